This design comes from an exercise in tuning for small area on the open sky130 flow, not from production work.
At most, simulation tests tie the RTL to the original design; equivalence was not proved.
The runs stand in the order in which they began. Some may have run side by side, so a run need not build on the results above it, and the first need not be the original design.
Not every run is shown, and edits may drop behaviour that the tests do not exercise.
The RTL of runs 2 to 5, 19, 25, 27 and 29 to 32 was laid out without a check of its function.

File: flow/run.sh
#!/bin/bash
# synth_recipe.tcl (not shown) runs the flow's synth.tcl, then flattens the netlist and writes it again
# the make line also repeats each setting of config.mk as NAME=value (left out here)
make -C /OpenROAD-flow-scripts/flow DESIGN_CONFIG=/design/flow/config.mk WORK_HOME=/design/flow/orfs CLKGATE_MAP_FILE= SYNTH_SCRIPT=/design/flow/synth_recipe.tcl finish
File: flow/config.mk
export PLATFORM = sky130hd
export DESIGN_NAME = cordic_pipelined
export DESIGN_NICKNAME = cordic_pipelined
export VERILOG_FILES = /design/flow/design.v
export SDC_FILE = /design/flow/constraint.sdc
export NUM_CORES = 4
export LEC_CHECK = 0
export CAP_MARGIN = 20
export CORE_MARGIN = 2
export CORE_UTILIZATION = 40
export SLEW_MARGIN = 20
File: flow/constraint.sdc
create_clock -name core_clock -period 5.0 [get_ports {clk}]
set_input_delay 1.0000 -clock core_clock [delete_from_list [all_inputs] [get_ports {clk}]]
set_output_delay 1.0000 -clock core_clock [all_outputs]
set_load 0.01 [all_outputs]
File: flow/design.v
`timescale 1ns/100ps
module cordic_stage(clk, x_i, y_i, z_i, x_o, y_o, z_o, arctan);
  parameter z_width = 12; 
  parameter iter_width = 17;  	 
  parameter i=0;  		 
  input signed [z_width:0] arctan;
  input clk;
  input signed [iter_width:0] x_i, y_i;
  input signed [z_width:0] z_i;
  output [iter_width:0] x_o, y_o;
  output [z_width:0] z_o;
  reg d;
  reg signed [iter_width:0] x_o, x_next;
  reg signed [iter_width:0] y_o, y_next;
  reg signed [z_width:0] z_o, z_next;
  always @ (posedge clk)
    begin
      x_o <= x_next;
      y_o <= y_next;
      z_o <= z_next; 
    end
  always @(*)
    begin    
      d = (z_i[11] == 0) ? 0 : 1;
      if(d == 0) begin
        x_next = x_i - (y_i >>> i);
        y_next = y_i + (x_i >>> i);
        z_next = z_i - arctan;
      end
      else begin
        x_next = x_i + (y_i >>> i);
        y_next = y_i - (x_i >>> i);
        z_next = z_i + arctan;
      end
  end
endmodule
`timescale 1ns/100ps
module cordic_pipelined(clk, z0, xn, yn);
  parameter z_width = 12; 
  parameter iter_width = 17;   
  input clk;
  input signed [z_width:0] z0;
  output reg signed [iter_width:0] xn, yn;
  parameter N = 10;  
  reg [(N-1):0] d;
  wire signed [iter_width:0] x [N:0];
  wire signed [iter_width:0] y [N:0];
  wire signed [z_width:0] z [N:0];
  reg signed [z_width:0] z_start;
  assign x[0] = 'b01_0011_0110_1110_1001;   
  assign y[0] = 0;
  assign z[0] = z_start;
  reg [(N-1):0] flip;
  wire flip_in;
  assign flip_in = ((z0[z_width]==1) && (z0 < 'h1A60)) || 
   	((z0[z_width]==0) && (z0 > 'h05A0));    
  always @ (posedge clk)
    flip <= {flip[(N-2):0], flip_in};
  always @ (flip, x[N], y[N]) begin
    if (flip[N-1]) begin    
  	xn = ~( x[N]-1 );  
	yn = ~( y[N]-1 );  
    end
    else begin		 
	xn = x[N];	 
	yn = y[N];	 
    end
  end
  always @ (z0) begin
    if (((z0[z_width]==1) && (z0 < 'h1A60)) || 
   	((z0[z_width]==0) && (z0 > 'h05A0))) begin    
	if (z0[z_width] == 1) begin 			 
	    z_start = z0 + 'hB40; 	   
	end
	else begin
	    z_start = z0 - 'hB40;	   
	end
    end
    else begin
	z_start = z0; 
    end
  end
  wire signed [z_width:0] arctan [(N-1):0];
  assign arctan[0] = 'b0_0010_1101_0000;  
  assign arctan[1] = 'b0_0001_1010_1001;  
  assign arctan[2] = 'b0_0000_1110_0000;  
  assign arctan[3] = 'b0_0000_0111_0010;  
  assign arctan[4] = 'b0_0000_0011_1001;  
  assign arctan[5] = 'b0_0000_0001_1100;  
  assign arctan[6] = 'b0_0000_0000_1110;  
  assign arctan[7] = 'b0_0000_0000_0111;  
  assign arctan[8] = 'b0_0000_0000_0011;  
  assign arctan[9] = 'b0_0000_0000_0001;  
  genvar i;
  generate
    for(i=0; i<N; i=i+1)
      begin: stage_generate
        cordic_stage #(.i(i)) stage_i
        (
          .clk(clk), 
          .x_i(x[i]), .x_o(x[i+1]), 
          .y_i(y[i]), .y_o(y[i+1]), 
          .z_i(z[i]), .z_o(z[i+1]),
          .arctan(arctan[i])
        );
      end
  endgenerate
endmodule
==> reports/qor.txt, run 1 <==
H-tree Lvls - 2
Endpoints failing hold - 0
Setup CP Type - in -> reg
Worst EP required - 5490 ps
Largest net degree at the start of global routing - 37
Cell Chain, Critical Path - clkdlybuf4s50_1, inv_1, ha_1, a21o_1, a21oi_1, nor2_1, o311ai_1, mux2i_4, inv_2, xnor2_1, ha_1, or3_1, a21oi_1, o21ai_1, xor2_1
Max_slew headroom - 0.391
R2R setup slack - 920 ps
First-pass GRT wire length - 104 mm
Clock sink count - 426
Ys Warns - 11
Max-slew violations - 0
Drt wl/cell - 14.4 um
HP Start - flip[7]
DRC viols - 0
Fraction of registers with async set or reset after synthesis - 0
Hpwl dp - 49.9 mm
Post-layout min period - 4170 ps
Primary FF master, synth - dfxtp_1
Total gr overflow - 0
CTS clock-pin slew for the worst setup and hold paths - 60 ps
Post-layout util - 0.450
Register area share after synthesis - 0.296
CTS root buf - clkbuf_16
Hold depth - 0
Largest area contributor in the netlist - dfxtp_1
Final wirelength - 61.8 mm
Die H - 272 um
Worst-Skew Late Latency - 600 ps
I/O pin count - 50
Slowest CP cell - o311ai_1
Critical Path AT - 4660 ps
Synth-to-Final Area Change - 11.5%
Post-CTS Repair Setup Buffers - 0
Share of the synthesized area in the top cell type - 0.296
Fill count - 7066
IO buf count - 49
FMAX - 0.240 GHz
Post-Syn Area - 28800 um2
Fin crit share - 0.834
Iter 0 DRT Violations - 1018
Setup TNS - 0 ps
# resized after CTS - 0
Post-Route Skew - 33.6 ps
Drt pass-1 iters - 5
Routability congestion estimate - 0.865
Antenna Nets Post-Route - 0
CORE AREA - 71400 um2
FF-to-FF path depth - 13
Synth Area per Inst - 8.87 um2
R2R Path End - stage_generate[4].stage_i.x_o[17]
RSZ-0062 raised after global routing - no
Post-synth top cells - 426 x dfxtp_1, 382 x ha_1, 359 x xnor2_1
Synth area leaders - dfxtp_1 30%, ha_1 17%, xnor2_1 11%
Die width - 272 um
CTS tree - yes
Critical path startpoint category - input port
CP Capture Type - register
FP Rows - 98
TritonCTS Buffers - 46
CP peak stage delay - 650 ps
Share of layout cells above drive strength 1 - 0.0438
Initial antenna violation count - 0
FF-to-FF Start - stage_generate[3].stage_i.y_o[8]
Worst slew pin tran - 901 ps
DR vias - 22000
Seq cells post-synth - 426
Max Cap Viol - 0
Hold Crit Endpoint - flip[8]
Total die area - 74100 um2
Most numerous cell in the Yosys netlist - dfxtp_1
Final setup viols - 0
Initial core utilization - 0.403
Post-synth EDFFs - 0
CTS Hold Bufs - 0
CTS max path bufs - 3
Netlist cell types - 76
Vias in the first global route - 21300
Final net count - 3722
Hold Crit Class - reg -> reg
Diode count - 0
Outcome - complete, no violations
Mapped Cells - 3243
Vias per cell - 5.12
Gr usage total - 0.168
Worst Path Max Fanout - 6
-- how the worst max path moves through the flow --
stage | end | from | depth (start not counted)
after CTS | xn[17] | stage_generate[9].stage_i.x_o[0] | 9
final | stage_generate[0].stage_i.z_o[10] | z0[12] | 15
after detailed placement | stage_generate[0].stage_i.z_o[10] | z0[12] | 15
after global placement | stage_generate[0].stage_i.z_o[10] | z0[12] | 15
after floorplan | stage_generate[0].stage_i.z_o[10] | z0[12] | 14
after global routing | stage_generate[0].stage_i.z_o[10] | z0[12] | 15
-- stage by stage --
| step | hold WS [ps] | area [um2] | setup slack (ps) | instances |
|---|---|---|---|---|
| 3_3_place_gp | 310 | 30300 | 194 | 4201 |
| 2_1_floorplan | 310 | 28800 | 1220 | 3243 |
| 3_5_place_dp | 312 | 30300 | 198 | 4201 |
| 6_report | 323 | 32100 | 830 | 4286 |
| 4_1_cts | 325 | 32100 | 822 | 4286 |
| 5_1_grt | 328 | 32100 | 506 | 4286 |
-- critical path, delay by kind of cell --
kind | cells | cell delay (ps)
AO/OA/AOI/OAI | 5 | 1410
buffers and inverters | 3 | 880
adder cells (fa/ha/maj) | 2 | 530
AND/OR/NAND/NOR | 2 | 440
XOR/XNOR | 2 | 220
multiplexers | 1 | 200
-- placed cells by master, fill, tap and decap left out, types with 49 or more instances in the layout --
master	netlist	routed
dfxtp_1	426	426
o21bai_1	53	53
a21oi_1	284	284
xor2_1	160	160
nor2_1	281	281
inv_1	203	203
a21o_1	85	85
o21ai_0	101	101
ha_1	382	382
clkdlybuf4s50_1	0	49
xnor2_1	359	359
nand2_1	140	140
nor3_1	107	107
-- area by class of cell --
cell class,instances,area [um2],area share
Clock inverter,24,423,0.0132
Inverter,204,766,0.0239
Sequential cell,426,8530,0.266
Timing Repair Buffer,61,581,0.0181
Multi-Input combinational cell,2560,19300,0.600
Tap cell,950,1190,0.0370
Clock buffer,61,1340,0.0417
-- state kept, by name, summed over array words and instances (netlist names) --
signal                      count
flip                           10
stage_generate.stage_i.y_o    162
stage_generate.stage_i.x_o    157
stage_generate.stage_i.z_o     97
-- cells by family after synthesis --
logic type               after synthesis  synth area share
other                                  1          0.000130
adder cells (fa/ha/maj)              409             0.185
multiplexers                          46            0.0174
flip-flops                           426             0.296
AND/OR/NAND/NOR                      808             0.137
XOR/XNOR                             520             0.159
buffers and inverters                257            0.0340
AO/OA/AOI/OAI                        776             0.172
-- per-layer routing --
metal  up-vias  track usage  part of all wire
met4         0       0.0442             0.022
met2       224        0.314              0.50
met3        83       0.0196             0.025
met5         -            0                 0
met1     10100        0.203              0.45
li1      11500            -                 -
Power of run 1 is left out: the tool's default activity adds up to more than one toggle a clock period on the data nets, which glitch-free logic cannot reach.
==> inputs of run 2 (changes only) <==
==> flow/design.v (replaced) <==
`timescale 1ns/100ps
module cordic_stage(x_i, y_i, d, x_o, y_o);
  parameter i = 0;
  input  signed [17:0] x_i, y_i;
  input  d;
  output signed [17:0] x_o, y_o;
  assign x_o = d ? x_i + (y_i >>> i) : x_i - (y_i >>> i);
  assign y_o = d ? y_i - (x_i >>> i) : y_i + (x_i >>> i);
endmodule
`timescale 1ns/100ps
module cordic_pipelined(clk, z0, xn, yn);
  input clk;
  input signed [12:0] z0;
  output signed [17:0] xn, yn;
  wire flip_in = (z0[12] && z0 < -13'sh5A0) || (!z0[12] && z0 > 13'sh5A0);
  wire signed [12:0] zs = flip_in ? (z0[12] ? z0 + 13'shB40 : z0 - 13'shB40) : z0;
  wire d0_in = zs[12];
  wire signed [12:0] z1_full = d0_in ? zs + 13'sh2D0 : zs - 13'sh2D0;
  reg flip1, d0_1; reg signed [10:0] z1_r;
  always @(posedge clk) begin flip1 <= flip_in; d0_1 <= d0_in; z1_r <= z1_full[10:0]; end
  wire d1 = z1_r[10];
  wire signed [10:0] z2 = d1 ? z1_r + 11'sh1A9 : z1_r - 11'sh1A9;
  wire d2 = z2[10];
  wire signed [10:0] z3 = d2 ? z2 + 11'sh0E0 : z2 - 11'sh0E0;
  reg flip2; reg [2:0] dd2; reg signed [8:0] z3_r;
  always @(posedge clk) begin flip2 <= flip1; dd2 <= {d2,d1,d0_1}; z3_r <= z3[8:0]; end
  wire d3 = z3_r[8];
  wire signed [8:0] z4 = d3 ? z3_r + 9'sh072 : z3_r - 9'sh072;
  wire d4 = z4[8];
  wire signed [8:0] z5 = d4 ? z4 + 9'sh039 : z4 - 9'sh039;
  wire d5 = z5[8];
  wire signed [8:0] z6 = d5 ? z5 + 9'sh01C : z5 - 9'sh01C;
  wire d6 = z6[8];
  wire signed [8:0] z7 = d6 ? z6 + 9'sh00E : z6 - 9'sh00E;
  reg flip3; reg [6:0] dd3; reg signed [4:0] z7_r;
  always @(posedge clk) begin flip3 <= flip2; dd3 <= {d6,d5,d4,d3,dd2}; z7_r <= z7[4:0]; end
  wire d7 = z7_r[4];
  wire signed [4:0] z8 = d7 ? z7_r + 5'sh07 : z7_r - 5'sh07;
  wire d8 = z8[4];
  wire signed [4:0] z9 = d8 ? z8 + 5'sh03 : z8 - 5'sh03;
  wire d9 = z9[4];
  reg [10:0] p4, p5, p6;
  always @(posedge clk) begin p4 <= {flip3, d9, d8, d7, dd3}; p5 <= p4; p6 <= p5; end
  reg signed [17:0] xl, yl;
  always @(*) begin
    case (p6[4:0])
      5'd0: begin xl = 18'h3c7d6; yl = 18'h1fc90; end
      5'd1: begin xl = 18'h1fc94; yl = 18'h0382a; end
      5'd2: begin xl = 18'h17528; yl = 18'h15e13; end
      5'd3: begin xl = 18'h15e14; yl = 18'h28ad8; end
      5'd4: begin xl = 18'h0bdc4; yl = 18'h1db2a; end
      5'd5: begin xl = 18'h1db2c; yl = 18'h3423c; end
      5'd6: begin xl = 18'h1edff; yl = 18'h0854a; end
      5'd7: begin xl = 18'h0854a; yl = 18'h21201; end
      5'd8: begin xl = 18'h046c0; yl = 18'h1fabf; end
      5'd9: begin xl = 18'h1fac1; yl = 18'h3b941; end
      5'd10: begin xl = 18'h1bfd8; yl = 18'h0f774; end
      5'd11: begin xl = 18'h0f775; yl = 18'h24028; end
      5'd12: begin xl = 18'h12ce5; yl = 18'h19dd6; end
      5'd13: begin xl = 18'h19dd6; yl = 18'h2d31b; end
      5'd14: begin xl = 18'h1ff9a; yl = 18'h00798; end
      5'd15: begin xl = 18'h00796; yl = 18'h20066; end
      5'd16: begin xl = 18'h00798; yl = 18'h1ff9a; end
      5'd17: begin xl = 18'h1ff9c; yl = 18'h3f868; end
      5'd18: begin xl = 18'h19dd6; yl = 18'h12ce5; end
      5'd19: begin xl = 18'h12ce4; yl = 18'h2622a; end
      5'd20: begin xl = 18'h0f774; yl = 18'h1bfd8; end
      5'd21: begin xl = 18'h1bfd8; yl = 18'h3088c; end
      5'd22: begin xl = 18'h1fabf; yl = 18'h046c0; end
      5'd23: begin xl = 18'h046be; yl = 18'h20541; end
      5'd24: begin xl = 18'h0854a; yl = 18'h1edff; end
      5'd25: begin xl = 18'h1edff; yl = 18'h37ab5; end
      5'd26: begin xl = 18'h1db2a; yl = 18'h0bdc4; end
      5'd27: begin xl = 18'h0bdc3; yl = 18'h224d6; end
      5'd28: begin xl = 18'h15e13; yl = 18'h17528; end
      5'd29: begin xl = 18'h17526; yl = 18'h2a1ed; end
      5'd30: begin xl = 18'h1fc90; yl = 18'h3c7d6; end
      5'd31: begin xl = 18'h3c7d2; yl = 18'h20370; end
      default: begin xl = 18'h0; yl = 18'h0; end
    endcase
  end
  wire signed [17:0] x6, y6;
  cordic_stage #(.i(5)) st5 (.x_i(xl), .y_i(yl), .d(p6[5]), .x_o(x6), .y_o(y6));
  reg signed [17:0] x7_r, y7_r; reg [4:0] q7;
  always @(posedge clk) begin x7_r <= x6; y7_r <= y6; q7 <= {p6[10], p6[9:6]}; end
  wire signed [17:0] x7, y7;
  cordic_stage #(.i(6)) st6 (.x_i(x7_r), .y_i(y7_r), .d(q7[0]), .x_o(x7), .y_o(y7));
  reg signed [17:0] x8_r, y8_r; reg [3:0] q8;
  always @(posedge clk) begin x8_r <= x7; y8_r <= y7; q8 <= {q7[4], q7[3:1]}; end
  wire signed [17:0] x8, y8;
  cordic_stage #(.i(7)) st7 (.x_i(x8_r), .y_i(y8_r), .d(q8[0]), .x_o(x8), .y_o(y8));
  reg signed [17:0] x9_r, y9_r; reg [2:0] q9;
  always @(posedge clk) begin x9_r <= x8; y9_r <= y8; q9 <= {q8[3], q8[2:1]}; end
  wire signed [17:0] x9, y9;
  cordic_stage #(.i(8)) st8 (.x_i(x9_r), .y_i(y9_r), .d(q9[0]), .x_o(x9), .y_o(y9));
  reg signed [17:0] x10_r, y10_r; reg [1:0] q10;
  always @(posedge clk) begin x10_r <= x9; y10_r <= y9; q10 <= {q9[2], q9[1]}; end
  wire signed [17:0] xf, yf;
  cordic_stage #(.i(9)) st9 (.x_i(x10_r), .y_i(y10_r), .d(q10[0]), .x_o(xf), .y_o(yf));
  assign xn = q10[1] ? -xf : xf;
  assign yn = q10[1] ? -yf : yf;
endmodule
==> reports/qor.txt, run 2 <==
Worst slew pin tran - 802 ps (was 901 ps)
CP Capture Type - primary output (was register)
Post-Synth Adder-Cell Area - 0.171 (was 0.185)
RSZ-0062 raised after global routing - yes (was no)
CTS root buf - clkbuf_16 (unchanged)
Clock sink count - 261 (was 426)
Final setup viols - 6 (was 0)
CORE AREA - 48500 um2 (was 71400 um2)
Setup CP Type - reg -> out (was in -> reg)
Vias in the first global route - 16700 (was 21300)
Register area share after synthesis - 0.267 (was 0.296)
Mapped Cells - 2342 (was 3243)
Gr usage total - 0.194 (was 0.168)
Critical path startpoint category - register (was input port)
Routability congestion estimate - 0.947 (was 0.865)
Post-synth EDFFs - 0 (unchanged)
Max_slew headroom - 0.465 (was 0.391)
Share of layout cells above drive strength 1 - 0.142 (was 0.0438)
Post-Syn Area - 19600 um2 (was 28800 um2)
TritonCTS Buffers - 29 (was 46)
Netlist cell types - 81 (was 76)
Initial core utilization - 0.403 (about the same)
DR vias - 16900 (was 22000)
Post-layout min period - 5260 ps (was 4170 ps)
CTS tree - yes (unchanged)
Largest family of logic cells by synthesized area - compound AO/OA/AOI/OAI gates (was adder cells)
Max-slew violations - 0 (unchanged)
Initial antenna violation count - 0 (unchanged)
Most frequent cells in the layout - 251 x dfxtp_1, 232 x ha_1, 209 x a21oi_1, 190 x xnor2_1, 178 x nor2_1 (was 426 x dfxtp_1, 382 x ha_1, 359 x xnor2_1, 284 x a21oi_1, 281 x nor2_1)
Worst-Skew Late Latency - 550 ps (was 600 ps)
R2R setup slack - 300 ps (was 920 ps)
Endpoints failing hold - 0 (unchanged)
First-pass GRT wire length - 81.8 mm (was 104 mm)
Hold Crit Class - reg -> reg (unchanged)
Antenna Nets Post-Route - 0 (unchanged)
Worst EP required - 4000 ps (was 5490 ps)
Largest area contributor in the netlist - dfxtp_1 (unchanged)
I/O pin count - 50 (unchanged)
H-tree Lvls - 1 (was 2)
CTS max path bufs - 3 (unchanged)
Share of the synthesized area in the top cell type - 0.267 (was 0.296)
CP most frequent cell - ha_4
Synth area leaders - dfxtp_1 27%, ha_1 15%, xnor2_1 8.6% (was dfxtp_1 30%, ha_1 17%, xnor2_1 11%)
CP peak stage delay - 480 ps (was 650 ps)
Synth-to-Final Area Change - 18.9% (was 11.5%)
Fraction of registers with async set or reset after synthesis - 0 (unchanged)
Ys Warns - 1 (was 11)
FMAX - 0.190 GHz (was 0.240 GHz)
Synth Area per Inst - 8.35 um2 (was 8.87 um2)
CTS Hold Bufs - 0 (unchanged)
Seq cells post-synth - 261 (was 426)
Die width - 225 um (was 272 um)
Fill count - 4725 (was 7066)
Slowest CP cell - or4_4 (was o311ai_1)
Largest net degree at the start of global routing - 73 (was 37)
Most common cell after layout, fill and taps aside - dfxtp_1 (unchanged)
Max Cap Viol - 0 (unchanged)
Cell Chain, Critical Path - inv_2, ha_4, nand2_4, nor3_4, nand2_1, ha_1, mux2_4, ha_4, or4_4, o21ba_4, o21ai_4, nor3b_4, o211ai_1, buf_4, o41ai_4, xnor3_1, buf_2 (was clkdlybuf4s50_1, inv_1, ha_1, a21o_1, a21oi_1, nor2_1, o311ai_1, mux2i_4, inv_2, xnor2_1, ha_1, or3_1, a21oi_1, o21ai_1, xor2_1)
Drt wl/cell - 15.9 um (was 14.4 um)
Worst setup margin - -261 ps (was 830 ps)
DP Worst Slack - -162 ps (was 198 ps)
Fin crit share - 1.05 (was 0.834)
Post-Synth Simple-Gate Area - 0.156 (was 0.137)
Post-synth top cells - 261 x dfxtp_1, 240 x ha_1, 219 x a21oi_1 (was 426 x dfxtp_1, 382 x ha_1, 359 x xnor2_1)
Mux cell area share after synthesis - 0.0209 (was 0.0174)
Die H - 225 um (was 272 um)
CTS clock-pin slew for the worst setup and hold paths - 60 ps (about the same)
Final wirelength - 49.8 mm (was 61.8 mm)
Compound-Gate Fraction of Synth Area - 0.215 (was 0.172)
Diode count - 0 (unchanged)
Hpwl dp - 39.1 mm (was 49.9 mm)
DRC viols - 0 (unchanged)
Post-Route Skew - 8.78 ps (was 33.6 ps)
Total gr overflow - 0 (unchanged)
IO buf count - 49 (unchanged)
SO Viols - negative setup slack
Outcome - failed layout checks (was complete, no violations)
FP Rows - 81 (was 98)
Most numerous cell in the Yosys netlist - dfxtp_1 (unchanged)
Critical Path AT - 4260 ps (was 4660 ps)
Worst Path Max Fanout - 3 (was 6)
Iter 0 DRT Violations - 830 (was 1018)
Xor/xnor share of the synthesized area - 0.128 (was 0.159)
Total die area - 50700 um2 (was 74100 um2)
Final net count - 2755 (was 3722)
Primary FF master, synth - dfxtp_1 (unchanged)
Vias per cell - 5.41 (was 5.12)
Drt pass-1 iters - 7 (was 5)
[run 2: cell count changes after synthesis, moves of 56 or more]
cell / change
a21oi_1: -65
dfxtp_1: -165
ha_1: -142
inv_1: -56
nor2_1: -101
xnor2_1: -166
xor2_1: -69
[run 2: cells by family after synthesis]
family          Yosys count
mux                      37
compound gates          666
xor+xnor                285
fa+ha+maj               257
simple gates            620
flops                   261
buf+inv                 216
[run 2: area by class of cell]
class,instances,area [um2],area share
clock buffer,31,743,0.0320
timing repair buffer,179,1450,0.0623
inverter,148,559,0.0241
sequential,261,5240,0.225
clock inverter,22,284,0.0122
multi-input combinational,1865,14200,0.610
tap,622,778,0.0335
[run 2: metrics by stage]
| step | cells | instance area [um2] | setup TNS, ps | util | hold WS, ps |
|---|---|---|---|---|---|
| after floorplan | 2342 | 19600 | 0 | - | 310 |
| after global placement | 3041 | 21300 | -121 | 0.439 | 311 |
| after detailed placement | 3041 | 21300 | -290 | 0.439 | 312 |
| after CTS | 3108 | 22700 | -1240 | 0.467 | 326 |
| after global routing | 3128 | 23200 | -2830 | 0.479 | 328 |
| final | 3128 | 23200 | -465 | 0.479 | 325 |
[run 2: layer usage]
metal | vias up | share of wire | GRT usage
met1 | 7860 | 0.41 | 0.216
met5 | - | 0 | 0
li1 | 8646 | - | -
met3 | 94 | 0.031 | 0.0179
met2 | 316 | 0.53 | 0.383
met4 | 0 | 0.032 | 0.0658
[run 2: final timing paths]
path / from / cells past startpoint / endpoint
max: x10_r[9] / 17 / yn[17]
min: p4[3] / 0 / p5[3]
max reg2reg: z3_r[8] / 26 / z7_r[3]
min reg2reg: p4[3] / 0 / p5[3]
[run 2: what timing repair did]
action	in CTS	in global routing
gates cloned	0	0
setup buffers	17	20
setup endpoints to repair	22	24
pin swaps	32	66
resized for setup	101	118
[run 2: worst max-delay path, delay by kind of cell, from the launching register on]
family	cells	cell delay, ps
AOI/OAI and AO/OA	4	850
xor gates and xnor gates	1	250
adders and majority gates	3	610
buffers and inverters	3	390
DFF	1	330
muxes	1	290
and+or+nand+nor	5	1000
Power of run 2 is left out for the same reason.
==> inputs of run 3 (changes only) <==
==> flow/design.v (replaced) <==
`timescale 1ns/100ps
module cordic_fa(a, b, c, s, co);
  input a, b, c;
  output s, co;
  assign s  = a ^ b ^ c;
  assign co = (a & b) | (a & c) | (b & c);
endmodule
module cordic_ha(a, b, s, co);
  input a, b;
  output s, co;
  assign s  = a ^ b;
  assign co = a & b;
endmodule
module cordic_cct(a, b, c, p, nco);
  input a, b, c;
  output p, nco;
  assign p   = a ^ b;
  assign nco = ~((a & b) | (p & c));
endmodule
module cordic_cci(a, b, nc, p, co);
  input a, b, nc;
  output p, co;
  assign p  = a ^ b;
  assign co = (a & b) | (p & ~nc);
endmodule
`timescale 1ns/100ps
module cordic_pipelined(clk, z0, xn, yn);
  input clk;
  input signed [12:0] z0;
  output [17:0] xn, yn;
  wire flip_in = (z0[12] && z0 < -13'sh5A0) || (!z0[12] && z0 > 13'sh5A0);
  wire [12:0] zs = flip_in ? (z0[12] ? z0 + 13'hB40 : z0 - 13'hB40) : z0;
  wire d0_c0 = zs[12];
  wire [10:0] z1_c0 = d0_c0 ? zs[10:0] + 11'h2D0 : zs[10:0] - 11'h2D0;
  reg f_r1, d0_r1; reg [10:0] z1_r1;
  always @(posedge clk) begin f_r1 <= flip_in; d0_r1 <= d0_c0; z1_r1 <= z1_c0; end
  wire d1_c1 = z1_r1[10];
  wire [9:0] z2_c1 = d1_c1 ? z1_r1[9:0] + 10'h1A9 : z1_r1[9:0] - 10'h1A9;
  wire d2_c1 = z2_c1[9];
  wire [8:0] z3_c1 = d2_c1 ? z2_c1[8:0] + 9'h0E0 : z2_c1[8:0] - 9'h0E0;
  reg f_r2; reg [2:0] d_r2; reg [8:0] z3_r2;
  always @(posedge clk) begin f_r2 <= f_r1; d_r2 <= {d2_c1, d1_c1, d0_r1}; z3_r2 <= z3_c1; end
  wire d3_c2 = z3_r2[8];
  wire [7:0] z4_c2 = d3_c2 ? z3_r2[7:0] + 8'h72 : z3_r2[7:0] - 8'h72;
  wire d4_c2 = z4_c2[7];
  wire [6:0] z5_c2 = d4_c2 ? z4_c2[6:0] + 7'h39 : z4_c2[6:0] - 7'h39;
  wire d5_c2 = z5_c2[6];
  wire [5:0] z6_c2 = d5_c2 ? z5_c2[5:0] + 6'h1C : z5_c2[5:0] - 6'h1C;
  reg f_r3; reg [5:0] d_r3; reg [5:0] z6_r3;
  always @(posedge clk) begin f_r3 <= f_r2; d_r3 <= {d5_c2, d4_c2, d3_c2, d_r2}; z6_r3 <= z6_c2; end
  wire d6 = z6_r3[5];
  wire [4:0] z7_c3 = d6 ? z6_r3[4:0] + 5'h0E : z6_r3[4:0] - 5'h0E;
  wire d7 = z7_c3[4];
  wire [3:0] z8_c3 = d7 ? z7_c3[3:0] + 4'h7 : z7_c3[3:0] - 4'h7;
  wire d8 = z8_c3[3];
  wire [3:0] z9_c3 = d8 ? z8_c3 + 4'h3 : z8_c3 - 4'h3;
  wire d9 = z9_c3[3];
  wire f = f_r3;
  wire d0 = d_r3[0], d1 = d_r3[1], d2 = d_r3[2], d3 = d_r3[3], d4 = d_r3[4], d5 = d_r3[5];
  wire lx0;
  wire lx1;
  wire lx2;
  wire lx3;
  wire lx4;
  wire lx5;
  wire lx6;
  wire lx7;
  wire lx8;
  wire lx9;
  wire lx10;
  wire lx11;
  wire lx12;
  wire lx13;
  wire lx14;
  wire lx15;
  wire lx16;
  wire lx17;
  wire ly0;
  wire ly1;
  wire ly2;
  wire ly3;
  wire ly4;
  wire ly5;
  wire ly6;
  wire ly7;
  wire ly8;
  wire ly9;
  wire ly10;
  wire ly11;
  wire ly12;
  wire ly13;
  wire ly14;
  wire ly15;
  wire ly16;
  wire ly17;
  wire nf;
  wire q5;
  wire q6;
  wire q7;
  wire q8;
  wire q9;
  wire xt5_0;
  wire xt5_1;
  wire xt5_2;
  wire xt5_3;
  wire xt5_4;
  wire xt5_5;
  wire xt5_6;
  wire xt5_7;
  wire xt5_8;
  wire xt5_9;
  wire xt5_10;
  wire xt5_11;
  wire xt5_12;
  wire xt5_13;
  wire xt5_14;
  wire xt5_15;
  wire xt5_16;
  wire xt5_17;
  wire yt5_0;
  wire yt5_1;
  wire yt5_2;
  wire yt5_3;
  wire yt5_4;
  wire yt5_5;
  wire yt5_6;
  wire yt5_7;
  wire yt5_8;
  wire yt5_9;
  wire yt5_10;
  wire yt5_11;
  wire yt5_12;
  wire yt5_13;
  wire yt5_14;
  wire yt5_15;
  wire yt5_16;
  wire yt5_17;
  wire ax5_s0;
  wire ax5_c1;
  wire ax5_s1;
  wire ax5_c2;
  wire ax5_s2;
  wire ax5_c3;
  wire ax5_s3;
  wire ax5_c4;
  wire ax5_s4;
  wire ax5_c5;
  wire ax5_s5;
  wire ax5_c6;
  wire ax5_s6;
  wire ax5_c7;
  wire ax5_s7;
  wire ax5_c8;
  wire ax5_s8;
  wire ax5_c9;
  wire ax5_s9;
  wire ax5_c10;
  wire ax5_s10;
  wire ax5_c11;
  wire ax5_s11;
  wire ax5_c12;
  wire ax5_s12;
  wire ax5_c13;
  wire ax5_s13;
  wire ax5_c14;
  wire ax5_s14;
  wire ax5_c15;
  wire ax5_s15;
  wire ax5_c16;
  wire ax5_s16;
  wire ax5_c17;
  wire ax5_s17;
  wire ax5_c18;
  wire xi5_5;
  wire xi5_6;
  wire xi5_7;
  wire xi5_8;
  wire xi5_9;
  wire xi5_10;
  wire xi5_11;
  wire xi5_12;
  wire xi5_13;
  wire xi5_14;
  wire xi5_15;
  wire xi5_16;
  wire xi5_17;
  wire ay5_s0;
  wire ay5_c1;
  wire ay5_s1;
  wire ay5_c2;
  wire ay5_s2;
  wire ay5_c3;
  wire ay5_s3;
  wire ay5_c4;
  wire ay5_s4;
  wire ay5_c5;
  wire ay5_s5;
  wire ay5_c6;
  wire ay5_s6;
  wire ay5_c7;
  wire ay5_s7;
  wire ay5_c8;
  wire ay5_s8;
  wire ay5_c9;
  wire ay5_s9;
  wire ay5_c10;
  wire ay5_s10;
  wire ay5_c11;
  wire ay5_s11;
  wire ay5_c12;
  wire ay5_s12;
  wire ay5_c13;
  wire ay5_s13;
  wire ay5_c14;
  wire ay5_s14;
  wire ay5_c15;
  wire ay5_s15;
  wire ay5_c16;
  wire ay5_s16;
  wire ay5_c17;
  wire ay5_s17;
  wire ay5_c18;
  wire e5;
  wire yt6_0;
  wire yt6_1;
  wire yt6_2;
  wire yt6_3;
  wire yt6_4;
  wire yt6_5;
  wire yt6_6;
  wire yt6_7;
  wire yt6_8;
  wire yt6_9;
  wire yt6_10;
  wire yt6_11;
  wire yt6_12;
  wire yt6_13;
  wire yt6_14;
  wire yt6_15;
  wire yt6_16;
  wire yt6_17;
  wire ax6_s0;
  wire ax6_c1;
  wire ax6_s1;
  wire ax6_c2;
  wire ax6_s2;
  wire ax6_c3;
  wire ax6_s3;
  wire ax6_c4;
  wire ax6_s4;
  wire ax6_c5;
  wire ax6_s5;
  wire ax6_c6;
  wire ax6_s6;
  wire ax6_c7;
  wire ax6_s7;
  wire ax6_c8;
  wire ax6_s8;
  wire ax6_c9;
  wire ax6_s9;
  wire ax6_c10;
  wire ax6_s10;
  wire ax6_c11;
  wire ax6_s11;
  wire ax6_c12;
  wire ax6_s12;
  wire ax6_c13;
  wire ax6_s13;
  wire ax6_c14;
  wire ax6_s14;
  wire ax6_c15;
  wire ax6_s15;
  wire ax6_c16;
  wire ax6_s16;
  wire ax6_c17;
  wire ax6_s17;
  wire ax6_c18;
  wire xi6_6;
  wire xi6_7;
  wire xi6_8;
  wire xi6_9;
  wire xi6_10;
  wire xi6_11;
  wire xi6_12;
  wire xi6_13;
  wire xi6_14;
  wire xi6_15;
  wire xi6_16;
  wire xi6_17;
  wire ay6_s0;
  wire ay6_c1;
  wire ay6_s1;
  wire ay6_c2;
  wire ay6_s2;
  wire ay6_c3;
  wire ay6_s3;
  wire ay6_c4;
  wire ay6_s4;
  wire ay6_c5;
  wire ay6_s5;
  wire ay6_c6;
  wire ay6_s6;
  wire ay6_c7;
  wire ay6_s7;
  wire ay6_c8;
  wire ay6_s8;
  wire ay6_c9;
  wire ay6_s9;
  wire ay6_c10;
  wire ay6_s10;
  wire ay6_c11;
  wire ay6_s11;
  wire ay6_c12;
  wire ay6_s12;
  wire ay6_c13;
  wire ay6_s13;
  wire ay6_c14;
  wire ay6_s14;
  wire ay6_c15;
  wire ay6_s15;
  wire ay6_c16;
  wire ay6_s16;
  wire ay6_c17;
  wire ay6_s17;
  wire ay6_c18;
  wire e6;
  wire yt7_0;
  wire yt7_1;
  wire yt7_2;
  wire yt7_3;
  wire yt7_4;
  wire yt7_5;
  wire yt7_6;
  wire yt7_7;
  wire yt7_8;
  wire yt7_9;
  wire yt7_10;
  wire yt7_11;
  wire yt7_12;
  wire yt7_13;
  wire yt7_14;
  wire yt7_15;
  wire yt7_16;
  wire yt7_17;
  wire ax7_s0;
  wire ax7_c1;
  wire ax7_s1;
  wire ax7_c2;
  wire ax7_s2;
  wire ax7_c3;
  wire ax7_s3;
  wire ax7_c4;
  wire ax7_s4;
  wire ax7_c5;
  wire ax7_s5;
  wire ax7_c6;
  wire ax7_s6;
  wire ax7_c7;
  wire ax7_s7;
  wire ax7_c8;
  wire ax7_s8;
  wire ax7_c9;
  wire ax7_s9;
  wire ax7_c10;
  wire ax7_s10;
  wire ax7_c11;
  wire ax7_s11;
  wire ax7_c12;
  wire ax7_s12;
  wire ax7_c13;
  wire ax7_s13;
  wire ax7_c14;
  wire ax7_s14;
  wire ax7_c15;
  wire ax7_s15;
  wire ax7_c16;
  wire ax7_s16;
  wire ax7_c17;
  wire ax7_s17;
  wire ax7_c18;
  wire xi7_7;
  wire xi7_8;
  wire xi7_9;
  wire xi7_10;
  wire xi7_11;
  wire xi7_12;
  wire xi7_13;
  wire xi7_14;
  wire xi7_15;
  wire xi7_16;
  wire xi7_17;
  wire ay7_s0;
  wire ay7_c1;
  wire ay7_s1;
  wire ay7_c2;
  wire ay7_s2;
  wire ay7_c3;
  wire ay7_s3;
  wire ay7_c4;
  wire ay7_s4;
  wire ay7_c5;
  wire ay7_s5;
  wire ay7_c6;
  wire ay7_s6;
  wire ay7_c7;
  wire ay7_s7;
  wire ay7_c8;
  wire ay7_s8;
  wire ay7_c9;
  wire ay7_s9;
  wire ay7_c10;
  wire ay7_s10;
  wire ay7_c11;
  wire ay7_s11;
  wire ay7_c12;
  wire ay7_s12;
  wire ay7_c13;
  wire ay7_s13;
  wire ay7_c14;
  wire ay7_s14;
  wire ay7_c15;
  wire ay7_s15;
  wire ay7_c16;
  wire ay7_s16;
  wire ay7_c17;
  wire ay7_s17;
  wire ay7_c18;
  wire e7;
  wire yt8_0;
  wire yt8_1;
  wire yt8_2;
  wire yt8_3;
  wire yt8_4;
  wire yt8_5;
  wire yt8_6;
  wire yt8_7;
  wire yt8_8;
  wire yt8_9;
  wire yt8_10;
  wire yt8_11;
  wire yt8_12;
  wire yt8_13;
  wire yt8_14;
  wire yt8_15;
  wire yt8_16;
  wire yt8_17;
  wire ax8_s0;
  wire ax8_c1;
  wire ax8_s1;
  wire ax8_c2;
  wire ax8_s2;
  wire ax8_c3;
  wire ax8_s3;
  wire ax8_c4;
  wire ax8_s4;
  wire ax8_c5;
  wire ax8_s5;
  wire ax8_c6;
  wire ax8_s6;
  wire ax8_c7;
  wire ax8_s7;
  wire ax8_c8;
  wire ax8_s8;
  wire ax8_c9;
  wire ax8_s9;
  wire ax8_c10;
  wire ax8_s10;
  wire ax8_c11;
  wire ax8_s11;
  wire ax8_c12;
  wire ax8_s12;
  wire ax8_c13;
  wire ax8_s13;
  wire ax8_c14;
  wire ax8_s14;
  wire ax8_c15;
  wire ax8_s15;
  wire ax8_c16;
  wire ax8_s16;
  wire ax8_c17;
  wire ax8_s17;
  wire ax8_c18;
  wire xi8_8;
  wire xi8_9;
  wire xi8_10;
  wire xi8_11;
  wire xi8_12;
  wire xi8_13;
  wire xi8_14;
  wire xi8_15;
  wire xi8_16;
  wire xi8_17;
  wire ay8_s0;
  wire ay8_c1;
  wire ay8_s1;
  wire ay8_c2;
  wire ay8_s2;
  wire ay8_c3;
  wire ay8_s3;
  wire ay8_c4;
  wire ay8_s4;
  wire ay8_c5;
  wire ay8_s5;
  wire ay8_c6;
  wire ay8_s6;
  wire ay8_c7;
  wire ay8_s7;
  wire ay8_c8;
  wire ay8_s8;
  wire ay8_c9;
  wire ay8_s9;
  wire ay8_c10;
  wire ay8_s10;
  wire ay8_c11;
  wire ay8_s11;
  wire ay8_c12;
  wire ay8_s12;
  wire ay8_c13;
  wire ay8_s13;
  wire ay8_c14;
  wire ay8_s14;
  wire ay8_c15;
  wire ay8_s15;
  wire ay8_c16;
  wire ay8_s16;
  wire ay8_c17;
  wire ay8_s17;
  wire ay8_c18;
  wire e8;
  wire yt9_0;
  wire yt9_1;
  wire yt9_2;
  wire yt9_3;
  wire yt9_4;
  wire yt9_5;
  wire yt9_6;
  wire yt9_7;
  wire yt9_8;
  wire yt9_9;
  wire yt9_10;
  wire yt9_11;
  wire yt9_12;
  wire yt9_13;
  wire yt9_14;
  wire yt9_15;
  wire yt9_16;
  wire yt9_17;
  wire ax9_s0;
  wire ax9_c1;
  wire ax9_s1;
  wire ax9_c2;
  wire ax9_s2;
  wire ax9_c3;
  wire ax9_s3;
  wire ax9_c4;
  wire ax9_s4;
  wire ax9_c5;
  wire ax9_s5;
  wire ax9_c6;
  wire ax9_s6;
  wire ax9_c7;
  wire ax9_s7;
  wire ax9_c8;
  wire ax9_s8;
  wire ax9_c9;
  wire ax9_s9;
  wire ax9_c10;
  wire ax9_s10;
  wire ax9_c11;
  wire ax9_s11;
  wire ax9_c12;
  wire ax9_s12;
  wire ax9_c13;
  wire ax9_s13;
  wire ax9_c14;
  wire ax9_s14;
  wire ax9_c15;
  wire ax9_s15;
  wire ax9_c16;
  wire ax9_s16;
  wire ax9_c17;
  wire ax9_s17;
  wire ax9_c18;
  wire xi9_9;
  wire xi9_10;
  wire xi9_11;
  wire xi9_12;
  wire xi9_13;
  wire xi9_14;
  wire xi9_15;
  wire xi9_16;
  wire xi9_17;
  wire ay9_s0;
  wire ay9_c1;
  wire ay9_s1;
  wire ay9_c2;
  wire ay9_s2;
  wire ay9_c3;
  wire ay9_s3;
  wire ay9_c4;
  wire ay9_s4;
  wire ay9_c5;
  wire ay9_s5;
  wire ay9_c6;
  wire ay9_s6;
  wire ay9_c7;
  wire ay9_s7;
  wire ay9_c8;
  wire ay9_s8;
  wire ay9_c9;
  wire ay9_s9;
  wire ay9_c10;
  wire ay9_s10;
  wire ay9_c11;
  wire ay9_s11;
  wire ay9_c12;
  wire ay9_s12;
  wire ay9_c13;
  wire ay9_s13;
  wire ay9_c14;
  wire ay9_s14;
  wire ay9_c15;
  wire ay9_s15;
  wire ay9_c16;
  wire ay9_s16;
  wire ay9_c17;
  wire ay9_s17;
  wire ay9_c18;
  wire nd9;
  wire yt10_0;
  wire yt10_1;
  wire yt10_2;
  wire yt10_3;
  wire yt10_4;
  wire yt10_5;
  wire yt10_6;
  wire yt10_7;
  wire yt10_8;
  wire yt10_9;
  wire yt10_10;
  wire yt10_11;
  wire yt10_12;
  wire yt10_13;
  wire yt10_14;
  wire yt10_15;
  wire yt10_16;
  wire yt10_17;
  wire xno0;
  wire xnh1;
  wire xno1;
  wire xnh2;
  wire xno2;
  wire xnh3;
  wire xno3;
  wire xnh4;
  wire xno4;
  wire xnh5;
  wire xno5;
  wire xnh6;
  wire xno6;
  wire xnh7;
  wire xno7;
  wire xnh8;
  wire xno8;
  wire xnh9;
  wire xno9;
  wire xnh10;
  wire xno10;
  wire xnh11;
  wire xno11;
  wire xnh12;
  wire xno12;
  wire xnh13;
  wire xno13;
  wire xnh14;
  wire xno14;
  wire xnh15;
  wire xno15;
  wire xnh16;
  wire xno16;
  wire xnh17;
  wire xno17;
  wire yno0;
  wire ynh1;
  wire yno1;
  wire ynh2;
  wire yno2;
  wire ynh3;
  wire yno3;
  wire ynh4;
  wire yno4;
  wire ynh5;
  wire yno5;
  wire ynh6;
  wire yno6;
  wire ynh7;
  wire yno7;
  wire ynh8;
  wire yno8;
  wire ynh9;
  wire yno9;
  wire ynh10;
  wire yno10;
  wire ynh11;
  wire yno11;
  wire ynh12;
  wire yno12;
  wire ynh13;
  wire yno13;
  wire ynh14;
  wire yno14;
  wire ynh15;
  wire yno15;
  wire ynh16;
  wire yno16;
  wire ynh17;
  wire yno17;
  function [35:0] lut5;
    input [4:0] dd;
    begin
      case (dd)
        5'd0: lut5 = {18'h1fc90, 18'h3c7d6};
        5'd1: lut5 = {18'h0382a, 18'h1fc94};
        5'd2: lut5 = {18'h15e13, 18'h17528};
        5'd3: lut5 = {18'h28ad8, 18'h15e14};
        5'd4: lut5 = {18'h1db2a, 18'h0bdc4};
        5'd5: lut5 = {18'h3423c, 18'h1db2c};
        5'd6: lut5 = {18'h0854a, 18'h1edff};
        5'd7: lut5 = {18'h21201, 18'h0854a};
        5'd8: lut5 = {18'h1fabf, 18'h046c0};
        5'd9: lut5 = {18'h3b941, 18'h1fac1};
        5'd10: lut5 = {18'h0f774, 18'h1bfd8};
        5'd11: lut5 = {18'h24028, 18'h0f775};
        5'd12: lut5 = {18'h19dd6, 18'h12ce5};
        5'd13: lut5 = {18'h2d31b, 18'h19dd6};
        5'd14: lut5 = {18'h00798, 18'h1ff9a};
        5'd15: lut5 = {18'h20066, 18'h00796};
        5'd16: lut5 = {18'h1ff9a, 18'h00798};
        5'd17: lut5 = {18'h3f868, 18'h1ff9c};
        5'd18: lut5 = {18'h12ce5, 18'h19dd6};
        5'd19: lut5 = {18'h2622a, 18'h12ce4};
        5'd20: lut5 = {18'h1bfd8, 18'h0f774};
        5'd21: lut5 = {18'h3088c, 18'h1bfd8};
        5'd22: lut5 = {18'h046c0, 18'h1fabf};
        5'd23: lut5 = {18'h20541, 18'h046be};
        5'd24: lut5 = {18'h1edff, 18'h0854a};
        5'd25: lut5 = {18'h37ab5, 18'h1edff};
        5'd26: lut5 = {18'h0bdc4, 18'h1db2a};
        5'd27: lut5 = {18'h224d6, 18'h0bdc3};
        5'd28: lut5 = {18'h17528, 18'h15e13};
        5'd29: lut5 = {18'h2a1ed, 18'h17526};
        5'd30: lut5 = {18'h3c7d6, 18'h1fc90};
        5'd31: lut5 = {18'h20370, 18'h3c7d2};
        default: lut5 = 36'h0;
      endcase
    end
  endfunction
  wire [35:0] lutv_c3 = lut5({d4,d3,d2,d1,d0});
  wire [35:0] lutv_c4 = lut5({d4_p4,d3_p4,d2_p4,d1_p4,d0_p4});
  wire [35:0] lutv_c5 = lut5({d4_p5,d3_p5,d2_p5,d1_p5,d0_p5});
  assign lx0 = lutv_c4[0];
  assign lx1 = lutv_c4[1];
  assign lx2 = lutv_c4[2];
  assign lx3 = lutv_c4[3];
  assign lx4 = lutv_c4[4];
  assign lx5 = lutv_c3[5];
  assign lx6 = lutv_c4[6];
  assign lx7 = lutv_c4[7];
  assign lx8 = lutv_c4[8];
  assign lx9 = lutv_c4[9];
  assign lx10 = lutv_c4[10];
  assign lx11 = lutv_c4[11];
  assign lx12 = lutv_c4[12];
  assign lx13 = lutv_c4[13];
  assign lx14 = lutv_c4[14];
  assign lx15 = lutv_c5[15];
  assign lx16 = lutv_c5[16];
  assign lx17 = lutv_c5[17];
  assign ly0 = lutv_c4[18];
  assign ly1 = lutv_c4[19];
  assign ly2 = lutv_c4[20];
  assign ly3 = lutv_c4[21];
  assign ly4 = lutv_c4[22];
  assign ly5 = lutv_c4[23];
  assign ly6 = lutv_c4[24];
  assign ly7 = lutv_c4[25];
  assign ly8 = lutv_c4[26];
  assign ly9 = lutv_c4[27];
  assign ly10 = lutv_c4[28];
  assign ly11 = lutv_c4[29];
  assign ly12 = lutv_c4[30];
  assign ly13 = lutv_c4[31];
  assign ly14 = lutv_c5[32];
  assign ly15 = lutv_c5[33];
  assign ly16 = lutv_c5[34];
  assign ly17 = lutv_c5[35];
  assign nf = ~f_p4;
  assign q5 = ~(f_p4 ^ d5_p4);
  assign q6 = ~(f_p5 ^ d6_p5);
  assign q7 = ~(f_p6 ^ d7_p6);
  assign q8 = ~(f_p7 ^ d8_p7);
  assign q9 = ~(f_p8 ^ d9_p8);
  assign xt5_0 = lx0 ^ f_p4;
  assign xt5_1 = lx1 ^ f_p4;
  assign xt5_2 = lx2 ^ f_p4;
  assign xt5_3 = lx3 ^ f_p4;
  assign xt5_4 = lx4 ^ f_p4;
  assign xt5_5 = lx5_p4 ^ f_p4;
  assign xt5_6 = lx6 ^ f_p4;
  assign xt5_7 = lx7 ^ f_p4;
  assign xt5_8 = lx8 ^ f_p4;
  assign xt5_9 = lx9 ^ f_p4;
  assign xt5_10 = lx10 ^ f_p4;
  assign xt5_11 = lx11 ^ f_p4;
  assign xt5_12 = lx12_p5 ^ f_p5;
  assign xt5_13 = lx13_p5 ^ f_p5;
  assign xt5_14 = lx14_p5 ^ f_p5;
  assign xt5_15 = lx15 ^ f_p5;
  assign xt5_16 = lx16 ^ f_p5;
  assign xt5_17 = lx17 ^ f_p5;
  assign yt5_0 = ly0 ^ q5;
  assign yt5_1 = ly1 ^ q5;
  assign yt5_2 = ly2 ^ q5;
  assign yt5_3 = ly3 ^ q5;
  assign yt5_4 = ly4 ^ q5;
  assign yt5_5 = ly5 ^ q5;
  assign yt5_6 = ly6 ^ q5;
  assign yt5_7 = ly7 ^ q5;
  assign yt5_8 = ly8 ^ q5;
  assign yt5_9 = ly9 ^ q5;
  assign yt5_10 = ly10 ^ q5;
  assign yt5_11 = ly11 ^ q5;
  assign yt5_12 = ly12_p5 ^ q5_p5;
  assign yt5_13 = ly13_p5 ^ q5_p5;
  assign yt5_14 = ly14 ^ q5_p5;
  assign yt5_15 = ly15 ^ q5_p5;
  assign yt5_16 = ly16 ^ q5_p5;
  assign yt5_17 = ly17 ^ q5_p5;
  cordic_fa u78 (.a(xt5_0), .b(yt5_5), .c(q5), .s(ax5_s0), .co(ax5_c1));
  cordic_fa u79 (.a(xt5_1), .b(yt5_6), .c(ax5_c1), .s(ax5_s1), .co(ax5_c2));
  cordic_fa u80 (.a(xt5_2), .b(yt5_7), .c(ax5_c2), .s(ax5_s2), .co(ax5_c3));
  cordic_fa u81 (.a(xt5_3), .b(yt5_8), .c(ax5_c3), .s(ax5_s3), .co(ax5_c4));
  cordic_fa u82 (.a(xt5_4), .b(yt5_9), .c(ax5_c4), .s(ax5_s4), .co(ax5_c5));
  cordic_fa u83 (.a(xt5_5), .b(yt5_10), .c(ax5_c5), .s(ax5_s5), .co(ax5_c6));
  cordic_fa u84 (.a(xt5_6_p5), .b(yt5_11_p5), .c(ax5_c6_p5), .s(ax5_s6), .co(ax5_c7));
  cordic_fa u85 (.a(xt5_7_p5), .b(yt5_12), .c(ax5_c7), .s(ax5_s7), .co(ax5_c8));
  cordic_fa u86 (.a(xt5_8_p5), .b(yt5_13), .c(ax5_c8), .s(ax5_s8), .co(ax5_c9));
  cordic_fa u87 (.a(xt5_9_p5), .b(yt5_14), .c(ax5_c9), .s(ax5_s9), .co(ax5_c10));
  cordic_fa u88 (.a(xt5_10_p5), .b(yt5_15), .c(ax5_c10), .s(ax5_s10), .co(ax5_c11));
  cordic_fa u89 (.a(xt5_11_p5), .b(yt5_16), .c(ax5_c11), .s(ax5_s11), .co(ax5_c12));
  cordic_fa u90 (.a(xt5_12), .b(yt5_17), .c(ax5_c12), .s(ax5_s12), .co(ax5_c13));
  cordic_fa u91 (.a(xt5_13), .b(yt5_17), .c(ax5_c13), .s(ax5_s13), .co(ax5_c14));
  cordic_fa u92 (.a(xt5_14), .b(yt5_17), .c(ax5_c14), .s(ax5_s14), .co(ax5_c15));
  cordic_fa u93 (.a(xt5_15_p6), .b(yt5_17_p6), .c(ax5_c15_p6), .s(ax5_s15), .co(ax5_c16));
  cordic_fa u94 (.a(xt5_16_p6), .b(yt5_17_p6), .c(ax5_c16), .s(ax5_s16), .co(ax5_c17));
  cordic_fa u95 (.a(xt5_17_p6), .b(yt5_17_p6), .c(ax5_c17), .s(ax5_s17), .co(ax5_c18));
  assign xi5_5 = ~xt5_5;
  assign xi5_6 = ~xt5_6;
  assign xi5_7 = ~xt5_7;
  assign xi5_8 = ~xt5_8;
  assign xi5_9 = ~xt5_9;
  assign xi5_10 = ~xt5_10;
  assign xi5_11 = ~xt5_11_p5;
  assign xi5_12 = ~xt5_12;
  assign xi5_13 = ~xt5_13;
  assign xi5_14 = ~xt5_14;
  assign xi5_15 = ~xt5_15;
  assign xi5_16 = ~xt5_16;
  assign xi5_17 = ~xt5_17;
  cordic_fa u109 (.a(yt5_0), .b(xi5_5), .c(nf), .s(ay5_s0), .co(ay5_c1));
  cordic_fa u110 (.a(yt5_1), .b(xi5_6), .c(ay5_c1), .s(ay5_s1), .co(ay5_c2));
  cordic_fa u111 (.a(yt5_2), .b(xi5_7), .c(ay5_c2), .s(ay5_s2), .co(ay5_c3));
  cordic_fa u112 (.a(yt5_3), .b(xi5_8), .c(ay5_c3), .s(ay5_s3), .co(ay5_c4));
  cordic_fa u113 (.a(yt5_4), .b(xi5_9), .c(ay5_c4), .s(ay5_s4), .co(ay5_c5));
  cordic_fa u114 (.a(yt5_5), .b(xi5_10), .c(ay5_c5), .s(ay5_s5), .co(ay5_c6));
  cordic_fa u115 (.a(yt5_6_p5), .b(xi5_11), .c(ay5_c6_p5), .s(ay5_s6), .co(ay5_c7));
  cordic_fa u116 (.a(yt5_7_p5), .b(xi5_12), .c(ay5_c7), .s(ay5_s7), .co(ay5_c8));
  cordic_fa u117 (.a(yt5_8_p5), .b(xi5_13), .c(ay5_c8), .s(ay5_s8), .co(ay5_c9));
  cordic_fa u118 (.a(yt5_9_p5), .b(xi5_14), .c(ay5_c9), .s(ay5_s9), .co(ay5_c10));
  cordic_fa u119 (.a(yt5_10_p5), .b(xi5_15), .c(ay5_c10), .s(ay5_s10), .co(ay5_c11));
  cordic_fa u120 (.a(yt5_11_p5), .b(xi5_16), .c(ay5_c11), .s(ay5_s11), .co(ay5_c12));
  cordic_fa u121 (.a(yt5_12), .b(xi5_17), .c(ay5_c12), .s(ay5_s12), .co(ay5_c13));
  cordic_fa u122 (.a(yt5_13), .b(xi5_17), .c(ay5_c13), .s(ay5_s13), .co(ay5_c14));
  cordic_fa u123 (.a(yt5_14), .b(xi5_17), .c(ay5_c14), .s(ay5_s14), .co(ay5_c15));
  cordic_fa u124 (.a(yt5_15_p6), .b(xi5_17_p6), .c(ay5_c15_p6), .s(ay5_s15), .co(ay5_c16));
  cordic_fa u125 (.a(yt5_16_p6), .b(xi5_17_p6), .c(ay5_c16), .s(ay5_s16), .co(ay5_c17));
  cordic_fa u126 (.a(yt5_17_p6), .b(xi5_17_p6), .c(ay5_c17), .s(ay5_s17), .co(ay5_c18));
  assign e5 = d5_p5 ^ d6_p5;
  assign yt6_0 = ay5_s0_p5 ^ e5;
  assign yt6_1 = ay5_s1_p5 ^ e5;
  assign yt6_2 = ay5_s2_p5 ^ e5;
  assign yt6_3 = ay5_s3_p5 ^ e5;
  assign yt6_4 = ay5_s4_p5 ^ e5;
  assign yt6_5 = ay5_s5_p5 ^ e5;
  assign yt6_6 = ay5_s6 ^ e5;
  assign yt6_7 = ay5_s7 ^ e5;
  assign yt6_8 = ay5_s8 ^ e5;
  assign yt6_9 = ay5_s9 ^ e5;
  assign yt6_10 = ay5_s10 ^ e5;
  assign yt6_11 = ay5_s11 ^ e5;
  assign yt6_12 = ay5_s12 ^ e5;
  assign yt6_13 = ay5_s13 ^ e5;
  assign yt6_14 = ay5_s14_p6 ^ e5_p6;
  assign yt6_15 = ay5_s15 ^ e5_p6;
  assign yt6_16 = ay5_s16 ^ e5_p6;
  assign yt6_17 = ay5_s17 ^ e5_p6;
  cordic_fa u146 (.a(ax5_s0_p5), .b(yt6_6), .c(q6), .s(ax6_s0), .co(ax6_c1));
  cordic_fa u147 (.a(ax5_s1_p5), .b(yt6_7), .c(ax6_c1), .s(ax6_s1), .co(ax6_c2));
  cordic_fa u148 (.a(ax5_s2_p5), .b(yt6_8), .c(ax6_c2), .s(ax6_s2), .co(ax6_c3));
  cordic_fa u149 (.a(ax5_s3_p5), .b(yt6_9), .c(ax6_c3), .s(ax6_s3), .co(ax6_c4));
  cordic_fa u150 (.a(ax5_s4_p5), .b(yt6_10), .c(ax6_c4), .s(ax6_s4), .co(ax6_c5));
  cordic_fa u151 (.a(ax5_s5_p5), .b(yt6_11), .c(ax6_c5), .s(ax6_s5), .co(ax6_c6));
  cordic_fa u152 (.a(ax5_s6), .b(yt6_12), .c(ax6_c6), .s(ax6_s6), .co(ax6_c7));
  cordic_fa u153 (.a(ax5_s7_p6), .b(yt6_13_p6), .c(ax6_c7_p6), .s(ax6_s7), .co(ax6_c8));
  cordic_fa u154 (.a(ax5_s8_p6), .b(yt6_14), .c(ax6_c8), .s(ax6_s8), .co(ax6_c9));
  cordic_fa u155 (.a(ax5_s9_p6), .b(yt6_15), .c(ax6_c9), .s(ax6_s9), .co(ax6_c10));
  cordic_fa u156 (.a(ax5_s10_p6), .b(yt6_16), .c(ax6_c10), .s(ax6_s10), .co(ax6_c11));
  cordic_fa u157 (.a(ax5_s11_p6), .b(yt6_17), .c(ax6_c11), .s(ax6_s11), .co(ax6_c12));
  cordic_fa u158 (.a(ax5_s12_p6), .b(yt6_17), .c(ax6_c12), .s(ax6_s12), .co(ax6_c13));
  cordic_fa u159 (.a(ax5_s13_p6), .b(yt6_17), .c(ax6_c13), .s(ax6_s13), .co(ax6_c14));
  cordic_fa u160 (.a(ax5_s14_p6), .b(yt6_17), .c(ax6_c14), .s(ax6_s14), .co(ax6_c15));
  cordic_fa u161 (.a(ax5_s15), .b(yt6_17), .c(ax6_c15), .s(ax6_s15), .co(ax6_c16));
  cordic_fa u162 (.a(ax5_s16_p7), .b(yt6_17_p7), .c(ax6_c16_p7), .s(ax6_s16), .co(ax6_c17));
  cordic_fa u163 (.a(ax5_s17_p7), .b(yt6_17_p7), .c(ax6_c17), .s(ax6_s17), .co(ax6_c18));
  assign xi6_6 = ~ax5_s6;
  assign xi6_7 = ~ax5_s7;
  assign xi6_8 = ~ax5_s8;
  assign xi6_9 = ~ax5_s9;
  assign xi6_10 = ~ax5_s10;
  assign xi6_11 = ~ax5_s11;
  assign xi6_12 = ~ax5_s12;
  assign xi6_13 = ~ax5_s13_p6;
  assign xi6_14 = ~ax5_s14_p6;
  assign xi6_15 = ~ax5_s15;
  assign xi6_16 = ~ax5_s16;
  assign xi6_17 = ~ax5_s17;
  cordic_fa u176 (.a(yt6_0), .b(xi6_6), .c(nf_p5), .s(ay6_s0), .co(ay6_c1));
  cordic_fa u177 (.a(yt6_1), .b(xi6_7), .c(ay6_c1), .s(ay6_s1), .co(ay6_c2));
  cordic_fa u178 (.a(yt6_2), .b(xi6_8), .c(ay6_c2), .s(ay6_s2), .co(ay6_c3));
  cordic_fa u179 (.a(yt6_3), .b(xi6_9), .c(ay6_c3), .s(ay6_s3), .co(ay6_c4));
  cordic_fa u180 (.a(yt6_4), .b(xi6_10), .c(ay6_c4), .s(ay6_s4), .co(ay6_c5));
  cordic_fa u181 (.a(yt6_5), .b(xi6_11), .c(ay6_c5), .s(ay6_s5), .co(ay6_c6));
  cordic_fa u182 (.a(yt6_6), .b(xi6_12), .c(ay6_c6), .s(ay6_s6), .co(ay6_c7));
  cordic_fa u183 (.a(yt6_7_p6), .b(xi6_13), .c(ay6_c7_p6), .s(ay6_s7), .co(ay6_c8));
  cordic_fa u184 (.a(yt6_8_p6), .b(xi6_14), .c(ay6_c8), .s(ay6_s8), .co(ay6_c9));
  cordic_fa u185 (.a(yt6_9_p6), .b(xi6_15), .c(ay6_c9), .s(ay6_s9), .co(ay6_c10));
  cordic_fa u186 (.a(yt6_10_p6), .b(xi6_16), .c(ay6_c10), .s(ay6_s10), .co(ay6_c11));
  cordic_fa u187 (.a(yt6_11_p6), .b(xi6_17), .c(ay6_c11), .s(ay6_s11), .co(ay6_c12));
  cordic_fa u188 (.a(yt6_12_p6), .b(xi6_17), .c(ay6_c12), .s(ay6_s12), .co(ay6_c13));
  cordic_fa u189 (.a(yt6_13_p6), .b(xi6_17), .c(ay6_c13), .s(ay6_s13), .co(ay6_c14));
  cordic_fa u190 (.a(yt6_14), .b(xi6_17), .c(ay6_c14), .s(ay6_s14), .co(ay6_c15));
  cordic_fa u191 (.a(yt6_15), .b(xi6_17), .c(ay6_c15), .s(ay6_s15), .co(ay6_c16));
  cordic_fa u192 (.a(yt6_16_p7), .b(xi6_17_p7), .c(ay6_c16_p7), .s(ay6_s16), .co(ay6_c17));
  cordic_fa u193 (.a(yt6_17_p7), .b(xi6_17_p7), .c(ay6_c17), .s(ay6_s17), .co(ay6_c18));
  assign e6 = d6_p6 ^ d7_p6;
  assign yt7_0 = ay6_s0_p6 ^ e6;
  assign yt7_1 = ay6_s1_p6 ^ e6;
  assign yt7_2 = ay6_s2_p6 ^ e6;
  assign yt7_3 = ay6_s3_p6 ^ e6;
  assign yt7_4 = ay6_s4_p6 ^ e6;
  assign yt7_5 = ay6_s5_p6 ^ e6;
  assign yt7_6 = ay6_s6_p6 ^ e6;
  assign yt7_7 = ay6_s7 ^ e6;
  assign yt7_8 = ay6_s8 ^ e6;
  assign yt7_9 = ay6_s9 ^ e6;
  assign yt7_10 = ay6_s10 ^ e6;
  assign yt7_11 = ay6_s11 ^ e6;
  assign yt7_12 = ay6_s12 ^ e6;
  assign yt7_13 = ay6_s13 ^ e6;
  assign yt7_14 = ay6_s14 ^ e6;
  assign yt7_15 = ay6_s15_p7 ^ e6_p7;
  assign yt7_16 = ay6_s16 ^ e6_p7;
  assign yt7_17 = ay6_s17 ^ e6_p7;
  cordic_fa u213 (.a(ax6_s0_p6), .b(yt7_7), .c(q7), .s(ax7_s0), .co(ax7_c1));
  cordic_fa u214 (.a(ax6_s1_p6), .b(yt7_8), .c(ax7_c1), .s(ax7_s1), .co(ax7_c2));
  cordic_fa u215 (.a(ax6_s2_p6), .b(yt7_9), .c(ax7_c2), .s(ax7_s2), .co(ax7_c3));
  cordic_fa u216 (.a(ax6_s3_p6), .b(yt7_10), .c(ax7_c3), .s(ax7_s3), .co(ax7_c4));
  cordic_fa u217 (.a(ax6_s4_p6), .b(yt7_11), .c(ax7_c4), .s(ax7_s4), .co(ax7_c5));
  cordic_fa u218 (.a(ax6_s5_p6), .b(yt7_12), .c(ax7_c5), .s(ax7_s5), .co(ax7_c6));
  cordic_fa u219 (.a(ax6_s6_p6), .b(yt7_13), .c(ax7_c6), .s(ax7_s6), .co(ax7_c7));
  cordic_fa u220 (.a(ax6_s7_p7), .b(yt7_14_p7), .c(ax7_c7_p7), .s(ax7_s7), .co(ax7_c8));
  cordic_fa u221 (.a(ax6_s8_p7), .b(yt7_15), .c(ax7_c8), .s(ax7_s8), .co(ax7_c9));
  cordic_fa u222 (.a(ax6_s9_p7), .b(yt7_16), .c(ax7_c9), .s(ax7_s9), .co(ax7_c10));
  cordic_fa u223 (.a(ax6_s10_p7), .b(yt7_17), .c(ax7_c10), .s(ax7_s10), .co(ax7_c11));
  cordic_fa u224 (.a(ax6_s11_p7), .b(yt7_17), .c(ax7_c11), .s(ax7_s11), .co(ax7_c12));
  cordic_fa u225 (.a(ax6_s12_p7), .b(yt7_17), .c(ax7_c12), .s(ax7_s12), .co(ax7_c13));
  cordic_fa u226 (.a(ax6_s13_p7), .b(yt7_17), .c(ax7_c13), .s(ax7_s13), .co(ax7_c14));
  cordic_fa u227 (.a(ax6_s14_p7), .b(yt7_17), .c(ax7_c14), .s(ax7_s14), .co(ax7_c15));
  cordic_fa u228 (.a(ax6_s15_p7), .b(yt7_17), .c(ax7_c15), .s(ax7_s15), .co(ax7_c16));
  cordic_fa u229 (.a(ax6_s16_p8), .b(yt7_17_p8), .c(ax7_c16_p8), .s(ax7_s16), .co(ax7_c17));
  cordic_fa u230 (.a(ax6_s17_p8), .b(yt7_17_p8), .c(ax7_c17), .s(ax7_s17), .co(ax7_c18));
  assign xi7_7 = ~ax6_s7;
  assign xi7_8 = ~ax6_s8;
  assign xi7_9 = ~ax6_s9;
  assign xi7_10 = ~ax6_s10;
  assign xi7_11 = ~ax6_s11;
  assign xi7_12 = ~ax6_s12;
  assign xi7_13 = ~ax6_s13;
  assign xi7_14 = ~ax6_s14_p7;
  assign xi7_15 = ~ax6_s15_p7;
  assign xi7_16 = ~ax6_s16;
  assign xi7_17 = ~ax6_s17;
  cordic_fa u242 (.a(yt7_0), .b(xi7_7), .c(nf_p6), .s(ay7_s0), .co(ay7_c1));
  cordic_fa u243 (.a(yt7_1), .b(xi7_8), .c(ay7_c1), .s(ay7_s1), .co(ay7_c2));
  cordic_fa u244 (.a(yt7_2), .b(xi7_9), .c(ay7_c2), .s(ay7_s2), .co(ay7_c3));
  cordic_fa u245 (.a(yt7_3), .b(xi7_10), .c(ay7_c3), .s(ay7_s3), .co(ay7_c4));
  cordic_fa u246 (.a(yt7_4), .b(xi7_11), .c(ay7_c4), .s(ay7_s4), .co(ay7_c5));
  cordic_fa u247 (.a(yt7_5), .b(xi7_12), .c(ay7_c5), .s(ay7_s5), .co(ay7_c6));
  cordic_fa u248 (.a(yt7_6), .b(xi7_13), .c(ay7_c6), .s(ay7_s6), .co(ay7_c7));
  cordic_fa u249 (.a(yt7_7_p7), .b(xi7_14), .c(ay7_c7_p7), .s(ay7_s7), .co(ay7_c8));
  cordic_fa u250 (.a(yt7_8_p7), .b(xi7_15), .c(ay7_c8), .s(ay7_s8), .co(ay7_c9));
  cordic_fa u251 (.a(yt7_9_p7), .b(xi7_16), .c(ay7_c9), .s(ay7_s9), .co(ay7_c10));
  cordic_fa u252 (.a(yt7_10_p7), .b(xi7_17), .c(ay7_c10), .s(ay7_s10), .co(ay7_c11));
  cordic_fa u253 (.a(yt7_11_p7), .b(xi7_17), .c(ay7_c11), .s(ay7_s11), .co(ay7_c12));
  cordic_fa u254 (.a(yt7_12_p7), .b(xi7_17), .c(ay7_c12), .s(ay7_s12), .co(ay7_c13));
  cordic_fa u255 (.a(yt7_13_p7), .b(xi7_17), .c(ay7_c13), .s(ay7_s13), .co(ay7_c14));
  cordic_fa u256 (.a(yt7_14_p7), .b(xi7_17), .c(ay7_c14), .s(ay7_s14), .co(ay7_c15));
  cordic_fa u257 (.a(yt7_15), .b(xi7_17), .c(ay7_c15), .s(ay7_s15), .co(ay7_c16));
  cordic_fa u258 (.a(yt7_16_p8), .b(xi7_17_p8), .c(ay7_c16_p8), .s(ay7_s16), .co(ay7_c17));
  cordic_fa u259 (.a(yt7_17_p8), .b(xi7_17_p8), .c(ay7_c17), .s(ay7_s17), .co(ay7_c18));
  assign e7 = d7_p7 ^ d8_p7;
  assign yt8_0 = ay7_s0_p7 ^ e7;
  assign yt8_1 = ay7_s1_p7 ^ e7;
  assign yt8_2 = ay7_s2_p7 ^ e7;
  assign yt8_3 = ay7_s3_p7 ^ e7;
  assign yt8_4 = ay7_s4_p7 ^ e7;
  assign yt8_5 = ay7_s5_p7 ^ e7;
  assign yt8_6 = ay7_s6_p7 ^ e7;
  assign yt8_7 = ay7_s7_p8 ^ e7_p8;
  assign yt8_8 = ay7_s8 ^ e7;
  assign yt8_9 = ay7_s9 ^ e7;
  assign yt8_10 = ay7_s10 ^ e7;
  assign yt8_11 = ay7_s11 ^ e7;
  assign yt8_12 = ay7_s12 ^ e7;
  assign yt8_13 = ay7_s13 ^ e7;
  assign yt8_14 = ay7_s14 ^ e7;
  assign yt8_15 = ay7_s15_p8 ^ e7_p8;
  assign yt8_16 = ay7_s16 ^ e7_p8;
  assign yt8_17 = ay7_s17 ^ e7_p8;
  cordic_fa u279 (.a(ax7_s0_p7), .b(yt8_8), .c(q8), .s(ax8_s0), .co(ax8_c1));
  cordic_fa u280 (.a(ax7_s1_p7), .b(yt8_9), .c(ax8_c1), .s(ax8_s1), .co(ax8_c2));
  cordic_fa u281 (.a(ax7_s2_p7), .b(yt8_10), .c(ax8_c2), .s(ax8_s2), .co(ax8_c3));
  cordic_fa u282 (.a(ax7_s3_p7), .b(yt8_11), .c(ax8_c3), .s(ax8_s3), .co(ax8_c4));
  cordic_fa u283 (.a(ax7_s4_p7), .b(yt8_12), .c(ax8_c4), .s(ax8_s4), .co(ax8_c5));
  cordic_fa u284 (.a(ax7_s5_p7), .b(yt8_13), .c(ax8_c5), .s(ax8_s5), .co(ax8_c6));
  cordic_fa u285 (.a(ax7_s6_p8), .b(yt8_14_p8), .c(ax8_c6_p8), .s(ax8_s6), .co(ax8_c7));
  cordic_fa u286 (.a(ax7_s7_p8), .b(yt8_15), .c(ax8_c7), .s(ax8_s7), .co(ax8_c8));
  cordic_fa u287 (.a(ax7_s8_p8), .b(yt8_16), .c(ax8_c8), .s(ax8_s8), .co(ax8_c9));
  cordic_fa u288 (.a(ax7_s9_p8), .b(yt8_17), .c(ax8_c9), .s(ax8_s9), .co(ax8_c10));
  cordic_fa u289 (.a(ax7_s10_p8), .b(yt8_17), .c(ax8_c10), .s(ax8_s10), .co(ax8_c11));
  cordic_fa u290 (.a(ax7_s11_p8), .b(yt8_17), .c(ax8_c11), .s(ax8_s11), .co(ax8_c12));
  cordic_fa u291 (.a(ax7_s12_p8), .b(yt8_17), .c(ax8_c12), .s(ax8_s12), .co(ax8_c13));
  cordic_fa u292 (.a(ax7_s13_p8), .b(yt8_17), .c(ax8_c13), .s(ax8_s13), .co(ax8_c14));
  cordic_fa u293 (.a(ax7_s14_p8), .b(yt8_17), .c(ax8_c14), .s(ax8_s14), .co(ax8_c15));
  cordic_fa u294 (.a(ax7_s15_p9), .b(yt8_17_p9), .c(ax8_c15_p9), .s(ax8_s15), .co(ax8_c16));
  cordic_fa u295 (.a(ax7_s16_p9), .b(yt8_17_p9), .c(ax8_c16), .s(ax8_s16), .co(ax8_c17));
  cordic_fa u296 (.a(ax7_s17_p9), .b(yt8_17_p9), .c(ax8_c17), .s(ax8_s17), .co(ax8_c18));
  assign xi8_8 = ~ax7_s8;
  assign xi8_9 = ~ax7_s9;
  assign xi8_10 = ~ax7_s10;
  assign xi8_11 = ~ax7_s11;
  assign xi8_12 = ~ax7_s12;
  assign xi8_13 = ~ax7_s13;
  assign xi8_14 = ~ax7_s14_p8;
  assign xi8_15 = ~ax7_s15_p8;
  assign xi8_16 = ~ax7_s16;
  assign xi8_17 = ~ax7_s17;
  cordic_fa u307 (.a(yt8_0), .b(xi8_8), .c(nf_p7), .s(ay8_s0), .co(ay8_c1));
  cordic_fa u308 (.a(yt8_1), .b(xi8_9), .c(ay8_c1), .s(ay8_s1), .co(ay8_c2));
  cordic_fa u309 (.a(yt8_2), .b(xi8_10), .c(ay8_c2), .s(ay8_s2), .co(ay8_c3));
  cordic_fa u310 (.a(yt8_3), .b(xi8_11), .c(ay8_c3), .s(ay8_s3), .co(ay8_c4));
  cordic_fa u311 (.a(yt8_4), .b(xi8_12), .c(ay8_c4), .s(ay8_s4), .co(ay8_c5));
  cordic_fa u312 (.a(yt8_5), .b(xi8_13), .c(ay8_c5), .s(ay8_s5), .co(ay8_c6));
  cordic_fa u313 (.a(yt8_6_p8), .b(xi8_14), .c(ay8_c6_p8), .s(ay8_s6), .co(ay8_c7));
  cordic_fa u314 (.a(yt8_7), .b(xi8_15), .c(ay8_c7), .s(ay8_s7), .co(ay8_c8));
  cordic_fa u315 (.a(yt8_8_p8), .b(xi8_16), .c(ay8_c8), .s(ay8_s8), .co(ay8_c9));
  cordic_fa u316 (.a(yt8_9_p8), .b(xi8_17), .c(ay8_c9), .s(ay8_s9), .co(ay8_c10));
  cordic_fa u317 (.a(yt8_10_p8), .b(xi8_17), .c(ay8_c10), .s(ay8_s10), .co(ay8_c11));
  cordic_fa u318 (.a(yt8_11_p8), .b(xi8_17), .c(ay8_c11), .s(ay8_s11), .co(ay8_c12));
  cordic_fa u319 (.a(yt8_12_p8), .b(xi8_17), .c(ay8_c12), .s(ay8_s12), .co(ay8_c13));
  cordic_fa u320 (.a(yt8_13_p8), .b(xi8_17), .c(ay8_c13), .s(ay8_s13), .co(ay8_c14));
  cordic_fa u321 (.a(yt8_14_p8), .b(xi8_17), .c(ay8_c14), .s(ay8_s14), .co(ay8_c15));
  cordic_fa u322 (.a(yt8_15_p9), .b(xi8_17_p9), .c(ay8_c15_p9), .s(ay8_s15), .co(ay8_c16));
  cordic_fa u323 (.a(yt8_16_p9), .b(xi8_17_p9), .c(ay8_c16), .s(ay8_s16), .co(ay8_c17));
  cordic_fa u324 (.a(yt8_17_p9), .b(xi8_17_p9), .c(ay8_c17), .s(ay8_s17), .co(ay8_c18));
  assign e8 = d8_p8 ^ d9_p8;
  assign yt9_0 = ay8_s0_p8 ^ e8;
  assign yt9_1 = ay8_s1_p8 ^ e8;
  assign yt9_2 = ay8_s2_p8 ^ e8;
  assign yt9_3 = ay8_s3_p8 ^ e8;
  assign yt9_4 = ay8_s4_p8 ^ e8;
  assign yt9_5 = ay8_s5_p9 ^ e8_p9;
  assign yt9_6 = ay8_s6_p9 ^ e8_p9;
  assign yt9_7 = ay8_s7_p9 ^ e8_p9;
  assign yt9_8 = ay8_s8_p9 ^ e8_p9;
  assign yt9_9 = ay8_s9 ^ e8;
  assign yt9_10 = ay8_s10 ^ e8;
  assign yt9_11 = ay8_s11 ^ e8;
  assign yt9_12 = ay8_s12 ^ e8;
  assign yt9_13 = ay8_s13 ^ e8;
  assign yt9_14 = ay8_s14_p9 ^ e8_p9;
  assign yt9_15 = ay8_s15 ^ e8_p9;
  assign yt9_16 = ay8_s16 ^ e8_p9;
  assign yt9_17 = ay8_s17 ^ e8_p9;
  cordic_fa u344 (.a(ax8_s0_p8), .b(yt9_9), .c(q9), .s(ax9_s0), .co(ax9_c1));
  cordic_fa u345 (.a(ax8_s1_p8), .b(yt9_10), .c(ax9_c1), .s(ax9_s1), .co(ax9_c2));
  cordic_fa u346 (.a(ax8_s2_p8), .b(yt9_11), .c(ax9_c2), .s(ax9_s2), .co(ax9_c3));
  cordic_fa u347 (.a(ax8_s3_p8), .b(yt9_12), .c(ax9_c3), .s(ax9_s3), .co(ax9_c4));
  cordic_fa u348 (.a(ax8_s4_p9), .b(yt9_13_p9), .c(ax9_c4_p9), .s(ax9_s4), .co(ax9_c5));
  cordic_fa u349 (.a(ax8_s5_p9), .b(yt9_14), .c(ax9_c5), .s(ax9_s5), .co(ax9_c6));
  cordic_fa u350 (.a(ax8_s6_p9), .b(yt9_15), .c(ax9_c6), .s(ax9_s6), .co(ax9_c7));
  cordic_fa u351 (.a(ax8_s7_p9), .b(yt9_16), .c(ax9_c7), .s(ax9_s7), .co(ax9_c8));
  cordic_fa u352 (.a(ax8_s8_p9), .b(yt9_17), .c(ax9_c8), .s(ax9_s8), .co(ax9_c9));
  cordic_fa u353 (.a(ax8_s9_p9), .b(yt9_17), .c(ax9_c9), .s(ax9_s9), .co(ax9_c10));
  cordic_fa u354 (.a(ax8_s10_p9), .b(yt9_17), .c(ax9_c10), .s(ax9_s10), .co(ax9_c11));
  cordic_fa u355 (.a(ax8_s11_p9), .b(yt9_17), .c(ax9_c11), .s(ax9_s11), .co(ax9_c12));
  cordic_fa u356 (.a(ax8_s12_p9), .b(yt9_17), .c(ax9_c12), .s(ax9_s12), .co(ax9_c13));
  cordic_fa u357 (.a(ax8_s13_p10), .b(yt9_17_p10), .c(ax9_c13_p10), .s(ax9_s13), .co(ax9_c14));
  cordic_fa u358 (.a(ax8_s14_p10), .b(yt9_17_p10), .c(ax9_c14), .s(ax9_s14), .co(ax9_c15));
  cordic_fa u359 (.a(ax8_s15_p10), .b(yt9_17_p10), .c(ax9_c15), .s(ax9_s15), .co(ax9_c16));
  cordic_fa u360 (.a(ax8_s16_p10), .b(yt9_17_p10), .c(ax9_c16), .s(ax9_s16), .co(ax9_c17));
  cordic_fa u361 (.a(ax8_s17_p10), .b(yt9_17_p10), .c(ax9_c17), .s(ax9_s17), .co(ax9_c18));
  assign xi9_9 = ~ax8_s9;
  assign xi9_10 = ~ax8_s10;
  assign xi9_11 = ~ax8_s11;
  assign xi9_12 = ~ax8_s12;
  assign xi9_13 = ~ax8_s13_p9;
  assign xi9_14 = ~ax8_s14_p9;
  assign xi9_15 = ~ax8_s15;
  assign xi9_16 = ~ax8_s16;
  assign xi9_17 = ~ax8_s17;
  cordic_fa u371 (.a(yt9_0), .b(xi9_9), .c(nf_p8), .s(ay9_s0), .co(ay9_c1));
  cordic_fa u372 (.a(yt9_1), .b(xi9_10), .c(ay9_c1), .s(ay9_s1), .co(ay9_c2));
  cordic_fa u373 (.a(yt9_2), .b(xi9_11), .c(ay9_c2), .s(ay9_s2), .co(ay9_c3));
  cordic_fa u374 (.a(yt9_3), .b(xi9_12), .c(ay9_c3), .s(ay9_s3), .co(ay9_c4));
  cordic_fa u375 (.a(yt9_4_p9), .b(xi9_13), .c(ay9_c4_p9), .s(ay9_s4), .co(ay9_c5));
  cordic_fa u376 (.a(yt9_5), .b(xi9_14), .c(ay9_c5), .s(ay9_s5), .co(ay9_c6));
  cordic_fa u377 (.a(yt9_6), .b(xi9_15), .c(ay9_c6), .s(ay9_s6), .co(ay9_c7));
  cordic_fa u378 (.a(yt9_7), .b(xi9_16), .c(ay9_c7), .s(ay9_s7), .co(ay9_c8));
  cordic_fa u379 (.a(yt9_8), .b(xi9_17), .c(ay9_c8), .s(ay9_s8), .co(ay9_c9));
  cordic_fa u380 (.a(yt9_9_p9), .b(xi9_17), .c(ay9_c9), .s(ay9_s9), .co(ay9_c10));
  cordic_fa u381 (.a(yt9_10_p9), .b(xi9_17), .c(ay9_c10), .s(ay9_s10), .co(ay9_c11));
  cordic_fa u382 (.a(yt9_11_p9), .b(xi9_17), .c(ay9_c11), .s(ay9_s11), .co(ay9_c12));
  cordic_fa u383 (.a(yt9_12_p9), .b(xi9_17), .c(ay9_c12), .s(ay9_s12), .co(ay9_c13));
  cordic_fa u384 (.a(yt9_13_p10), .b(xi9_17_p10), .c(ay9_c13_p10), .s(ay9_s13), .co(ay9_c14));
  cordic_fa u385 (.a(yt9_14_p10), .b(xi9_17_p10), .c(ay9_c14), .s(ay9_s14), .co(ay9_c15));
  cordic_fa u386 (.a(yt9_15_p10), .b(xi9_17_p10), .c(ay9_c15), .s(ay9_s15), .co(ay9_c16));
  cordic_fa u387 (.a(yt9_16_p10), .b(xi9_17_p10), .c(ay9_c16), .s(ay9_s16), .co(ay9_c17));
  cordic_fa u388 (.a(yt9_17_p10), .b(xi9_17_p10), .c(ay9_c17), .s(ay9_s17), .co(ay9_c18));
  assign nd9 = ~d9_p9;
  assign yt10_0 = ay9_s0_p9 ^ nd9;
  assign yt10_1 = ay9_s1_p9 ^ nd9;
  assign yt10_2 = ay9_s2_p9 ^ nd9;
  assign yt10_3 = ay9_s3_p9 ^ nd9;
  assign yt10_4 = ay9_s4 ^ nd9;
  assign yt10_5 = ay9_s5 ^ nd9;
  assign yt10_6 = ay9_s6_p10 ^ nd9_p10;
  assign yt10_7 = ay9_s7_p10 ^ nd9_p10;
  assign yt10_8 = ay9_s8_p10 ^ nd9_p10;
  assign yt10_9 = ay9_s9_p10 ^ nd9_p10;
  assign yt10_10 = ay9_s10_p10 ^ nd9_p10;
  assign yt10_11 = ay9_s11_p10 ^ nd9_p10;
  assign yt10_12 = ay9_s12_p10 ^ nd9_p10;
  assign yt10_13 = ay9_s13 ^ nd9_p10;
  assign yt10_14 = ay9_s14 ^ nd9_p10;
  assign yt10_15 = ay9_s15 ^ nd9_p10;
  assign yt10_16 = ay9_s16 ^ nd9_p10;
  assign yt10_17 = ay9_s17 ^ nd9_p10;
  cordic_ha u408 (.a(ax9_s0_p9), .b(f_p9), .s(xno0), .co(xnh1));
  cordic_ha u409 (.a(ax9_s1_p9), .b(xnh1), .s(xno1), .co(xnh2));
  cordic_ha u410 (.a(ax9_s2_p9), .b(xnh2), .s(xno2), .co(xnh3));
  cordic_ha u411 (.a(ax9_s3_p9), .b(xnh3), .s(xno3), .co(xnh4));
  cordic_ha u412 (.a(ax9_s4), .b(xnh4), .s(xno4), .co(xnh5));
  cordic_ha u413 (.a(ax9_s5_p10), .b(xnh5_p10), .s(xno5), .co(xnh6));
  cordic_ha u414 (.a(ax9_s6_p10), .b(xnh6), .s(xno6), .co(xnh7));
  cordic_ha u415 (.a(ax9_s7_p10), .b(xnh7), .s(xno7), .co(xnh8));
  cordic_ha u416 (.a(ax9_s8_p10), .b(xnh8), .s(xno8), .co(xnh9));
  cordic_ha u417 (.a(ax9_s9_p10), .b(xnh9), .s(xno9), .co(xnh10));
  cordic_ha u418 (.a(ax9_s10_p10), .b(xnh10), .s(xno10), .co(xnh11));
  cordic_ha u419 (.a(ax9_s11_p10), .b(xnh11), .s(xno11), .co(xnh12));
  cordic_ha u420 (.a(ax9_s12_p10), .b(xnh12), .s(xno12), .co(xnh13));
  cordic_ha u421 (.a(ax9_s13), .b(xnh13), .s(xno13), .co(xnh14));
  cordic_ha u422 (.a(ax9_s14), .b(xnh14), .s(xno14), .co(xnh15));
  cordic_ha u423 (.a(ax9_s15), .b(xnh15), .s(xno15), .co(xnh16));
  cordic_ha u424 (.a(ax9_s16), .b(xnh16), .s(xno16), .co(xnh17));
  assign xno17 = ax9_s17 ^ xnh17;
  cordic_ha u426 (.a(yt10_0), .b(f_p9), .s(yno0), .co(ynh1));
  cordic_ha u427 (.a(yt10_1), .b(ynh1), .s(yno1), .co(ynh2));
  cordic_ha u428 (.a(yt10_2), .b(ynh2), .s(yno2), .co(ynh3));
  cordic_ha u429 (.a(yt10_3), .b(ynh3), .s(yno3), .co(ynh4));
  cordic_ha u430 (.a(yt10_4), .b(ynh4), .s(yno4), .co(ynh5));
  cordic_ha u431 (.a(yt10_5_p10), .b(ynh5_p10), .s(yno5), .co(ynh6));
  cordic_ha u432 (.a(yt10_6), .b(ynh6), .s(yno6), .co(ynh7));
  cordic_ha u433 (.a(yt10_7), .b(ynh7), .s(yno7), .co(ynh8));
  cordic_ha u434 (.a(yt10_8), .b(ynh8), .s(yno8), .co(ynh9));
  cordic_ha u435 (.a(yt10_9), .b(ynh9), .s(yno9), .co(ynh10));
  cordic_ha u436 (.a(yt10_10), .b(ynh10), .s(yno10), .co(ynh11));
  cordic_ha u437 (.a(yt10_11), .b(ynh11), .s(yno11), .co(ynh12));
  cordic_ha u438 (.a(yt10_12), .b(ynh12), .s(yno12), .co(ynh13));
  cordic_ha u439 (.a(yt10_13), .b(ynh13), .s(yno13), .co(ynh14));
  cordic_ha u440 (.a(yt10_14), .b(ynh14), .s(yno14), .co(ynh15));
  cordic_ha u441 (.a(yt10_15), .b(ynh15), .s(yno15), .co(ynh16));
  cordic_ha u442 (.a(yt10_16), .b(ynh16), .s(yno16), .co(ynh17));
  assign yno17 = yt10_17 ^ ynh17;
  reg d0_p4;
  reg d0_p5;
  reg d1_p4;
  reg d1_p5;
  reg d2_p4;
  reg d2_p5;
  reg d3_p4;
  reg d3_p5;
  reg d4_p4;
  reg d4_p5;
  reg d5_p4;
  reg d5_p5;
  reg d6_p4;
  reg d6_p5;
  reg d6_p6;
  reg d7_p4;
  reg d7_p5;
  reg d7_p6;
  reg d7_p7;
  reg d8_p4;
  reg d8_p5;
  reg d8_p6;
  reg d8_p7;
  reg d8_p8;
  reg d9_p4;
  reg d9_p5;
  reg d9_p6;
  reg d9_p7;
  reg d9_p8;
  reg d9_p9;
  reg f_p4;
  reg f_p5;
  reg f_p6;
  reg f_p7;
  reg f_p8;
  reg f_p9;
  reg lx5_p4;
  reg lx12_p5;
  reg lx13_p5;
  reg lx14_p5;
  reg ly12_p5;
  reg ly13_p5;
  reg nf_p5;
  reg nf_p6;
  reg nf_p7;
  reg nf_p8;
  reg q5_p5;
  reg xt5_6_p5;
  reg xt5_7_p5;
  reg xt5_8_p5;
  reg xt5_9_p5;
  reg xt5_10_p5;
  reg xt5_11_p5;
  reg xt5_15_p6;
  reg xt5_16_p6;
  reg xt5_17_p6;
  reg yt5_6_p5;
  reg yt5_7_p5;
  reg yt5_8_p5;
  reg yt5_9_p5;
  reg yt5_10_p5;
  reg yt5_11_p5;
  reg yt5_15_p6;
  reg yt5_16_p6;
  reg yt5_17_p6;
  reg ax5_s0_p5;
  reg ax5_s1_p5;
  reg ax5_s2_p5;
  reg ax5_s3_p5;
  reg ax5_s4_p5;
  reg ax5_s5_p5;
  reg ax5_c6_p5;
  reg ax5_s7_p6;
  reg ax5_s8_p6;
  reg ax5_s9_p6;
  reg ax5_s10_p6;
  reg ax5_s11_p6;
  reg ax5_s12_p6;
  reg ax5_s13_p6;
  reg ax5_s14_p6;
  reg ax5_c15_p6;
  reg ax5_s16_p7;
  reg ax5_s17_p7;
  reg xi5_17_p6;
  reg ay5_s0_p5;
  reg ay5_s1_p5;
  reg ay5_s2_p5;
  reg ay5_s3_p5;
  reg ay5_s4_p5;
  reg ay5_s5_p5;
  reg ay5_c6_p5;
  reg ay5_s14_p6;
  reg ay5_c15_p6;
  reg e5_p6;
  reg yt6_7_p6;
  reg yt6_8_p6;
  reg yt6_9_p6;
  reg yt6_10_p6;
  reg yt6_11_p6;
  reg yt6_12_p6;
  reg yt6_13_p6;
  reg yt6_16_p7;
  reg yt6_17_p7;
  reg ax6_s0_p6;
  reg ax6_s1_p6;
  reg ax6_s2_p6;
  reg ax6_s3_p6;
  reg ax6_s4_p6;
  reg ax6_s5_p6;
  reg ax6_s6_p6;
  reg ax6_c7_p6;
  reg ax6_s7_p7;
  reg ax6_s8_p7;
  reg ax6_s9_p7;
  reg ax6_s10_p7;
  reg ax6_s11_p7;
  reg ax6_s12_p7;
  reg ax6_s13_p7;
  reg ax6_s14_p7;
  reg ax6_s15_p7;
  reg ax6_c16_p7;
  reg ax6_s16_p8;
  reg ax6_s17_p8;
  reg xi6_17_p7;
  reg ay6_s0_p6;
  reg ay6_s1_p6;
  reg ay6_s2_p6;
  reg ay6_s3_p6;
  reg ay6_s4_p6;
  reg ay6_s5_p6;
  reg ay6_s6_p6;
  reg ay6_c7_p6;
  reg ay6_s15_p7;
  reg ay6_c16_p7;
  reg e6_p7;
  reg yt7_7_p7;
  reg yt7_8_p7;
  reg yt7_9_p7;
  reg yt7_10_p7;
  reg yt7_11_p7;
  reg yt7_12_p7;
  reg yt7_13_p7;
  reg yt7_14_p7;
  reg yt7_16_p8;
  reg yt7_17_p8;
  reg ax7_s0_p7;
  reg ax7_s1_p7;
  reg ax7_s2_p7;
  reg ax7_s3_p7;
  reg ax7_s4_p7;
  reg ax7_s5_p7;
  reg ax7_s6_p7;
  reg ax7_s6_p8;
  reg ax7_c7_p7;
  reg ax7_s7_p8;
  reg ax7_s8_p8;
  reg ax7_s9_p8;
  reg ax7_s10_p8;
  reg ax7_s11_p8;
  reg ax7_s12_p8;
  reg ax7_s13_p8;
  reg ax7_s14_p8;
  reg ax7_s15_p8;
  reg ax7_s15_p9;
  reg ax7_c16_p8;
  reg ax7_s16_p9;
  reg ax7_s17_p9;
  reg xi7_17_p8;
  reg ay7_s0_p7;
  reg ay7_s1_p7;
  reg ay7_s2_p7;
  reg ay7_s3_p7;
  reg ay7_s4_p7;
  reg ay7_s5_p7;
  reg ay7_s6_p7;
  reg ay7_c7_p7;
  reg ay7_s7_p8;
  reg ay7_s15_p8;
  reg ay7_c16_p8;
  reg e7_p8;
  reg yt8_6_p8;
  reg yt8_8_p8;
  reg yt8_9_p8;
  reg yt8_10_p8;
  reg yt8_11_p8;
  reg yt8_12_p8;
  reg yt8_13_p8;
  reg yt8_14_p8;
  reg yt8_15_p9;
  reg yt8_16_p9;
  reg yt8_17_p9;
  reg ax8_s0_p8;
  reg ax8_s1_p8;
  reg ax8_s2_p8;
  reg ax8_s3_p8;
  reg ax8_s4_p8;
  reg ax8_s4_p9;
  reg ax8_s5_p8;
  reg ax8_s5_p9;
  reg ax8_c6_p8;
  reg ax8_s6_p9;
  reg ax8_s7_p9;
  reg ax8_s8_p9;
  reg ax8_s9_p9;
  reg ax8_s10_p9;
  reg ax8_s11_p9;
  reg ax8_s12_p9;
  reg ax8_s13_p9;
  reg ax8_s13_p10;
  reg ax8_s14_p9;
  reg ax8_s14_p10;
  reg ax8_c15_p9;
  reg ax8_s15_p10;
  reg ax8_s16_p10;
  reg ax8_s17_p10;
  reg xi8_17_p9;
  reg ay8_s0_p8;
  reg ay8_s1_p8;
  reg ay8_s2_p8;
  reg ay8_s3_p8;
  reg ay8_s4_p8;
  reg ay8_s5_p8;
  reg ay8_s5_p9;
  reg ay8_c6_p8;
  reg ay8_s6_p9;
  reg ay8_s7_p9;
  reg ay8_s8_p9;
  reg ay8_s14_p9;
  reg ay8_c15_p9;
  reg e8_p9;
  reg yt9_4_p9;
  reg yt9_9_p9;
  reg yt9_10_p9;
  reg yt9_11_p9;
  reg yt9_12_p9;
  reg yt9_13_p9;
  reg yt9_13_p10;
  reg yt9_14_p10;
  reg yt9_15_p10;
  reg yt9_16_p10;
  reg yt9_17_p10;
  reg ax9_s0_p9;
  reg ax9_s1_p9;
  reg ax9_s2_p9;
  reg ax9_s3_p9;
  reg ax9_c4_p9;
  reg ax9_s5_p10;
  reg ax9_s6_p10;
  reg ax9_s7_p10;
  reg ax9_s8_p10;
  reg ax9_s9_p10;
  reg ax9_s10_p10;
  reg ax9_s11_p10;
  reg ax9_s12_p10;
  reg ax9_c13_p10;
  reg xi9_17_p10;
  reg ay9_s0_p9;
  reg ay9_s1_p9;
  reg ay9_s2_p9;
  reg ay9_s3_p9;
  reg ay9_c4_p9;
  reg ay9_s6_p10;
  reg ay9_s7_p10;
  reg ay9_s8_p10;
  reg ay9_s9_p10;
  reg ay9_s10_p10;
  reg ay9_s11_p10;
  reg ay9_s12_p10;
  reg ay9_c13_p10;
  reg nd9_p10;
  reg yt10_5_p10;
  reg xno0_p10;
  reg xno1_p10;
  reg xno2_p10;
  reg xno3_p10;
  reg xno4_p10;
  reg xnh5_p10;
  reg yno0_p10;
  reg yno1_p10;
  reg yno2_p10;
  reg yno3_p10;
  reg yno4_p10;
  reg ynh5_p10;
  always @(posedge clk) begin
    d0_p4 <= d0;
    d0_p5 <= d0_p4;
    d1_p4 <= d1;
    d1_p5 <= d1_p4;
    d2_p4 <= d2;
    d2_p5 <= d2_p4;
    d3_p4 <= d3;
    d3_p5 <= d3_p4;
    d4_p4 <= d4;
    d4_p5 <= d4_p4;
    d5_p4 <= d5;
    d5_p5 <= d5_p4;
    d6_p4 <= d6;
    d6_p5 <= d6_p4;
    d6_p6 <= d6_p5;
    d7_p4 <= d7;
    d7_p5 <= d7_p4;
    d7_p6 <= d7_p5;
    d7_p7 <= d7_p6;
    d8_p4 <= d8;
    d8_p5 <= d8_p4;
    d8_p6 <= d8_p5;
    d8_p7 <= d8_p6;
    d8_p8 <= d8_p7;
    d9_p4 <= d9;
    d9_p5 <= d9_p4;
    d9_p6 <= d9_p5;
    d9_p7 <= d9_p6;
    d9_p8 <= d9_p7;
    d9_p9 <= d9_p8;
    f_p4 <= f;
    f_p5 <= f_p4;
    f_p6 <= f_p5;
    f_p7 <= f_p6;
    f_p8 <= f_p7;
    f_p9 <= f_p8;
    lx5_p4 <= lx5;
    lx12_p5 <= lx12;
    lx13_p5 <= lx13;
    lx14_p5 <= lx14;
    ly12_p5 <= ly12;
    ly13_p5 <= ly13;
    nf_p5 <= nf;
    nf_p6 <= nf_p5;
    nf_p7 <= nf_p6;
    nf_p8 <= nf_p7;
    q5_p5 <= q5;
    xt5_6_p5 <= xt5_6;
    xt5_7_p5 <= xt5_7;
    xt5_8_p5 <= xt5_8;
    xt5_9_p5 <= xt5_9;
    xt5_10_p5 <= xt5_10;
    xt5_11_p5 <= xt5_11;
    xt5_15_p6 <= xt5_15;
    xt5_16_p6 <= xt5_16;
    xt5_17_p6 <= xt5_17;
    yt5_6_p5 <= yt5_6;
    yt5_7_p5 <= yt5_7;
    yt5_8_p5 <= yt5_8;
    yt5_9_p5 <= yt5_9;
    yt5_10_p5 <= yt5_10;
    yt5_11_p5 <= yt5_11;
    yt5_15_p6 <= yt5_15;
    yt5_16_p6 <= yt5_16;
    yt5_17_p6 <= yt5_17;
    ax5_s0_p5 <= ax5_s0;
    ax5_s1_p5 <= ax5_s1;
    ax5_s2_p5 <= ax5_s2;
    ax5_s3_p5 <= ax5_s3;
    ax5_s4_p5 <= ax5_s4;
    ax5_s5_p5 <= ax5_s5;
    ax5_c6_p5 <= ax5_c6;
    ax5_s7_p6 <= ax5_s7;
    ax5_s8_p6 <= ax5_s8;
    ax5_s9_p6 <= ax5_s9;
    ax5_s10_p6 <= ax5_s10;
    ax5_s11_p6 <= ax5_s11;
    ax5_s12_p6 <= ax5_s12;
    ax5_s13_p6 <= ax5_s13;
    ax5_s14_p6 <= ax5_s14;
    ax5_c15_p6 <= ax5_c15;
    ax5_s16_p7 <= ax5_s16;
    ax5_s17_p7 <= ax5_s17;
    xi5_17_p6 <= xi5_17;
    ay5_s0_p5 <= ay5_s0;
    ay5_s1_p5 <= ay5_s1;
    ay5_s2_p5 <= ay5_s2;
    ay5_s3_p5 <= ay5_s3;
    ay5_s4_p5 <= ay5_s4;
    ay5_s5_p5 <= ay5_s5;
    ay5_c6_p5 <= ay5_c6;
    ay5_s14_p6 <= ay5_s14;
    ay5_c15_p6 <= ay5_c15;
    e5_p6 <= e5;
    yt6_7_p6 <= yt6_7;
    yt6_8_p6 <= yt6_8;
    yt6_9_p6 <= yt6_9;
    yt6_10_p6 <= yt6_10;
    yt6_11_p6 <= yt6_11;
    yt6_12_p6 <= yt6_12;
    yt6_13_p6 <= yt6_13;
    yt6_16_p7 <= yt6_16;
    yt6_17_p7 <= yt6_17;
    ax6_s0_p6 <= ax6_s0;
    ax6_s1_p6 <= ax6_s1;
    ax6_s2_p6 <= ax6_s2;
    ax6_s3_p6 <= ax6_s3;
    ax6_s4_p6 <= ax6_s4;
    ax6_s5_p6 <= ax6_s5;
    ax6_s6_p6 <= ax6_s6;
    ax6_c7_p6 <= ax6_c7;
    ax6_s7_p7 <= ax6_s7;
    ax6_s8_p7 <= ax6_s8;
    ax6_s9_p7 <= ax6_s9;
    ax6_s10_p7 <= ax6_s10;
    ax6_s11_p7 <= ax6_s11;
    ax6_s12_p7 <= ax6_s12;
    ax6_s13_p7 <= ax6_s13;
    ax6_s14_p7 <= ax6_s14;
    ax6_s15_p7 <= ax6_s15;
    ax6_c16_p7 <= ax6_c16;
    ax6_s16_p8 <= ax6_s16;
    ax6_s17_p8 <= ax6_s17;
    xi6_17_p7 <= xi6_17;
    ay6_s0_p6 <= ay6_s0;
    ay6_s1_p6 <= ay6_s1;
    ay6_s2_p6 <= ay6_s2;
    ay6_s3_p6 <= ay6_s3;
    ay6_s4_p6 <= ay6_s4;
    ay6_s5_p6 <= ay6_s5;
    ay6_s6_p6 <= ay6_s6;
    ay6_c7_p6 <= ay6_c7;
    ay6_s15_p7 <= ay6_s15;
    ay6_c16_p7 <= ay6_c16;
    e6_p7 <= e6;
    yt7_7_p7 <= yt7_7;
    yt7_8_p7 <= yt7_8;
    yt7_9_p7 <= yt7_9;
    yt7_10_p7 <= yt7_10;
    yt7_11_p7 <= yt7_11;
    yt7_12_p7 <= yt7_12;
    yt7_13_p7 <= yt7_13;
    yt7_14_p7 <= yt7_14;
    yt7_16_p8 <= yt7_16;
    yt7_17_p8 <= yt7_17;
    ax7_s0_p7 <= ax7_s0;
    ax7_s1_p7 <= ax7_s1;
    ax7_s2_p7 <= ax7_s2;
    ax7_s3_p7 <= ax7_s3;
    ax7_s4_p7 <= ax7_s4;
    ax7_s5_p7 <= ax7_s5;
    ax7_s6_p7 <= ax7_s6;
    ax7_s6_p8 <= ax7_s6_p7;
    ax7_c7_p7 <= ax7_c7;
    ax7_s7_p8 <= ax7_s7;
    ax7_s8_p8 <= ax7_s8;
    ax7_s9_p8 <= ax7_s9;
    ax7_s10_p8 <= ax7_s10;
    ax7_s11_p8 <= ax7_s11;
    ax7_s12_p8 <= ax7_s12;
    ax7_s13_p8 <= ax7_s13;
    ax7_s14_p8 <= ax7_s14;
    ax7_s15_p8 <= ax7_s15;
    ax7_s15_p9 <= ax7_s15_p8;
    ax7_c16_p8 <= ax7_c16;
    ax7_s16_p9 <= ax7_s16;
    ax7_s17_p9 <= ax7_s17;
    xi7_17_p8 <= xi7_17;
    ay7_s0_p7 <= ay7_s0;
    ay7_s1_p7 <= ay7_s1;
    ay7_s2_p7 <= ay7_s2;
    ay7_s3_p7 <= ay7_s3;
    ay7_s4_p7 <= ay7_s4;
    ay7_s5_p7 <= ay7_s5;
    ay7_s6_p7 <= ay7_s6;
    ay7_c7_p7 <= ay7_c7;
    ay7_s7_p8 <= ay7_s7;
    ay7_s15_p8 <= ay7_s15;
    ay7_c16_p8 <= ay7_c16;
    e7_p8 <= e7;
    yt8_6_p8 <= yt8_6;
    yt8_8_p8 <= yt8_8;
    yt8_9_p8 <= yt8_9;
    yt8_10_p8 <= yt8_10;
    yt8_11_p8 <= yt8_11;
    yt8_12_p8 <= yt8_12;
    yt8_13_p8 <= yt8_13;
    yt8_14_p8 <= yt8_14;
    yt8_15_p9 <= yt8_15;
    yt8_16_p9 <= yt8_16;
    yt8_17_p9 <= yt8_17;
    ax8_s0_p8 <= ax8_s0;
    ax8_s1_p8 <= ax8_s1;
    ax8_s2_p8 <= ax8_s2;
    ax8_s3_p8 <= ax8_s3;
    ax8_s4_p8 <= ax8_s4;
    ax8_s4_p9 <= ax8_s4_p8;
    ax8_s5_p8 <= ax8_s5;
    ax8_s5_p9 <= ax8_s5_p8;
    ax8_c6_p8 <= ax8_c6;
    ax8_s6_p9 <= ax8_s6;
    ax8_s7_p9 <= ax8_s7;
    ax8_s8_p9 <= ax8_s8;
    ax8_s9_p9 <= ax8_s9;
    ax8_s10_p9 <= ax8_s10;
    ax8_s11_p9 <= ax8_s11;
    ax8_s12_p9 <= ax8_s12;
    ax8_s13_p9 <= ax8_s13;
    ax8_s13_p10 <= ax8_s13_p9;
    ax8_s14_p9 <= ax8_s14;
    ax8_s14_p10 <= ax8_s14_p9;
    ax8_c15_p9 <= ax8_c15;
    ax8_s15_p10 <= ax8_s15;
    ax8_s16_p10 <= ax8_s16;
    ax8_s17_p10 <= ax8_s17;
    xi8_17_p9 <= xi8_17;
    ay8_s0_p8 <= ay8_s0;
    ay8_s1_p8 <= ay8_s1;
    ay8_s2_p8 <= ay8_s2;
    ay8_s3_p8 <= ay8_s3;
    ay8_s4_p8 <= ay8_s4;
    ay8_s5_p8 <= ay8_s5;
    ay8_s5_p9 <= ay8_s5_p8;
    ay8_c6_p8 <= ay8_c6;
    ay8_s6_p9 <= ay8_s6;
    ay8_s7_p9 <= ay8_s7;
    ay8_s8_p9 <= ay8_s8;
    ay8_s14_p9 <= ay8_s14;
    ay8_c15_p9 <= ay8_c15;
    e8_p9 <= e8;
    yt9_4_p9 <= yt9_4;
    yt9_9_p9 <= yt9_9;
    yt9_10_p9 <= yt9_10;
    yt9_11_p9 <= yt9_11;
    yt9_12_p9 <= yt9_12;
    yt9_13_p9 <= yt9_13;
    yt9_13_p10 <= yt9_13_p9;
    yt9_14_p10 <= yt9_14;
    yt9_15_p10 <= yt9_15;
    yt9_16_p10 <= yt9_16;
    yt9_17_p10 <= yt9_17;
    ax9_s0_p9 <= ax9_s0;
    ax9_s1_p9 <= ax9_s1;
    ax9_s2_p9 <= ax9_s2;
    ax9_s3_p9 <= ax9_s3;
    ax9_c4_p9 <= ax9_c4;
    ax9_s5_p10 <= ax9_s5;
    ax9_s6_p10 <= ax9_s6;
    ax9_s7_p10 <= ax9_s7;
    ax9_s8_p10 <= ax9_s8;
    ax9_s9_p10 <= ax9_s9;
    ax9_s10_p10 <= ax9_s10;
    ax9_s11_p10 <= ax9_s11;
    ax9_s12_p10 <= ax9_s12;
    ax9_c13_p10 <= ax9_c13;
    xi9_17_p10 <= xi9_17;
    ay9_s0_p9 <= ay9_s0;
    ay9_s1_p9 <= ay9_s1;
    ay9_s2_p9 <= ay9_s2;
    ay9_s3_p9 <= ay9_s3;
    ay9_c4_p9 <= ay9_c4;
    ay9_s6_p10 <= ay9_s6;
    ay9_s7_p10 <= ay9_s7;
    ay9_s8_p10 <= ay9_s8;
    ay9_s9_p10 <= ay9_s9;
    ay9_s10_p10 <= ay9_s10;
    ay9_s11_p10 <= ay9_s11;
    ay9_s12_p10 <= ay9_s12;
    ay9_c13_p10 <= ay9_c13;
    nd9_p10 <= nd9;
    yt10_5_p10 <= yt10_5;
    xno0_p10 <= xno0;
    xno1_p10 <= xno1;
    xno2_p10 <= xno2;
    xno3_p10 <= xno3;
    xno4_p10 <= xno4;
    xnh5_p10 <= xnh5;
    yno0_p10 <= yno0;
    yno1_p10 <= yno1;
    yno2_p10 <= yno2;
    yno3_p10 <= yno3;
    yno4_p10 <= yno4;
    ynh5_p10 <= ynh5;
  end
  assign xn = {xno17,xno16,xno15,xno14,xno13,xno12,xno11,xno10,xno9,xno8,xno7,xno6,xno5,xno4_p10,xno3_p10,xno2_p10,xno1_p10,xno0_p10};
  assign yn = {yno17,yno16,yno15,yno14,yno13,yno12,yno11,yno10,yno9,yno8,yno7,yno6,yno5,yno4_p10,yno3_p10,yno2_p10,yno1_p10,yno0_p10};
endmodule
--- a/flow/config.mk
+++ b/flow/config.mk
@@ -10,2 +10,3 @@
 export CORE_UTILIZATION = 40
 export SLEW_MARGIN = 20
+export SYNTH_HIERARCHICAL = 1
==> reports/qor.txt, run 3 <==
Outcome - complete, no violations (was failed layout checks)
DR vias - 8876 (was 16900)
Max-slew violations - 0 (unchanged)
H-tree Lvls - 2 (was 1)
Max_slew headroom - 0.446 (was 0.465)
GR Util met1 - 0.153 (was 0.216)
Setup CP Type - reg -> out (unchanged)
Register area share after synthesis - 0.424 (was 0.267)
Met3 Resource Use GR - 0.0212 (was 0.0179)
IO buf count - 49 (unchanged)
Synth area leaders - dfxtp_1 42%, fa_1 23%, ha_1 6.9% (was dfxtp_1 27%, ha_1 15%, xnor2_1 8.6%)
Worst Path Max Fanout - 6 (was 3)
Met2 Use GR - 0.244 (was 0.383)
Largest net degree at the start of global routing - 63 (was 73)
FP Rows - 74 (was 81)
Drt pass-1 iters - 4 (was 7)
Multi-input logic area - 8730 um2 (was 14200 um2)
Final net count - 1686 (was 2755)
# resized after CTS - 0 (was 101)
Total die area - 43200 um2 (was 50700 um2)
Ys Warns - 7 (was 1)
Largest area contributor in the netlist - dfxtp_1 (unchanged)
Post-synth top cells - 352 x dfxtp_1, 187 x fa_1, 110 x xnor2_1 (was 261 x dfxtp_1, 240 x ha_1, 219 x a21oi_1)
Primary FF master, synth - dfxtp_1 (unchanged)
Diode count - 0 (unchanged)
Seq cells post-synth - 352 (was 261)
Largest register FFs - 29
Iter 0 DRT Violations - 422 (was 830)
CTS max path bufs - 3 (unchanged)
Die H - 208 um (was 225 um)
CTS tree - yes (unchanged)
Share of the synthesized area in the top cell type - 0.424 (was 0.267)
CORE AREA - 40900 um2 (was 48500 um2)
Most numerous cell in the Yosys netlist - dfxtp_1 (unchanged)
Most common cell after layout, fill and taps aside - dfxtp_1 (unchanged)
FMAX - 0.210 GHz (was 0.190 GHz)
CTS clock-pin slew for the worst setup and hold paths - 60 ps (about the same)
Initial antenna violation count - 0 (unchanged)
Total gr overflow - 0 (unchanged)
Vias in the first global route - 9459 (was 16700)
Most frequent cells in the layout - 351 x dfxtp_1, 187 x fa_1, 108 x inv_1, 107 x xnor2_1, 91 x ha_1 (was 251 x dfxtp_1, 232 x ha_1, 209 x a21oi_1, 190 x xnor2_1, 178 x nor2_1)
Max Cap Viol - 0 (unchanged)
CTS root buf - clkbuf_16 (unchanged)
CP Capture Type - primary output (unchanged)
Clock sink count - 352 (was 261)
Final setup viols - 0 (was 6)
CTS Hold Bufs - 0 (unchanged)
Gr usage total - 0.132 (was 0.194)
Final wirelength - 27.7 mm (was 49.8 mm)
Die width - 208 um (was 225 um)
First-pass GRT wire length - 46.9 mm (was 81.8 mm)
Critical path startpoint category - register (unchanged)
Post-Route Skew - 24.6 ps (was 8.78 ps)
Antenna Nets Post-Route - 0 (unchanged)
Post-synth EDFFs - 0 (unchanged)
Synth-to-Final Area Change - 12.6% (was 18.9%)
Fin crit share - 0.951 (was 1.05)
Drt wl/cell - 14.2 um (was 15.9 um)
Layer with the highest usage - met2 (unchanged)
Register area - 7050 um2 (was 5240 um2)
I/O pin count - 50 (unchanged)
Post-CTS Repair Setup Buffers - 0 (was 17)
Post-Syn Area - 16600 um2 (was 19600 um2)
Synth Area per Inst - 12.1 um2 (was 8.35 um2)
DRC viols - 0 (unchanged)
Share of layout cells above drive strength 1 - 0.0795 (was 0.142)
Vias per cell - 4.54 (was 5.41)
Routability congestion estimate - 0.841 (was 0.947)
Fill count - 3777 (was 4725)
TritonCTS Buffers - 37 (was 29)
Worst EP required - 4000 ps (about the same)
Worst-Skew Late Latency - 510 ps (was 550 ps)
Setup TNS - 0 ps (was -465 ps)
Initial core utilization - 0.406 (was 0.403)
Hpwl dp - 21.8 mm (was 39.1 mm)
Endpoints failing hold - 0 (unchanged)
Post-layout min period - 4760 ps (was 5260 ps)
Fraction of registers with async set or reset after synthesis - 0 (unchanged)
Worst slew pin tran - 829 ps (was 802 ps)
RSZ-0062 raised after global routing - no (was yes)
Mapped Cells - 1371 (was 2342)
Hold Crit Class - reg -> reg (unchanged)
Critical Path AT - 3760 ps (was 4260 ps)
Netlist cell types - 67 (was 81)
==> run 3: worst paths after layout <==
check | cells after the start | slack (ps) | from | to
setup reg to reg | 20 | 490 | z3_r2[8] | z6_r3[5]
hold reg to reg | 0 | 320 | d6_p4 | d6_p5
hold / removal | 0 | 320 | d6_p4 | d6_p5
setup / recovery | 7 | 240 | yt9_17_p10 | xn[17]
==> run 3: kinds of logic (layout without fill, tap and decap cells) <==
group / count (synthesis) / in the layout / synth area share
multiplexers: 18 / 18 / 0.0151
AO/OA/AOI/OAI: 201 / 201 / 0.0778
adder cells (fa/ha/maj): 278 / 278 / 0.294
XOR/XNOR: 177 / 177 / 0.0950
AND/OR/NAND/NOR: 153 / 153 / 0.0425
buffers and inverters: 192 / 243 / 0.0519
flip-flops: 352 / 352 / 0.424
==> run 3: routing by layer <==
layer	share of wire	up-vias
met4	0.030	0
met3	0.035	58
met1	0.41	4226
met5	0	-
met2	0.53	148
li1	-	4444
==> run 3: Yosys stat by module, one instance, submodules excluded <==
module	cells inside	flops+latches	area, um2
cordic_fa	1	0	20.0
cordic_pipelined	1157	352	12600
cordic_ha	1	0	12.5
==> run 3: worst max-delay path, stage by stage, from the launching register on <==
cell and delay (ps):
dfxtp_1 430, fa_1 460, fa_1 390, fa_1 390, fa_1 390, fa_1 500, xor2_1 150, clkdlybuf4s50_1 550
==> run 3: through the flow <==
stage	setup WS [ps]	utilization	area [um2]	instances	hold slack (ps)
2_1_floorplan	602	-	16600	1371	310
3_3_place_gp	612	0.427	17500	1887	311
3_5_place_dp	494	0.427	17500	1887	312
4_1_cts	41.5	0.457	18700	1954	326
5_1_grt	44.1	0.457	18700	1954	325
6_report	244	0.457	18700	1954	322
==> run 3: final cells by class <==
class	count	share of cell area
well taps	532	0.0356
inverters	111	0.0225
multi-input cells	827	0.466
flip-flops and latches	352	0.376
clock inverters	14	0.00655
repair buffers	65	0.0327
clock buffers	53	0.0597
Power of run 3 is left out for the same reason.
==> inputs of run 4 (changes only) <==
--- a/flow/config.mk
+++ b/flow/config.mk
@@ -9,4 +9,6 @@
 export CORE_MARGIN = 2
 export CORE_UTILIZATION = 40
+export CTS_BUF_LIST = sky130_fd_sc_hd__clkbuf_2
+export CTS_CLUSTER_SIZE = 20
 export SLEW_MARGIN = 20
 export SYNTH_HIERARCHICAL = 1
==> reports/qor.txt, run 4 <==
Netlist cell types - 67 (unchanged)
Final setup viols - 0 (unchanged)
Clock sink count - 352 (unchanged)
Total die area - 43200 um2 (unchanged)
Drt wl/cell - 13.8 um (was 14.2 um)
Final net count - 1735 (was 1686)
CTS max path bufs - 3 (unchanged)
Max Cap Viol - 0 (unchanged)
Largest register FFs - 29 (unchanged)
Antenna Nets Post-Route - 0 (unchanged)
Crit path max-delay family - adder cells (unchanged)
CP Capture Type - primary output (unchanged)
Worst slew pin tran - 831 ps (was 829 ps)
Critical Path AT - 3790 ps (was 3760 ps)
Final instance area - 18300 um2 (was 18700 um2)
Post-layout min period - 4790 ps (was 4760 ps)
Total gr overflow - 0 (unchanged)
Max_slew headroom - 0.444 (was 0.446)
IO buf count - 49 (unchanged)
Gr usage total - 0.135 (was 0.132)
Synth-to-Final Area Change - 9.90% (was 12.6%)
Post-Route Skew - 92.3 ps (was 24.6 ps)
Post-synth top cells - 352 x dfxtp_1, 187 x fa_1, 110 x xnor2_1 (unchanged)
Cell Chain, Critical Path - fa_1, fa_1, fa_1, fa_1, fa_1, xnor2_1, xnor2_1, buf_2 (was fa_1, fa_1, fa_1, fa_1, fa_1, xor2_1, clkdlybuf4s50_1)
I/O pin count - 50 (unchanged)
Worst Path Max Fanout - 5 (was 6)
CTS clock-pin slew for the worst setup and hold paths - 110 ps (was 60 ps)
Iter 0 DRT Violations - 343 (was 422)
CTS Hold Bufs - 0 (unchanged)
Drt pass-1 iters - 5 (was 4)
Post-synth EDFFs - 0 (unchanged)
First-pass GRT wire length - 47.7 mm (was 46.9 mm)
Ys Warns - 7 (unchanged)
Primary FF master, synth - dfxtp_1 (unchanged)
Outcome - complete, no violations (unchanged)
Endpoints failing hold - 0 (unchanged)
Mapped Cells - 1371 (unchanged)
CP peak stage delay - 510 ps (was 550 ps)
Hold Crit Class - reg -> reg (unchanged)
DRC viols - 0 (unchanged)
Critical path startpoint category - register (unchanged)
CP Buf/Inv Count - 1 (unchanged)
Setup CP Type - reg -> out (unchanged)
CP most frequent cell - fa_1 (unchanged)
Max-slew violations - 0 (unchanged)
H-tree Lvls - 3 (was 2)
Worst-Skew Late Latency - 900 ps (was 510 ps)
RSZ-0062 raised after global routing - yes (was no)
Dpl cell area - 17500 um2 (unchanged)
CTS tree - yes (unchanged)
FMAX - 0.209 GHz (was 0.210 GHz)
Most common cell after layout, fill and taps aside - dfxtp_1 (unchanged)
WHS - 320 ps (was 322 ps)
Post-Syn Area - 16600 um2 (unchanged)
Most numerous cell in the Yosys netlist - dfxtp_1 (unchanged)
Fraction of registers with async set or reset after synthesis - 0 (unchanged)
FP Rows - 74 (unchanged)
Die H - 208 um (unchanged)
Share of layout cells above drive strength 1 - 0.126 (was 0.0795)
Die width - 208 um (unchanged)
Synth area leaders - dfxtp_1 42%, fa_1 23%, ha_1 6.9% (unchanged)
Vias per cell - 4.51 (was 4.54)
CORE AREA - 40900 um2 (unchanged)
Slowest CP cell - fa_1 (was clkdlybuf4s50_1)
Post-CTS Repair Setup Buffers - 0 (unchanged)
Synth Area per Inst - 12.1 um2 (unchanged)
Initial antenna violation count - 2 (was 0)
Most frequent cells in the layout - 349 x dfxtp_1, 187 x fa_1, 122 x clkbuf_2, 108 x inv_1, 107 x xnor2_1 (was 351 x dfxtp_1, 187 x fa_1, 108 x inv_1, 107 x xnor2_1, 91 x ha_1)
Share of the synthesized area in the top cell type - 0.424 (unchanged)
Initial core utilization - 0.406 (unchanged)
Largest area contributor in the netlist - dfxtp_1 (unchanged)
Final wirelength - 28.2 mm (was 27.7 mm)
Seq cells post-synth - 352 (unchanged)
Register area share after synthesis - 0.424 (unchanged)
TritonCTS Buffers - 86 (was 37)
Routability congestion estimate - 0.841 (unchanged)
Worst EP required - 4000 ps (about the same)
Fill count - 3881 (was 3777)
CTS root buf - clkbuf_2 (was clkbuf_16)
Hpwl dp - 21.8 mm (unchanged)
DR vias - 9202 (was 8876)
Vias in the first global route - 9892 (was 9459)
Largest net degree at the start of global routing - 63 (unchanged)
Fin crit share - 0.958 (was 0.951)
## run 4: cell families after synthesis
kind of cell / Yosys count / share of synthesized area
DFF: 352 / 0.424
adders and majority gates: 278 / 0.294
AOI/OAI and AO/OA: 201 / 0.0778
buffers and inverters: 192 / 0.0519
xor gates and xnor gates: 177 / 0.0950
and+or+nand+nor: 153 / 0.0425
muxes: 18 / 0.0151
## run 4: worst paths after layout
path | from | end | slack (ps) | depth (start not counted)
setup / recovery | xi9_17_p10 | yn[17] | 210 | 8
hold / removal | f_r3 | f_p4 | 320 | 0
setup reg to reg | z3_r2[8] | z6_r3[5] | 480 | 20
hold reg to reg | f_r3 | f_p4 | 320 | 0
## run 4: final cells by class
type | count | area (um2) | area share
diodes | 3 | 7.51 | 0.000411
clock buffers | 121 | 606 | 0.0332
clock inverters | 30 | 165 | 0.00904
inverters | 111 | 422 | 0.0231
multi-input cells | 827 | 8750 | 0.479
flip-flops and latches | 352 | 7050 | 0.386
well taps | 532 | 666 | 0.0364
repair buffers | 65 | 601 | 0.0329
## run 4: Yosys stat by module (local to each module, per instance)
module | times used | flip-flops and latches | cells inside
cordic_pipelined | 1 | 352 | 1157
cordic_ha | 34 | 0 | 1
cordic_fa | 180 | 0 | 1
## run 4: through the flow
stage / setup slack, ps / setup TNS (ps) / utilization / instances
after detailed placement: 494 / 0 / 0.427 / 1887
after floorplan: 602 / 0 / - / 1371
after global placement: 612 / 0 / 0.427 / 1887
after CTS: -109 / -109 / 0.446 / 2038
final: 211 / 0 / 0.446 / 2041
after global routing: -79.8 / -79.8 / 0.446 / 2041
## run 4: timing repair
action                                  4_1_cts  5_1_grt
endpoints found under the setup margin        5        6
gates resized for setup                       8       14
pin swaps                                     0        3
hold endpoints to repair                      0        0
## run 4: metal layers
metal  track usage  share of wire  vias up
met4        0.0501          0.022        0
met3        0.0313          0.044       51
met1         0.149           0.40     4353
li1              -              -     4602
met5             0              0        -
met2         0.249           0.53      196
Power of run 4 is left out for the same reason.
==> inputs of run 5 (changes only) <==
--- a/flow/config.mk
+++ b/flow/config.mk
@@ -9,6 +9,5 @@
 export CORE_MARGIN = 2
 export CORE_UTILIZATION = 40
-export CTS_BUF_LIST = sky130_fd_sc_hd__clkbuf_2
-export CTS_CLUSTER_SIZE = 20
+export CTS_BUF_LIST = sky130_fd_sc_hd__clkbuf_4
 export SLEW_MARGIN = 20
 export SYNTH_HIERARCHICAL = 1
==> reports/qor.txt, run 5 <==
CORE AREA - 40900 um2 (unchanged)
Synth Area per Inst - 12.1 um2 (unchanged)
H-tree Lvls - 3 (unchanged)
Critical path startpoint category - register (unchanged)
Register area - 7050 um2 (about the same)
CTS clock-pin slew for the worst setup and hold paths - 60 ps (was 110 ps)
Initial antenna violation count - 2 (unchanged)
Total die area - 43200 um2 (unchanged)
Synth area leaders - dfxtp_1 42%, fa_1 23%, ha_1 6.9% (unchanged)
Clock sink count - 352 (unchanged)
Fill count - 3841 (was 3881)
Drt wl/cell - 13.8 um (about the same)
Hold Crit Class - reg -> reg (unchanged)
Fin crit share - 0.941 (was 0.958)
HP Start - lut5$func$/design/flow/design.v:759$5471.$result[31] (was f_r3)
Outcome - complete, no violations (unchanged)
Max Cap Viol - 0 (unchanged)
Post-synth top cells - 352 x dfxtp_1, 187 x fa_1, 110 x xnor2_1 (unchanged)
Most common cell after layout, fill and taps aside - dfxtp_1 (unchanged)
Post-Synth Adder-Cell Area - 0.294 (unchanged)
R2R setup slack - 490 ps (was 480 ps)
DR vias - 9201 (was 9202)
Worst slew pin tran - 843 ps (was 831 ps)
Setup CP Type - reg -> out (unchanged)
First-pass GRT wire length - 47.9 mm (was 47.7 mm)
Die H - 208 um (unchanged)
CTS max path bufs - 3 (unchanged)
Register area share after synthesis - 0.424 (unchanged)
Final net count - 1738 (was 1735)
CP Capture Type - primary output (unchanged)
FF-to-FF path depth - 20 (unchanged)
Post-layout min period - 4700 ps (was 4790 ps)
Ys Warns - 7 (unchanged)
Compound-Gate Fraction of Synth Area - 0.0778 (unchanged)
Hpwl dp - 21.8 mm (unchanged)
Worst EP required - 4000 ps (about the same)
Routability congestion estimate - 0.841 (unchanged)
Largest family of logic cells by synthesized area - adder cells (unchanged)
Max-slew violations - 0 (unchanged)
Endpoints failing hold - 0 (unchanged)
Post-Syn Area - 16600 um2 (unchanged)
Final wirelength - 28.3 mm (was 28.2 mm)
Worst-Skew Late Latency - 730 ps (was 900 ps)
Vias in the first global route - 9986 (was 9892)
Seq cells post-synth - 352 (unchanged)
IO buf count - 49 (unchanged)
Largest area contributor in the netlist - dfxtp_1 (unchanged)
Hold Crit Endpoint - ly13_p5 (was f_p4)
Largest net degree at the start of global routing - 63 (unchanged)
Xor/xnor share of the synthesized area - 0.0950 (unchanged)
CTS tree - yes (unchanged)
Final setup viols - 0 (unchanged)
Largest register FFs - 29 (unchanged)
Worst Path Max Fanout - 5 (unchanged)
Post-Route Skew - 52.7 ps (was 92.3 ps)
Total gr overflow - 0 (unchanged)
Share of layout cells above drive strength 1 - 0.129 (was 0.126)
CTS root buf - clkbuf_4 (was clkbuf_2)
Post-synth EDFFs - 0 (unchanged)
I/O pin count - 50 (unchanged)
RSZ-0062 raised after global routing - no (was yes)
Drt pass-1 iters - 4 (was 5)
Fraction of registers with async set or reset after synthesis - 0 (unchanged)
Netlist cell types - 67 (unchanged)
Antenna Nets Post-Route - 0 (unchanged)
Mux cell area share after synthesis - 0.0151 (unchanged)
Primary FF master, synth - dfxtp_1 (unchanged)
Mapped Cells - 1371 (unchanged)
Post-Synth Simple-Gate Area - 0.0425 (unchanged)
Most frequent cells in the layout - 351 x dfxtp_1, 187 x fa_1, 132 x clkbuf_4, 108 x inv_1, 107 x xnor2_1 (was 349 x dfxtp_1, 187 x fa_1, 122 x clkbuf_2, 108 x inv_1, 107 x xnor2_1)
Setup TNS - 0 ps (unchanged)
DRC viols - 0 (unchanged)
Most numerous cell in the Yosys netlist - dfxtp_1 (unchanged)
Iter 0 DRT Violations - 370 (was 343)
FMAX - 0.213 GHz (was 0.209 GHz)
Gr usage total - 0.135 (about the same)
Synth-to-Final Area Change - 12.3% (was 9.90%)
Max_slew headroom - 0.436 (was 0.444)
Hold depth - 0 (unchanged)
Vias per cell - 4.49 (was 4.51)
FF-to-FF Start - z3_r2[8] (unchanged)
TritonCTS Buffers - 89 (was 86)
R2R Path End - z6_r3[5] (unchanged)
Initial core utilization - 0.406 (unchanged)
Multi-input logic area - 8730 um2 (was 8750 um2)
CTS Hold Bufs - 0 (unchanged)
Share of the synthesized area in the top cell type - 0.424 (unchanged)
Die width - 208 um (unchanged)
FP Rows - 74 (unchanged)
Critical Path AT - 3700 ps (was 3790 ps)
-- run 5: changes by cell type in the layout (fill, tap and decap cells not counted), moves of 2 or more --
cell and delta:
clkbuf_4 +132, ha_1 +6, ha_2 -6, dfxtp_1 +2, dfxtp_2 -2, inv_6 +5, clkinv_4 -3, clkbuf_2 -121
buf_2 -2, clkinv_2 +2, clkinv_1 -8
-- run 5: per-layer routing --
metal  vias to the layer above  track usage  part of all wire  routed length, um
li1                       4614            -                 -                  -
met1                      4356        0.149              0.40              11400
met2                       175        0.250              0.53              15100
met3                        56       0.0324             0.041               1160
met4                         0       0.0523             0.023                654
met5                         -            0                 0                  0
-- run 5: per-module statistics from Yosys, one instance, submodules excluded --
| module | times used | cells inside |
|---|---|---|
| cordic_fa | 180 | 1 |
| cordic_pipelined | 1 | 1157 |
| cordic_ha | 34 | 1 |
-- run 5: how the worst max path moves through the flow --
stage | endpoint | startpoint
finish | yn[17] | xi9_17_p10
global route | yn[17] | nd9_p10
CTS | xn[16] | xnh5_p10
floorplan | ay7_s6_p7 | d7_p6
detailed placement | z1_r1[10] | z0[7]
global placement | z1_r1[10] | z0[6]
-- run 5: worst max-delay path, stage by stage (launching register included) --
cell and delay, ps:
dfxtp_1 400, fa_1 440, fa_1 400, fa_1 400, fa_1 400, fa_1 460, xnor2_1 200, xnor2_1 140
clkbuf_2 150
-- run 5: metrics by stage --
step           cells  hold WS [ps]  instance area (um2)  setup WS [ps]  utilization
2_1_floorplan   1371           310                16600            602            -
3_3_place_gp    1887           311                17500            612        0.427
3_5_place_dp    1887           312                17500            494        0.427
4_1_cts         2045           318                18700           14.3        0.456
5_1_grt         2048           332                18700           27.3        0.456
6_report        2048           315                18700            296        0.456
-- run 5: logic make-up after synthesis --
kind of cell               Yosys count
adders and majority gates          278
muxes                               18
DFF                                352
xor gates and xnor gates           177
AOI/OAI and AO/OA                  201
buffers and inverters              192
and+or+nand+nor                    153
-- run 5: final cells by class --
cell class / instances / share of cell area
Timing Repair Buffer: 65 / 0.0328
Sequential cell: 352 / 0.378
Inverter: 111 / 0.0226
Clock buffer: 132 / 0.0531
Clock inverter: 26 / 0.00992
Tap cell: 532 / 0.0357
Multi-Input combinational cell: 827 / 0.468
Antenna cell: 3 / 0.000402
-- run 5: repair_timing --
action                                  4_1_cts  5_1_grt
gates resized for setup                       2        5
endpoints found under the setup margin        2        3
setup buffers                                 0        0
Power of run 5 is left out for the same reason.
==> run 6: too many edits to list; what changed since run 5 <==
flow/design.v: 1775 -> 1759 lines; modules unchanged: 4
  cordic_pipelined: edited, 1749 -> 1733 lines, not shown
--- a/flow/config.mk
+++ b/flow/config.mk
@@ -9,5 +9,7 @@
 export CORE_MARGIN = 2
 export CORE_UTILIZATION = 40
-export CTS_BUF_LIST = sky130_fd_sc_hd__clkbuf_4
+export CTS_BUF_LIST = sky130_fd_sc_hd__clkbuf_8
+export CTS_CLUSTER_DIAMETER = 100
+export CTS_CLUSTER_SIZE = 20
 export SLEW_MARGIN = 20
 export SYNTH_HIERARCHICAL = 1
==> reports/qor.txt, run 6 <==
Worst-Skew Late Latency - 550 ps (was 730 ps)
Hold Crit Class - reg -> reg (unchanged)
Most frequent cells in the layout - 285 x dfxtp_1, 147 x fa_1, 121 x xnor2_1, 74 x a21oi_1, 72 x ha_1 (was 351 x dfxtp_1, 187 x fa_1, 132 x clkbuf_4, 108 x inv_1, 107 x xnor2_1)
Register area - 5790 um2 (was 7050 um2)
IO buf count - 49 (unchanged)
First-pass GRT wire length - 52.5 mm (was 47.9 mm)
Synth-to-Final Area Change - 9.11% (was 12.3%)
Critical path startpoint category - register (unchanged)
Largest register FFs - 11 (was 29)
Primary FF master, synth - dfxtp_1 (unchanged)
Final net count - 1620 (was 1738)
Iter 0 DRT Violations - 582 (was 370)
CTS tree - yes (unchanged)
DR vias - 9592 (was 9201)
Register area share after synthesis - 0.382 (was 0.424)
H-tree Lvls - 1 (was 3)
Post-synth EDFFs - 0 (unchanged)
Crit path to - xn[17] (was yn[17])
Post-synth top cells - 289 x dfxtp_1, 147 x fa_1, 124 x xnor2_1 (was 352 x dfxtp_1, 187 x fa_1, 110 x xnor2_1)
CTS clock-pin slew for the worst setup and hold paths - 120 ps (was 60 ps)
Clock sink count - 289 (was 352)
Max Cap Viol - 0 (unchanged)
Endpoints failing hold - 0 (unchanged)
Routability congestion estimate - 0.937 (was 0.841)
Mapped Cells - 1351 (was 1371)
FF-to-FF Start - d0_p5 (was z3_r2[8])
Max_slew headroom - 0.412 (was 0.436)
Seq cells post-synth - 289 (was 352)
CORE AREA - 37500 um2 (was 40900 um2)
Outcome - complete, no violations (unchanged)
Total die area - 39400 um2 (was 43200 um2)
Most common cell after layout, fill and taps aside - dfxtp_1 (unchanged)
Netlist cell types - 80 (was 67)
Worst EP required - 4000 ps (about the same)
Post-Route Skew - 50.2 ps (was 52.7 ps)
Vias in the first global route - 9672 (was 9986)
Synth Area per Inst - 11.2 um2 (was 12.1 um2)
Largest net degree at the start of global routing - 51 (was 63)
Largest area contributor in the netlist - dfxtp_1 (unchanged)
Initial core utilization - 0.404 (was 0.406)
Ys Warns - 7 (unchanged)
Hpwl dp - 26.1 mm (was 21.8 mm)
Drt pass-1 iters - 5 (was 4)
Die H - 199 um (was 208 um)
TritonCTS Buffers - 18 (was 89)
Diode count - 0 (was 3)
Initial antenna violation count - 0 (was 2)
Post-layout min period - 4800 ps (was 4700 ps)
Synth area leaders - dfxtp_1 38%, fa_1 19%, xnor2_1 7.2% (was dfxtp_1 42%, fa_1 23%, ha_1 6.9%)
RSZ-0062 raised after global routing - no (unchanged)
CTS Hold Bufs - 0 (unchanged)
FMAX - 0.208 GHz (was 0.213 GHz)
Worst slew pin tran - 859 ps (was 843 ps)
Fill count - 3579 (was 3841)
CP startpoint - yt9_17_p10 (was xi9_17_p10)
Final setup viols - 0 (unchanged)
CP Capture Type - primary output (unchanged)
Multi-input logic area - 8670 um2 (was 8730 um2)
R2R Path End - ax6_s6_p6 (was z6_r3[5])
Setup TNS - 0 ps (unchanged)
Fin crit share - 0.960 (was 0.941)
Share of the synthesized area in the top cell type - 0.382 (was 0.424)
Inst Count DP - 1877 (was 1887)
Gr usage total - 0.171 (was 0.135)
CTS max path bufs - 3 (unchanged)
Die width - 199 um (was 208 um)
Max-slew violations - 0 (unchanged)
Antenna Nets Post-Route - 0 (unchanged)
Drt wl/cell - 17.4 um (was 13.8 um)
FF-to-FF path depth - 13 (was 20)
R2R setup slack - 300 ps (was 490 ps)
Setup CP Type - reg -> out (unchanged)
FP Rows - 71 (was 74)
Post-Syn Area - 15100 um2 (was 16600 um2)
DRC viols - 0 (unchanged)
Final wirelength - 33.0 mm (was 28.3 mm)
Most numerous cell in the Yosys netlist - dfxtp_1 (unchanged)
Worst Path Max Fanout - 6 (was 5)
Critical Path AT - 3800 ps (was 3700 ps)
Total gr overflow - 0 (unchanged)
Vias per cell - 5.06 (was 4.49)
Fraction of registers with async set or reset after synthesis - 0 (unchanged)
Share of layout cells above drive strength 1 - 0.0743 (was 0.129)
Finished Layout Cells - 1897 (was 2048)
I/O pin count - 50 (unchanged)
CTS root buf - clkbuf_8 (was clkbuf_4)
==> run 6: changes by cell type in the layout (fill, tap and decap cells not counted), sizes merged, moves of 12 or more <==
| cell | before | now |
|---|---|---|
| clkinv | 21 | 1 |
| dfxtp | 352 | 289 |
| nor2b | 5 | 33 |
| inv | 114 | 72 |
| ha | 91 | 73 |
| xor2 | 64 | 23 |
| a21oi | 51 | 74 |
| buf | 16 | 51 |
| nor3 | 10 | 22 |
| fa | 187 | 147 |
| clkbuf | 133 | 18 |
| xnor2 | 112 | 126 |
| nand2b | 4 | 23 |
==> run 6: critical path: stages (launching register included) <==
cell and delay (ps):
dfxtp_1 460, fa_1 460, fa_1 400, fa_1 400, fa_1 390, fa_1 500, xor2_1 140, clkdlybuf4s50_1 540
==> run 6: cell type report <==
class,count,share of cell area
multi-input cells,906,0.524
well taps,511,0.0387
clock buffers,18,0.0150
clock inverters,2,0.00151
flip-flops and latches,289,0.351
repair buffers,100,0.0538
inverters,71,0.0161
==> run 6: cells by family after synthesis <==
| family | count (synthesis) | share of synthesized area |
|---|---|---|
| adders and majority gates | 220 | 0.255 |
| and+or+nand+nor | 229 | 0.0800 |
| buffers and inverters | 156 | 0.0475 |
| muxes | 19 | 0.0202 |
| DFF | 289 | 0.382 |
| AOI/OAI and AO/OA | 289 | 0.129 |
| xor gates and xnor gates | 149 | 0.0872 |
==> run 6: worst min-delay path by stage <==
stage / startpoint / endpoint / slack [ps] / depth (start not counted)
after floorplan: ax7_s6_p7 / ax7_s6_p8 / 310 / 0
after global placement: d_r3[0] / d0_p4 / 310 / 0
after detailed placement: ay8_s5_p8 / ay8_s5_p9 / 310 / 0
after CTS: ay8_s5_p8 / ay8_s5_p9 / 330 / 0
after global routing: d9_p6 / d9_p7 / 340 / 0
final: d9_p6 / d9_p7 / 330 / 0
==> run 6: Yosys stat by module, one instance, submodules excluded <==
module	flip-flops and latches	copies in the design
cordic_fa	0	144
cordic_pipelined	289	1
==> run 6: what timing repair did <==
action / 4_1_cts / 5_1_grt
setup endpoints to repair: 1 / 4
buffers inserted: 0 / 0
resized for setup: 3 / 1
==> run 6: metal layers <==
metal | track usage | wire length (um)
met3 | 0.0214 | 1670
met4 | 0.0558 | 1000
met5 | 0 | 0
met1 | 0.212 | 13600
met2 | 0.307 | 16700
==> run 6: metrics by stage <==
stage                     area (um2)  hold slack, ps  setup WS (ps)   util
after CTS                      16500             332            138  0.441
after detailed placement       16200             313            216  0.433
after floorplan                15100             310            335      -
final                          16500             332            202  0.441
after global routing           16500             344           19.8  0.441
after global placement         16200             310            344  0.433
Power of run 6 is left out for the same reason.
==> inputs of run 7 (changes only) <==
==> flow/flow/run.sh (new file) <==
#!/bin/bash
# Standard layout, with the port buffers made from the smallest buffer cell.
cp standard.sh standard_sh.txt
export BUFFER_PORTS_ARGS="-buffer_cell sky130_fd_sc_hd__buf_1"
bash standard.sh > standard.log 2>&1
==> flow/standard.sh (new file) <==
#!/bin/bash
# synth_recipe.tcl (not shown) runs the flow's synth.tcl, then flattens the netlist and writes it again
# the make line also repeats each setting of config.mk as NAME=value (left out here)
make -C /OpenROAD-flow-scripts/flow DESIGN_CONFIG=/design/flow/config.mk WORK_HOME=/design/flow/orfs CLKGATE_MAP_FILE= SYNTH_SCRIPT=/design/flow/synth_recipe.tcl "${@:-finish}"
removed: flow/run.sh
==> reports/qor.txt, run 7 <==
FP Rows - 71 (unchanged)
Most frequent cells in the layout - 286 x dfxtp_1, 147 x fa_1, 120 x xnor2_1, 74 x a21oi_1, 72 x ha_1 (was 285 x dfxtp_1, 147 x fa_1, 121 x xnor2_1, 74 x a21oi_1, 72 x ha_1)
Post-layout min period - 4740 ps (was 4800 ps)
RSZ-0062 raised after global routing - no (unchanged)
Worst-Skew Late Latency - 550 ps (about the same)
Met3 Resource Use GR - 0.0266 (was 0.0214)
Initial antenna violation count - 1 (was 0)
FF-to-FF Start - d0_p5 (unchanged)
DP Worst Slack - 278 ps (was 216 ps)
Met2 Use GR - 0.312 (was 0.307)
Synth-to-Final Area Change - 7.48% (was 9.11%)
Netlist cell types - 80 (unchanged)
Routability congestion estimate - 0.963 (was 0.937)
Largest area contributor in the netlist - dfxtp_1 (unchanged)
CP startpoint - d0_p5 (was yt9_17_p10)
Worst EP required - 5410 ps (was 4000 ps)
Total die area - 39400 um2 (unchanged)
Gr usage total - 0.177 (was 0.171)
H-tree Lvls - 1 (unchanged)
Hpwl dp - 26.8 mm (was 26.1 mm)
Die H - 199 um (unchanged)
Post-CTS Repair Setup Buffers - 0 (unchanged)
Register area - 5790 um2 (about the same)
Critical path startpoint category - register (unchanged)
FMAX - 0.211 GHz (was 0.208 GHz)
Seq cells post-synth - 289 (unchanged)
Setup CP Type - reg -> reg (was reg -> out)
Final wirelength - 33.9 mm (was 33.0 mm)
CTS tree - yes (unchanged)
DRC viols - 0 (unchanged)
Fill count - 3625 (was 3579)
Post-synth EDFFs - 0 (unchanged)
CTS max path bufs - 3 (unchanged)
Die width - 199 um (unchanged)
First-pass GRT wire length - 54.0 mm (was 52.5 mm)
Share of layout cells above drive strength 1 - 0.0769 (was 0.0743)
Drt wl/cell - 17.8 um (was 17.4 um)
Largest register FFs - 11 (unchanged)
Initial core utilization - 0.404 (unchanged)
CP Capture Type - register (was primary output)
Register area share after synthesis - 0.382 (unchanged)
DR vias - 9704 (was 9592)
Max-slew violations - 0 (unchanged)
Total gr overflow - 0 (unchanged)
Outcome - complete, no violations (unchanged)
Mapped Cells - 1351 (unchanged)
Synth Area per Inst - 11.2 um2 (unchanged)
Worst slew pin tran - 875 ps (was 859 ps)
Setup TNS - 0 ps (unchanged)
Worst Path Max Fanout - 22 (was 6)
Largest net degree at the start of global routing - 38 (was 51)
CTS root buf - clkbuf_8 (unchanged)
Vias in the first global route - 9804 (was 9672)
Most numerous cell in the Yosys netlist - dfxtp_1 (unchanged)
Multi-input logic area - 8670 um2 (about the same)
CORE AREA - 37500 um2 (unchanged)
CTS clock-pin slew for the worst setup and hold paths - 120 ps (about the same)
Final setup viols - 0 (unchanged)
HP Start - d_r3[4] (was d9_p6)
Clock sink count - 289 (unchanged)
Post-Route Skew - 49.1 ps (was 50.2 ps)
Drt pass-1 iters - 5 (unchanged)
Layer with the highest usage - met2 (unchanged)
Iter 0 DRT Violations - 504 (was 582)
Max Cap Viol - 0 (unchanged)
IO buf count - 49 (unchanged)
Endpoints failing hold - 0 (unchanged)
Post-Syn Area - 15100 um2 (unchanged)
Fraction of registers with async set or reset after synthesis - 0 (unchanged)
Vias per cell - 5.10 (was 5.06)
Ys Warns - 7 (unchanged)
Post-synth top cells - 289 x dfxtp_1, 147 x fa_1, 124 x xnor2_1 (unchanged)
TritonCTS Buffers - 19 (was 18)
Max_slew headroom - 0.402 (was 0.412)
Antenna Nets Post-Route - 0 (unchanged)
Synth area leaders - dfxtp_1 38%, fa_1 19%, xnor2_1 7.2% (unchanged)
GR Util met1 - 0.219 (was 0.212)
Worst setup margin - 258 ps (was 202 ps)
Hold Crit Class - reg -> reg (unchanged)
Fin crit share - 0.948 (was 0.960)
Most common cell after layout, fill and taps aside - dfxtp_1 (unchanged)
Share of the synthesized area in the top cell type - 0.382 (unchanged)
Critical Path AT - 5160 ps (was 3800 ps)
I/O pin count - 50 (unchanged)
Final net count - 1623 (was 1620)
Primary FF master, synth - dfxtp_1 (unchanged)
-- run 7: through the flow --
stage,hold slack (ps),std cells,area (um2),util
5_1_grt,344,1902,16300,0.434
2_1_floorplan,310,1351,15100,-
3_3_place_gp,310,1879,16000,0.426
3_5_place_dp,312,1879,16000,0.426
6_report,337,1903,16300,0.434
4_1_cts,334,1902,16300,0.434
-- run 7: cell families after synthesis --
group,synth area share
adder cells (fa/ha/maj),0.255
XOR/XNOR,0.0872
flip-flops,0.382
buffers and inverters,0.0475
multiplexers,0.0202
AND/OR/NAND/NOR,0.0800
AO/OA/AOI/OAI,0.129
-- run 7: cell type report --
cell class                      count  area share
Multi-Input combinational cell    906       0.533
Sequential cell                   289       0.356
Tap cell                          511      0.0393
Timing Repair Buffer              102      0.0365
Inverter                           71      0.0164
Clock buffer                       19      0.0161
Clock inverter                      4     0.00292
Antenna cell                        1    0.000154
-- run 7: path summary, 6_finish.rpt --
| check | slack, ps | endpoint | cells past startpoint |
|---|---|---|---|
| min | 340 | d4_p4 | 0 |
| max | 260 | ax6_s6_p6 | 13 |
| max reg2reg | 260 | ax6_s6_p6 | 13 |
| min reg2reg | 340 | d4_p4 | 0 |
-- run 7: repair_timing --
| action | in CTS | in global routing |
|---|---|---|
| endpoints found under the setup margin | 0 | 1 |
| gates resized for setup | 0 | 2 |
| hold buffers | 0 | 0 |
-- run 7: routing by layer --
metal	vias up	routed length [um]
li1	4657	-
met1	4710	14100
met2	274	16800
met3	63	1800
met4	0	1160
met5	-	0
-- run 7: worst max-delay path, stage by stage, from the launching register on --
cell	delay (ps)
dfxtp_1	350
buf_4	270
ha_1	320
nand2b_1	160
and3_1	220
a2111oi_1	450
a31oi_1	140
xor2_1	220
fa_1	440
fa_1	400
fa_1	410
fa_1	400
fa_1	390
fa_1	440
-- run 7: per-module statistics from Yosys, one instance, submodules excluded --
module / cells inside / times used / flops+latches
cordic_fa: 1 / 144 / 0
cordic_pipelined: 1207 / 1 / 289
Power of run 7 is left out for the same reason.
--- run 8: outline of the changes from run 7 ---
flow/design.v: 1759 -> 1718 lines; modules unchanged: 4
  cordic_pipelined: edited, 1733 -> 1692 lines, not shown
==> flow/flow/run.sh (replaced) <==
#!/bin/bash
# The standard layout (standard.sh: ORFS synthesis through finish, unchanged),
# except that the input/output port buffers are made from the smallest buffer cell.
cp standard.sh standard_sh.txt
export BUFFER_PORTS_ARGS="-buffer_cell sky130_fd_sc_hd__buf_1"
bash standard.sh > standard.log 2>&1
==> reports/qor.txt, run 8 <==
Outcome - complete, no violations (unchanged)
Critical Path AT - 5290 ps (was 5160 ps)
Worst-Skew Late Latency - 540 ps (was 550 ps)
Mapped Cells - 1332 (was 1351)
Clock sink count - 269 (was 289)
Most frequent cells in the layout - 263 x dfxtp_1, 146 x fa_1, 130 x xnor2_1, 77 x ha_1, 74 x buf_4 (was 286 x dfxtp_1, 147 x fa_1, 120 x xnor2_1, 74 x a21oi_1, 72 x ha_1)
Dpl cell area - 15700 um2 (was 16000 um2)
Worst EP required - 5430 ps (was 5410 ps)
Share of layout cells above drive strength 1 - 0.0985 (was 0.0769)
Die width - 196 um (was 199 um)
Post-synth top cells - 269 x dfxtp_1, 147 x fa_1, 132 x xnor2_1 (was 289 x dfxtp_1, 147 x fa_1, 124 x xnor2_1)
DR vias - 9608 (was 9704)
Ys Warns - 7 (unchanged)
Final wirelength - 31.9 mm (was 33.9 mm)
Final instance area - 16000 um2 (was 16300 um2)
Post-synth EDFFs - 0 (unchanged)
Post-layout min period - 4860 ps (was 4740 ps)
Synth-to-Final Area Change - 8.96% (was 7.48%)
CP Buf/Inv Count - 0 (was 1)
Slowest CP cell - xnor2_1 (was a2111oi_1)
Gr usage total - 0.167 (was 0.177)
Crit path max-delay family - adder cells (unchanged)
Hold Crit Class - reg -> reg (unchanged)
Largest net degree at the start of global routing - 62 (was 38)
Cell Chain, Critical Path - xnor2_1, xnor2_1, fa_1, fa_1, fa_1, fa_1, fa_1, fa_1, fa_1, fa_1, fa_1 (was buf_4, ha_1, nand2b_1, and3_1, a2111oi_1, a31oi_1, xor2_1, fa_1, fa_1, fa_1, fa_1, fa_1, fa_1)
Worst Path Max Fanout - 4 (was 22)
Largest area contributor in the netlist - dfxtp_1 (unchanged)
CP Capture Type - register (unchanged)
DRC viols - 0 (unchanged)
CTS root buf - clkbuf_8 (unchanged)
Total gr overflow - 0 (unchanged)
Multi-input logic area - 8650 um2 (was 8670 um2)
Worst slew pin tran - 1030 ps (was 875 ps)
Antenna Nets Post-Route - 0 (unchanged)
Iter 0 DRT Violations - 840 (was 504)
CTS Hold Bufs - 0 (unchanged)
FMAX - 0.206 GHz (was 0.211 GHz)
Initial core utilization - 0.403 (was 0.404)
Endpoints failing hold - 0 (unchanged)
Vias per cell - 5.14 (was 5.10)
CP peak stage delay - 480 ps (was 450 ps)
Final net count - 1637 (was 1623)
Fin crit share - 0.972 (was 0.948)
Max-slew violations - 0 (unchanged)
Fraction of registers with async set or reset after synthesis - 0 (unchanged)
Seq cells post-synth - 269 (was 289)
Register area share after synthesis - 0.366 (was 0.382)
CTS max path bufs - 3 (unchanged)
Fill count - 3452 (was 3625)
Synth Area per Inst - 11.0 um2 (was 11.2 um2)
Total die area - 38300 um2 (was 39400 um2)
First-pass GRT wire length - 51.6 mm (was 54.0 mm)
Primary FF master, synth - dfxtp_1 (unchanged)
CTS clock-pin slew for the worst setup and hold paths - 110 ps (was 120 ps)
Final setup viols - 0 (unchanged)
Largest register FFs - 11 (unchanged)
FP Rows - 70 (was 71)
I/O pin count - 50 (unchanged)
Vias in the first global route - 9563 (was 9804)
DP Worst Slack - 117 ps (was 278 ps)
Most common cell after layout, fill and taps aside - dfxtp_1 (unchanged)
CORE AREA - 36400 um2 (was 37500 um2)
Setup TNS - 0 ps (unchanged)
Diode count - 0 (was 1)
Share of the synthesized area in the top cell type - 0.366 (was 0.382)
Hpwl dp - 25.2 mm (was 26.8 mm)
Synth area leaders - dfxtp_1 37%, fa_1 20%, xnor2_1 7.9% (was dfxtp_1 38%, fa_1 19%, xnor2_1 7.2%)
Post-Route Skew - 28.5 ps (was 49.1 ps)
H-tree Lvls - 1 (unchanged)
CTS tree - yes (unchanged)
Die H - 196 um (was 199 um)
Drt pass-1 iters - 6 (was 5)
Routability congestion estimate - 0.927 (was 0.963)
RSZ-0062 raised after global routing - yes (was no)
Drt wl/cell - 17.1 um (was 17.8 um)
Max_slew headroom - 0.311 (was 0.402)
Initial antenna violation count - 0 (was 1)
CP most frequent cell - fa_1 (unchanged)
Netlist cell types - 79 (was 80)
Most numerous cell in the Yosys netlist - dfxtp_1 (unchanged)
Max Cap Viol - 0 (unchanged)
Post-Syn Area - 14700 um2 (was 15100 um2)
Post-layout util - 0.440 (was 0.434)
TritonCTS Buffers - 18 (was 19)
IO buf count - 49 (unchanged)
Register area - 5400 um2 (was 5790 um2)
Critical path startpoint category - register (unchanged)
Worst setup margin - 140 ps (was 258 ps)
Setup CP Type - reg -> reg (unchanged)
-- run 8: changes by cell type in the layout (fill, tap and decap cells not counted), moves of 10 or more --
| cell | before | now |
|---|---|---|
| dfxtp_1 | 286 | 263 |
| buf_4 | 52 | 74 |
| xnor2_1 | 120 | 130 |
| nor2_1 | 49 | 59 |
| o22ai_1 | 2 | 12 |
| nor2b_1 | 33 | 20 |
| a21oi_1 | 74 | 64 |
| o21ai_0 | 45 | 56 |
-- run 8: Yosys stat by module (local to each module, per instance) --
module	cells	flip-flops and latches	cell area, um2
cordic_fa	1	0	20.0
cordic_pipelined	1188	269	11800
-- run 8: cells by family (layout without fill, tap and decap cells) --
logic type	after synthesis	count (layout)	synth area share
compound gates	290	290	0.134
xor+xnor	150	150	0.0899
fa+ha+maj	224	224	0.266
buf+inv	155	224	0.0473
flops	269	269	0.366
mux	24	24	0.0230
simple gates	220	220	0.0739
-- run 8: final cells by class --
class | count | share of cell area
Clock buffer | 18 | 0.0155
Clock inverter | 4 | 0.00297
Tap cell | 468 | 0.0366
Timing Repair Buffer | 126 | 0.0500
Sequential cell | 269 | 0.337
Multi-Input combinational cell | 908 | 0.540
Inverter | 76 | 0.0178
-- run 8: worst paths after layout --
kind | startpoint | endpoint | slack [ps] | cells past startpoint
hold / removal | d_r2[1] | d_r3[1] | 330 | 0
setup / recovery | d9_p9 | ax9_s11_p10 | 140 | 11
hold reg to reg | d_r2[1] | d_r3[1] | 330 | 0
setup reg to reg | d9_p9 | ax9_s11_p10 | 140 | 11
-- run 8: routing by layer --
layer  vias up  routed length, um  GRT usage
li1       4645                  -          -
met1      4667              13800      0.216
met2       249              16100      0.299
met3        47               1230     0.0172
met4         0                799     0.0455
met5         -                  0          0
-- run 8: worst register-to-register path, delay by kind of cell (launching register included) --
kind,cells,cell delay [ps]
flops,1,340
fa+ha+maj,9,3750
xor+xnor,2,680
-- run 8: stage by stage --
| step | std cells | hold slack [ps] |
|---|---|---|
| floorplan | 1332 | 310 |
| global placement | 1846 | 310 |
| detailed placement | 1846 | 312 |
| CTS | 1868 | 329 |
| global route | 1869 | 342 |
| finish | 1869 | 330 |
-- run 8: what timing repair did --
action / 4_1_cts / 5_1_grt
setup endpoints to repair: 2 / 7
endpoints found under the hold margin: 0 / 0
resized for setup: 2 / 9
setup buffers: 0 / 1
pin swaps: 0 / 1
Power of run 8 is left out for the same reason.
==> inputs of run 9 (changes only) <==
--- a/flow/config.mk
+++ b/flow/config.mk
@@ -8,5 +8,5 @@
 export CAP_MARGIN = 20
 export CORE_MARGIN = 2
-export CORE_UTILIZATION = 40
+export CORE_UTILIZATION = 60
 export CTS_BUF_LIST = sky130_fd_sc_hd__clkbuf_8
 export CTS_CLUSTER_DIAMETER = 100
==> reports/qor.txt, run 9 <==
Outcome - complete, no violations (unchanged)
Critical Path AT - 5260 ps (was 5290 ps)
CP most frequent cell - fa_1 (unchanged)
Fill count - 1879 (was 3452)
Mux cell area share after synthesis - 0.0230 (unchanged)
Hold Crit Class - reg -> reg (unchanged)
Largest register FFs - 11 (unchanged)
Synth Area per Inst - 11.0 um2 (unchanged)
Primary FF master, synth - dfxtp_1 (unchanged)
Most frequent cells in the layout - 262 x dfxtp_1, 145 x fa_1, 131 x xnor2_1, 77 x ha_1, 74 x buf_4 (was 263 x dfxtp_1, 146 x fa_1, 130 x xnor2_1, 77 x ha_1, 74 x buf_4)
Die width - 161 um (was 196 um)
CTS tree - yes (unchanged)
Diode count - 0 (unchanged)
FMAX - 0.206 GHz (about the same)
Initial core utilization - 0.608 (was 0.403)
CTS root buf - clkbuf_8 (unchanged)
Post-synth EDFFs - 0 (unchanged)
First-pass GRT wire length - 51.4 mm (was 51.6 mm)
Worst Path Max Fanout - 11 (was 4)
CORE AREA - 24200 um2 (was 36400 um2)
Max Cap Viol - 0 (unchanged)
Total die area - 25800 um2 (was 38300 um2)
Netlist cell types - 79 (unchanged)
Final wirelength - 31.6 mm (was 31.9 mm)
Initial antenna violation count - 0 (unchanged)
Most numerous cell in the Yosys netlist - dfxtp_1 (unchanged)
Final setup viols - 0 (unchanged)
CTS max path bufs - 3 (unchanged)
Post-Syn Area - 14700 um2 (unchanged)
Compound-Gate Fraction of Synth Area - 0.134 (unchanged)
Clock sink count - 269 (unchanged)
Worst slew pin tran - 849 ps (was 1030 ps)
Drt wl/cell - 18.4 um (was 17.1 um)
Post-layout util - 0.652 (was 0.440)
Setup CP Type - reg -> reg (unchanged)
IO buf count - 49 (unchanged)
Gr usage total - 0.253 (was 0.167)
H-tree Lvls - 1 (unchanged)
Post-Route Skew - 44.9 ps (was 28.5 ps)
Largest net degree at the start of global routing - 61 (was 62)
Share of the synthesized area in the top cell type - 0.366 (unchanged)
Seq cells post-synth - 269 (unchanged)
Worst EP required - 5400 ps (was 5430 ps)
Xor/xnor share of the synthesized area - 0.0899 (unchanged)
Largest area contributor in the netlist - dfxtp_1 (unchanged)
Multi-input logic area - 8640 um2 (was 8650 um2)
Max-slew violations - 0 (unchanged)
Crit path max-delay family - adder cells (unchanged)
Final net count - 1635 (was 1637)
Mapped Cells - 1332 (unchanged)
Vias in the first global route - 9658 (was 9563)
DR vias - 9627 (was 9608)
Vias per cell - 5.59 (was 5.14)
Largest family of logic cells by synthesized area - adder cells (unchanged)
DRC viols - 0 (unchanged)
CP Capture Type - register (unchanged)
Fin crit share - 0.970 (was 0.972)
Share of layout cells above drive strength 1 - 0.0973 (was 0.0985)
Slowest CP cell - dfxtp_1 (was xnor2_1)
Post-layout min period - 4850 ps (was 4860 ps)
Most common cell after layout, fill and taps aside - dfxtp_1 (unchanged)
Iter 0 DRT Violations - 554 (was 840)
Hpwl dp - 24.7 mm (was 25.2 mm)
RSZ-0062 raised after global routing - yes (unchanged)
Antenna Nets Post-Route - 0 (unchanged)
Synth area leaders - dfxtp_1 37%, fa_1 20%, xnor2_1 7.9% (unchanged)
Post-Synth Adder-Cell Area - 0.266 (unchanged)
Register area - 5400 um2 (about the same)
Fraction of registers with async set or reset after synthesis - 0 (unchanged)
TritonCTS Buffers - 18 (unchanged)
Die H - 161 um (was 196 um)
Critical path startpoint category - register (unchanged)
Ys Warns - 7 (unchanged)
Endpoints failing hold - 0 (unchanged)
Synth-to-Final Area Change - 7.34% (was 8.96%)
Total gr overflow - 0 (unchanged)
Post-synth top cells - 269 x dfxtp_1, 147 x fa_1, 132 x xnor2_1 (unchanged)
FP Rows - 57 (was 70)
CP peak stage delay - 470 ps (was 480 ps)
Register area share after synthesis - 0.366 (unchanged)
I/O pin count - 50 (unchanged)
Drt pass-1 iters - 5 (was 6)
Max_slew headroom - 0.430 (was 0.311)
Post-Synth Simple-Gate Area - 0.0739 (unchanged)
CTS clock-pin slew for the worst setup and hold paths - 120 ps (was 110 ps)
Cell Chain, Critical Path - xor2_2, buf_6, xnor2_1, fa_1, fa_1, fa_1, fa_1, fa_1, fa_1, fa_1, fa_1, fa_1 (was xnor2_1, xnor2_1, fa_1, fa_1, fa_1, fa_1, fa_1, fa_1, fa_1, fa_1, fa_1)
Routability congestion estimate - 0.975 (was 0.927)
Worst-Skew Late Latency - 540 ps (about the same)
CP Buf/Inv Count - 1 (was 0)
## run 9: cell counts after synthesis
No cell type changed its count.
## run 9: logic make-up after synthesis
family | Yosys count
AO/OA/AOI/OAI | 290
adder cells (fa/ha/maj) | 224
buffers and inverters | 155
multiplexers | 24
flip-flops | 269
AND/OR/NAND/NOR | 220
XOR/XNOR | 150
## run 9: area by class of cell
class	instances	share of cell area
Clock buffer	18	0.0157
Clock inverter	3	0.00262
Inverter	76	0.0181
Multi-Input combinational cell	908	0.548
Sequential cell	269	0.342
Tap cell	324	0.0257
Timing Repair Buffer	124	0.0477
## run 9: timing repair
item                                    CTS  global route
pin swaps                                 0             1
resized for setup                         1            12
setup buffers                             0             2
endpoints found under the setup margin    1            12
hold buffers                              0             0
## run 9: Yosys stat by module, one instance, submodules excluded
| module | flip-flops and latches | times used | cells |
|---|---|---|---|
| cordic_fa | 0 | 144 | 1 |
| cordic_pipelined | 269 | 1 | 1188 |
## run 9: worst register-to-register path, delay by kind of cell (launching register included)
kind | cells | cell delay [ps]
flops | 1 | 470
fa+ha+maj | 9 | 3700
xor+xnor | 2 | 340
buf+inv | 1 | 200
## run 9: through the flow
step | instances | setup slack [ps] | setup TNS [ps] | hold slack [ps] | cell area (um2)
2_1_floorplan | 1332 | 48.6 | 0 | 310 | 14700
5_1_grt | 1722 | -27.2 | -41.9 | 330 | 15800
3_3_place_gp | 1699 | 129 | 0 | 310 | 15400
4_1_cts | 1720 | 39.1 | 0 | 323 | 15700
6_report | 1722 | 148 | 0 | 324 | 15800
3_5_place_dp | 1699 | 72.3 | 0 | 312 | 15400
## run 9: final timing paths
path | start | endpoint | slack (ps) | cells after the start
max | f_p6 | ay6_s10_p7 | 150 | 12
min | d0_r1 | d_r2[0] | 320 | 0
max reg2reg | f_p6 | ay6_s10_p7 | 150 | 12
min reg2reg | d0_r1 | d_r2[0] | 320 | 0
## run 9: routing by layer
layer | global-route usage | up-vias | share of wire
met1 | 0.330 | 4630 | 0.42
met3 | 0.0289 | 56 | 0.051
met5 | 0 | - | 0
met2 | 0.445 | 284 | 0.50
li1 | - | 4657 | -
met4 | 0.0786 | 0 | 0.033
Power of run 9 is left out for the same reason.
==> inputs of run 10 (changes only) <==
--- a/flow/config.mk
+++ b/flow/config.mk
@@ -6,5 +6,5 @@
 export NUM_CORES = 4
 export LEC_CHECK = 0
-export CAP_MARGIN = 20
+export CAP_MARGIN = 5
 export CORE_MARGIN = 2
 export CORE_UTILIZATION = 60
@@ -12,4 +12,4 @@
 export CTS_CLUSTER_DIAMETER = 100
 export CTS_CLUSTER_SIZE = 20
-export SLEW_MARGIN = 20
+export SLEW_MARGIN = 5
 export SYNTH_HIERARCHICAL = 1
==> reports/qor.txt, run 10 <==
CTS tree - yes (unchanged)
H-tree Lvls - 1 (unchanged)
Final wirelength - 31.6 mm (unchanged)
Initial core utilization - 0.608 (unchanged)
Most common cell after layout, fill and taps aside - dfxtp_1 (unchanged)
Synth Area per Inst - 11.0 um2 (unchanged)
Post-Route Skew - 44.9 ps (unchanged)
Routability congestion estimate - 0.975 (unchanged)
Register area share after synthesis - 0.366 (unchanged)
Die H - 161 um (unchanged)
Vias in the first global route - 9658 (unchanged)
Post-Syn Area - 14700 um2 (unchanged)
I/O pin count - 50 (unchanged)
CTS max path bufs - 3 (unchanged)
FMAX - 0.206 GHz (unchanged)
Max-slew violations - 0 (unchanged)
Mapped Cells - 1332 (unchanged)
Share of the synthesized area in the top cell type - 0.366 (unchanged)
Synth-to-Final Area Change - 7.34% (unchanged)
Critical Path AT - 5260 ps (about the same)
IO buf count - 49 (unchanged)
RSZ-0062 raised after global routing - yes (unchanged)
WHS - 324 ps (unchanged)
Vias per cell - 5.59 (unchanged)
Cell Chain, Critical Path - xor2_2, buf_6, xnor2_1, fa_1, fa_1, fa_1, fa_1, fa_1, fa_1, fa_1, fa_1, fa_1 (unchanged)
Worst-Skew Late Latency - 540 ps (about the same)
Critical path startpoint category - register (unchanged)
Synth area leaders - dfxtp_1 37%, fa_1 20%, xnor2_1 7.9% (unchanged)
DP Worst Slack - 72.3 ps (unchanged)
TritonCTS Buffers - 18 (unchanged)
Largest register FFs - 11 (unchanged)
CTS Hold Bufs - 0 (unchanged)
Outcome - complete, no violations (unchanged)
DR vias - 9627 (unchanged)
Worst setup margin - 148 ps (unchanged)
Worst EP required - 5400 ps (about the same)
CTS clock-pin slew for the worst setup and hold paths - 120 ps (about the same)
Ys Warns - 7 (unchanged)
CP peak stage delay - 470 ps (about the same)
Gr usage total - 0.253 (unchanged)
Most frequent cells in the layout - 262 x dfxtp_1, 145 x fa_1, 131 x xnor2_1, 77 x ha_1, 74 x buf_4 (unchanged)
Total gr overflow - 0 (unchanged)
Final setup viols - 0 (unchanged)
Post-synth EDFFs - 0 (unchanged)
Largest area contributor in the netlist - dfxtp_1 (unchanged)
FF-to-FF path depth - 12 (unchanged)
Primary FF master, synth - dfxtp_1 (unchanged)
Hold Crit Class - reg -> reg (unchanged)
CP Capture Type - register (unchanged)
Diode count - 0 (unchanged)
Slowest CP cell - dfxtp_1 (unchanged)
Netlist cell types - 79 (unchanged)
Antenna Nets Post-Route - 0 (unchanged)
Iter 0 DRT Violations - 554 (unchanged)
Fraction of registers with async set or reset after synthesis - 0 (unchanged)
Max Cap Viol - 0 (unchanged)
Worst Path Max Fanout - 11 (unchanged)
CTS root buf - clkbuf_8 (unchanged)
Post-synth top cells - 269 x dfxtp_1, 147 x fa_1, 132 x xnor2_1 (unchanged)
Post-layout min period - 4850 ps (unchanged)
First-pass GRT wire length - 51.4 mm (unchanged)
Max_slew headroom - 0.430 (unchanged)
DRC viols - 0 (unchanged)
Largest net degree at the start of global routing - 61 (unchanged)
Final net count - 1635 (unchanged)
R2R setup slack - 150 ps (about the same)
Drt wl/cell - 18.4 um (unchanged)
FP Rows - 57 (unchanged)
Die width - 161 um (unchanged)
Worst slew pin tran - 849 ps (unchanged)
Hpwl dp - 24.7 mm (unchanged)
Initial antenna violation count - 0 (unchanged)
Endpoints failing hold - 0 (unchanged)
Drt pass-1 iters - 5 (unchanged)
Clock sink count - 269 (unchanged)
Setup CP Type - reg -> reg (unchanged)
Most numerous cell in the Yosys netlist - dfxtp_1 (unchanged)
Seq cells post-synth - 269 (unchanged)
CP most frequent cell - fa_1 (unchanged)
Hold depth - 0 (unchanged)
Fin crit share - 0.970 (unchanged)
Total die area - 25800 um2 (unchanged)
CORE AREA - 24200 um2 (unchanged)
Share of layout cells above drive strength 1 - 0.0973 (unchanged)
run 10: what timing repair did:
item,4_1_cts,5_1_grt
setup endpoints to repair,1,12
pin swaps,0,1
setup buffers,0,2
gates resized for setup,1,12
run 10: cell families after synthesis:
group / share of synthesized area
buffers and inverters: 0.0473
AO/OA/AOI/OAI: 0.134
multiplexers: 0.0230
flip-flops: 0.366
AND/OR/NAND/NOR: 0.0739
adder cells (fa/ha/maj): 0.266
XOR/XNOR: 0.0899
run 10: stage by stage:
stage | utilization | TNS, ps | cell area, um2 | std cells
after global routing | 0.652 | -41.9 | 15800 | 1722
after detailed placement | 0.638 | 0 | 15400 | 1699
final | 0.652 | 0 | 15800 | 1722
after global placement | 0.638 | 0 | 15400 | 1699
after CTS | 0.650 | 0 | 15700 | 1720
after floorplan | - | 0 | 14700 | 1332
run 10: modules after synthesis, one instance, submodules excluded:
module	flops+latches	cells	area (um2)	times used
cordic_pipelined	269	1188	11800	1
cordic_fa	0	1	20.0	144
run 10: path summary, 6_finish.rpt:
kind,to,from
setup / recovery,ay6_s10_p7,f_p6
hold / removal,d_r2[0],d0_r1
setup reg to reg,ay6_s10_p7,f_p6
hold reg to reg,d_r2[0],d0_r1
run 10: metal layers:
layer	up-vias	GRT usage	wire length, um
met5	-	0	0
met1	4630	0.330	13200
met4	0	0.0786	1030
met2	284	0.445	15800
li1	4657	-	-
met3	56	0.0289	1610
run 10: final cells by class:
type | instances | area (um2)
clock buffers | 18 | 248
inverters | 76 | 285
flip-flops and latches | 269 | 5400
fillers | 1879 | 8400
clock inverters | 3 | 41.3
multi-input cells | 908 | 8640
repair buffers | 124 | 752
well taps | 324 | 405
run 10: worst max-delay path: cells and delay by family (launching register included):
kind	cells	cell delay, ps
adder cells (fa/ha/maj)	9	3700
flip-flops	1	470
XOR/XNOR	2	340
buffers and inverters	1	200
Power of run 10 is left out for the same reason.
==> inputs of run 11 (changes only) <==
--- a/flow/config.mk
+++ b/flow/config.mk
@@ -6,10 +6,10 @@
 export NUM_CORES = 4
 export LEC_CHECK = 0
-export CAP_MARGIN = 5
+export CAP_MARGIN = 20
 export CORE_MARGIN = 2
 export CORE_UTILIZATION = 60
 export CTS_BUF_LIST = sky130_fd_sc_hd__clkbuf_8
 export CTS_CLUSTER_DIAMETER = 100
-export CTS_CLUSTER_SIZE = 20
-export SLEW_MARGIN = 5
+export CTS_CLUSTER_SIZE = 18
+export SLEW_MARGIN = 20
 export SYNTH_HIERARCHICAL = 1
==> reports/qor.txt, run 11 <==
Outcome - complete, no violations (unchanged)
Compound-Gate Fraction of Synth Area - 0.134 (unchanged)
Netlist cell types - 79 (unchanged)
Share of layout cells above drive strength 1 - 0.0979 (was 0.0973)
Ys Warns - 7 (unchanged)
TritonCTS Buffers - 19 (was 18)
First-pass GRT wire length - 51.2 mm (was 51.4 mm)
Post-synth EDFFs - 0 (unchanged)
Diode count - 0 (unchanged)
Synth-to-Final Area Change - 7.40% (was 7.34%)
FP Rows - 57 (unchanged)
Die H - 161 um (unchanged)
Routability congestion estimate - 0.975 (unchanged)
Register area - 5400 um2 (unchanged)
Worst-Skew Late Latency - 530 ps (was 540 ps)
CP startpoint - xi9_17_p10 (was f_p6)
Finished Layout Cells - 1723 (was 1722)
DR vias - 9612 (was 9627)
Hold depth - 0 (unchanged)
Vias per cell - 5.58 (was 5.59)
Hold Crit Class - reg -> reg (unchanged)
CTS max path bufs - 3 (unchanged)
Post-layout min period - 4870 ps (was 4850 ps)
Initial core utilization - 0.608 (unchanged)
CTS clock-pin slew for the worst setup and hold paths - 110 ps (was 120 ps)
Post-Route Skew - 24.1 ps (was 44.9 ps)
Primary FF master, synth - dfxtp_1 (unchanged)
Register area share after synthesis - 0.366 (unchanged)
Max Cap Viol - 0 (unchanged)
Inst Count DP - 1699 (unchanged)
I/O pin count - 50 (unchanged)
Seq cells post-synth - 269 (unchanged)
Initial antenna violation count - 0 (unchanged)
Final net count - 1636 (was 1635)
CORE AREA - 24200 um2 (unchanged)
Mux cell area share after synthesis - 0.0230 (unchanged)
FF-to-FF path depth - 14 (was 12)
CP Capture Type - primary output (was register)
Total gr overflow - 0 (unchanged)
Final setup viols - 0 (unchanged)
Final wirelength - 31.4 mm (was 31.6 mm)
Post-synth top cells - 269 x dfxtp_1, 147 x fa_1, 132 x xnor2_1 (unchanged)
Post-Synth Simple-Gate Area - 0.0739 (unchanged)
Hpwl dp - 24.7 mm (unchanged)
Iter 0 DRT Violations - 549 (was 554)
Most frequent cells in the layout - 262 x dfxtp_1, 146 x fa_1, 130 x xnor2_1, 77 x ha_1, 74 x buf_4 (was 262 x dfxtp_1, 145 x fa_1, 131 x xnor2_1, 77 x ha_1, 74 x buf_4)
Largest family of logic cells by synthesized area - adder cells (unchanged)
H-tree Lvls - 1 (unchanged)
Max-slew violations - 0 (unchanged)
Largest area contributor in the netlist - dfxtp_1 (unchanged)
Post-Synth Adder-Cell Area - 0.266 (unchanged)
Clock sink count - 269 (unchanged)
Largest net degree at the start of global routing - 61 (unchanged)
HP Start - d0_r1 (unchanged)
Gr usage total - 0.252 (was 0.253)
DP Worst Slack - 72.3 ps (unchanged)
Die width - 161 um (unchanged)
Fin crit share - 0.973 (was 0.970)
Setup CP Type - reg -> out (was reg -> reg)
Largest register FFs - 11 (unchanged)
FMAX - 0.206 GHz (about the same)
Fraction of registers with async set or reset after synthesis - 0 (unchanged)
Synth area leaders - dfxtp_1 37%, fa_1 20%, xnor2_1 7.9% (unchanged)
IO buf count - 49 (unchanged)
Critical path startpoint category - register (unchanged)
Share of the synthesized area in the top cell type - 0.366 (unchanged)
Mapped Cells - 1332 (unchanged)
Worst EP required - 4000 ps (was 5400 ps)
Vias in the first global route - 9669 (was 9658)
Post-Syn Area - 14700 um2 (unchanged)
Worst Path Max Fanout - 4 (was 11)
Drt pass-1 iters - 5 (unchanged)
Total die area - 25800 um2 (unchanged)
Worst setup margin - 135 ps (was 148 ps)
Xor/xnor share of the synthesized area - 0.0899 (unchanged)
CTS root buf - clkbuf_8 (unchanged)
DRC viols - 0 (unchanged)
Max_slew headroom - 0.403 (was 0.430)
Worst slew pin tran - 889 ps (was 849 ps)
Synth Area per Inst - 11.0 um2 (unchanged)
Drt wl/cell - 18.2 um (was 18.4 um)
Most common cell after layout, fill and taps aside - dfxtp_1 (unchanged)
CTS tree - yes (unchanged)
Most numerous cell in the Yosys netlist - dfxtp_1 (unchanged)
Critical Path AT - 3870 ps (was 5260 ps)
Fill count - 1870 (was 1879)
Antenna Nets Post-Route - 0 (unchanged)
FF-to-FF Start - d1_p6 (was f_p6)
Multi-input logic area - 8650 um2 (was 8640 um2)
Endpoints failing hold - 0 (unchanged)
run 11: final cells by class:
class / count / area share
clock inverters: 3 / 0.00198
clock buffers: 19 / 0.0166
well taps: 324 / 0.0257
repair buffers: 124 / 0.0476
flip-flops and latches: 269 / 0.342
inverters: 76 / 0.0181
multi-input cells: 908 / 0.548
run 11: worst paths after layout:
check                           slack (ps)         end
worst min register to register         320     d_r2[0]
worst min-delay path                   320     d_r2[0]
worst max-delay path                   130      yn[17]
worst max register to register         160  ay6_s10_p7
run 11: repair_timing:
item	4_1_cts	5_1_grt
gates resized for setup	1	12
pin swaps	0	1
hold buffers	0	0
endpoints found under the hold margin	0	0
endpoints found under the setup margin	1	10
setup buffers	0	2
run 11: through the flow:
stage	TNS [ps]	cell area (um2)	hold WS, ps	util
after floorplan	0	14700	310	-
after global placement	0	15400	310	0.638
after detailed placement	0	15400	312	0.638
after CTS	0	15700	318	0.650
after global routing	-19.4	15800	322	0.653
final	0	15800	321	0.653
run 11: modules after synthesis, one instance, submodules excluded:
module,cells inside,times used,flip-flops and latches
cordic_pipelined,1188,1,269
cordic_fa,1,144,0
run 11: cell families after synthesis:
group / count (synthesis)
simple gates: 220
compound gates: 290
xor+xnor: 150
flops: 269
buf+inv: 155
fa+ha+maj: 224
mux: 24
run 11: critical path: stages, from the launching register on:
cell      delay (ps)
dfxtp_4          370
fa_1             410
fa_1             390
fa_1             390
fa_1             390
fa_1             390
fa_1             520
xor2_1           190
xnor2_1          140
clkbuf_2         150
run 11: metal layers:
metal	part of all wire	track usage	wire length [um]	up-vias
li1	-	-	-	4661
met1	0.41	0.329	13000	4586
met2	0.50	0.443	15600	309
met3	0.057	0.0310	1800	56
met4	0.032	0.0758	1000	0
met5	0	0	0	-
Power of run 11 is left out for the same reason.
==> inputs of run 12 (changes only) <==
==> flow/flow/run.sh (replaced) <==
#!/bin/bash
# The standard layout (standard.sh: ORFS synthesis through finish, unchanged), except:
#  - the input/output port buffers are made from the smallest buffer cell,
#  - buffers that synthesis inserted are removed at floorplan (repair re-buffers where needed),
#  - after global routing, gates on paths with positive slack are downsized (RECOVER_POWER).
cp standard.sh standard_sh.txt
export BUFFER_PORTS_ARGS="-buffer_cell sky130_fd_sc_hd__buf_1"
export REMOVE_ABC_BUFFERS=1
export RECOVER_POWER=100
bash standard.sh > standard.log 2>&1
==> reports/qor.txt, run 12 <==
Clock sink count - 269 (unchanged)
Share of the synthesized area in the top cell type - 0.366 (unchanged)
Most common cell after layout, fill and taps aside - dfxtp_1 (unchanged)
Final setup viols - 0 (unchanged)
CP peak stage delay - 590 ps (was 520 ps)
Total die area - 25800 um2 (unchanged)
Antenna Nets Post-Route - 0 (unchanged)
SO Viols - max-capacitance violations, max-slew violations
Die width - 161 um (unchanged)
DRC viols - 0 (unchanged)
CTS tree - yes (unchanged)
Largest area contributor in the netlist - dfxtp_1 (unchanged)
Seq cells post-synth - 269 (unchanged)
Post-Route Skew - 46.8 ps (was 24.1 ps)
I/O pin count - 50 (unchanged)
Gr usage total - 0.248 (was 0.252)
Primary FF master, synth - dfxtp_1 (unchanged)
Hold Crit Class - reg -> reg (unchanged)
Hold Crit Endpoint - f_r2 (was d_r2[0])
Post-synth top cells - 269 x dfxtp_1, 147 x fa_1, 132 x xnor2_1 (unchanged)
FF-to-FF path depth - 11 (was 14)
IO buf count - 49 (unchanged)
Synth Area per Inst - 11.0 um2 (unchanged)
Most numerous cell in the Yosys netlist - dfxtp_1 (unchanged)
Met3 routed WL - 1.62 mm (was 1.80 mm)
Final net count - 1631 (was 1636)
Vias in the first global route - 9603 (was 9669)
RSZ-0062 raised after global routing - no
Fill count - 1989 (was 1870)
FF-to-FF Start - yt6_16_p7 (was d1_p6)
Top Layer Used - met4 (unchanged)
Hpwl dp - 24.1 mm (was 24.7 mm)
Synth-to-Final Area Change - 6.90% (was 7.40%)
Cell Chain, Critical Path - fa_1, inv_1, fa_1, fa_1, fa_1, fa_1, fa_1, fa_1, fa_1, fa_1, fa_1 (was fa_1, fa_1, fa_1, fa_1, fa_1, fa_1, xor2_1, xnor2_1, clkbuf_2)
Outcome - failed layout checks (was complete, no violations)
Initial core utilization - 0.608 (unchanged)
Worst slew pin tran - 2410 ps (was 889 ps)
Die H - 161 um (unchanged)
Post-Syn Area - 14700 um2 (unchanged)
Drt wl/cell - 18.0 um (was 18.2 um)
CP most frequent cell - fa_1 (unchanged)
Hold depth - 0 (unchanged)
Synth area leaders - dfxtp_1 37%, fa_1 20%, xnor2_1 7.9% (unchanged)
DP Worst Slack - 69.3 ps (was 72.3 ps)
Worst setup margin - 144 ps (was 135 ps)
Netlist cell types - 79 (unchanged)
Initial antenna violation count - 0 (unchanged)
Largest net degree at the start of global routing - 61 (unchanged)
Worst-Skew Late Latency - 550 ps (was 530 ps)
Critical Path AT - 5250 ps (was 3870 ps)
Post-layout min period - 4860 ps (was 4870 ps)
CORE AREA - 24200 um2 (unchanged)
Ys Warns - 7 (unchanged)
Share of layout cells above drive strength 1 - 0.0861 (was 0.0979)
R2R Path End - ay7_s11_p8 (was ay6_s10_p7)
Routability congestion estimate - 0.932 (was 0.975)
Met1 WL - 12.8 mm (was 13.0 mm)
Setup CP Type - reg -> reg (was reg -> out)
FMAX - 0.206 GHz (about the same)
FP Rows - 57 (unchanged)
Largest register FFs - 11 (unchanged)
WL met2 - 15.7 mm (was 15.6 mm)
Max_slew headroom - -0.606 (was 0.403)
Total gr overflow - 0 (unchanged)
Diode count - 0 (unchanged)
Mapped Cells - 1332 (unchanged)
CTS max path bufs - 3 (unchanged)
Fin crit share - 0.971 (was 0.973)
Register area share after synthesis - 0.366 (unchanged)
Max-slew violations - 197 (was 0)
HP Start - f_r1 (was d0_r1)
Most frequent cells in the layout - 263 x dfxtp_1, 143 x fa_1, 129 x xnor2_1, 76 x ha_1, 71 x inv_1 (was 262 x dfxtp_1, 146 x fa_1, 130 x xnor2_1, 77 x ha_1, 74 x buf_4)
Fraction of registers with async set or reset after synthesis - 0 (unchanged)
H-tree Lvls - 1 (unchanged)
Final wirelength - 30.9 mm (was 31.4 mm)
CTS clock-pin slew for the worst setup and hold paths - 120 ps (was 110 ps)
Drt pass-1 iters - 5 (unchanged)
Slowest CP cell - fa_1 (unchanged)
First-pass GRT wire length - 51.0 mm (was 51.2 mm)
DR vias - 9620 (was 9612)
Iter 0 DRT Violations - 884 (was 549)
Post-synth EDFFs - 0 (unchanged)
CP Capture Type - register (was primary output)
Worst EP required - 5400 ps (was 4000 ps)
TritonCTS Buffers - 18 (was 19)
R2R setup slack - 140 ps (was 160 ps)
Max Cap Viol - 4 (was 0)
Endpoints failing hold - 0 (unchanged)
Vias per cell - 5.60 (was 5.58)
CTS root buf - clkbuf_8 (unchanged)
Critical path startpoint category - register (unchanged)
Worst Path Max Fanout - 2 (was 4)
## run 12: cell counts after synthesis
No cell type changed its count.
## run 12: per-layer routing
layer,vias up,global-route usage
li1,4638,-
met1,4602,0.321
met3,60,0.0320
met4,0,0.0569
met2,320,0.445
met5,-,0
## run 12: logic make-up after synthesis
kind of cell	Yosys count	share of synthesized area
AOI/OAI and AO/OA	290	0.134
adders and majority gates	224	0.266
muxes	24	0.0230
xor gates and xnor gates	150	0.0899
DFF	269	0.366
buffers and inverters	155	0.0473
and+or+nand+nor	220	0.0739
## run 12: what timing repair did
item | 4_1_cts | 5_1_grt
pin swaps | 0 | 4
endpoints found under the setup margin | 1 | 12
setup buffers | 0 | 2
resized for setup | 1 | 26
cloned | 0 | 0
hold buffers | 0 | 0
## run 12: worst max path at each step
stage          startpoint    endpoint  slack [ps]  cells after the start
2_1_floorplan        f_p6   ay7_s1_p7        -720                     12
3_3_place_gp         f_p6   ay7_s1_p7         130                     12
3_5_place_dp         f_p6   ay7_s1_p7          70                     12
4_1_cts              f_p6   ay7_s1_p7          20                     12
5_1_grt              f_p6   ay7_s1_p7           6                     12
6_report        yt6_16_p7  ay7_s11_p8         140                     11
## run 12: final cells by class
| cell class | count | area (um2) | area share |
|---|---|---|---|
| multi-input cells | 908 | 8680 | 0.553 |
| clock inverters | 2 | 12.5 | 0.000796 |
| inverters | 76 | 285 | 0.0182 |
| clock buffers | 18 | 248 | 0.0158 |
| repair buffers | 120 | 684 | 0.0436 |
| flip-flops and latches | 269 | 5400 | 0.343 |
| well taps | 324 | 405 | 0.0258 |
## run 12: per-module statistics from Yosys, one instance, submodules excluded
module / area [um2] / flip-flops and latches
cordic_fa: 20.0 / 0
cordic_pipelined: 11800 / 269
## run 12: stage by stage
stage	TNS [ps]	instances	utilization	area [um2]	hold WS, ps
floorplan	-7520	1253	-	14300	310
global placement	0	1695	0.637	15400	310
detailed placement	0	1695	0.637	15400	312
CTS	0	1715	0.648	15700	332
global route	0	1717	0.650	15700	338
finish	0	1717	0.650	15700	330
## run 12: worst max-delay path, delay by kind of cell (launching register included)
kind / cells / cell delay, ps
buffers and inverters: 1 / 90
flip-flops: 1 / 370
adder cells (fa/ha/maj): 10 / 4290
Power of run 12 is left out for the same reason.
==> inputs of run 13 (changes only) <==
==> flow/flow/run.sh (replaced) <==
#!/bin/bash
# The standard layout (standard.sh: ORFS synthesis through finish, unchanged),
# except that the input/output port buffers are made from the smallest buffer cell.
cp standard.sh standard_sh.txt
export BUFFER_PORTS_ARGS="-buffer_cell sky130_fd_sc_hd__buf_1"
export REMOVE_ABC_BUFFERS=1
bash standard.sh > standard.log 2>&1
==> reports/qor.txt, run 13 <==
Worst EP required - 5400 ps (about the same)
Post-layout util - 0.653 (was 0.650)
FP Rows - 57 (unchanged)
Antenna Nets Post-Route - 0 (unchanged)
Largest area contributor in the netlist - dfxtp_1 (unchanged)
Post-Route Skew - 50.9 ps (was 46.8 ps)
CP Buf/Inv Count - 1 (unchanged)
Gr usage total - 0.248 (unchanged)
Hold Crit Endpoint - f_r2 (unchanged)
TritonCTS Buffers - 18 (unchanged)
Slowest CP cell - fa_1 (unchanged)
Critical path startpoint category - register (unchanged)
Worst-Skew Late Latency - 560 ps (was 550 ps)
DR vias - 9589 (was 9620)
DRC viols - 0 (unchanged)
Crit path max-delay family - adder cells (unchanged)
Mapped Cells - 1332 (unchanged)
Fill count - 1969 (was 1989)
CORE AREA - 24200 um2 (unchanged)
Die H - 161 um (unchanged)
Initial core utilization - 0.608 (unchanged)
Share of layout cells above drive strength 1 - 0.101 (was 0.0861)
R2R Path End - ay7_s11_p8 (unchanged)
RSZ-0062 raised after global routing - no (unchanged)
Post-Syn Area - 14700 um2 (unchanged)
DP Worst Slack - 69.3 ps (unchanged)
Synth Area per Inst - 11.0 um2 (unchanged)
CTS tree - yes (unchanged)
Worst slew pin tran - 852 ps (was 2410 ps)
Most numerous cell in the Yosys netlist - dfxtp_1 (unchanged)
Seq cells post-synth - 269 (unchanged)
Setup CP Type - reg -> reg (unchanged)
Endpoints failing hold - 0 (unchanged)
FF-to-FF Start - yt6_16_p7 (unchanged)
Post-layout min period - 4860 ps (about the same)
Routability congestion estimate - 0.932 (unchanged)
CTS root buf - clkbuf_8 (unchanged)
Iter 0 DRT Violations - 893 (was 884)
Hpwl dp - 24.1 mm (unchanged)
Final setup viols - 0 (unchanged)
Max Cap Viol - 0 (was 4)
Outcome - complete, no violations (was failed layout checks)
Worst Path Max Fanout - 2 (unchanged)
Synth-to-Final Area Change - 7.37% (was 6.90%)
I/O pin count - 50 (unchanged)
Drt wl/cell - 18.0 um (about the same)
FF-to-FF path depth - 11 (unchanged)
CP Capture Type - register (unchanged)
CTS max path bufs - 3 (unchanged)
CP peak stage delay - 590 ps (about the same)
Hold depth - 0 (unchanged)
Post-synth EDFFs - 0 (unchanged)
Diode count - 0 (unchanged)
Fraction of registers with async set or reset after synthesis - 0 (unchanged)
Fin crit share - 0.971 (about the same)
Cell Chain, Critical Path - fa_1, inv_1, fa_1, fa_1, fa_1, fa_1, fa_1, fa_1, fa_1, fa_1, fa_1 (unchanged)
Max-slew violations - 0 (was 197)
Final net count - 1631 (unchanged)
Drt pass-1 iters - 6 (was 5)
Vias per cell - 5.58 (was 5.60)
CTS clock-pin slew for the worst setup and hold paths - 120 ps (about the same)
Total gr overflow - 0 (unchanged)
Inst Count DP - 1695 (unchanged)
Most common cell after layout, fill and taps aside - dfxtp_1 (unchanged)
IO buf count - 49 (unchanged)
Primary FF master, synth - dfxtp_1 (unchanged)
Finished Layout Cells - 1717 (unchanged)
Share of the synthesized area in the top cell type - 0.366 (unchanged)
Max_slew headroom - 0.428 (was -0.606)
Most frequent cells in the layout - 262 x dfxtp_1, 143 x fa_1, 129 x xnor2_1, 76 x ha_1, 69 x inv_1 (was 263 x dfxtp_1, 143 x fa_1, 129 x xnor2_1, 76 x ha_1, 71 x inv_1)
WHS - 328 ps (was 330 ps)
Hold Crit Class - reg -> reg (unchanged)
CP most frequent cell - fa_1 (unchanged)
FMAX - 0.206 GHz (about the same)
HP Start - f_r1 (unchanged)
Synth area leaders - dfxtp_1 37%, fa_1 20%, xnor2_1 7.9% (unchanged)
Worst setup margin - 145 ps (was 144 ps)
Vias in the first global route - 9603 (unchanged)
H-tree Lvls - 1 (unchanged)
First-pass GRT wire length - 51.0 mm (unchanged)
R2R setup slack - 140 ps (about the same)
Initial antenna violation count - 0 (unchanged)
Total die area - 25800 um2 (unchanged)
Critical Path AT - 5250 ps (about the same)
Clock sink count - 269 (unchanged)
Die width - 161 um (unchanged)
Register area share after synthesis - 0.366 (unchanged)
Ys Warns - 7 (unchanged)
Largest net degree at the start of global routing - 61 (unchanged)
Final wirelength - 30.9 mm (about the same)
Largest register FFs - 11 (unchanged)
Post-synth top cells - 269 x dfxtp_1, 147 x fa_1, 132 x xnor2_1 (unchanged)
Netlist cell types - 79 (unchanged)
==> run 13: cell counts after synthesis <==
No cell type changed its count.
==> run 13: layout make-up <==
class                      instances  area (um2)  share of cell area
timing repair buffer             120         741              0.0469
inverter                          76         285              0.0181
multi-input combinational        908        8690               0.551
sequential                       269        5400               0.342
clock inverter                     2        12.5            0.000793
clock buffer                      18         248              0.0157
tap                              324         405              0.0257
==> run 13: timing repair <==
action,CTS,global route
hold buffers,0,0
resized for setup,1,26
endpoints found under the setup margin,1,12
gates cloned,0,0
setup buffers,0,2
pin swaps,0,4
==> run 13: per-stage QoR <==
step | cell area (um2) | setup TNS [ps]
6_report | 15800 | 0
5_1_grt | 15800 | 0
4_1_cts | 15700 | 0
3_5_place_dp | 15400 | 0
3_3_place_gp | 15400 | 0
2_1_floorplan | 14300 | -7520
==> run 13: kinds of logic after synthesis <==
group           share of synthesized area
compound gates                      0.134
xor+xnor                           0.0899
fa+ha+maj                           0.266
buf+inv                            0.0473
flops                               0.366
mux                                0.0230
simple gates                       0.0739
==> run 13: how the worst max path moves through the flow <==
stage | start | endpoint | slack (ps) | cells after the start
after floorplan | f_p6 | ay7_s1_p7 | -720 | 12
after global routing | f_p6 | ay7_s1_p7 | 6 | 12
after detailed placement | f_p6 | ay7_s1_p7 | 70 | 12
final | yt6_16_p7 | ay7_s11_p8 | 140 | 11
after CTS | f_p6 | ay7_s1_p7 | 20 | 12
after global placement | f_p6 | ay7_s1_p7 | 130 | 12
==> run 13: modules after synthesis (local to each module, per instance) <==
| module | cells | times used |
|---|---|---|
| cordic_fa | 1 | 144 |
| cordic_pipelined | 1188 | 1 |
==> run 13: routing by layer <==
metal,track usage,share of wire,up-vias
li1,-,-,4636
met1,0.321,0.42,4623
met2,0.445,0.51,286
met3,0.0320,0.052,44
met4,0.0569,0.021,0
met5,0,0,-
Power of run 13 is left out for the same reason.
==> inputs of run 14 (changes only) <==
--- a/flow/flow/run.sh
+++ b/flow/flow/run.sh
@@ -4,4 +4,3 @@
 cp standard.sh standard_sh.txt
 export BUFFER_PORTS_ARGS="-buffer_cell sky130_fd_sc_hd__buf_1"
-export REMOVE_ABC_BUFFERS=1
 bash standard.sh > standard.log 2>&1
--- a/flow/config.mk
+++ b/flow/config.mk
@@ -12,4 +12,5 @@
 export CTS_CLUSTER_DIAMETER = 100
 export CTS_CLUSTER_SIZE = 18
+export GPL_TIMING_DRIVEN = 0
 export SLEW_MARGIN = 20
 export SYNTH_HIERARCHICAL = 1
==> reports/qor.txt, run 14 <==
Critical path startpoint category - register (unchanged)
H-tree Lvls - 1 (unchanged)
HP Start - d_r3[5] (was f_r1)
Primary FF master, synth - dfxtp_1 (unchanged)
Hold Crit Class - reg -> reg (unchanged)
Clock sink count - 269 (unchanged)
Drt pass-1 iters - 5 (was 6)
Total gr overflow - 0 (unchanged)
Most numerous cell in the Yosys netlist - dfxtp_1 (unchanged)
Most frequent cells in the layout - 255 x dfxtp_1, 120 x xnor2_1, 116 x fa_1, 74 x ha_1, 64 x inv_1 (was 262 x dfxtp_1, 143 x fa_1, 129 x xnor2_1, 76 x ha_1, 69 x inv_1)
Routability congestion estimate - 0.993 (was 0.932)
FP Rows - 57 (unchanged)
Post-synth EDFFs - 0 (unchanged)
CORE AREA - 24200 um2 (unchanged)
Antenna Nets Post-Route - 0 (unchanged)
Initial antenna violation count - 0 (unchanged)
FMAX - 0.202 GHz (was 0.206 GHz)
Drt wl/cell - 22.3 um (was 18.0 um)
Dpl cell area - 15300 um2 (was 15400 um2)
Fraction of registers with async set or reset after synthesis - 0 (unchanged)
DR vias - 10500 (was 9589)
Post-synth top cells - 269 x dfxtp_1, 147 x fa_1, 132 x xnor2_1 (unchanged)
CTS tree - yes (unchanged)
I/O pin count - 50 (unchanged)
Total die area - 25800 um2 (unchanged)
Final instance area - 16400 um2 (was 15800 um2)
Worst-Skew Late Latency - 530 ps (was 560 ps)
Diode count - 0 (unchanged)
Max Cap Viol - 0 (unchanged)
Most common cell after layout, fill and taps aside - dfxtp_1 (unchanged)
Synth Area per Inst - 11.0 um2 (unchanged)
Synth area leaders - dfxtp_1 37%, fa_1 20%, xnor2_1 7.9% (unchanged)
CP peak stage delay - 600 ps (was 590 ps)
Hpwl dp - 28.1 mm (was 24.1 mm)
WHS - 326 ps (was 328 ps)
CP most frequent cell - buf_4 (was fa_1)
RSZ-0062 raised after global routing - yes (was no)
Vias per cell - 5.96 (was 5.58)
Seq cells post-synth - 269 (unchanged)
CTS max path bufs - 3 (unchanged)
Setup TNS - 0 ps (unchanged)
Mapped Cells - 1332 (unchanged)
Crit path max-delay family - buffers and inverters (was adder cells)
Outcome - complete, no violations (unchanged)
Synth-to-Final Area Change - 11.3% (was 7.37%)
DRC viols - 0 (unchanged)
Post-Syn Area - 14700 um2 (unchanged)
Slowest CP cell - fa_1 (unchanged)
FF-to-FF Start - d0_p6 (was yt6_16_p7)
CP startpoint - d0_p6 (was yt6_16_p7)
Final setup viols - 0 (unchanged)
Final wirelength - 39.2 mm (was 30.9 mm)
CTS root buf - clkbuf_8 (unchanged)
Worst Path Max Fanout - 10 (was 2)
Die width - 161 um (unchanged)
Critical Path AT - 5370 ps (was 5250 ps)
Initial core utilization - 0.608 (unchanged)
CP Capture Type - register (unchanged)
Worst EP required - 5420 ps (was 5400 ps)
Multi-input logic area - 8970 um2 (was 8690 um2)
Gr usage total - 0.300 (was 0.248)
TritonCTS Buffers - 19 (was 18)
Vias in the first global route - 10700 (was 9603)
Largest register FFs - 11 (unchanged)
Worst slew pin tran - 1120 ps (was 852 ps)
IO buf count - 48 (was 49)
CTS Hold Bufs - 0 (unchanged)
Largest net degree at the start of global routing - 19 (was 61)
Largest area contributor in the netlist - dfxtp_1 (unchanged)
Post-layout min period - 4950 ps (was 4860 ps)
Setup CP Type - reg -> reg (unchanged)
Final net count - 1674 (was 1631)
Register area share after synthesis - 0.366 (unchanged)
Ys Warns - 7 (unchanged)
First-pass GRT wire length - 59.5 mm (was 51.0 mm)
Post-Route Skew - 9.92 ps (was 50.9 ps)
Die H - 161 um (unchanged)
Fin crit share - 0.991 (was 0.971)
Register area - 5420 um2 (was 5400 um2)
CP Buf/Inv Count - 17 (was 1)
Share of the synthesized area in the top cell type - 0.366 (unchanged)
Iter 0 DRT Violations - 1021 (was 893)
Max_slew headroom - 0.245 (was 0.428)
Max-slew violations - 0 (unchanged)
Netlist cell types - 79 (unchanged)
CTS clock-pin slew for the worst setup and hold paths - 110 ps (was 120 ps)
Endpoints failing hold - 0 (unchanged)
Share of layout cells above drive strength 1 - 0.150 (was 0.101)
Fill count - 1713 (was 1969)
run 14: Yosys stat by module, one instance, submodules excluded:
module	flops+latches	area, um2
cordic_pipelined	269	11800
cordic_fa	0	20.0
run 14: final timing paths:
check / slack, ps / to / depth (start not counted)
max: 50 / ay7_s1_p7 / 25
min: 330 / d5_p4 / 0
max reg2reg: 50 / ay7_s1_p7 / 25
min reg2reg: 330 / d5_p4 / 0
run 14: timing repair:
| action | in CTS | in global routing |
|---|---|---|
| buffers inserted | 26 | 12 |
| pin swaps | 9 | 12 |
| setup endpoints to repair | 41 | 26 |
| gates resized for setup | 80 | 57 |
run 14: kinds of logic (layout without fill, tap and decap cells):
kind of cell    count (synthesis)  after routing  synth area share
flops                         269            269             0.366
simple gates                  220            220            0.0739
buf+inv                       155            260            0.0473
xor+xnor                      150            150            0.0899
fa+ha+maj                     224            224             0.266
mux                            24             24            0.0230
compound gates                290            290             0.134
run 14: final cells by class:
cell class | instances | area share
Buffer | 76 | 0.0303
Clock buffer | 19 | 0.0160
Clock inverter | 3 | 0.00184
Inverter | 76 | 0.0179
Multi-Input combinational cell | 908 | 0.549
Sequential cell | 269 | 0.331
Tap cell | 324 | 0.0248
Timing Repair Buffer | 86 | 0.0292
run 14: per-stage QoR:
stage / std cells / worst slack, ps / utilization
after CTS: 1751 / 0.187 / 0.665
after detailed placement: 1704 / -943 / 0.632
after floorplan: 1332 / 48.6 / -
after global routing: 1761 / -33.3 / 0.676
final: 1761 / 47.3 / 0.676
after global placement: 1704 / -933 / 0.632
run 14: metal layers:
metal | GRT usage | share of wire
met1 | 0.357 | 0.37
met2 | 0.547 | 0.51
met3 | 0.0501 | 0.074
met4 | 0.111 | 0.045
met5 | 0 | 0
Power of run 14 is left out for the same reason.
==> inputs of run 15 (changes only) <==
--- a/flow/config.mk
+++ b/flow/config.mk
@@ -8,9 +8,8 @@
 export CAP_MARGIN = 20
 export CORE_MARGIN = 2
-export CORE_UTILIZATION = 60
+export CORE_UTILIZATION = 75
 export CTS_BUF_LIST = sky130_fd_sc_hd__clkbuf_8
 export CTS_CLUSTER_DIAMETER = 100
 export CTS_CLUSTER_SIZE = 18
-export GPL_TIMING_DRIVEN = 0
 export SLEW_MARGIN = 20
 export SYNTH_HIERARCHICAL = 1
==> reports/qor.txt, run 15 <==
Outcome - failed layout checks (was complete, no violations)
SO Viols - negative setup slack
Seq cells post-synth - 269 (unchanged)
Fin crit share - 1.00 (was 0.991)
DRC viols - 0 (unchanged)
Critical Path AT - 5430 ps (was 5370 ps)
Max-slew violations - 0 (unchanged)
CP Capture Type - register (unchanged)
Post-synth top cells - 269 x dfxtp_1, 147 x fa_1, 132 x xnor2_1 (unchanged)
Total die area - 20700 um2 (was 25800 um2)
Iter 0 DRT Violations - 912 (was 1021)
Most frequent cells in the layout - 260 x dfxtp_1, 141 x fa_1, 126 x xnor2_1, 73 x ha_1, 67 x inv_1 (was 255 x dfxtp_1, 120 x xnor2_1, 116 x fa_1, 74 x ha_1, 64 x inv_1)
Synth area leaders - dfxtp_1 37%, fa_1 20%, xnor2_1 7.9% (unchanged)
Vias per cell - 6.25 (was 5.96)
Worst EP required - 5410 ps (was 5420 ps)
Hold Crit Class - reg -> reg (unchanged)
Share of the synthesized area in the top cell type - 0.366 (unchanged)
Routability congestion estimate - 0.989 (was 0.993)
Final wirelength - 36.6 mm (was 39.2 mm)
Largest register FFs - 11 (unchanged)
Ys Warns - 7 (unchanged)
Register area share after synthesis - 0.366 (unchanged)
Gr usage total - 0.345 (was 0.300)
I/O pin count - 50 (unchanged)
Final net count - 1626 (was 1674)
Antenna Nets Post-Route - 0 (unchanged)
CTS root buf - clkbuf_8 (unchanged)
CTS Hold Bufs - 0 (unchanged)
Fill count - 1106 (was 1713)
Initial antenna violation count - 1 (was 0)
IO buf count - 49 (was 48)
Setup TNS - -18.3 ps (was 0 ps)
Largest area contributor in the netlist - dfxtp_1 (unchanged)
CTS tree - yes (unchanged)
Drt pass-1 iters - 5 (unchanged)
Fraction of registers with async set or reset after synthesis - 0 (unchanged)
Setup CP Type - reg -> reg (unchanged)
CTS clock-pin slew for the worst setup and hold paths - 110 ps (about the same)
Die H - 144 um (was 161 um)
TritonCTS Buffers - 18 (was 19)
Synth-to-Final Area Change - 6.88% (was 11.3%)
Netlist cell types - 79 (unchanged)
Vias in the first global route - 10200 (was 10700)
CORE AREA - 19300 um2 (was 24200 um2)
Post-Syn Area - 14700 um2 (unchanged)
H-tree Lvls - 1 (unchanged)
Max_slew headroom - 0.302 (was 0.245)
Drt wl/cell - 22.1 um (was 22.3 um)
Worst Path Max Fanout - 2 (was 10)
Worst setup margin - -18.3 ps (was 47.3 ps)
Largest net degree at the start of global routing - 62 (was 19)
Diode count - 0 (unchanged)
Endpoints failing hold - 0 (unchanged)
Primary FF master, synth - dfxtp_1 (unchanged)
Final setup viols - 1 (was 0)
Initial core utilization - 0.760 (was 0.608)
Post-layout min period - 5020 ps (was 4950 ps)
Total gr overflow - 0 (unchanged)
Die width - 144 um (was 161 um)
FMAX - 0.199 GHz (was 0.202 GHz)
Hpwl dp - 26.6 mm (was 28.1 mm)
Worst-Skew Late Latency - 530 ps (about the same)
FP Rows - 51 (was 57)
Worst slew pin tran - 1040 ps (was 1120 ps)
Post-synth EDFFs - 0 (unchanged)
Most common cell after layout, fill and taps aside - dfxtp_1 (unchanged)
DR vias - 10300 (was 10500)
Clock sink count - 269 (unchanged)
Mapped Cells - 1332 (unchanged)
Most numerous cell in the Yosys netlist - dfxtp_1 (unchanged)
First-pass GRT wire length - 54.5 mm (was 59.5 mm)
Post-Route Skew - 14.0 ps (was 9.92 ps)
Synth Area per Inst - 11.0 um2 (unchanged)
Critical path startpoint category - register (unchanged)
CTS max path bufs - 3 (unchanged)
Max Cap Viol - 0 (unchanged)
Share of layout cells above drive strength 1 - 0.105 (was 0.150)
run 15: cell count changes in the layout (fill, tap and decap cells not counted), sizes merged:
cell      change
clkbuf       -31
buf          -17
clkinvlp      -2
inv           +1
run 15: critical path, cell delays in order, from the launching register on:
cell	delay, ps
dfxtp_1	390
xnor2_2	310
xnor2_1	210
fa_1	440
fa_1	390
fa_2	380
fa_1	420
fa_1	430
fa_1	550
inv_1	100
fa_1	430
fa_1	400
fa_1	460
run 15: path summary, 6_finish.rpt:
path                               from   endpoint  slack [ps]  cells past startpoint
worst min register to register  d_r3[3]      d3_p4         330                      0
worst max-delay path              d6_p7  ay8_s2_p8         -20                     12
worst max register to register    d6_p7  ay8_s2_p8         -20                     12
worst min-delay path            d_r3[3]      d3_p4         330                      0
run 15: cell families after synthesis:
| family | synth area share |
|---|---|
| xor gates and xnor gates | 0.0899 |
| muxes | 0.0230 |
| DFF | 0.366 |
| and+or+nand+nor | 0.0739 |
| buffers and inverters | 0.0473 |
| adders and majority gates | 0.266 |
| AOI/OAI and AO/OA | 0.134 |
run 15: metrics by stage:
stage               cell area (um2)   util  cells  hold slack [ps]  worst slack, ps
floorplan                     14700      -   1332              310             48.6
detailed placement            15300  0.790   1630              312             43.2
global placement              15300  0.790   1630              311              132
global route                  15700  0.812   1653              344             -103
CTS                           15600  0.805   1650              335             9.01
finish                        15700  0.812   1653              333            -18.3
run 15: final cells by class:
type                       instances  area, um2  share of cell area
timing repair buffer             115        699              0.0445
clock buffer                      18        248              0.0158
tap                              265        332              0.0211
multi-input combinational        908       8730               0.556
inverter                          76        289              0.0184
sequential                       269       5400               0.344
clock inverter                     2       12.5            0.000797
run 15: what timing repair did:
action                     4_1_cts  5_1_grt
setup endpoints to repair        6       17
gates resized for setup          4       35
setup buffers                    0        3
gates cloned                     0        0
pin swaps                        0        3
run 15: per-layer routing:
| metal | GRT usage | vias up | wire [um] |
|---|---|---|---|
| met3 | 0.0609 | 130 | 2790 |
| met5 | 0 | - | 16 |
| met4 | 0.159 | 2 | 1970 |
| met1 | 0.420 | 5018 | 13300 |
| met2 | 0.603 | 544 | 18500 |
| li1 | - | 4631 | - |
run 15: per-module statistics from Yosys (local to each module, per instance):
module,flip-flops and latches,times used,cells inside
cordic_pipelined,269,1,1188
cordic_fa,0,144,1
Power of run 15 is left out for the same reason.
--- run 16: outline of the changes from run 15 ---
flow/design.v: 1718 -> 1983 lines; modules unchanged: 4
  cordic_pipelined: edited, 1692 -> 1957 lines, not shown
--- a/flow/config.mk
+++ b/flow/config.mk
@@ -8,5 +8,5 @@
 export CAP_MARGIN = 20
 export CORE_MARGIN = 2
-export CORE_UTILIZATION = 75
+export CORE_UTILIZATION = 60
 export CTS_BUF_LIST = sky130_fd_sc_hd__clkbuf_8
 export CTS_CLUSTER_DIAMETER = 100
==> reports/qor.txt, run 16 <==
TritonCTS Buffers - 20 (was 18)
CTS tree - yes (unchanged)
Post-Route Skew - 19.7 ps (was 14.0 ps)
Most common cell after layout, fill and taps aside - dfxtp_1 (unchanged)
R2R setup slack - 140 ps (was -20 ps)
Worst-Skew Late Latency - 550 ps (was 530 ps)
Synth-to-Final Area Change - 7.16% (was 6.88%)
Critical Path AT - 5290 ps (was 5430 ps)
Register area - 5870 um2 (was 5400 um2)
Initial antenna violation count - 0 (was 1)
Drt wl/cell - 16.2 um (was 22.1 um)
Worst EP required - 5430 ps (was 5410 ps)
FP Rows - 56 (was 51)
Netlist cell types - 61 (was 79)
Fraction of registers with async set or reset after synthesis - 0 (unchanged)
CP startpoint - yt6_16_p7 (was d6_p7)
Register area share after synthesis - 0.403 (was 0.366)
Die width - 160 um (was 144 um)
Dpl cell area - 15300 um2 (about the same)
Outcome - complete, no violations (was failed layout checks)
Share of the synthesized area in the top cell type - 0.403 (was 0.366)
Crit path to - ay7_s11_p8 (was ay8_s2_p8)
Iter 0 DRT Violations - 304 (was 912)
Initial core utilization - 0.616 (was 0.760)
Fill count - 1829 (was 1106)
H-tree Lvls - 1 (unchanged)
Share of layout cells above drive strength 1 - 0.0817 (was 0.105)
Routability congestion estimate - 0.935 (was 0.989)
Most frequent cells in the layout - 291 x dfxtp_1, 181 x fa_1, 138 x xnor2_1, 91 x inv_1, 84 x ha_1 (was 260 x dfxtp_1, 141 x fa_1, 126 x xnor2_1, 73 x ha_1, 67 x inv_1)
Post-synth top cells - 293 x dfxtp_1, 183 x fa_1, 139 x xnor2_1 (was 269 x dfxtp_1, 147 x fa_1, 132 x xnor2_1)
Ys Warns - 7 (unchanged)
Max_slew headroom - 0.429 (was 0.302)
Post-synth EDFFs - 0 (unchanged)
Largest register FFs - 11 (unchanged)
Final wirelength - 25.2 mm (was 36.6 mm)
RSZ-0062 raised after global routing - yes
CTS max path bufs - 3 (unchanged)
Largest area contributor in the netlist - dfxtp_1 (unchanged)
Seq cells post-synth - 293 (was 269)
Synth area leaders - dfxtp_1 40%, fa_1 25%, xnor2_1 8.4% (was dfxtp_1 37%, fa_1 20%, xnor2_1 7.9%)
Fin crit share - 0.971 (was 1.00)
Die H - 160 um (was 144 um)
Endpoints failing hold - 0 (unchanged)
DR vias - 7884 (was 10300)
Clock sink count - 293 (was 269)
First-pass GRT wire length - 41.5 mm (was 54.5 mm)
Synth Area per Inst - 12.5 um2 (was 11.0 um2)
Final instance area - 15600 um2 (was 15700 um2)
Vias in the first global route - 8260 (was 10200)
IO buf count - 49 (unchanged)
Setup CP Type - reg -> reg (unchanged)
Max Cap Viol - 0 (unchanged)
Antenna Nets Post-Route - 0 (unchanged)
CORE AREA - 23600 um2 (was 19300 um2)
Vias per cell - 5.07 (was 6.25)
Most numerous cell in the Yosys netlist - dfxtp_1 (unchanged)
FF-to-FF Start - yt6_16_p7 (was d6_p7)
Gr usage total - 0.206 (was 0.345)
I/O pin count - 50 (unchanged)
Final setup viols - 0 (was 1)
Final net count - 1517 (was 1626)
CTS root buf - clkbuf_8 (unchanged)
Total gr overflow - 0 (unchanged)
Inst Count DP - 1533 (was 1630)
WHS - 335 ps (was 333 ps)
Critical path startpoint category - register (unchanged)
Hpwl dp - 20.5 mm (was 26.6 mm)
Total die area - 25500 um2 (was 20700 um2)
Largest net degree at the start of global routing - 35 (was 62)
R2R Path End - ay7_s11_p8 (was ay8_s2_p8)
Mapped Cells - 1163 (was 1332)
Post-layout min period - 4860 ps (was 5020 ps)
Worst Path Max Fanout - 2 (unchanged)
CP Capture Type - register (unchanged)
Primary FF master, synth - dfxtp_1 (unchanged)
Post-CTS Repair Setup Buffers - 0 (unchanged)
FMAX - 0.206 GHz (was 0.199 GHz)
FF-to-FF path depth - 11 (was 12)
Max-slew violations - 0 (unchanged)
Post-layout util - 0.660 (was 0.812)
Drt pass-1 iters - 4 (was 5)
CTS clock-pin slew for the worst setup and hold paths - 110 ps (about the same)
Diode count - 0 (unchanged)
Hold Crit Class - reg -> reg (unchanged)
Worst slew pin tran - 851 ps (was 1040 ps)
Post-Syn Area - 14500 um2 (was 14700 um2)
Finished Layout Cells - 1555 (was 1653)
Multi-input logic area - 8100 um2 (was 8730 um2)
DRC viols - 0 (unchanged)
run 16: changes by cell type after synthesis, sizes merged, moves of 10 or more:
| cell | before | now |
|---|---|---|
| buf | 49 | 36 |
| clkbuf | 30 | 9 |
| nand3 | 20 | 7 |
| nand2 | 47 | 31 |
| nor2 | 59 | 41 |
| dfxtp | 269 | 293 |
| inv | 74 | 92 |
| nor2b | 20 | 5 |
| fa | 147 | 183 |
| nand2b | 26 | 12 |
| o21ai | 62 | 33 |
| o211ai | 16 | 5 |
| o22ai | 12 | 2 |
run 16: what timing repair did:
action | in CTS | in global routing
endpoints found under the hold margin | 0 | 0
endpoints found under the setup margin | 1 | 4
hold buffers | 0 | 0
pin swaps | 0 | 1
resized for setup | 1 | 7
run 16: cells by family (layout without fill, tap and decap cells):
logic type               count (synthesis)  after routing  synth area share
AO/OA/AOI/OAI                          166            166            0.0740
XOR/XNOR                               161            161            0.0980
adder cells (fa/ha/maj)                267            267             0.324
flip-flops                             293            293             0.403
AND/OR/NAND/NOR                        121            121            0.0394
multiplexers                            17             17            0.0197
buffers and inverters                  138            211            0.0417
run 16: layout make-up:
type	count	share of cell area
Sequential cell	293	0.377
Inverter	93	0.0224
Timing Repair Buffer	96	0.0366
Clock inverter	1	0.00104
Tap cell	319	0.0256
Clock buffer	21	0.0185
Multi-Input combinational cell	732	0.519
run 16: modules after synthesis (local to each module, per instance):
module	copies in the design	cell area, um2	flip-flops and latches	cells inside
cordic_pipelined	1	10900	293	983
cordic_fa	180	20.0	0	1
run 16: worst min path at each step:
stage	start	end	slack, ps	cells past startpoint
finish	d_r3[3]	d3_p4	340	0
global route	f_r2	f_r3	340	0
CTS	d9_p6	d9_p7	340	0
detailed placement	d8_p6	d8_p7	310	0
global placement	d9_p7	d9_p8	310	0
floorplan	ay8_s2_p8	ay8_s2_p9	310	0
run 16: per-stage QoR:
stage               setup WS [ps]  setup TNS, ps
global placement              177              0
CTS                          30.4              0
global route                -3.16          -3.16
finish                        144              0
floorplan                    44.5              0
detailed placement            128              0
run 16: worst max-delay path, cell delays in order (launching register included):
cell and delay (ps):
dfxtp_1 360, fa_1 450, fa_1 580, inv_1 80, fa_1 420, fa_1 390, fa_1 400, fa_1 400
fa_1 410, fa_1 420, fa_1 400, fa_1 420
run 16: routing by layer:
metal	GRT usage	share of wire	vias up
li1	-	-	3882
met1	0.229	0.39	3866
met2	0.418	0.57	111
met4	0.0409	0.015	0
met5	0	0	-
met3	0.0223	0.028	25
Power of run 16 is left out for the same reason.
==> inputs of run 17 (changes only) <==
--- a/flow/config.mk
+++ b/flow/config.mk
@@ -9,7 +9,7 @@
 export CORE_MARGIN = 2
 export CORE_UTILIZATION = 60
-export CTS_BUF_LIST = sky130_fd_sc_hd__clkbuf_8
-export CTS_CLUSTER_DIAMETER = 100
-export CTS_CLUSTER_SIZE = 18
+export CTS_BUF_LIST = sky130_fd_sc_hd__clkbuf_4
+export CTS_CLUSTER_DIAMETER = 60
+export CTS_CLUSTER_SIZE = 10
 export SLEW_MARGIN = 20
 export SYNTH_HIERARCHICAL = 1
==> reports/qor.txt, run 17 <==
Outcome - complete, no violations (unchanged)
Vias in the first global route - 8406 (was 8260)
Final net count - 1533 (was 1517)
Largest net degree at the start of global routing - 35 (unchanged)
Register area - 5870 um2 (about the same)
Final setup viols - 0 (unchanged)
Mapped Cells - 1163 (unchanged)
CORE AREA - 23600 um2 (unchanged)
CP Capture Type - register (unchanged)
Synth Area per Inst - 12.5 um2 (unchanged)
CTS root buf - clkbuf_4 (was clkbuf_8)
Post-Route Skew - 28.1 ps (was 19.7 ps)
Worst Path Max Fanout - 2 (unchanged)
Netlist cell types - 61 (unchanged)
Final instance area - 15600 um2 (about the same)
Fraction of registers with async set or reset after synthesis - 0 (unchanged)
Drt wl/cell - 16.1 um (was 16.2 um)
Post-Syn Area - 14500 um2 (unchanged)
Drt pass-1 iters - 4 (unchanged)
Register area share after synthesis - 0.403 (unchanged)
TritonCTS Buffers - 35 (was 20)
Seq cells post-synth - 293 (unchanged)
Vias per cell - 5.05 (was 5.07)
Clock sink count - 293 (unchanged)
Most common cell after layout, fill and taps aside - dfxtp_1 (unchanged)
CP peak stage delay - 600 ps (was 580 ps)
H-tree Lvls - 2 (was 1)
FMAX - 0.207 GHz (was 0.206 GHz)
Setup CP Type - reg -> reg (unchanged)
DR vias - 7951 (was 7884)
Slowest CP cell - fa_1 (unchanged)
CP Buf/Inv Count - 1 (unchanged)
Post-synth EDFFs - 0 (unchanged)
Hpwl dp - 20.5 mm (unchanged)
Share of the synthesized area in the top cell type - 0.403 (unchanged)
First-pass GRT wire length - 41.8 mm (was 41.5 mm)
Initial antenna violation count - 1 (was 0)
Max_slew headroom - 0.416 (was 0.429)
Primary FF master, synth - dfxtp_1 (unchanged)
Fill count - 1817 (was 1829)
CTS max path bufs - 3 (unchanged)
Max Cap Viol - 0 (unchanged)
FP Rows - 56 (unchanged)
Share of layout cells above drive strength 1 - 0.0974 (was 0.0817)
CTS tree - yes (unchanged)
Hold Crit Class - reg -> reg (unchanged)
Multi-input logic area - 8100 um2 (about the same)
Final wirelength - 25.4 mm (was 25.2 mm)
Endpoints failing hold - 0 (unchanged)
Synth-to-Final Area Change - 7.18% (was 7.16%)
Max-slew violations - 0 (unchanged)
Ys Warns - 7 (unchanged)
Die H - 160 um (unchanged)
R2R setup slack - 160 ps (was 140 ps)
Post-layout min period - 4840 ps (was 4860 ps)
I/O pin count - 50 (unchanged)
Fin crit share - 0.968 (was 0.971)
Most frequent cells in the layout - 290 x dfxtp_1, 180 x fa_1, 138 x xnor2_1, 91 x inv_1, 82 x ha_1 (was 291 x dfxtp_1, 181 x fa_1, 138 x xnor2_1, 91 x inv_1, 84 x ha_1)
Routability congestion estimate - 0.935 (unchanged)
Worst EP required - 5490 ps (was 5430 ps)
Total gr overflow - 0 (unchanged)
Largest register FFs - 11 (unchanged)
Crit path max-delay family - adder cells (unchanged)
Cell Chain, Critical Path - fa_1, inv_1, fa_1, fa_1, fa_1, fa_1, fa_1, fa_1, fa_1, fa_1, fa_1 (was fa_1, fa_1, inv_1, fa_1, fa_1, fa_1, fa_1, fa_1, fa_1, fa_1, fa_1)
Antenna Nets Post-Route - 0 (unchanged)
Total die area - 25500 um2 (unchanged)
Most numerous cell in the Yosys netlist - dfxtp_1 (unchanged)
Dpl cell area - 15300 um2 (unchanged)
Post-layout util - 0.660 (about the same)
Initial core utilization - 0.616 (unchanged)
Gr usage total - 0.208 (was 0.206)
CP most frequent cell - fa_1 (unchanged)
Iter 0 DRT Violations - 317 (was 304)
Post-synth top cells - 293 x dfxtp_1, 183 x fa_1, 139 x xnor2_1 (unchanged)
Critical Path AT - 5330 ps (was 5290 ps)
Synth area leaders - dfxtp_1 40%, fa_1 25%, xnor2_1 8.4% (unchanged)
Die width - 160 um (unchanged)
RSZ-0062 raised after global routing - yes (unchanged)
Worst-Skew Late Latency - 620 ps (was 550 ps)
Largest area contributor in the netlist - dfxtp_1 (unchanged)
Critical path startpoint category - register (unchanged)
Worst slew pin tran - 869 ps (was 851 ps)
IO buf count - 49 (unchanged)
CTS clock-pin slew for the worst setup and hold paths - 100 ps (was 110 ps)
DRC viols - 0 (unchanged)
-- run 17: changes by cell type in the layout (fill, tap and decap cells not counted), sizes merged --
cell    before  now
buf         95   97
clkbuf      22   36
diode        0    2
inv         92   93
-- run 17: Yosys stat by module (local to each module, per instance) --
module / area, um2 / copies in the design / flip-flops and latches
cordic_fa: 20.0 / 180 / 0
cordic_pipelined: 10900 / 1 / 293
-- run 17: logic make-up (layout without fill, tap and decap cells) --
logic type,count (synthesis),in the layout,synth area share
flops,293,293,0.403
fa+ha+maj,267,267,0.324
compound gates,166,166,0.0740
xor+xnor,161,161,0.0980
buf+inv,138,228,0.0417
simple gates,121,121,0.0394
mux,17,17,0.0197
other cells,0,2,0
-- run 17: what timing repair did --
item | CTS | global route
hold buffers | 0 | 0
hold endpoints to repair | 0 | 0
setup endpoints to repair | 1 | 3
setup buffers | 1 | 0
pin swaps | 0 | 2
resized for setup | 3 | 10
-- run 17: metrics by stage --
| stage | hold slack, ps | worst slack (ps) | TNS (ps) | cells |
|---|---|---|---|---|
| 2_1_floorplan | 310 | 44.5 | 0 | 1163 |
| 6_report | 332 | 160 | 0 | 1574 |
| 4_1_cts | 336 | 3.36 | 0 | 1572 |
| 3_3_place_gp | 309 | 177 | 0 | 1533 |
| 5_1_grt | 338 | -5.19 | -5.19 | 1574 |
| 3_5_place_dp | 312 | 128 | 0 | 1533 |
-- run 17: worst paths after layout --
path | start | cells after the start | end
setup / recovery | xt5_8_p6 | 11 | ay6_s10_p7
hold / removal | d6_p4 | 0 | d6_p5
setup reg to reg | xt5_8_p6 | 11 | ay6_s10_p7
hold reg to reg | d6_p4 | 0 | d6_p5
-- run 17: final cells by class --
| type | count | share of cell area |
|---|---|---|
| Inverter | 93 | 0.0224 |
| Antenna cell | 2 | 0.000321 |
| Multi-Input combinational cell | 732 | 0.520 |
| Tap cell | 319 | 0.0256 |
| Timing Repair Buffer | 97 | 0.0373 |
| Sequential cell | 293 | 0.377 |
| Clock buffer | 36 | 0.0173 |
| Clock inverter | 2 | 0.000802 |
-- run 17: metal layers --
| layer | wire, um | track usage |
|---|---|---|
| met1 | 9630 | 0.226 |
| met2 | 14300 | 0.417 |
| met3 | 882 | 0.0314 |
| met4 | 522 | 0.0566 |
| met5 | 0 | 0 |
Power of run 17 is left out for the same reason.
==> inputs of run 18 (changes only) <==
--- a/flow/config.mk
+++ b/flow/config.mk
@@ -9,7 +9,7 @@
 export CORE_MARGIN = 2
 export CORE_UTILIZATION = 60
-export CTS_BUF_LIST = sky130_fd_sc_hd__clkbuf_4
-export CTS_CLUSTER_DIAMETER = 60
-export CTS_CLUSTER_SIZE = 10
+export CTS_BUF_LIST = sky130_fd_sc_hd__clkbuf_16
+export CTS_CLUSTER_DIAMETER = 100
+export CTS_CLUSTER_SIZE = 30
 export SLEW_MARGIN = 20
 export SYNTH_HIERARCHICAL = 1
==> reports/qor.txt, run 18 <==
IO buf count - 49 (unchanged)
Hold Crit Class - reg -> reg (unchanged)
Register area - 5870 um2 (about the same)
TritonCTS Buffers - 13 (was 35)
Post-layout min period - 4870 ps (was 4840 ps)
Drt pass-1 iters - 5 (was 4)
FP Rows - 56 (unchanged)
Worst EP required - 4000 ps (was 5490 ps)
Vias per cell - 5.09 (was 5.05)
DRC viols - 0 (unchanged)
WHS - 322 ps (was 332 ps)
CORE AREA - 23600 um2 (unchanged)
Fraction of registers with async set or reset after synthesis - 0 (unchanged)
Ys Warns - 7 (unchanged)
DP Worst Slack - 128 ps (unchanged)
Diode count - 0 (was 2)
Synth Area per Inst - 12.5 um2 (unchanged)
Largest register FFs - 11 (unchanged)
Critical Path AT - 3870 ps (was 5330 ps)
Post-Syn Area - 14500 um2 (unchanged)
Most frequent cells in the layout - 291 x dfxtp_1, 183 x fa_1, 138 x xnor2_1, 92 x inv_1, 84 x ha_1 (was 290 x dfxtp_1, 180 x fa_1, 138 x xnor2_1, 91 x inv_1, 82 x ha_1)
Iter 0 DRT Violations - 274 (was 317)
HP Start - d6_p4 (unchanged)
CTS max path bufs - 3 (unchanged)
Total gr overflow - 0 (unchanged)
Worst Path Max Fanout - 6 (was 2)
Post-CTS Repair Setup Buffers - 0 (was 1)
DR vias - 7885 (was 7951)
Outcome - complete, no violations (unchanged)
Post-synth top cells - 293 x dfxtp_1, 183 x fa_1, 139 x xnor2_1 (unchanged)
Register area share after synthesis - 0.403 (unchanged)
FF-to-FF path depth - 11 (unchanged)
Post-Route Skew - 24.2 ps (was 28.1 ps)
Synth area leaders - dfxtp_1 40%, fa_1 25%, xnor2_1 8.4% (unchanged)
Largest family of logic cells by synthesized area - adder cells (unchanged)
Seq cells post-synth - 293 (unchanged)
Largest area contributor in the netlist - dfxtp_1 (unchanged)
Fin crit share - 0.973 (was 0.968)
FMAX - 0.206 GHz (was 0.207 GHz)
R2R setup slack - 170 ps (was 160 ps)
Gr usage total - 0.203 (was 0.208)
Share of layout cells above drive strength 1 - 0.0740 (was 0.0974)
Hold depth - 0 (unchanged)
RSZ-0062 raised after global routing - yes (unchanged)
Worst-Skew Late Latency - 500 ps (was 620 ps)
CP Capture Type - primary output (was register)
CTS tree - yes (unchanged)
Post-Synth Adder-Cell Area - 0.324 (unchanged)
CTS clock-pin slew for the worst setup and hold paths - 110 ps (was 100 ps)
Initial antenna violation count - 0 (was 1)
Critical path startpoint category - register (unchanged)
Mapped Cells - 1163 (unchanged)
First-pass GRT wire length - 41.0 mm (was 41.8 mm)
# resized after CTS - 0 (was 3)
Total die area - 25500 um2 (unchanged)
H-tree Lvls - 1 (was 2)
Compound-Gate Fraction of Synth Area - 0.0740 (unchanged)
Die width - 160 um (unchanged)
Xor/xnor share of the synthesized area - 0.0980 (unchanged)
Die H - 160 um (unchanged)
Initial core utilization - 0.616 (unchanged)
Hpwl dp - 20.5 mm (unchanged)
Max Cap Viol - 0 (unchanged)
Clock sink count - 293 (unchanged)
Share of the synthesized area in the top cell type - 0.403 (unchanged)
Netlist cell types - 61 (unchanged)
Mux cell area share after synthesis - 0.0197 (unchanged)
Hold Crit Endpoint - d6_p5 (unchanged)
Final wirelength - 25.1 mm (was 25.4 mm)
I/O pin count - 50 (unchanged)
Most numerous cell in the Yosys netlist - dfxtp_1 (unchanged)
Vias in the first global route - 8211 (was 8406)
CTS root buf - clkbuf_16 (was clkbuf_4)
Routability congestion estimate - 0.935 (unchanged)
Final net count - 1510 (was 1533)
Worst slew pin tran - 844 ps (was 869 ps)
Endpoints failing hold - 0 (unchanged)
Setup TNS - 0 ps (unchanged)
Primary FF master, synth - dfxtp_1 (unchanged)
FF-to-FF Start - yt5_13_p6 (was xt5_8_p6)
R2R Path End - ay6_s10_p7 (unchanged)
Synth-to-Final Area Change - 7.38% (was 7.18%)
Setup CP Type - reg -> out (was reg -> reg)
Drt wl/cell - 16.2 um (was 16.1 um)
Post-synth EDFFs - 0 (unchanged)
Post-Synth Simple-Gate Area - 0.0394 (unchanged)
Max-slew violations - 0 (unchanged)
Largest net degree at the start of global routing - 35 (unchanged)
Worst setup margin - 134 ps (was 160 ps)
Antenna Nets Post-Route - 0 (unchanged)
Fill count - 1817 (unchanged)
Max_slew headroom - 0.433 (was 0.416)
CTS Hold Bufs - 0 (unchanged)
Multi-input logic area - 8090 um2 (was 8100 um2)
Final setup viols - 0 (unchanged)
Most common cell after layout, fill and taps aside - dfxtp_1 (unchanged)
## run 18: worst max-delay path by stage
stage	start	endpoint	slack, ps	cells after the start
after floorplan	f_p6	ay6_s10_p7	40	13
after global placement	d8_p8	ay8_s12_p9	180	12
after detailed placement	f_p6	ay6_s10_p7	130	12
after CTS	xi9_17_p10	yn[17]	10	9
after global routing	d8_p8	ay8_s12_p9	-5	12
final	xi9_17_p10	yn[17]	130	9
## run 18: cell families (layout without fill, tap and decap cells)
group,count (synthesis),in the layout
AND/OR/NAND/NOR,121,121
flip-flops,293,293
XOR/XNOR,161,161
multiplexers,17,17
buffers and inverters,138,205
adder cells (fa/ha/maj),267,267
AO/OA/AOI/OAI,166,166
## run 18: Yosys stat by module, one instance, submodules excluded
module	flops+latches	area, um2	cells	times used
cordic_pipelined	293	10900	983	1
cordic_fa	0	20.0	1	180
## run 18: critical path, stage by stage (launching register included)
cell	delay (ps)
dfxtp_4	400
fa_1	420
fa_1	400
fa_1	400
fa_1	400
fa_1	390
fa_1	500
xor2_1	160
xnor2_1	130
buf_1	160
## run 18: area by class of cell
cell class	instances	share of cell area
clock buffers	13	0.0208
clock inverters	3	0.00136
inverters	93	0.0223
multi-input cells	732	0.518
flip-flops and latches	293	0.376
well taps	319	0.0255
repair buffers	96	0.0362
## run 18: stage by stage
step	cell area, um2	std cells	utilization
6_report	15600	1549	0.662
2_1_floorplan	14600	1163	-
3_5_place_dp	15300	1533	0.646
4_1_cts	15600	1549	0.661
5_1_grt	15600	1549	0.662
3_3_place_gp	15300	1533	0.646
## run 18: per-layer routing
| metal | track usage | wire length [um] |
|---|---|---|
| met1 | 0.226 | 9650 |
| met4 | 0.0442 | 544 |
| met3 | 0.0171 | 618 |
| met5 | 0 | 0 |
| met2 | 0.414 | 14300 |
Power of run 18 is left out for the same reason.
==> inputs of run 19 (changes only) <==
--- a/flow/design.v
+++ b/flow/design.v
@@ -865,13 +865,12 @@
   localparam [31:0] TX17 = 32'h00000000;
   localparam [31:0] TY17 = 32'haaaaaaaa;
-  wire [4:0] ta_c4 = {d4_p4,d3_p4,d2_p4,d1_p4,d0_p4};
   wire [4:0] ta_c5 = {d4_p5,d3_p5,d2_p5,d1_p5,d0_p5};
   wire [4:0] ta_c6 = {d4_p6,d3_p6,d2_p6,d1_p6,d0_p6};
-  assign lx0 = TX0[ta_c4];
-  assign lx1 = TX1[ta_c4];
+  assign lx0 = TX0[ta_c5];
+  assign lx1 = TX1[ta_c5];
   assign lx2 = TX2[ta_c5];
   assign lx3 = TX3[ta_c5];
   assign lx4 = TX4[ta_c5];
-  assign lx5 = TX5[ta_c4];
+  assign lx5 = TX5[ta_c5];
   assign lx6 = TX6[ta_c5];
   assign lx7 = TX7[ta_c5];
@@ -883,14 +882,14 @@
   assign lx13 = TX13[ta_c5];
   assign lx14 = TX14[ta_c5];
-  assign lx15 = TX15[ta_c5];
-  assign lx16 = TX16[ta_c5];
+  assign lx15 = TX15[ta_c6];
+  assign lx16 = TX16[ta_c6];
   assign lx17 = TX17[ta_c6];
-  assign ly0 = TY0[ta_c4];
+  assign ly0 = TY0[ta_c5];
   assign ly1 = TY1[ta_c5];
   assign ly2 = TY2[ta_c5];
   assign ly3 = TY3[ta_c5];
   assign ly4 = TY4[ta_c5];
-  assign ly5 = TY5[ta_c4];
-  assign ly6 = TY6[ta_c4];
+  assign ly5 = TY5[ta_c5];
+  assign ly6 = TY6[ta_c5];
   assign ly7 = TY7[ta_c5];
   assign ly8 = TY8[ta_c5];
@@ -899,15 +898,15 @@
   assign ly11 = TY11[ta_c5];
   assign ly12 = TY12[ta_c5];
-  assign ly13 = TY13[ta_c5];
-  assign ly14 = TY14[ta_c5];
-  assign ly15 = TY15[ta_c5];
-  assign ly16 = TY16[ta_c5];
+  assign ly13 = TY13[ta_c6];
+  assign ly14 = TY14[ta_c6];
+  assign ly15 = TY15[ta_c6];
+  assign ly16 = TY16[ta_c6];
   assign ly17 = TY17[ta_c6];
-  assign xt5_0 = lx0_p5 ^ f_p5;
-  assign xt5_1 = lx1_p5 ^ f_p5;
+  assign xt5_0 = lx0 ^ f_p5;
+  assign xt5_1 = lx1 ^ f_p5;
   assign xt5_2 = lx2 ^ f_p5;
   assign xt5_3 = lx3 ^ f_p5;
   assign xt5_4 = lx4 ^ f_p5;
-  assign xt5_5 = lx5_p5 ^ f_p5;
+  assign xt5_5 = lx5 ^ f_p5;
   assign xt5_6 = lx6 ^ f_p5;
   assign xt5_7 = lx7 ^ f_p5;
@@ -916,12 +915,12 @@
   assign xt5_10 = lx10 ^ f_p5;
   assign xt5_11 = lx11 ^ f_p5;
-  assign xt5_12 = lx12 ^ f_p5;
-  assign xt5_13 = lx13 ^ f_p5;
+  assign xt5_12 = lx12_p6 ^ f_p6;
+  assign xt5_13 = lx13_p6 ^ f_p6;
   assign xt5_14 = lx14_p6 ^ f_p6;
-  assign xt5_15 = lx15_p6 ^ f_p6;
-  assign xt5_16 = lx16_p6 ^ f_p6;
+  assign xt5_15 = lx15 ^ f_p6;
+  assign xt5_16 = lx16 ^ f_p6;
   assign xt5_17 = lx17 ^ f_p6;
   assign q5_1 = ~(f_p5 ^ d5_p5);
-  assign yt5_0 = ly0_p5 ^ q5_1;
+  assign yt5_0 = ly0 ^ q5_1;
   assign q5_2 = ~(f_p5 ^ d5_p5);
   assign yt5_1 = ly1 ^ q5_2;
@@ -933,7 +932,7 @@
   assign yt5_4 = ly4 ^ q5_5;
   assign q5_6 = ~(f_p5 ^ d5_p5);
-  assign yt5_5 = ly5_p5 ^ q5_6;
+  assign yt5_5 = ly5 ^ q5_6;
   assign q5_7 = ~(f_p5 ^ d5_p5);
-  assign yt5_6 = ly6_p5 ^ q5_7;
+  assign yt5_6 = ly6 ^ q5_7;
   assign q5_8 = ~(f_p5 ^ d5_p5);
   assign yt5_7 = ly7 ^ q5_8;
@@ -943,17 +942,17 @@
   assign yt5_9 = ly9 ^ q5_10;
   assign q5_11 = ~(f_p5 ^ d5_p5);
-  assign yt5_10 = ly10 ^ q5_11;
-  assign q5_12 = ~(f_p5 ^ d5_p5);
-  assign yt5_11 = ly11 ^ q5_12;
-  assign q5_13 = ~(f_p5 ^ d5_p5);
-  assign yt5_12 = ly12 ^ q5_13;
-  assign q5_14 = ~(f_p5 ^ d5_p5);
+  assign yt5_10 = ly10_p6 ^ q5_11_p6;
+  assign q5_12 = ~(f_p6 ^ d5_p6);
+  assign yt5_11 = ly11_p6 ^ q5_12;
+  assign q5_13 = ~(f_p6 ^ d5_p6);
+  assign yt5_12 = ly12_p6 ^ q5_13;
+  assign q5_14 = ~(f_p6 ^ d5_p6);
   assign yt5_13 = ly13 ^ q5_14;
   assign q5_15 = ~(f_p6 ^ d5_p6);
-  assign yt5_14 = ly14_p6 ^ q5_15;
+  assign yt5_14 = ly14 ^ q5_15;
   assign q5_16 = ~(f_p6 ^ d5_p6);
-  assign yt5_15 = ly15_p6 ^ q5_16;
+  assign yt5_15 = ly15 ^ q5_16;
   assign q5_17 = ~(f_p6 ^ d5_p6);
-  assign yt5_16 = ly16_p6 ^ q5_17;
+  assign yt5_16 = ly16 ^ q5_17;
   assign q5_18 = ~(f_p6 ^ d5_p6);
   assign yt5_17 = ly17 ^ q5_18;
@@ -964,17 +963,17 @@
   cordic_fa u94 (.a(xt5_3), .b(yt5_8), .c(ax5_c3), .s(ax5_s3), .co(ax5_c4));
   cordic_fa u95 (.a(xt5_4), .b(yt5_9), .c(ax5_c4), .s(ax5_s4), .co(ax5_c5));
-  cordic_fa u96 (.a(xt5_5), .b(yt5_10), .c(ax5_c5), .s(ax5_s5), .co(ax5_c6));
-  cordic_fa u97 (.a(xt5_6), .b(yt5_11), .c(ax5_c6), .s(ax5_s6), .co(ax5_c7));
-  cordic_fa u98 (.a(xt5_7), .b(yt5_12), .c(ax5_c7), .s(ax5_s7), .co(ax5_c8));
-  cordic_fa u99 (.a(xt5_8_p6), .b(yt5_13_p6), .c(ax5_c8_p6), .s(ax5_s8), .co(ax5_c9));
+  cordic_fa u96 (.a(xt5_5_p6), .b(yt5_10), .c(ax5_c5_p6), .s(ax5_s5), .co(ax5_c6));
+  cordic_fa u97 (.a(xt5_6_p6), .b(yt5_11), .c(ax5_c6), .s(ax5_s6), .co(ax5_c7));
+  cordic_fa u98 (.a(xt5_7_p6), .b(yt5_12), .c(ax5_c7), .s(ax5_s7), .co(ax5_c8));
+  cordic_fa u99 (.a(xt5_8_p6), .b(yt5_13), .c(ax5_c8), .s(ax5_s8), .co(ax5_c9));
   cordic_fa u100 (.a(xt5_9_p6), .b(yt5_14), .c(ax5_c9), .s(ax5_s9), .co(ax5_c10));
   cordic_fa u101 (.a(xt5_10_p6), .b(yt5_15), .c(ax5_c10), .s(ax5_s10), .co(ax5_c11));
   cordic_fa u102 (.a(xt5_11_p6), .b(yt5_16), .c(ax5_c11), .s(ax5_s11), .co(ax5_c12));
-  cordic_fa u103 (.a(xt5_12_p6), .b(yt5_17), .c(ax5_c12), .s(ax5_s12), .co(ax5_c13));
-  cordic_fa u104 (.a(xt5_13_p6), .b(yt5_17), .c(ax5_c13), .s(ax5_s13), .co(ax5_c14));
+  cordic_fa u103 (.a(xt5_12), .b(yt5_17), .c(ax5_c12), .s(ax5_s12), .co(ax5_c13));
+  cordic_fa u104 (.a(xt5_13), .b(yt5_17), .c(ax5_c13), .s(ax5_s13), .co(ax5_c14));
   cordic_fa u105 (.a(xt5_14), .b(yt5_17), .c(ax5_c14), .s(ax5_s14), .co(ax5_c15));
-  cordic_fa u106 (.a(xt5_15), .b(yt5_17), .c(ax5_c15), .s(ax5_s15), .co(ax5_c16));
-  cordic_fa u107 (.a(xt5_16), .b(yt5_17), .c(ax5_c16), .s(ax5_s16), .co(ax5_c17));
-  cordic_fa u108 (.a(xt5_17), .b(yt5_17), .c(ax5_c17), .s(ax5_s17), .co(ax5_c18));
+  cordic_fa u106 (.a(xt5_15_p7), .b(yt5_17_p7), .c(ax5_c15_p7), .s(ax5_s15), .co(ax5_c16));
+  cordic_fa u107 (.a(xt5_16_p7), .b(yt5_17_p7), .c(ax5_c16), .s(ax5_s16), .co(ax5_c17));
+  cordic_fa u108 (.a(xt5_17_p7), .b(yt5_17_p7), .c(ax5_c17), .s(ax5_s17), .co(ax5_c18));
   assign xi5_5 = ~xt5_5;
   assign xi5_6 = ~xt5_6;
@@ -983,7 +982,7 @@
   assign xi5_9 = ~xt5_9;
   assign xi5_10 = ~xt5_10;
-  assign xi5_11 = ~xt5_11;
+  assign xi5_11 = ~xt5_11_p6;
   assign xi5_12 = ~xt5_12;
-  assign xi5_13 = ~xt5_13_p6;
+  assign xi5_13 = ~xt5_13;
   assign xi5_14 = ~xt5_14;
   assign xi5_15 = ~xt5_15;
@@ -997,20 +996,20 @@
   cordic_fa u127 (.a(yt5_4), .b(xi5_9), .c(ay5_c4), .s(ay5_s4), .co(ay5_c5));
   cordic_fa u128 (.a(yt5_5), .b(xi5_10), .c(ay5_c5), .s(ay5_s5), .co(ay5_c6));
-  cordic_fa u129 (.a(yt5_6), .b(xi5_11), .c(ay5_c6), .s(ay5_s6), .co(ay5_c7));
-  cordic_fa u130 (.a(yt5_7), .b(xi5_12), .c(ay5_c7), .s(ay5_s7), .co(ay5_c8));
-  cordic_fa u131 (.a(yt5_8_p6), .b(xi5_13), .c(ay5_c8_p6), .s(ay5_s8), .co(ay5_c9));
+  cordic_fa u129 (.a(yt5_6_p6), .b(xi5_11), .c(ay5_c6_p6), .s(ay5_s6), .co(ay5_c7));
+  cordic_fa u130 (.a(yt5_7_p6), .b(xi5_12), .c(ay5_c7), .s(ay5_s7), .co(ay5_c8));
+  cordic_fa u131 (.a(yt5_8_p6), .b(xi5_13), .c(ay5_c8), .s(ay5_s8), .co(ay5_c9));
   cordic_fa u132 (.a(yt5_9_p6), .b(xi5_14), .c(ay5_c9), .s(ay5_s9), .co(ay5_c10));
-  cordic_fa u133 (.a(yt5_10_p6), .b(xi5_15), .c(ay5_c10), .s(ay5_s10), .co(ay5_c11));
-  cordic_fa u134 (.a(yt5_11_p6), .b(xi5_16), .c(ay5_c11), .s(ay5_s11), .co(ay5_c12));
-  cordic_fa u135 (.a(yt5_12_p6), .b(xi5_17), .c(ay5_c12), .s(ay5_s12), .co(ay5_c13));
-  cordic_fa u136 (.a(yt5_13_p6), .b(xi5_17), .c(ay5_c13), .s(ay5_s13), .co(ay5_c14));
+  cordic_fa u133 (.a(yt5_10), .b(xi5_15), .c(ay5_c10), .s(ay5_s10), .co(ay5_c11));
+  cordic_fa u134 (.a(yt5_11), .b(xi5_16), .c(ay5_c11), .s(ay5_s11), .co(ay5_c12));
+  cordic_fa u135 (.a(yt5_12), .b(xi5_17), .c(ay5_c12), .s(ay5_s12), .co(ay5_c13));
+  cordic_fa u136 (.a(yt5_13), .b(xi5_17), .c(ay5_c13), .s(ay5_s13), .co(ay5_c14));
   cordic_fa u137 (.a(yt5_14), .b(xi5_17), .c(ay5_c14), .s(ay5_s14), .co(ay5_c15));
   cordic_fa u138 (.a(yt5_15), .b(xi5_17), .c(ay5_c15), .s(ay5_s15), .co(ay5_c16));
-  cordic_fa u139 (.a(yt5_16), .b(xi5_17), .c(ay5_c16), .s(ay5_s16), .co(ay5_c17));
-  cordic_fa u140 (.a(yt5_17), .b(xi5_17), .c(ay5_c17), .s(ay5_s17), .co(ay5_c18));
-  assign e5_21 = d5_p5 ^ d6_p5;
-  assign yt6_0 = ay5_s0 ^ e5_21;
-  assign e5_22 = d5_p5 ^ d6_p5;
-  assign yt6_1 = ay5_s1_p6 ^ e5_22_p6;
+  cordic_fa u139 (.a(yt5_16_p7), .b(xi5_17_p7), .c(ay5_c16_p7), .s(ay5_s16), .co(ay5_c17));
+  cordic_fa u140 (.a(yt5_17_p7), .b(xi5_17_p7), .c(ay5_c17), .s(ay5_s17), .co(ay5_c18));
+  assign e5_21 = d5_p6 ^ d6_p6;
+  assign yt6_0 = ay5_s0_p6 ^ e5_21;
+  assign e5_22 = d5_p6 ^ d6_p6;
+  assign yt6_1 = ay5_s1_p6 ^ e5_22;
   assign e5_23 = d5_p6 ^ d6_p6;
   assign yt6_2 = ay5_s2_p6 ^ e5_23;
@@ -1021,8 +1020,8 @@
   assign e5_26 = d5_p6 ^ d6_p6;
   assign yt6_5 = ay5_s5_p6 ^ e5_26;
-  assign e5_27 = d5_p5 ^ d6_p5;
+  assign e5_27 = d5_p6 ^ d6_p6;
   assign yt6_6 = ay5_s6 ^ e5_27;
   assign e5_28 = d5_p6 ^ d6_p6;
-  assign yt6_7 = ay5_s7_p6 ^ e5_28;
+  assign yt6_7 = ay5_s7 ^ e5_28;
   assign e5_29 = d5_p6 ^ d6_p6;
   assign yt6_8 = ay5_s8 ^ e5_29;
@@ -1040,30 +1039,30 @@
   assign yt6_14 = ay5_s14 ^ e5_35;
   assign e5_36 = d5_p6 ^ d6_p6;
-  assign yt6_15 = ay5_s15 ^ e5_36;
-  assign e5_37 = d5_p6 ^ d6_p6;
+  assign yt6_15 = ay5_s15_p7 ^ e5_36_p7;
+  assign e5_37 = d5_p7 ^ d6_p7;
   assign yt6_16 = ay5_s16 ^ e5_37;
   assign e5_38 = d5_p7 ^ d6_p7;
-  assign yt6_17 = ay5_s17_p7 ^ e5_38;
-  assign q6_39 = ~(f_p5 ^ d6_p5);
-  cordic_fa u178 (.a(ax5_s0_p6), .b(yt6_6_p6), .c(q6_39_p6), .s(ax6_s0), .co(ax6_c1));
+  assign yt6_17 = ay5_s17 ^ e5_38;
+  assign q6_39 = ~(f_p6 ^ d6_p6);
+  cordic_fa u178 (.a(ax5_s0_p6), .b(yt6_6), .c(q6_39), .s(ax6_s0), .co(ax6_c1));
   cordic_fa u179 (.a(ax5_s1_p6), .b(yt6_7), .c(ax6_c1), .s(ax6_s1), .co(ax6_c2));
   cordic_fa u180 (.a(ax5_s2_p6), .b(yt6_8), .c(ax6_c2), .s(ax6_s2), .co(ax6_c3));
   cordic_fa u181 (.a(ax5_s3_p6), .b(yt6_9), .c(ax6_c3), .s(ax6_s3), .co(ax6_c4));
   cordic_fa u182 (.a(ax5_s4_p6), .b(yt6_10), .c(ax6_c4), .s(ax6_s4), .co(ax6_c5));
-  cordic_fa u183 (.a(ax5_s5_p6), .b(yt6_11), .c(ax6_c5), .s(ax6_s5), .co(ax6_c6));
-  cordic_fa u184 (.a(ax5_s6_p6), .b(yt6_12), .c(ax6_c6), .s(ax6_s6), .co(ax6_c7));
-  cordic_fa u185 (.a(ax5_s7_p6), .b(yt6_13), .c(ax6_c7), .s(ax6_s7), .co(ax6_c8));
+  cordic_fa u183 (.a(ax5_s5), .b(yt6_11), .c(ax6_c5), .s(ax6_s5), .co(ax6_c6));
+  cordic_fa u184 (.a(ax5_s6), .b(yt6_12), .c(ax6_c6), .s(ax6_s6), .co(ax6_c7));
+  cordic_fa u185 (.a(ax5_s7), .b(yt6_13), .c(ax6_c7), .s(ax6_s7), .co(ax6_c8));
   cordic_fa u186 (.a(ax5_s8), .b(yt6_14), .c(ax6_c8), .s(ax6_s8), .co(ax6_c9));
-  cordic_fa u187 (.a(ax5_s9), .b(yt6_15), .c(ax6_c9), .s(ax6_s9), .co(ax6_c10));
-  cordic_fa u188 (.a(ax5_s10_p7), .b(yt6_16_p7), .c(ax6_c10_p7), .s(ax6_s10), .co(ax6_c11));
+  cordic_fa u187 (.a(ax5_s9_p7), .b(yt6_15), .c(ax6_c9_p7), .s(ax6_s9), .co(ax6_c10));
+  cordic_fa u188 (.a(ax5_s10_p7), .b(yt6_16), .c(ax6_c10), .s(ax6_s10), .co(ax6_c11));
   cordic_fa u189 (.a(ax5_s11_p7), .b(yt6_17), .c(ax6_c11), .s(ax6_s11), .co(ax6_c12));
   cordic_fa u190 (.a(ax5_s12_p7), .b(yt6_17), .c(ax6_c12), .s(ax6_s12), .co(ax6_c13));
   cordic_fa u191 (.a(ax5_s13_p7), .b(yt6_17), .c(ax6_c13), .s(ax6_s13), .co(ax6_c14));
   cordic_fa u192 (.a(ax5_s14_p7), .b(yt6_17), .c(ax6_c14), .s(ax6_s14), .co(ax6_c15));
-  cordic_fa u193 (.a(ax5_s15_p7), .b(yt6_17), .c(ax6_c15), .s(ax6_s15), .co(ax6_c16));
-  cordic_fa u194 (.a(ax5_s16_p7), .b(yt6_17), .c(ax6_c16), .s(ax6_s16), .co(ax6_c17));
-  cordic_fa u195 (.a(ax5_s17_p7), .b(yt6_17), .c(ax6_c17), .s(ax6_s17), .co(ax6_c18));
+  cordic_fa u193 (.a(ax5_s15), .b(yt6_17), .c(ax6_c15), .s(ax6_s15), .co(ax6_c16));
+  cordic_fa u194 (.a(ax5_s16), .b(yt6_17), .c(ax6_c16), .s(ax6_s16), .co(ax6_c17));
+  cordic_fa u195 (.a(ax5_s17), .b(yt6_17), .c(ax6_c17), .s(ax6_s17), .co(ax6_c18));
   assign xi6_6 = ~ax5_s6;
-  assign xi6_7 = ~ax5_s7_p6;
+  assign xi6_7 = ~ax5_s7;
   assign xi6_8 = ~ax5_s8;
   assign xi6_9 = ~ax5_s9;
@@ -1072,33 +1071,33 @@
   assign xi6_12 = ~ax5_s12;
   assign xi6_13 = ~ax5_s13;
-  assign xi6_14 = ~ax5_s14;
+  assign xi6_14 = ~ax5_s14_p7;
   assign xi6_15 = ~ax5_s15;
   assign xi6_16 = ~ax5_s16;
-  assign xi6_17 = ~ax5_s17_p7;
-  assign nf_40 = ~f_p5;
+  assign xi6_17 = ~ax5_s17;
+  assign nf_40 = ~f_p6;
   cordic_fa u209 (.a(yt6_0), .b(xi6_6), .c(nf_40), .s(ay6_s0), .co(ay6_c1));
-  cordic_fa u210 (.a(yt6_1), .b(xi6_7), .c(ay6_c1_p6), .s(ay6_s1), .co(ay6_c2));
+  cordic_fa u210 (.a(yt6_1), .b(xi6_7), .c(ay6_c1), .s(ay6_s1), .co(ay6_c2));
   cordic_fa u211 (.a(yt6_2), .b(xi6_8), .c(ay6_c2), .s(ay6_s2), .co(ay6_c3));
   cordic_fa u212 (.a(yt6_3), .b(xi6_9), .c(ay6_c3), .s(ay6_s3), .co(ay6_c4));
   cordic_fa u213 (.a(yt6_4), .b(xi6_10), .c(ay6_c4), .s(ay6_s4), .co(ay6_c5));
   cordic_fa u214 (.a(yt6_5), .b(xi6_11), .c(ay6_c5), .s(ay6_s5), .co(ay6_c6));
-  cordic_fa u215 (.a(yt6_6_p6), .b(xi6_12), .c(ay6_c6), .s(ay6_s6), .co(ay6_c7));
+  cordic_fa u215 (.a(yt6_6), .b(xi6_12), .c(ay6_c6), .s(ay6_s6), .co(ay6_c7));
   cordic_fa u216 (.a(yt6_7), .b(xi6_13), .c(ay6_c7), .s(ay6_s7), .co(ay6_c8));
-  cordic_fa u217 (.a(yt6_8), .b(xi6_14), .c(ay6_c8), .s(ay6_s8), .co(ay6_c9));
-  cordic_fa u218 (.a(yt6_9), .b(xi6_15), .c(ay6_c9), .s(ay6_s9), .co(ay6_c10));
-  cordic_fa u219 (.a(yt6_10), .b(xi6_16), .c(ay6_c10), .s(ay6_s10), .co(ay6_c11));
-  cordic_fa u220 (.a(yt6_11_p7), .b(xi6_17), .c(ay6_c11_p7), .s(ay6_s11), .co(ay6_c12));
+  cordic_fa u217 (.a(yt6_8_p7), .b(xi6_14), .c(ay6_c8_p7), .s(ay6_s8), .co(ay6_c9));
+  cordic_fa u218 (.a(yt6_9_p7), .b(xi6_15), .c(ay6_c9), .s(ay6_s9), .co(ay6_c10));
+  cordic_fa u219 (.a(yt6_10_p7), .b(xi6_16), .c(ay6_c10), .s(ay6_s10), .co(ay6_c11));
+  cordic_fa u220 (.a(yt6_11_p7), .b(xi6_17), .c(ay6_c11), .s(ay6_s11), .co(ay6_c12));
   cordic_fa u221 (.a(yt6_12_p7), .b(xi6_17), .c(ay6_c12), .s(ay6_s12), .co(ay6_c13));
   cordic_fa u222 (.a(yt6_13_p7), .b(xi6_17), .c(ay6_c13), .s(ay6_s13), .co(ay6_c14));
   cordic_fa u223 (.a(yt6_14_p7), .b(xi6_17), .c(ay6_c14), .s(ay6_s14), .co(ay6_c15));
-  cordic_fa u224 (.a(yt6_15_p7), .b(xi6_17), .c(ay6_c15), .s(ay6_s15), .co(ay6_c16));
-  cordic_fa u225 (.a(yt6_16_p7), .b(xi6_17), .c(ay6_c16), .s(ay6_s16), .co(ay6_c17));
+  cordic_fa u224 (.a(yt6_15), .b(xi6_17), .c(ay6_c15), .s(ay6_s15), .co(ay6_c16));
+  cordic_fa u225 (.a(yt6_16), .b(xi6_17), .c(ay6_c16), .s(ay6_s16), .co(ay6_c17));
   cordic_fa u226 (.a(yt6_17), .b(xi6_17), .c(ay6_c17), .s(ay6_s17), .co(ay6_c18));
   assign e6_41 = d6_p6 ^ d7_p6;
-  assign yt7_0 = ay6_s0_p6 ^ e6_41;
-  assign e6_42 = d6_p6 ^ d7_p6;
-  assign yt7_1 = ay6_s1 ^ e6_42;
-  assign e6_43 = d6_p6 ^ d7_p6;
-  assign yt7_2 = ay6_s2_p7 ^ e6_43_p7;
+  assign yt7_0 = ay6_s0 ^ e6_41;
+  assign e6_42 = d6_p7 ^ d7_p7;
+  assign yt7_1 = ay6_s1_p7 ^ e6_42;
+  assign e6_43 = d6_p7 ^ d7_p7;
+  assign yt7_2 = ay6_s2_p7 ^ e6_43;
   assign e6_44 = d6_p7 ^ d7_p7;
   assign yt7_3 = ay6_s3_p7 ^ e6_44;
@@ -1109,12 +1108,12 @@
   assign e6_47 = d6_p7 ^ d7_p7;
   assign yt7_6 = ay6_s6_p7 ^ e6_47;
-  assign e6_48 = d6_p6 ^ d7_p6;
-  assign yt7_7 = ay6_s7 ^ e6_48;
-  assign e6_49 = d6_p6 ^ d7_p6;
+  assign e6_48 = d6_p7 ^ d7_p7;
+  assign yt7_7 = ay6_s7_p7 ^ e6_48;
+  assign e6_49 = d6_p7 ^ d7_p7;
   assign yt7_8 = ay6_s8 ^ e6_49;
-  assign e6_50 = d6_p6 ^ d7_p6;
+  assign e6_50 = d6_p7 ^ d7_p7;
   assign yt7_9 = ay6_s9 ^ e6_50;
   assign e6_51 = d6_p7 ^ d7_p7;
-  assign yt7_10 = ay6_s10_p7 ^ e6_51;
+  assign yt7_10 = ay6_s10 ^ e6_51;
   assign e6_52 = d6_p7 ^ d7_p7;
   assign yt7_11 = ay6_s11 ^ e6_52;
@@ -1130,9 +1129,9 @@
   assign yt7_16 = ay6_s16 ^ e6_57;
   assign e6_58 = d6_p7 ^ d7_p7;
-  assign yt7_17 = ay6_s17 ^ e6_58;
-  assign q7_59 = ~(f_p6 ^ d7_p6);
-  cordic_fa u264 (.a(ax6_s0), .b(yt7_7), .c(q7_59), .s(ax7_s0), .co(ax7_c1));
-  cordic_fa u265 (.a(ax6_s1), .b(yt7_8), .c(ax7_c1), .s(ax7_s1), .co(ax7_c2));
-  cordic_fa u266 (.a(ax6_s2_p7), .b(yt7_9_p7), .c(ax7_c2_p7), .s(ax7_s2), .co(ax7_c3));
+  assign yt7_17 = ay6_s17_p8 ^ e6_58_p8;
+  assign q7_59 = ~(f_p7 ^ d7_p7);
+  cordic_fa u264 (.a(ax6_s0_p7), .b(yt7_7), .c(q7_59), .s(ax7_s0), .co(ax7_c1));
+  cordic_fa u265 (.a(ax6_s1_p7), .b(yt7_8), .c(ax7_c1), .s(ax7_s1), .co(ax7_c2));
+  cordic_fa u266 (.a(ax6_s2_p7), .b(yt7_9), .c(ax7_c2), .s(ax7_s2), .co(ax7_c3));
   cordic_fa u267 (.a(ax6_s3_p7), .b(yt7_10), .c(ax7_c3), .s(ax7_s3), .co(ax7_c4));
   cordic_fa u268 (.a(ax6_s4_p7), .b(yt7_11), .c(ax7_c4), .s(ax7_s4), .co(ax7_c5));
@@ -1141,16 +1140,16 @@
   cordic_fa u271 (.a(ax6_s7_p7), .b(yt7_14), .c(ax7_c7), .s(ax7_s7), .co(ax7_c8));
   cordic_fa u272 (.a(ax6_s8_p7), .b(yt7_15), .c(ax7_c8), .s(ax7_s8), .co(ax7_c9));
-  cordic_fa u273 (.a(ax6_s9_p7), .b(yt7_16), .c(ax7_c9), .s(ax7_s9), .co(ax7_c10));
-  cordic_fa u274 (.a(ax6_s10), .b(yt7_17), .c(ax7_c10), .s(ax7_s10), .co(ax7_c11));
-  cordic_fa u275 (.a(ax6_s11), .b(yt7_17), .c(ax7_c11), .s(ax7_s11), .co(ax7_c12));
-  cordic_fa u276 (.a(ax6_s12_p8), .b(yt7_17_p8), .c(ax7_c12_p8), .s(ax7_s12), .co(ax7_c13));
-  cordic_fa u277 (.a(ax6_s13_p8), .b(yt7_17_p8), .c(ax7_c13), .s(ax7_s13), .co(ax7_c14));
-  cordic_fa u278 (.a(ax6_s14_p8), .b(yt7_17_p8), .c(ax7_c14), .s(ax7_s14), .co(ax7_c15));
-  cordic_fa u279 (.a(ax6_s15_p8), .b(yt7_17_p8), .c(ax7_c15), .s(ax7_s15), .co(ax7_c16));
-  cordic_fa u280 (.a(ax6_s16_p8), .b(yt7_17_p8), .c(ax7_c16), .s(ax7_s16), .co(ax7_c17));
-  cordic_fa u281 (.a(ax6_s17_p8), .b(yt7_17_p8), .c(ax7_c17), .s(ax7_s17), .co(ax7_c18));
-  assign xi7_7 = ~ax6_s7;
-  assign xi7_8 = ~ax6_s8;
-  assign xi7_9 = ~ax6_s9_p7;
+  cordic_fa u273 (.a(ax6_s9), .b(yt7_16), .c(ax7_c9), .s(ax7_s9), .co(ax7_c10));
+  cordic_fa u274 (.a(ax6_s10_p8), .b(yt7_17), .c(ax7_c10_p8), .s(ax7_s10), .co(ax7_c11));
+  cordic_fa u275 (.a(ax6_s11_p8), .b(yt7_17), .c(ax7_c11), .s(ax7_s11), .co(ax7_c12));
+  cordic_fa u276 (.a(ax6_s12_p8), .b(yt7_17), .c(ax7_c12), .s(ax7_s12), .co(ax7_c13));
+  cordic_fa u277 (.a(ax6_s13_p8), .b(yt7_17), .c(ax7_c13), .s(ax7_s13), .co(ax7_c14));
+  cordic_fa u278 (.a(ax6_s14_p8), .b(yt7_17), .c(ax7_c14), .s(ax7_s14), .co(ax7_c15));
+  cordic_fa u279 (.a(ax6_s15_p8), .b(yt7_17), .c(ax7_c15), .s(ax7_s15), .co(ax7_c16));
+  cordic_fa u280 (.a(ax6_s16_p8), .b(yt7_17), .c(ax7_c16), .s(ax7_s16), .co(ax7_c17));
+  cordic_fa u281 (.a(ax6_s17_p8), .b(yt7_17), .c(ax7_c17), .s(ax7_s17), .co(ax7_c18));
+  assign xi7_7 = ~ax6_s7_p7;
+  assign xi7_8 = ~ax6_s8_p7;
+  assign xi7_9 = ~ax6_s9;
   assign xi7_10 = ~ax6_s10;
   assign xi7_11 = ~ax6_s11;
@@ -1161,31 +1160,31 @@
   assign xi7_16 = ~ax6_s16;
   assign xi7_17 = ~ax6_s17;
-  assign nf_60 = ~f_p6;
-  cordic_fa u294 (.a(yt7_0), .b(xi7_7), .c(nf_60), .s(ay7_s0), .co(ay7_c1));
+  assign nf_60 = ~f_p7;
+  cordic_fa u294 (.a(yt7_0_p7), .b(xi7_7), .c(nf_60), .s(ay7_s0), .co(ay7_c1));
   cordic_fa u295 (.a(yt7_1), .b(xi7_8), .c(ay7_c1), .s(ay7_s1), .co(ay7_c2));
-  cordic_fa u296 (.a(yt7_2), .b(xi7_9), .c(ay7_c2_p7), .s(ay7_s2), .co(ay7_c3));
+  cordic_fa u296 (.a(yt7_2), .b(xi7_9), .c(ay7_c2), .s(ay7_s2), .co(ay7_c3));
   cordic_fa u297 (.a(yt7_3), .b(xi7_10), .c(ay7_c3), .s(ay7_s3), .co(ay7_c4));
   cordic_fa u298 (.a(yt7_4), .b(xi7_11), .c(ay7_c4), .s(ay7_s4), .co(ay7_c5));
   cordic_fa u299 (.a(yt7_5), .b(xi7_12), .c(ay7_c5), .s(ay7_s5), .co(ay7_c6));
   cordic_fa u300 (.a(yt7_6), .b(xi7_13), .c(ay7_c6), .s(ay7_s6), .co(ay7_c7));
-  cordic_fa u301 (.a(yt7_7_p7), .b(xi7_14), .c(ay7_c7), .s(ay7_s7), .co(ay7_c8));
-  cordic_fa u302 (.a(yt7_8_p7), .b(xi7_15), .c(ay7_c8), .s(ay7_s8), .co(ay7_c9));
-  cordic_fa u303 (.a(yt7_9_p7), .b(xi7_16), .c(ay7_c9), .s(ay7_s9), .co(ay7_c10));
+  cordic_fa u301 (.a(yt7_7), .b(xi7_14), .c(ay7_c7), .s(ay7_s7), .co(ay7_c8));
+  cordic_fa u302 (.a(yt7_8), .b(xi7_15), .c(ay7_c8), .s(ay7_s8), .co(ay7_c9));
+  cordic_fa u303 (.a(yt7_9), .b(xi7_16), .c(ay7_c9), .s(ay7_s9), .co(ay7_c10));
   cordic_fa u304 (.a(yt7_10), .b(xi7_17), .c(ay7_c10), .s(ay7_s10), .co(ay7_c11));
-  cordic_fa u305 (.a(yt7_11), .b(xi7_17), .c(ay7_c11), .s(ay7_s11), .co(ay7_c12));
-  cordic_fa u306 (.a(yt7_12_p8), .b(xi7_17_p8), .c(ay7_c12_p8), .s(ay7_s12), .co(ay7_c13));
+  cordic_fa u305 (.a(yt7_11_p8), .b(xi7_17_p8), .c(ay7_c11_p8), .s(ay7_s11), .co(ay7_c12));
+  cordic_fa u306 (.a(yt7_12_p8), .b(xi7_17_p8), .c(ay7_c12), .s(ay7_s12), .co(ay7_c13));
   cordic_fa u307 (.a(yt7_13_p8), .b(xi7_17_p8), .c(ay7_c13), .s(ay7_s13), .co(ay7_c14));
   cordic_fa u308 (.a(yt7_14_p8), .b(xi7_17_p8), .c(ay7_c14), .s(ay7_s14), .co(ay7_c15));
   cordic_fa u309 (.a(yt7_15_p8), .b(xi7_17_p8), .c(ay7_c15), .s(ay7_s15), .co(ay7_c16));
   cordic_fa u310 (.a(yt7_16_p8), .b(xi7_17_p8), .c(ay7_c16), .s(ay7_s16), .co(ay7_c17));
-  cordic_fa u311 (.a(yt7_17_p8), .b(xi7_17_p8), .c(ay7_c17), .s(ay7_s17), .co(ay7_c18));
+  cordic_fa u311 (.a(yt7_17), .b(xi7_17_p8), .c(ay7_c17), .s(ay7_s17), .co(ay7_c18));
   assign e7_61 = d7_p7 ^ d8_p7;
-  assign yt8_0 = ay7_s0_p7 ^ e7_61;
-  assign e7_62 = d7_p7 ^ d8_p7;
-  assign yt8_1 = ay7_s1_p7 ^ e7_62;
-  assign e7_63 = d7_p7 ^ d8_p7;
-  assign yt8_2 = ay7_s2 ^ e7_63;
-  assign e7_64 = d7_p7 ^ d8_p7;
-  assign yt8_3 = ay7_s3_p8 ^ e7_64_p8;
+  assign yt8_0 = ay7_s0 ^ e7_61;
+  assign e7_62 = d7_p8 ^ d8_p8;
+  assign yt8_1 = ay7_s1_p8 ^ e7_62;
+  assign e7_63 = d7_p8 ^ d8_p8;
+  assign yt8_2 = ay7_s2_p8 ^ e7_63;
+  assign e7_64 = d7_p8 ^ d8_p8;
+  assign yt8_3 = ay7_s3_p8 ^ e7_64;
   assign e7_65 = d7_p8 ^ d8_p8;
   assign yt8_4 = ay7_s4_p8 ^ e7_65;
@@ -1200,8 +1199,8 @@
   assign e7_70 = d7_p7 ^ d8_p7;
   assign yt8_9 = ay7_s9 ^ e7_70;
-  assign e7_71 = d7_p7 ^ d8_p7;
-  assign yt8_10 = ay7_s10 ^ e7_71;
+  assign e7_71 = d7_p8 ^ d8_p8;
+  assign yt8_10 = ay7_s10_p8 ^ e7_71;
   assign e7_72 = d7_p8 ^ d8_p8;
-  assign yt8_11 = ay7_s11_p8 ^ e7_72;
+  assign yt8_11 = ay7_s11 ^ e7_72;
   assign e7_73 = d7_p8 ^ d8_p8;
   assign yt8_12 = ay7_s12 ^ e7_73;
@@ -1217,7 +1216,7 @@
   assign yt8_17 = ay7_s17 ^ e7_78;
   assign q8_79 = ~(f_p7 ^ d8_p7);
-  cordic_fa u349 (.a(ax7_s0_p7), .b(yt8_8), .c(q8_79), .s(ax8_s0), .co(ax8_c1));
-  cordic_fa u350 (.a(ax7_s1_p7), .b(yt8_9), .c(ax8_c1), .s(ax8_s1), .co(ax8_c2));
-  cordic_fa u351 (.a(ax7_s2_p8), .b(yt8_10_p8), .c(ax8_c2_p8), .s(ax8_s2), .co(ax8_c3));
+  cordic_fa u349 (.a(ax7_s0), .b(yt8_8), .c(q8_79), .s(ax8_s0), .co(ax8_c1));
+  cordic_fa u350 (.a(ax7_s1_p8), .b(yt8_9_p8), .c(ax8_c1_p8), .s(ax8_s1), .co(ax8_c2));
+  cordic_fa u351 (.a(ax7_s2_p8), .b(yt8_10), .c(ax8_c2), .s(ax8_s2), .co(ax8_c3));
   cordic_fa u352 (.a(ax7_s3_p8), .b(yt8_11), .c(ax8_c3), .s(ax8_s3), .co(ax8_c4));
   cordic_fa u353 (.a(ax7_s4_p8), .b(yt8_12), .c(ax8_c4), .s(ax8_s4), .co(ax8_c5));
@@ -1227,6 +1226,6 @@
   cordic_fa u357 (.a(ax7_s8_p8), .b(yt8_16), .c(ax8_c8), .s(ax8_s8), .co(ax8_c9));
   cordic_fa u358 (.a(ax7_s9_p8), .b(yt8_17), .c(ax8_c9), .s(ax8_s9), .co(ax8_c10));
-  cordic_fa u359 (.a(ax7_s10_p8), .b(yt8_17), .c(ax8_c10), .s(ax8_s10), .co(ax8_c11));
-  cordic_fa u360 (.a(ax7_s11_p8), .b(yt8_17), .c(ax8_c11), .s(ax8_s11), .co(ax8_c12));
+  cordic_fa u359 (.a(ax7_s10), .b(yt8_17), .c(ax8_c10), .s(ax8_s10), .co(ax8_c11));
+  cordic_fa u360 (.a(ax7_s11), .b(yt8_17), .c(ax8_c11), .s(ax8_s11), .co(ax8_c12));
   cordic_fa u361 (.a(ax7_s12_p9), .b(yt8_17_p9), .c(ax8_c12_p9), .s(ax8_s12), .co(ax8_c13));
   cordic_fa u362 (.a(ax7_s13_p9), .b(yt8_17_p9), .c(ax8_c13), .s(ax8_s13), .co(ax8_c14));
@@ -1235,8 +1234,8 @@
   cordic_fa u365 (.a(ax7_s16_p9), .b(yt8_17_p9), .c(ax8_c16), .s(ax8_s16), .co(ax8_c17));
   cordic_fa u366 (.a(ax7_s17_p9), .b(yt8_17_p9), .c(ax8_c17), .s(ax8_s17), .co(ax8_c18));
-  assign xi8_8 = ~ax7_s8;
-  assign xi8_9 = ~ax7_s9;
+  assign xi8_8 = ~ax7_s8_p8;
+  assign xi8_9 = ~ax7_s9_p8;
   assign xi8_10 = ~ax7_s10;
-  assign xi8_11 = ~ax7_s11_p8;
+  assign xi8_11 = ~ax7_s11;
   assign xi8_12 = ~ax7_s12;
   assign xi8_13 = ~ax7_s13;
@@ -1245,9 +1244,9 @@
   assign xi8_16 = ~ax7_s16;
   assign xi8_17 = ~ax7_s17;
-  assign nf_80 = ~f_p7;
-  cordic_fa u378 (.a(yt8_0), .b(xi8_8), .c(nf_80), .s(ay8_s0), .co(ay8_c1));
+  assign nf_80 = ~f_p8;
+  cordic_fa u378 (.a(yt8_0_p8), .b(xi8_8), .c(nf_80), .s(ay8_s0), .co(ay8_c1));
   cordic_fa u379 (.a(yt8_1), .b(xi8_9), .c(ay8_c1), .s(ay8_s1), .co(ay8_c2));
   cordic_fa u380 (.a(yt8_2), .b(xi8_10), .c(ay8_c2), .s(ay8_s2), .co(ay8_c3));
-  cordic_fa u381 (.a(yt8_3), .b(xi8_11), .c(ay8_c3_p8), .s(ay8_s3), .co(ay8_c4));
+  cordic_fa u381 (.a(yt8_3), .b(xi8_11), .c(ay8_c3), .s(ay8_s3), .co(ay8_c4));
   cordic_fa u382 (.a(yt8_4), .b(xi8_12), .c(ay8_c4), .s(ay8_s4), .co(ay8_c5));
   cordic_fa u383 (.a(yt8_5), .b(xi8_13), .c(ay8_c5), .s(ay8_s5), .co(ay8_c6));
@@ -1256,8 +1255,8 @@
   cordic_fa u386 (.a(yt8_8_p8), .b(xi8_16), .c(ay8_c8), .s(ay8_s8), .co(ay8_c9));
   cordic_fa u387 (.a(yt8_9_p8), .b(xi8_17), .c(ay8_c9), .s(ay8_s9), .co(ay8_c10));
-  cordic_fa u388 (.a(yt8_10_p8), .b(xi8_17), .c(ay8_c10), .s(ay8_s10), .co(ay8_c11));
-  cordic_fa u389 (.a(yt8_11), .b(xi8_17), .c(ay8_c11), .s(ay8_s11), .co(ay8_c12));
-  cordic_fa u390 (.a(yt8_12), .b(xi8_17), .c(ay8_c12), .s(ay8_s12), .co(ay8_c13));
-  cordic_fa u391 (.a(yt8_13_p9), .b(xi8_17_p9), .c(ay8_c13_p9), .s(ay8_s13), .co(ay8_c14));
+  cordic_fa u388 (.a(yt8_10), .b(xi8_17), .c(ay8_c10), .s(ay8_s10), .co(ay8_c11));
+  cordic_fa u389 (.a(yt8_11_p9), .b(xi8_17_p9), .c(ay8_c11_p9), .s(ay8_s11), .co(ay8_c12));
+  cordic_fa u390 (.a(yt8_12_p9), .b(xi8_17_p9), .c(ay8_c12), .s(ay8_s12), .co(ay8_c13));
+  cordic_fa u391 (.a(yt8_13_p9), .b(xi8_17_p9), .c(ay8_c13), .s(ay8_s13), .co(ay8_c14));
   cordic_fa u392 (.a(yt8_14_p9), .b(xi8_17_p9), .c(ay8_c14), .s(ay8_s14), .co(ay8_c15));
   cordic_fa u393 (.a(yt8_15_p9), .b(xi8_17_p9), .c(ay8_c15), .s(ay8_s15), .co(ay8_c16));
@@ -1265,9 +1264,9 @@
   cordic_fa u395 (.a(yt8_17_p9), .b(xi8_17_p9), .c(ay8_c17), .s(ay8_s17), .co(ay8_c18));
   assign e8_81 = d8_p8 ^ d9_p8;
-  assign yt9_0 = ay8_s0_p8 ^ e8_81;
+  assign yt9_0 = ay8_s0 ^ e8_81;
   assign e8_82 = d8_p8 ^ d9_p8;
-  assign yt9_1 = ay8_s1_p8 ^ e8_82;
-  assign e8_83 = d8_p8 ^ d9_p8;
-  assign yt9_2 = ay8_s2_p9 ^ e8_83_p9;
+  assign yt9_1 = ay8_s1 ^ e8_82;
+  assign e8_83 = d8_p9 ^ d9_p9;
+  assign yt9_2 = ay8_s2_p9 ^ e8_83;
   assign e8_84 = d8_p9 ^ d9_p9;
   assign yt9_3 = ay8_s3_p9 ^ e8_84;
@@ -1284,10 +1283,10 @@
   assign e8_90 = d8_p8 ^ d9_p8;
   assign yt9_9 = ay8_s9 ^ e8_90;
-  assign e8_91 = d8_p8 ^ d9_p8;
-  assign yt9_10 = ay8_s10 ^ e8_91;
-  assign e8_92 = d8_p8 ^ d9_p8;
-  assign yt9_11 = ay8_s11_p9 ^ e8_92_p9;
+  assign e8_91 = d8_p9 ^ d9_p9;
+  assign yt9_10 = ay8_s10_p9 ^ e8_91;
+  assign e8_92 = d8_p9 ^ d9_p9;
+  assign yt9_11 = ay8_s11 ^ e8_92;
   assign e8_93 = d8_p9 ^ d9_p9;
-  assign yt9_12 = ay8_s12_p9 ^ e8_93;
+  assign yt9_12 = ay8_s12 ^ e8_93;
   assign e8_94 = d8_p9 ^ d9_p9;
   assign yt9_13 = ay8_s13 ^ e8_94;
@@ -1301,7 +1300,7 @@
   assign yt9_17 = ay8_s17 ^ e8_98;
   assign q9_99 = ~(f_p8 ^ d9_p8);
-  cordic_fa u433 (.a(ax8_s0_p8), .b(yt9_9), .c(q9_99), .s(ax9_s0), .co(ax9_c1));
-  cordic_fa u434 (.a(ax8_s1_p8), .b(yt9_10), .c(ax9_c1), .s(ax9_s1), .co(ax9_c2));
-  cordic_fa u435 (.a(ax8_s2_p9), .b(yt9_11), .c(ax9_c2_p9), .s(ax9_s2), .co(ax9_c3));
+  cordic_fa u433 (.a(ax8_s0_p9), .b(yt9_9_p9), .c(q9_99_p9), .s(ax9_s0), .co(ax9_c1));
+  cordic_fa u434 (.a(ax8_s1_p9), .b(yt9_10), .c(ax9_c1), .s(ax9_s1), .co(ax9_c2));
+  cordic_fa u435 (.a(ax8_s2_p9), .b(yt9_11), .c(ax9_c2), .s(ax9_s2), .co(ax9_c3));
   cordic_fa u436 (.a(ax8_s3_p9), .b(yt9_12), .c(ax9_c3), .s(ax9_s3), .co(ax9_c4));
   cordic_fa u437 (.a(ax8_s4_p9), .b(yt9_13), .c(ax9_c4), .s(ax9_s4), .co(ax9_c5));
@@ -1312,6 +1311,6 @@
   cordic_fa u442 (.a(ax8_s9_p9), .b(yt9_17), .c(ax9_c9), .s(ax9_s9), .co(ax9_c10));
   cordic_fa u443 (.a(ax8_s10_p9), .b(yt9_17), .c(ax9_c10), .s(ax9_s10), .co(ax9_c11));
-  cordic_fa u444 (.a(ax8_s11_p9), .b(yt9_17), .c(ax9_c11), .s(ax9_s11), .co(ax9_c12));
-  cordic_fa u445 (.a(ax8_s12_p10), .b(yt9_17_p10), .c(ax9_c12_p10), .s(ax9_s12), .co(ax9_c13));
+  cordic_fa u444 (.a(ax8_s11_p10), .b(yt9_17_p10), .c(ax9_c11_p10), .s(ax9_s11), .co(ax9_c12));
+  cordic_fa u445 (.a(ax8_s12_p10), .b(yt9_17_p10), .c(ax9_c12), .s(ax9_s12), .co(ax9_c13));
   cordic_fa u446 (.a(ax8_s13_p10), .b(yt9_17_p10), .c(ax9_c13), .s(ax9_s13), .co(ax9_c14));
   cordic_fa u447 (.a(ax8_s14_p10), .b(yt9_17_p10), .c(ax9_c14), .s(ax9_s14), .co(ax9_c15));
@@ -1320,5 +1319,5 @@
   cordic_fa u450 (.a(ax8_s17_p10), .b(yt9_17_p10), .c(ax9_c17), .s(ax9_s17), .co(ax9_c18));
   assign xi9_9 = ~ax8_s9;
-  assign xi9_10 = ~ax8_s10;
+  assign xi9_10 = ~ax8_s10_p9;
   assign xi9_11 = ~ax8_s11_p9;
   assign xi9_12 = ~ax8_s12;
@@ -1330,6 +1329,6 @@
   assign nf_100 = ~f_p8;
   cordic_fa u461 (.a(yt9_0), .b(xi9_9), .c(nf_100), .s(ay9_s0), .co(ay9_c1));
-  cordic_fa u462 (.a(yt9_1), .b(xi9_10), .c(ay9_c1), .s(ay9_s1), .co(ay9_c2));
-  cordic_fa u463 (.a(yt9_2), .b(xi9_11), .c(ay9_c2_p9), .s(ay9_s2), .co(ay9_c3));
+  cordic_fa u462 (.a(yt9_1_p9), .b(xi9_10), .c(ay9_c1_p9), .s(ay9_s1), .co(ay9_c2));
+  cordic_fa u463 (.a(yt9_2), .b(xi9_11), .c(ay9_c2), .s(ay9_s2), .co(ay9_c3));
   cordic_fa u464 (.a(yt9_3), .b(xi9_12), .c(ay9_c3), .s(ay9_s3), .co(ay9_c4));
   cordic_fa u465 (.a(yt9_4), .b(xi9_13), .c(ay9_c4), .s(ay9_s4), .co(ay9_c5));
@@ -1339,5 +1338,5 @@
   cordic_fa u469 (.a(yt9_8), .b(xi9_17), .c(ay9_c8), .s(ay9_s8), .co(ay9_c9));
   cordic_fa u470 (.a(yt9_9_p9), .b(xi9_17), .c(ay9_c9), .s(ay9_s9), .co(ay9_c10));
-  cordic_fa u471 (.a(yt9_10_p9), .b(xi9_17), .c(ay9_c10), .s(ay9_s10), .co(ay9_c11));
+  cordic_fa u471 (.a(yt9_10), .b(xi9_17), .c(ay9_c10), .s(ay9_s10), .co(ay9_c11));
   cordic_fa u472 (.a(yt9_11), .b(xi9_17), .c(ay9_c11), .s(ay9_s11), .co(ay9_c12));
   cordic_fa u473 (.a(yt9_12_p10), .b(xi9_17_p10), .c(ay9_c12_p10), .s(ay9_s12), .co(ay9_c13));
@@ -1350,5 +1349,5 @@
   assign yt10_0 = ay9_s0_p9 ^ nd9_101;
   assign nd9_102 = ~d9_p9;
-  assign yt10_1 = ay9_s1_p9 ^ nd9_102;
+  assign yt10_1 = ay9_s1 ^ nd9_102;
   assign nd9_103 = ~d9_p9;
   assign yt10_2 = ay9_s2 ^ nd9_103;
@@ -1383,8 +1382,8 @@
   assign nd9_118 = ~d9_p10;
   assign yt10_17 = ay9_s17 ^ nd9_118;
-  assign xno0 = ax9_s0_p9 ^ f_p9;
-  assign xnh1 = ax9_s0_p9 & f_p9;
-  assign xno1 = ax9_s1_p9 ^ xnh1;
-  assign xnh2 = ax9_s1_p9 & xnh1;
+  assign xno0 = ax9_s0 ^ f_p9;
+  assign xnh1 = ax9_s0 & f_p9;
+  assign xno1 = ax9_s1 ^ xnh1;
+  assign xnh2 = ax9_s1 & xnh1;
   assign xno2 = ax9_s2 ^ xnh2;
   assign xnh3 = ax9_s2 & xnh2;
@@ -1405,6 +1404,6 @@
   assign xn[10] = ax9_s10_p10 ^ xnh10;
   assign xnh11 = ax9_s10_p10 & xnh10;
-  assign xn[11] = ax9_s11_p10 ^ xnh11;
-  assign xnh12 = ax9_s11_p10 & xnh11;
+  assign xn[11] = ax9_s11 ^ xnh11;
+  assign xnh12 = ax9_s11 & xnh11;
   assign xn[12] = ax9_s12 ^ xnh12;
   assign xnh13 = ax9_s12 & xnh12;
@@ -1500,28 +1499,27 @@
   reg f_p8;
   reg f_p9;
-  reg lx0_p5;
-  reg lx1_p5;
-  reg lx5_p5;
+  reg lx12_p6;
+  reg lx13_p6;
   reg lx14_p6;
-  reg lx15_p6;
-  reg lx16_p6;
-  reg ly0_p5;
-  reg ly5_p5;
-  reg ly6_p5;
-  reg ly14_p6;
-  reg ly15_p6;
-  reg ly16_p6;
+  reg ly10_p6;
+  reg ly11_p6;
+  reg ly12_p6;
+  reg xt5_5_p6;
+  reg xt5_6_p6;
+  reg xt5_7_p6;
   reg xt5_8_p6;
   reg xt5_9_p6;
   reg xt5_10_p6;
   reg xt5_11_p6;
-  reg xt5_12_p6;
-  reg xt5_13_p6;
+  reg xt5_15_p7;
+  reg xt5_16_p7;
+  reg xt5_17_p7;
+  reg yt5_6_p6;
+  reg yt5_7_p6;
   reg yt5_8_p6;
   reg yt5_9_p6;
-  reg yt5_10_p6;
-  reg yt5_11_p6;
-  reg yt5_12_p6;
-  reg yt5_13_p6;
+  reg q5_11_p6;
+  reg yt5_16_p7;
+  reg yt5_17_p7;
   reg ax5_s0_p6;
   reg ax5_s1_p6;
@@ -1529,8 +1527,6 @@
   reg ax5_s3_p6;
   reg ax5_s4_p6;
-  reg ax5_s5_p6;
-  reg ax5_s6_p6;
-  reg ax5_s7_p6;
-  reg ax5_c8_p6;
+  reg ax5_c5_p6;
+  reg ax5_s9_p7;
   reg ax5_s10_p7;
   reg ax5_s11_p7;
@@ -1538,7 +1534,7 @@
   reg ax5_s13_p7;
   reg ax5_s14_p7;
-  reg ax5_s15_p7;
-  reg ax5_s16_p7;
-  reg ax5_s17_p7;
+  reg ax5_c15_p7;
+  reg xi5_17_p7;
+  reg ay5_s0_p6;
   reg ay5_s1_p6;
   reg ay5_s2_p6;
@@ -1546,16 +1542,17 @@
   reg ay5_s4_p6;
   reg ay5_s5_p6;
-  reg ay5_s7_p6;
-  reg ay5_c8_p6;
-  reg ay5_s17_p7;
-  reg e5_22_p6;
-  reg yt6_6_p6;
+  reg ay5_c6_p6;
+  reg ay5_s15_p7;
+  reg ay5_c16_p7;
+  reg yt6_8_p7;
+  reg yt6_9_p7;
+  reg yt6_10_p7;
   reg yt6_11_p7;
   reg yt6_12_p7;
   reg yt6_13_p7;
   reg yt6_14_p7;
-  reg yt6_15_p7;
-  reg yt6_16_p7;
-  reg q6_39_p6;
+  reg e5_36_p7;
+  reg ax6_s0_p7;
+  reg ax6_s1_p7;
   reg ax6_s2_p7;
   reg ax6_s3_p7;
@@ -1565,6 +1562,7 @@
   reg ax6_s7_p7;
   reg ax6_s8_p7;
-  reg ax6_s9_p7;
-  reg ax6_c10_p7;
+  reg ax6_c9_p7;
+  reg ax6_s10_p8;
+  reg ax6_s11_p8;
   reg ax6_s12_p8;
   reg ax6_s13_p8;
@@ -1573,6 +1571,5 @@
   reg ax6_s16_p8;
   reg ax6_s17_p8;
-  reg ay6_s0_p6;
-  reg ay6_c1_p6;
+  reg ay6_s1_p7;
   reg ay6_s2_p7;
   reg ay6_s3_p7;
@@ -1580,10 +1577,9 @@
   reg ay6_s5_p7;
   reg ay6_s6_p7;
-  reg ay6_s10_p7;
-  reg ay6_c11_p7;
-  reg e6_43_p7;
-  reg yt7_7_p7;
-  reg yt7_8_p7;
-  reg yt7_9_p7;
+  reg ay6_s7_p7;
+  reg ay6_c8_p7;
+  reg ay6_s17_p8;
+  reg yt7_0_p7;
+  reg yt7_11_p8;
   reg yt7_12_p8;
   reg yt7_13_p8;
@@ -1591,8 +1587,6 @@
   reg yt7_15_p8;
   reg yt7_16_p8;
-  reg yt7_17_p8;
-  reg ax7_s0_p7;
-  reg ax7_s1_p7;
-  reg ax7_c2_p7;
+  reg e6_58_p8;
+  reg ax7_s1_p8;
   reg ax7_s2_p8;
   reg ax7_s3_p8;
@@ -1603,7 +1597,5 @@
   reg ax7_s8_p8;
   reg ax7_s9_p8;
-  reg ax7_s10_p8;
-  reg ax7_s11_p8;
-  reg ax7_c12_p8;
+  reg ax7_c10_p8;
   reg ax7_s12_p9;
   reg ax7_s13_p9;
@@ -1613,7 +1605,6 @@
   reg ax7_s17_p9;
   reg xi7_17_p8;
-  reg ay7_s0_p7;
-  reg ay7_s1_p7;
-  reg ay7_c2_p7;
+  reg ay7_s1_p8;
+  reg ay7_s2_p8;
   reg ay7_s3_p8;
   reg ay7_s4_p8;
@@ -1621,10 +1612,11 @@
   reg ay7_s6_p8;
   reg ay7_s7_p8;
-  reg ay7_s11_p8;
-  reg ay7_c12_p8;
-  reg e7_64_p8;
+  reg ay7_s10_p8;
+  reg ay7_c11_p8;
+  reg yt8_0_p8;
   reg yt8_8_p8;
   reg yt8_9_p8;
-  reg yt8_10_p8;
+  reg yt8_11_p9;
+  reg yt8_12_p9;
   reg yt8_13_p9;
   reg yt8_14_p9;
@@ -1633,6 +1625,7 @@
   reg yt8_17_p9;
   reg ax8_s0_p8;
-  reg ax8_s1_p8;
-  reg ax8_c2_p8;
+  reg ax8_s0_p9;
+  reg ax8_c1_p8;
+  reg ax8_s1_p9;
   reg ax8_s2_p9;
   reg ax8_s3_p9;
@@ -1645,4 +1638,5 @@
   reg ax8_s10_p9;
   reg ax8_s11_p9;
+  reg ax8_s11_p10;
   reg ax8_c12_p9;
   reg ax8_s12_p10;
@@ -1653,9 +1647,5 @@
   reg ax8_s17_p10;
   reg xi8_17_p9;
-  reg ay8_s0_p8;
-  reg ay8_s1_p8;
-  reg ay8_s2_p8;
   reg ay8_s2_p9;
-  reg ay8_c3_p8;
   reg ay8_s3_p9;
   reg ay8_s4_p9;
@@ -1664,11 +1654,8 @@
   reg ay8_s7_p9;
   reg ay8_s8_p9;
-  reg ay8_s11_p9;
-  reg ay8_s12_p9;
-  reg ay8_c13_p9;
-  reg e8_83_p9;
+  reg ay8_s10_p9;
+  reg ay8_c11_p9;
+  reg yt9_1_p9;
   reg yt9_9_p9;
-  reg yt9_10_p9;
-  reg e8_92_p9;
   reg yt9_12_p10;
   reg yt9_13_p10;
@@ -1677,7 +1664,5 @@
   reg yt9_16_p10;
   reg yt9_17_p10;
-  reg ax9_s0_p9;
-  reg ax9_s1_p9;
-  reg ax9_c2_p9;
+  reg q9_99_p9;
   reg ax9_s4_p10;
   reg ax9_s5_p10;
@@ -1687,10 +1672,8 @@
   reg ax9_s9_p10;
   reg ax9_s10_p10;
-  reg ax9_s11_p10;
-  reg ax9_c12_p10;
+  reg ax9_c11_p10;
   reg xi9_17_p10;
   reg ay9_s0_p9;
-  reg ay9_s1_p9;
-  reg ay9_c2_p9;
+  reg ay9_c1_p9;
   reg ay9_s5_p10;
   reg ay9_s6_p10;
@@ -1760,28 +1743,27 @@
     f_p8 <= f_p7;
     f_p9 <= f_p8;
-    lx0_p5 <= lx0;
-    lx1_p5 <= lx1;
-    lx5_p5 <= lx5;
+    lx12_p6 <= lx12;
+    lx13_p6 <= lx13;
     lx14_p6 <= lx14;
-    lx15_p6 <= lx15;
-    lx16_p6 <= lx16;
-    ly0_p5 <= ly0;
-    ly5_p5 <= ly5;
-    ly6_p5 <= ly6;
-    ly14_p6 <= ly14;
-    ly15_p6 <= ly15;
-    ly16_p6 <= ly16;
+    ly10_p6 <= ly10;
+    ly11_p6 <= ly11;
+    ly12_p6 <= ly12;
+    xt5_5_p6 <= xt5_5;
+    xt5_6_p6 <= xt5_6;
+    xt5_7_p6 <= xt5_7;
     xt5_8_p6 <= xt5_8;
     xt5_9_p6 <= xt5_9;
     xt5_10_p6 <= xt5_10;
     xt5_11_p6 <= xt5_11;
-    xt5_12_p6 <= xt5_12;
-    xt5_13_p6 <= xt5_13;
+    xt5_15_p7 <= xt5_15;
+    xt5_16_p7 <= xt5_16;
+    xt5_17_p7 <= xt5_17;
+    yt5_6_p6 <= yt5_6;
+    yt5_7_p6 <= yt5_7;
     yt5_8_p6 <= yt5_8;
     yt5_9_p6 <= yt5_9;
-    yt5_10_p6 <= yt5_10;
-    yt5_11_p6 <= yt5_11;
-    yt5_12_p6 <= yt5_12;
-    yt5_13_p6 <= yt5_13;
+    q5_11_p6 <= q5_11;
+    yt5_16_p7 <= yt5_16;
+    yt5_17_p7 <= yt5_17;
     ax5_s0_p6 <= ax5_s0;
     ax5_s1_p6 <= ax5_s1;
@@ -1789,8 +1771,6 @@
     ax5_s3_p6 <= ax5_s3;
     ax5_s4_p6 <= ax5_s4;
-    ax5_s5_p6 <= ax5_s5;
-    ax5_s6_p6 <= ax5_s6;
-    ax5_s7_p6 <= ax5_s7;
-    ax5_c8_p6 <= ax5_c8;
+    ax5_c5_p6 <= ax5_c5;
+    ax5_s9_p7 <= ax5_s9;
     ax5_s10_p7 <= ax5_s10;
     ax5_s11_p7 <= ax5_s11;
@@ -1798,7 +1778,7 @@
     ax5_s13_p7 <= ax5_s13;
     ax5_s14_p7 <= ax5_s14;
-    ax5_s15_p7 <= ax5_s15;
-    ax5_s16_p7 <= ax5_s16;
-    ax5_s17_p7 <= ax5_s17;
+    ax5_c15_p7 <= ax5_c15;
+    xi5_17_p7 <= xi5_17;
+    ay5_s0_p6 <= ay5_s0;
     ay5_s1_p6 <= ay5_s1;
     ay5_s2_p6 <= ay5_s2;
@@ -1806,16 +1786,17 @@
     ay5_s4_p6 <= ay5_s4;
     ay5_s5_p6 <= ay5_s5;
-    ay5_s7_p6 <= ay5_s7;
-    ay5_c8_p6 <= ay5_c8;
-    ay5_s17_p7 <= ay5_s17;
-    e5_22_p6 <= e5_22;
-    yt6_6_p6 <= yt6_6;
+    ay5_c6_p6 <= ay5_c6;
+    ay5_s15_p7 <= ay5_s15;
+    ay5_c16_p7 <= ay5_c16;
+    yt6_8_p7 <= yt6_8;
+    yt6_9_p7 <= yt6_9;
+    yt6_10_p7 <= yt6_10;
     yt6_11_p7 <= yt6_11;
     yt6_12_p7 <= yt6_12;
     yt6_13_p7 <= yt6_13;
     yt6_14_p7 <= yt6_14;
-    yt6_15_p7 <= yt6_15;
-    yt6_16_p7 <= yt6_16;
-    q6_39_p6 <= q6_39;
+    e5_36_p7 <= e5_36;
+    ax6_s0_p7 <= ax6_s0;
+    ax6_s1_p7 <= ax6_s1;
     ax6_s2_p7 <= ax6_s2;
     ax6_s3_p7 <= ax6_s3;
@@ -1825,6 +1806,7 @@
     ax6_s7_p7 <= ax6_s7;
     ax6_s8_p7 <= ax6_s8;
-    ax6_s9_p7 <= ax6_s9;
-    ax6_c10_p7 <= ax6_c10;
+    ax6_c9_p7 <= ax6_c9;
+    ax6_s10_p8 <= ax6_s10;
+    ax6_s11_p8 <= ax6_s11;
     ax6_s12_p8 <= ax6_s12;
     ax6_s13_p8 <= ax6_s13;
@@ -1833,6 +1815,5 @@
     ax6_s16_p8 <= ax6_s16;
     ax6_s17_p8 <= ax6_s17;
-    ay6_s0_p6 <= ay6_s0;
-    ay6_c1_p6 <= ay6_c1;
+    ay6_s1_p7 <= ay6_s1;
     ay6_s2_p7 <= ay6_s2;
     ay6_s3_p7 <= ay6_s3;
@@ -1840,10 +1821,9 @@
     ay6_s5_p7 <= ay6_s5;
     ay6_s6_p7 <= ay6_s6;
-    ay6_s10_p7 <= ay6_s10;
-    ay6_c11_p7 <= ay6_c11;
-    e6_43_p7 <= e6_43;
-    yt7_7_p7 <= yt7_7;
-    yt7_8_p7 <= yt7_8;
-    yt7_9_p7 <= yt7_9;
+    ay6_s7_p7 <= ay6_s7;
+    ay6_c8_p7 <= ay6_c8;
+    ay6_s17_p8 <= ay6_s17;
+    yt7_0_p7 <= yt7_0;
+    yt7_11_p8 <= yt7_11;
     yt7_12_p8 <= yt7_12;
     yt7_13_p8 <= yt7_13;
@@ -1851,8 +1831,6 @@
     yt7_15_p8 <= yt7_15;
     yt7_16_p8 <= yt7_16;
-    yt7_17_p8 <= yt7_17;
-    ax7_s0_p7 <= ax7_s0;
-    ax7_s1_p7 <= ax7_s1;
-    ax7_c2_p7 <= ax7_c2;
+    e6_58_p8 <= e6_58;
+    ax7_s1_p8 <= ax7_s1;
     ax7_s2_p8 <= ax7_s2;
     ax7_s3_p8 <= ax7_s3;
@@ -1863,7 +1841,5 @@
     ax7_s8_p8 <= ax7_s8;
     ax7_s9_p8 <= ax7_s9;
-    ax7_s10_p8 <= ax7_s10;
-    ax7_s11_p8 <= ax7_s11;
-    ax7_c12_p8 <= ax7_c12;
+    ax7_c10_p8 <= ax7_c10;
     ax7_s12_p9 <= ax7_s12;
     ax7_s13_p9 <= ax7_s13;
@@ -1873,7 +1849,6 @@
     ax7_s17_p9 <= ax7_s17;
     xi7_17_p8 <= xi7_17;
-    ay7_s0_p7 <= ay7_s0;
-    ay7_s1_p7 <= ay7_s1;
-    ay7_c2_p7 <= ay7_c2;
+    ay7_s1_p8 <= ay7_s1;
+    ay7_s2_p8 <= ay7_s2;
     ay7_s3_p8 <= ay7_s3;
     ay7_s4_p8 <= ay7_s4;
@@ -1881,10 +1856,11 @@
     ay7_s6_p8 <= ay7_s6;
     ay7_s7_p8 <= ay7_s7;
-    ay7_s11_p8 <= ay7_s11;
-    ay7_c12_p8 <= ay7_c12;
-    e7_64_p8 <= e7_64;
+    ay7_s10_p8 <= ay7_s10;
+    ay7_c11_p8 <= ay7_c11;
+    yt8_0_p8 <= yt8_0;
     yt8_8_p8 <= yt8_8;
     yt8_9_p8 <= yt8_9;
-    yt8_10_p8 <= yt8_10;
+    yt8_11_p9 <= yt8_11;
+    yt8_12_p9 <= yt8_12;
     yt8_13_p9 <= yt8_13;
     yt8_14_p9 <= yt8_14;
@@ -1893,6 +1869,7 @@
     yt8_17_p9 <= yt8_17;
     ax8_s0_p8 <= ax8_s0;
-    ax8_s1_p8 <= ax8_s1;
-    ax8_c2_p8 <= ax8_c2;
+    ax8_s0_p9 <= ax8_s0_p8;
+    ax8_c1_p8 <= ax8_c1;
+    ax8_s1_p9 <= ax8_s1;
     ax8_s2_p9 <= ax8_s2;
     ax8_s3_p9 <= ax8_s3;
@@ -1905,4 +1882,5 @@
     ax8_s10_p9 <= ax8_s10;
     ax8_s11_p9 <= ax8_s11;
+    ax8_s11_p10 <= ax8_s11_p9;
     ax8_c12_p9 <= ax8_c12;
     ax8_s12_p10 <= ax8_s12;
@@ -1913,9 +1891,5 @@
     ax8_s17_p10 <= ax8_s17;
     xi8_17_p9 <= xi8_17;
-    ay8_s0_p8 <= ay8_s0;
-    ay8_s1_p8 <= ay8_s1;
-    ay8_s2_p8 <= ay8_s2;
-    ay8_s2_p9 <= ay8_s2_p8;
-    ay8_c3_p8 <= ay8_c3;
+    ay8_s2_p9 <= ay8_s2;
     ay8_s3_p9 <= ay8_s3;
     ay8_s4_p9 <= ay8_s4;
@@ -1924,11 +1898,8 @@
     ay8_s7_p9 <= ay8_s7;
     ay8_s8_p9 <= ay8_s8;
-    ay8_s11_p9 <= ay8_s11;
-    ay8_s12_p9 <= ay8_s12;
-    ay8_c13_p9 <= ay8_c13;
-    e8_83_p9 <= e8_83;
+    ay8_s10_p9 <= ay8_s10;
+    ay8_c11_p9 <= ay8_c11;
+    yt9_1_p9 <= yt9_1;
     yt9_9_p9 <= yt9_9;
-    yt9_10_p9 <= yt9_10;
-    e8_92_p9 <= e8_92;
     yt9_12_p10 <= yt9_12;
     yt9_13_p10 <= yt9_13;
@@ -1937,7 +1908,5 @@
     yt9_16_p10 <= yt9_16;
     yt9_17_p10 <= yt9_17;
-    ax9_s0_p9 <= ax9_s0;
-    ax9_s1_p9 <= ax9_s1;
-    ax9_c2_p9 <= ax9_c2;
+    q9_99_p9 <= q9_99;
     ax9_s4_p10 <= ax9_s4;
     ax9_s5_p10 <= ax9_s5;
@@ -1947,10 +1916,8 @@
     ax9_s9_p10 <= ax9_s9;
     ax9_s10_p10 <= ax9_s10;
-    ax9_s11_p10 <= ax9_s11;
-    ax9_c12_p10 <= ax9_c12;
+    ax9_c11_p10 <= ax9_c11;
     xi9_17_p10 <= xi9_17;
     ay9_s0_p9 <= ay9_s0;
-    ay9_s1_p9 <= ay9_s1;
-    ay9_c2_p9 <= ay9_c2;
+    ay9_c1_p9 <= ay9_c1;
     ay9_s5_p10 <= ay9_s5;
     ay9_s6_p10 <= ay9_s6;
--- a/flow/config.mk
+++ b/flow/config.mk
@@ -9,7 +9,7 @@
 export CORE_MARGIN = 2
 export CORE_UTILIZATION = 60
-export CTS_BUF_LIST = sky130_fd_sc_hd__clkbuf_16
+export CTS_BUF_LIST = sky130_fd_sc_hd__clkbuf_8
 export CTS_CLUSTER_DIAMETER = 100
-export CTS_CLUSTER_SIZE = 30
+export CTS_CLUSTER_SIZE = 18
 export SLEW_MARGIN = 20
 export SYNTH_HIERARCHICAL = 1
==> reports/qor.txt, run 19 <==
Synth Area per Inst - 12.4 um2 (was 12.5 um2)
Largest family of logic cells by synthesized area - adder cells (unchanged)
HP Start - d1_p4 (was d6_p4)
Die width - 159 um (was 160 um)
Hpwl dp - 20.4 mm (was 20.5 mm)
Initial antenna violation count - 0 (unchanged)
R2R setup slack - 110 ps (was 170 ps)
DP Worst Slack - -175 ps (was 128 ps)
Worst EP required - 5420 ps (was 4000 ps)
Vias per cell - 5.05 (was 5.09)
CTS tree - yes (unchanged)
Worst-Skew Late Latency - 540 ps (was 500 ps)
Post-Synth Simple-Gate Area - 0.0398 (was 0.0394)
Gr usage total - 0.211 (was 0.203)
Fill count - 1819 (was 1817)
Critical Path AT - 5310 ps (was 3870 ps)
Post-Synth Adder-Cell Area - 0.326 (was 0.324)
FMAX - 0.205 GHz (was 0.206 GHz)
FF-to-FF Start - yt9_9_p9 (was yt5_13_p6)
Post-synth top cells - 281 x dfxtp_1, 183 x fa_1, 146 x xnor2_1 (was 293 x dfxtp_1, 183 x fa_1, 139 x xnor2_1)
Max Cap Viol - 0 (unchanged)
Most numerous cell in the Yosys netlist - dfxtp_1 (unchanged)
Hold Crit Endpoint - d1_p5 (was d6_p5)
Register area share after synthesis - 0.392 (was 0.403)
Mapped Cells - 1161 (was 1163)
Synth area leaders - dfxtp_1 39%, fa_1 26%, xnor2_1 8.9% (was dfxtp_1 40%, fa_1 25%, xnor2_1 8.4%)
Post-Syn Area - 14400 um2 (was 14500 um2)
Critical path startpoint category - register (unchanged)
Initial core utilization - 0.612 (was 0.616)
CTS max path bufs - 3 (unchanged)
Synth-to-Final Area Change - 10.2% (was 7.38%)
Seq cells post-synth - 281 (was 293)
Post-layout min period - 4890 ps (was 4870 ps)
Post-Route Skew - 17.5 ps (was 24.2 ps)
Most frequent cells in the layout - 271 x dfxtp_1, 137 x xnor2_1, 136 x fa_1, 85 x inv_1, 84 x buf_4 (was 291 x dfxtp_1, 183 x fa_1, 138 x xnor2_1, 92 x inv_1, 84 x ha_1)
CTS Hold Bufs - 0 (unchanged)
Setup CP Type - reg -> reg (was reg -> out)
Primary FF master, synth - dfxtp_1 (unchanged)
I/O pin count - 50 (unchanged)
Vias in the first global route - 8587 (was 8211)
Largest register FFs - 11 (unchanged)
Total die area - 25200 um2 (was 25500 um2)
Drt pass-1 iters - 7 (was 5)
FF-to-FF path depth - 11 (unchanged)
DR vias - 8012 (was 7885)
Fraction of registers with async set or reset after synthesis - 0 (unchanged)
Total gr overflow - 0 (unchanged)
CP Capture Type - register (was primary output)
Register area - 5640 um2 (was 5870 um2)
Clock sink count - 281 (was 293)
Hold Crit Class - reg -> reg (unchanged)
Largest area contributor in the netlist - dfxtp_1 (unchanged)
Hold depth - 0 (unchanged)
Routability congestion estimate - 0.932 (was 0.935)
Fin crit share - 0.977 (was 0.973)
DRC viols - 0 (unchanged)
FP Rows - 56 (unchanged)
Compound-Gate Fraction of Synth Area - 0.0768 (was 0.0740)
H-tree Lvls - 1 (unchanged)
CORE AREA - 23500 um2 (was 23600 um2)
Inst Count DP - 1556 (was 1533)
R2R Path End - ax9_s10_p10 (was ay6_s10_p7)
Max-slew violations - 0 (unchanged)
IO buf count - 49 (unchanged)
Xor/xnor share of the synthesized area - 0.101 (was 0.0980)
Post-synth EDFFs - 0 (unchanged)
Netlist cell types - 67 (was 61)
Worst Path Max Fanout - 2 (was 6)
CTS root buf - clkbuf_8 (was clkbuf_16)
Share of layout cells above drive strength 1 - 0.160 (was 0.0740)
Antenna Nets Post-Route - 0 (unchanged)
Share of the synthesized area in the top cell type - 0.392 (was 0.403)
Multi-input logic area - 8330 um2 (was 8090 um2)
Outcome - complete, no violations (unchanged)
Final wirelength - 25.3 mm (was 25.1 mm)
TritonCTS Buffers - 19 (was 13)
First-pass GRT wire length - 42.7 mm (was 41.0 mm)
Finished Layout Cells - 1586 (was 1549)
Die H - 159 um (was 160 um)
Iter 0 DRT Violations - 229 (was 274)
Ys Warns - 7 (unchanged)
CTS clock-pin slew for the worst setup and hold paths - 110 ps (about the same)
Final setup viols - 0 (unchanged)
Mux cell area share after synthesis - 0.0213 (was 0.0197)
RSZ-0062 raised after global routing - yes (unchanged)
Drt wl/cell - 15.9 um (was 16.2 um)
Worst slew pin tran - 686 ps (was 844 ps)
Worst setup margin - 114 ps (was 134 ps)
Diode count - 0 (unchanged)
Most common cell after layout, fill and taps aside - dfxtp_1 (unchanged)
Endpoints failing hold - 0 (unchanged)
Largest net degree at the start of global routing - 30 (was 35)
Final net count - 1545 (was 1510)
Max_slew headroom - 0.542 (was 0.433)
[run 19: cell types whose count changed after synthesis, sizes merged, moves of 6 or more]
cell | previous run | this run
o21ai | 33 | 44
o211ai | 5 | 11
a21oi | 58 | 50
nor3 | 13 | 5
o31ai | 4 | 10
dfxtp | 293 | 281
nor2 | 41 | 53
xnor2 | 141 | 148
[run 19: critical path: stages, from the launching register on]
cell and delay (ps):
dfxtp_1 350, fa_1 420, fa_1 410, fa_1 400, fa_1 390, fa_1 390, fa_1 390, fa_1 410
fa_1 420, fa_2 380, fa_1 390, fa_1 420
[run 19: repair_timing]
action	4_1_cts	5_1_grt
cloned	0	0
endpoints found under the hold margin	0	0
buffers inserted	2	7
pin swaps	5	14
setup endpoints to repair	9	19
gates resized for setup	21	40
[run 19: worst max path at each step]
stage          startpoint          end  slack (ps)  depth (start not counted)
2_1_floorplan   yt5_17_p7    ax7_s9_p8          -5                         12
3_3_place_gp    xt5_15_p7    ax7_s9_p8        -150                         12
3_5_place_dp    xt5_15_p7    ax7_s9_p8        -170                         12
4_1_cts             d8_p8   ax8_s11_p9           1                         12
5_1_grt         xt5_11_p6    ax6_s8_p7         -30                         12
6_report         yt9_9_p9  ax9_s10_p10         110                         11
[run 19: kinds of logic after synthesis]
kind of cell	count (synthesis)
buf+inv	137
compound gates	171
simple gates	125
flops	281
xor+xnor	163
fa+ha+maj	264
mux	20
[run 19: per-layer routing]
layer / part of all wire / track usage / vias up
met3: 0.029 / 0.0243 / 48
met5: 0 / 0 / -
met4: 0.032 / 0.0705 / 0
li1: - / - / 3959
met2: 0.56 / 0.418 / 145
met1: 0.38 / 0.232 / 3860
[run 19: modules after synthesis, one instance, submodules excluded]
module	flops+latches	area [um2]
cordic_pipelined	281	10800
cordic_fa	0	20.0
[run 19: per-stage QoR]
step            util  setup TNS, ps  instance area [um2]  hold WS (ps)
3_3_place_gp   0.652           -162                15300           310
5_1_grt        0.674          -37.3                15800           345
3_5_place_dp   0.652           -295                15300           312
6_report       0.674              0                15800           334
4_1_cts        0.667              0                15700           337
2_1_floorplan      -          -4.95                14400           310
[run 19: area by class of cell]
type                            instances  area share
Timing Repair Buffer                  134      0.0529
Inverter                               88      0.0209
Clock inverter                          2     0.00103
Multi-Input combinational cell        743       0.527
Sequential cell                       281       0.357
Clock buffer                           19      0.0165
Tap cell                              319      0.0252
Power of run 19 is left out for the same reason.
==> inputs of run 20 (changes only) <==
==> flow/design.v: back to that of run 16 <==
--- a/flow/config.mk
+++ b/flow/config.mk
@@ -12,4 +12,5 @@
 export CTS_CLUSTER_DIAMETER = 100
 export CTS_CLUSTER_SIZE = 18
+export PLACE_DENSITY = 0.8
 export SLEW_MARGIN = 20
 export SYNTH_HIERARCHICAL = 1
==> reports/qor.txt, run 20 <==
Largest register FFs - 11 (unchanged)
CP Buf/Inv Count - 1 (was 0)
Clock sink count - 293 (was 281)
DRC viols - 0 (unchanged)
Worst-Skew Late Latency - 540 ps (about the same)
CTS max path bufs - 3 (unchanged)
R2R Path End - ay6_s10_p7 (was ax9_s10_p10)
Share of the synthesized area in the top cell type - 0.403 (was 0.392)
Gr usage total - 0.205 (was 0.211)
Worst Path Max Fanout - 3 (was 2)
RSZ-0062 raised after global routing - yes (unchanged)
Most numerous cell in the Yosys netlist - dfxtp_1 (unchanged)
Vias per cell - 5.16 (was 5.05)
WL met2 - 14.1 mm (was 14.2 mm)
IO buf count - 49 (unchanged)
Iter 0 DRT Violations - 279 (was 229)
Seq cells post-synth - 293 (was 281)
Final wirelength - 25.5 mm (was 25.3 mm)
Primary FF master, synth - dfxtp_1 (unchanged)
Inst Count DP - 1532 (was 1556)
Critical Path AT - 5340 ps (was 5310 ps)
Total die area - 25500 um2 (was 25200 um2)
Ys Warns - 7 (unchanged)
Largest family of logic cells by synthesized area - adder cells (unchanged)
CTS clock-pin slew for the worst setup and hold paths - 100 ps (was 110 ps)
H-tree Lvls - 1 (unchanged)
DR vias - 8025 (was 8012)
DP Worst Slack - -15.5 ps (was -175 ps)
Compound-Gate Fraction of Synth Area - 0.0740 (was 0.0768)
CP most frequent cell - fa_1 (unchanged)
Die H - 160 um (was 159 um)
R2R setup slack - 90 ps (was 110 ps)
Top Layer Used - met4 (unchanged)
CTS Hold Bufs - 0 (unchanged)
Drt wl/cell - 16.4 um (was 15.9 um)
I/O pin count - 50 (unchanged)
Multi-input logic area - 8140 um2 (was 8330 um2)
Synth area leaders - dfxtp_1 40%, fa_1 25%, xnor2_1 8.4% (was dfxtp_1 39%, fa_1 26%, xnor2_1 8.9%)
Slowest CP cell - fa_1 (unchanged)
Post-Synth Adder-Cell Area - 0.324 (was 0.326)
Share of layout cells above drive strength 1 - 0.0906 (was 0.160)
Hold depth - 0 (unchanged)
CTS root buf - clkbuf_8 (unchanged)
Netlist cell types - 61 (was 67)
Fill count - 1729 (was 1819)
Worst setup margin - 90.1 ps (was 114 ps)
First-pass GRT wire length - 42.1 mm (was 42.7 mm)
TritonCTS Buffers - 20 (was 19)
FMAX - 0.204 GHz (was 0.205 GHz)
Max Cap Viol - 0 (unchanged)
Cell Chain, Critical Path - xor2_2, xnor2_1, fa_1, fa_1, fa_1, fa_1, fa_1, inv_1, fa_1, fa_1, fa_1, fa_1 (was fa_1, fa_1, fa_1, fa_1, fa_1, fa_1, fa_1, fa_1, fa_2, fa_1, fa_1)
Most common cell after layout, fill and taps aside - dfxtp_1 (unchanged)
Hold Crit Class - reg -> reg (unchanged)
Worst EP required - 5430 ps (was 5420 ps)
Post-layout min period - 4910 ps (was 4890 ps)
Max_slew headroom - 0.552 (was 0.542)
Post-synth top cells - 293 x dfxtp_1, 183 x fa_1, 139 x xnor2_1 (was 281 x dfxtp_1, 183 x fa_1, 146 x xnor2_1)
Post-Synth Simple-Gate Area - 0.0394 (was 0.0398)
Register area share after synthesis - 0.403 (was 0.392)
Setup CP Type - reg -> reg (unchanged)
Fraction of registers with async set or reset after synthesis - 0 (unchanged)
Critical path startpoint category - register (unchanged)
FF-to-FF path depth - 12 (was 11)
Finished Layout Cells - 1555 (was 1586)
Post-layout util - 0.661 (was 0.674)
Largest net degree at the start of global routing - 27 (was 30)
Most frequent cells in the layout - 289 x dfxtp_1, 177 x fa_1, 135 x xnor2_1, 90 x inv_1, 83 x ha_1 (was 271 x dfxtp_1, 137 x xnor2_1, 136 x fa_1, 85 x inv_1, 84 x buf_4)
Synth Area per Inst - 12.5 um2 (was 12.4 um2)
Final net count - 1516 (was 1545)
Hold Crit Endpoint - f_p5 (was d1_p5)
Initial antenna violation count - 0 (unchanged)
Post-Syn Area - 14500 um2 (was 14400 um2)
Routability congestion estimate - 0.896 (was 0.932)
Total gr overflow - 0 (unchanged)
Vias in the first global route - 8608 (was 8587)
CORE AREA - 23600 um2 (was 23500 um2)
Initial core utilization - 0.616 (was 0.612)
FF-to-FF Start - d5_p6 (was yt9_9_p9)
Post-synth EDFFs - 0 (unchanged)
CP peak stage delay - 560 ps (was 420 ps)
Die width - 160 um (was 159 um)
Crit path max-delay family - adder cells (unchanged)
Final instance area - 15600 um2 (was 15800 um2)
Max-slew violations - 0 (unchanged)
CTS tree - yes (unchanged)
Post-Route Skew - 14.1 ps (was 17.5 ps)
Endpoints failing hold - 0 (unchanged)
Post-CTS Repair Setup Buffers - 0 (was 2)
Met1 WL - 9.78 mm (was 9.54 mm)
Antenna Nets Post-Route - 0 (unchanged)
Xor/xnor share of the synthesized area - 0.0980 (was 0.101)
Worst slew pin tran - 667 ps (was 686 ps)
Mux cell area share after synthesis - 0.0197 (was 0.0213)
Fin crit share - 0.982 (was 0.977)
CP Capture Type - register (unchanged)
Final setup viols - 0 (unchanged)
Met3 routed WL - 765 um (was 733 um)
FP Rows - 56 (unchanged)
Drt pass-1 iters - 5 (was 7)
Mapped Cells - 1163 (was 1161)
Outcome - complete, no violations (unchanged)
HP Start - f_p4 (was d1_p4)
Hpwl dp - 20.6 mm (was 20.4 mm)
Dpl cell area - 15200 um2 (was 15300 um2)
Diode count - 0 (unchanged)
Largest area contributor in the netlist - dfxtp_1 (unchanged)
Synth-to-Final Area Change - 7.29% (was 10.2%)
Register area - 5870 um2 (was 5640 um2)
[run 20: kinds of logic (layout without fill, tap and decap cells)]
| group | after synthesis | in the layout |
|---|---|---|
| compound gates | 166 | 166 |
| xor+xnor | 161 | 161 |
| fa+ha+maj | 267 | 267 |
| buf+inv | 138 | 211 |
| flops | 293 | 293 |
| mux | 17 | 17 |
| simple gates | 121 | 121 |
[run 20: repair_timing]
| item | CTS | global route |
|---|---|---|
| gates resized for setup | 4 | 17 |
| pin swaps | 0 | 2 |
| setup endpoints to repair | 2 | 12 |
| hold endpoints to repair | 0 | 0 |
[run 20: per-module statistics from Yosys (local to each module, per instance)]
module,area (um2),cells inside,times used,flops+latches
cordic_fa,20.0,1,180,0
cordic_pipelined,10900,983,1,293
[run 20: per-layer routing]
layer / track usage / vias up
li1: - / 3894
met2: 0.399 / 151
met4: 0.0698 / 0
met3: 0.0216 / 60
met1: 0.233 / 3920
met5: 0 / -
[run 20: how the worst max path moves through the flow]
stage / start / to / slack (ps) / depth (start not counted)
6_report: d5_p6 / ay6_s10_p7 / 90 / 12
5_1_grt: f_p6 / ay6_s10_p7 / -60 / 12
4_1_cts: d5_p6 / ay6_s10_p7 / 0.6 / 12
3_5_place_dp: d1_p5 / ay5_s7_p6 / -20 / 14
3_3_place_gp: d1_p5 / ay5_s7_p6 / 40 / 14
2_1_floorplan: f_p6 / ay6_s10_p7 / 40 / 13
[run 20: through the flow]
step | hold slack (ps) | TNS [ps]
2_1_floorplan | 310 | 0
3_3_place_gp | 310 | 0
3_5_place_dp | 312 | -15.5
4_1_cts | 333 | 0
5_1_grt | 336 | -76.0
6_report | 327 | 0
[run 20: layout make-up]
class                   count  area share
well taps                 319      0.0256
clock buffers              21      0.0185
repair buffers             95      0.0347
clock inverters             2     0.00104
multi-input cells         732       0.522
flip-flops and latches    293       0.376
inverters                  93      0.0224
Power of run 20 is left out for the same reason.
==> inputs of run 21 (changes only) <==
--- a/flow/config.mk
+++ b/flow/config.mk
@@ -12,5 +12,5 @@
 export CTS_CLUSTER_DIAMETER = 100
 export CTS_CLUSTER_SIZE = 18
-export PLACE_DENSITY = 0.8
+export GPL_ROUTABILITY_DRIVEN = 0
 export SLEW_MARGIN = 20
 export SYNTH_HIERARCHICAL = 1
==> reports/qor.txt, run 21 <==
Outcome - complete, no violations (unchanged)
Ys Warns - 7 (unchanged)
Most numerous cell in the Yosys netlist - dfxtp_1 (unchanged)
Primary FF master, synth - dfxtp_1 (unchanged)
Worst slew pin tran - 941 ps (was 667 ps)
Seq cells post-synth - 293 (unchanged)
Final instance area - 15600 um2 (about the same)
Vias in the first global route - 8503 (was 8608)
Post-layout min period - 4870 ps (was 4910 ps)
Critical path startpoint category - register (unchanged)
First-pass GRT wire length - 41.7 mm (was 42.1 mm)
Slowest CP cell - fa_1 (unchanged)
Mapped Cells - 1163 (unchanged)
I/O pin count - 50 (unchanged)
TritonCTS Buffers - 20 (unchanged)
Crit path to - yn[17] (was ay6_s10_p7)
Drt wl/cell - 15.8 um (was 16.4 um)
IO buf count - 49 (unchanged)
CTS clock-pin slew for the worst setup and hold paths - 110 ps (was 100 ps)
Hold Crit Class - reg -> reg (unchanged)
Synth area leaders - dfxtp_1 40%, fa_1 25%, xnor2_1 8.4% (unchanged)
Synth Area per Inst - 12.5 um2 (unchanged)
Largest register FFs - 11 (unchanged)
DR vias - 7808 (was 8025)
Max-slew violations - 0 (unchanged)
Hpwl dp - 20.2 mm (was 20.6 mm)
Iter 0 DRT Violations - 247 (was 279)
Critical Path AT - 3870 ps (was 5340 ps)
CTS tree - yes (unchanged)
Netlist cell types - 61 (unchanged)
Share of layout cells above drive strength 1 - 0.0863 (was 0.0906)
Max Cap Viol - 0 (unchanged)
Antenna Nets Post-Route - 0 (unchanged)
Endpoints failing hold - 0 (unchanged)
Vias per cell - 5.01 (was 5.16)
Fraction of registers with async set or reset after synthesis - 0 (unchanged)
Dpl cell area - 15300 um2 (was 15200 um2)
CP most frequent cell - fa_1 (unchanged)
R2R setup slack - 160 ps (was 90 ps)
Final net count - 1520 (was 1516)
Worst EP required - 4000 ps (was 5430 ps)
Fin crit share - 0.974 (was 0.982)
Drt pass-1 iters - 6 (was 5)
HP Start - f_r3 (was f_p4)
Post-Route Skew - 19.4 ps (was 14.1 ps)
Largest net degree at the start of global routing - 28 (was 27)
Finished Layout Cells - 1559 (was 1555)
Initial antenna violation count - 0 (unchanged)
FF-to-FF path depth - 12 (unchanged)
CP Capture Type - primary output (was register)
DRC viols - 0 (unchanged)
Die H - 160 um (unchanged)
Total gr overflow - 0 (unchanged)
FP Rows - 56 (unchanged)
Post-synth EDFFs - 0 (unchanged)
WHS - 332 ps (was 327 ps)
CP peak stage delay - 510 ps (was 560 ps)
CTS root buf - clkbuf_8 (unchanged)
Cell Chain, Critical Path - fa_1, fa_1, fa_1, fa_1, fa_1, fa_1, xor2_1, xnor2_1, clkbuf_2 (was xor2_2, xnor2_1, fa_1, fa_1, fa_1, fa_1, fa_1, inv_1, fa_1, fa_1, fa_1, fa_1)
Most common cell after layout, fill and taps aside - dfxtp_1 (unchanged)
Register area share after synthesis - 0.403 (unchanged)
Diode count - 0 (unchanged)
FF-to-FF Start - d8_p8 (was d5_p6)
Post-Syn Area - 14500 um2 (unchanged)
Setup TNS - 0 ps (unchanged)
RSZ-0062 raised after global routing - yes (unchanged)
Worst-Skew Late Latency - 530 ps (was 540 ps)
Gr usage total - 0.204 (was 0.205)
Post-synth top cells - 293 x dfxtp_1, 183 x fa_1, 139 x xnor2_1 (unchanged)
Clock sink count - 293 (unchanged)
Initial core utilization - 0.616 (unchanged)
Largest area contributor in the netlist - dfxtp_1 (unchanged)
Synth-to-Final Area Change - 7.38% (was 7.29%)
FMAX - 0.205 GHz (was 0.204 GHz)
Worst Path Max Fanout - 6 (was 3)
Total die area - 25500 um2 (unchanged)
CORE AREA - 23600 um2 (unchanged)
H-tree Lvls - 1 (unchanged)
CTS max path bufs - 3 (unchanged)
Final wirelength - 24.6 mm (was 25.5 mm)
Max_slew headroom - 0.368 (was 0.552)
Share of the synthesized area in the top cell type - 0.403 (unchanged)
Final setup viols - 0 (unchanged)
Inst Count DP - 1536 (was 1532)
CP startpoint - xi9_17_p10 (was d5_p6)
Most frequent cells in the layout - 291 x dfxtp_1, 182 x fa_1, 135 x xnor2_1, 91 x inv_1, 84 x ha_1 (was 289 x dfxtp_1, 177 x fa_1, 135 x xnor2_1, 90 x inv_1, 83 x ha_1)
CTS Hold Bufs - 0 (unchanged)
Setup CP Type - reg -> out (was reg -> reg)
Die width - 160 um (unchanged)
R2R Path End - ay9_s1_p9 (was ay6_s10_p7)
-- run 21: how the worst min path moves through the flow --
stage                     end  slack, ps  cells past startpoint
global route             f_p4        340                      0
detailed placement       f_p5        310                      0
CTS                      f_p4        340                      0
global placement        d9_p5        310                      0
floorplan           ay8_s2_p9        310                      0
finish                   f_p4        330                      0
-- run 21: per-layer routing --
layer,share of wire,track usage
met1,0.38,0.225
met2,0.55,0.401
met3,0.030,0.0242
met4,0.038,0.0736
met5,0,0
-- run 21: through the flow --
stage               utilization  setup WS [ps]
floorplan                     -           44.5
global placement          0.647            115
detailed placement        0.647            109
CTS                       0.660           46.3
global route              0.662          -42.3
finish                    0.662            132
-- run 21: final cells by class --
cell class	instances	area (um2)
Multi-Input combinational cell	732	8120
Timing Repair Buffer	99	581
Fill cell	1849	7990
Tap cell	319	399
Clock inverter	2	17.5
Inverter	93	349
Clock buffer	21	289
Sequential cell	293	5870
-- run 21: cell families (layout without fill, tap and decap cells) --
family                   count (synthesis)  after routing  share of synthesized area
XOR/XNOR                               161            161                     0.0980
multiplexers                            17             17                     0.0197
AND/OR/NAND/NOR                        121            121                     0.0394
AO/OA/AOI/OAI                          166            166                     0.0740
buffers and inverters                  138            215                     0.0417
flip-flops                             293            293                      0.403
adder cells (fa/ha/maj)                267            267                      0.324
-- run 21: worst max-delay path, delay by kind of cell, from the launching register on --
kind | cells | cell delay [ps]
xor+xnor | 2 | 300
flops | 1 | 400
buf+inv | 1 | 150
fa+ha+maj | 6 | 2500
-- run 21: modules after synthesis (local to each module, per instance) --
module / times used / flops+latches / cells inside
cordic_pipelined: 1 / 293 / 983
cordic_fa: 180 / 0 / 1
-- run 21: repair_timing --
| action | CTS | global route |
|---|---|---|
| gates cloned | 0 | 0 |
| setup buffers | 0 | 0 |
| pin swaps | 0 | 1 |
| gates resized for setup | 1 | 9 |
| endpoints found under the setup margin | 1 | 10 |
Power of run 21 is left out for the same reason.
==> inputs of run 22 (changes only) <==
==> flow/flow/run.sh (replaced) <==
#!/bin/bash
# The standard layout (standard.sh: ORFS from synthesis through finish), with two changes:
#  - the input/output port buffers are made from the smallest buffer cell;
#  - synthesis maps the logic with an area-oriented ABC script (flow/abc_area_map.script)
#    in place of ORFS's abc_speed.script. Everything else in synthesis is ORFS's own
#    (run from a copy of ORFS's scripts folder in which only that one file differs).
set -e
rm -rf orfs_scripts
cp -r "$FLOW_HOME/scripts" orfs_scripts
cp flow/abc_area_map.script orfs_scripts/abc_speed.script
export SCRIPTS_DIR="$PWD/orfs_scripts"
export BUFFER_PORTS_ARGS="-buffer_cell sky130_fd_sc_hd__buf_1"
cp standard.sh standard_sh.txt
bash standard.sh > standard.log 2>&1
==> flow/flow/abc_area_map.script (new file) <==
strash
dch
map -a
topo
stime -c
buffer -c
upsize -c
dnsize -c
--- a/flow/config.mk
+++ b/flow/config.mk
@@ -12,5 +12,4 @@
 export CTS_CLUSTER_DIAMETER = 100
 export CTS_CLUSTER_SIZE = 18
-export GPL_ROUTABILITY_DRIVEN = 0
 export SLEW_MARGIN = 20
 export SYNTH_HIERARCHICAL = 1
==> reports/qor.txt, run 22 <==
Hold Crit Endpoint - d9_p6 (was f_p4)
DRC viols - 0 (unchanged)
Fraction of registers with async set or reset after synthesis - 0 (unchanged)
Register area share after synthesis - 0.410 (was 0.403)
Final wirelength - 25.5 mm (was 24.6 mm)
FP Rows - 56 (unchanged)
CP Buf/Inv Count - 1 (unchanged)
Worst Path Max Fanout - 2 (was 6)
Final net count - 1577 (was 1520)
Worst-Skew Late Latency - 550 ps (was 530 ps)
Endpoints failing hold - 0 (unchanged)
CP Capture Type - register (was primary output)
Max_slew headroom - 0.406 (was 0.368)
Hpwl dp - 20.8 mm (was 20.2 mm)
Hold Crit Class - reg -> reg (unchanged)
Setup CP Type - reg -> reg (was reg -> out)
Slowest CP cell - fa_1 (unchanged)
CP most frequent cell - fa_1 (unchanged)
R2R Path End - ay7_s11_p8 (was ay9_s1_p9)
Vias per cell - 4.91 (was 5.01)
WHS - 332 ps (about the same)
Hold depth - 0 (unchanged)
Drt pass-1 iters - 5 (was 6)
Diode count - 0 (unchanged)
CORE AREA - 23500 um2 (was 23600 um2)
CTS Hold Bufs - 0 (unchanged)
Share of layout cells above drive strength 1 - 0.0856 (was 0.0863)
Most common cell after layout, fill and taps aside - dfxtp_1 (unchanged)
Largest register FFs - 11 (unchanged)
Met3 Resource Use GR - 0.0234 (was 0.0242)
CTS tree - yes (unchanged)
Most numerous cell in the Yosys netlist - dfxtp_1 (unchanged)
Clock sink count - 293 (unchanged)
Primary FF master, synth - dfxtp_1 (unchanged)
Synth area leaders - dfxtp_1 41%, fa_1 26%, xor2_1 7.7% (was dfxtp_1 40%, fa_1 25%, xnor2_1 8.4%)
Synth Area per Inst - 11.8 um2 (was 12.5 um2)
Antenna Nets Post-Route - 0 (unchanged)
Mapped Cells - 1214 (was 1163)
TritonCTS Buffers - 20 (unchanged)
DR vias - 7935 (was 7808)
Post-synth EDFFs - 0 (unchanged)
CTS clock-pin slew for the worst setup and hold paths - 110 ps (about the same)
Share of the synthesized area in the top cell type - 0.410 (was 0.403)
FF-to-FF path depth - 11 (was 12)
First-pass GRT wire length - 40.8 mm (was 41.7 mm)
Max-slew violations - 0 (unchanged)
Largest area contributor in the netlist - dfxtp_1 (unchanged)
Crit path max-delay family - adder cells (unchanged)
Synth-to-Final Area Change - 8.12% (was 7.38%)
Final setup viols - 0 (unchanged)
Routability congestion estimate - 0.945
Critical Path AT - 5300 ps (was 3870 ps)
Ys Warns - 7 (unchanged)
GR Util met1 - 0.237 (was 0.225)
Initial core utilization - 0.610 (was 0.616)
Cell Chain, Critical Path - fa_1, inv_1, fa_1, fa_1, fa_1, fa_1, fa_1, fa_1, fa_1, fa_1, fa_1 (was fa_1, fa_1, fa_1, fa_1, fa_1, fa_1, xor2_1, xnor2_1, clkbuf_2)
Largest net degree at the start of global routing - 22 (was 28)
Iter 0 DRT Violations - 254 (was 247)
Post-layout min period - 4880 ps (was 4870 ps)
Met2 Use GR - 0.419 (was 0.401)
Drt wl/cell - 15.8 um (about the same)
FF-to-FF Start - yt6_16_p7 (was d8_p8)
Post-synth top cells - 293 x dfxtp_1, 183 x fa_1, 125 x xor2_1 (was 293 x dfxtp_1, 183 x fa_1, 139 x xnor2_1)
I/O pin count - 50 (unchanged)
Netlist cell types - 48 (was 61)
Most frequent cells in the layout - 284 x dfxtp_1, 179 x fa_1, 121 x inv_1, 117 x xor2_1, 82 x ha_1 (was 291 x dfxtp_1, 182 x fa_1, 135 x xnor2_1, 91 x inv_1, 84 x ha_1)
Total gr overflow - 0 (unchanged)
Post-Syn Area - 14300 um2 (was 14500 um2)
Outcome - complete, no violations (unchanged)
IO buf count - 49 (unchanged)
Worst slew pin tran - 888 ps (was 941 ps)
Post-Route Skew - 39.1 ps (was 19.4 ps)
Vias in the first global route - 8253 (was 8503)
Layer with the highest usage - met2 (unchanged)
Gr usage total - 0.212 (was 0.204)
FMAX - 0.205 GHz (about the same)
Critical path startpoint category - register (unchanged)
R2R setup slack - 120 ps (was 160 ps)
CP peak stage delay - 590 ps (was 510 ps)
Initial antenna violation count - 0 (unchanged)
Seq cells post-synth - 293 (unchanged)
CTS root buf - clkbuf_8 (unchanged)
Total die area - 25100 um2 (was 25500 um2)
Die width - 158 um (was 160 um)
HP Start - d9_p5 (was f_r3)
H-tree Lvls - 1 (unchanged)
Fin crit share - 0.977 (was 0.974)
CTS max path bufs - 3 (unchanged)
Max Cap Viol - 0 (unchanged)
Die H - 158 um (was 160 um)
Worst EP required - 5410 ps (was 4000 ps)
==> run 22: Yosys stat by module, one instance, submodules excluded <==
module            copies in the design  cell area [um2]  flip-flops and latches
cordic_fa                          180             20.0                       0
cordic_pipelined                     1            10700                     293
==> run 22: stage by stage <==
step / util / instances / instance area (um2) / setup slack [ps] / setup TNS (ps)
5_1_grt: 0.659 / 1615 / 15500 / -3.68 / -7.09
4_1_cts: 0.652 / 1609 / 15300 / -32.5 / -41.1
2_1_floorplan: - / 1214 / 14300 / 42.9 / 0
6_report: 0.659 / 1615 / 15500 / 117 / 0
3_5_place_dp: 0.638 / 1587 / 15000 / -70.5 / -298
3_3_place_gp: 0.638 / 1587 / 15000 / -47.8 / -128
==> run 22: cell families after synthesis <==
family / Yosys count / synth area share
DFF: 293 / 0.410
adders and majority gates: 267 / 0.330
and+or+nand+nor: 176 / 0.0510
buffers and inverters: 164 / 0.0484
xor gates and xnor gates: 160 / 0.0979
AOI/OAI and AO/OA: 153 / 0.0624
muxes: 1 / 0.000700
==> run 22: worst max-delay path by stage <==
stage                   start          to  cells after the start
finish              yt6_16_p7  ay7_s11_p8                     11
global route            d8_p8  ay8_s12_p9                     12
CTS                     d6_p6  ay6_s10_p7                     12
detailed placement      d7_p7  ay7_s11_p8                     12
global placement        d7_p7  ay7_s11_p8                     12
floorplan                f_p6  ay6_s10_p7                     13
==> run 22: final cells by class <==
type | instances | area (um2)
fillers | 1876 | 8000
multi-input cells | 757 | 7860
flip-flops and latches | 293 | 5880
repair buffers | 96 | 549
inverters | 128 | 480
well taps | 319 | 399
clock buffers | 20 | 275
clock inverters | 2 | 25.0
==> run 22: metal layers <==
| layer | vias to the layer above | share of wire |
|---|---|---|
| li1 | 3947 | - |
| met1 | 3794 | 0.39 |
| met2 | 152 | 0.55 |
| met3 | 42 | 0.029 |
| met4 | 0 | 0.029 |
| met5 | - | 0 |
==> run 22: worst reg2reg max path, cell delays in order (launching register included) <==
cell and delay (ps):
dfxtp_1 360, fa_1 590, inv_1 80, fa_1 450, fa_1 410, fa_1 390, fa_1 430, fa_1 420
fa_1 410, fa_1 400, fa_1 390, fa_1 420
==> run 22: repair_timing <==
item	in CTS	in global routing
buffers inserted	0	6
hold endpoints to repair	0	0
pin swaps	0	4
endpoints found under the setup margin	12	16
resized for setup	5	29
Power of run 22 is left out for the same reason.
==> inputs of run 23 (changes only) <==
==> flow/flow/abc_area_map.script (replaced) <==
strash
dch
map -a
strash
dch
map -a
topo
stime -c
buffer -c
upsize -c
dnsize -c
==> reports/qor.txt, run 23 <==
Outcome - complete, no violations (unchanged)
Diode count - 0 (unchanged)
Clock sink count - 293 (unchanged)
Final net count - 1552 (was 1577)
Slowest CP cell - fa_1 (unchanged)
Synth Area per Inst - 12.1 um2 (was 11.8 um2)
DRC viols - 0 (unchanged)
Synth area leaders - dfxtp_1 41%, fa_1 26%, xor2_1 7.5% (was dfxtp_1 41%, fa_1 26%, xor2_1 7.7%)
Fin crit share - 0.966 (was 0.977)
Critical Path AT - 5240 ps (was 5300 ps)
Vias per cell - 4.95 (was 4.91)
Most frequent cells in the layout - 288 x dfxtp_1, 182 x fa_1, 120 x inv_1, 119 x xor2_1, 82 x ha_1 (was 284 x dfxtp_1, 179 x fa_1, 121 x inv_1, 117 x xor2_1, 82 x ha_1)
Vias in the first global route - 8273 (was 8253)
CP Capture Type - register (unchanged)
TritonCTS Buffers - 20 (unchanged)
Setup TNS - 0 ps (unchanged)
CP peak stage delay - 570 ps (was 590 ps)
H-tree Lvls - 1 (unchanged)
Max_slew headroom - 0.472 (was 0.406)
Post-layout min period - 4830 ps (was 4880 ps)
Post-synth EDFFs - 0 (unchanged)
CTS root buf - clkbuf_8 (unchanged)
Inst Count DP - 1567 (was 1587)
Ys Warns - 7 (unchanged)
Worst setup margin - 171 ps (was 117 ps)
Largest net degree at the start of global routing - 28 (was 22)
Post-Route Skew - 37.0 ps (was 39.1 ps)
Final setup viols - 0 (unchanged)
Primary FF master, synth - dfxtp_1 (unchanged)
DP Worst Slack - 65.0 ps (was -70.5 ps)
Hold Crit Class - reg -> reg (unchanged)
Hpwl dp - 22.0 mm (was 20.8 mm)
Largest area contributor in the netlist - dfxtp_1 (unchanged)
Total gr overflow - 0 (unchanged)
DR vias - 7863 (was 7935)
Initial antenna violation count - 0 (unchanged)
Most numerous cell in the Yosys netlist - dfxtp_1 (unchanged)
Routability congestion estimate - 0.947 (was 0.945)
I/O pin count - 50 (unchanged)
Worst-Skew Late Latency - 540 ps (was 550 ps)
Antenna Nets Post-Route - 0 (unchanged)
Worst Path Max Fanout - 2 (unchanged)
CTS clock-pin slew for the worst setup and hold paths - 110 ps (about the same)
Cell Chain, Critical Path - fa_1, inv_1, fa_1, fa_1, fa_1, fa_1, fa_1, fa_1, fa_1, fa_1, fa_1 (unchanged)
Synth-to-Final Area Change - 7.91% (was 8.12%)
Iter 0 DRT Violations - 258 (was 254)
CTS max path bufs - 3 (unchanged)
Critical path startpoint category - register (unchanged)
CP most frequent cell - fa_1 (unchanged)
IO buf count - 49 (unchanged)
Post-layout util - 0.658 (was 0.659)
Share of the synthesized area in the top cell type - 0.411 (was 0.410)
Most common cell after layout, fill and taps aside - dfxtp_1 (unchanged)
CTS tree - yes (unchanged)
CORE AREA - 23400 um2 (was 23500 um2)
Max-slew violations - 0 (unchanged)
FP Rows - 56 (unchanged)
Endpoints failing hold - 0 (unchanged)
Netlist cell types - 47 (was 48)
Worst EP required - 5410 ps (about the same)
Gr usage total - 0.224 (was 0.212)
Setup CP Type - reg -> reg (unchanged)
Mapped Cells - 1184 (was 1214)
Hold depth - 0 (unchanged)
Die H - 158 um (about the same)
RSZ-0062 raised after global routing - no
Total die area - 25000 um2 (was 25100 um2)
Drt pass-1 iters - 5 (unchanged)
Register area share after synthesis - 0.411 (was 0.410)
Drt wl/cell - 16.8 um (was 15.8 um)
FMAX - 0.207 GHz (was 0.205 GHz)
Largest register FFs - 11 (unchanged)
Final wirelength - 26.7 mm (was 25.5 mm)
Share of layout cells above drive strength 1 - 0.0834 (was 0.0856)
Die width - 158 um (about the same)
Fraction of registers with async set or reset after synthesis - 0 (unchanged)
Initial core utilization - 0.610 (about the same)
Finished Layout Cells - 1590 (was 1615)
First-pass GRT wire length - 42.5 mm (was 40.8 mm)
CTS Hold Bufs - 0 (unchanged)
Post-Syn Area - 14300 um2 (about the same)
Worst slew pin tran - 789 ps (was 888 ps)
FF-to-FF path depth - 11 (unchanged)
Post-synth top cells - 293 x dfxtp_1, 183 x fa_1, 123 x xor2_1 (was 293 x dfxtp_1, 183 x fa_1, 125 x xor2_1)
Seq cells post-synth - 293 (unchanged)
Max Cap Viol - 0 (unchanged)
## run 23: cell families after synthesis
group | synth area share
AOI/OAI and AO/OA | 0.0655
DFF | 0.411
adders and majority gates | 0.330
buffers and inverters | 0.0483
and+or+nand+nor | 0.0466
xor gates and xnor gates | 0.0982
## run 23: final timing paths
check | slack [ps] | to | startpoint
worst min-delay path | 330 | d9_p8 | d9_p7
worst max-delay path | 170 | ay7_s11_p8 | yt6_16_p7
worst min register to register | 330 | d9_p8 | d9_p7
worst max register to register | 170 | ay7_s11_p8 | yt6_16_p7
## run 23: area by class of cell
cell class,instances,area [um2]
Tap cell,319,399
Sequential cell,293,5870
Clock inverter,2,25.0
Fill cell,1898,8000
Multi-Input combinational cell,733,7760
Clock buffer,20,275
Timing Repair Buffer,97,577
Inverter,126,485
## run 23: through the flow
step | area [um2] | hold slack [ps]
6_report | 15400 | 329
5_1_grt | 15400 | 333
4_1_cts | 15300 | 333
3_5_place_dp | 15000 | 312
3_3_place_gp | 15000 | 310
2_1_floorplan | 14300 | 310
## run 23: layer usage
layer,share of wire,wire [um],track usage
met1,0.38,10000,0.241
met2,0.55,14600,0.435
met3,0.036,949,0.0323
met4,0.041,1090,0.0935
met5,0,0,0
## run 23: worst max-delay path, delay by kind of cell (launching register included)
| kind | cells | cell delay (ps) |
|---|---|---|
| adders and majority gates | 10 | 4270 |
| DFF | 1 | 360 |
| buffers and inverters | 1 | 80 |
## run 23: repair_timing
| item | in CTS | in global routing |
|---|---|---|
| resized for setup | 0 | 21 |
| setup endpoints to repair | 0 | 15 |
| setup buffers | 0 | 1 |
## run 23: per-module statistics from Yosys (local to each module, per instance)
module / cells inside / cell area, um2
cordic_fa: 1 / 20.0
cordic_pipelined: 1004 / 10700
Power of run 23 is left out for the same reason.
==> inputs of run 24 (changes only) <==
==> flow/flow/abc_area_map.script (replaced) <==
strash
dch
map -a
strash
dch
map -a
topo
stime -c
dnsize -c
==> reports/qor.txt, run 24 <==
Outcome - complete, no violations (unchanged)
Total gr overflow - 0 (unchanged)
Fill count - 1778 (was 1898)
Drt pass-1 iters - 4 (was 5)
Endpoints failing hold - 0 (unchanged)
Share of the synthesized area in the top cell type - 0.418 (was 0.411)
CTS max path bufs - 3 (unchanged)
Max Cap Viol - 0 (unchanged)
Setup TNS - 0 ps (unchanged)
IO buf count - 49 (unchanged)
Worst-Skew Late Latency - 530 ps (was 540 ps)
Synth-to-Final Area Change - 9.73% (was 7.91%)
Post-Syn Area - 14000 um2 (was 14300 um2)
Vias in the first global route - 8157 (was 8273)
Antenna Nets Post-Route - 0 (unchanged)
Iter 0 DRT Violations - 264 (was 258)
FP Rows - 55 (was 56)
Total die area - 24700 um2 (was 25000 um2)
Final net count - 1563 (was 1552)
Setup CP Type - reg -> reg (unchanged)
Worst EP required - 5410 ps (about the same)
First-pass GRT wire length - 39.8 mm (was 42.5 mm)
Mapped Cells - 1161 (was 1184)
CTS clock-pin slew for the worst setup and hold paths - 100 ps (was 110 ps)
Gr usage total - 0.210 (was 0.224)
H-tree Lvls - 1 (unchanged)
Share of layout cells above drive strength 1 - 0.0857 (was 0.0834)
Initial antenna violation count - 0 (unchanged)
Multi-input logic area - 7730 um2 (was 7760 um2)
Final instance area - 15400 um2 (about the same)
Most frequent cells in the layout - 283 x dfxtp_1, 177 x fa_1, 123 x clkinv_1, 118 x xor2_1, 84 x ha_1 (was 288 x dfxtp_1, 182 x fa_1, 120 x inv_1, 119 x xor2_1, 82 x ha_1)
Vias per cell - 4.90 (was 4.95)
Largest register FFs - 11 (unchanged)
Netlist cell types - 34 (was 47)
Post-synth EDFFs - 0 (unchanged)
Worst Path Max Fanout - 2 (unchanged)
Most common cell after layout, fill and taps aside - dfxtp_1 (unchanged)
Ys Warns - 7 (unchanged)
CORE AREA - 22800 um2 (was 23400 um2)
CTS Hold Bufs - 0 (unchanged)
Worst setup margin - 171 ps (about the same)
Max_slew headroom - 0.446 (was 0.472)
Critical Path AT - 5240 ps (about the same)
Final wirelength - 24.7 mm (was 26.7 mm)
Clock sink count - 293 (unchanged)
Most numerous cell in the Yosys netlist - dfxtp_1 (unchanged)
Post-Route Skew - 25.0 ps (was 37.0 ps)
Largest net degree at the start of global routing - 28 (unchanged)
Initial core utilization - 0.617 (was 0.610)
Synth Area per Inst - 12.1 um2 (about the same)
DRC viols - 0 (unchanged)
Synth area leaders - dfxtp_1 42%, fa_1 26%, xor2_1 7.7% (was dfxtp_1 41%, fa_1 26%, xor2_1 7.5%)
Dpl cell area - 15000 um2 (about the same)
Register area share after synthesis - 0.418 (was 0.411)
Seq cells post-synth - 293 (unchanged)
Fraction of registers with async set or reset after synthesis - 0 (unchanged)
Critical path startpoint category - register (unchanged)
Hold Crit Class - reg -> reg (unchanged)
Post-synth top cells - 293 x dfxtp_1, 183 x fa_1, 126 x clkinv_1 (was 293 x dfxtp_1, 183 x fa_1, 123 x xor2_1)
CTS tree - yes (unchanged)
Worst slew pin tran - 829 ps (was 789 ps)
TritonCTS Buffers - 20 (unchanged)
Primary FF master, synth - dfxtp_1 (unchanged)
Final setup viols - 0 (unchanged)
Post-layout min period - 4830 ps (about the same)
DP Worst Slack - 17.7 ps (was 65.0 ps)
CP Capture Type - register (unchanged)
Routability congestion estimate - 0.932 (was 0.947)
Post-layout util - 0.677 (was 0.658)
Register area - 5880 um2 (was 5870 um2)
FMAX - 0.207 GHz (about the same)
I/O pin count - 50 (unchanged)
Fin crit share - 0.966 (about the same)
DR vias - 7825 (was 7863)
Drt wl/cell - 15.5 um (was 16.8 um)
Diode count - 0 (unchanged)
Die width - 157 um (was 158 um)
Hpwl dp - 20.4 mm (was 22.0 mm)
Largest area contributor in the netlist - dfxtp_1 (unchanged)
CTS root buf - clkbuf_8 (unchanged)
Max-slew violations - 0 (unchanged)
Die H - 157 um (was 158 um)
run 24: cell types whose count changed after synthesis, moves of 4 or more:
cell      delta
buf_2       -13
nor2_2       -6
clkbuf_1     -5
clkinv_1   +126
buf_6        -4
nor2_1       +8
inv_1      -120
inv_2        -4
run 24: repair_timing:
item,4_1_cts,5_1_grt
setup buffers,0,2
endpoints found under the setup margin,1,13
gates resized for setup,1,19
pin swaps,0,2
run 24: path summary, 6_finish.rpt:
check / from / end / cells after the start / slack, ps
setup reg to reg: e8_92_p9 / ax9_s11_p10 / 11 / 170
setup / recovery: e8_92_p9 / ax9_s11_p10 / 11 / 170
hold / removal: d_r3[1] / d1_p4 / 0 / 330
hold reg to reg: d_r3[1] / d1_p4 / 0 / 330
run 24: worst max-delay path, stage by stage (launching register included):
cell and delay [ps]:
dfxtp_1 360, xor2_1 210, fa_1 450, fa_1 470, fa_1 420, fa_1 400
fa_1 390, fa_1 420, fa_1 390, fa_1 390, fa_1 390, fa_1 430
run 24: final cells by class:
class / instances / share of cell area
clock inverter: 2 / 0.00130
multi-input combinational: 733 / 0.501
clock buffer: 21 / 0.0188
tap: 313 / 0.0254
inverter: 126 / 0.0309
timing repair buffer: 108 / 0.0408
sequential: 293 / 0.382
run 24: cell families after synthesis:
| kind of cell | count (synthesis) | synth area share |
|---|---|---|
| fa+ha+maj | 267 | 0.336 |
| compound gates | 153 | 0.0640 |
| flops | 293 | 0.418 |
| xor+xnor | 160 | 0.0998 |
| simple gates | 153 | 0.0448 |
| buf+inv | 135 | 0.0382 |
run 24: metrics by stage:
stage,std cells,hold WS [ps]
after floorplan,1161,310
after global placement,1571,312
after detailed placement,1571,312
after CTS,1594,336
after global routing,1596,336
final,1596,330
run 24: per-module statistics from Yosys (local to each module, per instance):
module            area, um2  flip-flops and latches
cordic_fa              20.0                       0
cordic_pipelined      10400                     293
run 24: routing by layer:
metal	vias up	wire length [um]	GRT usage
met1	3729	9630	0.225
met5	-	0	0
li1	3936	-	-
met2	124	13800	0.423
met3	36	713	0.0240
met4	0	639	0.0651
Power of run 24 is left out for the same reason.
## Run 25: large edit since run 24, in outline
flow/design.v: 1983 -> 1847 lines; modules unchanged: 4
  cordic_pipelined: edited, 1957 -> 1821 lines, not shown
==> flow/flow/abc_area_map.script (replaced) <==
strash
dch
map -a
strash
dch
map -a
topo
stime -c
buffer -c
upsize -c
dnsize -c
==> reports/qor.txt, run 25 <==
Outcome - complete, no violations (unchanged)
Initial core utilization - 0.604 (was 0.617)
Fill count - 1855 (was 1778)
R2R Path End - ay7_s1_p7 (was ax9_s11_p10)
RSZ-0062 raised after global routing - yes
WHS - 329 ps (was 330 ps)
IO buf count - 49 (unchanged)
Setup CP Type - reg -> reg (unchanged)
CTS root buf - clkbuf_8 (unchanged)
Most common cell after layout, fill and taps aside - dfxtp_1 (unchanged)
Final instance area - 15400 um2 (about the same)
Post-synth EDFFs - 0 (unchanged)
Mapped Cells - 1187 (was 1161)
CTS tree - yes (unchanged)
DR vias - 7983 (was 7825)
CP Capture Type - register (unchanged)
H-tree Lvls - 1 (unchanged)
Post-layout min period - 4870 ps (was 4830 ps)
I/O pin count - 50 (unchanged)
Drt wl/cell - 16.0 um (was 15.5 um)
First-pass GRT wire length - 42.1 mm (was 39.8 mm)
Vias in the first global route - 8412 (was 8157)
Routability congestion estimate - 0.888 (was 0.932)
Worst slew pin tran - 1040 ps (was 829 ps)
Die H - 157 um (about the same)
Critical path startpoint category - register (unchanged)
Total die area - 24700 um2 (about the same)
Vias per cell - 4.95 (was 4.90)
Final net count - 1570 (was 1563)
Fraction of registers with async set or reset after synthesis - 0 (unchanged)
Primary FF master, synth - dfxtp_1 (unchanged)
CP Buf/Inv Count - 1 (was 0)
Register area - 5720 um2 (was 5880 um2)
Cell Chain, Critical Path - xnor2_1, fa_1, fa_1, fa_1, fa_1, fa_1, fa_1, fa_1, fa_1, fa_1, inv_1, fa_1 (was xor2_1, fa_1, fa_1, fa_1, fa_1, fa_1, fa_1, fa_1, fa_1, fa_1, fa_1)
Hold depth - 0 (unchanged)
CP peak stage delay - 510 ps (was 470 ps)
Ys Warns - 7 (unchanged)
Synth-to-Final Area Change - 9.25% (was 9.73%)
Diode count - 0 (unchanged)
Multi-input logic area - 7710 um2 (was 7730 um2)
FMAX - 0.205 GHz (was 0.207 GHz)
Max Cap Viol - 0 (unchanged)
Hold Crit Endpoint - d5_p4 (was d1_p4)
FF-to-FF Start - f_p6 (was e8_92_p9)
Netlist cell types - 44 (was 34)
Synth area leaders - dfxtp_1 41%, fa_1 26%, xor2_1 7.8% (was dfxtp_1 42%, fa_1 26%, xor2_1 7.7%)
DRC viols - 0 (unchanged)
Worst Path Max Fanout - 6 (was 2)
Final setup viols - 0 (unchanged)
Clock sink count - 285 (was 293)
Hold Crit Class - reg -> reg (unchanged)
Die width - 157 um (about the same)
Crit path max-delay family - adder cells (unchanged)
Worst EP required - 5400 ps (was 5410 ps)
Share of the synthesized area in the top cell type - 0.406 (was 0.418)
Largest register FFs - 11 (unchanged)
Post-Route Skew - 21.9 ps (was 25.0 ps)
TritonCTS Buffers - 19 (was 20)
Slowest CP cell - fa_1 (unchanged)
Final wirelength - 25.8 mm (was 24.7 mm)
Largest net degree at the start of global routing - 22 (was 28)
CORE AREA - 23300 um2 (was 22800 um2)
Synth Area per Inst - 11.8 um2 (was 12.1 um2)
Post-synth top cells - 285 x dfxtp_1, 183 x fa_1, 144 x inv_1 (was 293 x dfxtp_1, 183 x fa_1, 126 x clkinv_1)
Antenna Nets Post-Route - 0 (unchanged)
CP most frequent cell - fa_1 (unchanged)
Gr usage total - 0.222 (was 0.210)
Max_slew headroom - 0.301 (was 0.446)
Hpwl dp - 21.3 mm (was 20.4 mm)
Seq cells post-synth - 285 (was 293)
Largest area contributor in the netlist - dfxtp_1 (unchanged)
Total gr overflow - 0 (unchanged)
Worst-Skew Late Latency - 530 ps (about the same)
CTS max path bufs - 3 (unchanged)
Endpoints failing hold - 0 (unchanged)
Drt pass-1 iters - 5 (was 4)
Share of layout cells above drive strength 1 - 0.0936 (was 0.0857)
HP Start - d_r3[5] (was d_r3[1])
Iter 0 DRT Violations - 351 (was 264)
R2R setup slack - 130 ps (was 170 ps)
Most numerous cell in the Yosys netlist - dfxtp_1 (unchanged)
Register area share after synthesis - 0.406 (was 0.418)
Critical Path AT - 5280 ps (was 5240 ps)
Initial antenna violation count - 0 (unchanged)
Most frequent cells in the layout - 279 x dfxtp_1, 180 x fa_1, 143 x inv_1, 119 x xor2_1, 77 x ha_1 (was 283 x dfxtp_1, 177 x fa_1, 123 x clkinv_1, 118 x xor2_1, 84 x ha_1)
FP Rows - 56 (was 55)
Max-slew violations - 0 (unchanged)
Post-Syn Area - 14100 um2 (was 14000 um2)
Fin crit share - 0.975 (was 0.966)
Dpl cell area - 15000 um2 (about the same)
FF-to-FF path depth - 12 (was 11)
CTS clock-pin slew for the worst setup and hold paths - 100 ps (about the same)
==> run 25: cell types whose count changed after synthesis, sizes merged, moves of 6 or more <==
cell / delta
inv: +148
clkinv: -126
buf: +14
clkbuf: +8
dfxtp: -8
a21oi: +7
nand3: -6
nor2: -6
==> run 25: worst max path at each step <==
stage / cells past startpoint / end / start / slack (ps)
2_1_floorplan: 13 / ay6_s10_p7 / f_p6 / 10
3_3_place_gp: 13 / ay7_s1_p7 / d6_p6 / 90
3_5_place_dp: 12 / ay7_s1_p7 / f_p6 / -50
4_1_cts: 12 / ay7_s1_p7 / d6_p6 / 30
5_1_grt: 12 / ay7_s1_p7 / f_p6 / -40
6_report: 12 / ay7_s1_p7 / f_p6 / 130
==> run 25: timing repair <==
action                     4_1_cts  5_1_grt
hold buffers                     0        0
pin swaps                        0        2
gates cloned                     0        0
setup endpoints to repair        2       15
resized for setup                3       23
setup buffers                    0        0
==> run 25: metal layers <==
metal  up-vias  wire (um)  share of wire  global-route usage
met5         -          0              0                   0
met1      3851       9700           0.38               0.246
li1       3924          -              -                   -
met4         0        748          0.029              0.0688
met2       161      14600           0.56               0.443
met3        47        808          0.031              0.0231
==> run 25: cell families (layout without fill, tap and decap cells) <==
family          after synthesis  count (layout)  synth area share
buf+inv                     179             285            0.0520
fa+ha+maj                   263             263             0.332
compound gates              159             159            0.0676
simple gates                140             140            0.0419
xor+xnor                    161             161             0.101
flops                       285             285             0.406
==> run 25: metrics by stage <==
stage	setup TNS (ps)	utilization	setup WS [ps]	instances
after floorplan	0	-	10.3	1187
after global placement	0	0.644	91.4	1591
after detailed placement	-48.1	0.644	-48.1	1591
after CTS	0	0.656	25.6	1612
after global routing	-43.8	0.660	-37.0	1612
final	0	0.660	127	1612
==> run 25: final cells by class <==
class                   instances  area share
flip-flops and latches        285       0.372
well taps                     319      0.0260
inverters                     148      0.0362
clock buffers                  19      0.0170
multi-input cells             723       0.502
clock inverters                 2    0.000815
repair buffers                116      0.0459
==> run 25: per-module statistics from Yosys, one instance, submodules excluded <==
module            cells  times used  flops+latches
cordic_fa             1         180              0
cordic_pipelined   1007           1            285
==> run 25: worst register-to-register path: stages, from the launching register on <==
cell and delay (ps):
dfxtp_4 400, xnor2_1 140, fa_1 400, fa_1 400
fa_1 390, fa_1 390, fa_1 400, fa_1 410
fa_1 430, fa_1 400, fa_1 510, inv_1 60
fa_1 440
Power of run 25 is left out for the same reason.
==> inputs of run 26 (changes only) <==
--- a/flow/design.v
+++ b/flow/design.v
@@ -774,38 +774,38 @@
   wire ynh16;
   wire ynh17;
-  localparam [31:0] TX0 = 32'h5a401a40;
-  localparam [31:0] TY0 = 32'ha3842385;
+  localparam [31:0] TX0 = 32'h9a401a40;
+  localparam [31:0] TY0 = 32'h23842384;
   localparam [31:0] TX1 = 32'hffc4e0c0;
-  localparam [31:0] TY1 = 32'h0909b155;
-  localparam [31:0] TX2 = 32'ha2deb87a;
-  localparam [31:0] TY2 = 32'haf249520;
-  localparam [31:0] TX3 = 32'h07e344e5;
-  localparam [31:0] TY3 = 32'hf13b697a;
-  localparam [31:0] TX4 = 32'h52f7ec4a;
-  localparam [31:0] TY4 = 32'h0b11752f;
-  localparam [31:0] TX5 = 32'ha6d81865;
-  localparam [31:0] TY5 = 32'hf30e8d30;
-  localparam [31:0] TX6 = 32'h0b3c3fd0;
-  localparam [31:0] TY6 = 32'hadd6964a;
-  localparam [31:0] TX7 = 32'h0aeff750;
-  localparam [31:0] TY7 = 32'haf75510a;
-  localparam [31:0] TX8 = 32'haf37ecf5;
-  localparam [31:0] TY8 = 32'hf5917650;
+  localparam [31:0] TY1 = 32'h8909b155;
+  localparam [31:0] TX2 = 32'h22deb87b;
+  localparam [31:0] TY2 = 32'hef249522;
+  localparam [31:0] TX3 = 32'h47e344e6;
+  localparam [31:0] TY3 = 32'h313b697b;
+  localparam [31:0] TX4 = 32'h12f7ec48;
+  localparam [31:0] TY4 = 32'h8b11752e;
+  localparam [31:0] TX5 = 32'h66d81866;
+  localparam [31:0] TY5 = 32'h330e8d33;
+  localparam [31:0] TX6 = 32'h8b3c3fd1;
+  localparam [31:0] TY6 = 32'hedd69648;
+  localparam [31:0] TX7 = 32'h8aeff751;
+  localparam [31:0] TY7 = 32'hef755108;
+  localparam [31:0] TX8 = 32'hef37ecf7;
+  localparam [31:0] TY8 = 32'h75917651;
   localparam [31:0] TX9 = 32'h54f3cf2a;
   localparam [31:0] TY9 = 32'h025965bf;
-  localparam [31:0] TX10 = 32'hfbbffddf;
-  localparam [31:0] TY10 = 32'h5dd55445;
-  localparam [31:0] TX11 = 32'h5e6e767a;
-  localparam [31:0] TY11 = 32'h0737131f;
+  localparam [31:0] TX10 = 32'hbbbffddd;
+  localparam [31:0] TY10 = 32'hddd55444;
+  localparam [31:0] TX11 = 32'hde6e767b;
+  localparam [31:0] TY11 = 32'h4737131d;
   localparam [31:0] TX12 = 32'hfc766e3f;
   localparam [31:0] TY12 = 32'h56133795;
   localparam [31:0] TX13 = 32'haa7a5e55;
   localparam [31:0] TY13 = 32'hff1f0700;
-  localparam [31:0] TX14 = 32'hf6d24b6f;
-  localparam [31:0] TY14 = 32'h534b2d35;
-  localparam [31:0] TX15 = 32'h0f766ef0;
-  localparam [31:0] TY15 = 32'ha513375a;
-  localparam [31:0] TX16 = 32'hf66e766f;
-  localparam [31:0] TY16 = 32'h53371335;
+  localparam [31:0] TX14 = 32'h76d24b6e;
+  localparam [31:0] TY14 = 32'h134b2d37;
+  localparam [31:0] TX15 = 32'hcf766ef3;
+  localparam [31:0] TY15 = 32'h65133759;
+  localparam [31:0] TX16 = 32'h766e766e;
+  localparam [31:0] TY16 = 32'h13371337;
   localparam [31:0] TX17 = 32'h00000000;
   localparam [31:0] TY17 = 32'haaaaaaaa;
==> reports/qor.txt, run 26 <==
CTS max path bufs - 3 (unchanged)
Most common cell after layout, fill and taps aside - dfxtp_1 (unchanged)
Most frequent cells in the layout - 274 x dfxtp_1, 180 x fa_1, 134 x inv_1, 115 x xor2_1, 77 x ha_1 (was 279 x dfxtp_1, 180 x fa_1, 143 x inv_1, 119 x xor2_1, 77 x ha_1)
Synth-to-Final Area Change - 8.27% (was 9.25%)
Dpl cell area - 14800 um2 (was 15000 um2)
CTS root buf - clkbuf_8 (unchanged)
Die H - 157 um (unchanged)
Drt pass-1 iters - 5 (unchanged)
TritonCTS Buffers - 19 (unchanged)
Die width - 157 um (unchanged)
Post-synth EDFFs - 0 (unchanged)
Antenna Nets Post-Route - 0 (unchanged)
Slowest CP cell - fa_1 (unchanged)
CP Capture Type - register (unchanged)
CP peak stage delay - 520 ps (was 510 ps)
Inst Count DP - 1560 (was 1591)
Synth Area per Inst - 12.0 um2 (was 11.8 um2)
Share of the synthesized area in the top cell type - 0.404 (was 0.406)
CORE AREA - 23300 um2 (unchanged)
Final net count - 1538 (was 1570)
Endpoints failing hold - 0 (unchanged)
Vias in the first global route - 8115 (was 8412)
Max_slew headroom - 0.346 (was 0.301)
H-tree Lvls - 1 (unchanged)
Gr usage total - 0.213 (was 0.222)
Hpwl dp - 20.9 mm (was 21.3 mm)
Fill count - 1850 (was 1855)
Max Cap Viol - 0 (unchanged)
HP Start - d9_p6 (was d_r3[5])
FMAX - 0.205 GHz (about the same)
Total die area - 24700 um2 (unchanged)
Diode count - 0 (unchanged)
Share of layout cells above drive strength 1 - 0.0911 (was 0.0936)
CTS tree - yes (unchanged)
Mapped Cells - 1175 (was 1187)
Largest register FFs - 11 (unchanged)
Synth area leaders - dfxtp_1 40%, fa_1 26%, xor2_1 7.5% (was dfxtp_1 41%, fa_1 26%, xor2_1 7.8%)
Worst Path Max Fanout - 5 (was 6)
First-pass GRT wire length - 40.4 mm (was 42.1 mm)
Primary FF master, synth - dfxtp_1 (unchanged)
Iter 0 DRT Violations - 292 (was 351)
Critical path startpoint category - register (unchanged)
Finished Layout Cells - 1582 (was 1612)
IO buf count - 49 (unchanged)
Worst slew pin tran - 977 ps (was 1040 ps)
Clock sink count - 284 (was 285)
Initial core utilization - 0.604 (unchanged)
Initial antenna violation count - 0 (unchanged)
CP startpoint - f_p6 (unchanged)
Register area share after synthesis - 0.404 (was 0.406)
FP Rows - 56 (unchanged)
Largest net degree at the start of global routing - 24 (was 22)
Outcome - complete, no violations (unchanged)
Netlist cell types - 48 (was 44)
Worst-Skew Late Latency - 540 ps (was 530 ps)
Worst setup margin - 133 ps (was 127 ps)
DRC viols - 0 (unchanged)
Vias per cell - 4.91 (was 4.95)
Hold Crit Class - reg -> reg (unchanged)
Final setup viols - 0 (unchanged)
DR vias - 7772 (was 7983)
Largest area contributor in the netlist - dfxtp_1 (unchanged)
Ys Warns - 7 (unchanged)
Fin crit share - 0.973 (was 0.975)
Total gr overflow - 0 (unchanged)
DP Worst Slack - -16.6 ps (was -48.1 ps)
Post-synth top cells - 284 x dfxtp_1, 183 x fa_1, 135 x inv_1 (was 285 x dfxtp_1, 183 x fa_1, 144 x inv_1)
Fraction of registers with async set or reset after synthesis - 0 (unchanged)
Most numerous cell in the Yosys netlist - dfxtp_1 (unchanged)
CTS Hold Bufs - 0 (unchanged)
FF-to-FF Start - f_p6 (unchanged)
Seq cells post-synth - 284 (was 285)
Worst EP required - 5420 ps (was 5400 ps)
Post-Syn Area - 14100 um2 (unchanged)
Post-Route Skew - 13.7 ps (was 21.9 ps)
Setup CP Type - reg -> reg (unchanged)
Cell Chain, Critical Path - xnor2_1, fa_1, fa_1, fa_1, fa_1, fa_2, fa_1, fa_1, fa_1, inv_1, fa_1, fa_1 (was xnor2_1, fa_1, fa_1, fa_1, fa_1, fa_1, fa_1, fa_1, fa_1, fa_1, inv_1, fa_1)
Post-layout min period - 4870 ps (about the same)
I/O pin count - 50 (unchanged)
Max-slew violations - 0 (unchanged)
R2R setup slack - 130 ps (about the same)
Critical Path AT - 5280 ps (about the same)
CTS clock-pin slew for the worst setup and hold paths - 110 ps (was 100 ps)
CP most frequent cell - fa_1 (unchanged)
Final instance area - 15200 um2 (was 15400 um2)
Routability congestion estimate - 0.911 (was 0.888)
Drt wl/cell - 16.0 um (about the same)
Final wirelength - 25.3 mm (was 25.8 mm)
==> run 26: cell count changes in the layout (fill, tap and decap cells not counted), sizes merged, moves of 3 or more <==
| cell | change |
|---|---|
| nor2 | -13 |
| xor2 | -5 |
| buf | -15 |
| nand3 | +9 |
| nand2 | +5 |
| o31ai | -4 |
| xnor2 | +5 |
| o21ai | -3 |
| inv | -8 |
| a31oi | +7 |
==> run 26: per-module statistics from Yosys (local to each module, per instance) <==
module            times used  cells inside  flops+latches
cordic_pipelined           1           995            284
cordic_fa                180             1              0
==> run 26: worst paths after layout <==
path,end,depth (start not counted)
setup / recovery,ay7_s1_p7,12
hold / removal,d9_p7,0
setup reg to reg,ay7_s1_p7,12
hold reg to reg,d9_p7,0
==> run 26: layout make-up <==
cell class	count	area, um2	area share
multi-input combinational	717	7690	0.505
sequential	284	5710	0.375
inverter	140	533	0.0350
clock buffer	19	262	0.0172
timing repair buffer	101	592	0.0389
tap	319	399	0.0262
clock inverter	2	37.5	0.00247
==> run 26: worst max-delay path, delay by kind of cell, from the launching register on <==
kind | cells | cell delay [ps]
adder cells (fa/ha/maj) | 10 | 4130
buffers and inverters | 1 | 60
flip-flops | 1 | 400
XOR/XNOR | 1 | 160
==> run 26: stage by stage <==
step | utilization | hold WS [ps] | TNS, ps
floorplan | - | 310 | 0
global placement | 0.637 | 311 | 0
detailed placement | 0.637 | 312 | -16.6
CTS | 0.650 | 336 | -6.34
global route | 0.654 | 337 | -18.3
finish | 0.654 | 331 | 0
==> run 26: logic make-up (layout without fill, tap and decap cells) <==
logic type,after synthesis,count (layout),share of synthesized area
XOR/XNOR,161,161,0.102
buffers and inverters,174,262,0.0537
AO/OA/AOI/OAI,155,155,0.0673
AND/OR/NAND/NOR,140,140,0.0430
adder cells (fa/ha/maj),261,261,0.330
flip-flops,284,284,0.404
==> run 26: repair_timing <==
item,in CTS,in global routing
setup endpoints to repair,3,15
gates cloned,0,0
resized for setup,5,23
buffers inserted,0,1
pin swaps,0,3
==> run 26: routing by layer <==
layer | global-route usage | part of all wire
met3 | 0.0234 | 0.029
met4 | 0.0680 | 0.031
met5 | 0 | 0
met1 | 0.222 | 0.37
met2 | 0.437 | 0.57
Power of run 26 is left out for the same reason.
==> run 27: too many edits to list; what changed since run 26 <==
flow/design.v: 1847 -> 1614 lines; modules unchanged: 4
  cordic_pipelined: edited, 1821 -> 1588 lines, shown in part
==> module cordic_pipelined as of run 27, first 54 of 1588 lines <==
module cordic_pipelined(clk, z0, xn, yn);
  input clk;
  input signed [12:0] z0;
  output [17:0] xn, yn;
  wire signed [12:0] za = z0;
  wire pos_big = za > 13'sh5A0;
  wire neg_big = za < -13'sh5A0;
  wire flip_in = pos_big | neg_big;
  wire d0_c0 = pos_big ? (za < 13'shB40) : neg_big ? (za < -13'shB40) : za[12];
  reg [10:0] k1;
  always @(*) begin
    case ({pos_big, neg_big, d0_c0})
      3'b100: k1 = 11'h1f0;
      3'b101: k1 = 11'h790;
      3'b010: k1 = 11'h070;
      3'b011: k1 = 11'h610;
      3'b001: k1 = 11'h2d0;
      default: k1 = 11'h530;
    endcase
  end
  wire [10:0] z1_c0 = za[10:0] + k1;
  reg f_r1, d0_r1; reg [10:0] z1_r1;
  always @(posedge clk) begin f_r1 <= flip_in; d0_r1 <= d0_c0; z1_r1 <= z1_c0; end
  wire signed [10:0] z1s = z1_r1;
  wire d1_c1 = z1_r1[10];
  wire d2_c1 = d1_c1 ? (z1s < -11'sh1A9) : (z1s < 11'sh1A9);
  reg [8:0] k2;
  always @(*) begin
    case ({d1_c1, d2_c1})
      2'b00: k2 = 9'h177;
      2'b01: k2 = 9'h137;
      2'b10: k2 = 9'h0c9;
      default: k2 = 9'h089;
    endcase
  end
  wire [8:0] z3_c1 = z1_r1[8:0] + k2;
  reg f_r2; reg [2:0] d_r2; reg [8:0] z3_r2;
  always @(posedge clk) begin f_r2 <= f_r1; d_r2 <= {d2_c1, d1_c1, d0_r1}; z3_r2 <= z3_c1; end
  wire signed [8:0] z3s = z3_r2;
  wire d3_c2 = z3_r2[8];
  wire d4_c2 = d3_c2 ? (z3s < -9'sh072) : (z3s < 9'sh072);
  wire d5_c2 = ({d3_c2, d4_c2} == 2'b00) ? (z3s < 9'sd171) :
               ({d3_c2, d4_c2} == 2'b01) ? (z3s < 9'sd57) :
               ({d3_c2, d4_c2} == 2'b10) ? (z3s < -9'sd57) : (z3s < -9'sd171);
  reg [5:0] k3;
  always @(*) begin
    case ({d3_c2, d4_c2, d5_c2})
      3'b000: k3 = 6'h39;
      3'b001: k3 = 6'h31;
      3'b010: k3 = 6'h2b;
      3'b011: k3 = 6'h23;
      3'b100: k3 = 6'h1d;
      3'b101: k3 = 6'h15;
      3'b110: k3 = 6'h0f;
==> reports/qor.txt, run 27 <==
Outcome - complete, no violations (unchanged)
Synth area leaders - dfxtp_1 38%, fa_1 21%, ha_1 7.1% (was dfxtp_1 40%, fa_1 26%, xor2_1 7.5%)
Antenna Nets Post-Route - 0 (unchanged)
Critical Path AT - 5270 ps (was 5280 ps)
Largest net degree at the start of global routing - 36 (was 24)
IO buf count - 49 (unchanged)
Register area - 5240 um2 (was 5710 um2)
Post-synth EDFFs - 0 (unchanged)
Post-Syn Area - 13800 um2 (was 14100 um2)
FF-to-FF Start - ax6_s12_p8 (was f_p6)
Final wirelength - 32.0 mm (was 25.3 mm)
Drt wl/cell - 18.5 um (was 16.0 um)
CTS root buf - clkbuf_8 (unchanged)
Worst slew pin tran - 874 ps (was 977 ps)
Synth-to-Final Area Change - 10.9% (was 8.27%)
FMAX - 0.206 GHz (was 0.205 GHz)
Inst Count DP - 1711 (was 1560)
Total gr overflow - 0 (unchanged)
Largest register FFs - 11 (unchanged)
Multi-input logic area - 7870 um2 (was 7690 um2)
Routability congestion estimate - 1.07 (was 0.911)
Final net count - 1688 (was 1538)
Post-layout util - 0.678 (was 0.654)
Setup CP Type - reg -> reg (unchanged)
Critical path startpoint category - register (unchanged)
Cell Chain, Critical Path - fa_1, fa_1, fa_1, fa_1, fa_1, fa_1, inv_1, fa_1, fa_1, fa_1, fa_1 (was xnor2_1, fa_1, fa_1, fa_1, fa_1, fa_2, fa_1, fa_1, fa_1, inv_1, fa_1, fa_1)
Post-synth top cells - 261 x dfxtp_1, 147 x fa_1, 143 x inv_1 (was 284 x dfxtp_1, 183 x fa_1, 135 x inv_1)
Total die area - 24300 um2 (was 24700 um2)
CP startpoint - ax6_s12_p8 (was f_p6)
Most numerous cell in the Yosys netlist - dfxtp_1 (unchanged)
Vias in the first global route - 9687 (was 8115)
Worst Path Max Fanout - 4 (was 5)
Gr usage total - 0.270 (was 0.213)
Post-Route Skew - 20.6 ps (was 13.7 ps)
CTS clock-pin slew for the worst setup and hold paths - 110 ps (about the same)
FF-to-FF path depth - 11 (was 12)
Iter 0 DRT Violations - 859 (was 292)
Die H - 156 um (was 157 um)
Max Cap Viol - 0 (unchanged)
CP Capture Type - register (unchanged)
Synth Area per Inst - 10.5 um2 (was 12.0 um2)
CORE AREA - 22600 um2 (was 23300 um2)
Fill count - 1765 (was 1850)
Crit path depth - 11 (was 12)
Crit path to - ay8_s12_p9 (was ay7_s1_p7)
Diode count - 0 (unchanged)
Finished Layout Cells - 1734 (was 1582)
Clock sink count - 261 (was 284)
DR vias - 9562 (was 7772)
Ys Warns - 7 (unchanged)
I/O pin count - 50 (unchanged)
CP most frequent cell - fa_1 (unchanged)
Most common cell after layout, fill and taps aside - dfxtp_1 (unchanged)
FP Rows - 55 (was 56)
Die width - 156 um (was 157 um)
R2R setup slack - 130 ps (about the same)
First-pass GRT wire length - 51.2 mm (was 40.4 mm)
CP peak stage delay - 510 ps (was 520 ps)
Fraction of registers with async set or reset after synthesis - 0 (unchanged)
Crit path max-delay family - adder cells (unchanged)
Hpwl dp - 25.8 mm (was 20.9 mm)
Hold Crit Class - reg -> reg (unchanged)
Share of the synthesized area in the top cell type - 0.378 (was 0.404)
Mapped Cells - 1321 (was 1175)
Worst-Skew Late Latency - 530 ps (was 540 ps)
Netlist cell types - 53 (was 48)
Worst EP required - 5400 ps (was 5420 ps)
CTS max path bufs - 3 (unchanged)
Register area share after synthesis - 0.378 (was 0.404)
Initial antenna violation count - 0 (unchanged)
Slowest CP cell - fa_1 (unchanged)
Fin crit share - 0.973 (about the same)
Drt pass-1 iters - 6 (was 5)
Hold depth - 0 (unchanged)
Post-layout min period - 4870 ps (about the same)
Most frequent cells in the layout - 249 x dfxtp_1, 142 x inv_1, 140 x fa_1, 106 x xor2_1, 104 x nor2_1 (was 274 x dfxtp_1, 180 x fa_1, 134 x inv_1, 115 x xor2_1, 77 x ha_1)
DRC viols - 0 (unchanged)
Seq cells post-synth - 261 (was 284)
CP Buf/Inv Count - 1 (unchanged)
CTS tree - yes (unchanged)
H-tree Lvls - 1 (unchanged)
TritonCTS Buffers - 18 (was 19)
Initial core utilization - 0.611 (was 0.604)
Vias per cell - 5.51 (was 4.91)
R2R Path End - ay8_s12_p9 (was ay7_s1_p7)
Largest area contributor in the netlist - dfxtp_1 (unchanged)
Endpoints failing hold - 0 (unchanged)
Max-slew violations - 0 (unchanged)
Share of layout cells above drive strength 1 - 0.125 (was 0.0911)
Final setup viols - 0 (unchanged)
Max_slew headroom - 0.415 (was 0.346)
Primary FF master, synth - dfxtp_1 (unchanged)
-- run 27: logic make-up (layout without fill, tap and decap cells) --
group | count (synthesis) | count (layout) | share of synthesized area
DFF | 261 | 261 | 0.378
AOI/OAI and AO/OA | 250 | 250 | 0.112
and+or+nand+nor | 241 | 241 | 0.0752
adders and majority gates | 226 | 226 | 0.284
buffers and inverters | 202 | 330 | 0.0601
xor gates and xnor gates | 141 | 141 | 0.0906
-- run 27: worst register-to-register path, cell delays in order, from the launching register on --
cell,delay [ps]
dfxtp_1,330
fa_1,450
fa_1,390
fa_1,400
fa_1,430
fa_1,420
fa_1,510
inv_1,130
fa_1,430
fa_1,400
fa_1,400
fa_1,440
-- run 27: worst min-delay path by stage --
stage | startpoint | to | slack, ps
2_1_floorplan | d_r3[0] | d0_p4 | 310
3_3_place_gp | d5_p4 | d5_p5 | 310
3_5_place_dp | d_r2[2] | d_r3[2] | 310
4_1_cts | d_r2[2] | d_r3[2] | 330
5_1_grt | d_r3[3] | d3_p4 | 340
6_report | d3_p4 | d3_p5 | 330
-- run 27: per-stage QoR --
stage,hold WS (ps),setup TNS (ps),setup slack [ps],area (um2)
after floorplan,310,0,5.75,13800
after global placement,310,0,49.5,14900
after detailed placement,312,-226,-118,14900
after CTS,332,0,7.92,15200
after global routing,341,-27.6,-25.0,15300
final,330,0,134,15300
-- run 27: modules after synthesis (local to each module, per instance) --
module	area, um2	cells	flops+latches
cordic_fa	20.0	1	0
cordic_pipelined	11000	1177	261
-- run 27: layer usage --
metal  routed length [um]  vias to the layer above  GRT usage
met1                13000                     4523      0.342
met2                15600                      393      0.477
li1                     -                     4542          -
met4                 1460                        0      0.101
met3                 1970                      104     0.0319
met5                    0                        -          0
-- run 27: what timing repair did --
action / 4_1_cts / 5_1_grt
setup buffers: 0 / 2
resized for setup: 6 / 29
endpoints found under the setup margin: 5 / 20
hold buffers: 0 / 0
pin swaps: 1 / 3
-- run 27: cell type report --
| type | instances | share of cell area |
|---|---|---|
| sequential | 261 | 0.342 |
| inverter | 158 | 0.0387 |
| clock inverter | 3 | 0.00302 |
| multi-input combinational | 858 | 0.513 |
| timing repair buffer | 151 | 0.0641 |
| clock buffer | 18 | 0.0161 |
| tap | 285 | 0.0232 |
Power of run 27 is left out for the same reason.
==> inputs of run 28 (changes only) <==
--- a/flow/design.v
+++ b/flow/design.v
@@ -705,6 +705,6 @@
   assign lx1 = TX1[ta_c5];
   assign lx2 = TX2[ta_c5];
-  assign lx3 = TX3[ta_c6];
-  assign lx4 = TX4[ta_c6];
+  assign lx3 = TX3[ta_c5];
+  assign lx4 = TX4[ta_c5];
   assign lx5 = TX5[ta_c6];
   assign lx6 = TX6[ta_c5];
@@ -712,5 +712,5 @@
   assign lx8 = TX8[ta_c5];
   assign lx9 = TX9[ta_c5];
-  assign lx10 = TX10[ta_c6];
+  assign lx10 = TX10[ta_c5];
   assign lx11 = TX11[ta_c6];
   assign lx12 = TX12[ta_c6];
@@ -724,11 +724,11 @@
   assign ly2 = TY2[ta_c5];
   assign ly3 = TY3[ta_c5];
-  assign ly4 = TY4[ta_c6];
+  assign ly4 = TY4[ta_c5];
   assign ly5 = TY5[ta_c6];
   assign ly6 = TY6[ta_c5];
   assign ly7 = TY7[ta_c5];
   assign ly8 = TY8[ta_c5];
-  assign ly9 = TY9[ta_c6];
-  assign ly10 = TY10[ta_c6];
+  assign ly9 = TY9[ta_c5];
+  assign ly10 = TY10[ta_c5];
   assign ly11 = TY11[ta_c6];
   assign ly12 = TY12[ta_c6];
@@ -741,6 +741,6 @@
   assign xt6_1 = lx1_p6 ^ f_p6;
   assign xt6_2 = lx2_p6 ^ f_p6;
-  assign xt6_3 = lx3 ^ f_p6;
-  assign xt6_4 = lx4 ^ f_p6;
+  assign xt6_3 = lx3_p6 ^ f_p6;
+  assign xt6_4 = lx4_p6 ^ f_p6;
   assign xt6_5 = lx5 ^ f_p6;
   assign xt6_6 = lx6 ^ f_p5;
@@ -748,5 +748,5 @@
   assign xt6_8 = lx8_p6 ^ f_p6;
   assign xt6_9 = lx9_p6 ^ f_p6;
-  assign xt6_10 = lx10 ^ f_p6;
+  assign xt6_10 = lx10_p6 ^ f_p6;
   assign xt6_11 = lx11 ^ f_p6;
   assign xt6_12 = lx12 ^ f_p6;
@@ -765,5 +765,5 @@
   assign yt6_3 = ly3_p6 ^ q6_4;
   assign q6_5 = ~(f_p6 ^ d6_p6);
-  assign yt6_4 = ly4 ^ q6_5;
+  assign yt6_4 = ly4_p6 ^ q6_5;
   assign q6_6 = ~(f_p6 ^ d6_p6);
   assign yt6_5 = ly5 ^ q6_6;
@@ -775,7 +775,7 @@
   assign yt6_8 = ly8_p6 ^ q6_9;
   assign q6_10 = ~(f_p6 ^ d6_p6);
-  assign yt6_9 = ly9 ^ q6_10;
+  assign yt6_9 = ly9_p6 ^ q6_10;
   assign q6_11 = ~(f_p6 ^ d6_p6);
-  assign yt6_10 = ly10 ^ q6_11;
+  assign yt6_10 = ly10_p6 ^ q6_11;
   assign q6_12 = ~(f_p6 ^ d6_p6);
   assign yt6_11 = ly11 ^ q6_12;
@@ -1206,13 +1206,19 @@
   reg lx1_p6;
   reg lx2_p6;
+  reg lx3_p6;
+  reg lx4_p6;
   reg lx7_p6;
   reg lx8_p6;
   reg lx9_p6;
+  reg lx10_p6;
   reg lx17_p7;
   reg ly1_p6;
   reg ly2_p6;
   reg ly3_p6;
+  reg ly4_p6;
   reg ly7_p6;
   reg ly8_p6;
+  reg ly9_p6;
+  reg ly10_p6;
   reg ly17_p7;
   reg xt6_0_p6;
@@ -1429,13 +1435,19 @@
     lx1_p6 <= lx1;
     lx2_p6 <= lx2;
+    lx3_p6 <= lx3;
+    lx4_p6 <= lx4;
     lx7_p6 <= lx7;
     lx8_p6 <= lx8;
     lx9_p6 <= lx9;
+    lx10_p6 <= lx10;
     lx17_p7 <= lx17;
     ly1_p6 <= ly1;
     ly2_p6 <= ly2;
     ly3_p6 <= ly3;
+    ly4_p6 <= ly4;
     ly7_p6 <= ly7;
     ly8_p6 <= ly8;
+    ly9_p6 <= ly9;
+    ly10_p6 <= ly10;
     ly17_p7 <= ly17;
     xt6_0_p6 <= xt6_0;
==> reports/qor.txt, run 28 <==
Outcome - complete, no violations (unchanged)
Final wirelength - 31.1 mm (was 32.0 mm)
Fin crit share - 0.973 (about the same)
Endpoints failing hold - 0 (unchanged)
Hpwl dp - 25.1 mm (was 25.8 mm)
Vias in the first global route - 9549 (was 9687)
Synth area leaders - dfxtp_1 39%, fa_1 21%, xor2_1 7.0% (was dfxtp_1 38%, fa_1 21%, ha_1 7.1%)
Max Cap Viol - 0 (unchanged)
H-tree Lvls - 1 (unchanged)
Primary FF master, synth - dfxtp_1 (unchanged)
Seq cells post-synth - 267 (was 261)
Die H - 155 um (was 156 um)
FP Rows - 55 (unchanged)
Max_slew headroom - 0.385 (was 0.415)
Total gr overflow - 0 (unchanged)
Critical path startpoint category - register (unchanged)
Share of layout cells above drive strength 1 - 0.0830 (was 0.125)
Post-synth top cells - 267 x dfxtp_1, 147 x fa_1, 142 x inv_1 (was 261 x dfxtp_1, 147 x fa_1, 143 x inv_1)
CTS Hold Bufs - 0 (unchanged)
Final setup viols - 0 (unchanged)
Drt pass-1 iters - 6 (unchanged)
Diode count - 0 (unchanged)
Drt wl/cell - 18.4 um (was 18.5 um)
Worst slew pin tran - 920 ps (was 874 ps)
IO buf count - 49 (unchanged)
Synth Area per Inst - 10.4 um2 (was 10.5 um2)
Largest area contributor in the netlist - dfxtp_1 (unchanged)
DRC viols - 0 (unchanged)
Iter 0 DRT Violations - 787 (was 859)
Most frequent cells in the layout - 260 x dfxtp_1, 141 x inv_1, 141 x fa_1, 121 x nor2_1, 106 x xor2_1 (was 249 x dfxtp_1, 142 x inv_1, 140 x fa_1, 106 x xor2_1, 104 x nor2_1)
Met3 Resource Use GR - 0.0401 (was 0.0319)
Post-Syn Area - 13800 um2 (about the same)
Register area share after synthesis - 0.389 (was 0.378)
Hold Crit Class - reg -> reg (unchanged)
CORE AREA - 22600 um2 (about the same)
I/O pin count - 50 (unchanged)
Synth-to-Final Area Change - 8.13% (was 10.9%)
DR vias - 9240 (was 9562)
Setup TNS - 0 ps (unchanged)
FMAX - 0.205 GHz (was 0.206 GHz)
Clock sink count - 267 (was 261)
First-pass GRT wire length - 49.8 mm (was 51.2 mm)
Total die area - 24200 um2 (was 24300 um2)
Gr usage total - 0.265 (was 0.270)
Met2 Use GR - 0.491 (was 0.477)
Fraction of registers with async set or reset after synthesis - 0 (unchanged)
Largest net degree at the start of global routing - 39 (was 36)
Largest register FFs - 11 (unchanged)
Layer with the highest usage - met2 (unchanged)
Worst-Skew Late Latency - 530 ps (about the same)
Share of the synthesized area in the top cell type - 0.389 (was 0.378)
Post-layout min period - 4870 ps (about the same)
TritonCTS Buffers - 18 (unchanged)
Most common cell after layout, fill and taps aside - dfxtp_1 (unchanged)
Ys Warns - 7 (unchanged)
Initial core utilization - 0.609 (was 0.611)
Most numerous cell in the Yosys netlist - dfxtp_1 (unchanged)
Post-synth EDFFs - 0 (unchanged)
Vias per cell - 5.45 (was 5.51)
Mapped Cells - 1325 (was 1321)
RSZ-0062 raised after global routing - no
CTS root buf - clkbuf_8 (unchanged)
Initial antenna violation count - 0 (unchanged)
CTS max path bufs - 3 (unchanged)
Setup CP Type - reg -> reg (unchanged)
CP Capture Type - register (unchanged)
Fill count - 1727 (was 1765)
Routability congestion estimate - 0.981 (was 1.07)
Worst Path Max Fanout - 4 (unchanged)
CTS clock-pin slew for the worst setup and hold paths - 110 ps (about the same)
Netlist cell types - 50 (was 53)
Max-slew violations - 0 (unchanged)
Antenna Nets Post-Route - 0 (unchanged)
Critical Path AT - 5280 ps (was 5270 ps)
Worst EP required - 5420 ps (was 5400 ps)
Final net count - 1640 (was 1688)
CTS tree - yes (unchanged)
Post-Route Skew - 18.5 ps (was 20.6 ps)
Die width - 155 um (was 156 um)
GR Util met1 - 0.329 (was 0.342)
==> run 28: cell count changes in the layout (fill, tap and decap cells not counted), sizes merged, moves of 3 or more <==
cell   previous run  this run
a32oi            10         3
o22ai             9        15
a32o              4         1
nand2            71        75
nand3            31        25
dfxtp           261       267
buf             150       108
nor3             21        17
o21ai            74        85
nor2            113       126
ha               79        70
inv             155       149
==> run 28: critical path, cell delays in order, from the launching register on <==
cell     delay, ps
dfxtp_2        360
xnor2_2        180
fa_1           410
fa_1           390
fa_1           400
fa_1           410
fa_2           360
fa_1           400
fa_1           410
fa_1           520
inv_1           60
fa_1           420
fa_1           430
==> run 28: path summary, 6_finish.rpt <==
path,startpoint,to,slack (ps),depth (start not counted)
worst max-delay path,d6_p6,ay7_s1_p7,130,12
worst min-delay path,d0_r1,d_r2[0],330,0
worst max register to register,d6_p6,ay7_s1_p7,130,12
worst min register to register,d0_r1,d_r2[0],330,0
==> run 28: cell families (layout without fill, tap and decap cells) <==
family	Yosys count	after routing	synth area share
buffers and inverters	196	280	0.0575
and+or+nand+nor	253	253	0.0760
adders and majority gates	217	217	0.278
AOI/OAI and AO/OA	251	251	0.110
xor gates and xnor gates	141	141	0.0898
DFF	267	267	0.389
==> run 28: final cells by class <==
type / instances / area [um2] / share of cell area
multi-input combinational: 862 / 7690 / 0.517
sequential: 267 / 5360 / 0.360
timing repair buffer: 108 / 639 / 0.0430
inverter: 152 / 571 / 0.0384
tap: 285 / 357 / 0.0240
clock buffer: 18 / 248 / 0.0167
clock inverter: 2 / 13.8 / 0.000925
==> run 28: layer usage <==
metal	vias up	share of wire
met3	43	0.063
li1	4449	-
met5	-	0
met4	0	0.017
met1	4401	0.40
met2	347	0.52
==> run 28: per-stage QoR <==
| stage | std cells | cell area [um2] | worst slack (ps) | hold WS, ps | util |
|---|---|---|---|---|---|
| after floorplan | 1325 | 13800 | 5.75 | 310 | - |
| after global placement | 1673 | 14500 | 155 | 311 | 0.643 |
| after detailed placement | 1673 | 14500 | 47.5 | 312 | 0.643 |
| after CTS | 1693 | 14800 | 13.9 | 337 | 0.655 |
| after global routing | 1694 | 14900 | 2.55 | 342 | 0.659 |
| final | 1694 | 14900 | 134 | 332 | 0.659 |
==> run 28: modules after synthesis (local to each module, per instance) <==
module / cell area, um2 / flip-flops and latches / copies in the design
cordic_fa: 20.0 / 0 / 144
cordic_pipelined: 10900 / 267 / 1
==> run 28: repair_timing <==
| action | in CTS | in global routing |
|---|---|---|
| gates resized for setup | 1 | 26 |
| buffers inserted | 0 | 1 |
| pin swaps | 0 | 5 |
| setup endpoints to repair | 1 | 12 |
Power of run 28 is left out for the same reason.
## Run 29: large edit since run 28, in outline
flow/design.v: 1626 -> 1859 lines; modules unchanged: 4
  cordic_pipelined: edited, 1600 -> 1833 lines, not shown
==> reports/qor.txt, run 29 <==
Die H - 157 um (was 155 um)
CTS root buf - clkbuf_8 (unchanged)
Most frequent cells in the layout - 282 x dfxtp_1, 179 x fa_1, 128 x inv_1, 113 x xor2_1, 77 x ha_1 (was 260 x dfxtp_1, 141 x inv_1, 141 x fa_1, 121 x nor2_1, 106 x xor2_1)
H-tree Lvls - 1 (unchanged)
Final wirelength - 24.6 mm (was 31.1 mm)
Post-layout util - 0.648 (was 0.659)
Clock sink count - 287 (was 267)
First-pass GRT wire length - 40.1 mm (was 49.8 mm)
Hold depth - 0 (unchanged)
Antenna Nets Post-Route - 0 (unchanged)
Worst slew pin tran - 998 ps (was 920 ps)
CTS max path bufs - 3 (unchanged)
Worst Path Max Fanout - 5 (was 4)
Worst-Skew Late Latency - 530 ps (about the same)
Post-Synth Simple-Gate Area - 0.0461 (was 0.0760)
Mapped Cells - 1178 (was 1325)
Dpl cell area - 14800 um2 (was 14500 um2)
Primary FF master, synth - dfxtp_1 (unchanged)
Initial antenna violation count - 0 (unchanged)
Share of the synthesized area in the top cell type - 0.408 (was 0.389)
CP Capture Type - register (unchanged)
DR vias - 7681 (was 9240)
Mux cell area share after synthesis - 0 (unchanged)
Max_slew headroom - 0.332 (was 0.385)
WL met2 - 13.6 mm (was 16.1 mm)
Initial core utilization - 0.606 (was 0.609)
Final setup viols - 0 (unchanged)
Worst setup margin - 83.8 ps (was 134 ps)
Vias per cell - 4.88 (was 5.45)
Post-Syn Area - 14100 um2 (was 13800 um2)
Critical path startpoint category - register (unchanged)
FMAX - 0.203 GHz (was 0.205 GHz)
TritonCTS Buffers - 19 (was 18)
Largest family of logic cells by synthesized area - adder cells (unchanged)
Post-CTS Repair Setup Buffers - 0 (unchanged)
Post-Synth Adder-Cell Area - 0.328 (was 0.278)
Drt pass-1 iters - 5 (was 6)
Ys Warns - 7 (unchanged)
Top Layer Used - met4 (unchanged)
Largest net degree at the start of global routing - 25 (was 39)
CORE AREA - 23300 um2 (was 22600 um2)
Gr usage total - 0.210 (was 0.265)
Post-layout min period - 4920 ps (was 4870 ps)
Fill count - 1837 (was 1727)
Most numerous cell in the Yosys netlist - dfxtp_1 (unchanged)
FP Rows - 56 (was 55)
Max-slew violations - 0 (unchanged)
Post-Route Skew - 15.8 ps (was 18.5 ps)
WHS - 322 ps (was 332 ps)
Met3 routed WL - 848 um (was 1.96 mm)
Worst EP required - 5410 ps (was 5420 ps)
DRC viols - 0 (unchanged)
Largest area contributor in the netlist - dfxtp_1 (unchanged)
CTS tree - yes (unchanged)
Max Cap Viol - 0 (unchanged)
Endpoints failing hold - 0 (unchanged)
Share of layout cells above drive strength 1 - 0.0772 (was 0.0830)
Compound-Gate Fraction of Synth Area - 0.0670 (was 0.110)
Netlist cell types - 48 (was 50)
Most common cell after layout, fill and taps aside - dfxtp_1 (unchanged)
CTS Hold Bufs - 0 (unchanged)
Hold Crit Class - reg -> reg (unchanged)
Fin crit share - 0.983 (was 0.973)
IO buf count - 49 (unchanged)
Xor/xnor share of the synthesized area - 0.100 (was 0.0898)
FF-to-FF path depth - 12 (unchanged)
Total die area - 24700 um2 (was 24200 um2)
CTS clock-pin slew for the worst setup and hold paths - 110 ps (about the same)
I/O pin count - 50 (unchanged)
Diode count - 0 (unchanged)
Critical Path AT - 5320 ps (was 5280 ps)
Drt wl/cell - 15.6 um (was 18.4 um)
Outcome - complete, no violations (unchanged)
Post-synth EDFFs - 0 (unchanged)
Final net count - 1530 (was 1640)
Total gr overflow - 0 (unchanged)
Final instance area - 15100 um2 (was 14900 um2)
DP Worst Slack - 28.3 ps (was 47.5 ps)
Post-synth top cells - 287 x dfxtp_1, 183 x fa_1, 130 x inv_1 (was 267 x dfxtp_1, 147 x fa_1, 142 x inv_1)
Vias in the first global route - 8039 (was 9549)
Seq cells post-synth - 287 (was 267)
Fraction of registers with async set or reset after synthesis - 0 (unchanged)
Hpwl dp - 20.2 mm (was 25.1 mm)
Register area share after synthesis - 0.408 (was 0.389)
Die width - 157 um (was 155 um)
Synth-to-Final Area Change - 7.07% (was 8.13%)
Iter 0 DRT Violations - 356 (was 787)
Met1 WL - 9.50 mm (was 12.5 mm)
Routability congestion estimate - 0.865 (was 0.981)
Setup CP Type - reg -> reg (unchanged)
Synth area leaders - dfxtp_1 41%, fa_1 26%, xor2_1 7.2% (was dfxtp_1 39%, fa_1 21%, xor2_1 7.0%)
RSZ-0062 raised after global routing - yes (was no)
Largest register FFs - 11 (unchanged)
Synth Area per Inst - 12.0 um2 (was 10.4 um2)
-- run 29: cell types whose count changed after synthesis, sizes merged, moves of 8 or more --
cell and delta:
inv -14, nand2 -22, o22ai -11, dfxtp +20, o311ai -9, nor2 -61
o21ai -39, fa +36, a21oi -18, nand3 -8, xnor2 +13, o211ai -8
-- run 29: worst max-delay path: stages (launching register included) --
cell	delay [ps]
dfxtp_2	380
xnor2_1	260
fa_1	470
xor2_1	210
fa_1	420
fa_1	380
fa_1	390
fa_1	440
fa_1	410
fa_1	530
inv_1	70
fa_1	400
fa_1	450
-- run 29: routing by layer --
metal,GRT usage,up-vias
li1,-,3835
met2,0.414,151
met5,0,-
met1,0.235,3653
met3,0.0251,42
met4,0.0606,0
-- run 29: stage by stage --
stage                     cells  setup TNS, ps
after floorplan            1178              0
after global placement     1554              0
after detailed placement   1554              0
after CTS                  1575              0
after global routing       1575          -80.3
final                      1575              0
-- run 29: what timing repair did --
action,4_1_cts,5_1_grt
gates resized for setup,3,13
endpoints found under the setup margin,1,15
pin swaps,0,1
-- run 29: layout make-up --
class                           count  area (um2)  area share
Clock inverter                      2        11.3    0.000747
Sequential cell                   287        5750       0.381
Timing Repair Buffer               89         485      0.0322
Inverter                          136         513      0.0340
Clock buffer                       19         262      0.0173
Multi-Input combinational cell    723        7660       0.508
Tap cell                          319         399      0.0265
-- run 29: per-module statistics from Yosys, one instance, submodules excluded --
module            flops+latches  cell area (um2)  cells inside  times used
cordic_fa                     0             20.0             1         180
cordic_pipelined            287            10500           998           1
-- run 29: final timing paths --
check	from	endpoint	slack (ps)
worst max-delay path	f_p6	ay7_s1_p7	80
worst min-delay path	f_p4	f_p5	320
worst max register to register	f_p6	ay7_s1_p7	80
worst min register to register	f_p4	f_p5	320
-- run 29: kinds of logic after synthesis --
logic type,count (synthesis)
AOI/OAI and AO/OA,154
adders and majority gates,260
DFF,287
buffers and inverters,168
and+or+nand+nor,149
xor gates and xnor gates,160
Power of run 29 is left out for the same reason.
--- run 30: outline of the changes from run 29 ---
flow/design.v: 1859 -> 1630 lines; modules unchanged: 4
  cordic_pipelined: edited, 1833 -> 1604 lines, shown in part
==> module cordic_pipelined as of run 30, first 54 of 1604 lines <==
module cordic_pipelined(clk, z0, xn, yn);
  input clk;
  input signed [12:0] z0;
  output [17:0] xn, yn;
  wire signed [12:0] za = z0;
  wire pos_big = za > 13'sh5A0;
  wire neg_big = za < -13'sh5A0;
  wire flip_in = pos_big | neg_big;
  wire d0_c0 = pos_big ? (za < 13'shB40) : neg_big ? (za < -13'shB40) : za[12];
  reg [10:0] k1;
  always @(*) begin
    case ({pos_big, neg_big, d0_c0})
      3'b100: k1 = 11'h1f0;
      3'b101: k1 = 11'h790;
      3'b010: k1 = 11'h070;
      3'b011: k1 = 11'h610;
      3'b001: k1 = 11'h2d0;
      default: k1 = 11'h530;
    endcase
  end
  wire [10:0] z1_c0 = za[10:0] + k1;
  reg f_r1, d0_r1; reg [10:0] z1_r1;
  always @(posedge clk) begin f_r1 <= flip_in; d0_r1 <= d0_c0; z1_r1 <= z1_c0; end
  wire signed [10:0] z1s = z1_r1;
  wire d1_c1 = z1_r1[10];
  wire d2_c1 = d1_c1 ? (z1s < -11'sh1A9) : (z1s < 11'sh1A9);
  reg [8:0] k2;
  always @(*) begin
    case ({d1_c1, d2_c1})
      2'b00: k2 = 9'h177;
      2'b01: k2 = 9'h137;
      2'b10: k2 = 9'h0c9;
      default: k2 = 9'h089;
    endcase
  end
  wire [8:0] z3_c1 = z1_r1[8:0] + k2;
  reg f_r2; reg [2:0] d_r2; reg [8:0] z3_r2;
  always @(posedge clk) begin f_r2 <= f_r1; d_r2 <= {d2_c1, d1_c1, d0_r1}; z3_r2 <= z3_c1; end
  wire signed [8:0] z3s = z3_r2;
  wire d3_c2 = z3_r2[8];
  wire d4_c2 = d3_c2 ? (z3s < -9'sh072) : (z3s < 9'sh072);
  wire d5_c2 = ({d3_c2, d4_c2} == 2'b00) ? (z3s < 9'sd171) :
               ({d3_c2, d4_c2} == 2'b01) ? (z3s < 9'sd57) :
               ({d3_c2, d4_c2} == 2'b10) ? (z3s < -9'sd57) : (z3s < -9'sd171);
  reg [5:0] k3;
  always @(*) begin
    case ({d3_c2, d4_c2, d5_c2})
      3'b000: k3 = 6'h39;
      3'b001: k3 = 6'h31;
      3'b010: k3 = 6'h2b;
      3'b011: k3 = 6'h23;
      3'b100: k3 = 6'h1d;
      3'b101: k3 = 6'h15;
      3'b110: k3 = 6'h0f;
==> reports/qor.txt, run 30 <==
Largest family of logic cells by synthesized area - adder cells (unchanged)
Total gr overflow - 0 (unchanged)
Post-Route Skew - 44.1 ps (was 15.8 ps)
CTS Hold Bufs - 0 (unchanged)
Largest area contributor in the netlist - dfxtp_1 (unchanged)
DP Worst Slack - 47.4 ps (was 28.3 ps)
CP Capture Type - primary output (was register)
DR vias - 9488 (was 7681)
Met3 Resource Use GR - 0.0391 (was 0.0251)
Netlist cell types - 52 (was 48)
Dpl cell area - 14700 um2 (was 14800 um2)
Hold Crit Class - reg -> reg (unchanged)
I/O pin count - 50 (unchanged)
Fin crit share - 0.969 (was 0.983)
Iter 0 DRT Violations - 789 (was 356)
Post-layout min period - 4850 ps (was 4920 ps)
Worst setup margin - 154 ps (was 83.8 ps)
First-pass GRT wire length - 48.8 mm (was 40.1 mm)
Hpwl dp - 24.7 mm (was 20.2 mm)
Compound-Gate Fraction of Synth Area - 0.115 (was 0.0670)
Diode count - 0 (unchanged)
Max_slew headroom - 0.409 (was 0.332)
RSZ-0062 raised after global routing - yes (unchanged)
Synth Area per Inst - 10.4 um2 (was 12.0 um2)
Initial antenna violation count - 0 (unchanged)
Setup CP Type - reg -> out (was reg -> reg)
Total die area - 24600 um2 (was 24700 um2)
CP Buf/Inv Count - 1 (unchanged)
Most frequent cells in the layout - 262 x dfxtp_1, 144 x fa_1, 141 x inv_1, 119 x nor2_1, 105 x xor2_1 (was 282 x dfxtp_1, 179 x fa_1, 128 x inv_1, 113 x xor2_1, 77 x ha_1)
Most numerous cell in the Yosys netlist - dfxtp_1 (unchanged)
Final setup viols - 0 (unchanged)
Final net count - 1650 (was 1530)
CTS clock-pin slew for the worst setup and hold paths - 100 ps (was 110 ps)
Crit path max-delay family - adder cells (unchanged)
CTS root buf - clkbuf_8 (unchanged)
Xor/xnor share of the synthesized area - 0.0873 (was 0.100)
Most common cell after layout, fill and taps aside - dfxtp_1 (unchanged)
Vias in the first global route - 9456 (was 8039)
Share of layout cells above drive strength 1 - 0.0687 (was 0.0772)
CORE AREA - 22800 um2 (was 23300 um2)
Fraction of registers with async set or reset after synthesis - 0 (unchanged)
Post-Syn Area - 14000 um2 (was 14100 um2)
DRC viols - 0 (unchanged)
Post-synth EDFFs - 0 (unchanged)
Critical path startpoint category - register (unchanged)
Synth-to-Final Area Change - 6.55% (was 7.07%)
Endpoints failing hold - 0 (unchanged)
Clock sink count - 269 (was 287)
Gr usage total - 0.257 (was 0.210)
Mapped Cells - 1353 (was 1178)
CTS max path bufs - 3 (unchanged)
Routability congestion estimate - 1.01 (was 0.865)
Post-synth top cells - 269 x dfxtp_1, 147 x fa_1, 141 x inv_1 (was 287 x dfxtp_1, 183 x fa_1, 130 x inv_1)
Critical Path AT - 3850 ps (was 5320 ps)
Met2 Use GR - 0.471 (was 0.414)
Final wirelength - 31.0 mm (was 24.6 mm)
Synth area leaders - dfxtp_1 38%, fa_1 21%, ha_1 7.0% (was dfxtp_1 41%, fa_1 26%, xor2_1 7.2%)
Slowest CP cell - dfxtp_1 (was fa_1)
Ys Warns - 7 (unchanged)
Primary FF master, synth - dfxtp_1 (unchanged)
Drt pass-1 iters - 6 (was 5)
Crit path depth - 16 (was 12)
R2R setup slack - 170 ps (was 80 ps)
Cell Chain, Critical Path - xnor2_1, ha_1, ha_1, ha_1, ha_1, ha_1, ha_1, ha_1, ha_1, ha_1, ha_1, ha_1, ha_1, xnor2_1, xor2_1, buf_2 (was xnor2_1, fa_1, xor2_1, fa_1, fa_1, fa_1, fa_1, fa_1, fa_1, inv_1, fa_1, fa_1)
Die H - 157 um (about the same)
H-tree Lvls - 1 (unchanged)
FF-to-FF Start - d8_p8 (was f_p6)
Share of the synthesized area in the top cell type - 0.384 (was 0.408)
Worst-Skew Late Latency - 550 ps (was 530 ps)
Worst Path Max Fanout - 2 (was 5)
Worst slew pin tran - 883 ps (was 998 ps)
Post-Synth Adder-Cell Area - 0.279 (was 0.328)
Layer with the highest usage - met2 (unchanged)
FMAX - 0.206 GHz (was 0.203 GHz)
Seq cells post-synth - 269 (was 287)
Largest net degree at the start of global routing - 42 (was 25)
Post-layout util - 0.657 (was 0.648)
Die width - 157 um (about the same)
Worst EP required - 4000 ps (was 5410 ps)
Register area share after synthesis - 0.384 (was 0.408)
GR Util met1 - 0.295 (was 0.235)
Drt wl/cell - 18.0 um (was 15.6 um)
CTS tree - yes (unchanged)
Max-slew violations - 0 (unchanged)
Final instance area - 15000 um2 (was 15100 um2)
Post-CTS Repair Setup Buffers - 0 (unchanged)
Crit path to - yn[17] (was ay7_s1_p7)
CP startpoint - d9_p10 (was f_p6)
Post-Synth Simple-Gate Area - 0.0745 (was 0.0461)
Outcome - complete, no violations (unchanged)
FP Rows - 55 (was 56)
CP most frequent cell - ha_1 (was fa_1)
Max Cap Viol - 0 (unchanged)
Mux cell area share after synthesis - 0 (unchanged)
Vias per cell - 5.50 (was 4.88)
FF-to-FF path depth - 12 (unchanged)
IO buf count - 49 (unchanged)
Largest register FFs - 11 (unchanged)
Antenna Nets Post-Route - 0 (unchanged)
CP peak stage delay - 390 ps (was 530 ps)
R2R Path End - ay9_s1_p9 (was ay7_s1_p7)
Initial core utilization - 0.616 (was 0.606)
TritonCTS Buffers - 18 (was 19)
## run 30: repair_timing
| action | 4_1_cts | 5_1_grt |
|---|---|---|
| pin swaps | 0 | 1 |
| setup endpoints to repair | 1 | 10 |
| gates resized for setup | 1 | 15 |
## run 30: final cells by class
type / count / area, um2
multi-input combinational: 882 / 7860
fill: 1785 / 7820
sequential: 269 / 5390
inverter: 151 / 567
timing repair buffer: 89 / 485
tap: 313 / 392
clock buffer: 18 / 248
clock inverter: 2 / 12.5
## run 30: Yosys stat by module, one instance, submodules excluded
module,cell area (um2),cells,flops+latches,times used
cordic_pipelined,11200,1209,269,1
cordic_fa,20.0,1,0,144
## run 30: logic make-up (layout without fill, tap and decap cells)
group                    after synthesis  after routing
buffers and inverters                202            260
XOR/XNOR                             140            140
adder cells (fa/ha/maj)              225            225
AND/OR/NAND/NOR                      252            252
flip-flops                           269            269
AO/OA/AOI/OAI                        265            265
## run 30: worst min-delay path by stage
stage / from / endpoint / cells past startpoint
2_1_floorplan: d_r3[0] / d0_p4 / 0
3_3_place_gp: d9_p7 / d9_p8 / 0
3_5_place_dp: d0_p4 / d0_p5 / 0
4_1_cts: d9_p6 / d9_p7 / 0
5_1_grt: d9_p4 / d9_p5 / 0
6_report: d_r3[1] / d1_p4 / 0
## run 30: metal layers
metal	share of wire	up-vias
met5	0	-
met4	0.054	0
met3	0.062	111
met2	0.51	413
met1	0.38	4458
li1	-	4506
## run 30: per-stage QoR
stage / instances / TNS, ps / hold slack [ps]
CTS: 1724 / 0 / 336
global placement: 1704 / 0 / 310
floorplan: 1353 / 0 / 310
global route: 1724 / -65.2 / 340
detailed placement: 1704 / 0 / 312
finish: 1724 / 0 / 332
Power of run 30 is left out for the same reason.
==> inputs of run 31 (changes only) <==
--- a/flow/design.v
+++ b/flow/design.v
@@ -664,38 +664,38 @@
   wire ynh16;
   wire ynh17;
-  localparam [63:0] TX0 = 64'ha94e9770a94e9770;
-  localparam [63:0] TY0 = 64'h055c3be0055c3be0;
-  localparam [63:0] TX1 = 64'h00127e8af31cf3ba;
-  localparam [63:0] TY1 = 64'h066d96e5a0b58e80;
-  localparam [63:0] TX2 = 64'hf26f6930acb57e4a;
-  localparam [63:0] TY2 = 64'ha3b77c90aec35325;
-  localparam [63:0] TX3 = 64'h5da6a2ff5f4765bf;
-  localparam [63:0] TY3 = 64'h5cf3fb5f552030df;
-  localparam [63:0] TX4 = 64'hf77fddb5adbbfeef;
-  localparam [63:0] TY4 = 64'h511544d0f4dd5775;
-  localparam [63:0] TX5 = 64'hf9dc286a56143b9f;
-  localparam [63:0] TY5 = 64'h5c46be3f03829dc5;
-  localparam [63:0] TX6 = 64'h0ada788a511e5b50;
-  localparam [63:0] TY6 = 64'haf4f1eef08870d0a;
-  localparam [63:0] TX7 = 64'h5bc9d79009eb93da;
-  localparam [63:0] TY7 = 64'h0d6c41caac7dc94f;
-  localparam [63:0] TX8 = 64'h561fdca0053bf86a;
-  localparam [63:0] TY8 = 64'h038546faa09d5e3f;
-  localparam [63:0] TX9 = 64'ha88fc54a52a3f115;
-  localparam [63:0] TY9 = 64'hfee5602f0bf95880;
-  localparam [63:0] TX10 = 64'h09dfe5b00da7fb90;
-  localparam [63:0] TY10 = 64'hac4570daa4f15dca;
-  localparam [63:0] TX11 = 64'hfa6a5a10085a565f;
-  localparam [63:0] TY11 = 64'h5f3f0f8aae0f0305;
+  localparam [63:0] TX0 = 64'ha94e9773a94e9773;
+  localparam [63:0] TY0 = 64'h455c3be2455c3be2;
+  localparam [63:0] TX1 = 64'h00127e88331cf3bb;
+  localparam [63:0] TY1 = 64'h466d96e620b58e80;
+  localparam [63:0] TX2 = 64'h326f6933ecb57e48;
+  localparam [63:0] TY2 = 64'h23b77c91eec35326;
+  localparam [63:0] TX3 = 64'hdda6a2ffdf4765bf;
+  localparam [63:0] TY3 = 64'hdcf3fb5d552030dd;
+  localparam [63:0] TX4 = 64'h777fddb7edbbfeee;
+  localparam [63:0] TY4 = 64'h111544d174dd5777;
+  localparam [63:0] TX5 = 64'hb9dc286a56143b9d;
+  localparam [63:0] TY5 = 64'hdc46be3f03829dc4;
+  localparam [63:0] TX6 = 64'h8ada7888111e5b51;
+  localparam [63:0] TY6 = 64'hef4f1eee88870d08;
+  localparam [63:0] TX7 = 64'h9bc9d79189eb93d9;
+  localparam [63:0] TY7 = 64'hcd6c41c8ec7dc94c;
+  localparam [63:0] TX8 = 64'h561fdca2453bf86a;
+  localparam [63:0] TY8 = 64'h038546fb209d5e3f;
+  localparam [63:0] TX9 = 64'ha88fc54812a3f115;
+  localparam [63:0] TY9 = 64'hfee5602e8bf95880;
+  localparam [63:0] TX10 = 64'h89dfe5b3cda7fb91;
+  localparam [63:0] TY10 = 64'hec4570d964f15dc8;
+  localparam [63:0] TX11 = 64'hba6a5a11885a565d;
+  localparam [63:0] TY11 = 64'hdf3f0f88ee0f0304;
   localparam [63:0] TX12 = 64'h01ebf3ea57cfd780;
   localparam [63:0] TY12 = 64'ha87d597f016541ea;
   localparam [63:0] TX13 = 64'hfee6dac0035b677f;
   localparam [63:0] TY13 = 64'h57734f6aa90d3115;
-  localparam [63:0] TX14 = 64'hf642cffa5ff3426f;
-  localparam [63:0] TY14 = 64'h532b655f05592b35;
-  localparam [63:0] TX15 = 64'h0f66ee75ae7766f0;
-  localparam [63:0] TY15 = 64'ha5337710f711335a;
-  localparam [63:0] TX16 = 64'hf67ef66ff66f7e6f;
-  localparam [63:0] TY16 = 64'h5317533553351735;
+  localparam [63:0] TX14 = 64'h7642cffbdff3426e;
+  localparam [63:0] TY14 = 64'h132b655d45592b37;
+  localparam [63:0] TX15 = 64'hcf66ee77ee7766f3;
+  localparam [63:0] TY15 = 64'h6533771177113359;
+  localparam [63:0] TX16 = 64'h767ef66e766f7e6e;
+  localparam [63:0] TY16 = 64'h1317533713351737;
   localparam [63:0] TX17 = 64'h0000800000010000;
   localparam [63:0] TY17 = 64'haaaaeaaaaaa8aaaa;
@@ -713,5 +713,5 @@
   assign lx9 = TX9[ta_c5];
   assign lx10 = TX10[ta_c5];
-  assign lx11 = TX11[ta_c5];
+  assign lx11 = TX11[ta_c6];
   assign lx12 = TX12[ta_c6];
   assign lx13 = TX13[ta_c6];
@@ -725,5 +725,5 @@
   assign ly3 = TY3[ta_c5];
   assign ly4 = TY4[ta_c5];
-  assign ly5 = TY5[ta_c5];
+  assign ly5 = TY5[ta_c6];
   assign ly6 = TY6[ta_c5];
   assign ly7 = TY7[ta_c5];
@@ -749,5 +749,5 @@
   assign xt6_9 = lx9_p6 ^ f_p6;
   assign xt6_10 = lx10_p6 ^ f_p6;
-  assign xt6_11 = lx11_p6 ^ f_p6;
+  assign xt6_11 = lx11 ^ f_p6;
   assign xt6_12 = lx12 ^ f_p6;
   assign xt6_13 = lx13 ^ f_p6;
@@ -767,5 +767,5 @@
   assign yt6_4 = ly4_p6 ^ q6_5;
   assign q6_6 = ~(f_p6 ^ d6_p6);
-  assign yt6_5 = ly5_p6 ^ q6_6;
+  assign yt6_5 = ly5 ^ q6_6;
   assign q6_7 = ~(f_p5 ^ d6_p5);
   assign yt6_6 = ly6 ^ q6_7;
@@ -1212,5 +1212,4 @@
   reg lx9_p6;
   reg lx10_p6;
-  reg lx11_p6;
   reg lx17_p7;
   reg ly1_p6;
@@ -1218,5 +1217,4 @@
   reg ly3_p6;
   reg ly4_p6;
-  reg ly5_p6;
   reg ly7_p6;
   reg ly8_p6;
@@ -1443,5 +1441,4 @@
     lx9_p6 <= lx9;
     lx10_p6 <= lx10;
-    lx11_p6 <= lx11;
     lx17_p7 <= lx17;
     ly1_p6 <= ly1;
@@ -1449,5 +1446,4 @@
     ly3_p6 <= ly3;
     ly4_p6 <= ly4;
-    ly5_p6 <= ly5;
     ly7_p6 <= ly7;
     ly8_p6 <= ly8;
==> reports/qor.txt, run 31 <==
Largest area contributor in the netlist - dfxtp_1 (unchanged)
Most common cell after layout, fill and taps aside - dfxtp_1 (unchanged)
CTS Hold Bufs - 0 (unchanged)
Setup CP Type - reg -> reg (was reg -> out)
CTS root buf - clkbuf_8 (unchanged)
Worst setup margin - 99.9 ps (was 154 ps)
Worst EP required - 5430 ps (was 4000 ps)
Post-CTS Repair Setup Buffers - 0 (unchanged)
Worst-Skew Late Latency - 550 ps (about the same)
Final setup viols - 0 (unchanged)
DP Worst Slack - 14.3 ps (was 47.4 ps)
Drt wl/cell - 19.2 um (was 18.0 um)
Max_slew headroom - 0.431 (was 0.409)
Final net count - 1641 (was 1650)
CTS tree - yes (unchanged)
CTS max path bufs - 3 (unchanged)
Post-layout min period - 4900 ps (was 4850 ps)
Synth Area per Inst - 10.4 um2 (about the same)
Largest register FFs - 11 (unchanged)
FMAX - 0.204 GHz (was 0.206 GHz)
CORE AREA - 22700 um2 (was 22800 um2)
Register area share after synthesis - 0.384 (about the same)
Critical Path AT - 5330 ps (was 3850 ps)
Ys Warns - 7 (unchanged)
FP Rows - 55 (unchanged)
Vias per cell - 5.61 (was 5.50)
CP Buf/Inv Count - 1 (unchanged)
Share of the synthesized area in the top cell type - 0.384 (about the same)
Synth area leaders - dfxtp_1 38%, fa_1 21%, xor2_1 6.8% (was dfxtp_1 38%, fa_1 21%, ha_1 7.0%)
Hpwl dp - 25.9 mm (was 24.7 mm)
Post-Synth Simple-Gate Area - 0.0825 (was 0.0745)
I/O pin count - 50 (unchanged)
First-pass GRT wire length - 51.2 mm (was 48.8 mm)
Finished Layout Cells - 1693 (was 1724)
Max-slew violations - 0 (unchanged)
DR vias - 9491 (was 9488)
Post-Synth Adder-Cell Area - 0.276 (was 0.279)
Inst Count DP - 1673 (was 1704)
Post-Route Skew - 47.5 ps (was 44.1 ps)
Fraction of registers with async set or reset after synthesis - 0 (unchanged)
CP peak stage delay - 520 ps (was 390 ps)
Seq cells post-synth - 267 (was 269)
Primary FF master, synth - dfxtp_1 (unchanged)
Worst Path Max Fanout - 3 (was 2)
Max Cap Viol - 0 (unchanged)
Hold Crit Class - reg -> reg (unchanged)
Total gr overflow - 0 (unchanged)
Largest family of logic cells by synthesized area - adder cells (unchanged)
Post-synth EDFFs - 0 (unchanged)
Initial core utilization - 0.613 (was 0.616)
Post-synth top cells - 267 x dfxtp_1, 147 x fa_1, 143 x inv_1 (was 269 x dfxtp_1, 147 x fa_1, 141 x inv_1)
Vias in the first global route - 9759 (was 9456)
Worst slew pin tran - 850 ps (was 883 ps)
Most numerous cell in the Yosys netlist - dfxtp_1 (unchanged)
Gr usage total - 0.272 (was 0.257)
Crit path max-delay family - adder cells (unchanged)
Clock sink count - 267 (was 269)
Endpoints failing hold - 0 (unchanged)
Drt pass-1 iters - 7 (was 6)
Outcome - complete, no violations (unchanged)
CP most frequent cell - fa_1 (was ha_1)
Antenna Nets Post-Route - 0 (unchanged)
Slowest CP cell - fa_1 (was dfxtp_1)
Diode count - 0 (unchanged)
Cell Chain, Critical Path - xor2_2, xor2_1, fa_1, fa_1, fa_1, fa_1, fa_1, fa_1, fa_1, inv_1, fa_1, fa_1 (was xnor2_1, ha_1, ha_1, ha_1, ha_1, ha_1, ha_1, ha_1, ha_1, ha_1, ha_1, ha_1, ha_1, xnor2_1, xor2_1, buf_2)
Initial antenna violation count - 0 (unchanged)
Mapped Cells - 1342 (was 1353)
Mux cell area share after synthesis - 0 (unchanged)
Xor/xnor share of the synthesized area - 0.0881 (was 0.0873)
Netlist cell types - 57 (was 52)
H-tree Lvls - 1 (unchanged)
CP Capture Type - register (was primary output)
Critical path startpoint category - register (unchanged)
Post-Syn Area - 13900 um2 (was 14000 um2)
Synth-to-Final Area Change - 6.64% (was 6.55%)
IO buf count - 49 (unchanged)
Routability congestion estimate - 0.948 (was 1.01)
CTS clock-pin slew for the worst setup and hold paths - 100 ps (about the same)
TritonCTS Buffers - 18 (unchanged)
Iter 0 DRT Violations - 681 (was 789)
Final wirelength - 32.6 mm (was 31.0 mm)
Die H - 156 um (was 157 um)
Total die area - 24400 um2 (was 24600 um2)
DRC viols - 0 (unchanged)
Die width - 156 um (was 157 um)
Fin crit share - 0.980 (was 0.969)
Most frequent cells in the layout - 262 x dfxtp_1, 144 x fa_1, 141 x inv_1, 112 x nor2_1, 105 x xor2_1 (was 262 x dfxtp_1, 144 x fa_1, 141 x inv_1, 119 x nor2_1, 105 x xor2_1)
Compound-Gate Fraction of Synth Area - 0.107 (was 0.115)
Share of layout cells above drive strength 1 - 0.0795 (was 0.0687)
Largest net degree at the start of global routing - 34 (was 42)
[run 31: path summary, 6_finish.rpt]
path / start / to / slack [ps] / cells past startpoint
min: d7_p5 / d7_p6 / 300 / 0
max: d8_p8 / ay9_s1_p9 / 100 / 12
min reg2reg: d7_p5 / d7_p6 / 300 / 0
max reg2reg: d8_p8 / ay9_s1_p9 / 100 / 12
[run 31: what timing repair did]
item / CTS / global route
pin swaps: 0 / 2
setup endpoints to repair: 2 / 10
gates resized for setup: 4 / 15
endpoints found under the hold margin: 0 / 0
[run 31: layout make-up]
cell class                 count  area (um2)
clock buffer                  18         248
clock inverter                 2        13.8
fill                        1759        7870
inverter                     155         593
multi-input combinational    873        7760
sequential                   267        5350
tap                          285         357
timing repair buffer          93         519
[run 31: per-stage QoR]
step                instance area, um2   util  hold slack, ps  TNS (ps)
floorplan                        13900      -             310         0
global placement                 14500  0.640             310         0
detailed placement               14500  0.640             312         0
CTS                              14800  0.652             305         0
global route                     14800  0.654             317     -43.3
finish                           14800  0.654             298         0
[run 31: cell families after synthesis]
| kind of cell | count (synthesis) |
|---|---|
| AOI/OAI and AO/OA | 244 |
| and+or+nand+nor | 270 |
| adders and majority gates | 219 |
| buffers and inverters | 202 |
| DFF | 267 |
| xor gates and xnor gates | 140 |
[run 31: modules after synthesis, one instance, submodules excluded]
module	copies in the design	cell area, um2	cells	flip-flops and latches
cordic_pipelined	1	11000	1198	267
cordic_fa	144	20.0	1	0
[run 31: metal layers]
metal | GRT usage | part of all wire
met1 | 0.318 | 0.38
met2 | 0.501 | 0.52
met3 | 0.0307 | 0.049
met4 | 0.123 | 0.048
met5 | 0 | 0
[run 31: worst register-to-register path, stage by stage, from the launching register on]
cell and delay, ps:
dfxtp_1 440, xor2_2 240, xor2_1 180, fa_1 440, fa_1 410, fa_1 410, fa_1 390, fa_1 410
fa_1 410, fa_1 520, inv_1 80, fa_1 430, fa_1 440
Power of run 31 is left out for the same reason.
==> inputs of run 32 (changes only) <==
--- a/flow/design.v
+++ b/flow/design.v
@@ -664,38 +664,38 @@
   wire ynh16;
   wire ynh17;
-  localparam [63:0] TX0 = 64'ha94e9773a94e9773;
-  localparam [63:0] TY0 = 64'h455c3be2455c3be2;
-  localparam [63:0] TX1 = 64'h00127e88331cf3bb;
-  localparam [63:0] TY1 = 64'h466d96e620b58e80;
-  localparam [63:0] TX2 = 64'h326f6933ecb57e48;
-  localparam [63:0] TY2 = 64'h23b77c91eec35326;
-  localparam [63:0] TX3 = 64'hdda6a2ffdf4765bf;
-  localparam [63:0] TY3 = 64'hdcf3fb5d552030dd;
-  localparam [63:0] TX4 = 64'h777fddb7edbbfeee;
-  localparam [63:0] TY4 = 64'h111544d174dd5777;
-  localparam [63:0] TX5 = 64'hb9dc286a56143b9d;
-  localparam [63:0] TY5 = 64'hdc46be3f03829dc4;
-  localparam [63:0] TX6 = 64'h8ada7888111e5b51;
-  localparam [63:0] TY6 = 64'hef4f1eee88870d08;
-  localparam [63:0] TX7 = 64'h9bc9d79189eb93d9;
-  localparam [63:0] TY7 = 64'hcd6c41c8ec7dc94c;
-  localparam [63:0] TX8 = 64'h561fdca2453bf86a;
-  localparam [63:0] TY8 = 64'h038546fb209d5e3f;
-  localparam [63:0] TX9 = 64'ha88fc54812a3f115;
-  localparam [63:0] TY9 = 64'hfee5602e8bf95880;
-  localparam [63:0] TX10 = 64'h89dfe5b3cda7fb91;
-  localparam [63:0] TY10 = 64'hec4570d964f15dc8;
-  localparam [63:0] TX11 = 64'hba6a5a11885a565d;
-  localparam [63:0] TY11 = 64'hdf3f0f88ee0f0304;
+  localparam [63:0] TX0 = 64'ha94e9770a94e9770;
+  localparam [63:0] TY0 = 64'h055c3be0055c3be0;
+  localparam [63:0] TX1 = 64'h00127e8af31cf3ba;
+  localparam [63:0] TY1 = 64'h066d96e5a0b58e80;
+  localparam [63:0] TX2 = 64'hf26f6930acb57e4a;
+  localparam [63:0] TY2 = 64'ha3b77c90aec35325;
+  localparam [63:0] TX3 = 64'h5da6a2ff5f4765bf;
+  localparam [63:0] TY3 = 64'h5cf3fb5f552030df;
+  localparam [63:0] TX4 = 64'hf77fddb5adbbfeef;
+  localparam [63:0] TY4 = 64'h511544d0f4dd5775;
+  localparam [63:0] TX5 = 64'hf9dc286a56143b9f;
+  localparam [63:0] TY5 = 64'h5c46be3f03829dc5;
+  localparam [63:0] TX6 = 64'h0ada788a511e5b50;
+  localparam [63:0] TY6 = 64'haf4f1eef08870d0a;
+  localparam [63:0] TX7 = 64'h5bc9d79009eb93da;
+  localparam [63:0] TY7 = 64'h0d6c41caac7dc94f;
+  localparam [63:0] TX8 = 64'h561fdca0053bf86a;
+  localparam [63:0] TY8 = 64'h038546faa09d5e3f;
+  localparam [63:0] TX9 = 64'ha88fc54a52a3f115;
+  localparam [63:0] TY9 = 64'hfee5602f0bf95880;
+  localparam [63:0] TX10 = 64'h09dfe5b00da7fb90;
+  localparam [63:0] TY10 = 64'hac4570daa4f15dca;
+  localparam [63:0] TX11 = 64'hfa6a5a10085a565f;
+  localparam [63:0] TY11 = 64'h5f3f0f8aae0f0305;
   localparam [63:0] TX12 = 64'h01ebf3ea57cfd780;
   localparam [63:0] TY12 = 64'ha87d597f016541ea;
   localparam [63:0] TX13 = 64'hfee6dac0035b677f;
   localparam [63:0] TY13 = 64'h57734f6aa90d3115;
-  localparam [63:0] TX14 = 64'h7642cffbdff3426e;
-  localparam [63:0] TY14 = 64'h132b655d45592b37;
-  localparam [63:0] TX15 = 64'hcf66ee77ee7766f3;
-  localparam [63:0] TY15 = 64'h6533771177113359;
-  localparam [63:0] TX16 = 64'h767ef66e766f7e6e;
-  localparam [63:0] TY16 = 64'h1317533713351737;
+  localparam [63:0] TX14 = 64'hf642cffa5ff3426f;
+  localparam [63:0] TY14 = 64'h532b655f05592b35;
+  localparam [63:0] TX15 = 64'h0f66ee75ae7766f0;
+  localparam [63:0] TY15 = 64'ha5337710f711335a;
+  localparam [63:0] TX16 = 64'hf67ef66ff66f7e6f;
+  localparam [63:0] TY16 = 64'h5317533553351735;
   localparam [63:0] TX17 = 64'h0000800000010000;
   localparam [63:0] TY17 = 64'haaaaeaaaaaa8aaaa;
@@ -707,5 +707,5 @@
   assign lx3 = TX3[ta_c5];
   assign lx4 = TX4[ta_c5];
-  assign lx5 = TX5[ta_c6];
+  assign lx5 = TX5[ta_c5];
   assign lx6 = TX6[ta_c5];
   assign lx7 = TX7[ta_c5];
@@ -713,6 +713,6 @@
   assign lx9 = TX9[ta_c5];
   assign lx10 = TX10[ta_c5];
-  assign lx11 = TX11[ta_c6];
-  assign lx12 = TX12[ta_c6];
+  assign lx11 = TX11[ta_c5];
+  assign lx12 = TX12[ta_c5];
   assign lx13 = TX13[ta_c6];
   assign lx14 = TX14[ta_c6];
@@ -725,5 +725,5 @@
   assign ly3 = TY3[ta_c5];
   assign ly4 = TY4[ta_c5];
-  assign ly5 = TY5[ta_c6];
+  assign ly5 = TY5[ta_c5];
   assign ly6 = TY6[ta_c5];
   assign ly7 = TY7[ta_c5];
@@ -731,6 +731,6 @@
   assign ly9 = TY9[ta_c5];
   assign ly10 = TY10[ta_c5];
-  assign ly11 = TY11[ta_c6];
-  assign ly12 = TY12[ta_c6];
+  assign ly11 = TY11[ta_c5];
+  assign ly12 = TY12[ta_c5];
   assign ly13 = TY13[ta_c6];
   assign ly14 = TY14[ta_c6];
@@ -739,27 +739,27 @@
   assign ly17 = TY17[ta_c6];
   assign xt6_0 = lx0 ^ f_p5;
-  assign xt6_1 = lx1_p6 ^ f_p6;
-  assign xt6_2 = lx2_p6 ^ f_p6;
+  assign xt6_1 = lx1 ^ f_p5;
+  assign xt6_2 = lx2 ^ f_p5;
   assign xt6_3 = lx3_p6 ^ f_p6;
   assign xt6_4 = lx4_p6 ^ f_p6;
-  assign xt6_5 = lx5 ^ f_p6;
+  assign xt6_5 = lx5_p6 ^ f_p6;
   assign xt6_6 = lx6 ^ f_p5;
-  assign xt6_7 = lx7_p6 ^ f_p6;
-  assign xt6_8 = lx8_p6 ^ f_p6;
+  assign xt6_7 = lx7 ^ f_p5;
+  assign xt6_8 = lx8 ^ f_p5;
   assign xt6_9 = lx9_p6 ^ f_p6;
   assign xt6_10 = lx10_p6 ^ f_p6;
-  assign xt6_11 = lx11 ^ f_p6;
-  assign xt6_12 = lx12 ^ f_p6;
+  assign xt6_11 = lx11_p6 ^ f_p6;
+  assign xt6_12 = lx12_p6 ^ f_p6;
   assign xt6_13 = lx13 ^ f_p6;
   assign xt6_14 = lx14 ^ f_p6;
   assign xt6_15 = lx15 ^ f_p6;
   assign xt6_16 = lx16 ^ f_p6;
-  assign xt6_17 = lx17_p7 ^ f_p7;
+  assign xt6_17 = lx17 ^ f_p6;
   assign q6_1 = ~(f_p5 ^ d6_p5);
   assign yt6_0 = ly0 ^ q6_1;
   assign q6_2 = ~(f_p5 ^ d6_p5);
-  assign yt6_1 = ly1_p6 ^ q6_2_p6;
-  assign q6_3 = ~(f_p6 ^ d6_p6);
-  assign yt6_2 = ly2_p6 ^ q6_3;
+  assign yt6_1 = ly1 ^ q6_2;
+  assign q6_3 = ~(f_p5 ^ d6_p5);
+  assign yt6_2 = ly2 ^ q6_3;
   assign q6_4 = ~(f_p6 ^ d6_p6);
   assign yt6_3 = ly3_p6 ^ q6_4;
@@ -767,11 +767,11 @@
   assign yt6_4 = ly4_p6 ^ q6_5;
   assign q6_6 = ~(f_p6 ^ d6_p6);
-  assign yt6_5 = ly5 ^ q6_6;
+  assign yt6_5 = ly5_p6 ^ q6_6;
   assign q6_7 = ~(f_p5 ^ d6_p5);
   assign yt6_6 = ly6 ^ q6_7;
-  assign q6_8 = ~(f_p6 ^ d6_p6);
-  assign yt6_7 = ly7_p6 ^ q6_8;
-  assign q6_9 = ~(f_p6 ^ d6_p6);
-  assign yt6_8 = ly8_p6 ^ q6_9;
+  assign q6_8 = ~(f_p5 ^ d6_p5);
+  assign yt6_7 = ly7 ^ q6_8;
+  assign q6_9 = ~(f_p5 ^ d6_p5);
+  assign yt6_8 = ly8 ^ q6_9;
   assign q6_10 = ~(f_p6 ^ d6_p6);
   assign yt6_9 = ly9_p6 ^ q6_10;
@@ -779,7 +779,7 @@
   assign yt6_10 = ly10_p6 ^ q6_11;
   assign q6_12 = ~(f_p6 ^ d6_p6);
-  assign yt6_11 = ly11 ^ q6_12;
+  assign yt6_11 = ly11_p6 ^ q6_12;
   assign q6_13 = ~(f_p6 ^ d6_p6);
-  assign yt6_12 = ly12 ^ q6_13;
+  assign yt6_12 = ly12_p6 ^ q6_13;
   assign q6_14 = ~(f_p6 ^ d6_p6);
   assign yt6_13 = ly13 ^ q6_14;
@@ -790,28 +790,28 @@
   assign q6_17 = ~(f_p6 ^ d6_p6);
   assign yt6_16 = ly16 ^ q6_17;
-  assign q6_18 = ~(f_p7 ^ d6_p7);
-  assign yt6_17 = ly17_p7 ^ q6_18;
-  assign q6_19 = ~(f_p6 ^ d6_p6);
-  cordic_fa u91 (.a(xt6_0_p6), .b(yt6_6_p6), .c(q6_19), .s(ax6_s0), .co(ax6_c1));
+  assign q6_18 = ~(f_p6 ^ d6_p6);
+  assign yt6_17 = ly17 ^ q6_18;
+  assign q6_19 = ~(f_p5 ^ d6_p5);
+  cordic_fa u91 (.a(xt6_0), .b(yt6_6), .c(q6_19), .s(ax6_s0), .co(ax6_c1));
   cordic_fa u92 (.a(xt6_1), .b(yt6_7), .c(ax6_c1), .s(ax6_s1), .co(ax6_c2));
-  cordic_fa u93 (.a(xt6_2), .b(yt6_8), .c(ax6_c2), .s(ax6_s2), .co(ax6_c3));
+  cordic_fa u93 (.a(xt6_2_p6), .b(yt6_8_p6), .c(ax6_c2_p6), .s(ax6_s2), .co(ax6_c3));
   cordic_fa u94 (.a(xt6_3), .b(yt6_9), .c(ax6_c3), .s(ax6_s3), .co(ax6_c4));
   cordic_fa u95 (.a(xt6_4), .b(yt6_10), .c(ax6_c4), .s(ax6_s4), .co(ax6_c5));
   cordic_fa u96 (.a(xt6_5), .b(yt6_11), .c(ax6_c5), .s(ax6_s5), .co(ax6_c6));
   cordic_fa u97 (.a(xt6_6_p6), .b(yt6_12), .c(ax6_c6), .s(ax6_s6), .co(ax6_c7));
-  cordic_fa u98 (.a(xt6_7), .b(yt6_13), .c(ax6_c7), .s(ax6_s7), .co(ax6_c8));
-  cordic_fa u99 (.a(xt6_8), .b(yt6_14), .c(ax6_c8), .s(ax6_s8), .co(ax6_c9));
+  cordic_fa u98 (.a(xt6_7_p6), .b(yt6_13), .c(ax6_c7), .s(ax6_s7), .co(ax6_c8));
+  cordic_fa u99 (.a(xt6_8_p6), .b(yt6_14), .c(ax6_c8), .s(ax6_s8), .co(ax6_c9));
   cordic_fa u100 (.a(xt6_9), .b(yt6_15), .c(ax6_c9), .s(ax6_s9), .co(ax6_c10));
-  cordic_fa u101 (.a(xt6_10_p7), .b(yt6_16_p7), .c(ax6_c10_p7), .s(ax6_s10), .co(ax6_c11));
-  cordic_fa u102 (.a(xt6_11_p7), .b(yt6_17), .c(ax6_c11), .s(ax6_s11), .co(ax6_c12));
-  cordic_fa u103 (.a(xt6_12_p7), .b(yt6_17), .c(ax6_c12), .s(ax6_s12), .co(ax6_c13));
-  cordic_fa u104 (.a(xt6_13_p7), .b(yt6_17), .c(ax6_c13), .s(ax6_s13), .co(ax6_c14));
-  cordic_fa u105 (.a(xt6_14_p7), .b(yt6_17), .c(ax6_c14), .s(ax6_s14), .co(ax6_c15));
-  cordic_fa u106 (.a(xt6_15_p7), .b(yt6_17), .c(ax6_c15), .s(ax6_s15), .co(ax6_c16));
-  cordic_fa u107 (.a(xt6_16_p7), .b(yt6_17), .c(ax6_c16), .s(ax6_s16), .co(ax6_c17));
-  cordic_fa u108 (.a(xt6_17), .b(yt6_17), .c(ax6_c17), .s(ax6_s17), .co(ax6_c18));
+  cordic_fa u101 (.a(xt6_10), .b(yt6_16), .c(ax6_c10), .s(ax6_s10), .co(ax6_c11));
+  cordic_fa u102 (.a(xt6_11), .b(yt6_17), .c(ax6_c11), .s(ax6_s11), .co(ax6_c12));
+  cordic_fa u103 (.a(xt6_12_p7), .b(yt6_17_p7), .c(ax6_c12_p7), .s(ax6_s12), .co(ax6_c13));
+  cordic_fa u104 (.a(xt6_13_p7), .b(yt6_17_p7), .c(ax6_c13), .s(ax6_s13), .co(ax6_c14));
+  cordic_fa u105 (.a(xt6_14_p7), .b(yt6_17_p7), .c(ax6_c14), .s(ax6_s14), .co(ax6_c15));
+  cordic_fa u106 (.a(xt6_15_p7), .b(yt6_17_p7), .c(ax6_c15), .s(ax6_s15), .co(ax6_c16));
+  cordic_fa u107 (.a(xt6_16_p7), .b(yt6_17_p7), .c(ax6_c16), .s(ax6_s16), .co(ax6_c17));
+  cordic_fa u108 (.a(xt6_17_p7), .b(yt6_17_p7), .c(ax6_c17), .s(ax6_s17), .co(ax6_c18));
   assign xi6_6_20 = ~xt6_6;
   assign xi6_7_21 = ~xt6_7;
-  assign xi6_8_22 = ~xt6_8;
+  assign xi6_8_22 = ~xt6_8_p6;
   assign xi6_9_23 = ~xt6_9;
   assign xi6_10_24 = ~xt6_10;
@@ -823,33 +823,33 @@
   assign xi6_16_30 = ~xt6_16;
   assign xi6_17_31 = ~xt6_17;
-  assign xi6_17_32 = ~xt6_17;
-  assign xi6_17_33 = ~xt6_17;
-  assign xi6_17_34 = ~xt6_17;
-  assign xi6_17_35 = ~xt6_17;
-  assign xi6_17_36 = ~xt6_17;
-  assign xi6_17_37 = ~xt6_17;
+  assign xi6_17_32 = ~xt6_17_p7;
+  assign xi6_17_33 = ~xt6_17_p7;
+  assign xi6_17_34 = ~xt6_17_p7;
+  assign xi6_17_35 = ~xt6_17_p7;
+  assign xi6_17_36 = ~xt6_17_p7;
+  assign xi6_17_37 = ~xt6_17_p7;
   assign nf_38 = ~f_p5;
   cordic_fa u128 (.a(yt6_0), .b(xi6_6_20), .c(nf_38), .s(ay6_s0), .co(ay6_c1));
-  cordic_fa u129 (.a(yt6_1), .b(xi6_7_21), .c(ay6_c1_p6), .s(ay6_s1), .co(ay6_c2));
-  cordic_fa u130 (.a(yt6_2), .b(xi6_8_22), .c(ay6_c2), .s(ay6_s2), .co(ay6_c3));
+  cordic_fa u129 (.a(yt6_1), .b(xi6_7_21), .c(ay6_c1), .s(ay6_s1), .co(ay6_c2));
+  cordic_fa u130 (.a(yt6_2_p6), .b(xi6_8_22), .c(ay6_c2_p6), .s(ay6_s2), .co(ay6_c3));
   cordic_fa u131 (.a(yt6_3), .b(xi6_9_23), .c(ay6_c3), .s(ay6_s3), .co(ay6_c4));
   cordic_fa u132 (.a(yt6_4), .b(xi6_10_24), .c(ay6_c4), .s(ay6_s4), .co(ay6_c5));
   cordic_fa u133 (.a(yt6_5), .b(xi6_11_25), .c(ay6_c5), .s(ay6_s5), .co(ay6_c6));
   cordic_fa u134 (.a(yt6_6_p6), .b(xi6_12_26), .c(ay6_c6), .s(ay6_s6), .co(ay6_c7));
-  cordic_fa u135 (.a(yt6_7), .b(xi6_13_27), .c(ay6_c7), .s(ay6_s7), .co(ay6_c8));
-  cordic_fa u136 (.a(yt6_8), .b(xi6_14_28), .c(ay6_c8), .s(ay6_s8), .co(ay6_c9));
+  cordic_fa u135 (.a(yt6_7_p6), .b(xi6_13_27), .c(ay6_c7), .s(ay6_s7), .co(ay6_c8));
+  cordic_fa u136 (.a(yt6_8_p6), .b(xi6_14_28), .c(ay6_c8), .s(ay6_s8), .co(ay6_c9));
   cordic_fa u137 (.a(yt6_9), .b(xi6_15_29), .c(ay6_c9), .s(ay6_s9), .co(ay6_c10));
   cordic_fa u138 (.a(yt6_10), .b(xi6_16_30), .c(ay6_c10), .s(ay6_s10), .co(ay6_c11));
-  cordic_fa u139 (.a(yt6_11_p7), .b(xi6_17_31), .c(ay6_c11_p7), .s(ay6_s11), .co(ay6_c12));
-  cordic_fa u140 (.a(yt6_12_p7), .b(xi6_17_32), .c(ay6_c12), .s(ay6_s12), .co(ay6_c13));
+  cordic_fa u139 (.a(yt6_11), .b(xi6_17_31), .c(ay6_c11), .s(ay6_s11), .co(ay6_c12));
+  cordic_fa u140 (.a(yt6_12_p7), .b(xi6_17_32), .c(ay6_c12_p7), .s(ay6_s12), .co(ay6_c13));
   cordic_fa u141 (.a(yt6_13_p7), .b(xi6_17_33), .c(ay6_c13), .s(ay6_s13), .co(ay6_c14));
   cordic_fa u142 (.a(yt6_14_p7), .b(xi6_17_34), .c(ay6_c14), .s(ay6_s14), .co(ay6_c15));
   cordic_fa u143 (.a(yt6_15_p7), .b(xi6_17_35), .c(ay6_c15), .s(ay6_s15), .co(ay6_c16));
   cordic_fa u144 (.a(yt6_16_p7), .b(xi6_17_36), .c(ay6_c16), .s(ay6_s16), .co(ay6_c17));
-  cordic_fa u145 (.a(yt6_17), .b(xi6_17_37), .c(ay6_c17), .s(ay6_s17), .co(ay6_c18));
+  cordic_fa u145 (.a(yt6_17_p7), .b(xi6_17_37), .c(ay6_c17), .s(ay6_s17), .co(ay6_c18));
   assign yt7_0 = ay6_s0_p6 ^ (d6_p6 ^ d7_p6);
-  assign yt7_1 = ay6_s1 ^ (d6_p6 ^ d7_p6);
+  assign yt7_1 = ay6_s1_p6 ^ (d6_p6 ^ d7_p6);
   assign yt7_2 = ay6_s2 ^ (d6_p6 ^ d7_p6);
-  assign yt7_3 = ay6_s3_p7 ^ (d6_p7 ^ d7_p7);
+  assign yt7_3 = ay6_s3 ^ (d6_p6 ^ d7_p6);
   assign yt7_4 = ay6_s4_p7 ^ (d6_p7 ^ d7_p7);
   assign yt7_5 = ay6_s5_p7 ^ (d6_p7 ^ d7_p7);
@@ -858,6 +858,6 @@
   assign yt7_8 = ay6_s8 ^ (d6_p6 ^ d7_p6);
   assign yt7_9 = ay6_s9 ^ (d6_p6 ^ d7_p6);
-  assign yt7_10 = ay6_s10_p7 ^ (d6_p7 ^ d7_p7);
-  assign yt7_11 = ay6_s11 ^ (d6_p7 ^ d7_p7);
+  assign yt7_10 = ay6_s10 ^ (d6_p6 ^ d7_p6);
+  assign yt7_11 = ay6_s11_p7 ^ (d6_p7 ^ d7_p7);
   assign yt7_12 = ay6_s12 ^ (d6_p7 ^ d7_p7);
   assign yt7_13 = ay6_s13 ^ (d6_p7 ^ d7_p7);
@@ -867,8 +867,8 @@
   assign yt7_17 = ay6_s17 ^ (d6_p7 ^ d7_p7);
   assign q7_39 = ~(f_p6 ^ d7_p6);
-  cordic_fa u165 (.a(ax6_s0), .b(yt7_7), .c(q7_39), .s(ax7_s0), .co(ax7_c1));
-  cordic_fa u166 (.a(ax6_s1), .b(yt7_8), .c(ax7_c1), .s(ax7_s1), .co(ax7_c2));
-  cordic_fa u167 (.a(ax6_s2_p7), .b(yt7_9_p7), .c(ax7_c2_p7), .s(ax7_s2), .co(ax7_c3));
-  cordic_fa u168 (.a(ax6_s3_p7), .b(yt7_10), .c(ax7_c3), .s(ax7_s3), .co(ax7_c4));
+  cordic_fa u165 (.a(ax6_s0_p6), .b(yt7_7), .c(q7_39), .s(ax7_s0), .co(ax7_c1));
+  cordic_fa u166 (.a(ax6_s1_p6), .b(yt7_8), .c(ax7_c1), .s(ax7_s1), .co(ax7_c2));
+  cordic_fa u167 (.a(ax6_s2), .b(yt7_9), .c(ax7_c2), .s(ax7_s2), .co(ax7_c3));
+  cordic_fa u168 (.a(ax6_s3_p7), .b(yt7_10_p7), .c(ax7_c3_p7), .s(ax7_s3), .co(ax7_c4));
   cordic_fa u169 (.a(ax6_s4_p7), .b(yt7_11), .c(ax7_c4), .s(ax7_s4), .co(ax7_c5));
   cordic_fa u170 (.a(ax6_s5_p7), .b(yt7_12), .c(ax7_c5), .s(ax7_s5), .co(ax7_c6));
@@ -877,8 +877,8 @@
   cordic_fa u173 (.a(ax6_s8_p7), .b(yt7_15), .c(ax7_c8), .s(ax7_s8), .co(ax7_c9));
   cordic_fa u174 (.a(ax6_s9_p7), .b(yt7_16), .c(ax7_c9), .s(ax7_s9), .co(ax7_c10));
-  cordic_fa u175 (.a(ax6_s10), .b(yt7_17), .c(ax7_c10), .s(ax7_s10), .co(ax7_c11));
-  cordic_fa u176 (.a(ax6_s11), .b(yt7_17), .c(ax7_c11), .s(ax7_s11), .co(ax7_c12));
-  cordic_fa u177 (.a(ax6_s12_p8), .b(yt7_17_p8), .c(ax7_c12_p8), .s(ax7_s12), .co(ax7_c13));
-  cordic_fa u178 (.a(ax6_s13_p8), .b(yt7_17_p8), .c(ax7_c13), .s(ax7_s13), .co(ax7_c14));
+  cordic_fa u175 (.a(ax6_s10_p7), .b(yt7_17), .c(ax7_c10), .s(ax7_s10), .co(ax7_c11));
+  cordic_fa u176 (.a(ax6_s11_p7), .b(yt7_17), .c(ax7_c11), .s(ax7_s11), .co(ax7_c12));
+  cordic_fa u177 (.a(ax6_s12), .b(yt7_17), .c(ax7_c12), .s(ax7_s12), .co(ax7_c13));
+  cordic_fa u178 (.a(ax6_s13_p8), .b(yt7_17_p8), .c(ax7_c13_p8), .s(ax7_s13), .co(ax7_c14));
   cordic_fa u179 (.a(ax6_s14_p8), .b(yt7_17_p8), .c(ax7_c14), .s(ax7_s14), .co(ax7_c15));
   cordic_fa u180 (.a(ax6_s15_p8), .b(yt7_17_p8), .c(ax7_c15), .s(ax7_s15), .co(ax7_c16));
@@ -887,7 +887,7 @@
   assign xi7_7_40 = ~ax6_s7;
   assign xi7_8_41 = ~ax6_s8;
-  assign xi7_9_42 = ~ax6_s9_p7;
-  assign xi7_10_43 = ~ax6_s10;
-  assign xi7_11_44 = ~ax6_s11;
+  assign xi7_9_42 = ~ax6_s9;
+  assign xi7_10_43 = ~ax6_s10_p7;
+  assign xi7_11_44 = ~ax6_s11_p7;
   assign xi7_12_45 = ~ax6_s12;
   assign xi7_13_46 = ~ax6_s13;
@@ -897,5 +897,5 @@
   assign xi7_17_50 = ~ax6_s17;
   assign xi7_17_51 = ~ax6_s17;
-  assign xi7_17_52 = ~ax6_s17_p8;
+  assign xi7_17_52 = ~ax6_s17;
   assign xi7_17_53 = ~ax6_s17_p8;
   assign xi7_17_54 = ~ax6_s17_p8;
@@ -906,6 +906,6 @@
   cordic_fa u202 (.a(yt7_0), .b(xi7_7_40), .c(nf_58), .s(ay7_s0), .co(ay7_c1));
   cordic_fa u203 (.a(yt7_1), .b(xi7_8_41), .c(ay7_c1), .s(ay7_s1), .co(ay7_c2));
-  cordic_fa u204 (.a(yt7_2_p7), .b(xi7_9_42), .c(ay7_c2_p7), .s(ay7_s2), .co(ay7_c3));
-  cordic_fa u205 (.a(yt7_3), .b(xi7_10_43), .c(ay7_c3), .s(ay7_s3), .co(ay7_c4));
+  cordic_fa u204 (.a(yt7_2), .b(xi7_9_42), .c(ay7_c2), .s(ay7_s2), .co(ay7_c3));
+  cordic_fa u205 (.a(yt7_3_p7), .b(xi7_10_43), .c(ay7_c3_p7), .s(ay7_s3), .co(ay7_c4));
   cordic_fa u206 (.a(yt7_4), .b(xi7_11_44), .c(ay7_c4), .s(ay7_s4), .co(ay7_c5));
   cordic_fa u207 (.a(yt7_5), .b(xi7_12_45), .c(ay7_c5), .s(ay7_s5), .co(ay7_c6));
@@ -914,8 +914,8 @@
   cordic_fa u210 (.a(yt7_8_p7), .b(xi7_15_48), .c(ay7_c8), .s(ay7_s8), .co(ay7_c9));
   cordic_fa u211 (.a(yt7_9_p7), .b(xi7_16_49), .c(ay7_c9), .s(ay7_s9), .co(ay7_c10));
-  cordic_fa u212 (.a(yt7_10), .b(xi7_17_50), .c(ay7_c10), .s(ay7_s10), .co(ay7_c11));
+  cordic_fa u212 (.a(yt7_10_p7), .b(xi7_17_50), .c(ay7_c10), .s(ay7_s10), .co(ay7_c11));
   cordic_fa u213 (.a(yt7_11), .b(xi7_17_51), .c(ay7_c11), .s(ay7_s11), .co(ay7_c12));
-  cordic_fa u214 (.a(yt7_12_p8), .b(xi7_17_52), .c(ay7_c12_p8), .s(ay7_s12), .co(ay7_c13));
-  cordic_fa u215 (.a(yt7_13_p8), .b(xi7_17_53), .c(ay7_c13), .s(ay7_s13), .co(ay7_c14));
+  cordic_fa u214 (.a(yt7_12), .b(xi7_17_52), .c(ay7_c12), .s(ay7_s12), .co(ay7_c13));
+  cordic_fa u215 (.a(yt7_13_p8), .b(xi7_17_53), .c(ay7_c13_p8), .s(ay7_s13), .co(ay7_c14));
   cordic_fa u216 (.a(yt7_14_p8), .b(xi7_17_54), .c(ay7_c14), .s(ay7_s14), .co(ay7_c15));
   cordic_fa u217 (.a(yt7_15_p8), .b(xi7_17_55), .c(ay7_c15), .s(ay7_s15), .co(ay7_c16));
@@ -924,5 +924,5 @@
   assign yt8_0 = ay7_s0_p7 ^ (d7_p7 ^ d8_p7);
   assign yt8_1 = ay7_s1_p7 ^ (d7_p7 ^ d8_p7);
-  assign yt8_2 = ay7_s2 ^ (d7_p7 ^ d8_p7);
+  assign yt8_2 = ay7_s2_p7 ^ (d7_p7 ^ d8_p7);
   assign yt8_3 = ay7_s3 ^ (d7_p7 ^ d8_p7);
   assign yt8_4 = ay7_s4_p8 ^ (d7_p8 ^ d8_p8);
@@ -933,6 +933,6 @@
   assign yt8_9 = ay7_s9 ^ (d7_p7 ^ d8_p7);
   assign yt8_10 = ay7_s10 ^ (d7_p7 ^ d8_p7);
-  assign yt8_11 = ay7_s11_p8 ^ (d7_p8 ^ d8_p8);
-  assign yt8_12 = ay7_s12 ^ (d7_p8 ^ d8_p8);
+  assign yt8_11 = ay7_s11 ^ (d7_p7 ^ d8_p7);
+  assign yt8_12 = ay7_s12_p8 ^ (d7_p8 ^ d8_p8);
   assign yt8_13 = ay7_s13 ^ (d7_p8 ^ d8_p8);
   assign yt8_14 = ay7_s14 ^ (d7_p8 ^ d8_p8);
@@ -943,6 +943,6 @@
   cordic_fa u239 (.a(ax7_s0_p7), .b(yt8_8), .c(q8_59), .s(ax8_s0), .co(ax8_c1));
   cordic_fa u240 (.a(ax7_s1_p7), .b(yt8_9), .c(ax8_c1), .s(ax8_s1), .co(ax8_c2));
-  cordic_fa u241 (.a(ax7_s2_p8), .b(yt8_10_p8), .c(ax8_c2_p8), .s(ax8_s2), .co(ax8_c3));
-  cordic_fa u242 (.a(ax7_s3_p8), .b(yt8_11), .c(ax8_c3), .s(ax8_s3), .co(ax8_c4));
+  cordic_fa u241 (.a(ax7_s2_p7), .b(yt8_10), .c(ax8_c2), .s(ax8_s2), .co(ax8_c3));
+  cordic_fa u242 (.a(ax7_s3_p8), .b(yt8_11_p8), .c(ax8_c3_p8), .s(ax8_s3), .co(ax8_c4));
   cordic_fa u243 (.a(ax7_s4_p8), .b(yt8_12), .c(ax8_c4), .s(ax8_s4), .co(ax8_c5));
   cordic_fa u244 (.a(ax7_s5_p8), .b(yt8_13), .c(ax8_c5), .s(ax8_s5), .co(ax8_c6));
@@ -953,6 +953,6 @@
   cordic_fa u249 (.a(ax7_s10_p8), .b(yt8_17), .c(ax8_c10), .s(ax8_s10), .co(ax8_c11));
   cordic_fa u250 (.a(ax7_s11_p8), .b(yt8_17), .c(ax8_c11), .s(ax8_s11), .co(ax8_c12));
-  cordic_fa u251 (.a(ax7_s12_p9), .b(yt8_17_p9), .c(ax8_c12_p9), .s(ax8_s12), .co(ax8_c13));
-  cordic_fa u252 (.a(ax7_s13_p9), .b(yt8_17_p9), .c(ax8_c13), .s(ax8_s13), .co(ax8_c14));
+  cordic_fa u251 (.a(ax7_s12_p8), .b(yt8_17), .c(ax8_c12), .s(ax8_s12), .co(ax8_c13));
+  cordic_fa u252 (.a(ax7_s13_p9), .b(yt8_17_p9), .c(ax8_c13_p9), .s(ax8_s13), .co(ax8_c14));
   cordic_fa u253 (.a(ax7_s14_p9), .b(yt8_17_p9), .c(ax8_c14), .s(ax8_s14), .co(ax8_c15));
   cordic_fa u254 (.a(ax7_s15_p9), .b(yt8_17_p9), .c(ax8_c15), .s(ax8_s15), .co(ax8_c16));
@@ -963,5 +963,5 @@
   assign xi8_10_62 = ~ax7_s10;
   assign xi8_11_63 = ~ax7_s11_p8;
-  assign xi8_12_64 = ~ax7_s12;
+  assign xi8_12_64 = ~ax7_s12_p8;
   assign xi8_13_65 = ~ax7_s13;
   assign xi8_14_66 = ~ax7_s14;
@@ -989,5 +989,5 @@
   cordic_fa u285 (.a(yt8_9_p8), .b(xi8_17_69), .c(ay8_c9), .s(ay8_s9), .co(ay8_c10));
   cordic_fa u286 (.a(yt8_10_p8), .b(xi8_17_70), .c(ay8_c10), .s(ay8_s10), .co(ay8_c11));
-  cordic_fa u287 (.a(yt8_11), .b(xi8_17_71), .c(ay8_c11), .s(ay8_s11), .co(ay8_c12));
+  cordic_fa u287 (.a(yt8_11_p8), .b(xi8_17_71), .c(ay8_c11), .s(ay8_s11), .co(ay8_c12));
   cordic_fa u288 (.a(yt8_12), .b(xi8_17_72), .c(ay8_c12), .s(ay8_s12), .co(ay8_c13));
   cordic_fa u289 (.a(yt8_13_p9), .b(xi8_17_73), .c(ay8_c13_p9), .s(ay8_s13), .co(ay8_c14));
@@ -1036,5 +1036,5 @@
   assign xi9_10_81 = ~ax8_s10;
   assign xi9_11_82 = ~ax8_s11_p9;
-  assign xi9_12_83 = ~ax8_s12;
+  assign xi9_12_83 = ~ax8_s12_p9;
   assign xi9_13_84 = ~ax8_s13;
   assign xi9_14_85 = ~ax8_s14;
@@ -1204,26 +1204,22 @@
   reg f_p8;
   reg f_p9;
-  reg lx1_p6;
-  reg lx2_p6;
   reg lx3_p6;
   reg lx4_p6;
-  reg lx7_p6;
-  reg lx8_p6;
+  reg lx5_p6;
   reg lx9_p6;
   reg lx10_p6;
-  reg lx17_p7;
-  reg ly1_p6;
-  reg ly2_p6;
+  reg lx11_p6;
+  reg lx12_p6;
   reg ly3_p6;
   reg ly4_p6;
-  reg ly7_p6;
-  reg ly8_p6;
+  reg ly5_p6;
   reg ly9_p6;
   reg ly10_p6;
-  reg ly17_p7;
-  reg xt6_0_p6;
+  reg ly11_p6;
+  reg ly12_p6;
+  reg xt6_2_p6;
   reg xt6_6_p6;
-  reg xt6_10_p7;
-  reg xt6_11_p7;
+  reg xt6_7_p6;
+  reg xt6_8_p6;
   reg xt6_12_p7;
   reg xt6_13_p7;
@@ -1231,7 +1227,9 @@
   reg xt6_15_p7;
   reg xt6_16_p7;
-  reg q6_2_p6;
+  reg xt6_17_p7;
+  reg yt6_2_p6;
   reg yt6_6_p6;
-  reg yt6_11_p7;
+  reg yt6_7_p6;
+  reg yt6_8_p6;
   reg yt6_12_p7;
   reg yt6_13_p7;
@@ -1239,5 +1237,8 @@
   reg yt6_15_p7;
   reg yt6_16_p7;
-  reg ax6_s2_p7;
+  reg yt6_17_p7;
+  reg ax6_s0_p6;
+  reg ax6_s1_p6;
+  reg ax6_c2_p6;
   reg ax6_s3_p7;
   reg ax6_s4_p7;
@@ -1247,6 +1248,7 @@
   reg ax6_s8_p7;
   reg ax6_s9_p7;
-  reg ax6_c10_p7;
-  reg ax6_s12_p8;
+  reg ax6_s10_p7;
+  reg ax6_s11_p7;
+  reg ax6_c12_p7;
   reg ax6_s13_p8;
   reg ax6_s14_p8;
@@ -1255,16 +1257,16 @@
   reg ax6_s17_p8;
   reg ay6_s0_p6;
-  reg ay6_c1_p6;
-  reg ay6_s3_p7;
+  reg ay6_s1_p6;
+  reg ay6_c2_p6;
   reg ay6_s4_p7;
   reg ay6_s5_p7;
   reg ay6_s6_p7;
-  reg ay6_s10_p7;
-  reg ay6_c11_p7;
-  reg yt7_2_p7;
+  reg ay6_s11_p7;
+  reg ay6_c12_p7;
+  reg yt7_3_p7;
   reg yt7_7_p7;
   reg yt7_8_p7;
   reg yt7_9_p7;
-  reg yt7_12_p8;
+  reg yt7_10_p7;
   reg yt7_13_p8;
   reg yt7_14_p8;
@@ -1274,6 +1276,6 @@
   reg ax7_s0_p7;
   reg ax7_s1_p7;
-  reg ax7_c2_p7;
-  reg ax7_s2_p8;
+  reg ax7_s2_p7;
+  reg ax7_c3_p7;
   reg ax7_s3_p8;
   reg ax7_s4_p8;
@@ -1285,6 +1287,6 @@
   reg ax7_s10_p8;
   reg ax7_s11_p8;
-  reg ax7_c12_p8;
-  reg ax7_s12_p9;
+  reg ax7_s12_p8;
+  reg ax7_c13_p8;
   reg ax7_s13_p9;
   reg ax7_s14_p9;
@@ -1294,15 +1296,17 @@
   reg ay7_s0_p7;
   reg ay7_s1_p7;
-  reg ay7_c2_p7;
+  reg ay7_s2_p7;
+  reg ay7_c3_p7;
   reg ay7_s4_p8;
   reg ay7_s5_p8;
   reg ay7_s6_p8;
   reg ay7_s7_p8;
-  reg ay7_s11_p8;
-  reg ay7_c12_p8;
+  reg ay7_s12_p8;
+  reg ay7_c13_p8;
   reg yt8_3_p8;
   reg yt8_8_p8;
   reg yt8_9_p8;
   reg yt8_10_p8;
+  reg yt8_11_p8;
   reg yt8_13_p9;
   reg yt8_14_p9;
@@ -1312,6 +1316,7 @@
   reg ax8_s0_p8;
   reg ax8_s1_p8;
-  reg ax8_c2_p8;
+  reg ax8_s2_p8;
   reg ax8_s2_p9;
+  reg ax8_c3_p8;
   reg ax8_s3_p9;
   reg ax8_s4_p9;
@@ -1323,6 +1328,7 @@
   reg ax8_s10_p9;
   reg ax8_s11_p9;
-  reg ax8_c12_p9;
+  reg ax8_s12_p9;
   reg ax8_s12_p10;
+  reg ax8_c13_p9;
   reg ax8_s13_p10;
   reg ax8_s14_p10;
@@ -1433,26 +1439,22 @@
     f_p8 <= f_p7;
     f_p9 <= f_p8;
-    lx1_p6 <= lx1;
-    lx2_p6 <= lx2;
     lx3_p6 <= lx3;
     lx4_p6 <= lx4;
-    lx7_p6 <= lx7;
-    lx8_p6 <= lx8;
+    lx5_p6 <= lx5;
     lx9_p6 <= lx9;
     lx10_p6 <= lx10;
-    lx17_p7 <= lx17;
-    ly1_p6 <= ly1;
-    ly2_p6 <= ly2;
+    lx11_p6 <= lx11;
+    lx12_p6 <= lx12;
     ly3_p6 <= ly3;
     ly4_p6 <= ly4;
-    ly7_p6 <= ly7;
-    ly8_p6 <= ly8;
+    ly5_p6 <= ly5;
     ly9_p6 <= ly9;
     ly10_p6 <= ly10;
-    ly17_p7 <= ly17;
-    xt6_0_p6 <= xt6_0;
+    ly11_p6 <= ly11;
+    ly12_p6 <= ly12;
+    xt6_2_p6 <= xt6_2;
     xt6_6_p6 <= xt6_6;
-    xt6_10_p7 <= xt6_10;
-    xt6_11_p7 <= xt6_11;
+    xt6_7_p6 <= xt6_7;
+    xt6_8_p6 <= xt6_8;
     xt6_12_p7 <= xt6_12;
     xt6_13_p7 <= xt6_13;
@@ -1460,7 +1462,9 @@
     xt6_15_p7 <= xt6_15;
     xt6_16_p7 <= xt6_16;
-    q6_2_p6 <= q6_2;
+    xt6_17_p7 <= xt6_17;
+    yt6_2_p6 <= yt6_2;
     yt6_6_p6 <= yt6_6;
-    yt6_11_p7 <= yt6_11;
+    yt6_7_p6 <= yt6_7;
+    yt6_8_p6 <= yt6_8;
     yt6_12_p7 <= yt6_12;
     yt6_13_p7 <= yt6_13;
@@ -1468,5 +1472,8 @@
     yt6_15_p7 <= yt6_15;
     yt6_16_p7 <= yt6_16;
-    ax6_s2_p7 <= ax6_s2;
+    yt6_17_p7 <= yt6_17;
+    ax6_s0_p6 <= ax6_s0;
+    ax6_s1_p6 <= ax6_s1;
+    ax6_c2_p6 <= ax6_c2;
     ax6_s3_p7 <= ax6_s3;
     ax6_s4_p7 <= ax6_s4;
@@ -1476,6 +1483,7 @@
     ax6_s8_p7 <= ax6_s8;
     ax6_s9_p7 <= ax6_s9;
-    ax6_c10_p7 <= ax6_c10;
-    ax6_s12_p8 <= ax6_s12;
+    ax6_s10_p7 <= ax6_s10;
+    ax6_s11_p7 <= ax6_s11;
+    ax6_c12_p7 <= ax6_c12;
     ax6_s13_p8 <= ax6_s13;
     ax6_s14_p8 <= ax6_s14;
@@ -1484,16 +1492,16 @@
     ax6_s17_p8 <= ax6_s17;
     ay6_s0_p6 <= ay6_s0;
-    ay6_c1_p6 <= ay6_c1;
-    ay6_s3_p7 <= ay6_s3;
+    ay6_s1_p6 <= ay6_s1;
+    ay6_c2_p6 <= ay6_c2;
     ay6_s4_p7 <= ay6_s4;
     ay6_s5_p7 <= ay6_s5;
     ay6_s6_p7 <= ay6_s6;
-    ay6_s10_p7 <= ay6_s10;
-    ay6_c11_p7 <= ay6_c11;
-    yt7_2_p7 <= yt7_2;
+    ay6_s11_p7 <= ay6_s11;
+    ay6_c12_p7 <= ay6_c12;
+    yt7_3_p7 <= yt7_3;
     yt7_7_p7 <= yt7_7;
     yt7_8_p7 <= yt7_8;
     yt7_9_p7 <= yt7_9;
-    yt7_12_p8 <= yt7_12;
+    yt7_10_p7 <= yt7_10;
     yt7_13_p8 <= yt7_13;
     yt7_14_p8 <= yt7_14;
@@ -1503,6 +1511,6 @@
     ax7_s0_p7 <= ax7_s0;
     ax7_s1_p7 <= ax7_s1;
-    ax7_c2_p7 <= ax7_c2;
-    ax7_s2_p8 <= ax7_s2;
+    ax7_s2_p7 <= ax7_s2;
+    ax7_c3_p7 <= ax7_c3;
     ax7_s3_p8 <= ax7_s3;
     ax7_s4_p8 <= ax7_s4;
@@ -1514,6 +1522,6 @@
     ax7_s10_p8 <= ax7_s10;
     ax7_s11_p8 <= ax7_s11;
-    ax7_c12_p8 <= ax7_c12;
-    ax7_s12_p9 <= ax7_s12;
+    ax7_s12_p8 <= ax7_s12;
+    ax7_c13_p8 <= ax7_c13;
     ax7_s13_p9 <= ax7_s13;
     ax7_s14_p9 <= ax7_s14;
@@ -1523,15 +1531,17 @@
     ay7_s0_p7 <= ay7_s0;
     ay7_s1_p7 <= ay7_s1;
-    ay7_c2_p7 <= ay7_c2;
+    ay7_s2_p7 <= ay7_s2;
+    ay7_c3_p7 <= ay7_c3;
     ay7_s4_p8 <= ay7_s4;
     ay7_s5_p8 <= ay7_s5;
     ay7_s6_p8 <= ay7_s6;
     ay7_s7_p8 <= ay7_s7;
-    ay7_s11_p8 <= ay7_s11;
-    ay7_c12_p8 <= ay7_c12;
+    ay7_s12_p8 <= ay7_s12;
+    ay7_c13_p8 <= ay7_c13;
     yt8_3_p8 <= yt8_3;
     yt8_8_p8 <= yt8_8;
     yt8_9_p8 <= yt8_9;
     yt8_10_p8 <= yt8_10;
+    yt8_11_p8 <= yt8_11;
     yt8_13_p9 <= yt8_13;
     yt8_14_p9 <= yt8_14;
@@ -1541,6 +1551,7 @@
     ax8_s0_p8 <= ax8_s0;
     ax8_s1_p8 <= ax8_s1;
-    ax8_c2_p8 <= ax8_c2;
-    ax8_s2_p9 <= ax8_s2;
+    ax8_s2_p8 <= ax8_s2;
+    ax8_s2_p9 <= ax8_s2_p8;
+    ax8_c3_p8 <= ax8_c3;
     ax8_s3_p9 <= ax8_s3;
     ax8_s4_p9 <= ax8_s4;
@@ -1552,6 +1563,7 @@
     ax8_s10_p9 <= ax8_s10;
     ax8_s11_p9 <= ax8_s11;
-    ax8_c12_p9 <= ax8_c12;
-    ax8_s12_p10 <= ax8_s12;
+    ax8_s12_p9 <= ax8_s12;
+    ax8_s12_p10 <= ax8_s12_p9;
+    ax8_c13_p9 <= ax8_c13;
     ax8_s13_p10 <= ax8_s13;
     ax8_s14_p10 <= ax8_s14;
==> reports/qor.txt, run 32 <==
Ys Warns - 7 (unchanged)
Most numerous cell in the Yosys netlist - dfxtp_1 (unchanged)
Vias per cell - 5.40 (was 5.61)
Register area share after synthesis - 0.387 (was 0.384)
Worst Path Max Fanout - 6 (was 3)
Synth area leaders - dfxtp_1 39%, fa_1 21%, ha_1 8.0% (was dfxtp_1 38%, fa_1 21%, xor2_1 6.8%)
Hpwl dp - 23.7 mm (was 25.9 mm)
Fin crit share - 0.961 (was 0.980)
FF-to-FF Start - ax6_s17_p8 (was d8_p8)
Mapped Cells - 1350 (was 1342)
TritonCTS Buffers - 19 (was 18)
Slowest CP cell - fa_1 (unchanged)
CTS root buf - clkbuf_8 (unchanged)
Fill count - 1969 (was 1759)
CP Capture Type - primary output (was register)
Routability congestion estimate - 1.01 (was 0.948)
Worst EP required - 4000 ps (was 5430 ps)
R2R setup slack - 220 ps (was 100 ps)
Post-layout util - 0.644 (was 0.654)
FMAX - 0.208 GHz (was 0.204 GHz)
Setup TNS - 0 ps (unchanged)
Post-Route Skew - 23.9 ps (was 47.5 ps)
Post-CTS Repair Setup Buffers - 0 (unchanged)
Most frequent cells in the layout - 270 x dfxtp_1, 145 x inv_1, 145 x fa_1, 106 x xor2_1, 102 x nor2_1 (was 262 x dfxtp_1, 144 x fa_1, 141 x inv_1, 112 x nor2_1, 105 x xor2_1)
I/O pin count - 50 (unchanged)
Outcome - complete, no violations (unchanged)
Seq cells post-synth - 273 (was 267)
Hold Crit Endpoint - d7_p5 (was d7_p6)
Largest net degree at the start of global routing - 41 (was 34)
Clock sink count - 273 (was 267)
Fraction of registers with async set or reset after synthesis - 0 (unchanged)
Most common cell after layout, fill and taps aside - dfxtp_1 (unchanged)
Iter 0 DRT Violations - 740 (was 681)
Cell Chain, Critical Path - inv_4, fa_2, fa_2, fa_1, fa_1, fa_1, fa_1, xnor2_1, xor2_1, buf_2 (was xor2_2, xor2_1, fa_1, fa_1, fa_1, fa_1, fa_1, fa_1, fa_1, inv_1, fa_1, fa_1)
Share of layout cells above drive strength 1 - 0.0557 (was 0.0795)
Post-layout min period - 4800 ps (was 4900 ps)
Diode count - 0 (unchanged)
Initial antenna violation count - 0 (unchanged)
Critical Path AT - 3800 ps (was 5330 ps)
Initial core utilization - 0.607 (was 0.613)
Netlist cell types - 44 (was 57)
Die H - 157 um (was 156 um)
Primary FF master, synth - dfxtp_1 (unchanged)
Largest area contributor in the netlist - dfxtp_1 (unchanged)
CTS clock-pin slew for the worst setup and hold paths - 100 ps (about the same)
Total die area - 24800 um2 (was 24400 um2)
Post-synth EDFFs - 0 (unchanged)
Endpoints failing hold - 0 (unchanged)
Antenna Nets Post-Route - 0 (unchanged)
Post-Syn Area - 14100 um2 (was 13900 um2)
First-pass GRT wire length - 47.4 mm (was 51.2 mm)
FP Rows - 56 (was 55)
H-tree Lvls - 1 (unchanged)
Setup CP Type - reg -> out (was reg -> reg)
Hold Crit Class - reg -> reg (unchanged)
CTS tree - yes (unchanged)
IO buf count - 49 (unchanged)
Share of the synthesized area in the top cell type - 0.387 (was 0.384)
Final net count - 1652 (was 1641)
Drt wl/cell - 17.4 um (was 19.2 um)
FF-to-FF path depth - 11 (was 12)
Dpl cell area - 14700 um2 (was 14500 um2)
Max Cap Viol - 0 (unchanged)
Drt pass-1 iters - 6 (was 7)
Critical path startpoint category - register (unchanged)
CTS max path bufs - 3 (unchanged)
Total gr overflow - 0 (unchanged)
Worst-Skew Late Latency - 520 ps (was 550 ps)
Max-slew violations - 0 (unchanged)
DR vias - 9285 (was 9491)
CP most frequent cell - fa_1 (unchanged)
R2R Path End - ax8_s12_p9 (was ay9_s1_p9)
CP peak stage delay - 500 ps (was 520 ps)
Crit path max-delay family - adder cells (unchanged)
Worst slew pin tran - 1070 ps (was 850 ps)
CORE AREA - 23300 um2 (was 22700 um2)
Vias in the first global route - 9191 (was 9759)
Synth Area per Inst - 10.5 um2 (was 10.4 um2)
DRC viols - 0 (unchanged)
Max_slew headroom - 0.278 (was 0.431)
DP Worst Slack - 187 ps (was 14.3 ps)
Die width - 157 um (was 156 um)
Final instance area - 15000 um2 (was 14800 um2)
Final setup viols - 0 (unchanged)
Synth-to-Final Area Change - 6.09% (was 6.64%)
Hold depth - 0 (unchanged)
CP Buf/Inv Count - 2 (was 1)
HP Start - d7_p4 (was d7_p5)
Gr usage total - 0.247 (was 0.272)
Worst setup margin - 195 ps (was 99.9 ps)
Final wirelength - 29.9 mm (was 32.6 mm)
Post-synth top cells - 273 x dfxtp_1, 147 x fa_1, 146 x inv_1 (was 267 x dfxtp_1, 147 x fa_1, 143 x inv_1)
Largest register FFs - 11 (unchanged)
run 32: worst max-delay path by stage:
stage | start | endpoint | slack, ps | cells past startpoint
after global routing | d9_p10 | yn[17] | -6 | 16
after CTS | ax8_s17_p10 | yn[17] | 9 | 10
after detailed placement | d9_p9 | ay9_s11_p10 | 190 | 12
after global placement | d9_p9 | ay9_s11_p10 | 230 | 12
final | ax8_s17_p10 | yn[17] | 200 | 10
after floorplan | d9_p9 | ay9_s11_p10 | 200 | 13
run 32: worst reg2reg max path: cells and delay by family (launching register included):
kind	cells	cell delay (ps)
adder cells (fa/ha/maj)	9	3840
flip-flops	1	380
XOR/XNOR	1	270
buffers and inverters	1	170
run 32: timing repair:
item / CTS / global route
pin swaps: 0 / 2
hold buffers: 0 / 0
endpoints found under the setup margin: 1 / 3
resized for setup: 2 / 9
run 32: layout make-up:
class / count / area, um2 / share of cell area
Multi-Input combinational cell: 873 / 7820 / 0.522
Sequential cell: 273 / 5470 / 0.365
Clock inverter: 2 / 23.8 / 0.00159
Tap cell: 319 / 399 / 0.0267
Clock buffer: 19 / 262 / 0.0175
Inverter: 156 / 588 / 0.0393
Timing Repair Buffer: 78 / 407 / 0.0272
run 32: metrics by stage:
stage	std cells	hold slack (ps)
2_1_floorplan	1350	310
3_3_place_gp	1699	310
3_5_place_dp	1699	312
4_1_cts	1720	335
5_1_grt	1720	333
6_report	1720	331
run 32: routing by layer:
metal / global-route usage / vias up / routed length (um)
met5: 0 / - / 0
met4: 0.103 / 0 / 1380
met3: 0.0328 / 84 / 1720
met2: 0.457 / 378 / 15400
met1: 0.288 / 4371 / 11400
li1: - / 4452 / -
run 32: cells by family (layout without fill, tap and decap cells):
| kind of cell | count (synthesis) | count (layout) | synth area share |
|---|---|---|---|
| buffers and inverters | 204 | 255 | 0.0589 |
| flip-flops | 273 | 273 | 0.387 |
| adder cells (fa/ha/maj) | 237 | 237 | 0.288 |
| AO/OA/AOI/OAI | 256 | 256 | 0.106 |
| XOR/XNOR | 139 | 139 | 0.0873 |
| AND/OR/NAND/NOR | 241 | 241 | 0.0717 |
run 32: per-module statistics from Yosys, one instance, submodules excluded:
| module | cell area, um2 | cells inside | copies in the design | flops+latches |
|---|---|---|---|---|
| cordic_pipelined | 11200 | 1206 | 1 | 273 |
| cordic_fa | 20.0 | 1 | 144 | 0 |
Power of run 32 is left out for the same reason.

[separate check: timing with driven ports]
Ports are ideal in the flow. The routed layouts listed here were re-timed in OpenROAD.
Step 1, drivers: a clkbuf_16 drives clk and a buf_2 each remaining input, both assumed.
Step 2 adds t to the input delays and takes it off the output delays; t is the mean of the earliest and latest rising clock arrival at the registers after step 1. Input paths then give back, and output paths get back, about the clock's delay inside the block.
a / b / c = no drivers / after step 1 / after step 2; a / b = the first two.
run | shift t [ns] | slack for setup (ns) | clock arrival spread, ns
run 1 | 0.654 | 0.830 / 0.833 / 0.213 | 0.034 / 0.034
run 2 | 0.595 | -0.261 / -0.312 / 0.284 | 0.009 / 0.009
run 3 | 0.551 | 0.244 / 0.195 / 0.491 | 0.025 / 0.025
run 4 | 0.894 | 0.211 / 0.168 / 0.475 | 0.102 / 0.103
run 5 | 0.749 | 0.296 / 0.252 / 0.492 | 0.058 / 0.058
run 6 | 0.575 | 0.202 / 0.152 / 0.301 | 0.051 / 0.052
run 7 | 0.572 | 0.258 / 0.258 / 0.258 | 0.050 / 0.049
run 8 | 0.581 | 0.140 / 0.132 / 0.140 | 0.029 / 0.029
run 9 | 0.566 | 0.148 / 0.118 / 0.148 | 0.046 / 0.045
run 10 | 0.566 | 0.148 / 0.118 / 0.148 | 0.046 / 0.045
run 11 | 0.569 | 0.135 / 0.088 / 0.158 | 0.025 / 0.025
run 12 | 0.577 | 0.144 / 0.144 / 0.144 | 0.049 / 0.048
run 13 | 0.578 | 0.145 / 0.145 / 0.145 | 0.053 / 0.052
run 14 | 0.573 | 0.047 / 0.047 / 0.047 | 0.013 / 0.013
run 15 | 0.567 | -0.018 / -0.018 / -0.018 | 0.014 / 0.014
run 16 | 0.583 | 0.144 / 0.107 / 0.144 | 0.020 / 0.020
run 17 | 0.645 | 0.160 / 0.154 / 0.160 | 0.028 / 0.029
run 18 | 0.538 | 0.134 / 0.086 / 0.166 | 0.024 / 0.024
run 19 | 0.576 | 0.114 / 0.114 / 0.114 | 0.022 / 0.022
run 20 | 0.573 | 0.090 / 0.090 / 0.090 | 0.014 / 0.014
run 21 | 0.562 | 0.132 / 0.087 / 0.159 | 0.020 / 0.019
run 22 | 0.578 | 0.117 / 0.117 / 0.117 | 0.041 / 0.041
run 23 | 0.567 | 0.171 / 0.171 / 0.171 | 0.037 / 0.038
run 24 | 0.561 | 0.171 / 0.171 / 0.171 | 0.026 / 0.026
run 25 | 0.558 | 0.127 / 0.127 / 0.127 | 0.022 / 0.023
run 26 | 0.570 | 0.133 / 0.133 / 0.133 | 0.017 / 0.017
run 27 | 0.565 | 0.134 / 0.124 / 0.134 | 0.021 / 0.021
run 28 | 0.568 | 0.134 / 0.133 / 0.134 | 0.022 / 0.022
run 29 | 0.570 | 0.084 / 0.084 / 0.084 | 0.017 / 0.017
run 30 | 0.577 | 0.154 / 0.109 / 0.169 | 0.047 / 0.047
run 31 | 0.570 | 0.100 / 0.100 / 0.100 | 0.049 / 0.049
run 32 | 0.560 | 0.195 / 0.150 / 0.219 | 0.029 / 0.029
For run 1, which loses most, drivers alone change the setup slack by +0.003 ns; drivers and shift together by -0.617 ns.
